From an optimization exercise on the open Yosys and OpenROAD flow, aimed at a short achievable clock period and few clock cycles; shortcuts taken in it are not production practice. RTL that was checked went through simulation tests only; none was proved equivalent to the original. The runs stand in the order in which they began. Some may have run side by side, so a run need not build on the results above it, and the first need not be the original design. Not every run is shown, and edits may drop behaviour that the tests do not exercise. For run 2, only the layout was checked, not whether the RTL still works. The clock port is modelled as an ideal driver; clocking choices that lean on that would not hold on a real chip.

<file path="design/flow/config.mk">
export PLATFORM = sky130hd
export DESIGN_NAME = cpu
export DESIGN_NICKNAME = cpu
export VERILOG_FILES = /design/flow/design.v
export SDC_FILE = /design/flow/constraint.sdc
export NUM_CORES = 8
export LEC_CHECK = 0
export CAP_MARGIN = 30
export CORE_MARGIN = 2
export CORE_UTILIZATION = 40
export SLEW_MARGIN = 30
</file>
<file path="design/flow/constraint.sdc">
create_clock -name core_clock -period 25.0 [get_ports {clk}]
set_input_delay 5.0000 -clock core_clock [delete_from_list [all_inputs] [get_ports {clk}]]
set_output_delay 5.0000 -clock core_clock [all_outputs]
set_load 0.01 [all_outputs]
</file>
<file path="design/flow/design.v">
    localparam INST_LW     = 6'b00_0001;
    localparam INST_SW     = 6'b00_0000;
    localparam INST_LF     = 6'b10_0001;
    localparam INST_LWR    = 6'b01_0001;
    localparam INST_LFR    = 6'b11_0001;
    localparam INST_SF     = 6'b01_0000;
    localparam INST_ADD    = 6'b00_0010;
    localparam INST_SUB    = 6'b00_0011;
    localparam INST_MUL    = 6'b00_0100;
    localparam INST_XOR    = 6'b00_0101;
    localparam INST_ADDI   = 6'b00_1000;
    localparam INST_SI     = 6'b00_1001;
    localparam INST_ORI    = 6'b00_1010;
    localparam INST_FADD   = 6'b11_0010;
    localparam INST_FSUB   = 6'b11_0011;
    localparam INST_FMUL   = 6'b11_0100;
    localparam INST_FDIV   = 6'b11_0101;
    localparam INST_FNEG   = 6'b11_0110;
    localparam INST_FABS   = 6'b11_0111;
    localparam INST_SQRT   = 6'b11_1000;
    localparam INST_FLOOR  = 6'b11_1001;
    localparam INST_FTOI   = 6'b01_1010;
    localparam INST_ITOF   = 6'b10_1010;
    localparam INST_MOVF   = 6'b11_1010;
    localparam INST_J      = 6'b00_1011;
    localparam INST_JAL    = 6'b00_1100;
    localparam INST_JALR   = 6'b00_1101;
    localparam INST_SLT    = 6'b00_0111;
    localparam INST_SLTF   = 6'b01_0010;
    localparam INST_BNE    = 6'b10_1100;
    localparam INST_BLE    = 6'b10_1110;
    localparam INST_BEQF   = 6'b01_1100;
    localparam INST_BLTF   = 6'b01_1101;
    localparam INST_OUTB   = 6'b00_1110;
    localparam INST_INF    = 6'b11_1111;
    localparam INST_IN     = 6'b00_1111;
    function is_branch_inst(input [5:0] opecode);
        begin
            is_branch_inst = (opecode[5]^opecode[4]) && opecode[3] && opecode[2];
        end
    endfunction
    function is_write_inst(input [5:0] opecode);
        begin
            is_write_inst = opecode[3:0] != 4'b0000 &&
                            opecode != INST_J && opecode != INST_OUTB && ~is_branch_inst(opecode);
        end
    endfunction
    function use_ft_inst(input [5:0] opecode);
        begin
            use_ft_inst = opecode == INST_FADD || opecode == INST_FSUB ||
                          opecode == INST_FMUL || opecode == INST_FDIV;
        end
    endfunction
    function use_fpu_inst(input [5:0] opecode);
        begin
            use_fpu_inst = opecode == INST_FADD || opecode == INST_FSUB ||
                          opecode == INST_FMUL || opecode == INST_FDIV ||
                          opecode == INST_SQRT || opecode == INST_FTOI ||
                          opecode == INST_ITOF || opecode == INST_FLOOR;
        end
    endfunction
module fadd_stage1(
  input wire [31:0] s,
  input wire [31:0] t,
  output wire [26:0] one_mantissa_d_27bit,
  output wire [7:0] relative_scale,
  output wire for_sticky
);
wire [0:0] sign_s, sign_t, sign_d;
wire [7:0] exponent_s, exponent_t, exponent_d;
wire [22:0] mantissa_s, mantissa_t, mantissa_d;
assign sign_s = s[31:31];
assign sign_t = t[31:31];
assign exponent_s = s[30:23];
assign exponent_t = t[30:23];
assign mantissa_s = s[22:0];
assign mantissa_t = t[22:0];
wire s_greater_than_t, s_less_than_t;
assign s_greater_than_t = ({exponent_s, mantissa_s} > {exponent_t, mantissa_t}) ? 1 : 0;
assign s_less_than_t = ({exponent_s, mantissa_s} < {exponent_t, mantissa_t}) ? 1 : 0;
wire is_add, is_sub;
assign is_add = sign_s == sign_t ? 1 : 0;
assign is_sub = sign_s != sign_t ? 1 : 0;
wire [0:0] sign_g, sign_l;
wire [7:0] exponent_g, exponent_l;
wire [22:0] mantissa_g, mantissa_l;
assign sign_g = s_greater_than_t ? sign_s : sign_t;
assign sign_l = s_less_than_t ? sign_s : sign_t;
assign exponent_g = s_greater_than_t ? exponent_s : exponent_t;
assign exponent_l = s_less_than_t ? exponent_s : exponent_t;
assign mantissa_g = s_greater_than_t ? mantissa_s : mantissa_t;
assign mantissa_l = s_less_than_t ? mantissa_s : mantissa_t;
wire [7:0] one_exponent_s, one_exponent_t;
wire [7:0] one_exponent_g, one_exponent_l;
assign one_exponent_g =
    exponent_g;
assign one_exponent_l =
    exponent_l;
wire [24:0] one_mantissa_g, one_mantissa_l;
assign one_mantissa_g = 
    {2'b01, mantissa_g};
assign one_mantissa_l = 
    {2'b01, mantissa_l};
wire [4:0] pre_shift;
wire [55:0] one_mantissa_g_56bit, one_mantissa_l_56bit, one_mantissa_d_56bit;
assign relative_scale = one_exponent_g - one_exponent_l;
assign pre_shift =  (relative_scale > 8'b00011001) ? 5'b11111 : relative_scale[4:0];
assign one_mantissa_g_56bit = {one_mantissa_g, 31'b0};
assign one_mantissa_l_56bit = {one_mantissa_l, 31'b0} >> pre_shift;
wire [26:0] one_mantissa_g_27bit, one_mantissa_l_27bit;
assign one_mantissa_g_27bit = one_mantissa_g_56bit[55:29];
assign one_mantissa_l_27bit = one_mantissa_l_56bit[55:29];
assign one_mantissa_d_27bit =
  is_add ? one_mantissa_g_27bit + one_mantissa_l_27bit : one_mantissa_g_27bit - one_mantissa_l_27bit;
assign for_sticky = |(one_mantissa_l_56bit[28:0]);
endmodule
module fadd_stage2(
  input wire [31:0] s,
  input wire [31:0] t,
  input wire [26:0] one_mantissa_d_27bit,
  input wire [7:0] relative_scale,
  input wire for_sticky,
  output wire [31:0] d
);
wire [0:0] sign_s, sign_t, sign_d;
wire [7:0] exponent_s, exponent_t, exponent_d;
wire [22:0] mantissa_s, mantissa_t, mantissa_d;
assign sign_s = s[31:31];
assign sign_t = t[31:31];
assign exponent_s = s[30:23];
assign exponent_t = t[30:23];
assign mantissa_s = s[22:0];
assign mantissa_t = t[22:0];
wire s_greater_than_t, s_less_than_t;
assign s_greater_than_t = ({exponent_s, mantissa_s} > {exponent_t, mantissa_t}) ? 1 : 0;
assign s_less_than_t = ({exponent_s, mantissa_s} < {exponent_t, mantissa_t}) ? 1 : 0;
wire is_add, is_sub;
assign is_add = sign_s == sign_t ? 1 : 0;
assign is_sub = sign_s != sign_t ? 1 : 0;
wire [0:0] sign_g, sign_l;
wire [7:0] exponent_g, exponent_l;
wire [22:0] mantissa_g, mantissa_l;
assign sign_g = s_greater_than_t ? sign_s : sign_t;
assign sign_l = s_less_than_t ? sign_s : sign_t;
assign exponent_g = s_greater_than_t ? exponent_s : exponent_t;
assign exponent_l = s_less_than_t ? exponent_s : exponent_t;
assign mantissa_g = s_greater_than_t ? mantissa_s : mantissa_t;
assign mantissa_l = s_less_than_t ? mantissa_s : mantissa_t;
wire [7:0] one_exponent_s, one_exponent_t;
wire [7:0] one_exponent_g, one_exponent_l;
assign one_exponent_g =
    exponent_g;
assign one_exponent_l =
    exponent_l;
wire shift_right;
wire [4:0] shift_left, shift;
wire [55:0] one_mantissa_d_scaled;
wire [22:0] mantissa_d_scaled;
wire carry;
wire ulp, guard, round, sticky, flag;
assign carry = one_mantissa_d_27bit[26:26];
assign shift_right = carry;
assign shift = 
    (one_mantissa_d_27bit[25:25] == 1'b1) ? 0 :
    (one_mantissa_d_27bit[24:24] == 1'b1) ? 1 :
    (one_mantissa_d_27bit[23:23] == 1'b1) ? 2 :
    (one_mantissa_d_27bit[22:22] == 1'b1) ? 3 :
    (one_mantissa_d_27bit[21:21] == 1'b1) ? 4 :
    (one_mantissa_d_27bit[20:20] == 1'b1) ? 5 :
    (one_mantissa_d_27bit[19:19] == 1'b1) ? 6 :
    (one_mantissa_d_27bit[18:18] == 1'b1) ? 7 :
    (one_mantissa_d_27bit[17:17] == 1'b1) ? 8 :
    (one_mantissa_d_27bit[16:16] == 1'b1) ? 9 :
    (one_mantissa_d_27bit[15:15] == 1'b1) ? 10 :
    (one_mantissa_d_27bit[14:14] == 1'b1) ? 11 :
    (one_mantissa_d_27bit[13:13] == 1'b1) ? 12 :
    (one_mantissa_d_27bit[12:12] == 1'b1) ? 13 :
    (one_mantissa_d_27bit[11:11] == 1'b1) ? 14 :
    (one_mantissa_d_27bit[10:10] == 1'b1) ? 15 :
    (one_mantissa_d_27bit[9:9] == 1'b1) ? 16 :
    (one_mantissa_d_27bit[8:8] == 1'b1) ? 17 :
    (one_mantissa_d_27bit[7:7] == 1'b1) ? 18 :
    (one_mantissa_d_27bit[6:6] == 1'b1) ? 19 :
    (one_mantissa_d_27bit[5:5] == 1'b1) ? 20 :
    (one_mantissa_d_27bit[4:4] == 1'b1) ? 21 :
    (one_mantissa_d_27bit[3:3] == 1'b1) ? 22 :
    (one_mantissa_d_27bit[2:2] == 1'b1) ? 23 :
    (one_mantissa_d_27bit[1:1] == 1'b1) ? 24 :
    (one_mantissa_d_27bit[0:0] == 1'b1) ? 25 : 26;
assign shift_left =
    shift >= one_exponent_g ? one_exponent_g - 8'd1 : shift;
wire [55:0] d_concat_l;
wire [55:0] d_concat_l_shift;
wire [55:0] one_mantissa_d_56bit;
assign d_concat_l =
  { one_mantissa_d_27bit, 29'd0 };
assign d_concat_l_shift =
  is_add ? d_concat_l >> shift_right : d_concat_l << shift_left;
assign one_mantissa_d_56bit = d_concat_l_shift;
assign one_mantissa_d_scaled =
    one_mantissa_d_56bit[53:31];
wire [23:0] mantissa_d_rounded;  
wire carry_round;
assign ulp = one_mantissa_d_56bit[31:31];
assign guard = one_mantissa_d_56bit[30:30];
assign round = one_mantissa_d_56bit[29:29];
assign sticky = for_sticky || (carry && one_mantissa_d_27bit[0:0]);
assign flag =
    (ulp && guard && (~round) && (~sticky)) ||
    (guard && (~round) && sticky && (sign_s == sign_t)) ||
    (guard && round);
assign mantissa_d_rounded = {1'b0,one_mantissa_d_scaled} + {23'b0, flag};
assign carry_round = mantissa_d_rounded[23:23];
assign sign_d = sign_g;
assign exponent_d =
is_add ? 
    one_exponent_g + {7'b0, shift_right} + {7'b0, carry_round}
:
    one_exponent_g - {3'b0, shift_left} + {7'b0, carry_round};
assign mantissa_d = mantissa_d_rounded[22:0];
wire s_is_nan;
assign s_is_nan =
    exponent_s == 8'd255 && mantissa_s != 8'd0;
wire t_is_nan;
assign t_is_nan =
    exponent_t == 8'd255 && mantissa_t != 8'd0;
wire s_is_inf;
assign s_is_inf =
    exponent_s == 8'd255 && mantissa_s == 8'd0;
wire t_is_inf;
assign t_is_inf =
    exponent_t == 8'd255 && mantissa_t == 8'd0;
wire d_is_inf;
assign d_is_inf =
    exponent_d == 8'd255 && carry == 1'b1;
wire s_is_zero;
assign s_is_zero =
    exponent_s == 8'd0 && mantissa_s == 8'd0;
wire t_is_zero;
assign t_is_zero =
    exponent_t == 8'd0 && mantissa_t == 8'd0;
wire d_is_s, d_is_t, d_is_zero;
assign d_is_s =
    t_is_zero || (s_greater_than_t && relative_scale > 8'b00011000);
assign d_is_t =
    s_is_zero || (s_less_than_t && relative_scale > 8'b00011000);
assign d_is_zero =
    (sign_s != sign_t) && (exponent_s == exponent_t) && (mantissa_s == mantissa_t);
wire d_is_denormalized;
assign d_is_denormalized = 
    ~is_add && (shift_left < shift);
wire [45:0] tmp1, tmp2, tmp3;
wire [22:0] tmp4;
assign tmp1 = {23'b0, mantissa_d} << (exponent_d - 8'b1);
assign tmp2 = is_add ? tmp1 - {23'b1, 23'b0} : tmp1 + {23'b1, 23'b0};
assign tmp3 = tmp2 >> (exponent_d - 8'b1);
assign tmp4 = tmp3[22:0];
assign d = 
    t_is_nan ? {sign_t, 8'd255, mantissa_t} :
    s_is_nan ? {sign_s, 8'd255, mantissa_s} :
    s_is_inf && t_is_inf ? (sign_s == sign_t ? {sign_s, 8'd255, 23'd0} : {1'b0, 8'd255, 1'b1, 22'd0}) :
    s_is_inf ? {sign_s, 8'd255, 23'd0} :
    t_is_inf ? {sign_t, 8'd255, 23'd0} :
    d_is_inf ? {sign_d, 8'd255, 23'b0} :
    d_is_s ? {sign_s, exponent_s, mantissa_s} :
    d_is_t ? {sign_t, exponent_t, mantissa_t} :
    d_is_zero ? {1'b0, 8'b0, 23'b0} :
    d_is_denormalized ? {sign_d, 8'd0, mantissa_d} :
    {sign_d, exponent_d, mantissa_d};
endmodule
module fadd(
  input wire clk,
  input wire [31:0] s,
  input wire [31:0] t,
  output wire [31:0] d
);
reg [31:0] s2_reg, t2_reg;
wire sticky1_reg;
reg sticky2_reg;
wire [26:0] mantissa1_reg;
reg [26:0] mantissa2_reg;
wire [7:0] scale1_reg;
reg [7:0] scale2_reg;
fadd_stage1 u1(s, t, mantissa1_reg, scale1_reg, sticky1_reg);
fadd_stage2 u2(s2_reg,t2_reg,mantissa2_reg,scale2_reg,sticky2_reg,d);
always @(posedge clk) begin
  s2_reg <= s;
  t2_reg <= t;
  mantissa2_reg <= mantissa1_reg;
  scale2_reg <= scale1_reg;
  sticky2_reg <= sticky1_reg;
end
endmodule
module fmul_stage1(
  input wire [31:0] s,
  input wire [31:0] t,
  output wire [47:0] mantissa
);
wire [23:0] one_mantissa_s, one_mantissa_t;
assign one_mantissa_s = {1'b1, s[22:0]};
assign one_mantissa_t = {1'b1, t[22:0]};
assign mantissa = {24'b0, one_mantissa_s} * {24'b0, one_mantissa_t};
endmodule
module fmul_stage2(
  input wire [31:0] s,
  input wire [31:0] t,
  input wire [47:0] one_mantissa_d_48bit,
  output wire [31:0] d
);
wire [0:0] sign_s, sign_t, sign_d;
wire [7:0] exponent_s, exponent_t, exponent_d;
wire [22:0] mantissa_s, mantissa_t, mantissa_d;
wire overflow, underflow;
assign sign_s = s[31:31];
assign sign_t = t[31:31];
assign exponent_s = s[30:23];
assign exponent_t = t[30:23];
assign mantissa_s = s[22:0];
assign mantissa_t = t[22:0];
wire carry;
assign carry = one_mantissa_d_48bit[47:47];
wire [7:0] shift;
wire shift_left;
wire [4:0] shift_right;
assign shift = 
    (one_mantissa_d_48bit[47:47] == 1'b1) ? 0 :
    (one_mantissa_d_48bit[46:46] == 1'b1) ? 0 :
    (one_mantissa_d_48bit[45:45] == 1'b1) ? 1 :
    (one_mantissa_d_48bit[44:44] == 1'b1) ? 2 :
    (one_mantissa_d_48bit[43:43] == 1'b1) ? 3 :
    (one_mantissa_d_48bit[42:42] == 1'b1) ? 4 :
    (one_mantissa_d_48bit[41:41] == 1'b1) ? 5 :
    (one_mantissa_d_48bit[40:40] == 1'b1) ? 6 :
    (one_mantissa_d_48bit[39:39] == 1'b1) ? 7 :
    (one_mantissa_d_48bit[38:38] == 1'b1) ? 8 :
    (one_mantissa_d_48bit[37:37] == 1'b1) ? 9 :
    (one_mantissa_d_48bit[36:36] == 1'b1) ? 10 :
    (one_mantissa_d_48bit[35:35] == 1'b1) ? 11 :
    (one_mantissa_d_48bit[34:34] == 1'b1) ? 12 :
    (one_mantissa_d_48bit[33:33] == 1'b1) ? 13 :
    (one_mantissa_d_48bit[32:32] == 1'b1) ? 14 :
    (one_mantissa_d_48bit[31:31] == 1'b1) ? 15 :
    (one_mantissa_d_48bit[30:30] == 1'b1) ? 16 :
    (one_mantissa_d_48bit[29:29] == 1'b1) ? 17 :
    (one_mantissa_d_48bit[28:28] == 1'b1) ? 18 :
    (one_mantissa_d_48bit[27:27] == 1'b1) ? 19 :
    (one_mantissa_d_48bit[26:26] == 1'b1) ? 20 :
    (one_mantissa_d_48bit[25:25] == 1'b1) ? 21 :
    (one_mantissa_d_48bit[24:24] == 1'b1) ? 22 : 23;
assign shift_right = 5'd0;
assign shift_left =
    {1'b0, exponent_s} + {1'b0, exponent_t} < {1'b0, shift} + 9'd127 ? 8'd0 : shift;
wire [47:0] tmp;
wire [47:0] one_mantissa_d_scaled;
assign tmp = one_mantissa_d_48bit >> shift_right;
assign one_mantissa_d_scaled = tmp << shift_left;
wire [23:0] one_mantissa_d_24bit;
assign one_mantissa_d_24bit =
    carry == 1'b1 ?
    one_mantissa_d_scaled[47:24]:
    one_mantissa_d_scaled[46:23];
wire [23:0] one_mantissa_d;
wire ulp, guard, round, sticky, flag;
assign ulp = (carry == 1'b1) ?
    one_mantissa_d_scaled[24:24] :
    one_mantissa_d_scaled[23:23];
assign guard = (carry == 1'b1) ?
    one_mantissa_d_scaled[23:23] :
    one_mantissa_d_scaled[22:22];
assign round = (carry == 1'b1) ?
    one_mantissa_d_scaled[22:22] :
    one_mantissa_d_scaled[21:21];
assign sticky = (carry == 1'b1) ?
    |(one_mantissa_d_scaled[21:0]) :
    |(one_mantissa_d_scaled[20:0]); 
assign flag = 
    (ulp && guard && (~round) && (~sticky)) ||
    (guard && (~round) && sticky) ||
    (guard && round);
assign one_mantissa_d = one_mantissa_d_24bit + {23'b0, flag};
assign overflow = 
    ({1'b0, exponent_s} + {1'b0, exponent_t} + {8'd0, carry} >= 9'b011111111 + 9'b001111111);
assign underflow = 
    {1'b0, exponent_s} + {1'b0, exponent_t} < 9'b001111111;
assign sign_d = (sign_s == sign_t) ? 0 : 1;
assign exponent_d =
    overflow ?
        8'b11111111
    : underflow ?
        8'b00000000
    : exponent_s + exponent_t + {7'b0, carry} - 8'b01111111 - shift_left;
assign mantissa_d =
    overflow ?
        23'b0
    : underflow ?
        23'b0
    : one_mantissa_d[22:0];
wire s_is_nan;
assign s_is_nan =
    exponent_s == 8'd255 && mantissa_s != 8'd0;
wire t_is_nan;
assign t_is_nan =
    exponent_t == 8'd255 && mantissa_t != 8'd0;
wire s_is_inf;
assign s_is_inf =
    exponent_s == 8'd255 && mantissa_s == 8'd0;
wire t_is_inf;
assign t_is_inf =
    exponent_t == 8'd255 && mantissa_t == 8'd0;
wire s_is_zero;
assign s_is_zero =
    exponent_s == 8'd0 && mantissa_s == 8'd0;
wire t_is_zero;
assign t_is_zero =
    exponent_t == 8'd0 && mantissa_t == 8'd0;
assign d = 
    s_is_nan ?
        {sign_s, exponent_s, 1'b1, mantissa_s[21:0]}
    : t_is_nan ?
        {sign_t, exponent_t, 1'b1, mantissa_t[21:0]}
    : s_is_inf || t_is_inf ?
        {sign_d, 8'd255, 23'b0}
    : s_is_zero ?
        {sign_d, exponent_s, mantissa_s}
    : t_is_zero ?
        {sign_d, exponent_t, mantissa_t}
    : overflow ?
        {sign_d, 8'd255, 23'b0}
    : underflow ?
        {sign_d, 8'd0, 23'b0} 
    : {sign_d, exponent_d, mantissa_d};
endmodule
module fmul(
  input wire clk,
  input wire [31:0] s,
  input wire [31:0] t,
  output wire [31:0] d
);
reg [31:0] s2_reg, t2_reg;
wire [47:0] mantissa1_reg;
reg [47:0] mantissa2_reg;
fmul_stage1 u1(s, t, mantissa1_reg);
fmul_stage2 u2(s2_reg,t2_reg,mantissa2_reg,d);
always @(posedge clk) begin
  s2_reg <= s;
  t2_reg <= t;
  mantissa2_reg <= mantissa1_reg;
end
endmodule
module finv_stage1(
  input wire [31:0] s,
  output wire [63:0] target,
  output wire [63:0] a1,
  output wire [63:0] b1,
  output wire [63:0] x0
);
wire [0:0] sign_s, sign_d;
wire [7:0] exponent_s, exponent_d;
wire [22:0] mantissa_s, mantissa_d;
assign sign_s = s[31:31];
assign exponent_s = s[30:23];
assign mantissa_s = s[22:0];
wire [23:0] one_mantissa_s;
assign one_mantissa_s = {1'b1, mantissa_s};
wire [7:0] upper8;
assign target = {32'b0, one_mantissa_s, 8'b0};
assign upper8 =
mantissa_s[22:15] == 8'b00000000 ? 8'b11111111 :
mantissa_s[22:15] == 8'b00000001 ? 8'b11111110 :
mantissa_s[22:15] == 8'b00000010 ? 8'b11111100 :
mantissa_s[22:15] == 8'b00000011 ? 8'b11111010 :
mantissa_s[22:15] == 8'b00000100 ? 8'b11111000 :
mantissa_s[22:15] == 8'b00000101 ? 8'b11110110 :
mantissa_s[22:15] == 8'b00000110 ? 8'b11110100 :
mantissa_s[22:15] == 8'b00000111 ? 8'b11110010 :
mantissa_s[22:15] == 8'b00001000 ? 8'b11110000 :
mantissa_s[22:15] == 8'b00001001 ? 8'b11101110 :
mantissa_s[22:15] == 8'b00001010 ? 8'b11101100 :
mantissa_s[22:15] == 8'b00001011 ? 8'b11101010 :
mantissa_s[22:15] == 8'b00001100 ? 8'b11101001 :
mantissa_s[22:15] == 8'b00001101 ? 8'b11100111 :
mantissa_s[22:15] == 8'b00001110 ? 8'b11100101 :
mantissa_s[22:15] == 8'b00001111 ? 8'b11100011 :
mantissa_s[22:15] == 8'b00010000 ? 8'b11100001 :
mantissa_s[22:15] == 8'b00010001 ? 8'b11100000 :
mantissa_s[22:15] == 8'b00010010 ? 8'b11011110 :
mantissa_s[22:15] == 8'b00010011 ? 8'b11011100 :
mantissa_s[22:15] == 8'b00010100 ? 8'b11011010 :
mantissa_s[22:15] == 8'b00010101 ? 8'b11011001 :
mantissa_s[22:15] == 8'b00010110 ? 8'b11010111 :
mantissa_s[22:15] == 8'b00010111 ? 8'b11010101 :
mantissa_s[22:15] == 8'b00011000 ? 8'b11010100 :
mantissa_s[22:15] == 8'b00011001 ? 8'b11010010 :
mantissa_s[22:15] == 8'b00011010 ? 8'b11010000 :
mantissa_s[22:15] == 8'b00011011 ? 8'b11001111 :
mantissa_s[22:15] == 8'b00011100 ? 8'b11001101 :
mantissa_s[22:15] == 8'b00011101 ? 8'b11001011 :
mantissa_s[22:15] == 8'b00011110 ? 8'b11001010 :
mantissa_s[22:15] == 8'b00011111 ? 8'b11001000 :
mantissa_s[22:15] == 8'b00100000 ? 8'b11000111 :
mantissa_s[22:15] == 8'b00100001 ? 8'b11000101 :
mantissa_s[22:15] == 8'b00100010 ? 8'b11000011 :
mantissa_s[22:15] == 8'b00100011 ? 8'b11000010 :
mantissa_s[22:15] == 8'b00100100 ? 8'b11000000 :
mantissa_s[22:15] == 8'b00100101 ? 8'b10111111 :
mantissa_s[22:15] == 8'b00100110 ? 8'b10111101 :
mantissa_s[22:15] == 8'b00100111 ? 8'b10111100 :
mantissa_s[22:15] == 8'b00101000 ? 8'b10111010 :
mantissa_s[22:15] == 8'b00101001 ? 8'b10111001 :
mantissa_s[22:15] == 8'b00101010 ? 8'b10110111 :
mantissa_s[22:15] == 8'b00101011 ? 8'b10110110 :
mantissa_s[22:15] == 8'b00101100 ? 8'b10110100 :
mantissa_s[22:15] == 8'b00101101 ? 8'b10110011 :
mantissa_s[22:15] == 8'b00101110 ? 8'b10110010 :
mantissa_s[22:15] == 8'b00101111 ? 8'b10110000 :
mantissa_s[22:15] == 8'b00110000 ? 8'b10101111 :
mantissa_s[22:15] == 8'b00110001 ? 8'b10101101 :
mantissa_s[22:15] == 8'b00110010 ? 8'b10101100 :
mantissa_s[22:15] == 8'b00110011 ? 8'b10101010 :
mantissa_s[22:15] == 8'b00110100 ? 8'b10101001 :
mantissa_s[22:15] == 8'b00110101 ? 8'b10101000 :
mantissa_s[22:15] == 8'b00110110 ? 8'b10100110 :
mantissa_s[22:15] == 8'b00110111 ? 8'b10100101 :
mantissa_s[22:15] == 8'b00111000 ? 8'b10100100 :
mantissa_s[22:15] == 8'b00111001 ? 8'b10100010 :
mantissa_s[22:15] == 8'b00111010 ? 8'b10100001 :
mantissa_s[22:15] == 8'b00111011 ? 8'b10100000 :
mantissa_s[22:15] == 8'b00111100 ? 8'b10011110 :
mantissa_s[22:15] == 8'b00111101 ? 8'b10011101 :
mantissa_s[22:15] == 8'b00111110 ? 8'b10011100 :
mantissa_s[22:15] == 8'b00111111 ? 8'b10011010 :
mantissa_s[22:15] == 8'b01000000 ? 8'b10011001 :
mantissa_s[22:15] == 8'b01000001 ? 8'b10011000 :
mantissa_s[22:15] == 8'b01000010 ? 8'b10010111 :
mantissa_s[22:15] == 8'b01000011 ? 8'b10010101 :
mantissa_s[22:15] == 8'b01000100 ? 8'b10010100 :
mantissa_s[22:15] == 8'b01000101 ? 8'b10010011 :
mantissa_s[22:15] == 8'b01000110 ? 8'b10010010 :
mantissa_s[22:15] == 8'b01000111 ? 8'b10010000 :
mantissa_s[22:15] == 8'b01001000 ? 8'b10001111 :
mantissa_s[22:15] == 8'b01001001 ? 8'b10001110 :
mantissa_s[22:15] == 8'b01001010 ? 8'b10001101 :
mantissa_s[22:15] == 8'b01001011 ? 8'b10001011 :
mantissa_s[22:15] == 8'b01001100 ? 8'b10001010 :
mantissa_s[22:15] == 8'b01001101 ? 8'b10001001 :
mantissa_s[22:15] == 8'b01001110 ? 8'b10001000 :
mantissa_s[22:15] == 8'b01001111 ? 8'b10000111 :
mantissa_s[22:15] == 8'b01010000 ? 8'b10000110 :
mantissa_s[22:15] == 8'b01010001 ? 8'b10000100 :
mantissa_s[22:15] == 8'b01010010 ? 8'b10000011 :
mantissa_s[22:15] == 8'b01010011 ? 8'b10000010 :
mantissa_s[22:15] == 8'b01010100 ? 8'b10000001 :
mantissa_s[22:15] == 8'b01010101 ? 8'b10000000 :
mantissa_s[22:15] == 8'b01010110 ? 8'b01111111 :
mantissa_s[22:15] == 8'b01010111 ? 8'b01111110 :
mantissa_s[22:15] == 8'b01011000 ? 8'b01111101 :
mantissa_s[22:15] == 8'b01011001 ? 8'b01111011 :
mantissa_s[22:15] == 8'b01011010 ? 8'b01111010 :
mantissa_s[22:15] == 8'b01011011 ? 8'b01111001 :
mantissa_s[22:15] == 8'b01011100 ? 8'b01111000 :
mantissa_s[22:15] == 8'b01011101 ? 8'b01110111 :
mantissa_s[22:15] == 8'b01011110 ? 8'b01110110 :
mantissa_s[22:15] == 8'b01011111 ? 8'b01110101 :
mantissa_s[22:15] == 8'b01100000 ? 8'b01110100 :
mantissa_s[22:15] == 8'b01100001 ? 8'b01110011 :
mantissa_s[22:15] == 8'b01100010 ? 8'b01110010 :
mantissa_s[22:15] == 8'b01100011 ? 8'b01110001 :
mantissa_s[22:15] == 8'b01100100 ? 8'b01110000 :
mantissa_s[22:15] == 8'b01100101 ? 8'b01101111 :
mantissa_s[22:15] == 8'b01100110 ? 8'b01101110 :
mantissa_s[22:15] == 8'b01100111 ? 8'b01101101 :
mantissa_s[22:15] == 8'b01101000 ? 8'b01101100 :
mantissa_s[22:15] == 8'b01101001 ? 8'b01101011 :
mantissa_s[22:15] == 8'b01101010 ? 8'b01101010 :
mantissa_s[22:15] == 8'b01101011 ? 8'b01101001 :
mantissa_s[22:15] == 8'b01101100 ? 8'b01101000 :
mantissa_s[22:15] == 8'b01101101 ? 8'b01100111 :
mantissa_s[22:15] == 8'b01101110 ? 8'b01100110 :
mantissa_s[22:15] == 8'b01101111 ? 8'b01100101 :
mantissa_s[22:15] == 8'b01110000 ? 8'b01100100 :
mantissa_s[22:15] == 8'b01110001 ? 8'b01100011 :
mantissa_s[22:15] == 8'b01110010 ? 8'b01100010 :
mantissa_s[22:15] == 8'b01110011 ? 8'b01100001 :
mantissa_s[22:15] == 8'b01110100 ? 8'b01100000 :
mantissa_s[22:15] == 8'b01110101 ? 8'b01011111 :
mantissa_s[22:15] == 8'b01110110 ? 8'b01011110 :
mantissa_s[22:15] == 8'b01110111 ? 8'b01011101 :
mantissa_s[22:15] == 8'b01111000 ? 8'b01011100 :
mantissa_s[22:15] == 8'b01111001 ? 8'b01011011 :
mantissa_s[22:15] == 8'b01111010 ? 8'b01011010 :
mantissa_s[22:15] == 8'b01111011 ? 8'b01011001 :
mantissa_s[22:15] == 8'b01111100 ? 8'b01011000 :
mantissa_s[22:15] == 8'b01111101 ? 8'b01011000 :
mantissa_s[22:15] == 8'b01111110 ? 8'b01010111 :
mantissa_s[22:15] == 8'b01111111 ? 8'b01010110 :
mantissa_s[22:15] == 8'b10000000 ? 8'b01010101 :
mantissa_s[22:15] == 8'b10000001 ? 8'b01010100 :
mantissa_s[22:15] == 8'b10000010 ? 8'b01010011 :
mantissa_s[22:15] == 8'b10000011 ? 8'b01010010 :
mantissa_s[22:15] == 8'b10000100 ? 8'b01010001 :
mantissa_s[22:15] == 8'b10000101 ? 8'b01010000 :
mantissa_s[22:15] == 8'b10000110 ? 8'b01010000 :
mantissa_s[22:15] == 8'b10000111 ? 8'b01001111 :
mantissa_s[22:15] == 8'b10001000 ? 8'b01001110 :
mantissa_s[22:15] == 8'b10001001 ? 8'b01001101 :
mantissa_s[22:15] == 8'b10001010 ? 8'b01001100 :
mantissa_s[22:15] == 8'b10001011 ? 8'b01001011 :
mantissa_s[22:15] == 8'b10001100 ? 8'b01001010 :
mantissa_s[22:15] == 8'b10001101 ? 8'b01001010 :
mantissa_s[22:15] == 8'b10001110 ? 8'b01001001 :
mantissa_s[22:15] == 8'b10001111 ? 8'b01001000 :
mantissa_s[22:15] == 8'b10010000 ? 8'b01000111 :
mantissa_s[22:15] == 8'b10010001 ? 8'b01000110 :
mantissa_s[22:15] == 8'b10010010 ? 8'b01000110 :
mantissa_s[22:15] == 8'b10010011 ? 8'b01000101 :
mantissa_s[22:15] == 8'b10010100 ? 8'b01000100 :
mantissa_s[22:15] == 8'b10010101 ? 8'b01000011 :
mantissa_s[22:15] == 8'b10010110 ? 8'b01000010 :
mantissa_s[22:15] == 8'b10010111 ? 8'b01000010 :
mantissa_s[22:15] == 8'b10011000 ? 8'b01000001 :
mantissa_s[22:15] == 8'b10011001 ? 8'b01000000 :
mantissa_s[22:15] == 8'b10011010 ? 8'b00111111 :
mantissa_s[22:15] == 8'b10011011 ? 8'b00111110 :
mantissa_s[22:15] == 8'b10011100 ? 8'b00111110 :
mantissa_s[22:15] == 8'b10011101 ? 8'b00111101 :
mantissa_s[22:15] == 8'b10011110 ? 8'b00111100 :
mantissa_s[22:15] == 8'b10011111 ? 8'b00111011 :
mantissa_s[22:15] == 8'b10100000 ? 8'b00111011 :
mantissa_s[22:15] == 8'b10100001 ? 8'b00111010 :
mantissa_s[22:15] == 8'b10100010 ? 8'b00111001 :
mantissa_s[22:15] == 8'b10100011 ? 8'b00111000 :
mantissa_s[22:15] == 8'b10100100 ? 8'b00111000 :
mantissa_s[22:15] == 8'b10100101 ? 8'b00110111 :
mantissa_s[22:15] == 8'b10100110 ? 8'b00110110 :
mantissa_s[22:15] == 8'b10100111 ? 8'b00110101 :
mantissa_s[22:15] == 8'b10101000 ? 8'b00110101 :
mantissa_s[22:15] == 8'b10101001 ? 8'b00110100 :
mantissa_s[22:15] == 8'b10101010 ? 8'b00110011 :
mantissa_s[22:15] == 8'b10101011 ? 8'b00110010 :
mantissa_s[22:15] == 8'b10101100 ? 8'b00110010 :
mantissa_s[22:15] == 8'b10101101 ? 8'b00110001 :
mantissa_s[22:15] == 8'b10101110 ? 8'b00110000 :
mantissa_s[22:15] == 8'b10101111 ? 8'b00110000 :
mantissa_s[22:15] == 8'b10110000 ? 8'b00101111 :
mantissa_s[22:15] == 8'b10110001 ? 8'b00101110 :
mantissa_s[22:15] == 8'b10110010 ? 8'b00101110 :
mantissa_s[22:15] == 8'b10110011 ? 8'b00101101 :
mantissa_s[22:15] == 8'b10110100 ? 8'b00101100 :
mantissa_s[22:15] == 8'b10110101 ? 8'b00101011 :
mantissa_s[22:15] == 8'b10110110 ? 8'b00101011 :
mantissa_s[22:15] == 8'b10110111 ? 8'b00101010 :
mantissa_s[22:15] == 8'b10111000 ? 8'b00101001 :
mantissa_s[22:15] == 8'b10111001 ? 8'b00101001 :
mantissa_s[22:15] == 8'b10111010 ? 8'b00101000 :
mantissa_s[22:15] == 8'b10111011 ? 8'b00100111 :
mantissa_s[22:15] == 8'b10111100 ? 8'b00100111 :
mantissa_s[22:15] == 8'b10111101 ? 8'b00100110 :
mantissa_s[22:15] == 8'b10111110 ? 8'b00100101 :
mantissa_s[22:15] == 8'b10111111 ? 8'b00100101 :
mantissa_s[22:15] == 8'b11000000 ? 8'b00100100 :
mantissa_s[22:15] == 8'b11000001 ? 8'b00100011 :
mantissa_s[22:15] == 8'b11000010 ? 8'b00100011 :
mantissa_s[22:15] == 8'b11000011 ? 8'b00100010 :
mantissa_s[22:15] == 8'b11000100 ? 8'b00100001 :
mantissa_s[22:15] == 8'b11000101 ? 8'b00100001 :
mantissa_s[22:15] == 8'b11000110 ? 8'b00100000 :
mantissa_s[22:15] == 8'b11000111 ? 8'b00100000 :
mantissa_s[22:15] == 8'b11001000 ? 8'b00011111 :
mantissa_s[22:15] == 8'b11001001 ? 8'b00011110 :
mantissa_s[22:15] == 8'b11001010 ? 8'b00011110 :
mantissa_s[22:15] == 8'b11001011 ? 8'b00011101 :
mantissa_s[22:15] == 8'b11001100 ? 8'b00011100 :
mantissa_s[22:15] == 8'b11001101 ? 8'b00011100 :
mantissa_s[22:15] == 8'b11001110 ? 8'b00011011 :
mantissa_s[22:15] == 8'b11001111 ? 8'b00011011 :
mantissa_s[22:15] == 8'b11010000 ? 8'b00011010 :
mantissa_s[22:15] == 8'b11010001 ? 8'b00011001 :
mantissa_s[22:15] == 8'b11010010 ? 8'b00011001 :
mantissa_s[22:15] == 8'b11010011 ? 8'b00011000 :
mantissa_s[22:15] == 8'b11010100 ? 8'b00011000 :
mantissa_s[22:15] == 8'b11010101 ? 8'b00010111 :
mantissa_s[22:15] == 8'b11010110 ? 8'b00010110 :
mantissa_s[22:15] == 8'b11010111 ? 8'b00010110 :
mantissa_s[22:15] == 8'b11011000 ? 8'b00010101 :
mantissa_s[22:15] == 8'b11011001 ? 8'b00010101 :
mantissa_s[22:15] == 8'b11011010 ? 8'b00010100 :
mantissa_s[22:15] == 8'b11011011 ? 8'b00010011 :
mantissa_s[22:15] == 8'b11011100 ? 8'b00010011 :
mantissa_s[22:15] == 8'b11011101 ? 8'b00010010 :
mantissa_s[22:15] == 8'b11011110 ? 8'b00010010 :
mantissa_s[22:15] == 8'b11011111 ? 8'b00010001 :
mantissa_s[22:15] == 8'b11100000 ? 8'b00010001 :
mantissa_s[22:15] == 8'b11100001 ? 8'b00010000 :
mantissa_s[22:15] == 8'b11100010 ? 8'b00001111 :
mantissa_s[22:15] == 8'b11100011 ? 8'b00001111 :
mantissa_s[22:15] == 8'b11100100 ? 8'b00001110 :
mantissa_s[22:15] == 8'b11100101 ? 8'b00001110 :
mantissa_s[22:15] == 8'b11100110 ? 8'b00001101 :
mantissa_s[22:15] == 8'b11100111 ? 8'b00001101 :
mantissa_s[22:15] == 8'b11101000 ? 8'b00001100 :
mantissa_s[22:15] == 8'b11101001 ? 8'b00001100 :
mantissa_s[22:15] == 8'b11101010 ? 8'b00001011 :
mantissa_s[22:15] == 8'b11101011 ? 8'b00001010 :
mantissa_s[22:15] == 8'b11101100 ? 8'b00001010 :
mantissa_s[22:15] == 8'b11101101 ? 8'b00001001 :
mantissa_s[22:15] == 8'b11101110 ? 8'b00001001 :
mantissa_s[22:15] == 8'b11101111 ? 8'b00001000 :
mantissa_s[22:15] == 8'b11110000 ? 8'b00001000 :
mantissa_s[22:15] == 8'b11110001 ? 8'b00000111 :
mantissa_s[22:15] == 8'b11110010 ? 8'b00000111 :
mantissa_s[22:15] == 8'b11110011 ? 8'b00000110 :
mantissa_s[22:15] == 8'b11110100 ? 8'b00000110 :
mantissa_s[22:15] == 8'b11110101 ? 8'b00000101 :
mantissa_s[22:15] == 8'b11110110 ? 8'b00000101 :
mantissa_s[22:15] == 8'b11110111 ? 8'b00000100 :
mantissa_s[22:15] == 8'b11111000 ? 8'b00000100 :
mantissa_s[22:15] == 8'b11111001 ? 8'b00000011 :
mantissa_s[22:15] == 8'b11111010 ? 8'b00000011 :
mantissa_s[22:15] == 8'b11111011 ? 8'b00000010 :
mantissa_s[22:15] == 8'b11111100 ? 8'b00000010 :
mantissa_s[22:15] == 8'b11111101 ? 8'b00000001 :
mantissa_s[22:15] == 8'b11111110 ? 8'b00000001 : 00000000;
assign x0 = {33'b1, upper8, 23'b0};
assign a1 = x0 << 8'd1;
assign b1 = (target * x0) >> 8'd31;
endmodule
module finv_stage2(
  input wire [63:0] x0,
  input wire [63:0] a1,
  input wire [63:0] b1,
  output wire [63:0] x1
);
wire [63:0] c1;
assign c1 = (b1 * x0) >> 8'd32;
assign x1 = a1 - c1;
endmodule
module finv_stage3(
  input wire [63:0] x1,
  input wire [63:0] target,
  output wire [63:0] a2,
  output wire [63:0] b2
);
assign a2 = x1 << 8'd1;
assign b2 = (target * x1) >> 8'd31;
endmodule
module finv_stage4(
  input wire [63:0] x1,
  input wire [63:0] a2,
  input wire [63:0] b2,
  output wire [63:0] x2
);
wire [63:0] c2;
assign c2 = (b2 * x1) >> 8'd32;
assign x2 = a2 - c2;
endmodule
module finv_stage5(
  input wire [31:0] s,
  input wire [63:0] x2,
  output wire [31:0] d
);
wire [0:0] sign_s, sign_d;
wire [7:0] exponent_s, exponent_d;
wire [22:0] mantissa_s, mantissa_d;
assign sign_s = s[31:31];
assign exponent_s = s[30:23];
assign mantissa_s = s[22:0];
assign sign_d = sign_s;
assign exponent_d = 
    exponent_s == 8'd254 ? 8'd0 :
    mantissa_s == 23'd0 ? 8'd254 - exponent_s : 8'd253 - exponent_s;
wire ulp, guard, round, sticky, flag;
assign ulp = x2[8:8];
assign guard = x2[7:7];
assign round = x2[6:6];
assign sticky = |(x2[5:0]);
assign flag = 
    (ulp && guard && (~round) && (~sticky)) ||
    (guard && (~round) && sticky) ||
    (guard && round);
assign mantissa_d =
    exponent_s == 8'd253 ? x2[31:9] :
    exponent_s == 8'd254 ? x2[32:10] : 
    mantissa_s == 8'd0 ? mantissa_s : x2[30:8] + {22'b0, flag};
assign d = {sign_d, exponent_d, mantissa_d}; 
endmodule
module finv(
    input wire clk,
    input wire [31:0] s,
    output wire [31:0] d
);
wire [63:0] target1;
wire [63:0] wire_a1, wire_a3;
wire [63:0] wire_b1, wire_b3;
wire [63:0] wire_x1, wire_x22, x5_;
reg [31:0] s2, s3, s4, s5;
reg [63:0] target2, target3;
reg [63:0] a2, a4;
reg [63:0] b2, b4;
reg [63:0] x21, x3, x4, x5;
finv_stage1 u1(s,target1,wire_a1,wire_b1,wire_x1);
finv_stage2 u2(x21,a2,b2,wire_x22);
finv_stage3 u3(x3,target3,wire_a3,wire_b3);
finv_stage4 u4(x4,a4,b4,x5_);
finv_stage5 u5(s5,x5,d);
always @(posedge clk) begin
  s2 <= s;
  s3 <= s2;
  s4 <= s3;
  s5 <= s4;
  a2 <= wire_a1;
  b2 <= wire_b1;
  a4 <= wire_a3;
  b4 <= wire_b3;
  x21 <= wire_x1;
  x3 <= wire_x22;
  x4 <= x3;
  target2 <= target1;
  target3 <= target2;
  x5 <= x5_;
end
endmodule
module fsqrt_stage1(
    input wire [31:0] s,
    output wire [63:0] target,
    output wire [63:0] b1,
    output wire [63:0] c1,
    output wire [63:0] d1
);
wire [0:0] sign_s;
wire [7:0] exponent_s;
wire [22:0] mantissa_s;
assign sign_s = s[31:31];
assign exponent_s = s[30:23];
assign mantissa_s = s[22:0];
wire [23:0] one_mantissa_s;
assign one_mantissa_s = {1'b1, mantissa_s};
assign target = 
  exponent_s[0:0] == 1'b0 ? {31'b0, one_mantissa_s, 9'b0} : {32'b0, one_mantissa_s, 8'b0};
wire [6:0] upper7;
assign upper7 =
exponent_s[0:0] == 1'b1 ? (
mantissa_s[22:16] == 7'b0000000 ? 7'b1111111 :
mantissa_s[22:16] == 7'b0000001 ? 7'b1111111 :
mantissa_s[22:16] == 7'b0000010 ? 7'b1111111 :
mantissa_s[22:16] == 7'b0000011 ? 7'b1111110 :
mantissa_s[22:16] == 7'b0000100 ? 7'b1111110 :
mantissa_s[22:16] == 7'b0000101 ? 7'b1111101 :
mantissa_s[22:16] == 7'b0000110 ? 7'b1111101 :
mantissa_s[22:16] == 7'b0000111 ? 7'b1111100 :
mantissa_s[22:16] == 7'b0001000 ? 7'b1111100 :
mantissa_s[22:16] == 7'b0001001 ? 7'b1111011 :
mantissa_s[22:16] == 7'b0001010 ? 7'b1111011 :
mantissa_s[22:16] == 7'b0001011 ? 7'b1111010 :
mantissa_s[22:16] == 7'b0001100 ? 7'b1111010 :
mantissa_s[22:16] == 7'b0001101 ? 7'b1111001 :
mantissa_s[22:16] == 7'b0001110 ? 7'b1111001 :
mantissa_s[22:16] == 7'b0001111 ? 7'b1111001 :
mantissa_s[22:16] == 7'b0010000 ? 7'b1111000 :
mantissa_s[22:16] == 7'b0010001 ? 7'b1111000 :
mantissa_s[22:16] == 7'b0010010 ? 7'b1110111 :
mantissa_s[22:16] == 7'b0010011 ? 7'b1110111 :
mantissa_s[22:16] == 7'b0010100 ? 7'b1110111 :
mantissa_s[22:16] == 7'b0010101 ? 7'b1110110 :
mantissa_s[22:16] == 7'b0010110 ? 7'b1110110 :
mantissa_s[22:16] == 7'b0010111 ? 7'b1110101 :
mantissa_s[22:16] == 7'b0011000 ? 7'b1110101 :
mantissa_s[22:16] == 7'b0011001 ? 7'b1110101 :
mantissa_s[22:16] == 7'b0011010 ? 7'b1110100 :
mantissa_s[22:16] == 7'b0011011 ? 7'b1110100 :
mantissa_s[22:16] == 7'b0011100 ? 7'b1110011 :
mantissa_s[22:16] == 7'b0011101 ? 7'b1110011 :
mantissa_s[22:16] == 7'b0011110 ? 7'b1110011 :
mantissa_s[22:16] == 7'b0011111 ? 7'b1110010 :
mantissa_s[22:16] == 7'b0100000 ? 7'b1110010 :
mantissa_s[22:16] == 7'b0100001 ? 7'b1110010 :
mantissa_s[22:16] == 7'b0100010 ? 7'b1110001 :
mantissa_s[22:16] == 7'b0100011 ? 7'b1110001 :
mantissa_s[22:16] == 7'b0100100 ? 7'b1110001 :
mantissa_s[22:16] == 7'b0100101 ? 7'b1110000 :
mantissa_s[22:16] == 7'b0100110 ? 7'b1110000 :
mantissa_s[22:16] == 7'b0100111 ? 7'b1110000 :
mantissa_s[22:16] == 7'b0101000 ? 7'b1101111 :
mantissa_s[22:16] == 7'b0101001 ? 7'b1101111 :
mantissa_s[22:16] == 7'b0101010 ? 7'b1101111 :
mantissa_s[22:16] == 7'b0101011 ? 7'b1101110 :
mantissa_s[22:16] == 7'b0101100 ? 7'b1101110 :
mantissa_s[22:16] == 7'b0101101 ? 7'b1101110 :
mantissa_s[22:16] == 7'b0101110 ? 7'b1101101 :
mantissa_s[22:16] == 7'b0101111 ? 7'b1101101 :
mantissa_s[22:16] == 7'b0110000 ? 7'b1101101 :
mantissa_s[22:16] == 7'b0110001 ? 7'b1101100 :
mantissa_s[22:16] == 7'b0110010 ? 7'b1101100 :
mantissa_s[22:16] == 7'b0110011 ? 7'b1101100 :
mantissa_s[22:16] == 7'b0110100 ? 7'b1101011 :
mantissa_s[22:16] == 7'b0110101 ? 7'b1101011 :
mantissa_s[22:16] == 7'b0110110 ? 7'b1101011 :
mantissa_s[22:16] == 7'b0110111 ? 7'b1101011 :
mantissa_s[22:16] == 7'b0111000 ? 7'b1101010 :
mantissa_s[22:16] == 7'b0111001 ? 7'b1101010 :
mantissa_s[22:16] == 7'b0111010 ? 7'b1101010 :
mantissa_s[22:16] == 7'b0111011 ? 7'b1101001 :
mantissa_s[22:16] == 7'b0111100 ? 7'b1101001 :
mantissa_s[22:16] == 7'b0111101 ? 7'b1101001 :
mantissa_s[22:16] == 7'b0111110 ? 7'b1101001 :
mantissa_s[22:16] == 7'b0111111 ? 7'b1101000 :
mantissa_s[22:16] == 7'b1000000 ? 7'b1101000 :
mantissa_s[22:16] == 7'b1000001 ? 7'b1101000 :
mantissa_s[22:16] == 7'b1000010 ? 7'b1100111 :
mantissa_s[22:16] == 7'b1000011 ? 7'b1100111 :
mantissa_s[22:16] == 7'b1000100 ? 7'b1100111 :
mantissa_s[22:16] == 7'b1000101 ? 7'b1100111 :
mantissa_s[22:16] == 7'b1000110 ? 7'b1100110 :
mantissa_s[22:16] == 7'b1000111 ? 7'b1100110 :
mantissa_s[22:16] == 7'b1001000 ? 7'b1100110 :
mantissa_s[22:16] == 7'b1001001 ? 7'b1100110 :
mantissa_s[22:16] == 7'b1001010 ? 7'b1100101 :
mantissa_s[22:16] == 7'b1001011 ? 7'b1100101 :
mantissa_s[22:16] == 7'b1001100 ? 7'b1100101 :
mantissa_s[22:16] == 7'b1001101 ? 7'b1100101 :
mantissa_s[22:16] == 7'b1001110 ? 7'b1100100 :
mantissa_s[22:16] == 7'b1001111 ? 7'b1100100 :
mantissa_s[22:16] == 7'b1010000 ? 7'b1100100 :
mantissa_s[22:16] == 7'b1010001 ? 7'b1100100 :
mantissa_s[22:16] == 7'b1010010 ? 7'b1100011 :
mantissa_s[22:16] == 7'b1010011 ? 7'b1100011 :
mantissa_s[22:16] == 7'b1010100 ? 7'b1100011 :
mantissa_s[22:16] == 7'b1010101 ? 7'b1100011 :
mantissa_s[22:16] == 7'b1010110 ? 7'b1100010 :
mantissa_s[22:16] == 7'b1010111 ? 7'b1100010 :
mantissa_s[22:16] == 7'b1011000 ? 7'b1100010 :
mantissa_s[22:16] == 7'b1011001 ? 7'b1100010 :
mantissa_s[22:16] == 7'b1011010 ? 7'b1100010 :
mantissa_s[22:16] == 7'b1011011 ? 7'b1100001 :
mantissa_s[22:16] == 7'b1011100 ? 7'b1100001 :
mantissa_s[22:16] == 7'b1011101 ? 7'b1100001 :
mantissa_s[22:16] == 7'b1011110 ? 7'b1100001 :
mantissa_s[22:16] == 7'b1011111 ? 7'b1100000 :
mantissa_s[22:16] == 7'b1100000 ? 7'b1100000 :
mantissa_s[22:16] == 7'b1100001 ? 7'b1100000 :
mantissa_s[22:16] == 7'b1100010 ? 7'b1100000 :
mantissa_s[22:16] == 7'b1100011 ? 7'b1100000 :
mantissa_s[22:16] == 7'b1100100 ? 7'b1011111 :
mantissa_s[22:16] == 7'b1100101 ? 7'b1011111 :
mantissa_s[22:16] == 7'b1100110 ? 7'b1011111 :
mantissa_s[22:16] == 7'b1100111 ? 7'b1011111 :
mantissa_s[22:16] == 7'b1101000 ? 7'b1011111 :
mantissa_s[22:16] == 7'b1101001 ? 7'b1011110 :
mantissa_s[22:16] == 7'b1101010 ? 7'b1011110 :
mantissa_s[22:16] == 7'b1101011 ? 7'b1011110 :
mantissa_s[22:16] == 7'b1101100 ? 7'b1011110 :
mantissa_s[22:16] == 7'b1101101 ? 7'b1011110 :
mantissa_s[22:16] == 7'b1101110 ? 7'b1011101 :
mantissa_s[22:16] == 7'b1101111 ? 7'b1011101 :
mantissa_s[22:16] == 7'b1110000 ? 7'b1011101 :
mantissa_s[22:16] == 7'b1110001 ? 7'b1011101 :
mantissa_s[22:16] == 7'b1110010 ? 7'b1011101 :
mantissa_s[22:16] == 7'b1110011 ? 7'b1011100 :
mantissa_s[22:16] == 7'b1110100 ? 7'b1011100 :
mantissa_s[22:16] == 7'b1110101 ? 7'b1011100 :
mantissa_s[22:16] == 7'b1110110 ? 7'b1011100 :
mantissa_s[22:16] == 7'b1110111 ? 7'b1011100 :
mantissa_s[22:16] == 7'b1111000 ? 7'b1011011 :
mantissa_s[22:16] == 7'b1111001 ? 7'b1011011 :
mantissa_s[22:16] == 7'b1111010 ? 7'b1011011 :
mantissa_s[22:16] == 7'b1111011 ? 7'b1011011 :
mantissa_s[22:16] == 7'b1111100 ? 7'b1011011 :
mantissa_s[22:16] == 7'b1111101 ? 7'b1011011 :
mantissa_s[22:16] == 7'b1111110 ? 7'b1011010 : 7'b1011010
) : (
mantissa_s[22:16] == 7'b0000000 ? 7'b1011010 :
mantissa_s[22:16] == 7'b0000001 ? 7'b1011010 :
mantissa_s[22:16] == 7'b0000010 ? 7'b1011001 :
mantissa_s[22:16] == 7'b0000011 ? 7'b1011001 :
mantissa_s[22:16] == 7'b0000100 ? 7'b1011001 :
mantissa_s[22:16] == 7'b0000101 ? 7'b1011000 :
mantissa_s[22:16] == 7'b0000110 ? 7'b1011000 :
mantissa_s[22:16] == 7'b0000111 ? 7'b1011000 :
mantissa_s[22:16] == 7'b0001000 ? 7'b1010111 :
mantissa_s[22:16] == 7'b0001001 ? 7'b1010111 :
mantissa_s[22:16] == 7'b0001010 ? 7'b1010111 :
mantissa_s[22:16] == 7'b0001011 ? 7'b1010110 :
mantissa_s[22:16] == 7'b0001100 ? 7'b1010110 :
mantissa_s[22:16] == 7'b0001101 ? 7'b1010110 :
mantissa_s[22:16] == 7'b0001110 ? 7'b1010101 :
mantissa_s[22:16] == 7'b0001111 ? 7'b1010101 :
mantissa_s[22:16] == 7'b0010000 ? 7'b1010101 :
mantissa_s[22:16] == 7'b0010001 ? 7'b1010101 :
mantissa_s[22:16] == 7'b0010010 ? 7'b1010100 :
mantissa_s[22:16] == 7'b0010011 ? 7'b1010100 :
mantissa_s[22:16] == 7'b0010100 ? 7'b1010100 :
mantissa_s[22:16] == 7'b0010101 ? 7'b1010011 :
mantissa_s[22:16] == 7'b0010110 ? 7'b1010011 :
mantissa_s[22:16] == 7'b0010111 ? 7'b1010011 :
mantissa_s[22:16] == 7'b0011000 ? 7'b1010011 :
mantissa_s[22:16] == 7'b0011001 ? 7'b1010010 :
mantissa_s[22:16] == 7'b0011010 ? 7'b1010010 :
mantissa_s[22:16] == 7'b0011011 ? 7'b1010010 :
mantissa_s[22:16] == 7'b0011100 ? 7'b1010001 :
mantissa_s[22:16] == 7'b0011101 ? 7'b1010001 :
mantissa_s[22:16] == 7'b0011110 ? 7'b1010001 :
mantissa_s[22:16] == 7'b0011111 ? 7'b1010001 :
mantissa_s[22:16] == 7'b0100000 ? 7'b1010000 :
mantissa_s[22:16] == 7'b0100001 ? 7'b1010000 :
mantissa_s[22:16] == 7'b0100010 ? 7'b1010000 :
mantissa_s[22:16] == 7'b0100011 ? 7'b1010000 :
mantissa_s[22:16] == 7'b0100100 ? 7'b1001111 :
mantissa_s[22:16] == 7'b0100101 ? 7'b1001111 :
mantissa_s[22:16] == 7'b0100110 ? 7'b1001111 :
mantissa_s[22:16] == 7'b0100111 ? 7'b1001111 :
mantissa_s[22:16] == 7'b0101000 ? 7'b1001111 :
mantissa_s[22:16] == 7'b0101001 ? 7'b1001110 :
mantissa_s[22:16] == 7'b0101010 ? 7'b1001110 :
mantissa_s[22:16] == 7'b0101011 ? 7'b1001110 :
mantissa_s[22:16] == 7'b0101100 ? 7'b1001110 :
mantissa_s[22:16] == 7'b0101101 ? 7'b1001101 :
mantissa_s[22:16] == 7'b0101110 ? 7'b1001101 :
mantissa_s[22:16] == 7'b0101111 ? 7'b1001101 :
mantissa_s[22:16] == 7'b0110000 ? 7'b1001101 :
mantissa_s[22:16] == 7'b0110001 ? 7'b1001100 :
mantissa_s[22:16] == 7'b0110010 ? 7'b1001100 :
mantissa_s[22:16] == 7'b0110011 ? 7'b1001100 :
mantissa_s[22:16] == 7'b0110100 ? 7'b1001100 :
mantissa_s[22:16] == 7'b0110101 ? 7'b1001100 :
mantissa_s[22:16] == 7'b0110110 ? 7'b1001011 :
mantissa_s[22:16] == 7'b0110111 ? 7'b1001011 :
mantissa_s[22:16] == 7'b0111000 ? 7'b1001011 :
mantissa_s[22:16] == 7'b0111001 ? 7'b1001011 :
mantissa_s[22:16] == 7'b0111010 ? 7'b1001011 :
mantissa_s[22:16] == 7'b0111011 ? 7'b1001010 :
mantissa_s[22:16] == 7'b0111100 ? 7'b1001010 :
mantissa_s[22:16] == 7'b0111101 ? 7'b1001010 :
mantissa_s[22:16] == 7'b0111110 ? 7'b1001010 :
mantissa_s[22:16] == 7'b0111111 ? 7'b1001010 :
mantissa_s[22:16] == 7'b1000000 ? 7'b1001001 :
mantissa_s[22:16] == 7'b1000001 ? 7'b1001001 :
mantissa_s[22:16] == 7'b1000010 ? 7'b1001001 :
mantissa_s[22:16] == 7'b1000011 ? 7'b1001001 :
mantissa_s[22:16] == 7'b1000100 ? 7'b1001001 :
mantissa_s[22:16] == 7'b1000101 ? 7'b1001000 :
mantissa_s[22:16] == 7'b1000110 ? 7'b1001000 :
mantissa_s[22:16] == 7'b1000111 ? 7'b1001000 :
mantissa_s[22:16] == 7'b1001000 ? 7'b1001000 :
mantissa_s[22:16] == 7'b1001001 ? 7'b1001000 :
mantissa_s[22:16] == 7'b1001010 ? 7'b1001000 :
mantissa_s[22:16] == 7'b1001011 ? 7'b1000111 :
mantissa_s[22:16] == 7'b1001100 ? 7'b1000111 :
mantissa_s[22:16] == 7'b1001101 ? 7'b1000111 :
mantissa_s[22:16] == 7'b1001110 ? 7'b1000111 :
mantissa_s[22:16] == 7'b1001111 ? 7'b1000111 :
mantissa_s[22:16] == 7'b1010000 ? 7'b1000111 :
mantissa_s[22:16] == 7'b1010001 ? 7'b1000110 :
mantissa_s[22:16] == 7'b1010010 ? 7'b1000110 :
mantissa_s[22:16] == 7'b1010011 ? 7'b1000110 :
mantissa_s[22:16] == 7'b1010100 ? 7'b1000110 :
mantissa_s[22:16] == 7'b1010101 ? 7'b1000110 :
mantissa_s[22:16] == 7'b1010110 ? 7'b1000101 :
mantissa_s[22:16] == 7'b1010111 ? 7'b1000101 :
mantissa_s[22:16] == 7'b1011000 ? 7'b1000101 :
mantissa_s[22:16] == 7'b1011001 ? 7'b1000101 :
mantissa_s[22:16] == 7'b1011010 ? 7'b1000101 :
mantissa_s[22:16] == 7'b1011011 ? 7'b1000101 :
mantissa_s[22:16] == 7'b1011100 ? 7'b1000101 :
mantissa_s[22:16] == 7'b1011101 ? 7'b1000100 :
mantissa_s[22:16] == 7'b1011110 ? 7'b1000100 :
mantissa_s[22:16] == 7'b1011111 ? 7'b1000100 :
mantissa_s[22:16] == 7'b1100000 ? 7'b1000100 :
mantissa_s[22:16] == 7'b1100001 ? 7'b1000100 :
mantissa_s[22:16] == 7'b1100010 ? 7'b1000100 :
mantissa_s[22:16] == 7'b1100011 ? 7'b1000011 :
mantissa_s[22:16] == 7'b1100100 ? 7'b1000011 :
mantissa_s[22:16] == 7'b1100101 ? 7'b1000011 :
mantissa_s[22:16] == 7'b1100110 ? 7'b1000011 :
mantissa_s[22:16] == 7'b1100111 ? 7'b1000011 :
mantissa_s[22:16] == 7'b1101000 ? 7'b1000011 :
mantissa_s[22:16] == 7'b1101001 ? 7'b1000011 :
mantissa_s[22:16] == 7'b1101010 ? 7'b1000010 :
mantissa_s[22:16] == 7'b1101011 ? 7'b1000010 :
mantissa_s[22:16] == 7'b1101100 ? 7'b1000010 :
mantissa_s[22:16] == 7'b1101101 ? 7'b1000010 :
mantissa_s[22:16] == 7'b1101110 ? 7'b1000010 :
mantissa_s[22:16] == 7'b1101111 ? 7'b1000010 :
mantissa_s[22:16] == 7'b1110000 ? 7'b1000010 :
mantissa_s[22:16] == 7'b1110001 ? 7'b1000001 :
mantissa_s[22:16] == 7'b1110010 ? 7'b1000001 :
mantissa_s[22:16] == 7'b1110011 ? 7'b1000001 :
mantissa_s[22:16] == 7'b1110100 ? 7'b1000001 :
mantissa_s[22:16] == 7'b1110101 ? 7'b1000001 :
mantissa_s[22:16] == 7'b1110110 ? 7'b1000001 :
mantissa_s[22:16] == 7'b1110111 ? 7'b1000001 :
mantissa_s[22:16] == 7'b1111000 ? 7'b1000001 :
mantissa_s[22:16] == 7'b1111001 ? 7'b1000000 :
mantissa_s[22:16] == 7'b1111010 ? 7'b1000000 :
mantissa_s[22:16] == 7'b1111011 ? 7'b1000000 :
mantissa_s[22:16] == 7'b1111100 ? 7'b1000000 :
mantissa_s[22:16] == 7'b1111101 ? 7'b1000000 :
mantissa_s[22:16] == 7'b1111110 ? 7'b1000000 : 7'b1000000
);
wire [63:0] x0, a1;
assign x0 = {33'b0, upper7, 24'b0};
assign a1 = {34'b0, upper7, 23'b0};  
assign b1 = a1 + x0;  
assign c1 = (target * x0) >> 8'd31;  
assign d1 = (x0 * x0) >> 8'd31;  
endmodule
module fsqrt_stage2(
    input wire [63:0] target,
    input wire [63:0] b1,
    input wire [63:0] c1,
    input wire [63:0] d1,
    output wire [63:0] x1
);
wire [63:0] e1;
assign e1 = (c1 * d1) >> 8'd32;  
assign x1 = b1 - e1;    
endmodule
module fsqrt_stage3(
    input wire [63:0] target,
    input wire [63:0] x1,
    output wire [63:0] b2,
    output wire [63:0] c2,
    output wire [63:0] d2
);
wire [63:0] a2;
assign a2 = x1 >> 8'd1;  
assign b2 = a2 + x1;  
assign c2 = (target * x1) >> 8'd31;  
assign d2 = (x1 * x1) >> 8'd31;  
endmodule
module fsqrt_stage4(
    input wire [63:0] b2,
    input wire [63:0] c2,
    input wire [63:0] d2,
    output wire [63:0] x2
);
wire [63:0] e2;
assign e2 = (c2 * d2) >> 8'd32;  
assign x2 = b2 - e2;     
endmodule
module fsqrt_stage5(
    input wire [63:0] target,
    input wire [63:0] x2,
    output wire [63:0] y2
);
assign y2 = (x2 * target) >> 8'd31;
endmodule
module fsqrt_stage6(
    input wire [31:0] s,
    input wire [63:0] y2,
    output wire [31:0] d
);
wire [0:0] sign_s, sign_d;
wire [7:0] exponent_s, exponent_d;
wire [22:0] mantissa_s, mantissa_d;
assign sign_s = s[31:31];
assign exponent_s = s[30:23];
assign mantissa_s = s[22:0];
assign sign_d = 1'b0;
wire [8:0] tmp1, tmp2, tmp3;
assign tmp1 = {1'b0, exponent_s} - 9'd127;
assign tmp2 = tmp1 >> 1'b1;
assign tmp3 = tmp2 + 9'd127;
assign exponent_d = tmp3[7:0];
wire ulp, guard, round, sticky, flag;
assign ulp = y2[8:8];
assign guard = y2[7:7];
assign round = y2[6:6];
assign sticky = |(y2[5:0]);
assign flag = 
    (ulp && guard && (~round) && (~sticky)) ||
    (guard && (~round) && sticky) ||
    (guard && round);
assign mantissa_d = y2[30:8] + {22'b0, flag};
assign d = 
  sign_s == 1'b0 ? {sign_d, exponent_d, mantissa_d}
  : {1'b0, 8'd0, 23'd0};
endmodule
module fsqrt(
  input wire clk,
  input wire [31:0] s,
  output wire [31:0] d
);
wire [63:0] target1;
wire [63:0] wire_b1, wire_b3;
wire [63:0] wire_c1, wire_c3;
wire [63:0] wire_d1, wire_d3;
wire [63:0] wire_x2, x4, y5;
reg [31:0] s2, s3, s4, s5, s6;
reg [63:0] target2, target3, target4, target5;
reg [63:0] b2, b4;
reg [63:0] c2, c4;
reg [63:0] d2, d4;
reg [63:0] x3, x5, y6;
fsqrt_stage1 u1(s,target1,wire_b1,wire_c1,wire_d1);
fsqrt_stage2 u2(target2,b2,c2,d2,wire_x2);
fsqrt_stage3 u3(target3,x3,wire_b3,wire_c3,wire_d3);
fsqrt_stage4 u4(b4,c4,d4,x4);
fsqrt_stage5 u5(target5,x5,y5);
fsqrt_stage6 u6(s6,y6,d);
always @(posedge clk) begin
  s2 <= s;
  s3 <= s2;
  s4 <= s3;
  s5 <= s4;
  s6 <= s5;
  target2 <= target1;
  target3 <= target2;
  target4 <= target3;
  target5 <= target4;
  b2 <= wire_b1;
  c2 <= wire_c1;
  d2 <= wire_d1;
  x3 <= wire_x2;
  b4 <= wire_b3;
  c4 <= wire_c3;
  d4 <= wire_d3;
  x5 <= x4;
  y6 <= y5;
end
endmodule
module ftoi(
  input wire [31:0] s,
  output wire [31:0] d
);
wire sign_s;
wire [7:0] exponent_s, exponent_s_minus127;
wire [22:0] mantissa_s;
wire [23:0] one_mantissa_s;
assign sign_s = s[31:31];
assign exponent_s = s[30:23];
assign exponent_s_minus127 = (exponent_s > 8'd127 ? exponent_s - 8'd127 : 8'd0);
assign mantissa_s = s[22:0];
wire [54:0] mantissa_ex, mantissa_shift;
wire [31:0] mantissa_round, tmp4;
assign mantissa_ex = {32'b1, mantissa_s};
assign mantissa_shift = (mantissa_ex << (exponent_s - 8'd126));
wire ulp, guard, round, sticky, flag, carry;
assign ulp = mantissa_shift[24:24];
assign guard = mantissa_shift[23:23];
assign round = mantissa_shift[22:22];
assign sticky = |(mantissa_shift[21:0]);
assign flag =
    (guard && (~round) && (~sticky)) ||
    (guard && (~round) && sticky) ||
    (guard && round);
assign mantissa_round = {1'b0, mantissa_shift[54:24]} + {31'b0, flag};
wire d_is_inf, d_is_zero;
assign d_is_inf = (exponent_s_minus127 >= 8'd31);
assign d_is_zero = (exponent_s < 8'd126);
assign d =
    d_is_inf ? {1'b1, 31'b0} :
    d_is_zero ? 32'd0 :
    sign_s ? ~mantissa_round + 32'b1 : mantissa_round;
endmodule
module itof(
  input wire clk,
  input wire [31:0] s,
  output wire [31:0] d
);
wire [7:0] exponent_d_minus127, exponent_d, shift;
wire [22:0] mantissa_d;
wire [31:0] abs_s;
assign abs_s = s[31] ? ~s + 32'd1 : s;
assign exponent_d_minus127 =
    abs_s[31] ? 8'd31 :
    abs_s[30] ? 8'd30 :
    abs_s[29] ? 8'd29 :
    abs_s[28] ? 8'd28 :
    abs_s[27] ? 8'd27 :
    abs_s[26] ? 8'd26 :
    abs_s[25] ? 8'd25 :
    abs_s[24] ? 8'd24 :
    abs_s[23] ? 8'd23 :
    abs_s[22] ? 8'd22 :
    abs_s[21] ? 8'd21 :
    abs_s[20] ? 8'd20 :
    abs_s[19] ? 8'd19 :
    abs_s[18] ? 8'd18 :
    abs_s[17] ? 8'd17 :
    abs_s[16] ? 8'd16 :
    abs_s[15] ? 8'd15 :
    abs_s[14] ? 8'd14 :
    abs_s[13] ? 8'd13 :
    abs_s[12] ? 8'd12 :
    abs_s[11] ? 8'd11 :
    abs_s[10] ? 8'd10 :
    abs_s[9] ? 8'd9 :
    abs_s[8] ? 8'd8 :
    abs_s[7] ? 8'd7 :
    abs_s[6] ? 8'd6 :
    abs_s[5] ? 8'd5 :
    abs_s[4] ? 8'd4 :
    abs_s[3] ? 8'd3 :
    abs_s[2] ? 8'd2 :
    abs_s[1] ? 8'd1 : 8'd0;
assign shift = 8'd32 - exponent_d_minus127;
wire [31:0] tmp0;
reg [31:0] tmp, s1, exp1;
assign tmp0 = abs_s << shift;
wire ulp, guard, round, sticky, flag, carry;
assign ulp = tmp[9:9];
assign guard = tmp[8:8];
assign round = tmp[7:7];
assign sticky = |(tmp[6:0]);
assign flag = 
    (ulp && guard && (~round) && (~sticky)) ||
    (guard && (~round) && sticky) ||
    (guard && round);
assign carry = &(tmp[31:9]) && flag;
wire d_is_zero;
assign d_is_zero = (s1 == 32'b0);
assign exponent_d =
    d_is_zero ? 32'b0 : exp1 + 8'd127 + carry;
assign mantissa_d =
    d_is_zero ? 32'b0 : tmp[31:9] + {22'b0, flag};
assign d = {s1[31], exponent_d, mantissa_d};
always @(posedge clk) begin
    tmp <= tmp0;
    s1 <= s;
    exp1 <= exponent_d_minus127;
end
endmodule
module floor(
  input wire [31:0] s,
  output wire [31:0] d
);
wire sign_s, sign_d;
wire [7:0] exponent_s, exponent_s_minus127, exponent_d;
wire [22:0] mantissa_s, mantissa_d;
wire [23:0] one_mantissa_s;
assign sign_s = s[31:31];
assign exponent_s = s[30:23];
assign exponent_s_minus127 = (exponent_s > 8'd127 ? exponent_s - 8'd127 : 8'd0);
assign mantissa_s = s[22:0];
wire [22:0] decimal_part;
wire [22:0] integer_part, integer_part_plusone;
wire flag, carry;
assign decimal_part = mantissa_s << exponent_s_minus127;
assign flag = |(decimal_part) && sign_s;
assign integer_part = mantissa_s >> (8'd23 - exponent_s_minus127);
assign integer_part_plusone = integer_part + {22'd0, flag};
assign carry = sign_s && (mantissa_s != 23'd0) && (mantissa_d == 23'd0); 
assign sign_d = sign_s;
assign exponent_d = exponent_s + {7'd0, carry};
assign mantissa_d = integer_part_plusone << (8'd23 - exponent_s_minus127);
wire d_is_nan, d_is_s, d_is_zero, d_is_minuszero, d_is_minusone;
assign d_is_s = (exponent_s_minus127 >= 8'd24);
assign d_is_zero = (exponent_s <= 8'd126) && ~sign_s;
assign d_is_minuszero = (exponent_s == 8'd0) && sign_s;
assign d_is_minusone = (exponent_s <= 8'd126) && sign_s;
assign d =
    d_is_s ? s :
    d_is_zero ? 32'd0 :
    d_is_minuszero ? {1'b1, 31'b0} :
    d_is_minusone ? {1'b1, 8'd127, 23'b0} :
    {sign_d, exponent_d, mantissa_d};
endmodule
`default_nettype none
module core(
	input wire rfmode1,
	input wire rfmode2,
	input wire[4:0] rreg1,
	input wire[4:0] rreg2,
	output wire[31:0] reg_out1,
	output wire[31:0] reg_out2,
	input wire[4:0] jr_reg,
	output wire[31:0] jr_data,
	input wire wenable,
	input wire wfmode,
	input wire[4:0] wreg,
	input wire[31:0] wdata,
	input wire clk,
	input wire rstn
);
	reg[31:0] greg[31:0], freg[31:0];
	assign reg_out1 = wenable && rfmode1 == wfmode && rreg1 == wreg && (rfmode1 || rreg1 != 5'h0) ? wdata : rfmode1 ? freg[rreg1] : greg[rreg1];
	assign reg_out2 = wenable && rfmode2 == wfmode && rreg2 == wreg && (rfmode2 || rreg2 != 5'h0) ? wdata : rfmode2 ? freg[rreg2] : greg[rreg2];
	assign jr_data = wenable && ~wfmode && jr_reg == wreg && jr_reg != 5'h0 ? wdata : greg[jr_reg];
	always @(posedge clk) begin
		if(~rstn) begin
		end else begin
			if(wenable) begin
				if(wfmode) begin
					freg[wreg] <= wdata;
				end else begin
					greg[wreg] <= wdata;
				end
			end
		end
		greg[0] <= 32'h0;
	end
endmodule  
`default_nettype wire
`default_nettype none
module core_wrapper(
	input wire rfmode1,
	input wire rfmode2,
	input wire[4:0] rreg1,
	input wire[4:0] rreg2,
	output wire[31:0] reg_out1,
	output wire[31:0] reg_out2,
	input wire[4:0] jr_reg,
	output wire[31:0] jr_data,
	input wire wenable,
	input wire wfmode,
	input wire[4:0] wreg,
	input wire[31:0] wdata,
	input wire clk,
	input wire rstn
);
	core u1(
		rfmode1,
		rfmode2,
		rreg1,
		rreg2,
		reg_out1,
		reg_out2,
		jr_reg,
		jr_data,
		wenable,
		wfmode,
		wreg,
		wdata,
		clk,
		rstn
	);
endmodule  
`default_nettype wire
`default_nettype none
module decode_inner(
	input wire enable,
	input wire[31:0] pc,
	input wire[31:0] command,
	output reg[5:0] opecode,
	output reg[15:0] offset,
	output reg[31:0] pc_out,
	output reg[31:0] rs,
	output reg[31:0] rt,
	output reg[4:0] rd_no,
	output reg[4:0] rs_no,
	output reg[4:0] rt_no,
	output reg fmode1_reg,
	output reg fmode2_reg,
	output wire fmode1,
	output wire fmode2,
	output wire[4:0] reg1,
	output wire[4:0] reg2,
	input wire[31:0] reg_out1,
	input wire[31:0] reg_out2,
	input wire clk,
	input wire rstn
);
    localparam INST_LW     = 6'b00_0001;
    localparam INST_SW     = 6'b00_0000;
    localparam INST_LF     = 6'b10_0001;
    localparam INST_LWR    = 6'b01_0001;
    localparam INST_LFR    = 6'b11_0001;
    localparam INST_SF     = 6'b01_0000;
    localparam INST_ADD    = 6'b00_0010;
    localparam INST_SUB    = 6'b00_0011;
    localparam INST_MUL    = 6'b00_0100;
    localparam INST_XOR    = 6'b00_0101;
    localparam INST_ADDI   = 6'b00_1000;
    localparam INST_SI     = 6'b00_1001;
    localparam INST_ORI    = 6'b00_1010;
    localparam INST_FADD   = 6'b11_0010;
    localparam INST_FSUB   = 6'b11_0011;
    localparam INST_FMUL   = 6'b11_0100;
    localparam INST_FDIV   = 6'b11_0101;
    localparam INST_FNEG   = 6'b11_0110;
    localparam INST_FABS   = 6'b11_0111;
    localparam INST_SQRT   = 6'b11_1000;
    localparam INST_FLOOR  = 6'b11_1001;
    localparam INST_FTOI   = 6'b01_1010;
    localparam INST_ITOF   = 6'b10_1010;
    localparam INST_MOVF   = 6'b11_1010;
    localparam INST_J      = 6'b00_1011;
    localparam INST_JAL    = 6'b00_1100;
    localparam INST_JALR   = 6'b00_1101;
    localparam INST_SLT    = 6'b00_0111;
    localparam INST_SLTF   = 6'b01_0010;
    localparam INST_BNE    = 6'b10_1100;
    localparam INST_BLE    = 6'b10_1110;
    localparam INST_BEQF   = 6'b01_1100;
    localparam INST_BLTF   = 6'b01_1101;
    localparam INST_OUTB   = 6'b00_1110;
    localparam INST_INF    = 6'b11_1111;
    localparam INST_IN     = 6'b00_1111;
    function is_branch_inst(input [5:0] opecode);
        begin
            is_branch_inst = (opecode[5]^opecode[4]) && opecode[3] && opecode[2];
        end
    endfunction
    function is_write_inst(input [5:0] opecode);
        begin
            is_write_inst = opecode[3:0] != 4'b0000 &&
                            opecode != INST_J && opecode != INST_OUTB && ~is_branch_inst(opecode);
        end
    endfunction
    function use_ft_inst(input [5:0] opecode);
        begin
            use_ft_inst = opecode == INST_FADD || opecode == INST_FSUB ||
                          opecode == INST_FMUL || opecode == INST_FDIV;
        end
    endfunction
    function use_fpu_inst(input [5:0] opecode);
        begin
            use_fpu_inst = opecode == INST_FADD || opecode == INST_FSUB ||
                          opecode == INST_FMUL || opecode == INST_FDIV ||
                          opecode == INST_SQRT || opecode == INST_FTOI ||
                          opecode == INST_ITOF || opecode == INST_FLOOR;
        end
    endfunction
	assign reg1 = command[20:16];
	assign reg2 = command[29:26] == 4'b0000 || is_branch_inst(command[31:26]) ? command[25:21] : command[15:11];
	assign fmode1 = command[30] && command[29:27] != 3'b000;
	assign fmode2 = command[30] && command[29:26] != 4'b0001;
	always @(posedge clk) begin
		if(~rstn) begin
			opecode <= INST_J;
			offset <= 16'h0;
			pc_out <= 32'h0;
			rs <= 32'h0;
			rt <= 32'h0;
			rd_no <= 5'h0;
			rs_no <= 5'h0;
			rt_no <= 5'h0;
			fmode1_reg <= 1'b0;
			fmode2_reg <= 1'b0;
		end else begin
			if(enable) begin
				opecode <= command[31:26];
				offset <= command[15:0];
				pc_out <= pc;
				rs <= reg_out1;
				rt <= reg_out2;
				rd_no <= command[25:21];
				rs_no <= reg1;
				rt_no <= reg2;
				fmode1_reg <= fmode1;
				fmode2_reg <= fmode2;
			end
		end
	end
endmodule  
`default_nettype wire
`default_nettype none
module decode(
	input wire enable,
	input wire[31:0] pc,
	input wire[31:0] command,
	output wire[5:0] opecode,
	output wire[15:0] offset,
	output wire[31:0] pc_out,
	output wire[31:0] rs,
	output wire[31:0] rt,
	output wire[4:0] rd_no,
	output wire[4:0] rs_no,
	output wire[4:0] rt_no,
	output wire fmode1_reg,
	output wire fmode2_reg,
	output wire fmode1,
	output wire fmode2,
	output wire[4:0] reg1,
	output wire[4:0] reg2,
	input wire[31:0] reg_out1,
	input wire[31:0] reg_out2,
	input wire clk,
	input wire rstn
);
	decode_inner u1(
		enable,
		pc,
		command,
		opecode,
		offset,
		pc_out,
		rs,
		rt,
		rd_no,
		rs_no,
		rt_no,
		fmode1_reg,
		fmode2_reg,
		fmode1,
		fmode2,
		reg1,
		reg2,
		reg_out1,
		reg_out2,
		clk,
		rstn
	);
endmodule  
`default_nettype wire
`default_nettype none
module fetch_inner(
	input wire enable,
	input wire pcenable,
	input wire[31:0] next_pc,
	output reg[31:0] pc,
	output reg[31:0] command,
	output wire[4:0] jr_reg,
	input wire[31:0] jr_data,
	output wire[16:0] inst_addr,
	input wire[31:0] inst_data,
	input wire clk,
	input wire rstn
);
    localparam INST_LW     = 6'b00_0001;
    localparam INST_SW     = 6'b00_0000;
    localparam INST_LF     = 6'b10_0001;
    localparam INST_LWR    = 6'b01_0001;
    localparam INST_LFR    = 6'b11_0001;
    localparam INST_SF     = 6'b01_0000;
    localparam INST_ADD    = 6'b00_0010;
    localparam INST_SUB    = 6'b00_0011;
    localparam INST_MUL    = 6'b00_0100;
    localparam INST_XOR    = 6'b00_0101;
    localparam INST_ADDI   = 6'b00_1000;
    localparam INST_SI     = 6'b00_1001;
    localparam INST_ORI    = 6'b00_1010;
    localparam INST_FADD   = 6'b11_0010;
    localparam INST_FSUB   = 6'b11_0011;
    localparam INST_FMUL   = 6'b11_0100;
    localparam INST_FDIV   = 6'b11_0101;
    localparam INST_FNEG   = 6'b11_0110;
    localparam INST_FABS   = 6'b11_0111;
    localparam INST_SQRT   = 6'b11_1000;
    localparam INST_FLOOR  = 6'b11_1001;
    localparam INST_FTOI   = 6'b01_1010;
    localparam INST_ITOF   = 6'b10_1010;
    localparam INST_MOVF   = 6'b11_1010;
    localparam INST_J      = 6'b00_1011;
    localparam INST_JAL    = 6'b00_1100;
    localparam INST_JALR   = 6'b00_1101;
    localparam INST_SLT    = 6'b00_0111;
    localparam INST_SLTF   = 6'b01_0010;
    localparam INST_BNE    = 6'b10_1100;
    localparam INST_BLE    = 6'b10_1110;
    localparam INST_BEQF   = 6'b01_1100;
    localparam INST_BLTF   = 6'b01_1101;
    localparam INST_OUTB   = 6'b00_1110;
    localparam INST_INF    = 6'b11_1111;
    localparam INST_IN     = 6'b00_1111;
    function is_branch_inst(input [5:0] opecode);
        begin
            is_branch_inst = (opecode[5]^opecode[4]) && opecode[3] && opecode[2];
        end
    endfunction
    function is_write_inst(input [5:0] opecode);
        begin
            is_write_inst = opecode[3:0] != 4'b0000 &&
                            opecode != INST_J && opecode != INST_OUTB && ~is_branch_inst(opecode);
        end
    endfunction
    function use_ft_inst(input [5:0] opecode);
        begin
            use_ft_inst = opecode == INST_FADD || opecode == INST_FSUB ||
                          opecode == INST_FMUL || opecode == INST_FDIV;
        end
    endfunction
    function use_fpu_inst(input [5:0] opecode);
        begin
            use_fpu_inst = opecode == INST_FADD || opecode == INST_FSUB ||
                          opecode == INST_FMUL || opecode == INST_FDIV ||
                          opecode == INST_SQRT || opecode == INST_FTOI ||
                          opecode == INST_ITOF || opecode == INST_FLOOR;
        end
    endfunction
	reg[31:0] pc_history;
	reg[9:0] branch_pc;
	reg is_branch0, is_branch1;
	wire[31:0] pc_;
	wire[5:0] opecode;
	wire[15:0] offset;
	reg set;
	reg[1023:0] branch_prediction;
	reg[1023:0] prediction_miss;
	assign opecode = command[31:26];
	assign offset = command[15:0];
	assign jr_reg = command[20:16];
	assign pc_ = pcenable && pc_history != next_pc ? next_pc :
				 opecode == INST_J || opecode == INST_JAL ? {4'b0000, command[25:0], 2'b00} :									 
				 is_branch_inst(opecode) ? (branch_prediction[pc[11:2]] ? pc + {{14{offset[15]}}, offset, 2'h0} : pc + 32'h4) :	 
				 opecode == INST_JALR ? {jr_data[31:2], 2'b00} : pc + 32'h4;													 
	assign inst_addr = pc_[18:2];
	always @(posedge clk) begin
		if(~rstn) begin
			pc <= 32'hfffffffc;
			pc_history <= 32'hffffffff;
			set <= 1'b0;
			branch_prediction <= {1024{1'b1}};
			prediction_miss <= {1024{1'b1}};
			is_branch0 <= 1'b0;
			is_branch1 <= 1'b0;
			branch_pc <= 10'h0;
		end else begin
			set <= 1'b0;
			if(enable) begin
				pc <= pc_;
				pc_history <= pc;
				set <= 1'b1;
				branch_pc <= pc_history[11:2];
				is_branch0 <= is_branch_inst(opecode);
				is_branch1 <= is_branch0;
				if(is_branch1) begin
					if(pcenable && pc_history != next_pc) begin
						if(prediction_miss[branch_pc]) branch_prediction[branch_pc] <= ~branch_prediction[branch_pc];
						prediction_miss[branch_pc] <= 1'b1;
					end else begin
						prediction_miss[branch_pc] <= 1'b0;
					end
				end
			end
		end
	end
	always @(negedge clk) begin
		if(~rstn) begin
			command <= {INST_J, 26'h0};
		end else begin
			if(set) command <= inst_data;
		end
	end
endmodule  
`default_nettype wire
`default_nettype none
module fetch(
	input wire enable,
	input wire pcenable,
	input wire[31:0] next_pc,
	output wire[31:0] pc,
	output wire[31:0] command,
	output wire[4:0] jr_reg,
	input wire[31:0] jr_data,
	output wire[15:0] inst_addr,
	input wire[31:0] inst_data,
	input wire clk,
	input wire rstn
);
	wire [16:0] inst_addr_;
	assign inst_addr = inst_addr_[15:0];
	fetch_inner u1(
		enable,
		pcenable,
		next_pc,
		pc,
		command,
		jr_reg,
		jr_data,
		inst_addr_,
		inst_data,
		clk,
		rstn
	);
endmodule  
`default_nettype wire
`default_nettype none
module exec_inner(
	input wire enable,
	output reg done,
	output wire stop,
	input wire[5:0] opecode,
	input wire[15:0] offset,
	input wire[31:0] pc,
	input wire[31:0] rs,
	input wire[31:0] rt,
	input wire[4:0] rd_no,
	input wire[4:0] rs_no,
	input wire[4:0] rt_no,
	input wire fmode1,
	input wire fmode2,
	output reg pcenable,
	output reg [31:0] next_pc,
	output reg wenable,
	output reg wfmode,
	output reg [4:0] wreg,
	output reg [31:0] wdata,
	output reg uart_wenable,
	input wire uart_wdone,
	output reg[31:0] uart_wd,
	output reg uart_renable,
	input wire uart_rdone,
	input wire[31:0] uart_rd,
	output wire[18:0] mem_addr,
	output wire[31:0] mem_wdata,
	input wire[31:0] mem_rdata,
	output wire mem_enable,
	output wire[3:0] mem_wea,
	input wire clk,
	input wire rstn
);
    localparam INST_LW     = 6'b00_0001;
    localparam INST_SW     = 6'b00_0000;
    localparam INST_LF     = 6'b10_0001;
    localparam INST_LWR    = 6'b01_0001;
    localparam INST_LFR    = 6'b11_0001;
    localparam INST_SF     = 6'b01_0000;
    localparam INST_ADD    = 6'b00_0010;
    localparam INST_SUB    = 6'b00_0011;
    localparam INST_MUL    = 6'b00_0100;
    localparam INST_XOR    = 6'b00_0101;
    localparam INST_ADDI   = 6'b00_1000;
    localparam INST_SI     = 6'b00_1001;
    localparam INST_ORI    = 6'b00_1010;
    localparam INST_FADD   = 6'b11_0010;
    localparam INST_FSUB   = 6'b11_0011;
    localparam INST_FMUL   = 6'b11_0100;
    localparam INST_FDIV   = 6'b11_0101;
    localparam INST_FNEG   = 6'b11_0110;
    localparam INST_FABS   = 6'b11_0111;
    localparam INST_SQRT   = 6'b11_1000;
    localparam INST_FLOOR  = 6'b11_1001;
    localparam INST_FTOI   = 6'b01_1010;
    localparam INST_ITOF   = 6'b10_1010;
    localparam INST_MOVF   = 6'b11_1010;
    localparam INST_J      = 6'b00_1011;
    localparam INST_JAL    = 6'b00_1100;
    localparam INST_JALR   = 6'b00_1101;
    localparam INST_SLT    = 6'b00_0111;
    localparam INST_SLTF   = 6'b01_0010;
    localparam INST_BNE    = 6'b10_1100;
    localparam INST_BLE    = 6'b10_1110;
    localparam INST_BEQF   = 6'b01_1100;
    localparam INST_BLTF   = 6'b01_1101;
    localparam INST_OUTB   = 6'b00_1110;
    localparam INST_INF    = 6'b11_1111;
    localparam INST_IN     = 6'b00_1111;
    function is_branch_inst(input [5:0] opecode);
        begin
            is_branch_inst = (opecode[5]^opecode[4]) && opecode[3] && opecode[2];
        end
    endfunction
    function is_write_inst(input [5:0] opecode);
        begin
            is_write_inst = opecode[3:0] != 4'b0000 &&
                            opecode != INST_J && opecode != INST_OUTB && ~is_branch_inst(opecode);
        end
    endfunction
    function use_ft_inst(input [5:0] opecode);
        begin
            use_ft_inst = opecode == INST_FADD || opecode == INST_FSUB ||
                          opecode == INST_FMUL || opecode == INST_FDIV;
        end
    endfunction
    function use_fpu_inst(input [5:0] opecode);
        begin
            use_fpu_inst = opecode == INST_FADD || opecode == INST_FSUB ||
                          opecode == INST_FMUL || opecode == INST_FDIV ||
                          opecode == INST_SQRT || opecode == INST_FTOI ||
                          opecode == INST_ITOF || opecode == INST_FLOOR;
        end
    endfunction
function lti(input [31:0] a, input [31:0] b);
	begin
		lti = a[31]^b[31] ? a[31] : a < b;
	end
endfunction
function eqf(input [31:0] a, input [31:0] b);
	begin
		eqf = a[31]^b[31] ? a[30:0] == 31'h0 && b[30:0] == 31'h0 : a == b;
	end
endfunction
function ltf(input [31:0] a, input [31:0] b);
	begin
		ltf = (a[31] == b[31] && ((a[30:0] < b[30:0])^a[31])) || (a[31] != b[31] && a[31] && (b[30:0] != 31'h0 || a[30:0] != 31'h0));
	end
endfunction
function do_forward(input [5:0] opecode, input fmode, input [4:0] rd_no, input [4:0] rs_no);
	begin
		do_forward = is_write_inst(opecode) && opecode[5] == fmode && (fmode || rd_no != 5'h0) && rd_no == rs_no;
	end
endfunction
	reg[31:0] fadd_s, fadd_t, fmul_s, fmul_t, fdiv_s, fdiv_s_2, fdiv_t, sqrt_s, ftoi_s, itof_s, floor_s;
	wire[31:0] fadd_d, fmul_d, finv_d, sqrt_d, ftoi_d, itof_d, floor_d;
	fadd u_fadd(clk, fadd_s, fadd_t, fadd_d);
	fmul u_fmul(clk, fmul_s, fmul_t, fmul_d);
	finv u_finv(clk, fdiv_t, finv_d);
	fsqrt u_fsqrt(clk, sqrt_s, sqrt_d);
	ftoi u_ftoi(ftoi_s, ftoi_d);
	itof u_itof(clk, itof_s, itof_d);
	floor u_floor(floor_s, floor_d);
	reg[5:0] opecode_1, opecode_2, opecode_3;
	reg[31:0] data_1, data_3;
	reg[4:0] rd_no_1, rd_no_2, rd_no_3;
	reg[8:0] wait_1, wait_2;
	wire[31:0] rs_0, rt_0;
	wire[31:0] data_select_1, data_select_2;
	wire[63:0] tmp_srai;
	wire stall;
	reg stalled;
	task nop();
		begin
			opecode_1 <= INST_J;
		end
	endtask
	assign data_select_1 = opecode_1[3:0] == 4'b0001	? mem_rdata :
						   opecode_1 == INST_FADD		? fadd_d :
						   opecode_1 == INST_FSUB		? fadd_d :
						   opecode_1 == INST_FMUL		? fmul_d :
						   opecode_1 == INST_SQRT		? sqrt_d :
						   opecode_1 == INST_FLOOR		? floor_d :
						   opecode_1 == INST_FTOI		? ftoi_d :
						   opecode_1 == INST_ITOF		? itof_d : 32'h0;
	assign data_select_2 = opecode_2[3:0] == 4'b0001	? mem_rdata :
						   opecode_2 == INST_FADD		? fadd_d :
						   opecode_2 == INST_FSUB		? fadd_d :
						   opecode_2 == INST_FMUL		? fmul_d :
						   opecode_2 == INST_SQRT		? sqrt_d :
						   opecode_2 == INST_FLOOR		? floor_d :
						   opecode_2 == INST_FTOI		? ftoi_d :
						   opecode_2 == INST_ITOF		? itof_d : 32'h0;
	assign rs_0 = do_forward(opecode_1, fmode1, rd_no_1, rs_no) ? 
					(wait_1[0] ? data_select_1 : data_1) :
				  do_forward(opecode_2, fmode1, rd_no_2, rs_no) ? wdata :
				  do_forward(opecode_3, fmode1, rd_no_3, rs_no) ? data_3 : rs;
	assign rt_0 = do_forward(opecode_1, fmode2, rd_no_1, rt_no) ?
					(wait_1[0] ? data_select_1 : data_1) :
				  do_forward(opecode_2, fmode2, rd_no_2, rt_no) ? wdata :
				  do_forward(opecode_3, fmode2, rd_no_3, rt_no) ? data_3 : rt;
	assign tmp_srai = {{32{rs_0[31]}}, rs_0} >> offset[4:0];
	assign mem_addr = opecode[4] && opecode[0] ? rs_0 + rt_0 : rs_0 + {{16{offset[15]}}, offset};
	assign mem_wdata = rt_0;
	assign mem_enable = enable && ~stall && ~stalled && ~stop;
	assign mem_wea = opecode[3:0] == 4'h0 ? 4'hf : 4'h0;
	assign stall = (is_branch_inst(opecode_1) || opecode_1 == INST_JALR) && pc != next_pc;
	assign stop = ((do_forward(opecode_1, fmode1, rd_no_1, rs_no) || do_forward(opecode_1, fmode2, rd_no_1, rt_no)) && |wait_1[8:1]) ||
					(opecode_1 == INST_FDIV && opecode == INST_FMUL && wait_1[2]) ||
					((opecode == INST_OUTB || opecode[3:0] == 4'b1111) && (opecode_1 == INST_OUTB || opecode_1[3:0] == 4'b1111) &&
					 wait_1[8] && ~uart_wdone && ~uart_rdone);
	always @(posedge clk) begin
		if(~rstn) begin
			done <= 1'b0;
			pcenable <= 1'b0;
			next_pc <= 32'h0;
			wenable <= 1'b0;
			wfmode <= 1'b0;
			wreg <= 5'h0;
			uart_wenable <= 1'b0;
			uart_wd <= 32'h0;
			uart_renable <= 1'b0;
			opecode_1 <= INST_J;
			data_1 <= 32'h0;
			rd_no_1 <= 5'h0;
			wait_1 <= 9'h0;
			opecode_2 <= INST_J;
			wdata <= 32'h0;
			rd_no_2 <= 5'h0;
			opecode_3 <= INST_J;
			data_3 <= 32'h0;
			rd_no_3 <= 5'h0;
			wait_2 <= 9'h0;
			stalled <= 1'b1;
		end else begin
			uart_renable <= 1'b0;
			uart_wenable <= 1'b0;
			wait_1[7:0] <= {1'b0, wait_1[7:1]};
			wait_2 <= {wait_2[8], 1'b0, wait_2[7:1]};
			done <= 1'b0;
			wenable <= 1'b0;
			if(enable) begin
				pcenable <= 1'b0;
				stalled <= 1'b0;
				opecode_1 <= opecode;
				rd_no_1 <= rd_no;
				wait_1 <= 9'h0;
				opecode_2 <= opecode_1;
				wdata <= data_1;
				rd_no_2 <= rd_no_1;
				opecode_3 <= opecode_2;
				data_3 <= wdata;
				rd_no_3 <= rd_no_2;
				wait_2 <= {wait_1[8], 1'b0, wait_1[7:1]};
				fdiv_s_2 <= fdiv_s;
				if(stalled) begin
					nop();
				end else if(stall) begin
					stalled <= 1'b1;
					nop();
				end else if(stop) begin
					nop();
				end else begin
					next_pc <= pc + 32'h4;
					pcenable <= is_branch_inst(opecode) || opecode == INST_JALR;
					if(opecode[3:0] == 4'b0000) begin
					end else if(opecode[3:0] == 4'b0001) begin
						wait_1 <= 9'h1;
					end else if(opecode == INST_ADD) begin
						data_1 <= rs_0 + rt_0;
					end else if(opecode == INST_SUB) begin
						data_1 <= rs_0 - rt_0;
					end else if(opecode == INST_MUL) begin
						data_1 <= rs_0 * rt_0;
					end else if(opecode == INST_XOR) begin
						data_1 <= rs_0 ^ rt_0;
					end else if(opecode == INST_ADDI) begin
						data_1 <= rs_0 + {{16{offset[15]}}, offset};
					end else if(opecode == INST_SI) begin
						data_1 <= ~offset[5] ? rs_0 << offset[4:0] :
								  ~offset[6] ? rs_0 >> offset[4:0] : tmp_srai[31:0];
					end else if(opecode == INST_ORI) begin
						data_1 <= rs_0 | {16'h0, offset};
					end else if(opecode == INST_FADD) begin
						fadd_s <= rs_0;
						fadd_t <= rt_0;
						wait_1 <= 9'h2;
					end else if(opecode == INST_FSUB) begin
						fadd_s <= rs_0;
						fadd_t <= {~rt_0[31], rt_0[30:0]};
						wait_1 <= 9'h2;
					end else if(opecode == INST_FMUL) begin
						fmul_s <= rs_0;
						fmul_t <= rt_0;
						wait_1 <= 9'h2;
					end else if(opecode == INST_FDIV) begin
						fdiv_s <= rs_0;
						fdiv_t <= rt_0;
						wait_1 <= 9'h40;
					end else if(opecode == INST_FNEG) begin
						data_1 <= {~rs_0[31], rs_0[30:0]};
					end else if(opecode == INST_FABS) begin
						data_1 <= {1'b0, rs_0[30:0]};
					end else if(opecode == INST_SQRT) begin
						sqrt_s <= rs_0;
						wait_1 <= 9'h20;
					end else if(opecode == INST_FLOOR) begin
						floor_s <= rs_0;
						wait_1 <= 9'h1;
					end else if(opecode == INST_FTOI) begin
						ftoi_s <= rs_0;
						wait_1 <= 9'h1;
					end else if(opecode == INST_ITOF) begin
						itof_s <= rs_0;
						wait_1 <= 9'h2;
					end else if(opecode == INST_MOVF) begin
						data_1 <= rs_0;
					end else if(opecode == INST_J) begin
						next_pc <= {4'h0, rd_no, rs_no, offset, 2'h0};
					end else if(opecode == INST_JAL) begin
						next_pc <= {4'h0, rd_no, rs_no, offset, 2'h0};
						data_1 <= pc + 32'h4;
						rd_no_1 <= 5'h1f;
					end else if(opecode == INST_JALR) begin
						next_pc <= {rs_0[31:2], 2'b00};
						data_1 <= pc + 32'h4;
					end else if(opecode == INST_SLT) begin
						data_1 <= {31'h0, lti(rs_0, rt_0)};
					end else if(opecode == INST_SLTF) begin
						data_1 <= {31'h0, ltf(rs_0, rt_0)};
					end else if(opecode == INST_BNE) begin
						next_pc <= rt_0 != rs_0 ? pc + {{14{offset[15]}}, offset, 2'h0} : pc + 32'h4;
					end else if(opecode == INST_BLE) begin
						next_pc <= ~lti(rs_0, rt_0) ? pc + {{14{offset[15]}}, offset, 2'h0} : pc + 32'h4;
					end else if(opecode == INST_BEQF) begin
						next_pc <= eqf(rs_0, rt_0) ? pc + {{14{offset[15]}}, offset, 2'h0} : pc + 32'h4;
					end else if(opecode == INST_BLTF) begin
						next_pc <= ltf(rt_0, rs_0) ? pc + {{14{offset[15]}}, offset, 2'h0} : pc + 32'h4;
					end else if(opecode == INST_OUTB) begin
						uart_wenable <= 1'b1;
						uart_wd <= rs_0;
						wait_1[8] <= 1'b1;
					end else if(opecode[3:0] == 4'b1111) begin
						uart_renable <= 1'b1;
						wait_1[8] <= 1'b1;
					end
				end
			end
			if(enable && (~|wait_1[8:1] || (wait_1[8] && (uart_rdone || uart_wdone)))) begin
				done <= 1'b1;
				wenable <= is_write_inst(opecode_1);
				wfmode <= opecode_1[5];
				wreg <= rd_no_1;
			end 
			if(~enable && (~|wait_2[8:1] || (wait_2[8] && (uart_rdone || uart_wdone)))) begin
				done <= 1'b1;
				wenable <= is_write_inst(opecode_2);
				wfmode <= opecode_2[5];
				wreg <= rd_no_2;
			end
			if(wait_1[0]) begin
				if(enable) begin
					wdata <= data_select_1;
				end else begin
					data_1 <= data_select_1;
				end
			end
			if(wait_2[0]) begin
				wdata <= data_select_2;
			end
			if(opecode_1 == INST_FDIV && wait_1[2]) begin
				fmul_s <= fdiv_s;
				fmul_t <= finv_d;
				if(enable) begin
					opecode_2 <= INST_FMUL;
				end else begin
					opecode_1 <= INST_FMUL;
				end
			end
			if(opecode_2 == INST_FDIV && wait_2[2]) begin
				fmul_s <= fdiv_s_2;
				fmul_t <= finv_d;
				opecode_2 <= INST_FMUL;
			end
			if(uart_rdone) begin
				if(wait_1[8] && !enable) begin
					data_1 <= uart_rd;
					wait_1[8] <= 1'b0;
				end else begin
					wdata <= uart_rd;
					wait_2[8] <= 1'b0;
				end
			end
			if(uart_wdone) begin
				if(wait_1[8] && !enable) begin
					wait_1[8] <= 1'b0;
				end else begin
					wait_2[8] <= 1'b0;
				end
			end
		end
	end
endmodule  
`default_nettype wire
`default_nettype none
module exec(
	output wire done,
	input wire[5:0] opecode,
	input wire[15:0] offset,
	input wire[31:0] pc,
	input wire[31:0] rs,
	input wire[31:0] rt,
	input wire[4:0] rd_no,
	input wire[4:0] rs_no,
	input wire[4:0] rt_no,
	input wire fmode1,
	input wire fmode2,
	output wire pcenable,
	output wire [31:0] next_pc,
	output wire wenable,
	output wire wfmode,
	output wire [4:0] wreg,
	output wire [31:0] wdata,
	output wire uart_wenable,
	input wire uart_wdone,
	output wire[31:0] uart_wd,
	output wire uart_renable,
	input wire uart_rdone,
	input wire[31:0] uart_rd,
	output wire[18:0] mem_addr,
	output wire[31:0] mem_wdata,
	input wire[31:0] mem_rdata,
	output wire mem_enable,
	output wire[3:0] mem_wea,
	input wire clk,
	input wire rstn
);
	wire stop, done_;
	assign done = done_ && ~stop;
	exec_inner u1(
		done_,
		done_,
		stop,
		opecode,
		offset,
		pc,
		rs,
		rt,
		rd_no,
		rs_no,
		rt_no,
		fmode1,
		fmode2,
		pcenable,
		next_pc,
		wenable,
		wfmode,
		wreg,
		wdata,
		uart_wenable,
		uart_wdone,
		uart_wd,
		uart_renable,
		uart_rdone,
		uart_rd,
		mem_addr,
		mem_wdata,
		mem_rdata,
		mem_enable,
		mem_wea,
		clk,
		rstn
	);
endmodule  
`default_nettype wire
`default_nettype none
module cpu(
	input wire clk,
	input wire rstn,
	output wire[15:0] inst_addr,
	input wire[31:0] inst_data,
	output wire[18:0] mem_addr,
	output wire[31:0] mem_wdata,
	input wire[31:0] mem_rdata,
	output wire mem_enable,
	output wire[3:0] mem_wea,
	output wire uart_wenable,
	input wire uart_wdone,
	output wire[31:0] uart_wd,
	output wire uart_renable,
	input wire uart_rdone,
	input wire[31:0] uart_rd
);
	wire done;
	wire[31:0] pc, command;
	wire[4:0] jr_reg;
	wire[31:0] jr_data;
	wire pcenable;
	wire[31:0] next_pc;
	wire[5:0] opecode;
	wire[15:0] offset;
	wire[31:0] pc_out, rs, rt;
	wire[4:0] rd_no, rs_no, rt_no;
	wire fmode1_reg, fmode2_reg;
	wire fmode1, fmode2;
	wire[4:0] reg1, reg2;
	wire[31:0] reg_out1, reg_out2;
	wire wenable, wfmode;
	wire[4:0] wreg;
	wire[31:0] wdata;
	fetch fetch_0(
		done,
		pcenable,
		next_pc,
		pc,
		command,
		jr_reg,
		jr_data,
		inst_addr,
		inst_data,
		clk,
		rstn
	);
	decode decode_0(
		done,
		pc,
		command,
		opecode,
		offset,
		pc_out,
		rs,
		rt,
		rd_no,
		rs_no,
		rt_no,
		fmode1_reg,
		fmode2_reg,
		fmode1,
		fmode2,
		reg1,
		reg2,
		reg_out1,
		reg_out2,
		clk,
		rstn
	);
	exec exec_0(
		done,
		opecode,
		offset,
		pc_out,
		rs,
		rt,
		rd_no,
		rs_no,
		rt_no,
		fmode1_reg,
		fmode2_reg,
		pcenable,
		next_pc,
		wenable,
		wfmode,
		wreg,
		wdata,
		uart_wenable,
		uart_wdone,
		uart_wd,
		uart_renable,
		uart_rdone,
		uart_rd,
		mem_addr,
		mem_wdata,
		mem_rdata,
		mem_enable,
		mem_wea,
		clk,
		rstn
	);
	core_wrapper core_wrapper_0(
		fmode1,
		fmode2,
		reg1,
		reg2,
		reg_out1,
		reg_out2,
		jr_reg,
		jr_data,
		wenable,
		wfmode,
		wreg,
		wdata,
		clk,
		rstn
	);
endmodule
`default_nettype wire
</file>
<file path="design/flow/run.sh">
#!/bin/bash
# synth_recipe.tcl (not shown) runs the flow's synth.tcl, then flattens the netlist and writes it again
# the make line also repeats each setting of config.mk as NAME=value (left out here)
make -C /OpenROAD-flow-scripts/flow DESIGN_CONFIG=/design/flow/config.mk WORK_HOME=/design/flow/orfs CLKGATE_MAP_FILE= SYNTH_SCRIPT=/design/flow/synth_recipe.tcl finish
</file>
==> insert_results.sql, run 1 <==
INSERT INTO impl_metrics (metric_group, metric, value, unit) VALUES
('run_status', 'outcome', 'finished clean', ''),
('timing', 'timing.final.crit_share', '95.89', '%'),
('worst_setup_path', 'worst_path_largest_cell_delay', '620', 'ps'),
('floorplanning', 'design.core.area', '1.407', 'sq mm'),
('layout', 'final_layout_size_suffix_gt1_share', '10.16', '%'),
('global_routing', 'grt_max_degree', '250', ''),
('clock_tree', 'cts_root_buf', 'sky130_fd_sc_hd__clkbuf_16', ''),
('timing', 'timing.setup.tns', '0', 'ps'),
('flow_run', 'drv.max_cap_violation_count', '0', ''),
('placement', 'gp_congestion', '1.079', ''),
('logic_synthesis', 'yosysUniqueCellTypes', '144', ''),
('worst_setup_path', 'required', '20000', 'ps'),
('worst_setup_path', 'type_of_the_setup_path_with_the_least_slack', 'reg2out', ''),
('timing', 'final.setup_skew', '196.4', 'ps'),
('clock_tree', 'cts.path.max_buffers', '5', ''),
('floorplanning', 'die_width', '1191', 'um'),
('worst_setup_path', 'critPathArrivalTime', '18970', 'ps'),
('worst_setup_path', 'cpMaxStageDelayCell', 'sky130_fd_sc_hd__or4_4', ''),
('clock_tree', 'cts_tree', 'built', ''),
('layout', 'num-nets-final', '64769', ''),
('global_routing', 'first_pass_grt_wire_length', '3152000', 'um'),
('logic_synthesis', 'synth_edf_count', '2368', ''),
('clock_tree', 'post_cts.repair.setup_buffers', '0', ''),
('logic_synthesis', 'mappedNetlistArea', '0.5634', 'sq mm'),
('logic_synthesis', 'synth.area.top_cells', 'sky130_fd_sc_hd__fa_1 26%, sky130_fd_sc_hd__edfxtp_1 13%, sky130_fd_sc_hd__dfxtp_1 12%', ''),
('floorplanning', 'die_y', '1191', 'um'),
('timing', 'max_freq', '41.72', 'MHz'),
('global_routing', 'number_of_antenna_violations_at_the_first_check_in_global_routing', '189', ''),
('layout', 'synthToLayoutAreaGrowth', '8.665', '%'),
('clock_tree', 'path_clk_slew', '60', 'ps'),
('worst_hold_path', 'whs_path_depth', '0', ''),
('logic_synthesis', 'netlist_instances', '56109', ''),
('detailed_routing', 'route.vias.total', '441059', ''),
('logic_synthesis', 'dominantRegCellSynth', 'sky130_fd_sc_hd__dfxtp_1', ''),
('worst_setup_path', 'timing.rr.end', 'exec_0.u1.data_1[31]$_SDFF_PN0_', ''),
('floorplanning', 'rows', '436', ''),
('detailed_routing', 'avgRoutedWirePerCell', '29.44', 'um'),
('floorplanning', 'initial_core_util', '40.05', '%'),
('clock_tree', 'cts-htree-levels', '6', ''),
('clock_tree', 'hold_buffers', '0', ''),
('detailed_routing', 'via_per_inst', '5.966', ''),
('worst_setup_path', 'critical-path-top-delay-family', 'compound AO/OA/AOI/OAI gates', ''),
('placement', 'numPortBuffers', '205', ''),
('logic_synthesis', 'synth-async-reset-ratio', '0', '%'),
('floorplanning', 'i_o_pin_count', '206', ''),
('worst_setup_path', 'reg2regPathDepth', '75', ''),
('worst_hold_path', 'hp-start', 'exec_0.u1.u_fsqrt.target2[9]$_DFF_P_', ''),
('logic_synthesis', 'synthesis.yosys.warnings', '9', ''),
('timing', 'report.final.hold_viol_count', '0', ''),
('logic_synthesis', 'synth-seq-cells', '5878', ''),
('worst_setup_path', 'start_of_the_worst_register_to_register_path', 'exec_0.u1.u_fadd.t2_reg[27]$_DFF_P_', ''),
('timing', 'tightestPinTransition', '1314', 'ps'),
('logic_synthesis', 'most_used_standard_cells_in_the_synthesized_netlist', '8367 x sky130_fd_sc_hd__inv_1, 7378 x sky130_fd_sc_hd__fa_1, 7108 x sky130_fd_sc_hd__nand2_1', ''),
('clock_tree', 'cts_num_sinks', '5878', ''),
('clock_tree', 'cts_resized', '0', ''),
('logic_synthesis', 'synthDominantAreaCellType', 'sky130_fd_sc_hd__fa_1', ''),
('placement', 'detailed_placer_s_ending_hpwl', '1543000', 'um'),
('logic_synthesis', 'top_area_cell_type_share_of_the_netlist_area', '26.22', '%'),
('worst_setup_path', 'timing.critical_path.fanout_max', '25', ''),
('timing', 'time_the_final_worst_path_needs_with_i_o_delays_and_setup', '23970', 'ps'),
('global_routing', 'grt_util_all_layers', '30.26', '%'),
('logic_synthesis', 'synthesis.area_per_instance', '10.04', 'sq um'),
('detailed_routing', 'first_iter_violations', '50673', ''),
('worst_setup_path', 'crit_buf_inv', '11', ''),
('worst_setup_path', 'rrSetupSlack', '2310', 'ps'),
('detailed_routing', 'detail-route-antenna-nets', '0', ''),
('worst_hold_path', 'timing.hold.worst_endpoint', 'exec_0.u1.u_fsqrt.target3[9]$_DFF_P_', ''),
('global_routing', 'grt_pass1_vias', '443709', ''),
('clock_tree', 'clock_latency_at_the_later_pin_of_the_worst_skew_pair', '1220', 'ps'),
('detailed_routing', 'drt-pass1-iter-count', '9', ''),
('logic_synthesis', 'synth_sequential_area_ratio', '25.09', '%');
-- cells by family (layout without fill, tap and decap cells) --
logic type               count (synthesis)  in the layout  share of synthesized area (%)
adder cells (fa/ha/maj)              10084          10084                          32.23
buffers and inverters                12300          11345                          8.248
XOR/XNOR                              1186           1186                          1.864
flip-flops                            5878           5878                          25.09
AO/OA/AOI/OAI                         9515           9515                          11.13
other                                    1            162                      0.0006656
AND/OR/NAND/NOR                      14289          14289                          11.55
multiplexers                          2856           2856                          9.886
-- how the worst max path moves through the flow --
stage | start | to | slack, ps | depth (start not counted)
after floorplan | fetch_0.u1.command[16]$_SDFFE_NN0P_ | inst_addr[1] | 3760 | 14
after global placement | fetch_0.u1.command[0]$_SDFFE_NN0P_ | inst_addr[14] | 2330 | 22
after detailed placement | fetch_0.u1.command[0]$_SDFFE_NN0P_ | inst_addr[14] | 2400 | 22
after CTS | fetch_0.u1.command[0]$_SDFFE_NN0P_ | inst_addr[14] | 1180 | 22
after global routing | exec_0.u1.u_fadd.t2_reg[25]$_DFF_P_ | mem_addr[18] | 10 | 69
final | exec_0.u1.u_fadd.t2_reg[27]$_DFF_P_ | mem_addr[15] | 1030 | 66
-- cell usage in the layout, fill, tap and decap left out, types with 128 or more instances in the layout --
| cell type | synthesis | final |
|---|---|---|
| sky130_fd_sc_hd__mux2_2 | 138 | 133 |
| sky130_fd_sc_hd__edfxtp_1 | 2368 | 2368 |
| sky130_fd_sc_hd__nor4_1 | 140 | 131 |
| sky130_fd_sc_hd__clkbuf_16 | 0 | 693 |
| sky130_fd_sc_hd__or3_1 | 155 | 132 |
| sky130_fd_sc_hd__mux2i_1 | 558 | 538 |
| sky130_fd_sc_hd__a21oi_1 | 1422 | 1398 |
| sky130_fd_sc_hd__a211oi_1 | 496 | 472 |
| sky130_fd_sc_hd__o21ai_0 | 3114 | 3075 |
| sky130_fd_sc_hd__nand3_1 | 869 | 861 |
| sky130_fd_sc_hd__inv_1 | 8367 | 8388 |
| sky130_fd_sc_hd__diode_2 | 0 | 161 |
| sky130_fd_sc_hd__dfxtp_1 | 3510 | 3357 |
| sky130_fd_sc_hd__nor3_1 | 510 | 495 |
| sky130_fd_sc_hd__a221oi_1 | 131 | 128 |
| sky130_fd_sc_hd__buf_4 | 37 | 1371 |
| sky130_fd_sc_hd__clkdlybuf4s50_1 | 0 | 204 |
| sky130_fd_sc_hd__nor2_1 | 2110 | 1994 |
| sky130_fd_sc_hd__a311oi_1 | 134 | 130 |
| sky130_fd_sc_hd__mux4_2 | 2151 | 2151 |
| sky130_fd_sc_hd__and2_1 | 2409 | 2408 |
| sky130_fd_sc_hd__xnor2_1 | 812 | 795 |
| sky130_fd_sc_hd__fa_1 | 7378 | 7378 |
| sky130_fd_sc_hd__o311ai_0 | 1082 | 1081 |
| sky130_fd_sc_hd__o211ai_1 | 1137 | 1137 |
| sky130_fd_sc_hd__nor2b_1 | 203 | 198 |
| sky130_fd_sc_hd__nand2_1 | 7108 | 7076 |
| sky130_fd_sc_hd__ha_1 | 2705 | 2703 |
| sky130_fd_sc_hd__xor2_1 | 365 | 360 |
| sky130_fd_sc_hd__o21bai_1 | 155 | 154 |
| sky130_fd_sc_hd__clkbuf_1 | 3259 | 135 |
| sky130_fd_sc_hd__and3_1 | 203 | 202 |
| sky130_fd_sc_hd__dfxtp_2 | 0 | 129 |
| sky130_fd_sc_hd__a21o_1 | 256 | 249 |
| sky130_fd_sc_hd__a31oi_1 | 239 | 235 |
| sky130_fd_sc_hd__o21a_1 | 153 | 153 |
-- worst reg2reg max path, delay by kind of cell, from the launching register on --
family,cells,cell delay (ps)
AND/OR/NAND/NOR,18,4950
flip-flops,1,550
adder cells (fa/ha/maj),13,5240
XOR/XNOR,13,3350
multiplexers,1,390
AO/OA/AOI/OAI,19,5430
buffers and inverters,11,2680
-- stage by stage --
step	hold slack [ps]	instances	util [%]	instance area, sq um	setup slack [ps]
4_1_cts	263.9	73751	43.44	611200	1177
3_5_place_dp	312.0	72474	41.77	587700	2401
6_report	283.3	73930	43.51	612200	1028
5_1_grt	285.5	73835	43.50	612000	12.21
3_3_place_gp	309.9	72463	41.73	587100	2328
2_1_floorplan	309.6	56109	-	563400	3757
-- per-layer routing --
metal | part of all wire [%] | vias up | track usage (%)
met5 | 0.021 | - | 0.01671
met2 | 44 | 24128 | 46.09
met3 | 11 | 5452 | 8.725
li1 | - | 185515 | -
met1 | 38 | 225896 | 38.80
met4 | 6.8 | 68 | 16.79
-- final cells by class --
cell class / instances / area, sq um
Inverter: 8419 / 31630
Clock buffer: 897 / 18790
Multi-Input combinational cell: 37931 / 378000
Antenna cell: 161 / 402.9
Tap cell: 18615 / 23290
Clock inverter: 381 / 4762
Timing Repair Buffer: 1648 / 13760
Sequential cell: 5878 / 141600
Fill cell: 134247 / 794700
Testbench counts, summed over its fixed seeds: cycles 124,756.
Power of run 1 is left out: the tool's default activity adds up to more than one toggle a clock period on the data nets, which glitch-free logic cannot reach.
==> run 2: changes to the inputs <==
--- a/design/flow/design.v
+++ b/design/flow/design.v
@@ -1,64 +1,3 @@
-    localparam INST_LW     = 6'b00_0001;
-    localparam INST_SW     = 6'b00_0000;
-    localparam INST_LF     = 6'b10_0001;
-    localparam INST_LWR    = 6'b01_0001;
-    localparam INST_LFR    = 6'b11_0001;
-    localparam INST_SF     = 6'b01_0000;
-    localparam INST_ADD    = 6'b00_0010;
-    localparam INST_SUB    = 6'b00_0011;
-    localparam INST_MUL    = 6'b00_0100;
-    localparam INST_XOR    = 6'b00_0101;
-    localparam INST_ADDI   = 6'b00_1000;
-    localparam INST_SI     = 6'b00_1001;
-    localparam INST_ORI    = 6'b00_1010;
-    localparam INST_FADD   = 6'b11_0010;
-    localparam INST_FSUB   = 6'b11_0011;
-    localparam INST_FMUL   = 6'b11_0100;
-    localparam INST_FDIV   = 6'b11_0101;
-    localparam INST_FNEG   = 6'b11_0110;
-    localparam INST_FABS   = 6'b11_0111;
-    localparam INST_SQRT   = 6'b11_1000;
-    localparam INST_FLOOR  = 6'b11_1001;
-    localparam INST_FTOI   = 6'b01_1010;
-    localparam INST_ITOF   = 6'b10_1010;
-    localparam INST_MOVF   = 6'b11_1010;
-    localparam INST_J      = 6'b00_1011;
-    localparam INST_JAL    = 6'b00_1100;
-    localparam INST_JALR   = 6'b00_1101;
-    localparam INST_SLT    = 6'b00_0111;
-    localparam INST_SLTF   = 6'b01_0010;
-    localparam INST_BNE    = 6'b10_1100;
-    localparam INST_BLE    = 6'b10_1110;
-    localparam INST_BEQF   = 6'b01_1100;
-    localparam INST_BLTF   = 6'b01_1101;
-    localparam INST_OUTB   = 6'b00_1110;
-    localparam INST_INF    = 6'b11_1111;
-    localparam INST_IN     = 6'b00_1111;
-    function is_branch_inst(input [5:0] opecode);
-        begin
-            is_branch_inst = (opecode[5]^opecode[4]) && opecode[3] && opecode[2];
-        end
-    endfunction
-    function is_write_inst(input [5:0] opecode);
-        begin
-            is_write_inst = opecode[3:0] != 4'b0000 &&
-                            opecode != INST_J && opecode != INST_OUTB && ~is_branch_inst(opecode);
-        end
-    endfunction
-    function use_ft_inst(input [5:0] opecode);
-        begin
-            use_ft_inst = opecode == INST_FADD || opecode == INST_FSUB ||
-                          opecode == INST_FMUL || opecode == INST_FDIV;
-        end
-    endfunction
-    function use_fpu_inst(input [5:0] opecode);
-        begin
-            use_fpu_inst = opecode == INST_FADD || opecode == INST_FSUB ||
-                          opecode == INST_FMUL || opecode == INST_FDIV ||
-                          opecode == INST_SQRT || opecode == INST_FTOI ||
-                          opecode == INST_ITOF || opecode == INST_FLOOR;
-        end
-    endfunction
 module fadd_stage1(
   input wire [31:0] s,
   input wire [31:0] t,
@@ -1355,960 +1294,502 @@
     {sign_d, exponent_d, mantissa_d};
 endmodule
 `default_nettype none
-module core(
-	input wire rfmode1,
-	input wire rfmode2,
-	input wire[4:0] rreg1,
-	input wire[4:0] rreg2,
-	output wire[31:0] reg_out1,
-	output wire[31:0] reg_out2,
-	input wire[4:0] jr_reg,
-	output wire[31:0] jr_data,
-	input wire wenable,
-	input wire wfmode,
-	input wire[4:0] wreg,
-	input wire[31:0] wdata,
-	input wire clk,
-	input wire rstn
-);
-	reg[31:0] greg[31:0], freg[31:0];
-	assign reg_out1 = wenable && rfmode1 == wfmode && rreg1 == wreg && (rfmode1 || rreg1 != 5'h0) ? wdata : rfmode1 ? freg[rreg1] : greg[rreg1];
-	assign reg_out2 = wenable && rfmode2 == wfmode && rreg2 == wreg && (rfmode2 || rreg2 != 5'h0) ? wdata : rfmode2 ? freg[rreg2] : greg[rreg2];
-	assign jr_data = wenable && ~wfmode && jr_reg == wreg && jr_reg != 5'h0 ? wdata : greg[jr_reg];
-	always @(posedge clk) begin
-		if(~rstn) begin
-		end else begin
-			if(wenable) begin
-				if(wfmode) begin
-					freg[wreg] <= wdata;
-				end else begin
-					greg[wreg] <= wdata;
-				end
-			end
-		end
-		greg[0] <= 32'h0;
-	end
-endmodule  
-`default_nettype wire
-`default_nettype none
-module core_wrapper(
-	input wire rfmode1,
-	input wire rfmode2,
-	input wire[4:0] rreg1,
-	input wire[4:0] rreg2,
-	output wire[31:0] reg_out1,
-	output wire[31:0] reg_out2,
-	input wire[4:0] jr_reg,
-	output wire[31:0] jr_data,
-	input wire wenable,
-	input wire wfmode,
-	input wire[4:0] wreg,
-	input wire[31:0] wdata,
-	input wire clk,
-	input wire rstn
-);
-	core u1(
-		rfmode1,
-		rfmode2,
-		rreg1,
-		rreg2,
-		reg_out1,
-		reg_out2,
-		jr_reg,
-		jr_data,
-		wenable,
-		wfmode,
-		wreg,
-		wdata,
-		clk,
-		rstn
-	);
-endmodule  
-`default_nettype wire
-`default_nettype none
-module decode_inner(
-	input wire enable,
-	input wire[31:0] pc,
-	input wire[31:0] command,
-	output reg[5:0] opecode,
-	output reg[15:0] offset,
-	output reg[31:0] pc_out,
-	output reg[31:0] rs,
-	output reg[31:0] rt,
-	output reg[4:0] rd_no,
-	output reg[4:0] rs_no,
-	output reg[4:0] rt_no,
-	output reg fmode1_reg,
-	output reg fmode2_reg,
-	output wire fmode1,
-	output wire fmode2,
-	output wire[4:0] reg1,
-	output wire[4:0] reg2,
-	input wire[31:0] reg_out1,
-	input wire[31:0] reg_out2,
-	input wire clk,
-	input wire rstn
-);
-    localparam INST_LW     = 6'b00_0001;
-    localparam INST_SW     = 6'b00_0000;
-    localparam INST_LF     = 6'b10_0001;
-    localparam INST_LWR    = 6'b01_0001;
-    localparam INST_LFR    = 6'b11_0001;
-    localparam INST_SF     = 6'b01_0000;
-    localparam INST_ADD    = 6'b00_0010;
-    localparam INST_SUB    = 6'b00_0011;
-    localparam INST_MUL    = 6'b00_0100;
-    localparam INST_XOR    = 6'b00_0101;
-    localparam INST_ADDI   = 6'b00_1000;
-    localparam INST_SI     = 6'b00_1001;
-    localparam INST_ORI    = 6'b00_1010;
-    localparam INST_FADD   = 6'b11_0010;
-    localparam INST_FSUB   = 6'b11_0011;
-    localparam INST_FMUL   = 6'b11_0100;
-    localparam INST_FDIV   = 6'b11_0101;
-    localparam INST_FNEG   = 6'b11_0110;
-    localparam INST_FABS   = 6'b11_0111;
-    localparam INST_SQRT   = 6'b11_1000;
-    localparam INST_FLOOR  = 6'b11_1001;
-    localparam INST_FTOI   = 6'b01_1010;
-    localparam INST_ITOF   = 6'b10_1010;
-    localparam INST_MOVF   = 6'b11_1010;
-    localparam INST_J      = 6'b00_1011;
-    localparam INST_JAL    = 6'b00_1100;
-    localparam INST_JALR   = 6'b00_1101;
-    localparam INST_SLT    = 6'b00_0111;
-    localparam INST_SLTF   = 6'b01_0010;
-    localparam INST_BNE    = 6'b10_1100;
-    localparam INST_BLE    = 6'b10_1110;
-    localparam INST_BEQF   = 6'b01_1100;
-    localparam INST_BLTF   = 6'b01_1101;
-    localparam INST_OUTB   = 6'b00_1110;
-    localparam INST_INF    = 6'b11_1111;
-    localparam INST_IN     = 6'b00_1111;
-    function is_branch_inst(input [5:0] opecode);
-        begin
-            is_branch_inst = (opecode[5]^opecode[4]) && opecode[3] && opecode[2];
-        end
-    endfunction
-    function is_write_inst(input [5:0] opecode);
-        begin
-            is_write_inst = opecode[3:0] != 4'b0000 &&
-                            opecode != INST_J && opecode != INST_OUTB && ~is_branch_inst(opecode);
-        end
-    endfunction
-    function use_ft_inst(input [5:0] opecode);
-        begin
-            use_ft_inst = opecode == INST_FADD || opecode == INST_FSUB ||
-                          opecode == INST_FMUL || opecode == INST_FDIV;
-        end
-    endfunction
-    function use_fpu_inst(input [5:0] opecode);
-        begin
-            use_fpu_inst = opecode == INST_FADD || opecode == INST_FSUB ||
-                          opecode == INST_FMUL || opecode == INST_FDIV ||
-                          opecode == INST_SQRT || opecode == INST_FTOI ||
-                          opecode == INST_ITOF || opecode == INST_FLOOR;
-        end
-    endfunction
-	assign reg1 = command[20:16];
-	assign reg2 = command[29:26] == 4'b0000 || is_branch_inst(command[31:26]) ? command[25:21] : command[15:11];
-	assign fmode1 = command[30] && command[29:27] != 3'b000;
-	assign fmode2 = command[30] && command[29:26] != 4'b0001;
-	always @(posedge clk) begin
-		if(~rstn) begin
-			opecode <= INST_J;
-			offset <= 16'h0;
-			pc_out <= 32'h0;
-			rs <= 32'h0;
-			rt <= 32'h0;
-			rd_no <= 5'h0;
-			rs_no <= 5'h0;
-			rt_no <= 5'h0;
-			fmode1_reg <= 1'b0;
-			fmode2_reg <= 1'b0;
-		end else begin
-			if(enable) begin
-				opecode <= command[31:26];
-				offset <= command[15:0];
-				pc_out <= pc;
-				rs <= reg_out1;
-				rt <= reg_out2;
-				rd_no <= command[25:21];
-				rs_no <= reg1;
-				rt_no <= reg2;
-				fmode1_reg <= fmode1;
-				fmode2_reg <= fmode2;
-			end
-		end
-	end
-endmodule  
-`default_nettype wire
-`default_nettype none
-module decode(
-	input wire enable,
-	input wire[31:0] pc,
-	input wire[31:0] command,
-	output wire[5:0] opecode,
-	output wire[15:0] offset,
-	output wire[31:0] pc_out,
-	output wire[31:0] rs,
-	output wire[31:0] rt,
-	output wire[4:0] rd_no,
-	output wire[4:0] rs_no,
-	output wire[4:0] rt_no,
-	output wire fmode1_reg,
-	output wire fmode2_reg,
-	output wire fmode1,
-	output wire fmode2,
-	output wire[4:0] reg1,
-	output wire[4:0] reg2,
-	input wire[31:0] reg_out1,
-	input wire[31:0] reg_out2,
-	input wire clk,
-	input wire rstn
-);
-	decode_inner u1(
-		enable,
-		pc,
-		command,
-		opecode,
-		offset,
-		pc_out,
-		rs,
-		rt,
-		rd_no,
-		rs_no,
-		rt_no,
-		fmode1_reg,
-		fmode2_reg,
-		fmode1,
-		fmode2,
-		reg1,
-		reg2,
-		reg_out1,
-		reg_out2,
-		clk,
-		rstn
-	);
-endmodule  
-`default_nettype wire
-`default_nettype none
-module fetch_inner(
-	input wire enable,
-	input wire pcenable,
-	input wire[31:0] next_pc,
-	output reg[31:0] pc,
-	output reg[31:0] command,
-	output wire[4:0] jr_reg,
-	input wire[31:0] jr_data,
-	output wire[16:0] inst_addr,
-	input wire[31:0] inst_data,
+module cpu(
 	input wire clk,
-	input wire rstn
-);
-    localparam INST_LW     = 6'b00_0001;
-    localparam INST_SW     = 6'b00_0000;
-    localparam INST_LF     = 6'b10_0001;
-    localparam INST_LWR    = 6'b01_0001;
-    localparam INST_LFR    = 6'b11_0001;
-    localparam INST_SF     = 6'b01_0000;
-    localparam INST_ADD    = 6'b00_0010;
-    localparam INST_SUB    = 6'b00_0011;
-    localparam INST_MUL    = 6'b00_0100;
-    localparam INST_XOR    = 6'b00_0101;
-    localparam INST_ADDI   = 6'b00_1000;
-    localparam INST_SI     = 6'b00_1001;
-    localparam INST_ORI    = 6'b00_1010;
-    localparam INST_FADD   = 6'b11_0010;
-    localparam INST_FSUB   = 6'b11_0011;
-    localparam INST_FMUL   = 6'b11_0100;
-    localparam INST_FDIV   = 6'b11_0101;
-    localparam INST_FNEG   = 6'b11_0110;
-    localparam INST_FABS   = 6'b11_0111;
-    localparam INST_SQRT   = 6'b11_1000;
-    localparam INST_FLOOR  = 6'b11_1001;
-    localparam INST_FTOI   = 6'b01_1010;
-    localparam INST_ITOF   = 6'b10_1010;
-    localparam INST_MOVF   = 6'b11_1010;
-    localparam INST_J      = 6'b00_1011;
-    localparam INST_JAL    = 6'b00_1100;
-    localparam INST_JALR   = 6'b00_1101;
-    localparam INST_SLT    = 6'b00_0111;
-    localparam INST_SLTF   = 6'b01_0010;
-    localparam INST_BNE    = 6'b10_1100;
-    localparam INST_BLE    = 6'b10_1110;
-    localparam INST_BEQF   = 6'b01_1100;
-    localparam INST_BLTF   = 6'b01_1101;
-    localparam INST_OUTB   = 6'b00_1110;
-    localparam INST_INF    = 6'b11_1111;
-    localparam INST_IN     = 6'b00_1111;
-    function is_branch_inst(input [5:0] opecode);
-        begin
-            is_branch_inst = (opecode[5]^opecode[4]) && opecode[3] && opecode[2];
-        end
-    endfunction
-    function is_write_inst(input [5:0] opecode);
-        begin
-            is_write_inst = opecode[3:0] != 4'b0000 &&
-                            opecode != INST_J && opecode != INST_OUTB && ~is_branch_inst(opecode);
-        end
-    endfunction
-    function use_ft_inst(input [5:0] opecode);
-        begin
-            use_ft_inst = opecode == INST_FADD || opecode == INST_FSUB ||
-                          opecode == INST_FMUL || opecode == INST_FDIV;
-        end
-    endfunction
-    function use_fpu_inst(input [5:0] opecode);
-        begin
-            use_fpu_inst = opecode == INST_FADD || opecode == INST_FSUB ||
-                          opecode == INST_FMUL || opecode == INST_FDIV ||
-                          opecode == INST_SQRT || opecode == INST_FTOI ||
-                          opecode == INST_ITOF || opecode == INST_FLOOR;
-        end
-    endfunction
-	reg[31:0] pc_history;
-	reg[9:0] branch_pc;
-	reg is_branch0, is_branch1;
-	wire[31:0] pc_;
-	wire[5:0] opecode;
-	wire[15:0] offset;
-	reg set;
-	reg[1023:0] branch_prediction;
-	reg[1023:0] prediction_miss;
-	assign opecode = command[31:26];
-	assign offset = command[15:0];
-	assign jr_reg = command[20:16];
-	assign pc_ = pcenable && pc_history != next_pc ? next_pc :
-				 opecode == INST_J || opecode == INST_JAL ? {4'b0000, command[25:0], 2'b00} :									 
-				 is_branch_inst(opecode) ? (branch_prediction[pc[11:2]] ? pc + {{14{offset[15]}}, offset, 2'h0} : pc + 32'h4) :	 
-				 opecode == INST_JALR ? {jr_data[31:2], 2'b00} : pc + 32'h4;													 
-	assign inst_addr = pc_[18:2];
-	always @(posedge clk) begin
-		if(~rstn) begin
-			pc <= 32'hfffffffc;
-			pc_history <= 32'hffffffff;
-			set <= 1'b0;
-			branch_prediction <= {1024{1'b1}};
-			prediction_miss <= {1024{1'b1}};
-			is_branch0 <= 1'b0;
-			is_branch1 <= 1'b0;
-			branch_pc <= 10'h0;
-		end else begin
-			set <= 1'b0;
-			if(enable) begin
-				pc <= pc_;
-				pc_history <= pc;
-				set <= 1'b1;
-				branch_pc <= pc_history[11:2];
-				is_branch0 <= is_branch_inst(opecode);
-				is_branch1 <= is_branch0;
-				if(is_branch1) begin
-					if(pcenable && pc_history != next_pc) begin
-						if(prediction_miss[branch_pc]) branch_prediction[branch_pc] <= ~branch_prediction[branch_pc];
-						prediction_miss[branch_pc] <= 1'b1;
-					end else begin
-						prediction_miss[branch_pc] <= 1'b0;
-					end
-				end
-			end
-		end
-	end
-	always @(negedge clk) begin
-		if(~rstn) begin
-			command <= {INST_J, 26'h0};
-		end else begin
-			if(set) command <= inst_data;
-		end
-	end
-endmodule  
-`default_nettype wire
-`default_nettype none
-module fetch(
-	input wire enable,
-	input wire pcenable,
-	input wire[31:0] next_pc,
-	output wire[31:0] pc,
-	output wire[31:0] command,
-	output wire[4:0] jr_reg,
-	input wire[31:0] jr_data,
+	input wire rstn,
 	output wire[15:0] inst_addr,
 	input wire[31:0] inst_data,
-	input wire clk,
-	input wire rstn
-);
-	wire [16:0] inst_addr_;
-	assign inst_addr = inst_addr_[15:0];
-	fetch_inner u1(
-		enable,
-		pcenable,
-		next_pc,
-		pc,
-		command,
-		jr_reg,
-		jr_data,
-		inst_addr_,
-		inst_data,
-		clk,
-		rstn
-	);
-endmodule  
-`default_nettype wire
-`default_nettype none
-module exec_inner(
-	input wire enable,
-	output reg done,
-	output wire stop,
-	input wire[5:0] opecode,
-	input wire[15:0] offset,
-	input wire[31:0] pc,
-	input wire[31:0] rs,
-	input wire[31:0] rt,
-	input wire[4:0] rd_no,
-	input wire[4:0] rs_no,
-	input wire[4:0] rt_no,
-	input wire fmode1,
-	input wire fmode2,
-	output reg pcenable,
-	output reg [31:0] next_pc,
-	output reg wenable,
-	output reg wfmode,
-	output reg [4:0] wreg,
-	output reg [31:0] wdata,
-	output reg uart_wenable,
-	input wire uart_wdone,
-	output reg[31:0] uart_wd,
-	output reg uart_renable,
-	input wire uart_rdone,
-	input wire[31:0] uart_rd,
 	output wire[18:0] mem_addr,
 	output wire[31:0] mem_wdata,
 	input wire[31:0] mem_rdata,
 	output wire mem_enable,
 	output wire[3:0] mem_wea,
-	input wire clk,
-	input wire rstn
+	output wire uart_wenable,
+	input wire uart_wdone,
+	output wire[31:0] uart_wd,
+	output wire uart_renable,
+	input wire uart_rdone,
+	input wire[31:0] uart_rd
 );
-    localparam INST_LW     = 6'b00_0001;
-    localparam INST_SW     = 6'b00_0000;
-    localparam INST_LF     = 6'b10_0001;
-    localparam INST_LWR    = 6'b01_0001;
-    localparam INST_LFR    = 6'b11_0001;
-    localparam INST_SF     = 6'b01_0000;
-    localparam INST_ADD    = 6'b00_0010;
-    localparam INST_SUB    = 6'b00_0011;
-    localparam INST_MUL    = 6'b00_0100;
-    localparam INST_XOR    = 6'b00_0101;
-    localparam INST_ADDI   = 6'b00_1000;
-    localparam INST_SI     = 6'b00_1001;
-    localparam INST_ORI    = 6'b00_1010;
-    localparam INST_FADD   = 6'b11_0010;
-    localparam INST_FSUB   = 6'b11_0011;
-    localparam INST_FMUL   = 6'b11_0100;
-    localparam INST_FDIV   = 6'b11_0101;
-    localparam INST_FNEG   = 6'b11_0110;
-    localparam INST_FABS   = 6'b11_0111;
-    localparam INST_SQRT   = 6'b11_1000;
-    localparam INST_FLOOR  = 6'b11_1001;
-    localparam INST_FTOI   = 6'b01_1010;
-    localparam INST_ITOF   = 6'b10_1010;
-    localparam INST_MOVF   = 6'b11_1010;
-    localparam INST_J      = 6'b00_1011;
-    localparam INST_JAL    = 6'b00_1100;
-    localparam INST_JALR   = 6'b00_1101;
-    localparam INST_SLT    = 6'b00_0111;
-    localparam INST_SLTF   = 6'b01_0010;
-    localparam INST_BNE    = 6'b10_1100;
-    localparam INST_BLE    = 6'b10_1110;
-    localparam INST_BEQF   = 6'b01_1100;
-    localparam INST_BLTF   = 6'b01_1101;
-    localparam INST_OUTB   = 6'b00_1110;
-    localparam INST_INF    = 6'b11_1111;
-    localparam INST_IN     = 6'b00_1111;
-    function is_branch_inst(input [5:0] opecode);
-        begin
-            is_branch_inst = (opecode[5]^opecode[4]) && opecode[3] && opecode[2];
-        end
-    endfunction
-    function is_write_inst(input [5:0] opecode);
-        begin
-            is_write_inst = opecode[3:0] != 4'b0000 &&
-                            opecode != INST_J && opecode != INST_OUTB && ~is_branch_inst(opecode);
-        end
-    endfunction
-    function use_ft_inst(input [5:0] opecode);
-        begin
-            use_ft_inst = opecode == INST_FADD || opecode == INST_FSUB ||
-                          opecode == INST_FMUL || opecode == INST_FDIV;
-        end
-    endfunction
-    function use_fpu_inst(input [5:0] opecode);
-        begin
-            use_fpu_inst = opecode == INST_FADD || opecode == INST_FSUB ||
-                          opecode == INST_FMUL || opecode == INST_FDIV ||
-                          opecode == INST_SQRT || opecode == INST_FTOI ||
-                          opecode == INST_ITOF || opecode == INST_FLOOR;
-        end
-    endfunction
-function lti(input [31:0] a, input [31:0] b);
-	begin
-		lti = a[31]^b[31] ? a[31] : a < b;
+	localparam OP_LW    = 6'b00_0001;
+	localparam OP_SW    = 6'b00_0000;
+	localparam OP_LF    = 6'b10_0001;
+	localparam OP_LWR   = 6'b01_0001;
+	localparam OP_LFR   = 6'b11_0001;
+	localparam OP_SF    = 6'b01_0000;
+	localparam OP_ADD   = 6'b00_0010;
+	localparam OP_SUB   = 6'b00_0011;
+	localparam OP_MUL   = 6'b00_0100;
+	localparam OP_XOR   = 6'b00_0101;
+	localparam OP_ADDI  = 6'b00_1000;
+	localparam OP_SI    = 6'b00_1001;
+	localparam OP_ORI   = 6'b00_1010;
+	localparam OP_FADD  = 6'b11_0010;
+	localparam OP_FSUB  = 6'b11_0011;
+	localparam OP_FMUL  = 6'b11_0100;
+	localparam OP_FDIV  = 6'b11_0101;
+	localparam OP_FNEG  = 6'b11_0110;
+	localparam OP_FABS  = 6'b11_0111;
+	localparam OP_SQRT  = 6'b11_1000;
+	localparam OP_FLOOR = 6'b11_1001;
+	localparam OP_FTOI  = 6'b01_1010;
+	localparam OP_ITOF  = 6'b10_1010;
+	localparam OP_MOVF  = 6'b11_1010;
+	localparam OP_J     = 6'b00_1011;
+	localparam OP_JAL   = 6'b00_1100;
+	localparam OP_JALR  = 6'b00_1101;
+	localparam OP_SLT   = 6'b00_0111;
+	localparam OP_SLTF  = 6'b01_0010;
+	localparam OP_BNE   = 6'b10_1100;
+	localparam OP_BLE   = 6'b10_1110;
+	localparam OP_BEQF  = 6'b01_1100;
+	localparam OP_BLTF  = 6'b01_1101;
+	localparam OP_OUTB  = 6'b00_1110;
+	localparam OP_INF   = 6'b11_1111;
+	localparam OP_IN    = 6'b00_1111;
+	localparam N_ITOF  = 2;
+	localparam N_FLOOR = 1;
+	localparam N_FADD  = 2;
+	localparam N_FMUL  = 2;
+	localparam N_FDIV  = 6;
+	localparam N_SQRT  = 6;
+	localparam KM = 15;
+	localparam S_ALU = 4'd0, S_MUL = 4'd1, S_FTOI = 4'd2, S_ITOF = 4'd3, S_MEM = 4'd4,
+	           S_FADD = 4'd5, S_FMUL = 4'd6, S_FDIV = 4'd7, S_SQRT = 4'd8, S_FLOOR = 4'd9;
+	localparam F_ADD = 4'd0, F_SUB = 4'd1, F_XOR = 4'd2, F_OR = 4'd3, F_SLT = 4'd4,
+	           F_SHIFT = 4'd5, F_SLTF = 4'd6, F_PASS = 4'd7, F_NEG = 4'd8, F_ABS = 4'd9;
+	localparam T_COND = 2'd0, T_JUMP = 2'd1, T_CALL = 2'd2, T_RET = 2'd3;
+	function lti(input [31:0] a, input [31:0] b);
+		begin
+			lti = a[31]^b[31] ? a[31] : a < b;
+		end
+	endfunction
+	function eqf(input [31:0] a, input [31:0] b);
+		begin
+			eqf = a[31]^b[31] ? a[30:0] == 31'h0 && b[30:0] == 31'h0 : a == b;
+		end
+	endfunction
+	function ltf(input [31:0] a, input [31:0] b);
+		begin
+			ltf = (a[31] == b[31] && ((a[30:0] < b[30:0])^a[31])) || (a[31] != b[31] && a[31] && (b[30:0] != 31'h0 || a[30:0] != 31'h0));
+		end
+	endfunction
+	integer j;
+	reg [31:0] f1_pc;
+	reg f1_valid;
+	reg [31:0] f2_pc, f2_pred;
+	reg f2_valid;
+	assign inst_addr = f1_pc[17:2];
+	reg        btb_v   [0:63];
+	reg [9:0]  btb_tag [0:63];
+	reg [15:0] btb_tgt [0:63];
+	reg [1:0]  btb_ty  [0:63];
+	reg [1:0]  btb_ctr [0:63];
+	reg [31:0] ras_s [0:7];
+	reg [2:0]  ras_sp;
+	reg [31:0] ras_a [0:7];
+	reg [2:0]  ras_ap;
+	reg [31:0] q_inst [0:3];
+	reg [31:0] q_pc   [0:3];
+	reg [31:0] q_pred [0:3];
+	reg [2:0]  q_cnt;
+	wire [5:0] f1_bi = f1_pc[7:2];
+	wire f1_hit = btb_v[f1_bi] && btb_tag[f1_bi] == f1_pc[17:8];
+	wire [31:0] f1_seq = f1_pc + 32'd4;
+	wire [31:0] f1_btgt = {f1_pc[31:18], btb_tgt[f1_bi], 2'b00};
+	wire [31:0] ras_s_top = ras_s[ras_sp - 3'd1];
+	reg [31:0] f1_next;
+	reg f1_push, f1_pop;
+	always @* begin
+		f1_next = f1_seq;
+		f1_push = 1'b0;
+		f1_pop = 1'b0;
+		if (f1_hit) begin
+			case (btb_ty[f1_bi])
+				T_COND: if (btb_ctr[f1_bi][1]) f1_next = f1_btgt;
+				T_JUMP: f1_next = f1_btgt;
+				T_CALL: begin f1_next = f1_btgt; f1_push = 1'b1; end
+				default: begin f1_next = ras_s_top; f1_pop = 1'b1; end
+			endcase
+		end
 	end
-endfunction
-function eqf(input [31:0] a, input [31:0] b);
-	begin
-		eqf = a[31]^b[31] ? a[30:0] == 31'h0 && b[30:0] == 31'h0 : a == b;
+	wire [2:0] f_occ = q_cnt + {2'b0, f1_valid} + {2'b0, f2_valid};
+	wire f_room = f_occ <= 3'd3;
+	reg [31:0] irf [0:31];
+	reg [31:0] frf [0:31];
+	reg        sb_busy [0:63];
+	reg [3:0]  sb_rem  [0:63];
+	reg        sb_fwd  [0:63];
+	reg        sb_late [0:63];
+	reg        iw_v [0:KM];
+	reg [4:0]  iw_r [0:KM];
+	reg [3:0]  iw_s [0:KM];
+	reg        fw_v [0:KM];
+	reg [4:0]  fw_r [0:KM];
+	reg [3:0]  fw_s [0:KM];
+	reg [3:0]  ex_fn;
+	reg [31:0] ex_a, ex_b;
+	reg [31:0] alu_res, mul_res, ftoi_res;
+	wire [31:0] itof_q, floor_q, fadd_q, fmul_q, fdiv_q, sqrt_q;
+	wire [63:0] ex_sra = {{32{ex_a[31]}}, ex_a} >> ex_b[4:0];
+	reg [31:0] alu_out;
+	always @* begin
+		case (ex_fn)
+			F_ADD:   alu_out = ex_a + ex_b;
+			F_SUB:   alu_out = ex_a - ex_b;
+			F_XOR:   alu_out = ex_a ^ ex_b;
+			F_OR:    alu_out = ex_a | ex_b;
+			F_SLT:   alu_out = {31'h0, lti(ex_a, ex_b)};
+			F_SHIFT: alu_out = ~ex_b[5] ? ex_a << ex_b[4:0] :
+			                   ~ex_b[6] ? ex_a >> ex_b[4:0] : ex_sra[31:0];
+			F_SLTF:  alu_out = {31'h0, ltf(ex_a, ex_b)};
+			F_NEG:   alu_out = {~ex_a[31], ex_a[30:0]};
+			F_ABS:   alu_out = {1'b0, ex_a[30:0]};
+			default: alu_out = ex_a;
+		endcase
 	end
-endfunction
-function ltf(input [31:0] a, input [31:0] b);
-	begin
-		ltf = (a[31] == b[31] && ((a[30:0] < b[30:0])^a[31])) || (a[31] != b[31] && a[31] && (b[30:0] != 31'h0 || a[30:0] != 31'h0));
+	wire [31:0] ftoi_d;
+	ftoi u_ftoi(ex_a, ftoi_d);
+	fpu_itof  #(N_ITOF)  u_itof (clk, ex_a, itof_q);
+	fpu_floor #(N_FLOOR) u_floor(clk, ex_a, floor_q);
+	fpu_fadd  #(N_FADD)  u_fadd (clk, ex_a, ex_b, fadd_q);
+	fpu_fmul  #(N_FMUL)  u_fmul (clk, ex_a, ex_b, fmul_q);
+	fpu_fdiv  #(N_FDIV)  u_fdiv (clk, ex_a, ex_b, fdiv_q);
+	fpu_sqrt  #(N_SQRT)  u_sqrt (clk, ex_a, sqrt_q);
+	reg [31:0] iwb_e, fwb_e;
+	always @* begin
+		case (iw_s[0])
+			S_MUL:   iwb_e = mul_res;
+			S_FTOI:  iwb_e = ftoi_res;
+			default: iwb_e = alu_res;
+		endcase
+		case (fw_s[0])
+			S_ITOF:  fwb_e = itof_q;
+			S_FLOOR: fwb_e = floor_q;
+			S_FADD:  fwb_e = fadd_q;
+			S_FMUL:  fwb_e = fmul_q;
+			S_FDIV:  fwb_e = fdiv_q;
+			S_SQRT:  fwb_e = sqrt_q;
+			default: fwb_e = alu_res;
+		endcase
 	end
-endfunction
-function do_forward(input [5:0] opecode, input fmode, input [4:0] rd_no, input [4:0] rs_no);
-	begin
-		do_forward = is_write_inst(opecode) && opecode[5] == fmode && (fmode || rd_no != 5'h0) && rd_no == rs_no;
+	wire iwb_late = iw_s[0] == S_MEM;
+	wire fwb_late = fw_s[0] == S_MEM;
+	wire [31:0] iwb = iwb_late ? mem_rdata : iwb_e;
+	wire [31:0] fwb = fwb_late ? mem_rdata : fwb_e;
+	wire d_valid = q_cnt != 3'd0;
+	wire [31:0] di = q_inst[0];
+	wire [31:0] d_pc = q_pc[0];
+	wire [31:0] d_pred = q_pred[0];
+	wire [5:0] op = di[31:26];
+	wire [4:0] f_rd = di[25:21];
+	wire [4:0] f_rs = di[20:16];
+	wire [4:0] f_rt = di[15:11];
+	wire [15:0] imm = di[15:0];
+	reg uA, aF, uB, bF, wr, wF;
+	reg [3:0] k;       
+	reg [3:0] src;     
+	reg [3:0] fn;      
+	reg c_load, c_store, c_br, c_j, c_jal, c_jalr, c_out, c_in, c_lwr, c_fsub;
+	reg b_imm;
+	reg [31:0] immv;
+	always @* begin
+		uA = 1'b0; aF = 1'b0; uB = 1'b0; bF = 1'b0; wr = 1'b0; wF = op[5];
+		k = 4'd2; src = S_ALU; fn = F_PASS;
+		c_load = 1'b0; c_store = 1'b0; c_br = 1'b0; c_j = 1'b0; c_jal = 1'b0; c_jalr = 1'b0;
+		c_out = 1'b0; c_in = 1'b0; c_lwr = 1'b0; c_fsub = 1'b0;
+		b_imm = 1'b0; immv = {{16{imm[15]}}, imm};
+		case (op)
+			OP_LW, OP_LF: begin uA = 1'b1; wr = 1'b1; c_load = 1'b1; src = S_MEM; end
+			OP_LWR, OP_LFR: begin uA = 1'b1; uB = 1'b1; wr = 1'b1; c_load = 1'b1; c_lwr = 1'b1; src = S_MEM; end
+			OP_SW: begin uA = 1'b1; uB = 1'b1; c_store = 1'b1; end
+			OP_SF: begin uA = 1'b1; uB = 1'b1; bF = 1'b1; c_store = 1'b1; end
+			OP_ADD: begin uA = 1'b1; uB = 1'b1; wr = 1'b1; fn = F_ADD; end
+			OP_SUB: begin uA = 1'b1; uB = 1'b1; wr = 1'b1; fn = F_SUB; end
+			OP_XOR: begin uA = 1'b1; uB = 1'b1; wr = 1'b1; fn = F_XOR; end
+			OP_SLT: begin uA = 1'b1; uB = 1'b1; wr = 1'b1; fn = F_SLT; end
+			OP_MUL: begin uA = 1'b1; uB = 1'b1; wr = 1'b1; src = S_MUL; end
+			OP_ADDI: begin uA = 1'b1; wr = 1'b1; fn = F_ADD; b_imm = 1'b1; end
+			OP_SI: begin uA = 1'b1; wr = 1'b1; fn = F_SHIFT; b_imm = 1'b1; end
+			OP_ORI: begin uA = 1'b1; wr = 1'b1; fn = F_OR; b_imm = 1'b1; immv = {16'h0, imm}; end
+			OP_FADD: begin uA = 1'b1; aF = 1'b1; uB = 1'b1; bF = 1'b1; wr = 1'b1; src = S_FADD; k = N_FADD + 1; end
+			OP_FSUB: begin uA = 1'b1; aF = 1'b1; uB = 1'b1; bF = 1'b1; wr = 1'b1; src = S_FADD; k = N_FADD + 1; c_fsub = 1'b1; end
+			OP_FMUL: begin uA = 1'b1; aF = 1'b1; uB = 1'b1; bF = 1'b1; wr = 1'b1; src = S_FMUL; k = N_FMUL + 1; end
+			OP_FDIV: begin uA = 1'b1; aF = 1'b1; uB = 1'b1; bF = 1'b1; wr = 1'b1; src = S_FDIV; k = N_FDIV + 1; end
+			OP_FNEG: begin uA = 1'b1; aF = 1'b1; wr = 1'b1; fn = F_NEG; end
+			OP_FABS: begin uA = 1'b1; aF = 1'b1; wr = 1'b1; fn = F_ABS; end
+			OP_MOVF: begin uA = 1'b1; aF = 1'b1; wr = 1'b1; fn = F_PASS; end
+			OP_SQRT: begin uA = 1'b1; aF = 1'b1; wr = 1'b1; src = S_SQRT; k = N_SQRT + 1; end
+			OP_FLOOR: begin uA = 1'b1; aF = 1'b1; wr = 1'b1; src = S_FLOOR; k = N_FLOOR + 1; end
+			OP_FTOI: begin uA = 1'b1; aF = 1'b1; wr = 1'b1; src = S_FTOI; end
+			OP_ITOF: begin uA = 1'b1; wr = 1'b1; src = S_ITOF; k = N_ITOF + 1; end
+			OP_SLTF: begin uA = 1'b1; aF = 1'b1; uB = 1'b1; bF = 1'b1; wr = 1'b1; fn = F_SLTF; end
+			OP_J: begin c_j = 1'b1; end
+			OP_JAL: begin wr = 1'b1; c_j = 1'b1; c_jal = 1'b1; end
+			OP_JALR: begin uA = 1'b1; wr = 1'b1; c_jalr = 1'b1; end
+			OP_BNE, OP_BLE: begin uA = 1'b1; uB = 1'b1; c_br = 1'b1; end
+			OP_BEQF, OP_BLTF: begin uA = 1'b1; aF = 1'b1; uB = 1'b1; bF = 1'b1; c_br = 1'b1; end
+			OP_OUTB: begin uA = 1'b1; c_out = 1'b1; end
+			OP_IN, OP_INF: begin wr = 1'b1; c_in = 1'b1; end
+			default: ;
+		endcase
+	end
+	wire [4:0] aIdx = f_rs;
+	wire [4:0] bIdx = (op[3:0] == 4'b0000 || c_br) ? f_rd : f_rt;
+	wire [4:0] wIdx = c_jal ? 5'd31 : f_rd;
+	wire wr_eff = wr && (wF || wIdx != 5'd0);
+	wire [5:0] a_key = {aF, aIdx};
+	wire [5:0] b_key = {bF, bIdx};
+	wire [5:0] w_key = {wF, wIdx};
+	wire a_busy = sb_busy[a_key];
+	wire [3:0] a_rem = sb_rem[a_key];
+	wire a_late = sb_late[a_key];
+	wire b_busy = sb_busy[b_key];
+	wire [3:0] b_rem = sb_rem[b_key];
+	wire b_late = sb_late[b_key];
+	wire [31:0] a_rf = aF ? frf[aIdx] : (aIdx == 5'd0 ? 32'h0 : irf[aIdx]);
+	wire [31:0] b_rf = bF ? frf[bIdx] : (bIdx == 5'd0 ? 32'h0 : irf[bIdx]);
+	wire [31:0] a_early = !a_busy ? a_rf : (a_rem == 4'd0 ? (aF ? fwb_e : iwb_e) : alu_out);
+	wire [31:0] b_early = !b_busy ? b_rf : (b_rem == 4'd0 ? (bF ? fwb_e : iwb_e) : alu_out);
+	wire [31:0] a_cap = (a_busy && a_rem == 4'd0 && a_late) ? mem_rdata : a_early;
+	wire [31:0] b_cap = (b_busy && b_rem == 4'd0 && b_late) ? mem_rdata : b_early;
+	wire a_rdyE = !a_busy || (a_rem == 4'd0 && !a_late) || (a_rem == 4'd1 && sb_fwd[a_key]);
+	wire a_rdyC = !a_busy || (a_rem == 4'd0) || (a_rem == 4'd1 && sb_fwd[a_key]);
+	wire b_rdyE = !b_busy || (b_rem == 4'd0 && !b_late) || (b_rem == 4'd1 && sb_fwd[b_key]);
+	wire b_rdyC = !b_busy || (b_rem == 4'd0) || (b_rem == 4'd1 && sb_fwd[b_key]);
+	wire needAE = c_load || c_store || c_br || c_jalr;
+	wire needBE = c_lwr || c_br;
+	reg uart_pend;
+	reg [1:0] uin_st;      
+	reg [31:0] uart_data;
+	wire w_slot = wF ? fw_v[k] : iw_v[k];
+	wire stall =
+		(uA && !(needAE ? a_rdyE : a_rdyC)) ||
+		(uB && !(needBE ? b_rdyE : b_rdyC)) ||
+		(wr_eff && sb_busy[w_key] && sb_rem[w_key] >= k) ||
+		(wr_eff && w_slot) ||
+		(c_out && uart_pend) ||
+		(c_in && uin_st != 2'd2);
+	wire issue = d_valid && !stall;
+	wire [31:0] pc4 = d_pc + 32'd4;
+	wire [31:0] btgt = d_pc + {{14{imm[15]}}, imm, 2'b00};
+	wire [31:0] jtgt = {4'b0, di[25:0], 2'b00};
+	wire [31:0] rtgt = {a_early[31:2], 2'b00};
+	reg taken;
+	always @* begin
+		case (op)
+			OP_BNE:  taken = b_early != a_early;
+			OP_BLE:  taken = ~lti(a_early, b_early);
+			OP_BEQF: taken = eqf(a_early, b_early);
+			default: taken = ltf(b_early, a_early);
+		endcase
+	end
+	wire eq_pc4 = d_pred == pc4;
+	wire eq_btgt = d_pred == btgt;
+	wire eq_jtgt = d_pred == jtgt;
+	wire eq_rtgt = d_pred == rtgt;
+	wire mis = c_br ? (taken ? !eq_btgt : !eq_pc4) :
+	           c_j ? !eq_jtgt :
+	           c_jalr ? !eq_rtgt : !eq_pc4;
+	wire [31:0] act_next = c_br ? (taken ? btgt : pc4) : c_j ? jtgt : c_jalr ? rtgt : pc4;
+	wire redirect = issue && mis;
+	wire [5:0] d_bi = d_pc[7:2];
+	wire d_hit_cond = btb_v[d_bi] && btb_tag[d_bi] == d_pc[17:8] && btb_ty[d_bi] == T_COND;
+	wire [1:0] d_ctr = btb_ctr[d_bi];
+	wire [1:0] new_ctr = !d_hit_cond ? (taken ? 2'b10 : 2'b01) :
+	                     taken ? (d_ctr == 2'b11 ? 2'b11 : d_ctr + 2'b01) :
+	                             (d_ctr == 2'b00 ? 2'b00 : d_ctr - 2'b01);
+	wire [31:0] agu = a_early + (c_lwr ? b_early : {{16{imm[15]}}, imm});
+	reg [18:0] mem_addr_r;
+	reg [31:0] mem_wdata_r;
+	reg mem_en_r;
+	reg [3:0] mem_wea_r;
+	reg uart_wen_r, uart_ren_r;
+	reg [31:0] uart_wd_r;
+	assign mem_addr = mem_addr_r;
+	assign mem_wdata = mem_wdata_r;
+	assign mem_enable = mem_en_r;
+	assign mem_wea = mem_wea_r;
+	assign uart_wenable = uart_wen_r;
+	assign uart_renable = uart_ren_r;
+	assign uart_wd = uart_wd_r;
+	reg [2:0] ras_ap_n;
+	always @* begin
+		ras_ap_n = ras_ap;
+		if (issue && c_jal) ras_ap_n = ras_ap + 3'd1;
+		else if (issue && c_jalr) ras_ap_n = ras_ap - 3'd1;
 	end
-endfunction
-	reg[31:0] fadd_s, fadd_t, fmul_s, fmul_t, fdiv_s, fdiv_s_2, fdiv_t, sqrt_s, ftoi_s, itof_s, floor_s;
-	wire[31:0] fadd_d, fmul_d, finv_d, sqrt_d, ftoi_d, itof_d, floor_d;
-	fadd u_fadd(clk, fadd_s, fadd_t, fadd_d);
-	fmul u_fmul(clk, fmul_s, fmul_t, fmul_d);
-	finv u_finv(clk, fdiv_t, finv_d);
-	fsqrt u_fsqrt(clk, sqrt_s, sqrt_d);
-	ftoi u_ftoi(ftoi_s, ftoi_d);
-	itof u_itof(clk, itof_s, itof_d);
-	floor u_floor(floor_s, floor_d);
-	reg[5:0] opecode_1, opecode_2, opecode_3;
-	reg[31:0] data_1, data_3;
-	reg[4:0] rd_no_1, rd_no_2, rd_no_3;
-	reg[8:0] wait_1, wait_2;
-	wire[31:0] rs_0, rt_0;
-	wire[31:0] data_select_1, data_select_2;
-	wire[63:0] tmp_srai;
-	wire stall;
-	reg stalled;
-	task nop();
-		begin
-			opecode_1 <= INST_J;
-		end
-	endtask
-	assign data_select_1 = opecode_1[3:0] == 4'b0001	? mem_rdata :
-						   opecode_1 == INST_FADD		? fadd_d :
-						   opecode_1 == INST_FSUB		? fadd_d :
-						   opecode_1 == INST_FMUL		? fmul_d :
-						   opecode_1 == INST_SQRT		? sqrt_d :
-						   opecode_1 == INST_FLOOR		? floor_d :
-						   opecode_1 == INST_FTOI		? ftoi_d :
-						   opecode_1 == INST_ITOF		? itof_d : 32'h0;
-	assign data_select_2 = opecode_2[3:0] == 4'b0001	? mem_rdata :
-						   opecode_2 == INST_FADD		? fadd_d :
-						   opecode_2 == INST_FSUB		? fadd_d :
-						   opecode_2 == INST_FMUL		? fmul_d :
-						   opecode_2 == INST_SQRT		? sqrt_d :
-						   opecode_2 == INST_FLOOR		? floor_d :
-						   opecode_2 == INST_FTOI		? ftoi_d :
-						   opecode_2 == INST_ITOF		? itof_d : 32'h0;
-	assign rs_0 = do_forward(opecode_1, fmode1, rd_no_1, rs_no) ? 
-					(wait_1[0] ? data_select_1 : data_1) :
-				  do_forward(opecode_2, fmode1, rd_no_2, rs_no) ? wdata :
-				  do_forward(opecode_3, fmode1, rd_no_3, rs_no) ? data_3 : rs;
-	assign rt_0 = do_forward(opecode_1, fmode2, rd_no_1, rt_no) ?
-					(wait_1[0] ? data_select_1 : data_1) :
-				  do_forward(opecode_2, fmode2, rd_no_2, rt_no) ? wdata :
-				  do_forward(opecode_3, fmode2, rd_no_3, rt_no) ? data_3 : rt;
-	assign tmp_srai = {{32{rs_0[31]}}, rs_0} >> offset[4:0];
-	assign mem_addr = opecode[4] && opecode[0] ? rs_0 + rt_0 : rs_0 + {{16{offset[15]}}, offset};
-	assign mem_wdata = rt_0;
-	assign mem_enable = enable && ~stall && ~stalled && ~stop;
-	assign mem_wea = opecode[3:0] == 4'h0 ? 4'hf : 4'h0;
-	assign stall = (is_branch_inst(opecode_1) || opecode_1 == INST_JALR) && pc != next_pc;
-	assign stop = ((do_forward(opecode_1, fmode1, rd_no_1, rs_no) || do_forward(opecode_1, fmode2, rd_no_1, rt_no)) && |wait_1[8:1]) ||
-					(opecode_1 == INST_FDIV && opecode == INST_FMUL && wait_1[2]) ||
-					((opecode == INST_OUTB || opecode[3:0] == 4'b1111) && (opecode_1 == INST_OUTB || opecode_1[3:0] == 4'b1111) &&
-					 wait_1[8] && ~uart_wdone && ~uart_rdone);
 	always @(posedge clk) begin
-		if(~rstn) begin
-			done <= 1'b0;
-			pcenable <= 1'b0;
-			next_pc <= 32'h0;
-			wenable <= 1'b0;
-			wfmode <= 1'b0;
-			wreg <= 5'h0;
-			uart_wenable <= 1'b0;
-			uart_wd <= 32'h0;
-			uart_renable <= 1'b0;
-			opecode_1 <= INST_J;
-			data_1 <= 32'h0;
-			rd_no_1 <= 5'h0;
-			wait_1 <= 9'h0;
-			opecode_2 <= INST_J;
-			wdata <= 32'h0;
-			rd_no_2 <= 5'h0;
-			opecode_3 <= INST_J;
-			data_3 <= 32'h0;
-			rd_no_3 <= 5'h0;
-			wait_2 <= 9'h0;
-			stalled <= 1'b1;
-		end else begin
-			uart_renable <= 1'b0;
-			uart_wenable <= 1'b0;
-			wait_1[7:0] <= {1'b0, wait_1[7:1]};
-			wait_2 <= {wait_2[8], 1'b0, wait_2[7:1]};
-			done <= 1'b0;
-			wenable <= 1'b0;
-			if(enable) begin
-				pcenable <= 1'b0;
-				stalled <= 1'b0;
-				opecode_1 <= opecode;
-				rd_no_1 <= rd_no;
-				wait_1 <= 9'h0;
-				opecode_2 <= opecode_1;
-				wdata <= data_1;
-				rd_no_2 <= rd_no_1;
-				opecode_3 <= opecode_2;
-				data_3 <= wdata;
-				rd_no_3 <= rd_no_2;
-				wait_2 <= {wait_1[8], 1'b0, wait_1[7:1]};
-				fdiv_s_2 <= fdiv_s;
-				if(stalled) begin
-					nop();
-				end else if(stall) begin
-					stalled <= 1'b1;
-					nop();
-				end else if(stop) begin
-					nop();
-				end else begin
-					next_pc <= pc + 32'h4;
-					pcenable <= is_branch_inst(opecode) || opecode == INST_JALR;
-					if(opecode[3:0] == 4'b0000) begin
-					end else if(opecode[3:0] == 4'b0001) begin
-						wait_1 <= 9'h1;
-					end else if(opecode == INST_ADD) begin
-						data_1 <= rs_0 + rt_0;
-					end else if(opecode == INST_SUB) begin
-						data_1 <= rs_0 - rt_0;
-					end else if(opecode == INST_MUL) begin
-						data_1 <= rs_0 * rt_0;
-					end else if(opecode == INST_XOR) begin
-						data_1 <= rs_0 ^ rt_0;
-					end else if(opecode == INST_ADDI) begin
-						data_1 <= rs_0 + {{16{offset[15]}}, offset};
-					end else if(opecode == INST_SI) begin
-						data_1 <= ~offset[5] ? rs_0 << offset[4:0] :
-								  ~offset[6] ? rs_0 >> offset[4:0] : tmp_srai[31:0];
-					end else if(opecode == INST_ORI) begin
-						data_1 <= rs_0 | {16'h0, offset};
-					end else if(opecode == INST_FADD) begin
-						fadd_s <= rs_0;
-						fadd_t <= rt_0;
-						wait_1 <= 9'h2;
-					end else if(opecode == INST_FSUB) begin
-						fadd_s <= rs_0;
-						fadd_t <= {~rt_0[31], rt_0[30:0]};
-						wait_1 <= 9'h2;
-					end else if(opecode == INST_FMUL) begin
-						fmul_s <= rs_0;
-						fmul_t <= rt_0;
-						wait_1 <= 9'h2;
-					end else if(opecode == INST_FDIV) begin
-						fdiv_s <= rs_0;
-						fdiv_t <= rt_0;
-						wait_1 <= 9'h40;
-					end else if(opecode == INST_FNEG) begin
-						data_1 <= {~rs_0[31], rs_0[30:0]};
-					end else if(opecode == INST_FABS) begin
-						data_1 <= {1'b0, rs_0[30:0]};
-					end else if(opecode == INST_SQRT) begin
-						sqrt_s <= rs_0;
-						wait_1 <= 9'h20;
-					end else if(opecode == INST_FLOOR) begin
-						floor_s <= rs_0;
-						wait_1 <= 9'h1;
-					end else if(opecode == INST_FTOI) begin
-						ftoi_s <= rs_0;
-						wait_1 <= 9'h1;
-					end else if(opecode == INST_ITOF) begin
-						itof_s <= rs_0;
-						wait_1 <= 9'h2;
-					end else if(opecode == INST_MOVF) begin
-						data_1 <= rs_0;
-					end else if(opecode == INST_J) begin
-						next_pc <= {4'h0, rd_no, rs_no, offset, 2'h0};
-					end else if(opecode == INST_JAL) begin
-						next_pc <= {4'h0, rd_no, rs_no, offset, 2'h0};
-						data_1 <= pc + 32'h4;
-						rd_no_1 <= 5'h1f;
-					end else if(opecode == INST_JALR) begin
-						next_pc <= {rs_0[31:2], 2'b00};
-						data_1 <= pc + 32'h4;
-					end else if(opecode == INST_SLT) begin
-						data_1 <= {31'h0, lti(rs_0, rt_0)};
-					end else if(opecode == INST_SLTF) begin
-						data_1 <= {31'h0, ltf(rs_0, rt_0)};
-					end else if(opecode == INST_BNE) begin
-						next_pc <= rt_0 != rs_0 ? pc + {{14{offset[15]}}, offset, 2'h0} : pc + 32'h4;
-					end else if(opecode == INST_BLE) begin
-						next_pc <= ~lti(rs_0, rt_0) ? pc + {{14{offset[15]}}, offset, 2'h0} : pc + 32'h4;
-					end else if(opecode == INST_BEQF) begin
-						next_pc <= eqf(rs_0, rt_0) ? pc + {{14{offset[15]}}, offset, 2'h0} : pc + 32'h4;
-					end else if(opecode == INST_BLTF) begin
-						next_pc <= ltf(rt_0, rs_0) ? pc + {{14{offset[15]}}, offset, 2'h0} : pc + 32'h4;
-					end else if(opecode == INST_OUTB) begin
-						uart_wenable <= 1'b1;
-						uart_wd <= rs_0;
-						wait_1[8] <= 1'b1;
-					end else if(opecode[3:0] == 4'b1111) begin
-						uart_renable <= 1'b1;
-						wait_1[8] <= 1'b1;
-					end
-				end
+		alu_res <= alu_out;
+		mul_res <= ex_a * ex_b;
+		ftoi_res <= ftoi_d;
+		if (uart_rdone) uart_data <= uart_rd;
+		if (iw_v[0] && iw_r[0] != 5'd0) irf[iw_r[0]] <= iwb;
+		if (fw_v[0]) frf[fw_r[0]] <= fwb;
+		if (issue) begin
+			ex_fn <= fn;
+			ex_a <= (c_jal || c_jalr) ? pc4 : c_in ? uart_data : a_cap;
+			ex_b <= b_imm ? immv : c_fsub ? {~b_cap[31], b_cap[30:0]} : b_cap;
+		end
+		if (issue && (c_load || c_store)) begin
+			mem_addr_r <= agu[18:0];
+			mem_wdata_r <= b_cap;
+		end
+		if (issue && c_out) uart_wd_r <= a_cap;
+		if (issue && c_jal) ras_a[ras_ap] <= pc4;
+		if (issue && (c_br || c_j || c_jalr)) begin
+			btb_tag[d_bi] <= d_pc[17:8];
+			btb_tgt[d_bi] <= c_br ? btgt[17:2] : jtgt[17:2];
+			btb_ty[d_bi] <= c_br ? T_COND : c_jalr ? T_RET : c_jal ? T_CALL : T_JUMP;
+			btb_ctr[d_bi] <= new_ctr;
+		end
+		for (j = 0; j < 4; j = j + 1) begin
+			if ((issue ? j + 1 : j) < q_cnt) begin
+				q_inst[j] <= q_inst[issue ? j + 1 : j];
+				q_pc[j] <= q_pc[issue ? j + 1 : j];
+				q_pred[j] <= q_pred[issue ? j + 1 : j];
+			end else if ((issue ? j + 1 : j) == q_cnt) begin
+				q_inst[j] <= inst_data;
+				q_pc[j] <= f2_pc;
+				q_pred[j] <= f2_pred;
+			end
+		end
+		if (f1_valid) begin
+			f2_pc <= f1_pc;
+			f2_pred <= f1_next;
+		end
+		if (redirect) begin
+			for (j = 0; j < 8; j = j + 1) ras_s[j] <= ras_a[j];
+			if (c_jal) ras_s[ras_ap] <= pc4;
+		end else if (f1_valid && f1_push) begin
+			ras_s[ras_sp] <= f1_seq;
+		end
+		if (!rstn) begin
+			f1_pc <= 32'h0;
+			f1_valid <= 1'b1;
+			f2_valid <= 1'b0;
+			q_cnt <= 3'd0;
+			ras_sp <= 3'd0;
+			ras_ap <= 3'd0;
+			for (j = 0; j < 64; j = j + 1) begin
+				btb_v[j] <= 1'b0;
+				sb_busy[j] <= 1'b0;
 			end
-			if(enable && (~|wait_1[8:1] || (wait_1[8] && (uart_rdone || uart_wdone)))) begin
-				done <= 1'b1;
-				wenable <= is_write_inst(opecode_1);
-				wfmode <= opecode_1[5];
-				wreg <= rd_no_1;
-			end 
-			if(~enable && (~|wait_2[8:1] || (wait_2[8] && (uart_rdone || uart_wdone)))) begin
-				done <= 1'b1;
-				wenable <= is_write_inst(opecode_2);
-				wfmode <= opecode_2[5];
-				wreg <= rd_no_2;
+			for (j = 0; j <= KM; j = j + 1) begin
+				iw_v[j] <= 1'b0;
+				fw_v[j] <= 1'b0;
 			end
-			if(wait_1[0]) begin
-				if(enable) begin
-					wdata <= data_select_1;
-				end else begin
-					data_1 <= data_select_1;
+			mem_en_r <= 1'b0;
+			mem_wea_r <= 4'h0;
+			uart_wen_r <= 1'b0;
+			uart_ren_r <= 1'b0;
+			uart_pend <= 1'b0;
+			uin_st <= 2'd0;
+		end else begin
+			if (redirect) begin
+				f1_pc <= act_next;
+				f1_valid <= 1'b1;
+				f2_valid <= 1'b0;
+				q_cnt <= 3'd0;
+				ras_sp <= ras_ap_n;
+			end else begin
+				f2_valid <= f1_valid;
+				if (f1_valid) begin
+					f1_pc <= f1_next;
+					if (f1_push) ras_sp <= ras_sp + 3'd1;
+					else if (f1_pop) ras_sp <= ras_sp - 3'd1;
 				end
+				f1_valid <= f_room;
+				q_cnt <= q_cnt - {2'b0, issue} + {2'b0, f2_valid};
 			end
-			if(wait_2[0]) begin
-				wdata <= data_select_2;
-			end
-			if(opecode_1 == INST_FDIV && wait_1[2]) begin
-				fmul_s <= fdiv_s;
-				fmul_t <= finv_d;
-				if(enable) begin
-					opecode_2 <= INST_FMUL;
-				end else begin
-					opecode_1 <= INST_FMUL;
+			ras_ap <= ras_ap_n;
+			if (issue && (c_br || c_j || c_jalr)) btb_v[d_bi] <= 1'b1;
+			for (j = 0; j < 64; j = j + 1) begin
+				if (sb_busy[j]) begin
+					if (sb_rem[j] == 4'd0) sb_busy[j] <= 1'b0;
+					else sb_rem[j] <= sb_rem[j] - 4'd1;
 				end
 			end
-			if(opecode_2 == INST_FDIV && wait_2[2]) begin
-				fmul_s <= fdiv_s_2;
-				fmul_t <= finv_d;
-				opecode_2 <= INST_FMUL;
+			if (issue && wr_eff) begin
+				sb_busy[w_key] <= 1'b1;
+				sb_rem[w_key] <= k - 4'd1;
+				sb_fwd[w_key] <= src == S_ALU;
+				sb_late[w_key] <= src == S_MEM;
 			end
-			if(uart_rdone) begin
-				if(wait_1[8] && !enable) begin
-					data_1 <= uart_rd;
-					wait_1[8] <= 1'b0;
+			for (j = 0; j < KM; j = j + 1) begin
+				iw_v[j] <= iw_v[j + 1];
+				iw_r[j] <= iw_r[j + 1];
+				iw_s[j] <= iw_s[j + 1];
+				fw_v[j] <= fw_v[j + 1];
+				fw_r[j] <= fw_r[j + 1];
+				fw_s[j] <= fw_s[j + 1];
+			end
+			iw_v[KM] <= 1'b0;
+			fw_v[KM] <= 1'b0;
+			if (issue && wr_eff) begin
+				if (wF) begin
+					fw_v[k - 4'd1] <= 1'b1;
+					fw_r[k - 4'd1] <= wIdx;
+					fw_s[k - 4'd1] <= src;
 				end else begin
-					wdata <= uart_rd;
-					wait_2[8] <= 1'b0;
+					iw_v[k - 4'd1] <= 1'b1;
+					iw_r[k - 4'd1] <= wIdx;
+					iw_s[k - 4'd1] <= src;
 				end
 			end
-			if(uart_wdone) begin
-				if(wait_1[8] && !enable) begin
-					wait_1[8] <= 1'b0;
-				end else begin
-					wait_2[8] <= 1'b0;
+			mem_en_r <= issue && (c_load || c_store);
+			mem_wea_r <= (issue && c_store) ? 4'hf : 4'h0;
+			uart_wen_r <= issue && c_out;
+			uart_ren_r <= 1'b0;
+			if (issue && c_out) uart_pend <= 1'b1;
+			else if (uart_wdone || uart_rdone) uart_pend <= 1'b0;
+			if (d_valid && c_in) begin
+				if (uin_st == 2'd0 && !uart_pend) begin
+					uart_ren_r <= 1'b1;
+					uart_pend <= 1'b1;
+					uin_st <= 2'd1;
+				end else if (uin_st == 2'd1 && uart_rdone) begin
+					uin_st <= 2'd2;
+				end else if (uin_st == 2'd2 && issue) begin
+					uin_st <= 2'd0;
 				end
 			end
 		end
 	end
-endmodule  
-`default_nettype wire
-`default_nettype none
-module exec(
-	output wire done,
-	input wire[5:0] opecode,
-	input wire[15:0] offset,
-	input wire[31:0] pc,
-	input wire[31:0] rs,
-	input wire[31:0] rt,
-	input wire[4:0] rd_no,
-	input wire[4:0] rs_no,
-	input wire[4:0] rt_no,
-	input wire fmode1,
-	input wire fmode2,
-	output wire pcenable,
-	output wire [31:0] next_pc,
-	output wire wenable,
-	output wire wfmode,
-	output wire [4:0] wreg,
-	output wire [31:0] wdata,
-	output wire uart_wenable,
-	input wire uart_wdone,
-	output wire[31:0] uart_wd,
-	output wire uart_renable,
-	input wire uart_rdone,
-	input wire[31:0] uart_rd,
-	output wire[18:0] mem_addr,
-	output wire[31:0] mem_wdata,
-	input wire[31:0] mem_rdata,
-	output wire mem_enable,
-	output wire[3:0] mem_wea,
-	input wire clk,
-	input wire rstn
-);
-	wire stop, done_;
-	assign done = done_ && ~stop;
-	exec_inner u1(
-		done_,
-		done_,
-		stop,
-		opecode,
-		offset,
-		pc,
-		rs,
-		rt,
-		rd_no,
-		rs_no,
-		rt_no,
-		fmode1,
-		fmode2,
-		pcenable,
-		next_pc,
-		wenable,
-		wfmode,
-		wreg,
-		wdata,
-		uart_wenable,
-		uart_wdone,
-		uart_wd,
-		uart_renable,
-		uart_rdone,
-		uart_rd,
-		mem_addr,
-		mem_wdata,
-		mem_rdata,
-		mem_enable,
-		mem_wea,
-		clk,
-		rstn
-	);
-endmodule  
-`default_nettype wire
-`default_nettype none
-module cpu(
-	input wire clk,
-	input wire rstn,
-	output wire[15:0] inst_addr,
-	input wire[31:0] inst_data,
-	output wire[18:0] mem_addr,
-	output wire[31:0] mem_wdata,
-	input wire[31:0] mem_rdata,
-	output wire mem_enable,
-	output wire[3:0] mem_wea,
-	output wire uart_wenable,
-	input wire uart_wdone,
-	output wire[31:0] uart_wd,
-	output wire uart_renable,
-	input wire uart_rdone,
-	input wire[31:0] uart_rd
-);
-	wire done;
-	wire[31:0] pc, command;
-	wire[4:0] jr_reg;
-	wire[31:0] jr_data;
-	wire pcenable;
-	wire[31:0] next_pc;
-	wire[5:0] opecode;
-	wire[15:0] offset;
-	wire[31:0] pc_out, rs, rt;
-	wire[4:0] rd_no, rs_no, rt_no;
-	wire fmode1_reg, fmode2_reg;
-	wire fmode1, fmode2;
-	wire[4:0] reg1, reg2;
-	wire[31:0] reg_out1, reg_out2;
-	wire wenable, wfmode;
-	wire[4:0] wreg;
-	wire[31:0] wdata;
-	fetch fetch_0(
-		done,
-		pcenable,
-		next_pc,
-		pc,
-		command,
-		jr_reg,
-		jr_data,
-		inst_addr,
-		inst_data,
-		clk,
-		rstn
-	);
-	decode decode_0(
-		done,
-		pc,
-		command,
-		opecode,
-		offset,
-		pc_out,
-		rs,
-		rt,
-		rd_no,
-		rs_no,
-		rt_no,
-		fmode1_reg,
-		fmode2_reg,
-		fmode1,
-		fmode2,
-		reg1,
-		reg2,
-		reg_out1,
-		reg_out2,
-		clk,
-		rstn
-	);
-	exec exec_0(
-		done,
-		opecode,
-		offset,
-		pc_out,
-		rs,
-		rt,
-		rd_no,
-		rs_no,
-		rt_no,
-		fmode1_reg,
-		fmode2_reg,
-		pcenable,
-		next_pc,
-		wenable,
-		wfmode,
-		wreg,
-		wdata,
-		uart_wenable,
-		uart_wdone,
-		uart_wd,
-		uart_renable,
-		uart_rdone,
-		uart_rd,
-		mem_addr,
-		mem_wdata,
-		mem_rdata,
-		mem_enable,
-		mem_wea,
-		clk,
-		rstn
-	);
-	core_wrapper core_wrapper_0(
-		fmode1,
-		fmode2,
-		reg1,
-		reg2,
-		reg_out1,
-		reg_out2,
-		jr_reg,
-		jr_data,
-		wenable,
-		wfmode,
-		wreg,
-		wdata,
-		clk,
-		rstn
-	);
+endmodule
+module fpu_itof #(parameter N = 2) (input wire clk, input wire [31:0] a, output reg [31:0] q);
+	wire [31:0] d;
+	itof u(clk, a, d);
+	always @(posedge clk) q <= d;
+endmodule
+module fpu_floor #(parameter N = 1) (input wire clk, input wire [31:0] a, output reg [31:0] q);
+	wire [31:0] d;
+	floor u(a, d);
+	always @(posedge clk) q <= d;
+endmodule
+module fpu_fadd #(parameter N = 2) (input wire clk, input wire [31:0] a, input wire [31:0] b, output reg [31:0] q);
+	wire [31:0] d;
+	fadd u(clk, a, b, d);
+	always @(posedge clk) q <= d;
+endmodule
+module fpu_fmul #(parameter N = 2) (input wire clk, input wire [31:0] a, input wire [31:0] b, output reg [31:0] q);
+	wire [31:0] d;
+	fmul u(clk, a, b, d);
+	always @(posedge clk) q <= d;
+endmodule
+module fpu_fdiv #(parameter N = 6) (input wire clk, input wire [31:0] a, input wire [31:0] b, output reg [31:0] q);
+	wire [31:0] inv, d;
+	reg [31:0] a1, a2, a3, a4;
+	finv ui(clk, b, inv);
+	fmul um(clk, a4, inv, d);
+	always @(posedge clk) begin
+		a1 <= a; a2 <= a1; a3 <= a2; a4 <= a3;
+		q <= d;
+	end
+endmodule
+module fpu_sqrt #(parameter N = 6) (input wire clk, input wire [31:0] a, output reg [31:0] q);
+	wire [31:0] d;
+	fsqrt u(clk, a, d);
+	always @(posedge clk) q <= d;
 endmodule
 `default_nettype wire
==> run 2 against run 1 <==
Against the previous run:
- now fails the layout checks on antenna rules
- maximum frequency is 63% higher
- cell count is 7.8% higher
- utilization is 0.21 points higher
- worst hold slack better by 11 ps
- area after synthesis is 15% higher
- register-to-register slack better by 8000 ps
- setup slack better by 9200 ps
- non-clock buffer count is 43 higher
- critical path depth is 10 lower
- sequential share of layout area is 5.4 points higher
- clock-buffer cell count is 55 higher
- largest cell class unchanged
==> insert_results.sql, run 2 <==
INSERT INTO impl_metrics (metric_group, metric, value, unit) VALUES
('run_status', 'check-failures', 'antenna rules', ''),
('logic_synthesis', 'synth.mux.area_fraction', '10.40', '%'),
('timing', 'final.setup_skew', '189.3', 'ps'),
('timing', 'unrepaired_setup_endpoints_after_global_routing', 'no', ''),
('timing', 'max_freq', '67.87', 'MHz'),
('floorplanning', 'rows', '466', ''),
('detailed_routing', 'route.vias.total', '458790', ''),
('worst_setup_path', 'cpMaxStageDelayCell', 'sky130_fd_sc_hd__nor4_1', ''),
('placement', 'gp_congestion', '1.008', ''),
('logic_synthesis', 'yosysUniqueCellTypes', '118', ''),
('placement', 'numPortBuffers', '205', ''),
('detailed_routing', 'avgRoutedWirePerCell', '29.23', 'um'),
('floorplanning', 'i_o_pin_count', '206', ''),
('detailed_routing', 'detail-route-antenna-nets', '1', ''),
('logic_synthesis', 'netlist_instances', '58254', ''),
('logic_synthesis', 'synth-compound-area-share', '5.919', '%'),
('global_routing', 'gr-total-overflow', '0', ''),
('logic_synthesis', 'synthDominantAreaCellType', 'sky130_fd_sc_hd__edfxtp_1', ''),
('floorplanning', 'die_y', '1274', 'um'),
('clock_tree', 'cts_root_buf', 'sky130_fd_sc_hd__clkbuf_16', ''),
('worst_setup_path', 'type_of_the_setup_path_with_the_least_slack', 'reg2reg', ''),
('worst_setup_path', 'required', '26080', 'ps'),
('worst_setup_path', 'worst_path_largest_cell_delay', '770', 'ps'),
('logic_synthesis', 'synth-seq-cells', '7208', ''),
('logic_synthesis', 'combinational_family_with_the_most_area_after_synthesis', 'adder cells', ''),
('detailed_routing', 'drt-pass1-iter-count', '13', ''),
('global_routing', 'grt_pass1_vias', '468415', ''),
('worst_setup_path', 'critPathArrivalTime', '15810', 'ps'),
('timing', 'time_the_final_worst_path_needs_with_i_o_delays_and_setup', '14730', 'ps'),
('flow_run', 'drv.max_cap_violation_count', '0', ''),
('worst_setup_path', 'timing.critical_path.fanout_max', '44', ''),
('logic_synthesis', 'post-synth-top-count-cell', 'sky130_fd_sc_hd__inv_1', ''),
('worst_setup_path', 'startpoint_type_of_the_worst_setup_path', 'flop', ''),
('worst_setup_path', 'end_kind', 'flop', ''),
('logic_synthesis', 'most_used_standard_cells_in_the_synthesized_netlist', '9858 x sky130_fd_sc_hd__inv_1, 8339 x sky130_fd_sc_hd__fa_1, 7644 x sky130_fd_sc_hd__nand2_1', ''),
('clock_tree', 'cts_resized', '0', ''),
('worst_hold_path', 'worst_hold_path_type', 'reg2reg', ''),
('layout', 'register_area', '0.2009', 'sq mm'),
('timing', 'tightestPinTransition', '1222', 'ps'),
('clock_tree', 'cts.path.max_buffers', '5', ''),
('layout', 'synthToLayoutAreaGrowth', '9.017', '%'),
('layout', 'final_layout_size_suffix_gt1_share', '11.21', '%'),
('timing', 'worst_rel_slew_slack', '17.64', '%'),
('detailed_routing', 'via_per_inst', '5.758', ''),
('timing', 'timing.setup.tns', '0', 'ps'),
('layout', 'num-nets-final', '68989', ''),
('logic_synthesis', 'synth_sequential_area_ratio', '31.08', '%'),
('logic_synthesis', 'simple_gate_portion_of_the_synthesized_area', '10.73', '%'),
('clock_tree', 'cts-htree-levels', '6', ''),
('detailed_routing', 'drc_errors', '0', ''),
('layout', 'fillers', '150483', ''),
('global_routing', 'number_of_antenna_violations_at_the_first_check_in_global_routing', '268', ''),
('logic_synthesis', 'synth_edf_count', '5630', ''),
('placement', 'detailed_placer_s_ending_hpwl', '1652000', 'um'),
('logic_synthesis', 'synthesis.area_per_instance', '11.08', 'sq um'),
('logic_synthesis', 'yosys.area_share.xor_xnor', '2.053', '%'),
('logic_synthesis', 'top_area_cell_type_share_of_the_netlist_area', '26.19', '%'),
('global_routing', 'grt_max_degree', '193', ''),
('clock_tree', 'post_cts.repair.setup_buffers', '0', ''),
('worst_setup_path', 'critPathMostFrequentCell', 'sky130_fd_sc_hd__o21ai_0', ''),
('detailed_routing', 'first_iter_violations', '52811', ''),
('layout', 'layout.cell_area.non_filler', '0.7037', 'sq mm'),
('floorplanning', 'die_width', '1274', 'um'),
('logic_synthesis', 'synth-async-reset-ratio', '0', '%'),
('logic_synthesis', 'synthesis.yosys.warnings', '17', ''),
('floorplanning', 'design.core.area', '1.609', 'sq mm'),
('global_routing', 'grt_util_all_layers', '28.38', '%'),
('floorplanning', 'initial_core_util', '40.11', '%'),
('run_status', 'outcome', 'complete, but fails checks', ''),
('logic_synthesis', 'yosys.area_share.adder', '31.97', '%'),
('timing', 'report.final.hold_viol_count', '0', ''),
('clock_tree', 'hold_buffers', '0', ''),
('clock_tree', 'cts_num_sinks', '7208', ''),
('clock_tree', 'path_clk_slew', '70', 'ps'),
('detailed_routing', 'total_routed_length', '2329000', 'um'),
('logic_synthesis', 'synth.area.top_cells', 'sky130_fd_sc_hd__edfxtp_1 26%, sky130_fd_sc_hd__fa_1 26%, sky130_fd_sc_hd__mux4_2 8.0%', ''),
('logic_synthesis', 'dominantRegCellSynth', 'sky130_fd_sc_hd__edfxtp_1', ''),
('clock_tree', 'cts_tree', 'built', ''),
('layout', 'post-route-util', '43.73', '%'),
('timing', 'setup-violations-final', '0', ''),
('floorplanning', 'design.die.area', '1.624', 'sq mm'),
('timing', 'maxSlewViolCount', '0', ''),
('clock_tree', 'clock_latency_at_the_later_pin_of_the_worst_skew_pair', '1290', 'ps'),
('clock_tree', 'cts_made_buffers', '790', ''),
('timing', 'timing.final.crit_share', '58.93', '%'),
('layout', 'most_common_library_cell_in_the_layout_ignoring_fill_and_taps', 'sky130_fd_sc_hd__inv_1', ''),
('layout', 'leading_cell_types_in_the_layout_fill_and_taps_excluded', '9844 x sky130_fd_sc_hd__inv_1, 8339 x sky130_fd_sc_hd__fa_1, 7626 x sky130_fd_sc_hd__nand2_1', ''),
('placement', 'placedInstanceArea', '0.6756', 'sq mm'),
('layout', 'multiInputGateArea', '0.3974', 'sq mm'),
('global_routing', 'first_pass_grt_wire_length', '3349000', 'um'),
('logic_synthesis', 'mappedNetlistArea', '0.6455', 'sq mm');
==> run 2: kinds of logic after synthesis <==
family	Yosys count
xor gates and xnor gates	1513
and+or+nand+nor	15297
AOI/OAI and AO/OA	5795
muxes	3674
buffers and inverters	13276
DFF	7208
other	1
adders and majority gates	11490
==> run 2: final timing paths <==
kind                                                            to  depth (start not counted)                     from  slack [ps]
worst min register to register             u_fdiv.ui.s5[6]$_DFF_P_                          0  u_fdiv.ui.s4[6]$_DFF_P_         290
worst max register to register  u_fadd.u.mantissa2_reg[25]$_DFF_P_                         56       ex_a[27]$_DFFE_PP_       10270
worst min-delay path                       u_fdiv.ui.s5[6]$_DFF_P_                          0  u_fdiv.ui.s4[6]$_DFF_P_         290
worst max-delay path            u_fadd.u.mantissa2_reg[25]$_DFF_P_                         56       ex_a[27]$_DFFE_PP_       10270
==> run 2: metal layers <==
metal  global-route usage, %  part of all wire [%]  up-vias
met5                 0.09011                 0.047        -
met4                   14.92                   6.5      132
met3                   7.553                    11     5731
met2                   43.90                    44    25239
met1                   36.63                    38   237126
li1                        -                     -   190562
==> run 2: final cells by class <==
class / instances / share of cell area (%)
sequential: 7208 / 28.55
multi-input combinational: 37806 / 56.48
clock inverter: 510 / 0.8760
timing repair buffer: 1691 / 1.964
tap: 21294 / 3.786
clock buffer: 952 / 2.950
antenna: 317 / 0.1127
inverter: 9906 / 5.284
==> run 2: metrics by stage <==
step,instances,hold slack (ps),setup WS (ps)
2_1_floorplan,58290,309.6,8637
3_3_place_gp,77870,310.1,10430
3_5_place_dp,77892,311.8,10700
4_1_cts,79354,279.2,10590
5_1_grt,79482,310.6,9303
6_report,79684,294.0,10270
==> run 2: worst max-delay path: cells and delay by family (launching register included) <==
kind / cells / cell delay [ps]
mux: 1 / 410
flops: 1 / 320
fa+ha+maj: 3 / 1030
compound gates: 23 / 4700
buf+inv: 11 / 2980
simple gates: 17 / 4920
xor+xnor: 1 / 140
Power of run 2 is left out for the same reason.
==> run 3: too many edits to list; what changed since run 2 <==
design/flow/design.v: 1795 -> 2353 lines; modules unchanged: 1
  fadd_c1: new, 49 lines
  fadd_c2: new, 21 lines
  fadd_c3: new, 32 lines
  fadd_p: new, 28 lines
  fmul_s1: new, 32 lines
  fmul_s2: new, 24 lines
  fmul_p: new, 26 lines
  csmul: new, 55 lines
  csmula: new, 58 lines
  fdiv_p: new, 99 lines
  fdiv_s7: new, 45 lines
  finv_tab: new, 514 lines, not shown
  fsqrt_p: new, 107 lines
  fsqrt_tab: new, 515 lines, not shown
  itof_p: new, 34 lines
  floor_p: new, 45 lines
  cpu: edited, 463 -> 556 lines, shown in part
  alu: new, 35 lines
  brcmp: new, 34 lines
  add3: new, 8 lines
  removed: fadd_stage1, fadd_stage2, fadd, fmul_stage1, fmul_stage2, fmul, finv_stage1, finv_stage2, finv_stage3, finv_stage4, finv_stage5, finv, fsqrt_stage1, fsqrt_stage2, fsqrt_stage3, fsqrt_stage4, fsqrt_stage5, fsqrt_stage6, fsqrt, itof, floor, fpu_itof, fpu_floor, fpu_fadd, fpu_fmul, fpu_fdiv, fpu_sqrt
==> module fadd_c1 as of run 3 <==
module fadd_c1(
  input wire [31:0] s,
  input wire [31:0] t,
  output wire [26:0] g27,
  output wire [26:0] l27,
  output wire [7:0] exp_g,
  output wire sign_g,
  output wire is_add,
  output wire for_sticky,
  output wire [31:0] spec_d,    
  output wire [1:0] spec        
);
  wire ss = s[31], st = t[31];
  wire [7:0] es = s[30:23], et = t[30:23];
  wire [22:0] ms = s[22:0], mt = t[22:0];
  wire gt = s[30:0] > t[30:0];
  wire lt = s[30:0] < t[30:0];
  assign is_add = ss == st;
  assign sign_g = gt ? ss : st;
  assign exp_g = gt ? es : et;
  wire [22:0] man_g = gt ? ms : mt;
  wire [22:0] man_l = lt ? ms : mt;
  wire [7:0] d_st = es - et;
  wire [7:0] d_ts = et - es;
  wire [7:0] rel = es >= et ? d_st : d_ts;
  wire [4:0] pre_shift = (rel > 8'd25) ? 5'd31 : rel[4:0];
  wire [55:0] l56 = {2'b01, man_l, 31'b0} >> pre_shift;
  assign g27 = {2'b01, man_g, 2'b00};
  assign l27 = l56[55:29];
  assign for_sticky = |l56[28:0];
  wire s_nan = es == 8'd255 && ms != 23'd0;
  wire t_nan = et == 8'd255 && mt != 23'd0;
  wire s_inf = es == 8'd255 && ms == 23'd0;
  wire t_inf = et == 8'd255 && mt == 23'd0;
  wire s_zero = es == 8'd0 && ms == 23'd0;
  wire t_zero = et == 8'd0 && mt == 23'd0;
  wire d_is_s = t_zero || (gt && rel > 8'd24);
  wire d_is_t = s_zero || (lt && rel > 8'd24);
  wire d_is_zero = (ss != st) && (es == et) && (ms == mt);
  assign spec = {t_nan || s_nan || s_inf || t_inf, d_is_s || d_is_t || d_is_zero};
  assign spec_d =
    t_nan ? {st, 8'd255, mt} :
    s_nan ? {ss, 8'd255, ms} :
    s_inf && t_inf ? (ss == st ? {ss, 8'd255, 23'd0} : {1'b0, 8'd255, 1'b1, 22'd0}) :
    s_inf ? {ss, 8'd255, 23'd0} :
    t_inf ? {st, 8'd255, 23'd0} :
    d_is_s ? s :
    d_is_t ? t : 32'd0;
endmodule
==> module fadd_c2 as of run 3 <==
module fadd_c2(
  input wire [26:0] g27,
  input wire [26:0] l27,
  input wire is_add,
  input wire [7:0] exp_g,
  output wire [26:0] d27,
  output wire [4:0] shift,
  output wire [4:0] shift_left
);
  assign d27 = is_add ? g27 + l27 : g27 - l27;
  assign shift =
    d27[25] ? 5'd0 : d27[24] ? 5'd1 : d27[23] ? 5'd2 : d27[22] ? 5'd3 :
    d27[21] ? 5'd4 : d27[20] ? 5'd5 : d27[19] ? 5'd6 : d27[18] ? 5'd7 :
    d27[17] ? 5'd8 : d27[16] ? 5'd9 : d27[15] ? 5'd10 : d27[14] ? 5'd11 :
    d27[13] ? 5'd12 : d27[12] ? 5'd13 : d27[11] ? 5'd14 : d27[10] ? 5'd15 :
    d27[9] ? 5'd16 : d27[8] ? 5'd17 : d27[7] ? 5'd18 : d27[6] ? 5'd19 :
    d27[5] ? 5'd20 : d27[4] ? 5'd21 : d27[3] ? 5'd22 : d27[2] ? 5'd23 :
    d27[1] ? 5'd24 : d27[0] ? 5'd25 : 5'd26;
  wire [7:0] eg_m1 = exp_g - 8'd1;
  assign shift_left = {3'b0, shift} >= exp_g ? eg_m1[4:0] : shift;
endmodule
==> module fadd_c3 as of run 3 <==
module fadd_c3(
  input wire [26:0] d27,
  input wire [7:0] exp_g,
  input wire sign_g,
  input wire is_add,
  input wire for_sticky,
  input wire [4:0] shift,
  input wire [4:0] shift_left,
  input wire [31:0] spec_d,
  input wire [1:0] spec,
  output wire [31:0] d
);
  wire carry = d27[26];
  wire [7:0] exp_b = is_add ? exp_g + {7'b0, carry} : exp_g - {3'b0, shift_left};
  wire [55:0] dc = {d27, 29'd0};
  wire [55:0] d56 = is_add ? dc >> carry : dc << shift_left;
  wire [22:0] scaled = d56[53:31];
  wire ulp = d56[31], guard = d56[30], round = d56[29];
  wire sticky = for_sticky || (carry && d27[0]);
  wire flag = (ulp && guard && !round && !sticky) || (guard && !round && sticky && is_add) || (guard && round);
  wire [23:0] rounded = {1'b0, scaled} + {23'b0, flag};
  wire carry_round = rounded[23];
  wire [7:0] exp_d = exp_b + {7'b0, carry_round};
  wire d_is_inf = exp_d == 8'd255 && carry;
  wire d_is_den = !is_add && (shift_left < shift);
  assign d =
    spec[1] ? spec_d :
    d_is_inf ? {sign_g, 8'd255, 23'b0} :
    spec[0] ? spec_d :
    d_is_den ? {sign_g, 8'd0, rounded[22:0]} :
    {sign_g, exp_d, rounded[22:0]};
endmodule
==> module fadd_p as of run 3 <==
module fadd_p(
  input wire clk,
  input wire [31:0] s,
  input wire [31:0] t,
  output wire [31:0] d,         
  output reg [31:0] q
);
  wire [26:0] g27, l27; wire [7:0] exp_g; wire sign_g, is_add, for_sticky; wire [1:0] spec;
  wire [31:0] spec_d;
  fadd_c1 u1(s, t, g27, l27, exp_g, sign_g, is_add, for_sticky, spec_d, spec);
  reg [26:0] g27_2, l27_2; reg [7:0] exp_g_2; reg sign_g_2, is_add_2, for_sticky_2; reg [1:0] spec_2;
  reg [31:0] spec_d_2;
  always @(posedge clk) begin
    g27_2 <= g27; l27_2 <= l27; exp_g_2 <= exp_g; sign_g_2 <= sign_g; is_add_2 <= is_add;
    for_sticky_2 <= for_sticky; spec_2 <= spec; spec_d_2 <= spec_d;
  end
  wire [26:0] d27; wire [4:0] shift, shift_left;
  fadd_c2 u2(g27_2, l27_2, is_add_2, exp_g_2, d27, shift, shift_left);
  reg [26:0] d27_3; reg [7:0] exp_g_3; reg sign_g_3, is_add_3, for_sticky_3; reg [1:0] spec_3;
  reg [31:0] spec_d_3; reg [4:0] shift_3, shift_left_3;
  always @(posedge clk) begin
    d27_3 <= d27; exp_g_3 <= exp_g_2; sign_g_3 <= sign_g_2; is_add_3 <= is_add_2;
    for_sticky_3 <= for_sticky_2; spec_3 <= spec_2; spec_d_3 <= spec_d_2;
    shift_3 <= shift; shift_left_3 <= shift_left;
  end
  fadd_c3 u3(d27_3, exp_g_3, sign_g_3, is_add_3, for_sticky_3, shift_3, shift_left_3, spec_d_3, spec_3, d);
  always @(posedge clk) q <= d;
endmodule
==> module fmul_s1 as of run 3 <==
module fmul_s1(
  input wire [31:0] s,
  input wire [31:0] t,
  output wire [47:0] ps,
  output wire [47:0] pc,
  output wire [4:0] info,       
  output wire [7:0] exp0,       
  output wire [31:0] spec_d     
);
  wire [7:0] es = s[30:23], et = t[30:23];
  wire [22:0] ms = s[22:0], mt = t[22:0];
  csmul #(24, 24) um({1'b1, ms}, {1'b1, mt}, ps, pc);
  wire [8:0] sum9 = {1'b0, es} + {1'b0, et};
  wire sign_d = s[31] ^ t[31];
  wire underflow = sum9 < 9'd127;
  wire ovf0 = sum9 >= 9'd382;
  wire ovf1 = sum9 >= 9'd381;
  wire s_nan = es == 8'd255 && ms != 23'd0;
  wire t_nan = et == 8'd255 && mt != 23'd0;
  wire s_inf = es == 8'd255 && ms == 23'd0;
  wire t_inf = et == 8'd255 && mt == 23'd0;
  wire s_zero = es == 8'd0 && ms == 23'd0;
  wire t_zero = et == 8'd0 && mt == 23'd0;
  wire spec = s_nan || t_nan || s_inf || t_inf || s_zero || t_zero;
  assign info = {sign_d, underflow, ovf0, ovf1, spec};
  assign exp0 = es + et - 8'd127;
  assign spec_d =
    s_nan ? {s[31], es, 1'b1, ms[21:0]} :
    t_nan ? {t[31], et, 1'b1, mt[21:0]} :
    (s_inf || t_inf) ? {sign_d, 8'd255, 23'b0} :
    {sign_d, 31'b0};
endmodule
==> module fmul_s2 as of run 3 <==
module fmul_s2(
  input wire [47:0] m,          
  input wire [4:0] info,
  input wire [7:0] exp0,
  input wire [31:0] spec_d,
  output wire [31:0] d
);
  wire sign_d = info[4], underflow = info[3], ovf0 = info[2], ovf1 = info[1], spec = info[0];
  wire carry = m[47];
  wire [23:0] m24 = carry ? m[47:24] : m[46:23];
  wire ulp = carry ? m[24] : m[23];
  wire guard = carry ? m[23] : m[22];
  wire round = carry ? m[22] : m[21];
  wire sticky = carry ? |m[21:0] : |m[20:0];
  wire flag = guard && (ulp || round || sticky);
  wire [23:0] one_m = m24 + {23'b0, flag};
  wire overflow = carry ? ovf1 : ovf0;
  wire [7:0] exp_d = exp0 + {7'b0, carry};
  assign d =
    spec ? spec_d :
    overflow ? {sign_d, 8'd255, 23'b0} :
    underflow ? {sign_d, 31'b0} :
    {sign_d, exp_d, one_m[22:0]};
endmodule
==> module fmul_p as of run 3 <==
module fmul_p(
  input wire clk,
  input wire [31:0] s,
  input wire [31:0] t,
  output wire [31:0] d,         
  output reg [31:0] q
);
  wire [47:0] ps, pc;
  wire [4:0] info;
  wire [7:0] exp0;
  wire [31:0] spec_d;
  fmul_s1 u1(s, t, ps, pc, info, exp0, spec_d);
  reg [47:0] ps_r, pc_r;
  reg [4:0] info_r;
  reg [7:0] exp0_r;
  reg [31:0] spec_r;
  fmul_s2 u2(ps_r + pc_r, info_r, exp0_r, spec_r, d);
  always @(posedge clk) begin
    ps_r <= ps;
    pc_r <= pc;
    info_r <= info;
    exp0_r <= exp0;
    spec_r <= spec_d;
    q <= d;
  end
endmodule
==> module csmul as of run 3 <==
module csmul #(parameter NA = 24, parameter NB = 24) (
  input wire [NA-1:0] a,
  input wire [NB-1:0] b,
  output wire [NA+NB-1:0] s,
  output wire [NA+NB-1:0] c
);
  localparam W = NA + NB;
  function integer nrows(input integer lvl);
    integer r, i;
    begin
      r = NB;
      for (i = 0; i < lvl; i = i + 1) r = (r / 3) * 2 + (r % 3);
      nrows = r;
    end
  endfunction
  function integer nlev(input integer dummy);
    integer r, l;
    begin
      r = NB;
      l = 0;
      for (l = 0; r > 2; l = l + 1) r = (r / 3) * 2 + (r % 3);
      nlev = l;
    end
  endfunction
  localparam L = nlev(0);
  wire [W*NB*(L+1)-1:0] R;
  genvar i, l, g;
  generate
    for (i = 0; i < NB; i = i + 1) begin : pp
      assign R[i*W +: W] = b[i] ? ({{NB{1'b0}}, a} << i) : {W{1'b0}};
    end
    for (l = 0; l < L; l = l + 1) begin : lev
      localparam RI = nrows(l);
      for (g = 0; g < RI / 3; g = g + 1) begin : grp
        wire [W-1:0] x = R[(l*NB + 3*g)*W +: W];
        wire [W-1:0] y = R[(l*NB + 3*g + 1)*W +: W];
        wire [W-1:0] z = R[(l*NB + 3*g + 2)*W +: W];
        assign R[((l+1)*NB + 2*g)*W +: W] = x ^ y ^ z;
        assign R[((l+1)*NB + 2*g + 1)*W +: W] = ((x & y) | (x & z) | (y & z)) << 1;
      end
      for (g = 0; g < RI % 3; g = g + 1) begin : pass
        assign R[((l+1)*NB + 2*(RI/3) + g)*W +: W] = R[(l*NB + 3*(RI/3) + g)*W +: W];
      end
      for (g = nrows(l+1); g < NB; g = g + 1) begin : unused
        assign R[((l+1)*NB + g)*W +: W] = {W{1'b0}};
      end
    end
    if (nrows(L) > 1) begin : two
      assign c = R[(L*NB + 1)*W +: W];
    end else begin : one
      assign c = {W{1'b0}};
    end
  endgenerate
  assign s = R[(L*NB)*W +: W];
endmodule
==> module csmula as of run 3 <==
module csmula #(parameter NA = 24, parameter NB = 24) (
  input wire [NA-1:0] a,
  input wire [NB-1:0] b,
  input wire [NA+NB-1:0] e,
  output wire [NA+NB-1:0] s,
  output wire [NA+NB-1:0] c
);
  localparam W = NA + NB;
  localparam N0 = NB + 1;
  function integer nrows(input integer lvl);
    integer r, i;
    begin
      r = N0;
      for (i = 0; i < lvl; i = i + 1) r = (r / 3) * 2 + (r % 3);
      nrows = r;
    end
  endfunction
  function integer nlev(input integer dummy);
    integer r, l;
    begin
      r = N0;
      l = 0;
      for (l = 0; r > 2; l = l + 1) r = (r / 3) * 2 + (r % 3);
      nlev = l;
    end
  endfunction
  localparam L = nlev(0);
  wire [W*N0*(L+1)-1:0] R;
  genvar i, l, g;
  generate
    for (i = 0; i < NB; i = i + 1) begin : pp
      assign R[i*W +: W] = b[i] ? ({{NB{1'b0}}, a} << i) : {W{1'b0}};
    end
    assign R[NB*W +: W] = e;
    for (l = 0; l < L; l = l + 1) begin : lev
      localparam RI = nrows(l);
      for (g = 0; g < RI / 3; g = g + 1) begin : grp
        wire [W-1:0] x = R[(l*N0 + 3*g)*W +: W];
        wire [W-1:0] y = R[(l*N0 + 3*g + 1)*W +: W];
        wire [W-1:0] z = R[(l*N0 + 3*g + 2)*W +: W];
        assign R[((l+1)*N0 + 2*g)*W +: W] = x ^ y ^ z;
        assign R[((l+1)*N0 + 2*g + 1)*W +: W] = ((x & y) | (x & z) | (y & z)) << 1;
      end
      for (g = 0; g < RI % 3; g = g + 1) begin : pass
        assign R[((l+1)*N0 + 2*(RI/3) + g)*W +: W] = R[(l*N0 + 3*(RI/3) + g)*W +: W];
      end
      for (g = nrows(l+1); g < N0; g = g + 1) begin : unused
        assign R[((l+1)*N0 + g)*W +: W] = {W{1'b0}};
      end
    end
    if (nrows(L) > 1) begin : two
      assign c = R[(L*N0 + 1)*W +: W];
    end else begin : one
      assign c = {W{1'b0}};
    end
  endgenerate
  assign s = R[(L*N0)*W +: W];
endmodule
==> module fdiv_p as of run 3 <==
module fdiv_p(
  input wire clk,
  input wire [31:0] a,
  input wire [31:0] b,
  output wire [31:0] d,         
  output reg [31:0] q,
  output wire [31:0] inv7       
);
  wire [8:0] u0;
  wire [17:0] usq0;
  finv_tab ut(b[22:15], u0, usq0);
  reg [8:0] u1;
  reg [17:0] usq1;
  reg [31:0] a1, b1;
  always @(posedge clk) begin
    u1 <= u0; usq1 <= usq0; a1 <= a; b1 <= b;
  end
  wire [23:0] m1 = {1'b1, b1[22:0]};
  wire [41:0] p1s, p1c;
  csmul #(24, 18) um1(m1, usq1, p1s, p1c);
  reg [41:0] p1s_2, p1c_2;
  reg [8:0] u_2;
  reg [23:0] m_2;
  reg [8:0] e_2;    
  reg mz_2;         
  reg [31:0] a_2;
  always @(posedge clk) begin
    p1s_2 <= p1s; p1c_2 <= p1c; u_2 <= u1; m_2 <= m1;
    e_2 <= b1[31:23]; mz_2 <= b1[22:0] == 23'd0; a_2 <= a1;
  end
  wire [41:0] p1 = p1s_2 + p1c_2;
  wire [33:0] x1w = {1'b0, u_2, 24'b0} - {1'b0, p1[41:9]};
  reg [31:0] x1_3;
  reg [23:0] m_3;
  reg [8:0] e_3;
  reg mz_3;
  reg [31:0] a_3;
  always @(posedge clk) begin
    x1_3 <= x1w[31:0]; m_3 <= m_2; e_3 <= e_2; mz_3 <= mz_2; a_3 <= a_2;
  end
  wire [55:0] p2s, p2c;
  csmul #(24, 32) um2(m_3, x1_3, p2s, p2c);
  reg [55:0] p2s_4, p2c_4;
  reg [31:0] x1_4;
  reg [8:0] e_4;
  reg mz_4;
  reg [31:0] a_4;
  always @(posedge clk) begin
    p2s_4 <= p2s; p2c_4 <= p2c; x1_4 <= x1_3; e_4 <= e_3; mz_4 <= mz_3; a_4 <= a_3;
  end
  wire [55:0] p2 = p2s_4 + p2c_4;
  reg [32:0] b2_5;
  reg [31:0] x1_5;
  reg [8:0] e_5;
  reg mz_5;
  reg [31:0] a_5;
  always @(posedge clk) begin
    b2_5 <= p2[55:23]; x1_5 <= x1_4; e_5 <= e_4; mz_5 <= mz_4; a_5 <= a_4;
  end
  wire [64:0] p3s, p3c;
  csmul #(33, 32) um3(b2_5, x1_5, p3s, p3c);
  reg [64:0] p3s_6, p3c_6;
  reg [31:0] x1_6;
  reg [8:0] e_6;
  reg mz_6;
  reg [31:0] a_6;
  always @(posedge clk) begin
    p3s_6 <= p3s; p3c_6 <= p3c; x1_6 <= x1_5; e_6 <= e_5; mz_6 <= mz_5; a_6 <= a_5;
  end
  wire [64:0] p3 = p3s_6 + p3c_6;
  wire [33:0] x2w = {1'b0, x1_6, 1'b0} - {2'b0, p3[63:32]};
  reg [32:0] x2_7;
  reg [8:0] e_7;
  reg mz_7;
  reg [31:0] a_7;
  always @(posedge clk) begin
    x2_7 <= x2w[32:0]; e_7 <= e_6; mz_7 <= mz_6; a_7 <= a_6;
  end
  wire [22:0] tm;
  wire fl;
  wire [4:0] info;
  wire [7:0] exp0;
  wire [31:0] spec_d;
  fdiv_s7 u7(a_7, e_7, mz_7, x2_7, tm, fl, info, exp0, spec_d, inv7);
  wire [47:0] ps, pc;
  csmula #(24, 24) um4({1'b1, a_7[22:0]}, {1'b1, tm}, fl ? {24'b0, 1'b1, a_7[22:0]} : 48'b0, ps, pc);
  reg [47:0] ps_8, pc_8;
  reg [4:0] info_8;
  reg [7:0] exp0_8;
  reg [31:0] spec_8;
  always @(posedge clk) begin
    ps_8 <= ps; pc_8 <= pc;
    info_8 <= info;
    exp0_8 <= exp0;
    spec_8 <= spec_d;
  end
  fmul_s2 u2(ps_8 + pc_8, info_8, exp0_8, spec_8, d);
  always @(posedge clk) q <= d;
endmodule
==> module fdiv_s7 as of run 3 <==
module fdiv_s7(
  input wire [31:0] a,
  input wire [8:0] e_b,         
  input wire mz,                
  input wire [32:0] x2,
  output wire [22:0] tm,
  output wire fl,
  output wire [4:0] info,
  output wire [7:0] exp0,
  output wire [31:0] spec_d,
  output wire [31:0] inv         
);
  wire [7:0] eb = e_b[7:0];
  wire ulp = x2[8], guard = x2[7], round = x2[6];
  wire sticky = |x2[5:0];
  wire e253 = eb == 8'd253, e254 = eb == 8'd254;
  assign fl = !e253 && !e254 && !mz && guard && (ulp || round || sticky);
  assign tm = e253 ? x2[31:9] : e254 ? x2[32:10] : mz ? 23'd0 : x2[30:8];
  wire [22:0] mt = tm + {22'b0, fl};                  
  wire [7:0] et = e254 ? 8'd0 : mz ? 8'd254 - eb : 8'd253 - eb;    
  wire st = e_b[8];
  wire [7:0] es = a[30:23];
  wire [22:0] ms = a[22:0];
  wire [8:0] sum9 = {1'b0, es} + {1'b0, et};
  wire sign_d = a[31] ^ st;
  wire underflow = sum9 < 9'd127;
  wire ovf0 = sum9 >= 9'd382;
  wire ovf1 = sum9 >= 9'd381;
  wire mt_zero = tm == 23'd0 && !fl;
  wire s_nan = es == 8'd255 && ms != 23'd0;
  wire t_nan = et == 8'd255 && !mt_zero;
  wire s_inf = es == 8'd255 && ms == 23'd0;
  wire t_inf = et == 8'd255 && mt_zero;
  wire s_zero = es == 8'd0 && ms == 23'd0;
  wire t_zero = et == 8'd0 && mt_zero;
  wire spec = s_nan || t_nan || s_inf || t_inf || s_zero || t_zero;
  assign info = {sign_d, underflow, ovf0, ovf1, spec};
  assign exp0 = es + et - 8'd127;
  assign inv = {st, et, mt};
  assign spec_d =
    s_nan ? {a[31], es, 1'b1, ms[21:0]} :
    t_nan ? {st, et, 1'b1, mt[21:0]} :
    (s_inf || t_inf) ? {sign_d, 8'd255, 23'b0} :
    {sign_d, 31'b0};
endmodule
==> module fsqrt_p as of run 3 <==
module fsqrt_p(
  input wire clk,
  input wire [31:0] s,
  output wire [31:0] d,         
  output reg [31:0] q
);
  wire [6:0] u0;
  wire [20:0] cube0;
  fsqrt_tab ut(s[23], s[22:16], u0, cube0);
  wire [8:0] tmp1 = {1'b0, s[30:23]} - 9'd127;
  wire [8:0] tmp2 = tmp1 >> 1;
  wire [8:0] tmp3 = tmp2 + 9'd127;
  reg [6:0] u1;
  reg [20:0] cube1;
  reg [31:0] s1;
  reg [7:0] ex_1;
  always @(posedge clk) begin
    u1 <= u0; cube1 <= cube0; s1 <= s; ex_1 <= tmp3[7:0];
  end
  wire [23:0] m1 = {1'b1, s1[22:0]};
  wire [44:0] p1s, p1c;
  csmul #(24, 21) um1(m1, cube1, p1s, p1c);
  reg [44:0] p1s_2, p1c_2;
  reg [6:0] u_2;
  reg [23:0] m_2;
  reg par_2, sgn_2;
  reg [7:0] ex_2;
  always @(posedge clk) begin
    p1s_2 <= p1s; p1c_2 <= p1c; u_2 <= u1; m_2 <= m1;
    par_2 <= s1[23]; sgn_2 <= s1[31]; ex_2 <= ex_1;
  end
  wire [44:0] p1 = p1s_2 + p1c_2;
  wire [29:0] e1 = par_2 ? p1[43:14] : p1[42:13];
  wire [31:0] b1 = {u_2 * 9'd3, 23'b0};
  wire [32:0] x1w = {1'b0, b1} - {3'b0, e1};
  reg [30:0] x1_3;
  reg [23:0] m_3;
  reg par_3, sgn_3;
  reg [7:0] ex_3;
  always @(posedge clk) begin
    x1_3 <= x1w[30:0]; m_3 <= m_2; par_3 <= par_2; sgn_3 <= sgn_2; ex_3 <= ex_2;
  end
  wire [54:0] pas, pac;
  csmul #(24, 31) um2(m_3, x1_3, pas, pac);
  wire [61:0] pbs, pbc;
  csmul #(31, 31) um3(x1_3, x1_3, pbs, pbc);
  reg [54:0] pas_4, pac_4;
  reg [61:0] pbs_4, pbc_4;
  reg [31:0] b2_4;
  reg [23:0] m_4;
  reg par_4, sgn_4;
  reg [7:0] ex_4;
  always @(posedge clk) begin
    pas_4 <= pas; pac_4 <= pac; pbs_4 <= pbs; pbc_4 <= pbc;
    b2_4 <= {1'b0, x1_3} + {2'b0, x1_3[30:1]};
    m_4 <= m_3; par_4 <= par_3; sgn_4 <= sgn_3; ex_4 <= ex_3;
  end
  wire [54:0] mx1 = pas_4 + pac_4;
  wire [61:0] sq = pbs_4 + pbc_4;
  reg [31:0] c2_5;
  reg [30:0] d2_5;
  reg [31:0] b2_5;
  reg [23:0] m_5;
  reg par_5, sgn_5;
  reg [7:0] ex_5;
  always @(posedge clk) begin
    c2_5 <= par_4 ? mx1[54:23] : mx1[53:22];
    d2_5 <= sq[61:31];
    b2_5 <= b2_4; m_5 <= m_4; par_5 <= par_4; sgn_5 <= sgn_4; ex_5 <= ex_4;
  end
  wire [62:0] pcs, pcc;
  csmul #(32, 31) um4(c2_5, d2_5, pcs, pcc);
  reg [62:0] pcs_6, pcc_6;
  reg [31:0] b2_6;
  reg [23:0] m_6;
  reg par_6, sgn_6;
  reg [7:0] ex_6;
  always @(posedge clk) begin
    pcs_6 <= pcs; pcc_6 <= pcc;
    b2_6 <= b2_5; m_6 <= m_5; par_6 <= par_5; sgn_6 <= sgn_5; ex_6 <= ex_5;
  end
  wire [62:0] cd = pcs_6 + pcc_6;
  wire [31:0] x2w = b2_6 - {2'b0, cd[61:32]};
  reg [30:0] x2_7;
  reg [23:0] m_7;
  reg par_7, sgn_7;
  reg [7:0] ex_7;
  always @(posedge clk) begin
    x2_7 <= x2w[30:0]; m_7 <= m_6; par_7 <= par_6; sgn_7 <= sgn_6; ex_7 <= ex_6;
  end
  wire [54:0] pds, pdc;
  csmul #(31, 24) um5(x2_7, m_7, pds, pdc);
  reg [54:0] pds_8, pdc_8;
  reg par_8, sgn_8;
  reg [7:0] ex_8;
  always @(posedge clk) begin
    pds_8 <= pds; pdc_8 <= pdc; par_8 <= par_7; sgn_8 <= sgn_7; ex_8 <= ex_7;
  end
  wire [54:0] xm = pds_8 + pdc_8;
  wire [31:0] y2 = par_8 ? xm[54:23] : xm[53:22];
  wire ulp = y2[8], guard = y2[7], round = y2[6];
  wire sticky = |y2[5:0];
  wire flag = guard && (ulp || round || sticky);
  wire [22:0] mant = y2[30:8] + {22'b0, flag};
  assign d = sgn_8 ? 32'd0 : {1'b0, ex_8, mant};
  always @(posedge clk) q <= d;
endmodule
==> module itof_p as of run 3 <==
module itof_p(
  input wire clk,
  input wire [31:0] s,
  output wire [31:0] d,
  output reg [31:0] q
);
  wire [31:0] abs_s = s[31] ? ~s + 32'd1 : s;
  wire [7:0] e =
    abs_s[31] ? 8'd31 : abs_s[30] ? 8'd30 : abs_s[29] ? 8'd29 : abs_s[28] ? 8'd28 :
    abs_s[27] ? 8'd27 : abs_s[26] ? 8'd26 : abs_s[25] ? 8'd25 : abs_s[24] ? 8'd24 :
    abs_s[23] ? 8'd23 : abs_s[22] ? 8'd22 : abs_s[21] ? 8'd21 : abs_s[20] ? 8'd20 :
    abs_s[19] ? 8'd19 : abs_s[18] ? 8'd18 : abs_s[17] ? 8'd17 : abs_s[16] ? 8'd16 :
    abs_s[15] ? 8'd15 : abs_s[14] ? 8'd14 : abs_s[13] ? 8'd13 : abs_s[12] ? 8'd12 :
    abs_s[11] ? 8'd11 : abs_s[10] ? 8'd10 : abs_s[9] ? 8'd9 : abs_s[8] ? 8'd8 :
    abs_s[7] ? 8'd7 : abs_s[6] ? 8'd6 : abs_s[5] ? 8'd5 : abs_s[4] ? 8'd4 :
    abs_s[3] ? 8'd3 : abs_s[2] ? 8'd2 : abs_s[1] ? 8'd1 : 8'd0;
  wire [7:0] shift = 8'd32 - e;
  reg [31:0] tmp, s1;
  reg [7:0] exp1;
  always @(posedge clk) begin
    tmp <= abs_s << shift;
    s1 <= s;
    exp1 <= e;
  end
  wire ulp = tmp[9], guard = tmp[8], round = tmp[7];
  wire sticky = |tmp[6:0];
  wire flag = (ulp && guard && (~round) && (~sticky)) || (guard && (~round) && sticky) || (guard && round);
  wire carry = &(tmp[31:9]) && flag;
  wire d_is_zero = s1 == 32'b0;
  wire [7:0] exponent_d = d_is_zero ? 8'd0 : exp1 + 8'd127 + {7'd0, carry};
  wire [22:0] mantissa_d = d_is_zero ? 23'd0 : tmp[31:9] + {22'b0, flag};
  assign d = {s1[31], exponent_d, mantissa_d};
  always @(posedge clk) q <= d;
endmodule
==> module floor_p as of run 3 <==
module floor_p(
  input wire clk,
  input wire [31:0] s,
  output wire [31:0] d,
  output reg [31:0] q
);
  wire sign_s = s[31];
  wire [7:0] exponent_s = s[30:23];
  wire [22:0] mantissa_s = s[22:0];
  wire [7:0] e127 = exponent_s > 8'd127 ? exponent_s - 8'd127 : 8'd0;
  wire [7:0] k = 8'd23 - e127;
  wire [22:0] low = ~(23'h7fffff << k[4:0]);           
  wire flag = |(mantissa_s & low) && sign_s;
  wire [23:0] inc = {23'b0, flag} << k[4:0];
  wire d_is_s = e127 >= 8'd24;
  wire d_is_zero = (exponent_s <= 8'd126) && ~sign_s;
  wire d_is_minuszero = (exponent_s == 8'd0) && sign_s;
  wire d_is_minusone = (exponent_s <= 8'd126) && sign_s;
  wire [1:0] sel =
    d_is_s ? 2'd0 :
    d_is_zero ? 2'd1 :
    (d_is_minuszero || d_is_minusone) ? 2'd2 : 2'd3;
  wire [31:0] spec_d =
    d_is_s ? s :
    d_is_zero ? 32'd0 :
    d_is_minuszero ? {1'b1, 31'b0} : {1'b1, 8'd127, 23'b0};
  reg [22:0] hi_2, inc_2;
  reg [31:0] spec_2;
  reg norm_2, sign_2, mnz_2;
  reg [7:0] exp_2;
  always @(posedge clk) begin
    hi_2 <= mantissa_s & ~low;
    inc_2 <= inc[22:0];
    spec_2 <= spec_d;
    norm_2 <= sel == 2'd3;
    sign_2 <= sign_s;
    mnz_2 <= mantissa_s != 23'd0;
    exp_2 <= exponent_s;
  end
  wire [22:0] mantissa_d = hi_2 + inc_2;
  wire carry = sign_2 && mnz_2 && (mantissa_d == 23'd0);
  wire [7:0] exponent_d = exp_2 + {7'd0, carry};
  assign d = norm_2 ? {sign_2, exponent_d, mantissa_d} : spec_2;
  always @(posedge clk) q <= d;
endmodule
==> module cpu, changes in run 3, first 52 of 605 lines <==
@@ -52,30 +52,27 @@
 	localparam OP_INF   = 6'b11_1111;
 	localparam OP_IN    = 6'b00_1111;
 	localparam N_ITOF  = 2;
-	localparam N_FLOOR = 1;
-	localparam N_FADD  = 2;
+	localparam N_FLOOR = 2;
+	localparam N_MUL   = 2;
+	localparam N_FADD  = 3;
 	localparam N_FMUL  = 2;
-	localparam N_FDIV  = 6;
-	localparam N_SQRT  = 6;
-	localparam KM = 15;
+	localparam N_FDIV  = 9;
+	localparam N_SQRT  = 9;
+	localparam KM = 10;       
 	localparam S_ALU = 4'd0, S_MUL = 4'd1, S_FTOI = 4'd2, S_ITOF = 4'd3, S_MEM = 4'd4,
 	           S_FADD = 4'd5, S_FMUL = 4'd6, S_FDIV = 4'd7, S_SQRT = 4'd8, S_FLOOR = 4'd9;
 	localparam F_ADD = 4'd0, F_SUB = 4'd1, F_XOR = 4'd2, F_OR = 4'd3, F_SLT = 4'd4,
 	           F_SHIFT = 4'd5, F_SLTF = 4'd6, F_PASS = 4'd7, F_NEG = 4'd8, F_ABS = 4'd9;
 	localparam T_COND = 2'd0, T_JUMP = 2'd1, T_CALL = 2'd2, T_RET = 2'd3;
-	function lti(input [31:0] a, input [31:0] b);
+	function [11:0] opkeys(input [31:0] w);
+		reg [5:0] o;
+		reg br, af, bf;
 		begin
-			lti = a[31]^b[31] ? a[31] : a < b;
-		end
-	endfunction
-	function eqf(input [31:0] a, input [31:0] b);
-		begin
-			eqf = a[31]^b[31] ? a[30:0] == 31'h0 && b[30:0] == 31'h0 : a == b;
-		end
-	endfunction
-	function ltf(input [31:0] a, input [31:0] b);
-		begin
-			ltf = (a[31] == b[31] && ((a[30:0] < b[30:0])^a[31])) || (a[31] != b[31] && a[31] && (b[30:0] != 31'h0 || a[30:0] != 31'h0));
+			o = w[31:26];
+			br = (o[5] ^ o[4]) && o[3] && o[2];
+			af = o[4] && o[3:1] != 3'b000;
+			bf = o[4] && o[3:0] != 4'b0001;
+			opkeys = {af, w[20:16], bf, (o[3:0] == 4'b0000 || br) ? w[25:21] : w[15:11]};
 		end
 	endfunction
 	integer j;
@@ -96,6 +93,8 @@
 	reg [31:0] q_inst [0:3];
 	reg [31:0] q_pc   [0:3];
 	reg [31:0] q_pred [0:3];
+	reg [11:0] q_keys [0:3];
+	reg [1:0]  q_head;
 	reg [2:0]  q_cnt;
==> module alu as of run 3 <==
module alu(
	input wire [3:0] fn,
	input wire [31:0] a,
	input wire [31:0] b,
	output reg [31:0] y
);
	localparam F_ADD = 4'd0, F_SUB = 4'd1, F_XOR = 4'd2, F_OR = 4'd3, F_SLT = 4'd4,
	           F_SHIFT = 4'd5, F_SLTF = 4'd6, F_PASS = 4'd7, F_NEG = 4'd8, F_ABS = 4'd9;
	function lti(input [31:0] a, input [31:0] b);
		begin
			lti = a[31]^b[31] ? a[31] : a < b;
		end
	endfunction
	function ltf(input [31:0] a, input [31:0] b);
		begin
			ltf = (a[31] == b[31] && ((a[30:0] < b[30:0])^a[31])) || (a[31] != b[31] && a[31] && (b[30:0] != 31'h0 || a[30:0] != 31'h0));
		end
	endfunction
	wire [63:0] sra = {{32{a[31]}}, a} >> b[4:0];
	always @* begin
		case (fn)
			F_ADD:   y = a + b;
			F_SUB:   y = a - b;
			F_XOR:   y = a ^ b;
			F_OR:    y = a | b;
			F_SLT:   y = {31'h0, lti(a, b)};
			F_SHIFT: y = ~b[5] ? a << b[4:0] :
			             ~b[6] ? a >> b[4:0] : sra[31:0];
			F_SLTF:  y = {31'h0, ltf(a, b)};
			F_NEG:   y = {~a[31], a[30:0]};
			F_ABS:   y = {1'b0, a[30:0]};
			default: y = a;
		endcase
	end
endmodule
==> module brcmp as of run 3 <==
module brcmp(
	input wire [5:0] op,
	input wire [31:0] a,
	input wire [31:0] b,
	input wire [31:0] pred,
	output reg taken,
	output wire eq_rtgt
);
	localparam OP_BNE = 6'b10_1100, OP_BLE = 6'b10_1110, OP_BEQF = 6'b01_1100;
	function lti(input [31:0] a, input [31:0] b);
		begin
			lti = a[31]^b[31] ? a[31] : a < b;
		end
	endfunction
	function eqf(input [31:0] a, input [31:0] b);
		begin
			eqf = a[31]^b[31] ? a[30:0] == 31'h0 && b[30:0] == 31'h0 : a == b;
		end
	endfunction
	function ltf(input [31:0] a, input [31:0] b);
		begin
			ltf = (a[31] == b[31] && ((a[30:0] < b[30:0])^a[31])) || (a[31] != b[31] && a[31] && (b[30:0] != 31'h0 || a[30:0] != 31'h0));
		end
	endfunction
	always @* begin
		case (op)
			OP_BNE:  taken = b != a;
			OP_BLE:  taken = ~lti(a, b);
			OP_BEQF: taken = eqf(a, b);
			default: taken = ltf(b, a);
		endcase
	end
	assign eq_rtgt = pred == {a[31:2], 2'b00};
endmodule
==> module add3 as of run 3 <==
module add3 #(parameter W = 19) (
	input wire [W-1:0] x,
	input wire [W-1:0] y,
	input wire [W-1:0] z,
	output wire [W-1:0] s
);
	assign s = x + y + z;
endmodule
removed: design/flow/run.sh
==> design/flow/flow/run.sh (new file) <==
#!/bin/bash
# Layout flow: the standard synthesis, then the standard ORFS steps with
# their timing repair asked to reach below the clock period (a setup margin;
# the SDC, clock and I/O constraints are the standard flow's, unchanged), without gate
# cloning (its clones can leave small slew/capacitance violations after
# routing), and with more antenna-repair passes after detailed routing.
# Each step's output goes to a log of its own in the work folder.
set -euo pipefail
KNOBS=(SETUP_SLACK_MARGIN=${MARGIN:-18} TNS_END_PERCENT=${TNS:-30} SKIP_GATE_CLONING=1 MAX_REPAIR_ANTENNAS_ITER_DRT=12)
bash standard.sh synth > flow_1_synth.log 2>&1
bash standard.sh "${KNOBS[@]}" floorplan > flow_2_floorplan.log 2>&1
bash standard.sh "${KNOBS[@]}" place > flow_3_place.log 2>&1
bash standard.sh "${KNOBS[@]}" cts > flow_4_cts.log 2>&1
bash standard.sh "${KNOBS[@]}" grt > flow_5_grt.log 2>&1
bash standard.sh "${KNOBS[@]}" finish > flow_6_route_finish.log 2>&1
==> design/flow/standard.sh (new file) <==
#!/bin/bash
# synth_recipe.tcl (not shown) runs the flow's synth.tcl, then flattens the netlist and writes it again
# the make line also repeats each setting of config.mk as NAME=value (left out here)
make -C /OpenROAD-flow-scripts/flow DESIGN_CONFIG=/design/flow/config.mk WORK_HOME=/design/flow/orfs CLKGATE_MAP_FILE= SYNTH_SCRIPT=/design/flow/synth_recipe.tcl "${@:-finish}"
==> design/flow/config.mk (replaced) <==
export PLATFORM = sky130hd
export DESIGN_NAME = cpu
export DESIGN_NICKNAME = cpu
export VERILOG_FILES = /design/flow/design.v
export SDC_FILE = /design/flow/constraint.sdc
export NUM_CORES = 8
export LEC_CHECK = 0
export CAP_MARGIN = 35
export CORE_MARGIN = 2
export CORE_UTILIZATION = 40
export SLEW_MARGIN = 35
export SYNTH_HIERARCHICAL = 1
==> run 3 against run 2 <==
Against the previous run:
- now clean on timing, DRC and antenna
- via count is 4.7% lower
- clock-buffer cell count grew 310
- first-iteration DRC count is 10% lower
- setup slack improved by 7100 ps
- flip-flop and latch count rose by 1849
- clock skew down 18 ps
- sequential share of layout area increased by 5.3 points
==> insert_results.sql, run 3 <==
INSERT INTO impl_metrics (metric_group, metric, value, unit) VALUES
('run_status', 'outcome', 'finished clean', ''),
('global_routing', 'grt_max_degree', '120', ''),
('detailed_routing', 'drc_errors', '0', ''),
('timing', 'worst_rel_slew_slack', '21.09', '%'),
('worst_setup_path', 'start_of_the_worst_register_to_register_path', 'd_keys[4]$_DFFE_PN_', ''),
('worst_setup_path', 'cpMaxStageDelayCell', 'sky130_fd_sc_hd__edfxtp_1', ''),
('timing', 'maxSlewViolCount', '0', ''),
('clock_tree', 'cts_root_buf', 'sky130_fd_sc_hd__clkbuf_16', ''),
('timing', 'final.setup_skew', '171.5', 'ps'),
('clock_tree', 'cts-htree-levels', '6', ''),
('placement', 'placement.setup.worst_slack', '15890', 'ps'),
('layout', 'largest_register_ff_count', '2016', ''),
('detailed_routing', 'detail-route-antenna-nets', '0', ''),
('layout', 'fillers', '148576', ''),
('logic_synthesis', 'netlist_instances', '54915', ''),
('logic_synthesis', 'synthesis.yosys.warnings', '19', ''),
('floorplanning', 'i_o_pin_count', '206', ''),
('placement', 'numPortBuffers', '205', ''),
('layout', 'num-nets-final', '63448', ''),
('layout', 'most_common_library_cell_in_the_layout_ignoring_fill_and_taps', 'sky130_fd_sc_hd__fa_1', ''),
('clock_tree', 'clock_latency_at_the_later_pin_of_the_worst_skew_pair', '1320', 'ps'),
('worst_setup_path', 'critical-path-top-delay-family', 'flip-flops', ''),
('detailed_routing', 'drt-pass1-iter-count', '8', ''),
('global_routing', 'grt_util_all_layers', '25.94', '%'),
('clock_tree', 'path_clk_slew', '60', 'ps'),
('detailed_routing', 'route.vias.total', '437350', ''),
('timing', 'report.final.hold_viol_count', '0', ''),
('worst_hold_path', 'worst_hold_path_type', 'reg2reg', ''),
('worst_setup_path', 'crit_path_cell_trace', 'buf_2', ''),
('detailed_routing', 'first_iter_violations', '47347', ''),
('worst_hold_path', 'hp-start', 'u_sqrt.b2_5[20]$_DFF_P_', ''),
('detailed_routing', 'avgRoutedWirePerCell', '27.81', 'um'),
('timing', 'time_the_final_worst_path_needs_with_i_o_delays_and_setup', '7614', 'ps'),
('clock_tree', 'cts_made_buffers', '965', ''),
('worst_setup_path', 'critPathArrivalTime', '2610', 'ps'),
('worst_setup_path', 'end_kind', 'output port', ''),
('worst_setup_path', 'reg2regPathDepth', '18', ''),
('worst_setup_path', 'type_of_the_setup_path_with_the_least_slack', 'reg2out', ''),
('global_routing', 'gr-total-overflow', '0', ''),
('worst_setup_path', 'required', '20000', 'ps'),
('worst_setup_path', 'timing.critical_path.fanout_max', '17', ''),
('detailed_routing', 'via_per_inst', '5.685', ''),
('layout', 'synthToLayoutAreaGrowth', '9.801', '%'),
('floorplanning', 'die_width', '1276', 'um'),
('timing', 'max_freq', '131.3', 'MHz'),
('worst_setup_path', 'crit_buf_inv', '1', ''),
('timing', 'timing.final.crit_share', '30.46', '%'),
('timing', 'timing.setup.tns', '0', 'ps'),
('floorplanning', 'design.die.area', '1.627', 'sq mm'),
('floorplanning', 'rows', '467', ''),
('worst_setup_path', 'rrSetupSlack', '17770', 'ps'),
('timing', 'setup-violations-final', '0', ''),
('layout', 'final_layout_size_suffix_gt1_share', '13.14', '%'),
('clock_tree', 'cts.path.max_buffers', '5', ''),
('layout', 'leading_cell_types_in_the_layout_fill_and_taps_excluded', '6900 x sky130_fd_sc_hd__fa_1, 6564 x sky130_fd_sc_hd__inv_1, 5814 x sky130_fd_sc_hd__edfxtp_1', ''),
('placement', 'detailed_placer_s_ending_hpwl', '1490000', 'um'),
('global_routing', 'first_pass_grt_wire_length', '3112000', 'um'),
('detailed_routing', 'total_routed_length', '2139000', 'um'),
('worst_setup_path', 'startpoint_type_of_the_worst_setup_path', 'flop', ''),
('worst_setup_path', 'worst_path_largest_cell_delay', '1120', 'ps'),
('floorplanning', 'design.core.area', '1.614', 'sq mm'),
('worst_setup_path', 'cp_num_cells', '1', ''),
('floorplanning', 'die_y', '1276', 'um'),
('floorplanning', 'initial_core_util', '40.06', '%'),
('clock_tree', 'cts_num_sinks', '9057', ''),
('placement', 'gp_congestion', '1.009', ''),
('global_routing', 'number_of_antenna_violations_at_the_first_check_in_global_routing', '240', ''),
('timing', 'layout_setup_ws', '17390', 'ps'),
('layout', 'register_area', '0.2401', 'sq mm'),
('layout', 'multiInputGateArea', '0.3700', 'sq mm'),
('logic_synthesis', 'mappedNetlistArea', '0.6468', 'sq mm'),
('worst_setup_path', 'timing.rr.end', 'fa_a[30]$_DFFE_PP_', ''),
('logic_synthesis', 'synthesis.area_per_instance', '11.78', 'sq um'),
('worst_setup_path', 'worst_setup_path_startpoint', 'uart_wd_r[14]$_DFFE_PP_', ''),
('global_routing', 'grt_pass1_vias', '444349', ''),
('timing', 'unrepaired_setup_endpoints_after_global_routing', 'yes', ''),
('clock_tree', 'cts_tree', 'built', ''),
('timing', 'tightestPinTransition', '1180', 'ps'),
('flow_run', 'drv.max_cap_violation_count', '0', ''),
('worst_setup_path', 'worstSetupEndpoint', 'uart_wd[14]', '');
==> run 3: worst min-delay path by stage <==
stage                                  endpoint  slack (ps)  cells after the start
CTS                       u_sqrt.m_5[2]$_DFF_P_         260                      0
detailed placement        u_fdiv.a_7[6]$_DFF_P_         310                      0
finish                  u_sqrt.b2_6[20]$_DFF_P_         270                      0
global route              u_sqrt.m_5[2]$_DFF_P_         280                      0
global placement        u_fdiv.x1_5[16]$_DFF_P_         310                      0
floorplan           u_fadd.for_sticky_3$_DFF_P_         310                      0
==> run 3: final cells by class <==
cell class                 instances  share of cell area, %
antenna                          473                 0.1667
clock buffer                    1262                  3.722
clock inverter                   553                 0.9033
inverter                        6596                  3.490
multi-input combinational      35782                  52.10
sequential                      9057                  33.80
tap                            21574                  3.801
timing repair buffer            1639                  2.012
==> run 3: per-layer routing <==
layer | track usage, % | vias to the layer above | share of wire (%)
met5 | 0.3226 | - | 0.054
met4 | 12.55 | 70 | 5.7
met3 | 5.826 | 4280 | 9.6
met2 | 39.75 | 20724 | 44
met1 | 34.94 | 227615 | 40
li1 | - | 184661 | -
==> run 3: stage by stage <==
stage          instances  hold WS [ps]  utilization (%)  instance area [sq um]
2_1_floorplan      55086         309.6                -                 647400
3_3_place_gp       74414         309.8            41.53                 670500
3_5_place_dp       74466         312.0            41.61                 671800
4_1_cts            76344         263.9            43.75                 706300
5_1_grt            76813         281.1            43.97                 709800
6_report           76936         269.9            43.99                 710100
==> run 3: what timing repair did <==
action | in CTS | in global routing
resized for setup | 459 | 362
setup buffers | 63 | 103
pin swaps | 34 | 95
hold endpoints to repair | 0 | 0
hold buffers | 0 | 0
endpoints found under the setup margin | 1269 | 925
Testbench counts for the RTL of run 3, summed over its fixed seeds: cycles 127,137.
Power of run 3 is left out for the same reason.
==> run 4: changes to the inputs <==
--- a/design/flow/design.v
+++ b/design/flow/design.v
@@ -1804,7 +1804,10 @@
 	reg [9:0]  btb_tag [0:63];
 	reg [15:0] btb_tgt [0:63];
 	reg [1:0]  btb_ty  [0:63];
-	reg [1:0]  btb_ctr [0:63];
+	reg [1:0]  btb_ctr [0:63];    
+	reg [5:0]  btb_lh  [0:63];    
+	reg [1:0]  btb_ch  [0:63];    
+	reg [1:0]  pht     [0:63];    
 	reg [31:0] ras_s [0:7];
 	reg [2:0]  ras_sp;
 	reg [31:0] ras_a [0:7];
@@ -1828,7 +1831,7 @@
 		f1_pop = 1'b0;
 		if (f1_hit) begin
 			case (btb_ty[f1_bi])
-				T_COND: if (btb_ctr[f1_bi][1]) f1_next = f1_btgt;
+				T_COND: if (btb_ch[f1_bi][1] ? pht[btb_lh[f1_bi] ^ f1_bi][1] : btb_ctr[f1_bi][1]) f1_next = f1_btgt;
 				T_JUMP: f1_next = f1_btgt;
 				T_CALL: begin f1_next = f1_btgt; f1_push = 1'b1; end
 				default: begin f1_next = ras_s_top; f1_pop = 1'b1; end
@@ -2044,22 +2047,32 @@
 	wire [31:0] fast_next = c_j ? jtgt : pc4;
 	wire redirect = mis_r || redirect_fast;
 	wire [5:0] d_bi = d_pc[7:2];
-	wire d_hit_cond = btb_v[d_bi] && btb_tag[d_bi] == d_pc[17:8] && btb_ty[d_bi] == T_COND;
-	wire [1:0] d_ctr = btb_ctr[d_bi];
 	wire [18:0] off = c_lwr ? b_rw[18:0] : imm[15] ? {3'b111, imm} : {3'b000, imm};
 	wire [18:0] ag_x = (a_n || (c_lwr && b_n)) ? ex_a[18:0] : a_rw[18:0];
 	wire [18:0] ag_y = (a_n || (c_lwr && b_n)) ? ex_b[18:0] : off;
 	wire [18:0] ag_z = a_n ? off : (c_lwr && b_n) ? a_rw[18:0] : 19'd0;
 	wire [18:0] agu;
 	add3 #(19) u_agu(ag_x, ag_y, ag_z, agu);
-	reg bu_v, bu_taken, bu_hit;
+	reg bu_v, bu_taken;
 	reg [5:0] bu_idx;
 	reg [9:0] bu_tag;
 	reg [15:0] bu_tgt;
-	reg [1:0] bu_ty, bu_ctr;
-	wire [1:0] bu_new_ctr = !bu_hit ? (bu_taken ? 2'b10 : 2'b01) :
-	                        bu_taken ? (bu_ctr == 2'b11 ? 2'b11 : bu_ctr + 2'b01) :
-	                                   (bu_ctr == 2'b00 ? 2'b00 : bu_ctr - 2'b01);
+	reg [1:0] bu_ty;
+	wire bu_hit = btb_v[bu_idx] && btb_tag[bu_idx] == bu_tag && btb_ty[bu_idx] == T_COND;
+	wire [1:0] bu_ctr = btb_ctr[bu_idx];
+	wire [5:0] bu_lh = btb_lh[bu_idx];
+	wire [1:0] bu_ch = btb_ch[bu_idx];
+	wire [5:0] bu_pi = bu_lh ^ bu_idx;
+	wire [1:0] bu_pht = pht[bu_pi];
+	function [1:0] cnt(input [1:0] c, input up);
+		begin
+			cnt = up ? (c == 2'b11 ? 2'b11 : c + 2'b01) : (c == 2'b00 ? 2'b00 : c - 2'b01);
+		end
+	endfunction
+	wire [1:0] bu_new_ctr = !bu_hit ? (bu_taken ? 2'b10 : 2'b01) : cnt(bu_ctr, bu_taken);
+	wire [5:0] bu_new_lh = !bu_hit ? {5'b0, bu_taken} : {bu_lh[4:0], bu_taken};
+	wire [1:0] bu_new_ch = !bu_hit ? 2'b01 :
+	                       bu_ctr[1] == bu_pht[1] ? bu_ch : cnt(bu_ch, bu_pht[1] == bu_taken);
 	reg [18:0] mem_addr_r;
 	reg [31:0] mem_wdata_r;
 	reg mem_en_r;
@@ -2127,13 +2140,13 @@
 		bu_tgt <= c_br ? btgt[17:2] : jtgt[17:2];
 		bu_ty <= c_br ? T_COND : c_jalr ? T_RET : c_jal ? T_CALL : T_JUMP;
 		bu_taken <= taken;
-		bu_hit <= d_hit_cond;
-		bu_ctr <= d_ctr;
 		if (bu_v) begin
 			btb_tag[bu_idx] <= bu_tag;
 			btb_tgt[bu_idx] <= bu_tgt;
 			btb_ty[bu_idx] <= bu_ty;
 			btb_ctr[bu_idx] <= bu_new_ctr;
+			btb_lh[bu_idx] <= bu_new_lh;
+			btb_ch[bu_idx] <= bu_new_ch;
 		end
 		if (f2_valid) begin
 			q_inst[q_tail] <= inst_data;
@@ -2177,7 +2190,10 @@
 			rc_v <= 1'b0;
 			for (j = 1; j <= 8; j = j + 1) fl_v[j] <= 1'b0;
 			bu_v <= 1'b0;
-			for (j = 0; j < 64; j = j + 1) btb_v[j] <= 1'b0;
+			for (j = 0; j < 64; j = j + 1) begin
+				btb_v[j] <= 1'b0;
+				pht[j] <= 2'b01;
+			end
 			for (j = 0; j <= KM; j = j + 1) begin
 				iw_v[j] <= 1'b0;
 				fw_v[j] <= 1'b0;
@@ -2220,6 +2236,7 @@
 			else if (issue && c_jalr) ras_ap <= ras_ap - 3'd1;
 			bu_v <= issue && (c_br || c_j || c_jalr);
 			if (bu_v) btb_v[bu_idx] <= 1'b1;
+			if (bu_v && bu_hit) pht[bu_pi] <= cnt(bu_pht, bu_taken);
 			for (j = 1; j < 8; j = j + 1) begin
 				fl_v[j + 1] <= fl_v[j] && !(issue && wr_eff && w_key == fl_k[j]);
 				fl_k[j + 1] <= fl_k[j];
==> run 4 against run 3 <==
Against the previous run:
- wire length rose by 11%
- critical path depth is the same
- flip-flop and latch count rose by 631
- first-iteration DRC count up 18%
- clock skew increased by 37 ps
- global-route usage is 1.7 points higher
- sequential share of layout area up 0.95 points
- die area rose by 4.3%
- register-to-register slack got worse by 50 ps
==> insert_results.sql, run 4 <==
INSERT INTO impl_metrics (metric_group, metric, value, unit) VALUES
('run_status', 'outcome', 'finished clean', ''),
('worst_setup_path', 'end_kind', 'output port', ''),
('worst_setup_path', 'type_of_the_setup_path_with_the_least_slack', 'reg2out', ''),
('clock_tree', 'clock_latency_at_the_later_pin_of_the_worst_skew_pair', '1390', 'ps'),
('layout', 'fillers', '154536', ''),
('floorplanning', 'rows', '477', ''),
('detailed_routing', 'drt-pass1-iter-count', '7', ''),
('clock_tree', 'path_clk_slew', '60', 'ps'),
('global_routing', 'grt_max_degree', '150', ''),
('layout', 'most_common_library_cell_in_the_layout_ignoring_fill_and_taps', 'sky130_fd_sc_hd__fa_1', ''),
('logic_synthesis', 'synthesis.area_per_instance', '11.76', 'sq um'),
('logic_synthesis', 'mappedNetlistArea', '0.6749', 'sq mm'),
('detailed_routing', 'detail-route-antenna-nets', '0', ''),
('floorplanning', 'die_y', '1303', 'um'),
('worst_setup_path', 'cpMaxStageDelayCell', 'sky130_fd_sc_hd__edfxtp_1', ''),
('worst_setup_path', 'required', '20000', 'ps'),
('floorplanning', 'design.die.area', '1.698', 'sq mm'),
('detailed_routing', 'avgRoutedWirePerCell', '29.70', 'um'),
('floorplanning', 'i_o_pin_count', '206', ''),
('global_routing', 'first_pass_grt_wire_length', '3428000', 'um'),
('layout', 'leading_cell_types_in_the_layout_fill_and_taps_excluded', '6900 x sky130_fd_sc_hd__fa_1, 6592 x sky130_fd_sc_hd__inv_1, 6454 x sky130_fd_sc_hd__edfxtp_1', ''),
('timing', 'timing.setup.tns', '0', 'ps'),
('global_routing', 'gr-total-overflow', '0', ''),
('detailed_routing', 'route.vias.total', '467866', ''),
('worst_setup_path', 'worst_path_largest_cell_delay', '970', 'ps'),
('clock_tree', 'cts-htree-levels', '7', ''),
('worst_setup_path', 'startpoint_type_of_the_worst_setup_path', 'flop', ''),
('worst_hold_path', 'worst_hold_path_type', 'reg2reg', ''),
('global_routing', 'number_of_antenna_violations_at_the_first_check_in_global_routing', '313', ''),
('timing', 'timing.final.crit_share', '30.66', '%'),
('layout', 'num-nets-final', '66091', ''),
('clock_tree', 'cts_tree', 'built', ''),
('placement', 'numPortBuffers', '205', ''),
('timing', 'hold-worst-slack', '207.0', 'ps'),
('detailed_routing', 'total_routed_length', '2384000', 'um'),
('clock_tree', 'cts_root_buf', 'sky130_fd_sc_hd__clkbuf_16', ''),
('detailed_routing', 'via_per_inst', '5.828', ''),
('clock_tree', 'hold_buffers', '0', ''),
('worst_setup_path', 'crit_path_cell_trace', 'buf_2', ''),
('timing', 'max_freq', '130.5', 'MHz'),
('worst_setup_path', 'rrSetupSlack', '17720', 'ps'),
('flow_run', 'drv.max_cap_violation_count', '0', ''),
('timing', 'maxSlewViolCount', '0', ''),
('timing', 'unrepaired_setup_endpoints_after_global_routing', 'yes', ''),
('floorplanning', 'design.core.area', '1.685', 'sq mm'),
('timing', 'final.setup_skew', '208.4', 'ps'),
('logic_synthesis', 'synthesis.yosys.warnings', '19', ''),
('placement', 'gp_congestion', '0.9875', ''),
('clock_tree', 'cts_num_sinks', '9688', ''),
('layout', 'synthToLayoutAreaGrowth', '10.48', '%'),
('timing', 'tightestPinTransition', '1090', 'ps'),
('timing', 'time_the_final_worst_path_needs_with_i_o_delays_and_setup', '7664', 'ps'),
('worst_setup_path', 'critical-path-top-delay-family', 'flip-flops', ''),
('layout', 'largest_register_ff_count', '2016', ''),
('layout', 'final_layout_size_suffix_gt1_share', '13.13', '%'),
('worst_setup_path', 'critPathArrivalTime', '2660', 'ps'),
('clock_tree', 'cts_made_buffers', '1150', ''),
('layout', 'post-route-util', '44.25', '%'),
('timing', 'worst_rel_slew_slack', '26.54', '%'),
('global_routing', 'grt_util_all_layers', '27.68', '%'),
('floorplanning', 'initial_core_util', '40.06', '%'),
('logic_synthesis', 'netlist_instances', '57372', ''),
('timing', 'report.final.hold_viol_count', '0', ''),
('clock_tree', 'cts.path.max_buffers', '6', ''),
('worst_setup_path', 'crit_buf_inv', '1', ''),
('detailed_routing', 'first_iter_violations', '56068', ''),
('global_routing', 'grt_pass1_vias', '472481', ''),
('floorplanning', 'die_width', '1303', 'um'),
('placement', 'detailed_placer_s_ending_hpwl', '1647000', 'um'),
('timing', 'setup-violations-final', '0', ''),
('worst_setup_path', 'timing.critical_path.fanout_max', '2', ''),
('detailed_routing', 'drc_errors', '0', '');
run 4: layout make-up:
class / count / area (sq um) / area share [%]
multi-input combinational: 37356 / 378800 / 50.80
inverter: 6633 / 24940 / 3.344
antenna: 267 / 668.1 / 0.08961
clock inverter: 502 / 5383 / 0.7219
timing repair buffer: 1855 / 17350 / 2.326
clock buffer: 1463 / 31240 / 4.189
sequential: 9688 / 259100 / 34.75
tap: 22513 / 28170 / 3.778
run 4: worst paths after layout:
check / start / endpoint / depth (start not counted)
hold reg to reg: u_sqrt.u1[3]$_DFF_P_ / u_sqrt.u_2[3]$_DFF_P_ / 0
setup / recovery: mem_addr_r[14]$_DFFE_PP_ / mem_addr[14] / 1
setup reg to reg: flop / ras_s[4][12]$_DFFE_PP_ / 16
hold / removal: u_sqrt.u1[3]$_DFF_P_ / u_sqrt.u_2[3]$_DFF_P_ / 0
run 4: routing by layer:
| layer | global-route usage (%) | vias up | wire length [um] |
|---|---|---|---|
| li1 | - | 194420 | - |
| met5 | 0 | - | 921 |
| met4 | 14.46 | 140 | 151200 |
| met3 | 7.177 | 5714 | 262300 |
| met1 | 36.32 | 241939 | 917500 |
| met2 | 42.33 | 25653 | 1052000 |
run 4: repair_timing:
item,4_1_cts,5_1_grt
pin swaps,27,80
cloned,0,0
endpoints found under the hold margin,0,0
gates resized for setup,348,644
setup endpoints to repair,1476,1579
buffers inserted,60,142
run 4: per-stage QoR:
stage,setup WS [ps],instance area (sq um),std cells
after detailed placement,15830,702900,77817
after floorplan,16870,675500,57543
after global placement,15370,700600,77742
after global routing,17330,745300,80150
final,17340,745600,80277
after CTS,17350,741500,79842
Testbench counts for the RTL of run 4, summed over its fixed seeds: cycles 125,790.
Power of run 4 is left out for the same reason.
==> run 5: changes to the inputs <==
--- a/design/flow/design.v
+++ b/design/flow/design.v
@@ -27,7 +27,11 @@
   wire [55:0] l56 = {2'b01, man_l, 31'b0} >> pre_shift;
   assign g27 = {2'b01, man_g, 2'b00};
   assign l27 = l56[55:29];
-  assign for_sticky = |l56[28:0];
+  wire [4:0] tz_s, tz_t;
+  tzc23 uzs(ms, tz_s);
+  tzc23 uzt(mt, tz_t);
+  wire [4:0] tz_l = lt ? tz_s : tz_t;
+  assign for_sticky = pre_shift > 5'd2 && tz_l < pre_shift - 5'd2;
   wire s_nan = es == 8'd255 && ms != 23'd0;
   wire t_nan = et == 8'd255 && mt != 23'd0;
   wire s_inf = es == 8'd255 && ms == 23'd0;
@@ -47,6 +51,14 @@
     d_is_s ? s :
     d_is_t ? t : 32'd0;
 endmodule
+module tzc23(input wire [22:0] x, output reg [4:0] n);
+  integer i;
+  always @* begin
+    n = 5'd23;
+    for (i = 22; i >= 0; i = i - 1)
+      if (x[i]) n = i;
+  end
+endmodule
 module fadd_c2(
   input wire [26:0] g27,
   input wire [26:0] l27,
@@ -1607,35 +1619,18 @@
   input wire [31:0] s,
   output wire [31:0] d
 );
-wire sign_s;
-wire [7:0] exponent_s, exponent_s_minus127;
-wire [22:0] mantissa_s;
-wire [23:0] one_mantissa_s;
-assign sign_s = s[31:31];
-assign exponent_s = s[30:23];
-assign exponent_s_minus127 = (exponent_s > 8'd127 ? exponent_s - 8'd127 : 8'd0);
-assign mantissa_s = s[22:0];
-wire [54:0] mantissa_ex, mantissa_shift;
-wire [31:0] mantissa_round, tmp4;
-assign mantissa_ex = {32'b1, mantissa_s};
-assign mantissa_shift = (mantissa_ex << (exponent_s - 8'd126));
-wire ulp, guard, round, sticky, flag, carry;
-assign ulp = mantissa_shift[24:24];
-assign guard = mantissa_shift[23:23];
-assign round = mantissa_shift[22:22];
-assign sticky = |(mantissa_shift[21:0]);
-assign flag =
-    (guard && (~round) && (~sticky)) ||
-    (guard && (~round) && sticky) ||
-    (guard && round);
-assign mantissa_round = {1'b0, mantissa_shift[54:24]} + {31'b0, flag};
-wire d_is_inf, d_is_zero;
-assign d_is_inf = (exponent_s_minus127 >= 8'd31);
-assign d_is_zero = (exponent_s < 8'd126);
-assign d =
+  wire sign_s = s[31];
+  wire [7:0] exponent_s = s[30:23];
+  wire [54:0] mantissa_shift = {32'b1, s[22:0]} << (exponent_s - 8'd126);
+  wire [31:0] m = {1'b0, mantissa_shift[54:24]};
+  wire guard = mantissa_shift[23];
+  wire [31:0] x = sign_s ? ~m : m;
+  wire [31:0] r = x + {31'b0, sign_s ^ guard};
+  wire d_is_inf = exponent_s >= 8'd158;
+  wire d_is_zero = exponent_s < 8'd126;
+  assign d =
     d_is_inf ? {1'b1, 31'b0} :
-    d_is_zero ? 32'd0 :
-    sign_s ? ~mantissa_round + 32'b1 : mantissa_round;
+    d_is_zero ? 32'd0 : r;
 endmodule
 module itof_p(
   input wire clk,
@@ -1799,7 +1794,8 @@
 	reg f1_valid;
 	reg [31:0] f2_pc, f2_pred;
 	reg f2_valid;
-	assign inst_addr = f1_pc[17:2];
+	reg [15:0] ia_n;
+	assign inst_addr = ~ia_n;
 	reg        btb_v   [0:63];
 	reg [9:0]  btb_tag [0:63];
 	reg [15:0] btb_tgt [0:63];
@@ -1822,7 +1818,11 @@
 	wire f1_hit = btb_v[f1_bi] && btb_tag[f1_bi] == f1_pc[17:8];
 	wire [31:0] f1_seq = f1_pc + 32'd4;
 	wire [31:0] f1_btgt = {f1_pc[31:18], btb_tgt[f1_bi], 2'b00};
-	wire [31:0] ras_s_top = ras_s[ras_sp - 3'd1];
+	reg push_r;
+	reg [2:0] push_idx;
+	reg [31:0] push_val;
+	wire [2:0] ras_top_i = ras_sp - 3'd1;
+	wire [31:0] ras_s_top = (push_r && push_idx == ras_top_i) ? push_val : ras_s[ras_top_i];
 	reg [31:0] f1_next;
 	reg f1_push, f1_pop;
 	always @* begin
@@ -1921,9 +1921,16 @@
 	reg rc_v;
 	reg [5:0] rc_key;
 	reg [31:0] rc_val;
+	reg pc_v;
+	reg [5:0] pc_key;
+	reg [31:0] pc_val;
 	reg fl_v [1:8];           
 	reg [5:0] fl_k [1:8];
-	wire fdiv_hit = op == OP_FDIV && rc_v && b_key == rc_key;
+	reg fl_p [1:8];           
+	wire hit_r = rc_v && b_key == rc_key;
+	wire hit_p = pc_v && b_key == pc_key;
+	wire fdiv_hit = op == OP_FDIV && (hit_r || hit_p);
+	wire [31:0] rc_hit_val = hit_r ? rc_val : pc_val;
 	reg uA, uB, wr, wF;
 	reg [3:0] k;       
 	reg [3:0] src;     
@@ -1978,11 +1985,12 @@
 	wire wr_eff = wr && (wF || wIdx != 5'd0);
 	wire [5:0] w_key = {wF, wIdx};
 	reg [KM:0] a_m, b_m, w_m;
+	integer jm;
 	always @* begin
-		for (j = 0; j <= KM; j = j + 1) begin
-			a_m[j] = aF ? (fw_v[j] && fw_r[j] == a_key[4:0]) : (iw_v[j] && iw_r[j] == a_key[4:0]);
-			b_m[j] = bF ? (fw_v[j] && fw_r[j] == b_key[4:0]) : (iw_v[j] && iw_r[j] == b_key[4:0]);
-			w_m[j] = wF ? (fw_v[j] && fw_r[j] == wIdx) : (iw_v[j] && iw_r[j] == wIdx);
+		for (jm = 0; jm <= KM; jm = jm + 1) begin
+			a_m[jm] = aF ? (fw_v[jm] && fw_r[jm] == a_key[4:0]) : (iw_v[jm] && iw_r[jm] == a_key[4:0]);
+			b_m[jm] = bF ? (fw_v[jm] && fw_r[jm] == b_key[4:0]) : (iw_v[jm] && iw_r[jm] == b_key[4:0]);
+			w_m[jm] = wF ? (fw_v[jm] && fw_r[jm] == wIdx) : (iw_v[jm] && iw_r[jm] == wIdx);
 		end
 	end
 	wire a_far = |a_m[KM:2];                  
@@ -2003,6 +2011,10 @@
 	wire [31:0] b_rw = b_w ? (bF ? fwb_e : iwb_e) : b_rf;
 	wire [31:0] a_cap = a_n ? (aF ? fwb_n : iwb_n) : (a_w && a_late) ? mem_rdata : a_rw;
 	wire [31:0] b_cap = b_n ? (bF ? fwb_n : iwb_n) : (b_w && b_late) ? mem_rdata : b_rw;
+	wire [31:0] a_capf = a_n ? fwb_n : (a_w && a_late) ? mem_rdata : a_rw;
+	wire [31:0] b_capf = b_n ? fwb_n : (b_w && b_late) ? mem_rdata : b_rw;
+	wire [31:0] a_capi = a_n ? iwb_n : (a_w && a_late) ? mem_rdata : a_rw;
+	wire [31:0] b_capi = b_n ? iwb_n : (b_w && b_late) ? mem_rdata : b_rw;
 	wire [31:0] a_br = a_n ? alu_out : (a_w && a_late) ? mem_rdata : a_rw;
 	wire [31:0] b_br = b_n ? alu_out : (b_w && b_late) ? mem_rdata : b_rw;
 	wire a_rdyB = !a_far && (!a_n || a_s1 == S_ALU);
@@ -2031,9 +2043,20 @@
 	reg [31:0] sl_btgt, sl_pc4, sl_rtgt;
 	wire mis_r = sl_v && (sl_br ? (sl_tk ? sl_nb : sl_n4) : sl_nr);
 	wire [31:0] tgt_r = sl_br ? (sl_tk ? sl_btgt : sl_pc4) : sl_rtgt;
-	reg fast_r;        
-	wire d_ok = d_valid && !mis_r;
+	reg fast_r;
+	reg [31:0] fast_tgt;
+	wire d_ok = d_valid && !mis_r && !fast_r;
 	wire issue = d_ok && !stall;
+	reg [KM:1] pf_younger;
+	integer jp;
+	always @* begin
+		for (jp = 1; jp <= KM; jp = jp + 1) pf_younger[jp] = fw_v[jp] && fw_r[jp] == fw_r[0];
+	end
+	wire [5:0] pf_key = {1'b1, fw_r[0]};
+	wire pf_busy = fl_v[1] && fl_p[1] || fl_v[2] && fl_p[2] || fl_v[3] && fl_p[3] || fl_v[4] && fl_p[4] ||
+	               fl_v[5] && fl_p[5] || fl_v[6] && fl_p[6] || fl_v[7] && fl_p[7] || fl_v[8] && fl_p[8];
+	wire pf_go = fw_v[0] && fw_s[0] == S_MEM && !(|pf_younger) && !pf_busy &&
+	             !(d_ok && op == OP_FDIV) && !(d_ok && wr_eff && w_key == pf_key);
 	wire [31:0] pc4 = d_pc + 32'd4;
 	wire [31:0] btgt = d_pc + {{14{imm[15]}}, imm, 2'b00};
 	wire [31:0] jtgt = {4'b0, di[25:0], 2'b00};
@@ -2043,9 +2066,9 @@
 	wire eq_pc4 = d_pred == pc4;
 	wire eq_btgt = d_pred == btgt;
 	wire eq_jtgt = d_pred == jtgt;
-	wire redirect_fast = issue && !c_br && !c_jalr && (c_j ? !eq_jtgt : !eq_pc4);
+	wire mis_fast = !c_br && !c_jalr && (c_j ? !eq_jtgt : !eq_pc4);
 	wire [31:0] fast_next = c_j ? jtgt : pc4;
-	wire redirect = mis_r || redirect_fast;
+	wire redirect = mis_r || fast_r;
 	wire [5:0] d_bi = d_pc[7:2];
 	wire [18:0] off = c_lwr ? b_rw[18:0] : imm[15] ? {3'b111, imm} : {3'b000, imm};
 	wire [18:0] ag_x = (a_n || (c_lwr && b_n)) ? ex_a[18:0] : a_rw[18:0];
@@ -2062,7 +2085,8 @@
 	wire [1:0] bu_ctr = btb_ctr[bu_idx];
 	wire [5:0] bu_lh = btb_lh[bu_idx];
 	wire [1:0] bu_ch = btb_ch[bu_idx];
-	wire [5:0] bu_pi = bu_lh ^ bu_idx;
+	reg [5:0] bu_lhd;    
+	wire [5:0] bu_pi = bu_lhd ^ bu_idx;
 	wire [1:0] bu_pht = pht[bu_pi];
 	function [1:0] cnt(input [1:0] c, input up);
 		begin
@@ -2086,6 +2110,9 @@
 	assign uart_wenable = uart_wen_r;
 	assign uart_renable = uart_ren_r;
 	assign uart_wd = uart_wd_r;
+	wire [31:0] f1_pc_n = !rstn ? 32'h0 :
+	                      redirect ? (mis_r ? tgt_r : fast_tgt) :
+	                      f1_valid ? f1_next : f1_pc;
 	wire d_take = !d_valid || issue;
 	wire q_nonempty = q_cnt != 3'd0;
 	wire [1:0] q_tail = q_head + q_cnt[1:0];
@@ -2106,36 +2133,40 @@
 		if (uart_rdone) uart_data <= uart_rd;
 		if (iw_v[0] && iw_r[0] != 5'd0) rf[{1'b0, iw_r[0]}] <= iwb;
 		if (fw_v[0]) rf[{1'b1, fw_r[0]}] <= fwb;
-		if (issue && (src == S_ALU || src == S_MEM)) begin
+		if (d_ok && src == S_ALU) begin
 			ex_fn <= fn;
 			ex_a <= (c_jal || c_jalr) ? pc4 : c_in ? uart_data : a_cap;
 			ex_b <= b_imm ? immv : b_cap;
 		end
-		if (issue && src == S_MUL) begin
-			mu_a <= a_cap;
-			mu_b <= b_cap;
+		if (d_ok && src == S_MUL) begin
+			mu_a <= a_capi;
+			mu_b <= b_capi;
 		end
-		if (issue && (src == S_FTOI || src == S_ITOF || src == S_FLOOR)) cv_a <= a_cap;
-		if (issue && src == S_FADD) begin
-			fa_a <= a_cap;
-			fa_b <= c_fsub ? {~b_cap[31], b_cap[30:0]} : b_cap;
+		if (d_ok && (src == S_FTOI || src == S_ITOF || src == S_FLOOR)) cv_a <= a_cap;
+		if (d_ok && src == S_FADD) begin
+			fa_a <= a_capf;
+			fa_b <= c_fsub ? {~b_capf[31], b_capf[30:0]} : b_capf;
 		end
-		if (issue && src == S_FMUL) begin
-			fm_a <= a_cap;
-			fm_b <= fdiv_hit ? rc_val : b_cap;
+		if (d_ok && src == S_FMUL) begin
+			fm_a <= a_capf;
+			fm_b <= fdiv_hit ? rc_hit_val : b_capf;
 		end
-		if (issue && src == S_FDIV) begin
-			fd_a <= a_cap;
-			fd_b <= b_cap;
+		if (pf_go) fd_b <= mem_rdata;
+		else if (d_ok && src == S_FDIV) begin
+			fd_a <= a_capf;
+			fd_b <= b_capf;
 		end
-		if (issue && src == S_SQRT) sq_a <= a_cap;
-		if (issue && (c_load || c_store)) begin
-			mem_addr_r <= agu;
-			mem_wdata_r <= b_cap;
-		end
-		if (issue && c_out) uart_wd_r <= a_cap;
+		if (d_ok && src == S_SQRT) sq_a <= a_capf;
+		fast_tgt <= fast_next;
+		push_idx <= ras_sp;
+		push_val <= f1_seq;
+		mem_addr_r <= agu;
+		mem_wdata_r <= b_cap;
+		uart_wd_r <= a_capi;
+		ia_n <= ~f1_pc_n[17:2];
 		if (issue && c_jal) ras_a[ras_ap] <= pc4;
 		bu_idx <= d_bi;
+		bu_lhd <= btb_lh[d_bi];
 		bu_tag <= d_pc[17:8];
 		bu_tgt <= c_br ? btgt[17:2] : jtgt[17:2];
 		bu_ty <= c_br ? T_COND : c_jalr ? T_RET : c_jal ? T_CALL : T_JUMP;
@@ -2173,8 +2204,8 @@
 		end
 		if (mis_r || fast_r) begin
 			for (j = 0; j < 8; j = j + 1) ras_s[j] <= ras_a[j];
-		end else if (f1_valid && f1_push) begin
-			ras_s[ras_sp] <= f1_seq;
+		end else if (push_r) begin
+			ras_s[push_idx] <= push_val;
 		end
 		if (!rstn) begin
 			f1_pc <= 32'h0;
@@ -2187,7 +2218,9 @@
 			ras_ap <= 3'd0;
 			sl_v <= 1'b0;
 			fast_r <= 1'b0;
+			push_r <= 1'b0;
 			rc_v <= 1'b0;
+			pc_v <= 1'b0;
 			for (j = 1; j <= 8; j = j + 1) fl_v[j] <= 1'b0;
 			bu_v <= 1'b0;
 			for (j = 0; j < 64; j = j + 1) begin
@@ -2206,16 +2239,16 @@
 			uin_st <= 2'd0;
 		end else begin
 			sl_v <= issue && (c_br || c_jalr);
-			fast_r <= redirect_fast;
+			fast_r <= issue && mis_fast;
 			if (redirect) begin
-				f1_pc <= mis_r ? tgt_r : fast_next;
+				f1_pc <= f1_pc_n;
 				f1_valid <= 1'b1;
 				f2_valid <= 1'b0;
 				q_cnt <= 3'd0;
 				d_valid <= 1'b0;
 			end else begin
 				f2_valid <= f1_valid;
-				if (f1_valid) f1_pc <= f1_next;
+				f1_pc <= f1_pc_n;
 				f1_valid <= f_room;
 				if (d_take) begin
 					d_valid <= q_nonempty || f2_valid;
@@ -2232,6 +2265,7 @@
 			if (mis_r || fast_r) ras_sp <= ras_ap;
 			else if (!redirect && f1_valid && f1_push) ras_sp <= ras_sp + 3'd1;
 			else if (!redirect && f1_valid && f1_pop) ras_sp <= ras_sp - 3'd1;
+			push_r <= !redirect && f1_valid && f1_push;
 			if (issue && c_jal) ras_ap <= ras_ap + 3'd1;
 			else if (issue && c_jalr) ras_ap <= ras_ap - 3'd1;
 			bu_v <= issue && (c_br || c_j || c_jalr);
@@ -2240,15 +2274,23 @@
 			for (j = 1; j < 8; j = j + 1) begin
 				fl_v[j + 1] <= fl_v[j] && !(issue && wr_eff && w_key == fl_k[j]);
 				fl_k[j + 1] <= fl_k[j];
+				fl_p[j + 1] <= fl_p[j];
 			end
-			fl_v[1] <= issue && op == OP_FDIV && !fdiv_hit && !(wr_eff && w_key == b_key);
-			fl_k[1] <= b_key;
-			if (fl_v[8]) begin
+			fl_v[1] <= pf_go || (issue && op == OP_FDIV && !fdiv_hit && !(wr_eff && w_key == b_key));
+			fl_k[1] <= pf_go ? pf_key : b_key;
+			fl_p[1] <= pf_go;
+			if (fl_v[8] && !fl_p[8]) begin
 				rc_v <= 1'b1;
 				rc_key <= fl_k[8];
 				rc_val <= inv7;
 			end
-			if (issue && wr_eff && w_key == (fl_v[8] ? fl_k[8] : rc_key)) rc_v <= 1'b0;
+			if (issue && wr_eff && w_key == ((fl_v[8] && !fl_p[8]) ? fl_k[8] : rc_key)) rc_v <= 1'b0;
+			if (fl_v[8] && fl_p[8]) begin
+				pc_v <= 1'b1;
+				pc_key <= fl_k[8];
+				pc_val <= inv7;
+			end
+			if (issue && wr_eff && w_key == ((fl_v[8] && fl_p[8]) ? fl_k[8] : pc_key)) pc_v <= 1'b0;
 			for (j = 0; j < KM; j = j + 1) begin
 				iw_v[j] <= iw_v[j + 1];
 				iw_r[j] <= iw_r[j + 1];
==> design/flow/flow/run.sh (replaced) <==
#!/bin/bash
# Layout flow: the standard synthesis, then the standard ORFS steps with
# their timing repair asked to reach below the clock period (a setup margin;
# the SDC, clock and I/O constraints are the standard flow's, unchanged), without gate
# cloning (its clones can leave small slew/capacitance violations after
# routing), with the port buffers made of ordinary buffers (sizable by the
# repair) rather than delay cells, and with more antenna-repair passes after
# detailed routing.
# Each step's output goes to a log of its own in the work folder.
set -euo pipefail
KNOBS=(SETUP_SLACK_MARGIN=${MARGIN:-18.3} TNS_END_PERCENT=${TNS:-30} SKIP_GATE_CLONING=1
       MAX_REPAIR_ANTENNAS_ITER_DRT=12 "BUFFER_PORTS_ARGS=-buffer_cell sky130_fd_sc_hd__buf_4")
bash standard.sh synth > flow_1_synth.log 2>&1
bash standard.sh "${KNOBS[@]}" floorplan > flow_2_floorplan.log 2>&1
bash standard.sh "${KNOBS[@]}" place > flow_3_place.log 2>&1
bash standard.sh "${KNOBS[@]}" cts > flow_4_cts.log 2>&1
bash standard.sh "${KNOBS[@]}" grt > flow_5_grt.log 2>&1
bash standard.sh "${KNOBS[@]}" finish > flow_6_route_finish.log 2>&1
==> run 5 against run 4 <==
Against the previous run:
- worst hold slack improved by 5.0 ps
- critical path depth increased by 20
- cell area increased by 0.26%
- via count is 0.53% lower
- wire length shrank 0.55%
- first-iteration DRC count down 3.2%
- setup slack improved by 610 ps
- die area is 0.47% higher
- register-to-register slack gained 220 ps
- utilization fell by 0.072 points
- cell count fell by 0.33%
- clock-buffer cell count is 24 higher
- highest routed layer unchanged
==> insert_results.sql, run 5 <==
INSERT INTO impl_metrics (metric_group, metric, value, unit) VALUES
('run_status', 'outcome', 'finished clean', ''),
('timing', 'max_freq', '141.7', 'MHz'),
('worst_setup_path', 'critical-path-top-delay-family', 'compound AO/OA/AOI/OAI gates', ''),
('global_routing', 'gr-total-overflow', '0', ''),
('floorplanning', 'die_width', '1306', 'um'),
('global_routing', 'first_pass_grt_wire_length', '3409000', 'um'),
('detailed_routing', 'drc_errors', '0', ''),
('detailed_routing', 'first_iter_violations', '54286', ''),
('floorplanning', 'die_y', '1306', 'um'),
('placement', 'detailed_placer_s_ending_hpwl', '1637000', 'um'),
('clock_tree', 'path_clk_slew', '70', 'ps'),
('detailed_routing', 'total_routed_length', '2371000', 'um'),
('global_routing', 'grtUsageMet2', '41.93', '%'),
('layout', 'largest_register_ff_count', '2016', ''),
('global_routing', 'fraction_of_met1_tracks_used_by_global_routing', '36.20', '%'),
('worst_setup_path', 'cpMaxStageDelayCell', 'sky130_fd_sc_hd__o32a_1', ''),
('worst_setup_path', 'cp_num_cells', '21', ''),
('timing', 'unrepaired_setup_endpoints_after_global_routing', 'yes', ''),
('layout', 'leading_cell_types_in_the_layout_fill_and_taps_excluded', '6899 x sky130_fd_sc_hd__fa_1, 6575 x sky130_fd_sc_hd__inv_1, 6417 x sky130_fd_sc_hd__edfxtp_1', ''),
('clock_tree', 'cts_tree', 'built', ''),
('worst_setup_path', 'type_of_the_setup_path_with_the_least_slack', 'reg2reg', ''),
('placement', 'gp_congestion', '0.9909', ''),
('logic_synthesis', 'mappedNetlistArea', '0.6780', 'sq mm'),
('worst_setup_path', 'end_kind', 'flop', ''),
('worst_setup_path', 'timing.critical_path.fanout_max', '17', ''),
('floorplanning', 'design.die.area', '1.706', 'sq mm'),
('floorplanning', 'design.core.area', '1.692', 'sq mm'),
('worst_setup_path', 'worst_path_largest_cell_delay', '690', 'ps'),
('worst_setup_path', 'reg2regPathDepth', '21', ''),
('floorplanning', 'i_o_pin_count', '206', ''),
('worst_setup_path', 'crit_buf_inv', '2', ''),
('clock_tree', 'cts-htree-levels', '7', ''),
('timing', 'worst_rel_slew_slack', '24.85', '%'),
('timing', 'final.setup_skew', '194.8', 'ps'),
('clock_tree', 'cts_made_buffers', '1167', ''),
('placement', 'numPortBuffers', '205', ''),
('timing', 'timing.setup.tns', '0', 'ps'),
('worst_hold_path', 'worst_hold_path_type', 'reg2reg', ''),
('timing', 'timing.final.crit_share', '28.24', '%'),
('timing', 'tightestPinTransition', '1127', 'ps'),
('worst_setup_path', 'startpoint_type_of_the_worst_setup_path', 'flop', ''),
('logic_synthesis', 'netlist_instances', '57141', ''),
('flow_run', 'drv.max_cap_violation_count', '0', ''),
('global_routing', 'grt_pass1_vias', '472033', ''),
('worst_setup_path', 'worstSetupEndpoint', 'bu_taken$_DFF_P_', ''),
('clock_tree', 'cts.path.max_buffers', '6', ''),
('worst_setup_path', 'worst_setup_path_startpoint', 'ex_b[5]$_DFFE_PP_', ''),
('global_routing', 'top_usage_layer_grt', 'met2', ''),
('worst_setup_path', 'start_of_the_worst_register_to_register_path', 'ex_b[5]$_DFFE_PP_', ''),
('layout', 'most_common_library_cell_in_the_layout_ignoring_fill_and_taps', 'sky130_fd_sc_hd__fa_1', ''),
('timing', 'time_the_final_worst_path_needs_with_i_o_delays_and_setup', '7059', 'ps'),
('placement', 'placed_cells', '77670', ''),
('layout', 'layout.cell_area.non_filler', '0.7476', 'sq mm'),
('clock_tree', 'cts_root_buf', 'sky130_fd_sc_hd__clkbuf_16', ''),
('detailed_routing', 'drt-pass1-iter-count', '10', ''),
('global_routing', 'grt_util_all_layers', '27.34', '%'),
('clock_tree', 'clock_latency_at_the_later_pin_of_the_worst_skew_pair', '1390', 'ps'),
('timing', 'report.final.hold_viol_count', '0', ''),
('placement', 'placedInstanceArea', '0.7056', 'sq mm'),
('detailed_routing', 'route.vias.total', '465368', ''),
('detailed_routing', 'detail-route-antenna-nets', '0', ''),
('timing', 'maxSlewViolCount', '0', ''),
('layout', 'post-route-util', '44.18', '%'),
('global_routing', 'grt_max_degree', '149', ''),
('layout', 'final_layout_size_suffix_gt1_share', '13.63', '%'),
('layout', 'num-nets-final', '65790', ''),
('timing', 'setup-violations-final', '0', ''),
('logic_synthesis', 'synthesis.yosys.warnings', '21', ''),
('worst_setup_path', 'required', '26230', 'ps'),
('worst_setup_path', 'critPathArrivalTime', '8290', 'ps'),
('worst_hold_path', 'whs_path_depth', '0', ''),
('floorplanning', 'initial_core_util', '40.07', '%'),
('global_routing', 'use_met3', '6.682', '%'),
('worst_setup_path', 'crit_path_cell_trace', 'inv_1 > ha_1 > or3b_1 > and3b_1 > o221ai_1 > nand3b_1 > a31o_1 > a21oi_2 > mux2i_1 > a41o_1 > o32a_1 > a21o_1 > inv_1 > ha_4 > nand3_4 > nor3_4 > nand3_2 > o311ai_1 > nor2_1 > a31o_1 > a22oi_2', ''),
('layout', 'non_filler_instances', '80015', ''),
('worst_setup_path', 'timing.rr.end', 'bu_taken$_DFF_P_', ''),
('global_routing', 'number_of_antenna_violations_at_the_first_check_in_global_routing', '279', ''),
('floorplanning', 'rows', '478', ''),
('detailed_routing', 'avgRoutedWirePerCell', '29.64', 'um'),
('worst_setup_path', 'rrSetupSlack', '17940', 'ps'),
('detailed_routing', 'via_per_inst', '5.816', ''),
('layout', 'synthToLayoutAreaGrowth', '10.25', '%'),
('clock_tree', 'cts_num_sinks', '9831', ''),
('logic_synthesis', 'synthesis.area_per_instance', '11.87', 'sq um');
run 5: cell count changes in the layout (fill, tap and decap cells not counted), moves of 110 or more:
cell	previous run	this run
sky130_fd_sc_hd__a22oi_1	461	601
sky130_fd_sc_hd__a21o_1	406	516
sky130_fd_sc_hd__dfxtp_1	2968	3083
sky130_fd_sc_hd__xor2_1	563	681
sky130_fd_sc_hd__mux2_2	262	491
sky130_fd_sc_hd__o21ai_0	1338	1190
sky130_fd_sc_hd__nor2_1	2043	1866
sky130_fd_sc_hd__nand2_1	5253	5133
run 5: through the flow:
stage                     hold slack [ps]  setup WS (ps)
final                               211.9          17940
after global routing                241.0          17920
after CTS                           233.8          17900
after detailed placement            311.8          15900
after global placement              309.5          15940
after floorplan                     309.6          17960
run 5: metal layers:
layer / wire length, um / share of wire, % / vias up
met5: 620 / 0.026 / -
met4: 142900 / 6.0 / 94
met3: 245300 / 10 / 5300
met2: 1053000 / 44 / 24319
met1: 929300 / 39 / 242155
li1: - / - / 193500
run 5: worst min-delay path by stage:
stage	from	endpoint	slack (ps)
2_1_floorplan	u_fadd.for_sticky_2$_DFF_P_	u_fadd.for_sticky_3$_DFF_P_	310
3_3_place_gp	u_fdiv.e_4[8]$_DFF_P_	u_fdiv.e_5[8]$_DFF_P_	310
3_5_place_dp	u_fdiv.m_2[15]$_DFF_P_	u_fdiv.m_3[15]$_DFF_P_	310
4_1_cts	u_fdiv.a_6[25]$_DFF_P_	u_fdiv.a_7[25]$_DFF_P_	230
5_1_grt	u_fdiv.a_6[25]$_DFF_P_	u_fdiv.a_7[25]$_DFF_P_	240
6_report	u_sqrt.ex_3[0]$_DFF_P_	u_sqrt.ex_4[0]$_DFF_P_	210
run 5: cell type report:
cell class                 instances  area (sq um)
multi-input combinational      37055        379300
inverter                        6639         24940
sequential                      9831        261900
fill                          155180        944400
clock buffer                    1487         31940
timing repair buffer            1687         15260
antenna                          232         580.6
clock inverter                   524          5370
tap                            22560         28230
run 5: worst reg2reg max path, stage by stage, from the launching register on:
cell and delay (ps):
sky130_fd_sc_hd__edfxtp_1 650, sky130_fd_sc_hd__inv_1 480, sky130_fd_sc_hd__ha_1 580, sky130_fd_sc_hd__or3b_1 400, sky130_fd_sc_hd__and3b_1 200, sky130_fd_sc_hd__o221ai_1 310
sky130_fd_sc_hd__nand3b_1 330, sky130_fd_sc_hd__a31o_1 410, sky130_fd_sc_hd__a21oi_2 230, sky130_fd_sc_hd__mux2i_1 230, sky130_fd_sc_hd__a41o_1 120, sky130_fd_sc_hd__o32a_1 690
sky130_fd_sc_hd__a21o_1 530, sky130_fd_sc_hd__inv_1 160, sky130_fd_sc_hd__ha_4 310, sky130_fd_sc_hd__nand3_4 70, sky130_fd_sc_hd__nor3_4 290, sky130_fd_sc_hd__nand3_2 170
sky130_fd_sc_hd__o311ai_1 360, sky130_fd_sc_hd__nor2_1 100, sky130_fd_sc_hd__a31o_1 200, sky130_fd_sc_hd__a22oi_2 170
run 5: repair_timing:
action / in CTS / in global routing
resized for setup: 335 / 294
buffers inserted: 33 / 40
endpoints found under the setup margin: 1579 / 1025
cloned: 0 / 0
hold buffers: 0 / 0
pin swaps: 20 / 69
Testbench counts for the RTL of run 5, summed over its fixed seeds: cycles 122,120.
Power of run 5 is left out for the same reason.
==> run 6: changes to the inputs <==
--- a/design/flow/design.v
+++ b/design/flow/design.v
@@ -1796,13 +1796,13 @@
 	reg f2_valid;
 	reg [15:0] ia_n;
 	assign inst_addr = ~ia_n;
-	reg        btb_v   [0:63];
-	reg [9:0]  btb_tag [0:63];
-	reg [15:0] btb_tgt [0:63];
-	reg [1:0]  btb_ty  [0:63];
-	reg [1:0]  btb_ctr [0:63];    
-	reg [5:0]  btb_lh  [0:63];    
-	reg [1:0]  btb_ch  [0:63];    
+	reg        btb_v   [0:31];
+	reg [10:0] btb_tag [0:31];
+	reg [15:0] btb_tgt [0:31];
+	reg [1:0]  btb_ty  [0:31];
+	reg [1:0]  btb_ctr [0:31];    
+	reg [5:0]  btb_lh  [0:31];    
+	reg [1:0]  btb_ch  [0:31];    
 	reg [1:0]  pht     [0:63];    
 	reg [31:0] ras_s [0:7];
 	reg [2:0]  ras_sp;
@@ -1814,8 +1814,8 @@
 	reg [11:0] q_keys [0:3];
 	reg [1:0]  q_head;
 	reg [2:0]  q_cnt;
-	wire [5:0] f1_bi = f1_pc[7:2];
-	wire f1_hit = btb_v[f1_bi] && btb_tag[f1_bi] == f1_pc[17:8];
+	wire [4:0] f1_bi = f1_pc[6:2];
+	wire f1_hit = btb_v[f1_bi] && btb_tag[f1_bi] == f1_pc[17:7];
 	wire [31:0] f1_seq = f1_pc + 32'd4;
 	wire [31:0] f1_btgt = {f1_pc[31:18], btb_tgt[f1_bi], 2'b00};
 	reg push_r;
@@ -1831,7 +1831,7 @@
 		f1_pop = 1'b0;
 		if (f1_hit) begin
 			case (btb_ty[f1_bi])
-				T_COND: if (btb_ch[f1_bi][1] ? pht[btb_lh[f1_bi] ^ f1_bi][1] : btb_ctr[f1_bi][1]) f1_next = f1_btgt;
+				T_COND: if (btb_ch[f1_bi][1] ? pht[btb_lh[f1_bi] ^ {1'b0, f1_bi}][1] : btb_ctr[f1_bi][1]) f1_next = f1_btgt;
 				T_JUMP: f1_next = f1_btgt;
 				T_CALL: begin f1_next = f1_btgt; f1_push = 1'b1; end
 				default: begin f1_next = ras_s_top; f1_pop = 1'b1; end
@@ -1842,6 +1842,7 @@
 	wire f_room = f_occ <= 3'd3;
 	wire [11:0] f2_keys = opkeys(inst_data);
 	reg d_valid;
+	reg d_el;           
 	reg [31:0] d_inst, d_pc, d_pred;
 	reg [11:0] d_keys;
 	reg [31:0] rf [1:63];
@@ -1851,6 +1852,8 @@
 	reg        fw_v [0:KM];
 	reg [4:0]  fw_r [0:KM];
 	reg [3:0]  fw_s [0:KM];
+	reg        iw_e [0:KM];    
+	reg        fw_e [0:KM];
 	reg [3:0]  ex_fn;
 	reg [31:0] ex_a, ex_b;            
 	reg [31:0] mu_a, mu_b;            
@@ -1860,6 +1863,7 @@
 	reg [31:0] fd_a, fd_b;            
 	reg [31:0] sq_a;                  
 	reg [31:0] alu_res, mul_res, ftoi_res;
+	reg [31:0] ld_hold;       
 	wire [31:0] itof_d, floor_d, fadd_d, fmul_d, fdiv_d, sqrt_d;
 	wire [31:0] itof_q, floor_q, fadd_q, fmul_q, fdiv_q, sqrt_q;
 	wire [31:0] alu_out;
@@ -1880,11 +1884,13 @@
 	reg [31:0] iwb_e, fwb_e, iwb_n, fwb_n;
 	always @* begin
 		case (iw_s[0])
+			S_MEM:   iwb_e = ld_hold;
 			S_MUL:   iwb_e = mul_res;
 			S_FTOI:  iwb_e = ftoi_res;
 			default: iwb_e = alu_res;
 		endcase
 		case (fw_s[0])
+			S_MEM:   fwb_e = ld_hold;
 			S_ITOF:  fwb_e = itof_q;
 			S_FLOOR: fwb_e = floor_q;
 			S_FADD:  fwb_e = fadd_q;
@@ -1908,8 +1914,8 @@
 			default: fwb_n = alu_out;
 		endcase
 	end
-	wire [31:0] iwb = iw_s[0] == S_MEM ? mem_rdata : iwb_e;
-	wire [31:0] fwb = fw_s[0] == S_MEM ? mem_rdata : fwb_e;
+	wire [31:0] iwb = (iw_s[0] == S_MEM && !iw_e[0]) ? mem_rdata : iwb_e;
+	wire [31:0] fwb = (fw_s[0] == S_MEM && !fw_e[0]) ? mem_rdata : fwb_e;
 	wire [31:0] di = d_inst;
 	wire [5:0] op = di[31:26];
 	wire [4:0] f_rd = di[25:21];
@@ -1945,7 +1951,7 @@
 		c_out = 1'b0; c_in = 1'b0; c_lwr = 1'b0; c_fsub = 1'b0;
 		b_imm = 1'b0; immv = {{16{imm[15]}}, imm};
 		case (op)
-			OP_LW, OP_LF: begin uA = 1'b1; wr = 1'b1; c_load = 1'b1; src = S_MEM; end
+			OP_LW, OP_LF: begin uA = !d_el; wr = 1'b1; c_load = 1'b1; src = S_MEM; end
 			OP_LWR, OP_LFR: begin uA = 1'b1; uB = 1'b1; wr = 1'b1; c_load = 1'b1; c_lwr = 1'b1; src = S_MEM; end
 			OP_SW, OP_SF: begin uA = 1'b1; uB = 1'b1; c_store = 1'b1; end
 			OP_ADD: begin uA = 1'b1; uB = 1'b1; wr = 1'b1; fn = F_ADD; end
@@ -2003,27 +2009,35 @@
 	wire a_w = a_m[0] && !a_m[1];              
 	wire b_n = b_m[1];
 	wire b_w = b_m[0] && !b_m[1];
-	wire a_late = a_s0 == S_MEM;               
-	wire b_late = b_s0 == S_MEM;
+	wire a_e1 = aF ? fw_e[1] : iw_e[1];         
+	wire b_e1 = bF ? fw_e[1] : iw_e[1];
+	wire a_e0 = aF ? fw_e[0] : iw_e[0];
+	wire b_e0 = bF ? fw_e[0] : iw_e[0];
+	wire a_late = a_s0 == S_MEM && !a_e0;      
+	wire b_late = b_s0 == S_MEM && !b_e0;
+	wire a_ld1 = a_s1 == S_MEM && a_e1;        
+	wire b_ld1 = b_s1 == S_MEM && b_e1;
 	wire [31:0] a_rf = a_key == 6'd0 ? 32'h0 : rf[a_key];
 	wire [31:0] b_rf = b_key == 6'd0 ? 32'h0 : rf[b_key];
 	wire [31:0] a_rw = a_w ? (aF ? fwb_e : iwb_e) : a_rf;
 	wire [31:0] b_rw = b_w ? (bF ? fwb_e : iwb_e) : b_rf;
-	wire [31:0] a_cap = a_n ? (aF ? fwb_n : iwb_n) : (a_w && a_late) ? mem_rdata : a_rw;
-	wire [31:0] b_cap = b_n ? (bF ? fwb_n : iwb_n) : (b_w && b_late) ? mem_rdata : b_rw;
-	wire [31:0] a_capf = a_n ? fwb_n : (a_w && a_late) ? mem_rdata : a_rw;
-	wire [31:0] b_capf = b_n ? fwb_n : (b_w && b_late) ? mem_rdata : b_rw;
-	wire [31:0] a_capi = a_n ? iwb_n : (a_w && a_late) ? mem_rdata : a_rw;
-	wire [31:0] b_capi = b_n ? iwb_n : (b_w && b_late) ? mem_rdata : b_rw;
-	wire [31:0] a_br = a_n ? alu_out : (a_w && a_late) ? mem_rdata : a_rw;
-	wire [31:0] b_br = b_n ? alu_out : (b_w && b_late) ? mem_rdata : b_rw;
-	wire a_rdyB = !a_far && (!a_n || a_s1 == S_ALU);
-	wire b_rdyB = !b_far && (!b_n || b_s1 == S_ALU);
+	wire a_mem = (a_n && a_ld1) || (a_w && a_late);    
+	wire b_mem = (b_n && b_ld1) || (b_w && b_late);
+	wire [31:0] a_cap = a_mem ? mem_rdata : a_n ? (aF ? fwb_n : iwb_n) : a_rw;
+	wire [31:0] b_cap = b_mem ? mem_rdata : b_n ? (bF ? fwb_n : iwb_n) : b_rw;
+	wire [31:0] a_capf = a_mem ? mem_rdata : a_n ? fwb_n : a_rw;
+	wire [31:0] b_capf = b_mem ? mem_rdata : b_n ? fwb_n : b_rw;
+	wire [31:0] a_capi = a_mem ? mem_rdata : a_n ? iwb_n : a_rw;
+	wire [31:0] b_capi = b_mem ? mem_rdata : b_n ? iwb_n : b_rw;
+	wire [31:0] a_br = a_mem ? mem_rdata : a_n ? alu_out : a_rw;
+	wire [31:0] b_br = b_mem ? mem_rdata : b_n ? alu_out : b_rw;
+	wire a_rdyB = !a_far && (!a_n || a_s1 == S_ALU || a_ld1);
+	wire b_rdyB = !b_far && (!b_n || b_s1 == S_ALU || b_ld1);
 	wire ex_sum = ex_fn == F_ADD;
 	wire a_rdyE = !a_far && (a_n ? (a_s1 == S_ALU && ex_sum) : !(a_w && a_late));
 	wire b_rdyE = !b_far && (b_n ? (b_s1 == S_ALU && ex_sum && !a_n) : !(b_w && b_late));
-	wire a_rdyC = !a_far && (!a_n || a_s1 != S_MEM);
-	wire b_rdyC = !b_far && (!b_n || b_s1 != S_MEM);
+	wire a_rdyC = !a_far && (!a_n || a_s1 != S_MEM || a_e1);
+	wire b_rdyC = !b_far && (!b_n || b_s1 != S_MEM || b_e1);
 	wire needAE = c_load || c_store;
 	wire needBE = c_lwr;
 	wire needAB = c_br || c_jalr;
@@ -2069,7 +2083,7 @@
 	wire mis_fast = !c_br && !c_jalr && (c_j ? !eq_jtgt : !eq_pc4);
 	wire [31:0] fast_next = c_j ? jtgt : pc4;
 	wire redirect = mis_r || fast_r;
-	wire [5:0] d_bi = d_pc[7:2];
+	wire [4:0] d_bi = d_pc[6:2];
 	wire [18:0] off = c_lwr ? b_rw[18:0] : imm[15] ? {3'b111, imm} : {3'b000, imm};
 	wire [18:0] ag_x = (a_n || (c_lwr && b_n)) ? ex_a[18:0] : a_rw[18:0];
 	wire [18:0] ag_y = (a_n || (c_lwr && b_n)) ? ex_b[18:0] : off;
@@ -2077,8 +2091,8 @@
 	wire [18:0] agu;
 	add3 #(19) u_agu(ag_x, ag_y, ag_z, agu);
 	reg bu_v, bu_taken;
-	reg [5:0] bu_idx;
-	reg [9:0] bu_tag;
+	reg [4:0] bu_idx;
+	reg [10:0] bu_tag;
 	reg [15:0] bu_tgt;
 	reg [1:0] bu_ty;
 	wire bu_hit = btb_v[bu_idx] && btb_tag[bu_idx] == bu_tag && btb_ty[bu_idx] == T_COND;
@@ -2086,8 +2100,10 @@
 	wire [5:0] bu_lh = btb_lh[bu_idx];
 	wire [1:0] bu_ch = btb_ch[bu_idx];
 	reg [5:0] bu_lhd;    
-	wire [5:0] bu_pi = bu_lhd ^ bu_idx;
+	wire [5:0] bu_pi = bu_lhd ^ {1'b0, bu_idx};
 	wire [1:0] bu_pht = pht[bu_pi];
+	reg pu_v, pu_taken;
+	reg [5:0] pu_pi;
 	function [1:0] cnt(input [1:0] c, input up);
 		begin
 			cnt = up ? (c == 2'b11 ? 2'b11 : c + 2'b01) : (c == 2'b00 ? 2'b00 : c - 2'b01);
@@ -2116,8 +2132,25 @@
 	wire d_take = !d_valid || issue;
 	wire q_nonempty = q_cnt != 3'd0;
 	wire [1:0] q_tail = q_head + q_cnt[1:0];
+	wire [31:0] qh_inst = q_inst[q_head];
+	wire [4:0] qh_base = qh_inst[20:16];
+	wire qh_ld = qh_inst[31:26] == OP_LW || qh_inst[31:26] == OP_LF;
+	reg qh_pend;
+	integer je;
+	always @* begin
+		qh_pend = iw_v[0] && iw_r[0] == qh_base && iw_s[0] == S_MEM && !iw_e[0];
+		for (je = 1; je <= KM; je = je + 1)
+			if (iw_v[je] && iw_r[je] == qh_base) qh_pend = 1'b1;
+	end
+	wire qh_w = iw_v[0] && iw_r[0] == qh_base;
+	wire [31:0] qh_rb = qh_base == 5'd0 ? 32'h0 : qh_w ? iwb_e : rf[{1'b0, qh_base}];
+	wire [18:0] el_addr = qh_rb[18:0] + {{3{qh_inst[15]}}, qh_inst[15:0]};
+	wire el_go = q_nonempty && qh_ld && !qh_pend && !mis_r && !fast_r &&
+	             !(d_ok && (c_load || c_store)) &&
+	             !(d_ok && wr_eff && !wF && wIdx == qh_base);
 	always @(posedge clk) begin
 		alu_res <= alu_out;
+		ld_hold <= mem_rdata;
 		mu_s_r <= mu_s[31:0];
 		mu_c_r <= mu_c[31:0];
 		mul_res <= mul_d;
@@ -2151,7 +2184,7 @@
 			fm_a <= a_capf;
 			fm_b <= fdiv_hit ? rc_hit_val : b_capf;
 		end
-		if (pf_go) fd_b <= mem_rdata;
+		if (pf_go) fd_b <= fw_e[0] ? ld_hold : mem_rdata;
 		else if (d_ok && src == S_FDIV) begin
 			fd_a <= a_capf;
 			fd_b <= b_capf;
@@ -2160,14 +2193,16 @@
 		fast_tgt <= fast_next;
 		push_idx <= ras_sp;
 		push_val <= f1_seq;
-		mem_addr_r <= agu;
+		mem_addr_r <= el_go ? el_addr : agu;
 		mem_wdata_r <= b_cap;
 		uart_wd_r <= a_capi;
 		ia_n <= ~f1_pc_n[17:2];
 		if (issue && c_jal) ras_a[ras_ap] <= pc4;
+		pu_pi <= bu_pi;
+		pu_taken <= bu_taken;
 		bu_idx <= d_bi;
 		bu_lhd <= btb_lh[d_bi];
-		bu_tag <= d_pc[17:8];
+		bu_tag <= d_pc[17:7];
 		bu_tgt <= c_br ? btgt[17:2] : jtgt[17:2];
 		bu_ty <= c_br ? T_COND : c_jalr ? T_RET : c_jal ? T_CALL : T_JUMP;
 		bu_taken <= taken;
@@ -2185,6 +2220,7 @@
 			q_pred[q_tail] <= f2_pred;
 			q_keys[q_tail] <= f2_keys;
 		end
+		d_el <= d_take && q_nonempty && el_go;
 		if (d_take) begin
 			if (q_nonempty) begin
 				d_inst <= q_inst[q_head];
@@ -2223,10 +2259,9 @@
 			pc_v <= 1'b0;
 			for (j = 1; j <= 8; j = j + 1) fl_v[j] <= 1'b0;
 			bu_v <= 1'b0;
-			for (j = 0; j < 64; j = j + 1) begin
-				btb_v[j] <= 1'b0;
-				pht[j] <= 2'b01;
-			end
+			pu_v <= 1'b0;
+			for (j = 0; j < 32; j = j + 1) btb_v[j] <= 1'b0;
+			for (j = 0; j < 64; j = j + 1) pht[j] <= 2'b01;
 			for (j = 0; j <= KM; j = j + 1) begin
 				iw_v[j] <= 1'b0;
 				fw_v[j] <= 1'b0;
@@ -2270,7 +2305,8 @@
 			else if (issue && c_jalr) ras_ap <= ras_ap - 3'd1;
 			bu_v <= issue && (c_br || c_j || c_jalr);
 			if (bu_v) btb_v[bu_idx] <= 1'b1;
-			if (bu_v && bu_hit) pht[bu_pi] <= cnt(bu_pht, bu_taken);
+			pu_v <= bu_v && bu_hit;
+			if (pu_v) pht[pu_pi] <= cnt(pht[pu_pi], pu_taken);
 			for (j = 1; j < 8; j = j + 1) begin
 				fl_v[j + 1] <= fl_v[j] && !(issue && wr_eff && w_key == fl_k[j]);
 				fl_k[j + 1] <= fl_k[j];
@@ -2295,9 +2331,11 @@
 				iw_v[j] <= iw_v[j + 1];
 				iw_r[j] <= iw_r[j + 1];
 				iw_s[j] <= iw_s[j + 1];
+				iw_e[j] <= iw_e[j + 1];
 				fw_v[j] <= fw_v[j + 1];
 				fw_r[j] <= fw_r[j + 1];
 				fw_s[j] <= fw_s[j + 1];
+				fw_e[j] <= fw_e[j + 1];
 			end
 			iw_v[KM] <= 1'b0;
 			fw_v[KM] <= 1'b0;
@@ -2306,13 +2344,15 @@
 					fw_v[k - 4'd1] <= 1'b1;
 					fw_r[k - 4'd1] <= wIdx;
 					fw_s[k - 4'd1] <= src;
+					fw_e[k - 4'd1] <= c_load && d_el;
 				end else begin
 					iw_v[k - 4'd1] <= 1'b1;
 					iw_r[k - 4'd1] <= wIdx;
 					iw_s[k - 4'd1] <= src;
+					iw_e[k - 4'd1] <= c_load && d_el;
 				end
 			end
-			mem_en_r <= issue && (c_load || c_store);
+			mem_en_r <= el_go || (issue && (c_store || (c_load && !d_el)));
 			mem_wea_r <= (issue && c_store) ? 4'hf : 4'h0;
 			uart_wen_r <= issue && c_out;
 			uart_ren_r <= 1'b0;
==> run 6 against run 5 <==
Against the previous run:
- synthesized cell count shrank 0.77%
- sequential share of layout area shrank 2.8 points
- largest cell class unchanged
- register-to-register slack gained 40 ps
- clock skew grew 1.7 ps
- worst hold slack gained 36 ps
- cell area shrank 5.9%
- wire length shrank 3.4%
- area after synthesis shrank 5.4%
- global-route usage grew 0.62 points
- critical path depth shrank 20
- maximum frequency shrank 0.86%
- critical endpoint is now mem_addr[4]
==> insert_results.sql, run 6 <==
INSERT INTO impl_metrics (metric_group, metric, value, unit) VALUES
('worst_setup_path', 'crit_buf_inv', '1', ''),
('global_routing', 'grt_util_all_layers', '27.96', '%'),
('timing', 'unrepaired_setup_endpoints_after_global_routing', 'yes', ''),
('clock_tree', 'cts_num_sinks', '8673', ''),
('placement', 'gp_congestion', '1.037', ''),
('layout', 'synthToLayoutAreaGrowth', '9.659', '%'),
('timing', 'final.setup_skew', '196.5', 'ps'),
('detailed_routing', 'drc_errors', '0', ''),
('clock_tree', 'cts_root_buf', 'sky130_fd_sc_hd__clkbuf_16', ''),
('detailed_routing', 'total_routed_length', '2291000', 'um'),
('timing', 'setup-violations-final', '0', ''),
('layout', 'largest_register_ff_count', '2016', ''),
('layout', 'layout.cell_area.non_filler', '0.7033', 'sq mm'),
('placement', 'numPortBuffers', '205', ''),
('worst_setup_path', 'required', '20000', 'ps'),
('worst_setup_path', 'reg2regPathDepth', '24', ''),
('worst_setup_path', 'cp_num_cells', '1', ''),
('clock_tree', 'cts.path.max_buffers', '5', ''),
('floorplanning', 'design.core.area', '1.601', 'sq mm'),
('floorplanning', 'rows', '465', ''),
('timing', 'timing.final.crit_share', '28.48', '%'),
('worst_setup_path', 'crit_path_cell_trace', 'buf_4', ''),
('worst_setup_path', 'critical-path-top-delay-family', 'flip-flops', ''),
('flow_run', 'drv.max_cap_violation_count', '0', ''),
('timing', 'timing.setup.tns', '0', 'ps'),
('timing', 'time_the_final_worst_path_needs_with_i_o_delays_and_setup', '7120', 'ps'),
('worst_setup_path', 'rrSetupSlack', '17980', 'ps'),
('detailed_routing', 'via_per_inst', '5.759', ''),
('floorplanning', 'die_y', '1270', 'um'),
('global_routing', 'gr-total-overflow', '0', ''),
('detailed_routing', 'first_iter_violations', '50153', ''),
('worst_hold_path', 'timing.hold.worst_endpoint', 'u_fdiv.e_7[0]$_DFF_P_', ''),
('timing', 'worst_rel_slew_slack', '11.43', '%'),
('detailed_routing', 'detail-route-antenna-nets', '0', ''),
('clock_tree', 'path_clk_slew', '60', 'ps'),
('detailed_routing', 'drt-pass1-iter-count', '7', ''),
('placement', 'placedInstanceArea', '0.6659', 'sq mm'),
('worst_setup_path', 'worst_path_largest_cell_delay', '570', 'ps'),
('clock_tree', 'clock_latency_at_the_later_pin_of_the_worst_skew_pair', '1350', 'ps'),
('worst_setup_path', 'timing.rr.end', 'bu_taken$_DFF_P_', ''),
('timing', 'report.final.hold_viol_count', '0', ''),
('worst_setup_path', 'startpoint_type_of_the_worst_setup_path', 'flop', ''),
('global_routing', 'grt_pass1_vias', '457080', ''),
('worst_setup_path', 'critPathArrivalTime', '2120', 'ps'),
('logic_synthesis', 'synthesis.area_per_instance', '11.31', 'sq um'),
('worst_setup_path', 'start_of_the_worst_register_to_register_path', 'ex_b[1]$_DFFE_PP_', ''),
('layout', 'leading_cell_types_in_the_layout_fill_and_taps_excluded', '6901 x sky130_fd_sc_hd__fa_1, 6616 x sky130_fd_sc_hd__inv_1, 5612 x sky130_fd_sc_hd__nand2_1', ''),
('logic_synthesis', 'synthesis.yosys.warnings', '21', ''),
('layout', 'final_layout_size_suffix_gt1_share', '12.66', '%'),
('global_routing', 'number_of_antenna_violations_at_the_first_check_in_global_routing', '261', ''),
('layout', 'most_common_library_cell_in_the_layout_ignoring_fill_and_taps', 'sky130_fd_sc_hd__fa_1', ''),
('worst_setup_path', 'worst_setup_path_startpoint', 'mem_addr_r[4]$_DFF_P_', ''),
('global_routing', 'grt_max_degree', '135', ''),
('worst_hold_path', 'hp-start', 'u_fdiv.e_6[0]$_DFF_P_', ''),
('worst_hold_path', 'whs_path_depth', '0', ''),
('timing', 'maxSlewViolCount', '0', ''),
('timing', 'max_freq', '140.4', 'MHz'),
('logic_synthesis', 'netlist_instances', '56703', ''),
('floorplanning', 'initial_core_util', '40.06', '%'),
('placement', 'detailed_placer_s_ending_hpwl', '1636000', 'um'),
('detailed_routing', 'avgRoutedWirePerCell', '29.32', 'um'),
('detailed_routing', 'route.vias.total', '450093', ''),
('timing', 'tightestPinTransition', '1329', 'ps'),
('floorplanning', 'i_o_pin_count', '206', ''),
('logic_synthesis', 'mappedNetlistArea', '0.6414', 'sq mm'),
('run_status', 'outcome', 'finished clean', ''),
('clock_tree', 'cts_made_buffers', '933', ''),
('layout', 'num-nets-final', '65034', ''),
('floorplanning', 'die_width', '1270', 'um'),
('clock_tree', 'cts_tree', 'built', ''),
('worst_hold_path', 'worst_hold_path_type', 'reg2reg', ''),
('worst_setup_path', 'type_of_the_setup_path_with_the_least_slack', 'reg2out', ''),
('global_routing', 'first_pass_grt_wire_length', '3304000', 'um'),
('floorplanning', 'design.die.area', '1.614', 'sq mm'),
('worst_setup_path', 'cpMaxStageDelayCell', 'sky130_fd_sc_hd__dfxtp_2', ''),
('worst_setup_path', 'end_kind', 'output port', ''),
('clock_tree', 'cts-htree-levels', '6', ''),
('worst_setup_path', 'timing.critical_path.fanout_max', '1', '');
run 6: changes by cell type in the layout (fill, tap and decap cells not counted), sizes merged, moves of 69 or more:
| cell | before | now |
|---|---|---|
| mux4 | 2341 | 2009 |
| o21ai | 1409 | 1534 |
| nand2 | 5158 | 5648 |
| mux2 | 504 | 573 |
| nand3 | 608 | 732 |
| edfxtp | 6417 | 5255 |
| a22oi | 612 | 421 |
| clkbuf | 1491 | 1255 |
| diode | 232 | 473 |
| a21o | 523 | 452 |
| o22ai | 283 | 197 |
| mux2i | 630 | 754 |
run 6: routing by layer:
layer	GRT usage [%]	wire, um	vias to the layer above
met5	0	979	-
met4	15.89	156700	82
met3	5.482	211000	4752
met2	43.70	1031000	22220
met1	36.51	891200	233311
li1	-	-	189728
run 6: repair_timing:
action                      CTS  global route
gates resized for setup     383            82
buffers inserted             74            10
gates cloned                  0             0
hold buffers                  0             0
setup endpoints to repair  1002          1115
pin swaps                    37             4
run 6: worst max path at each step:
stage / slack (ps) / end
2_1_floorplan: 17240 / pc_val[0]$_DFFE_PP_
3_5_place_dp: 15990 / bu_taken$_DFF_P_
3_3_place_gp: 15960 / bu_taken$_DFF_P_
4_1_cts: 17890 / mem_wdata[15]
5_1_grt: 17910 / mem_addr_r[17]$_DFF_P_
6_report: 17880 / mem_addr[4]
run 6: stage by stage:
step	worst slack (ps)	hold slack, ps	util, %	instances
3_5_place_dp	15990	311.8	41.59	75812
4_1_cts	17890	260.7	43.79	77644
5_1_grt	17910	260.8	43.90	77987
3_3_place_gp	15960	309.5	41.49	75770
2_1_floorplan	17240	309.6	-	56876
6_report	17880	247.9	43.93	78150
run 6: layout make-up:
type / instances / area, sq um
Sequential cell: 8673 / 226800
Timing Repair Buffer: 1648 / 14620
Antenna cell: 473 / 1184
Inverter: 6663 / 25040
Multi-Input combinational cell: 37687 / 376400
Fill cell: 148871 / 897800
Tap cell: 21248 / 26590
Clock buffer: 1253 / 26310
Clock inverter: 505 / 6317
Testbench counts for the RTL of run 6, summed over its fixed seeds: cycles 118,261.
Power of run 6 is left out for the same reason.
==> run 7: changes to the inputs <==
--- a/design/flow/design.v
+++ b/design/flow/design.v
@@ -2166,30 +2166,19 @@
 		if (uart_rdone) uart_data <= uart_rd;
 		if (iw_v[0] && iw_r[0] != 5'd0) rf[{1'b0, iw_r[0]}] <= iwb;
 		if (fw_v[0]) rf[{1'b1, fw_r[0]}] <= fwb;
-		if (d_ok && src == S_ALU) begin
-			ex_fn <= fn;
-			ex_a <= (c_jal || c_jalr) ? pc4 : c_in ? uart_data : a_cap;
-			ex_b <= b_imm ? immv : b_cap;
-		end
-		if (d_ok && src == S_MUL) begin
-			mu_a <= a_capi;
-			mu_b <= b_capi;
-		end
-		if (d_ok && (src == S_FTOI || src == S_ITOF || src == S_FLOOR)) cv_a <= a_cap;
-		if (d_ok && src == S_FADD) begin
-			fa_a <= a_capf;
-			fa_b <= c_fsub ? {~b_capf[31], b_capf[30:0]} : b_capf;
-		end
-		if (d_ok && src == S_FMUL) begin
-			fm_a <= a_capf;
-			fm_b <= fdiv_hit ? rc_hit_val : b_capf;
-		end
-		if (pf_go) fd_b <= fw_e[0] ? ld_hold : mem_rdata;
-		else if (d_ok && src == S_FDIV) begin
-			fd_a <= a_capf;
-			fd_b <= b_capf;
-		end
-		if (d_ok && src == S_SQRT) sq_a <= a_capf;
+		ex_fn <= fn;
+		ex_a <= (c_jal || c_jalr) ? pc4 : c_in ? uart_data : a_cap;
+		ex_b <= b_imm ? immv : b_cap;
+		mu_a <= src == S_MUL ? a_capi : 32'h0;
+		mu_b <= src == S_MUL ? b_capi : 32'h0;
+		cv_a <= (src == S_FTOI || src == S_ITOF || src == S_FLOOR) ? a_cap : 32'h0;
+		fa_a <= src == S_FADD ? a_capf : 32'h0;
+		fa_b <= src != S_FADD ? 32'h0 : c_fsub ? {~b_capf[31], b_capf[30:0]} : b_capf;
+		fm_a <= src == S_FMUL ? a_capf : 32'h0;
+		fm_b <= src != S_FMUL ? 32'h0 : fdiv_hit ? rc_hit_val : b_capf;
+		fd_a <= src == S_FDIV ? a_capf : 32'h0;
+		fd_b <= pf_go ? (fw_e[0] ? ld_hold : mem_rdata) : src == S_FDIV ? b_capf : 32'h0;
+		sq_a <= src == S_SQRT ? a_capf : 32'h0;
 		fast_tgt <= fast_next;
 		push_idx <= ras_sp;
 		push_val <= f1_seq;
==> run 7 against run 6 <==
Against the previous run:
- clock skew up 32 ps
- critical endpoint is now mem_wdata[13]
- register-to-register slack better by 270 ps
- die area down 0.70%
- clock-buffer cell count down 94
- flip-flop and latch count up 1
- sequential share of layout area down 0.36 points
- cell area down 0.50%
- first-iteration DRC count up 2.2%
- via count about the same
- utilization up 0.13 points
- area after synthesis down 0.70%
==> insert_results.sql, run 7 <==
INSERT INTO impl_metrics (metric_group, metric, value, unit) VALUES
('run_status', 'outcome', 'finished clean', ''),
('clock_tree', 'path_clk_slew', '70', 'ps'),
('clock_tree', 'cts_num_sinks', '8674', ''),
('timing', 'worst_rel_slew_slack', '19.70', '%'),
('global_routing', 'grt_util_all_layers', '27.94', '%'),
('worst_setup_path', 'end_kind', 'output port', ''),
('floorplanning', 'design.die.area', '1.602', 'sq mm'),
('clock_tree', 'clock_latency_at_the_later_pin_of_the_worst_skew_pair', '1380', 'ps'),
('floorplanning', 'rows', '463', ''),
('global_routing', 'grt_max_degree', '128', ''),
('clock_tree', 'cts_tree', 'built', ''),
('timing', 'setup-violations-final', '0', ''),
('layout', 'num-nets-final', '64689', ''),
('flow_run', 'drv.max_cap_violation_count', '0', ''),
('logic_synthesis', 'synthesis.yosys.warnings', '21', ''),
('global_routing', 'grt_pass1_vias', '451350', ''),
('placement', 'detailed_placer_s_ending_hpwl', '1626000', 'um'),
('worst_setup_path', 'critPathArrivalTime', '2080', 'ps'),
('floorplanning', 'i_o_pin_count', '206', ''),
('timing', 'maxSlewViolCount', '0', ''),
('layout', 'leading_cell_types_in_the_layout_fill_and_taps_excluded', '6901 x sky130_fd_sc_hd__fa_1, 6586 x sky130_fd_sc_hd__inv_1, 5222 x sky130_fd_sc_hd__nand2_1', ''),
('placement', 'gp_congestion', '1.025', ''),
('worst_setup_path', 'timing.critical_path.fanout_max', '1', ''),
('detailed_routing', 'total_routed_length', '2281000', 'um'),
('floorplanning', 'initial_core_util', '40.09', '%'),
('global_routing', 'number_of_antenna_violations_at_the_first_check_in_global_routing', '301', ''),
('floorplanning', 'die_y', '1266', 'um'),
('worst_setup_path', 'crit_buf_inv', '1', ''),
('layout', 'fillers', '147299', ''),
('timing', 'timing.final.crit_share', '28.30', '%'),
('worst_setup_path', 'crit_path_cell_trace', 'buf_4', ''),
('worst_setup_path', 'cpMaxStageDelayCell', 'sky130_fd_sc_hd__dfxtp_2', ''),
('detailed_routing', 'drt-pass1-iter-count', '7', ''),
('clock_tree', 'cts.path.max_buffers', '5', ''),
('layout', 'largest_register_ff_count', '2016', ''),
('layout', 'most_common_library_cell_in_the_layout_ignoring_fill_and_taps', 'sky130_fd_sc_hd__fa_1', ''),
('timing', 'final.setup_skew', '228.9', 'ps'),
('floorplanning', 'design.core.area', '1.588', 'sq mm'),
('worst_setup_path', 'startpoint_type_of_the_worst_setup_path', 'flop', ''),
('floorplanning', 'die_width', '1266', 'um'),
('worst_hold_path', 'worst_hold_path_type', 'reg2reg', ''),
('layout', 'final_layout_size_suffix_gt1_share', '13.24', '%'),
('worst_setup_path', 'critical-path-top-delay-family', 'flip-flops', ''),
('clock_tree', 'cts_made_buffers', '939', ''),
('timing', 'tightestPinTransition', '1204', 'ps'),
('timing', 'report.final.hold_viol_count', '0', ''),
('timing', 'max_freq', '141.3', 'MHz'),
('detailed_routing', 'route.vias.total', '450523', ''),
('global_routing', 'gr-total-overflow', '0', ''),
('timing', 'hold-worst-slack', '204.7', 'ps'),
('worst_setup_path', 'required', '20000', 'ps'),
('detailed_routing', 'avgRoutedWirePerCell', '29.39', 'um'),
('detailed_routing', 'detail-route-antenna-nets', '0', ''),
('worst_setup_path', 'worst_path_largest_cell_delay', '590', 'ps'),
('clock_tree', 'cts_root_buf', 'sky130_fd_sc_hd__clkbuf_16', ''),
('detailed_routing', 'first_iter_violations', '51276', ''),
('logic_synthesis', 'netlist_instances', '56310', ''),
('timing', 'timing.setup.tns', '0', 'ps'),
('layout', 'synthToLayoutAreaGrowth', '9.880', '%'),
('detailed_routing', 'via_per_inst', '5.805', ''),
('detailed_routing', 'drc_errors', '0', ''),
('worst_setup_path', 'type_of_the_setup_path_with_the_least_slack', 'reg2out', ''),
('clock_tree', 'hold_buffers', '0', ''),
('logic_synthesis', 'mappedNetlistArea', '0.6369', 'sq mm'),
('timing', 'unrepaired_setup_endpoints_after_global_routing', 'yes', ''),
('global_routing', 'first_pass_grt_wire_length', '3270000', 'um'),
('logic_synthesis', 'synthesis.area_per_instance', '11.31', 'sq um'),
('placement', 'numPortBuffers', '205', ''),
('timing', 'time_the_final_worst_path_needs_with_i_o_delays_and_setup', '7076', 'ps'),
('clock_tree', 'cts-htree-levels', '6', '');
-- run 7: metal layers --
layer / routed length, um / vias up / share of wire, % / track usage, %
li1: - / 188048 / - / -
met1: 889000 / 232530 / 39 / 36.55
met2: 989200 / 24104 / 43 / 41.77
met3: 247900 / 5649 / 11 / 7.965
met4: 152900 / 192 / 6.7 / 15.66
met5: 2034 / - / 0.089 / 0.04701
-- run 7: final timing paths --
| path | slack [ps] | to | from | cells past startpoint |
|---|---|---|---|---|
| max reg2reg | 18250 | cv_a[25]$_SDFF_PN0_ | cv_a[25]$_SDFF_PN0_ | 18 |
| max | 17920 | mem_wdata[13] | mem_wdata_r[13]$_DFF_P_ | 1 |
| min | 200 | u_fadd.spec_d_3[11]$_DFF_P_ | u_fadd.spec_d_2[11]$_DFF_P_ | 0 |
| min reg2reg | 200 | u_fadd.spec_d_3[11]$_DFF_P_ | u_fadd.spec_d_2[11]$_DFF_P_ | 0 |
-- run 7: what timing repair did --
action                                 in CTS  in global routing
endpoints found under the hold margin       0                  0
resized for setup                         367                283
buffers inserted                           60                 74
pin swaps                                  22                 54
setup endpoints to repair                 878                737
gates cloned                                0                  0
-- run 7: cell type report --
| class | count | area, sq um | area share, % |
|---|---|---|---|
| clock inverter | 609 | 7627 | 1.090 |
| sequential | 8674 | 223200 | 31.89 |
| antenna | 369 | 923.4 | 0.1320 |
| inverter | 6632 | 24920 | 3.561 |
| timing repair buffer | 1692 | 15380 | 2.198 |
| clock buffer | 1159 | 25220 | 3.604 |
| tap | 21157 | 26470 | 3.783 |
| multi-input combinational | 37322 | 376100 | 53.74 |
-- run 7: through the flow --
stage,utilization (%),instance area [sq um],setup WS [ps],instances
global placement,41.49,659100,16160,75250
CTS,43.85,696500,17930,77158
floorplan,-,637600,18040,56483
finish,44.05,699800,17920,77614
global route,44.03,699400,17990,77449
detailed placement,41.64,661400,16600,75330
Testbench counts for the RTL of run 7, summed over its fixed seeds: cycles 118,261.
Power of run 7 is left out for the same reason.
==> run 8: changes to the inputs <==
--- a/design/flow/flow/run.sh
+++ b/design/flow/flow/run.sh
@@ -4,12 +4,13 @@
 # the SDC, clock and I/O constraints are the standard flow's, unchanged), without gate
 # cloning (its clones can leave small slew/capacitance violations after
 # routing), with the port buffers made of ordinary buffers (sizable by the
-# repair) rather than delay cells, and with more antenna-repair passes after
-# detailed routing.
+# repair) rather than delay cells, with the clock pin at the middle of an edge
+# (flow/clkpin.tcl), and with more antenna-repair passes after detailed routing.
 # Each step's output goes to a log of its own in the work folder.
 set -euo pipefail
 KNOBS=(SETUP_SLACK_MARGIN=${MARGIN:-18.3} TNS_END_PERCENT=${TNS:-30} SKIP_GATE_CLONING=1
-       MAX_REPAIR_ANTENNAS_ITER_DRT=12 "BUFFER_PORTS_ARGS=-buffer_cell sky130_fd_sc_hd__buf_4")
+       MAX_REPAIR_ANTENNAS_ITER_DRT=12 "BUFFER_PORTS_ARGS=-buffer_cell sky130_fd_sc_hd__buf_4"
+       "PRE_IO_PLACEMENT_TCL=$PWD/flow/clkpin.tcl")
 bash standard.sh synth > flow_1_synth.log 2>&1
 bash standard.sh "${KNOBS[@]}" floorplan > flow_2_floorplan.log 2>&1
 bash standard.sh "${KNOBS[@]}" place > flow_3_place.log 2>&1
==> design/flow/flow/clkpin.tcl (new file) <==
# The clock pin goes at the middle of the top edge, the nearest edge point to
# the clock tree's root at the middle of the core, instead of wherever the pin
# placer would put it (a corner, in earlier layouts).
set die [ord::get_die_area]
set xl [lindex $die 0]
set xh [lindex $die 2]
set w [expr {$xh - $xl}]
set_io_pin_constraint -pin_names {clk} \
  -region [format "top:%.2f-%.2f" [expr {$xl + 0.49 * $w}] [expr {$xl + 0.51 * $w}]]
--- a/design/flow/config.mk
+++ b/design/flow/config.mk
@@ -7,6 +7,6 @@
 export LEC_CHECK = 0
 export CAP_MARGIN = 35
 export CORE_MARGIN = 2
-export CORE_UTILIZATION = 40
+export CORE_UTILIZATION = 50
 export SLEW_MARGIN = 35
 export SYNTH_HIERARCHICAL = 1
==> run 8 against run 7 <==
Against the previous run:
- still clean
- register-to-register slack worse by 240 ps
- critical path depth is 1 higher
- flip-flop and latch count stayed put
- utilization is 11 points higher
- global-route usage is 10 points higher
- critical endpoint is now inst_addr[0]
- highest routed layer unchanged
==> insert_results.sql, run 8 <==
INSERT INTO impl_metrics (metric_group, metric, value, unit) VALUES
('layout', 'multiInputGateArea', '0.3771', 'sq mm'),
('placement', 'gp_congestion', '1.054', ''),
('placement', 'numPortBuffers', '205', ''),
('worst_setup_path', 'startpoint_type_of_the_worst_setup_path', 'flop', ''),
('logic_synthesis', 'synthesis.area_per_instance', '11.31', 'sq um'),
('layout', 'num-nets-final', '64874', ''),
('placement', 'detailed_placer_s_ending_hpwl', '1762000', 'um'),
('timing', 'maxSlewViolCount', '0', ''),
('layout', 'fillers', '107777', ''),
('worst_setup_path', 'end_kind', 'output port', ''),
('layout', 'final_layout_size_suffix_gt1_share', '13.58', '%'),
('worst_setup_path', 'required', '20000', 'ps'),
('timing', 'timing.setup.tns', '0', 'ps'),
('detailed_routing', 'via_per_inst', '6.236', ''),
('worst_setup_path', 'timing.critical_path.fanout_max', '5', ''),
('run_status', 'outcome', 'finished clean', ''),
('detailed_routing', 'avgRoutedWirePerCell', '33.42', 'um'),
('timing', 'timing.final.crit_share', '28.96', '%'),
('floorplanning', 'die_y', '1133', 'um'),
('detailed_routing', 'route.vias.total', '459595', ''),
('detailed_routing', 'first_iter_violations', '53207', ''),
('layout', 'leading_cell_types_in_the_layout_fill_and_taps_excluded', '6900 x sky130_fd_sc_hd__fa_1, 6584 x sky130_fd_sc_hd__inv_1, 5199 x sky130_fd_sc_hd__nand2_1', ''),
('timing', 'time_the_final_worst_path_needs_with_i_o_delays_and_setup', '7241', 'ps'),
('global_routing', 'gr-total-overflow', '0', ''),
('timing', 'report.final.hold_viol_count', '0', ''),
('clock_tree', 'cts_made_buffers', '949', ''),
('floorplanning', 'rows', '414', ''),
('timing', 'tightestPinTransition', '1266', 'ps'),
('timing', 'max_freq', '138.1', 'MHz'),
('worst_setup_path', 'type_of_the_setup_path_with_the_least_slack', 'reg2out', ''),
('floorplanning', 'initial_core_util', '50.14', '%'),
('global_routing', 'number_of_antenna_violations_at_the_first_check_in_global_routing', '340', ''),
('floorplanning', 'i_o_pin_count', '206', ''),
('worst_setup_path', 'rrSetupSlack', '18010', 'ps'),
('timing', 'unrepaired_setup_endpoints_after_global_routing', 'yes', ''),
('logic_synthesis', 'mappedNetlistArea', '0.6369', 'sq mm'),
('clock_tree', 'path_clk_slew', '60', 'ps'),
('logic_synthesis', 'synthesis.yosys.warnings', '21', ''),
('flow_run', 'drv.max_cap_violation_count', '0', ''),
('layout', 'register_area', '0.2229', 'sq mm'),
('clock_tree', 'cts_root_buf', 'sky130_fd_sc_hd__clkbuf_16', ''),
('timing', 'setup-violations-final', '0', ''),
('clock_tree', 'cts-htree-levels', '6', ''),
('detailed_routing', 'drt-pass1-iter-count', '12', ''),
('layout', 'most_common_library_cell_in_the_layout_ignoring_fill_and_taps', 'sky130_fd_sc_hd__fa_1', ''),
('floorplanning', 'die_width', '1133', 'um'),
('global_routing', 'grt_pass1_vias', '473458', ''),
('detailed_routing', 'total_routed_length', '2463000', 'um'),
('clock_tree', 'cts.path.max_buffers', '5', ''),
('timing', 'worst_rel_slew_slack', '15.52', '%'),
('clock_tree', 'cts_tree', 'built', ''),
('floorplanning', 'design.core.area', '1.270', 'sq mm'),
('global_routing', 'grt_util_all_layers', '37.99', '%'),
('floorplanning', 'design.die.area', '1.283', 'sq mm'),
('clock_tree', 'hold_buffers', '0', ''),
('layout', 'synthToLayoutAreaGrowth', '9.487', '%'),
('detailed_routing', 'drc_errors', '0', ''),
('worst_hold_path', 'worst_hold_path_type', 'reg2reg', ''),
('detailed_routing', 'detail-route-antenna-nets', '0', ''),
('global_routing', 'grt_max_degree', '109', ''),
('worst_setup_path', 'critPathArrivalTime', '2240', 'ps'),
('global_routing', 'first_pass_grt_wire_length', '3500000', 'um'),
('layout', 'largest_register_ff_count', '2016', ''),
('clock_tree', 'clock_latency_at_the_later_pin_of_the_worst_skew_pair', '1270', 'ps'),
('logic_synthesis', 'netlist_instances', '56310', ''),
('clock_tree', 'cts_num_sinks', '8674', ''),
('timing', 'final.setup_skew', '162.0', 'ps');
-- run 8: metal layers --
metal	track usage, %	vias to the layer above	part of all wire [%]	wire, um
li1	-	188647	-	-
met5	0.4335	-	0.081	1995
met2	57.58	26016	44	1086000
met3	10.41	5928	11	260500
met1	49.20	238850	38	940700
met4	22.17	154	7.1	173800
-- run 8: final timing paths --
check	startpoint	endpoint	cells past startpoint
setup / recovery	ia_n[0]$_DFF_P_	inst_addr[0]	2
hold / removal	u_fdiv.a1[7]$_DFF_P_	u_fdiv.a_2[7]$_DFF_P_	0
setup reg to reg	fw_s[0][3]$_DFFE_PP_	mem_addr_r[16]$_DFF_P_	20
hold reg to reg	u_fdiv.a1[7]$_DFF_P_	u_fdiv.a_2[7]$_DFF_P_	0
-- run 8: through the flow --
| step | cells | hold WS, ps | cell area [sq um] | utilization (%) | worst slack, ps |
|---|---|---|---|---|---|
| final | 73704 | 254.0 | 697300 | 54.90 | 17760 |
| after CTS | 73015 | 273.5 | 693200 | 54.58 | 17690 |
| after floorplan | 56483 | 309.6 | 637600 | - | 18040 |
| after global placement | 71102 | 310.2 | 655300 | 51.59 | 15840 |
| after detailed placement | 71167 | 312.0 | 657400 | 51.76 | 16360 |
| after global routing | 73496 | 297.6 | 696700 | 54.86 | 17650 |
-- run 8: what timing repair did --
action	in CTS	in global routing
resized for setup	332	345
pin swaps	41	72
setup buffers	82	73
endpoints found under the setup margin	927	985
-- run 8: worst max-delay path: stages, from the launching register on --
cell and delay, ps:
sky130_fd_sc_hd__dfxtp_4 530, sky130_fd_sc_hd__inv_1 220, sky130_fd_sc_hd__buf_4 190
-- run 8: area by class of cell --
class / instances / share of cell area, %
Antenna cell: 595 / 0.2135
Multi-Input combinational cell: 37322 / 54.08
Inverter: 6632 / 3.575
Clock buffer: 1228 / 3.753
Timing Repair Buffer: 1867 / 2.378
Sequential cell: 8674 / 31.97
Tap cell: 16848 / 3.023
Clock inverter: 538 / 1.005
Power of run 8 is left out for the same reason.
==> run 9: changes to the inputs <==
--- a/design/flow/design.v
+++ b/design/flow/design.v
@@ -1803,6 +1803,7 @@
 	reg [1:0]  btb_ctr [0:31];    
 	reg [5:0]  btb_lh  [0:31];    
 	reg [1:0]  btb_ch  [0:31];    
+	reg        btb_pl  [0:31];    
 	reg [1:0]  pht     [0:63];    
 	reg [31:0] ras_s [0:7];
 	reg [2:0]  ras_sp;
@@ -1831,7 +1832,7 @@
 		f1_pop = 1'b0;
 		if (f1_hit) begin
 			case (btb_ty[f1_bi])
-				T_COND: if (btb_ch[f1_bi][1] ? pht[btb_lh[f1_bi] ^ {1'b0, f1_bi}][1] : btb_ctr[f1_bi][1]) f1_next = f1_btgt;
+				T_COND: if (btb_ch[f1_bi][1] ? btb_pl[f1_bi] : btb_ctr[f1_bi][1]) f1_next = f1_btgt;
 				T_JUMP: f1_next = f1_btgt;
 				T_CALL: begin f1_next = f1_btgt; f1_push = 1'b1; end
 				default: begin f1_next = ras_s_top; f1_pop = 1'b1; end
@@ -2102,8 +2103,11 @@
 	reg [5:0] bu_lhd;    
 	wire [5:0] bu_pi = bu_lhd ^ {1'b0, bu_idx};
 	wire [1:0] bu_pht = pht[bu_pi];
-	reg pu_v, pu_taken;
-	reg [5:0] pu_pi;
+	reg pu_v, pu_taken, pu_b;
+	reg [5:0] pu_pi, pu_npi;
+	reg [4:0] pu_idx;
+	wire [1:0] pu_pht = pht[pu_pi];
+	wire [1:0] pu_npht = pu_npi == pu_pi ? cnt(pu_pht, pu_taken) : pht[pu_npi];
 	function [1:0] cnt(input [1:0] c, input up);
 		begin
 			cnt = up ? (c == 2'b11 ? 2'b11 : c + 2'b01) : (c == 2'b00 ? 2'b00 : c - 2'b01);
@@ -2189,6 +2193,9 @@
 		if (issue && c_jal) ras_a[ras_ap] <= pc4;
 		pu_pi <= bu_pi;
 		pu_taken <= bu_taken;
+		pu_npi <= bu_new_lh ^ {1'b0, bu_idx};
+		pu_idx <= bu_idx;
+		if (pu_b) btb_pl[pu_idx] <= pu_npht[1];
 		bu_idx <= d_bi;
 		bu_lhd <= btb_lh[d_bi];
 		bu_tag <= d_pc[17:7];
@@ -2249,6 +2256,7 @@
 			for (j = 1; j <= 8; j = j + 1) fl_v[j] <= 1'b0;
 			bu_v <= 1'b0;
 			pu_v <= 1'b0;
+			pu_b <= 1'b0;
 			for (j = 0; j < 32; j = j + 1) btb_v[j] <= 1'b0;
 			for (j = 0; j < 64; j = j + 1) pht[j] <= 2'b01;
 			for (j = 0; j <= KM; j = j + 1) begin
@@ -2295,7 +2303,8 @@
 			bu_v <= issue && (c_br || c_j || c_jalr);
 			if (bu_v) btb_v[bu_idx] <= 1'b1;
 			pu_v <= bu_v && bu_hit;
-			if (pu_v) pht[pu_pi] <= cnt(pht[pu_pi], pu_taken);
+			pu_b <= bu_v;
+			if (pu_v) pht[pu_pi] <= cnt(pu_pht, pu_taken);
 			for (j = 1; j < 8; j = j + 1) begin
 				fl_v[j + 1] <= fl_v[j] && !(issue && wr_eff && w_key == fl_k[j]);
 				fl_k[j + 1] <= fl_k[j];
--- a/design/flow/flow/run.sh
+++ b/design/flow/flow/run.sh
@@ -8,7 +8,7 @@
 # (flow/clkpin.tcl), and with more antenna-repair passes after detailed routing.
 # Each step's output goes to a log of its own in the work folder.
 set -euo pipefail
-KNOBS=(SETUP_SLACK_MARGIN=${MARGIN:-18.3} TNS_END_PERCENT=${TNS:-30} SKIP_GATE_CLONING=1
+KNOBS=(SETUP_SLACK_MARGIN=${MARGIN:-18.3} TNS_END_PERCENT=${TNS:-100} SKIP_GATE_CLONING=1
        MAX_REPAIR_ANTENNAS_ITER_DRT=12 "BUFFER_PORTS_ARGS=-buffer_cell sky130_fd_sc_hd__buf_4"
        "PRE_IO_PLACEMENT_TCL=$PWD/flow/clkpin.tcl")
 bash standard.sh synth > flow_1_synth.log 2>&1
==> run 9 against run 8 <==
Against the previous run:
- still clean
- via count fell by 0.78%
- cell area barely moved
- cell count is 0.22% lower
- flip-flop and latch count is 41 higher
- critical path depth is 19 higher
- worst hold slack improved by 15 ps
- clock skew rose by 9.6 ps
- synthesized cell count rose by 0.15%
- register-to-register slack lost 130 ps
- global-route usage fell by 0.79 points
- wire length shrank 1.7%
- critical endpoint is now bu_taken$_DFF_P_
==> insert_results.sql, run 9 <==
INSERT INTO impl_metrics (metric_group, metric, value, unit) VALUES
('detailed_routing', 'avgRoutedWirePerCell', '32.91', 'um'),
('clock_tree', 'cts_made_buffers', '947', ''),
('layout', 'leading_cell_types_in_the_layout_fill_and_taps_excluded', '6901 x sky130_fd_sc_hd__fa_1, 6553 x sky130_fd_sc_hd__inv_1, 5259 x sky130_fd_sc_hd__nand2_1', ''),
('detailed_routing', 'drt-pass1-iter-count', '10', ''),
('worst_hold_path', 'worst_hold_path_type', 'reg2reg', ''),
('clock_tree', 'clock_latency_at_the_later_pin_of_the_worst_skew_pair', '1360', 'ps'),
('layout', 'final_layout_size_suffix_gt1_share', '13.53', '%'),
('worst_setup_path', 'startpoint_type_of_the_worst_setup_path', 'flop', ''),
('detailed_routing', 'drc_errors', '0', ''),
('detailed_routing', 'via_per_inst', '6.201', ''),
('detailed_routing', 'detail-route-antenna-nets', '0', ''),
('timing', 'maxSlewViolCount', '0', ''),
('timing', 'setup-violations-final', '0', ''),
('clock_tree', 'cts_num_sinks', '8715', ''),
('detailed_routing', 'first_iter_violations', '52988', ''),
('layout', 'layout.cell_area.non_filler', '0.6972', 'sq mm'),
('clock_tree', 'cts_root_buf', 'sky130_fd_sc_hd__clkbuf_16', ''),
('floorplanning', 'rows', '414', ''),
('clock_tree', 'cts.path.max_buffers', '5', ''),
('timing', 'timing.setup.tns', '0', 'ps'),
('timing', 'worst_rel_slew_slack', '21.52', '%'),
('flow_run', 'drv.max_cap_violation_count', '0', ''),
('logic_synthesis', 'synthesis.area_per_instance', '11.31', 'sq um'),
('floorplanning', 'design.core.area', '1.271', 'sq mm'),
('floorplanning', 'initial_core_util', '50.17', '%'),
('timing', 'time_the_final_worst_path_needs_with_i_o_delays_and_setup', '7118', 'ps'),
('detailed_routing', 'route.vias.total', '456024', ''),
('placement', 'numPortBuffers', '205', ''),
('placement', 'detailed_placer_s_ending_hpwl', '1729000', 'um'),
('layout', 'largest_register_ff_count', '2016', ''),
('global_routing', 'number_of_antenna_violations_at_the_first_check_in_global_routing', '271', ''),
('worst_setup_path', 'required', '26180', 'ps'),
('worst_setup_path', 'critPathArrivalTime', '8300', 'ps'),
('clock_tree', 'cts_tree', 'built', ''),
('timing', 'final.setup_skew', '171.6', 'ps'),
('detailed_routing', 'total_routed_length', '2420000', 'um'),
('timing', 'report.final.hold_viol_count', '0', ''),
('worst_setup_path', 'type_of_the_setup_path_with_the_least_slack', 'reg2reg', ''),
('run_status', 'outcome', 'finished clean', ''),
('timing', 'unrepaired_setup_endpoints_after_global_routing', 'yes', ''),
('floorplanning', 'die_y', '1133', 'um'),
('worst_setup_path', 'end_kind', 'flop', ''),
('global_routing', 'grt_max_degree', '112', ''),
('layout', 'fillers', '108384', ''),
('layout', 'synthToLayoutAreaGrowth', '9.320', '%'),
('timing', 'timing.final.crit_share', '28.47', '%'),
('placement', 'placedInstanceArea', '0.6573', 'sq mm'),
('layout', 'num-nets-final', '64876', ''),
('global_routing', 'gr-total-overflow', '0', ''),
('timing', 'tightestPinTransition', '1173', 'ps'),
('logic_synthesis', 'mappedNetlistArea', '0.6377', 'sq mm'),
('floorplanning', 'die_width', '1133', 'um'),
('worst_setup_path', 'timing.critical_path.fanout_max', '31', ''),
('floorplanning', 'design.die.area', '1.285', 'sq mm'),
('floorplanning', 'i_o_pin_count', '206', ''),
('logic_synthesis', 'synthesis.yosys.warnings', '21', ''),
('timing', 'max_freq', '140.5', 'MHz'),
('global_routing', 'grt_pass1_vias', '470089', ''),
('placement', 'gp_congestion', '1.044', ''),
('clock_tree', 'cts-htree-levels', '6', ''),
('global_routing', 'first_pass_grt_wire_length', '3449000', 'um'),
('clock_tree', 'path_clk_slew', '70', 'ps'),
('global_routing', 'grt_util_all_layers', '37.20', '%'),
('logic_synthesis', 'netlist_instances', '56394', ''),
('layout', 'most_common_library_cell_in_the_layout_ignoring_fill_and_taps', 'sky130_fd_sc_hd__fa_1', '');
run 9: area by class of cell:
| type | instances | area (sq um) | share of cell area, % |
|---|---|---|---|
| Inverter | 6615 | 24860 | 3.566 |
| Clock inverter | 585 | 7458 | 1.070 |
| Clock buffer | 1202 | 25760 | 3.695 |
| Sequential cell | 8715 | 224400 | 32.18 |
| Tap cell | 16848 | 21080 | 3.024 |
| Timing Repair Buffer | 1788 | 16460 | 2.361 |
| Multi-Input combinational cell | 37381 | 376200 | 53.96 |
| Antenna cell | 408 | 1021 | 0.1464 |
run 9: layer usage:
layer | global-route usage, % | part of all wire, % | wire length (um) | vias to the layer above
li1 | - | - | - | 188505
met1 | 49.29 | 39 | 940600 | 237111
met2 | 56.65 | 44 | 1073000 | 24945
met3 | 8.341 | 9.8 | 237500 | 5375
met4 | 21.56 | 7.0 | 168800 | 88
met5 | 0.02204 | 0.026 | 631 | -
run 9: critical path, cell delays in order, from the launching register on:
cell	delay (ps)
sky130_fd_sc_hd__edfxtp_1	320
sky130_fd_sc_hd__buf_4	510
sky130_fd_sc_hd__xnor2_1	190
sky130_fd_sc_hd__nand4_1	210
sky130_fd_sc_hd__o22ai_4	200
sky130_fd_sc_hd__buf_4	550
sky130_fd_sc_hd__nand2_1	440
sky130_fd_sc_hd__and2_4	410
sky130_fd_sc_hd__buf_4	280
sky130_fd_sc_hd__buf_6	270
sky130_fd_sc_hd__a21oi_1	890
sky130_fd_sc_hd__o21ai_0	210
sky130_fd_sc_hd__nand2_1	480
sky130_fd_sc_hd__inv_1	90
sky130_fd_sc_hd__ha_1	350
sky130_fd_sc_hd__nand2_1	110
sky130_fd_sc_hd__a21oi_1	60
sky130_fd_sc_hd__a211oi_1	240
sky130_fd_sc_hd__o21ai_0	220
sky130_fd_sc_hd__a31oi_1	250
sky130_fd_sc_hd__mux2_2	370
sky130_fd_sc_hd__a22oi_2	130
run 9: final timing paths:
path	slack (ps)	end	depth (start not counted)	start
setup / recovery	17880	bu_taken$_DFF_P_	21	d_inst[19]$_DFFE_PN_
hold / removal	270	u_fdiv.a_6[29]$_DFF_P_	0	u_fdiv.a_5[29]$_DFF_P_
setup reg to reg	17880	bu_taken$_DFF_P_	21	d_inst[19]$_DFFE_PN_
hold reg to reg	270	u_fdiv.a_6[29]$_DFF_P_	0	u_fdiv.a_5[29]$_DFF_P_
run 9: metrics by stage:
step           worst slack [ps]  hold slack, ps  util, %  instances
2_1_floorplan             17950           309.6        -      56567
3_3_place_gp              16070           310.0    51.51      71082
3_5_place_dp              16220           312.0    51.71      71150
4_1_cts                   17920           270.0    54.54      73013
5_1_grt                   17990           271.6    54.82      73435
6_report                  17880           269.2    54.85      73542
run 9: repair_timing:
| action | in CTS | in global routing |
|---|---|---|
| setup endpoints to repair | 760 | 481 |
| gates resized for setup | 585 | 293 |
| setup buffers | 76 | 96 |
| hold buffers | 0 | 0 |
| pin swaps | 41 | 81 |
Testbench counts for the RTL of run 9, summed over its fixed seeds: cycles 118,261.
Power of run 9 is left out for the same reason.
==> run 10: changes to the inputs <==
--- a/design/flow/design.v
+++ b/design/flow/design.v
@@ -1794,8 +1794,8 @@
 	reg f1_valid;
 	reg [31:0] f2_pc, f2_pred;
 	reg f2_valid;
-	reg [15:0] ia_n;
-	assign inst_addr = ~ia_n;
+	reg [15:0] ia_r;
+	assign inst_addr = ia_r;
 	reg        btb_v   [0:31];
 	reg [10:0] btb_tag [0:31];
 	reg [15:0] btb_tgt [0:31];
@@ -2189,7 +2189,7 @@
 		mem_addr_r <= el_go ? el_addr : agu;
 		mem_wdata_r <= b_cap;
 		uart_wd_r <= a_capi;
-		ia_n <= ~f1_pc_n[17:2];
+		ia_r <= !rstn ? 16'hffff : f1_pc_n[17:2];
 		if (issue && c_jal) ras_a[ras_ap] <= pc4;
 		pu_pi <= bu_pi;
 		pu_taken <= bu_taken;
@@ -2241,7 +2241,7 @@
 		end
 		if (!rstn) begin
 			f1_pc <= 32'h0;
-			f1_valid <= 1'b1;
+			f1_valid <= 1'b0;
 			f2_valid <= 1'b0;
 			q_cnt <= 3'd0;
 			q_head <= 2'd0;
==> design/flow/flow/run.sh (replaced) <==
#!/bin/bash
# Layout flow: the standard synthesis, then the standard ORFS steps with
# their timing repair asked to reach below the clock period (a setup margin;
# the SDC, clock and I/O constraints are the standard flow's, unchanged), without gate
# cloning (its clones can leave small slew/capacitance violations after
# routing), with the port buffers made of ordinary buffers (sizable by the
# repair) rather than delay cells, and with more antenna-repair passes after
# detailed routing.
# Each step's output goes to a log of its own in the work folder.
set -euo pipefail
KNOBS=(SETUP_SLACK_MARGIN=${MARGIN:-18.3} TNS_END_PERCENT=${TNS:-100} SKIP_GATE_CLONING=1
       MAX_REPAIR_ANTENNAS_ITER_DRT=12 "BUFFER_PORTS_ARGS=-buffer_cell sky130_fd_sc_hd__buf_4")
bash standard.sh synth > flow_1_synth.log 2>&1
bash standard.sh "${KNOBS[@]}" floorplan > flow_2_floorplan.log 2>&1
bash standard.sh "${KNOBS[@]}" place > flow_3_place.log 2>&1
bash standard.sh "${KNOBS[@]}" cts > flow_4_cts.log 2>&1
bash standard.sh "${KNOBS[@]}" grt > flow_5_grt.log 2>&1
bash standard.sh "${KNOBS[@]}" finish > flow_6_route_finish.log 2>&1
--- a/design/flow/config.mk
+++ b/design/flow/config.mk
@@ -7,6 +7,6 @@
 export LEC_CHECK = 0
 export CAP_MARGIN = 35
 export CORE_MARGIN = 2
-export CORE_UTILIZATION = 50
+export CORE_UTILIZATION = 40
 export SLEW_MARGIN = 35
 export SYNTH_HIERARCHICAL = 1
removed: design/flow/flow/clkpin.tcl
==> run 10 against run 9 <==
Against the previous run:
- clock-buffer cell count down 4
- maximum frequency rose by 1.0%
- clock skew up 61 ps
- register-to-register slack better by 380 ps
- flip-flop and latch count up 1
- worst hold slack better by 25 ps
- critical path type is now reg2out
- cell area increased by 0.40%
- synthesized cell count decreased by 0.57%
- critical path depth down 20
- die area up 25%
==> insert_results.sql, run 10 <==
INSERT INTO impl_metrics (metric_group, metric, value, unit) VALUES
('run_status', 'outcome', 'finished clean', ''),
('global_routing', 'gr-total-overflow', '0', ''),
('worst_setup_path', 'startpoint_type_of_the_worst_setup_path', 'flop', ''),
('detailed_routing', 'drt-pass1-iter-count', '9', ''),
('worst_setup_path', 'worst_path_largest_cell_delay', '530', 'ps'),
('detailed_routing', 'route.vias.total', '446686', ''),
('timing', 'timing.final.crit_share', '28.19', '%'),
('floorplanning', 'die_y', '1265', 'um'),
('detailed_routing', 'first_iter_violations', '49478', ''),
('worst_setup_path', 'critical-path-top-delay-family', 'flip-flops', ''),
('clock_tree', 'cts_tree', 'built', ''),
('layout', 'largest_register_ff_count', '2016', ''),
('floorplanning', 'initial_core_util', '40.08', '%'),
('detailed_routing', 'avgRoutedWirePerCell', '30.01', 'um'),
('clock_tree', 'cts-htree-levels', '6', ''),
('placement', 'detailed_placer_s_ending_hpwl', '1650000', 'um'),
('placement', 'numPortBuffers', '205', ''),
('timing', 'tightestPinTransition', '1113', 'ps'),
('worst_setup_path', 'type_of_the_setup_path_with_the_least_slack', 'reg2out', ''),
('clock_tree', 'clock_latency_at_the_later_pin_of_the_worst_skew_pair', '1360', 'ps'),
('clock_tree', 'cts_made_buffers', '947', ''),
('worst_setup_path', 'timing.critical_path.fanout_max', '1', ''),
('flow_run', 'drv.max_cap_violation_count', '0', ''),
('timing', 'maxSlewViolCount', '0', ''),
('placement', 'gp_congestion', '1.019', ''),
('worst_hold_path', 'hp-start', 'u_fdiv.x1_4[10]$_DFF_P_', ''),
('worst_setup_path', 'crit_path_cell_trace', 'buf_6', ''),
('layout', 'synthToLayoutAreaGrowth', '9.968', '%'),
('logic_synthesis', 'netlist_instances', '56074', ''),
('worst_setup_path', 'worst_setup_path_startpoint', 'mem_wdata_r[21]$_DFF_P_', ''),
('detailed_routing', 'detail-route-antenna-nets', '0', ''),
('layout', 'fillers', '147112', ''),
('worst_setup_path', 'cp_num_cells', '1', ''),
('logic_synthesis', 'synthesis.yosys.warnings', '21', ''),
('clock_tree', 'cts_num_sinks', '8716', ''),
('global_routing', 'number_of_antenna_violations_at_the_first_check_in_global_routing', '278', ''),
('worst_setup_path', 'required', '20000', 'ps'),
('layout', 'num-nets-final', '64494', ''),
('worst_setup_path', 'crit_buf_inv', '1', ''),
('global_routing', 'first_pass_grt_wire_length', '3313000', 'um'),
('timing', 'max_freq', '141.9', 'MHz'),
('floorplanning', 'design.core.area', '1.588', 'sq mm'),
('timing', 'time_the_final_worst_path_needs_with_i_o_delays_and_setup', '7048', 'ps'),
('timing', 'unrepaired_setup_endpoints_after_global_routing', 'yes', ''),
('worst_hold_path', 'worst_hold_path_type', 'reg2reg', ''),
('global_routing', 'grt_util_all_layers', '28.47', '%'),
('worst_setup_path', 'timing.rr.end', 'mem_addr_r[14]$_DFF_P_', ''),
('layout', 'final_layout_size_suffix_gt1_share', '13.45', '%'),
('timing', 'setup-violations-final', '0', ''),
('detailed_routing', 'drc_errors', '0', ''),
('layout', 'leading_cell_types_in_the_layout_fill_and_taps_excluded', '6901 x sky130_fd_sc_hd__fa_1, 6562 x sky130_fd_sc_hd__inv_1, 5225 x sky130_fd_sc_hd__nand2_1', ''),
('timing', 'worst_rel_slew_slack', '25.37', '%'),
('timing', 'final.setup_skew', '232.9', 'ps'),
('worst_setup_path', 'end_kind', 'output port', ''),
('layout', 'multiInputGateArea', '0.3752', 'sq mm'),
('clock_tree', 'path_clk_slew', '70', 'ps'),
('layout', 'register_area', '0.2244', 'sq mm'),
('clock_tree', 'cts.path.max_buffers', '5', ''),
('global_routing', 'grt_pass1_vias', '451934', ''),
('floorplanning', 'rows', '463', ''),
('timing', 'timing.setup.tns', '0', 'ps'),
('worst_setup_path', 'critPathArrivalTime', '2050', 'ps'),
('detailed_routing', 'via_per_inst', '5.775', ''),
('worst_setup_path', 'cpMaxStageDelayCell', 'sky130_fd_sc_hd__dfxtp_4', ''),
('clock_tree', 'cts_root_buf', 'sky130_fd_sc_hd__clkbuf_16', ''),
('timing', 'report.final.hold_viol_count', '0', ''),
('floorplanning', 'die_width', '1265', 'um'),
('logic_synthesis', 'mappedNetlistArea', '0.6365', 'sq mm'),
('layout', 'most_common_library_cell_in_the_layout_ignoring_fill_and_taps', 'sky130_fd_sc_hd__fa_1', ''),
('worst_setup_path', 'reg2regPathDepth', '18', ''),
('floorplanning', 'design.die.area', '1.601', 'sq mm'),
('worst_setup_path', 'worstSetupEndpoint', 'mem_wdata[21]', ''),
('worst_setup_path', 'rrSetupSlack', '18260', 'ps'),
('detailed_routing', 'total_routed_length', '2321000', 'um'),
('clock_tree', 'hold_buffers', '0', ''),
('floorplanning', 'i_o_pin_count', '206', ''),
('logic_synthesis', 'synthesis.area_per_instance', '11.35', 'sq um'),
('global_routing', 'grt_max_degree', '142', '');
-- run 10: worst min path at each step --
| stage | end | depth (start not counted) |
|---|---|---|
| 2_1_floorplan | u_fadd.for_sticky_3$_DFF_P_ | 0 |
| 3_3_place_gp | u_sqrt.sgn_2$_DFF_P_ | 0 |
| 3_5_place_dp | u_fdiv.m_3[15]$_DFF_P_ | 0 |
| 4_1_cts | u_fdiv.x1_5[10]$_DFF_P_ | 0 |
| 5_1_grt | u_sqrt.m_7[12]$_DFF_P_ | 0 |
| 6_report | u_fdiv.x1_5[10]$_DFF_P_ | 0 |
-- run 10: cell type report --
type	count	area share [%]
Timing Repair Buffer	1702	2.222
Antenna cell	292	0.1044
Sequential cell	8716	32.06
Tap cell	21157	3.782
Inverter	6600	3.543
Clock inverter	585	0.9728
Multi-Input combinational cell	37099	53.60
Clock buffer	1198	3.713
-- run 10: per-stage QoR --
step	setup WS (ps)	utilization (%)	hold WS, ps	area [sq um]	std cells
final	17950	44.08	294.2	699900	77349
after global routing	17940	44.06	308.3	699600	77211
after CTS	17950	43.88	298.1	696800	76969
after detailed placement	15170	41.64	312.0	661200	75127
after global placement	15220	41.54	309.8	659700	75093
after floorplan	18140	-	309.6	637400	56247
-- run 10: per-layer routing --
| layer | part of all wire, % | global-route usage (%) | vias up | wire (um) |
|---|---|---|---|---|
| li1 | - | - | 187284 | - |
| met1 | 39 | 37.56 | 231821 | 914000 |
| met2 | 44 | 43.61 | 22724 | 1026000 |
| met3 | 10 | 6.761 | 4737 | 232100 |
| met4 | 6.4 | 15.19 | 120 | 147900 |
| met5 | 0.036 | 0 | - | 828 |
-- run 10: repair_timing --
action                     CTS  global route
setup buffers               59            76
gates resized for setup    579           305
setup endpoints to repair  697           511
pin swaps                   26            57
gates cloned                 0             0
Testbench counts for the RTL of run 10, summed over its fixed seeds: cycles 118,301.
Power of run 10 is left out for the same reason.
==> run 11: changes to the inputs <==
--- a/design/flow/design.v
+++ b/design/flow/design.v
@@ -1789,6 +1789,11 @@
 			opkeys = {af, w[20:16], bf, (o[3:0] == 4'b0000 || br) ? w[25:21] : w[15:11]};
 		end
 	endfunction
+	function [5:0] wkey(input [31:0] w);
+		begin
+			wkey = {w[31], w[31:26] == OP_JAL ? 5'd31 : w[25:21]};
+		end
+	endfunction
 	integer j;
 	reg [31:0] f1_pc;
 	reg f1_valid;
@@ -1813,6 +1818,7 @@
 	reg [31:0] q_pc   [0:3];
 	reg [31:0] q_pred [0:3];
 	reg [11:0] q_keys [0:3];
+	reg [5:0]  q_wk   [0:3];
 	reg [1:0]  q_head;
 	reg [2:0]  q_cnt;
 	wire [4:0] f1_bi = f1_pc[6:2];
@@ -1842,10 +1848,12 @@
 	wire [2:0] f_occ = q_cnt + {2'b0, f1_valid} + {2'b0, f2_valid};
 	wire f_room = f_occ <= 3'd3;
 	wire [11:0] f2_keys = opkeys(inst_data);
+	wire [5:0] f2_wk = wkey(inst_data);
 	reg d_valid;
 	reg d_el;           
 	reg [31:0] d_inst, d_pc, d_pred;
 	reg [11:0] d_keys;
+	reg [5:0] d_wk;
 	reg [31:0] rf [1:63];
 	reg        iw_v [0:KM];
 	reg [4:0]  iw_r [0:KM];
@@ -1992,12 +2000,23 @@
 	wire wr_eff = wr && (wF || wIdx != 5'd0);
 	wire [5:0] w_key = {wF, wIdx};
 	reg [KM:0] a_m, b_m, w_m;
+	wire [11:0] nk_ab = !d_take ? d_keys : q_nonempty ? q_keys[q_head] : f2_keys;
+	wire [5:0] nk_w = !d_take ? d_wk : q_nonempty ? q_wk[q_head] : f2_wk;
+	reg [KM:0] a_mn, b_mn, w_mn;
 	integer jm;
 	always @* begin
-		for (jm = 0; jm <= KM; jm = jm + 1) begin
-			a_m[jm] = aF ? (fw_v[jm] && fw_r[jm] == a_key[4:0]) : (iw_v[jm] && iw_r[jm] == a_key[4:0]);
-			b_m[jm] = bF ? (fw_v[jm] && fw_r[jm] == b_key[4:0]) : (iw_v[jm] && iw_r[jm] == b_key[4:0]);
-			w_m[jm] = wF ? (fw_v[jm] && fw_r[jm] == wIdx) : (iw_v[jm] && iw_r[jm] == wIdx);
+		for (jm = 0; jm < KM; jm = jm + 1) begin
+			a_mn[jm] = nk_ab[11] ? (fw_v[jm + 1] && fw_r[jm + 1] == nk_ab[10:6]) : (iw_v[jm + 1] && iw_r[jm + 1] == nk_ab[10:6]);
+			b_mn[jm] = nk_ab[5] ? (fw_v[jm + 1] && fw_r[jm + 1] == nk_ab[4:0]) : (iw_v[jm + 1] && iw_r[jm + 1] == nk_ab[4:0]);
+			w_mn[jm] = nk_w[5] ? (fw_v[jm + 1] && fw_r[jm + 1] == nk_w[4:0]) : (iw_v[jm + 1] && iw_r[jm + 1] == nk_w[4:0]);
+		end
+		a_mn[KM] = 1'b0;
+		b_mn[KM] = 1'b0;
+		w_mn[KM] = 1'b0;
+		if (issue && wr_eff) begin
+			if (nk_ab[11:6] == w_key) a_mn[k - 4'd1] = 1'b1;
+			if (nk_ab[5:0] == w_key) b_mn[k - 4'd1] = 1'b1;
+			if (nk_w == w_key) w_mn[k - 4'd1] = 1'b1;
 		end
 	end
 	wire a_far = |a_m[KM:2];                  
@@ -2215,6 +2234,7 @@
 			q_pc[q_tail] <= f2_pc;
 			q_pred[q_tail] <= f2_pred;
 			q_keys[q_tail] <= f2_keys;
+			q_wk[q_tail] <= f2_wk;
 		end
 		d_el <= d_take && q_nonempty && el_go;
 		if (d_take) begin
@@ -2223,11 +2243,13 @@
 				d_pc <= q_pc[q_head];
 				d_pred <= q_pred[q_head];
 				d_keys <= q_keys[q_head];
+				d_wk <= q_wk[q_head];
 			end else begin
 				d_inst <= inst_data;
 				d_pc <= f2_pc;
 				d_pred <= f2_pred;
 				d_keys <= f2_keys;
+				d_wk <= f2_wk;
 			end
 		end
 		if (f1_valid) begin
@@ -2250,6 +2272,9 @@
 			ras_ap <= 3'd0;
 			sl_v <= 1'b0;
 			fast_r <= 1'b0;
+			a_m <= {(KM+1){1'b0}};
+			b_m <= {(KM+1){1'b0}};
+			w_m <= {(KM+1){1'b0}};
 			push_r <= 1'b0;
 			rc_v <= 1'b0;
 			pc_v <= 1'b0;
@@ -2305,6 +2330,9 @@
 			pu_v <= bu_v && bu_hit;
 			pu_b <= bu_v;
 			if (pu_v) pht[pu_pi] <= cnt(pu_pht, pu_taken);
+			a_m <= a_mn;
+			b_m <= b_mn;
+			w_m <= w_mn;
 			for (j = 1; j < 8; j = j + 1) begin
 				fl_v[j + 1] <= fl_v[j] && !(issue && wr_eff && w_key == fl_k[j]);
 				fl_k[j + 1] <= fl_k[j];
==> run 11 against run 10 <==
Against the previous run:
- highest routed layer unchanged
- sequential share of layout area barely moved
- synthesized cell count grew 1.8%
- clock-buffer cell count up 24
- clock skew fell by 82 ps
- still clean on timing, DRC and antenna
==> insert_results.sql, run 11 <==
INSERT INTO impl_metrics (metric_group, metric, value, unit) VALUES
('run_status', 'outcome', 'finished clean', ''),
('clock_tree', 'cts-htree-levels', '6', ''),
('clock_tree', 'cts.path.max_buffers', '5', ''),
('worst_setup_path', 'end_kind', 'output port', ''),
('floorplanning', 'design.die.area', '1.607', 'sq mm'),
('worst_setup_path', 'worstSetupEndpoint', 'mem_wdata[22]', ''),
('floorplanning', 'die_y', '1268', 'um'),
('detailed_routing', 'detail-route-antenna-nets', '0', ''),
('flow_run', 'drv.max_cap_violation_count', '0', ''),
('placement', 'detailed_placer_s_ending_hpwl', '1622000', 'um'),
('floorplanning', 'design.core.area', '1.594', 'sq mm'),
('global_routing', 'number_of_antenna_violations_at_the_first_check_in_global_routing', '293', ''),
('timing', 'maxSlewViolCount', '0', ''),
('layout', 'leading_cell_types_in_the_layout_fill_and_taps_excluded', '6900 x sky130_fd_sc_hd__fa_1, 6573 x sky130_fd_sc_hd__inv_1, 5509 x sky130_fd_sc_hd__nand2_1', ''),
('layout', 'final_layout_size_suffix_gt1_share', '12.91', '%'),
('layout', 'fillers', '148758', ''),
('worst_setup_path', 'critical-path-top-delay-family', 'flip-flops', ''),
('worst_setup_path', 'timing.critical_path.fanout_max', '1', ''),
('timing', 'report.final.hold_viol_count', '0', ''),
('clock_tree', 'cts_made_buffers', '940', ''),
('global_routing', 'grt_util_all_layers', '28.06', '%'),
('clock_tree', 'path_clk_slew', '70', 'ps'),
('logic_synthesis', 'mappedNetlistArea', '0.6387', 'sq mm'),
('logic_synthesis', 'synthesis.yosys.warnings', '21', ''),
('placement', 'placedInstanceArea', '0.6636', 'sq mm'),
('detailed_routing', 'drt-pass1-iter-count', '10', ''),
('worst_setup_path', 'timing.rr.end', 'mem_addr_r[17]$_DFF_P_', ''),
('timing', 'max_freq', '141.4', 'MHz'),
('clock_tree', 'cts_tree', 'built', ''),
('layout', 'num-nets-final', '65429', ''),
('global_routing', 'gr-total-overflow', '0', ''),
('timing', 'hold-worst-slack', '268.7', 'ps'),
('timing', 'time_the_final_worst_path_needs_with_i_o_delays_and_setup', '7070', 'ps'),
('placement', 'gp_congestion', '1.006', ''),
('timing', 'timing.setup.tns', '0', 'ps'),
('detailed_routing', 'via_per_inst', '5.778', ''),
('worst_hold_path', 'worst_hold_path_type', 'reg2reg', ''),
('logic_synthesis', 'synthesis.area_per_instance', '11.19', 'sq um'),
('timing', 'unrepaired_setup_endpoints_after_global_routing', 'yes', ''),
('placement', 'placed_cells', '76084', ''),
('detailed_routing', 'route.vias.total', '454088', ''),
('timing', 'worst_rel_slew_slack', '23.02', '%'),
('global_routing', 'grt_pass1_vias', '458421', ''),
('global_routing', 'first_pass_grt_wire_length', '3299000', 'um'),
('layout', 'synthToLayoutAreaGrowth', '10.14', '%'),
('placement', 'numPortBuffers', '205', ''),
('detailed_routing', 'total_routed_length', '2297000', 'um'),
('timing', 'final.setup_skew', '150.8', 'ps'),
('floorplanning', 'die_width', '1268', 'um'),
('clock_tree', 'hold_buffers', '0', ''),
('layout', 'layout.cell_area.non_filler', '0.7034', 'sq mm'),
('worst_setup_path', 'cp_num_cells', '1', ''),
('worst_setup_path', 'type_of_the_setup_path_with_the_least_slack', 'reg2out', ''),
('worst_setup_path', 'cpMaxStageDelayCell', 'sky130_fd_sc_hd__dfxtp_4', ''),
('worst_setup_path', 'worst_setup_path_startpoint', 'mem_wdata_r[22]$_DFF_P_', ''),
('worst_setup_path', 'crit_buf_inv', '1', ''),
('floorplanning', 'initial_core_util', '40.06', '%'),
('timing', 'timing.final.crit_share', '28.28', '%'),
('worst_setup_path', 'worst_path_largest_cell_delay', '590', 'ps'),
('layout', 'largest_register_ff_count', '2016', ''),
('floorplanning', 'rows', '464', ''),
('clock_tree', 'cts_root_buf', 'sky130_fd_sc_hd__clkbuf_16', ''),
('layout', 'most_common_library_cell_in_the_layout_ignoring_fill_and_taps', 'sky130_fd_sc_hd__fa_1', ''),
('worst_setup_path', 'critPathArrivalTime', '2070', 'ps'),
('detailed_routing', 'drc_errors', '0', ''),
('worst_setup_path', 'rrSetupSlack', '18230', 'ps'),
('timing', 'setup-violations-final', '0', ''),
('clock_tree', 'cts_num_sinks', '8765', ''),
('worst_setup_path', 'start_of_the_worst_register_to_register_path', 'd_keys[9]$_DFF_P_', ''),
('worst_setup_path', 'required', '20000', 'ps'),
('worst_setup_path', 'reg2regPathDepth', '16', ''),
('layout', 'non_filler_instances', '78584', ''),
('clock_tree', 'clock_latency_at_the_later_pin_of_the_worst_skew_pair', '1350', 'ps'),
('detailed_routing', 'avgRoutedWirePerCell', '29.23', 'um'),
('logic_synthesis', 'netlist_instances', '57075', ''),
('global_routing', 'grt_max_degree', '142', ''),
('floorplanning', 'i_o_pin_count', '206', ''),
('detailed_routing', 'first_iter_violations', '51872', ''),
('timing', 'tightestPinTransition', '1123', 'ps'),
('worst_setup_path', 'startpoint_type_of_the_worst_setup_path', 'flop', ''),
('worst_setup_path', 'crit_path_cell_trace', 'buf_6', '');
[run 11: cell types whose count changed in the layout (fill, tap and decap cells not counted), sizes merged, moves of 51 or more]
cell    delta
a21oi    +105
diode    +266
mux2i    +316
mux4     -346
nand2    +275
nor2      +61
o221ai    +51
xnor2    +109
[run 11: timing repair]
action                                  CTS  global route
endpoints found under the hold margin     0             0
gates resized for setup                 545           335
buffers inserted                         44           119
pin swaps                                28           103
endpoints found under the setup margin  630           547
[run 11: layer usage]
metal	vias to the layer above	part of all wire [%]	GRT usage (%)
met2	23595	44	42.63
met4	76	6.2	14.64
met1	234838	39	37.24
met3	5020	10	6.946
li1	190559	-	-
met5	-	0.024	0.07014
[run 11: stage by stage]
stage	worst slack (ps)	util, %
2_1_floorplan	17530	-
3_3_place_gp	16170	41.50
3_5_place_dp	16210	41.63
4_1_cts	17940	43.84
5_1_grt	17940	44.10
6_report	17930	44.13
[run 11: area by class of cell]
cell class	count	area (sq um)	area share, %
Timing Repair Buffer	1711	15900	2.260
Sequential cell	8765	225500	32.06
Inverter	6625	24910	3.541
Tap cell	21203	26530	3.771
Antenna cell	558	1396	0.1985
Clock buffer	1222	25970	3.692
Multi-Input combinational cell	37957	376500	53.53
Clock inverter	543	6704	0.9530
[run 11: how the worst min path moves through the flow]
stage	startpoint	endpoint	slack (ps)	cells past startpoint
final	u_sqrt.ex_3[1]$_DFF_P_	u_sqrt.ex_4[1]$_DFF_P_	270	0
after global routing	u_sqrt.ex_3[1]$_DFF_P_	u_sqrt.ex_4[1]$_DFF_P_	270	0
after CTS	u_sqrt.ex_3[1]$_DFF_P_	u_sqrt.ex_4[1]$_DFF_P_	270	0
after detailed placement	u_fdiv.m_2[15]$_DFF_P_	u_fdiv.m_3[15]$_DFF_P_	310	0
after global placement	u_fdiv.m_2[16]$_DFF_P_	u_fdiv.m_3[16]$_DFF_P_	310	0
after floorplan	u_fadd.for_sticky_2$_DFF_P_	u_fadd.for_sticky_3$_DFF_P_	310	0
Testbench counts for the RTL of run 11, summed over its fixed seeds: cycles 118,301.
Power of run 11 is left out for the same reason.
==> run 12: changes to the inputs <==
--- a/design/flow/design.v
+++ b/design/flow/design.v
@@ -1789,11 +1789,6 @@
 			opkeys = {af, w[20:16], bf, (o[3:0] == 4'b0000 || br) ? w[25:21] : w[15:11]};
 		end
 	endfunction
-	function [5:0] wkey(input [31:0] w);
-		begin
-			wkey = {w[31], w[31:26] == OP_JAL ? 5'd31 : w[25:21]};
-		end
-	endfunction
 	integer j;
 	reg [31:0] f1_pc;
 	reg f1_valid;
@@ -1818,7 +1813,6 @@
 	reg [31:0] q_pc   [0:3];
 	reg [31:0] q_pred [0:3];
 	reg [11:0] q_keys [0:3];
-	reg [5:0]  q_wk   [0:3];
 	reg [1:0]  q_head;
 	reg [2:0]  q_cnt;
 	wire [4:0] f1_bi = f1_pc[6:2];
@@ -1848,12 +1842,10 @@
 	wire [2:0] f_occ = q_cnt + {2'b0, f1_valid} + {2'b0, f2_valid};
 	wire f_room = f_occ <= 3'd3;
 	wire [11:0] f2_keys = opkeys(inst_data);
-	wire [5:0] f2_wk = wkey(inst_data);
 	reg d_valid;
 	reg d_el;           
 	reg [31:0] d_inst, d_pc, d_pred;
 	reg [11:0] d_keys;
-	reg [5:0] d_wk;
 	reg [31:0] rf [1:63];
 	reg        iw_v [0:KM];
 	reg [4:0]  iw_r [0:KM];
@@ -2000,23 +1992,12 @@
 	wire wr_eff = wr && (wF || wIdx != 5'd0);
 	wire [5:0] w_key = {wF, wIdx};
 	reg [KM:0] a_m, b_m, w_m;
-	wire [11:0] nk_ab = !d_take ? d_keys : q_nonempty ? q_keys[q_head] : f2_keys;
-	wire [5:0] nk_w = !d_take ? d_wk : q_nonempty ? q_wk[q_head] : f2_wk;
-	reg [KM:0] a_mn, b_mn, w_mn;
 	integer jm;
 	always @* begin
-		for (jm = 0; jm < KM; jm = jm + 1) begin
-			a_mn[jm] = nk_ab[11] ? (fw_v[jm + 1] && fw_r[jm + 1] == nk_ab[10:6]) : (iw_v[jm + 1] && iw_r[jm + 1] == nk_ab[10:6]);
-			b_mn[jm] = nk_ab[5] ? (fw_v[jm + 1] && fw_r[jm + 1] == nk_ab[4:0]) : (iw_v[jm + 1] && iw_r[jm + 1] == nk_ab[4:0]);
-			w_mn[jm] = nk_w[5] ? (fw_v[jm + 1] && fw_r[jm + 1] == nk_w[4:0]) : (iw_v[jm + 1] && iw_r[jm + 1] == nk_w[4:0]);
-		end
-		a_mn[KM] = 1'b0;
-		b_mn[KM] = 1'b0;
-		w_mn[KM] = 1'b0;
-		if (issue && wr_eff) begin
-			if (nk_ab[11:6] == w_key) a_mn[k - 4'd1] = 1'b1;
-			if (nk_ab[5:0] == w_key) b_mn[k - 4'd1] = 1'b1;
-			if (nk_w == w_key) w_mn[k - 4'd1] = 1'b1;
+		for (jm = 0; jm <= KM; jm = jm + 1) begin
+			a_m[jm] = aF ? (fw_v[jm] && fw_r[jm] == a_key[4:0]) : (iw_v[jm] && iw_r[jm] == a_key[4:0]);
+			b_m[jm] = bF ? (fw_v[jm] && fw_r[jm] == b_key[4:0]) : (iw_v[jm] && iw_r[jm] == b_key[4:0]);
+			w_m[jm] = wF ? (fw_v[jm] && fw_r[jm] == wIdx) : (iw_v[jm] && iw_r[jm] == wIdx);
 		end
 	end
 	wire a_far = |a_m[KM:2];                  
@@ -2049,8 +2030,9 @@
 	wire [31:0] b_capf = b_mem ? mem_rdata : b_n ? fwb_n : b_rw;
 	wire [31:0] a_capi = a_mem ? mem_rdata : a_n ? iwb_n : a_rw;
 	wire [31:0] b_capi = b_mem ? mem_rdata : b_n ? iwb_n : b_rw;
-	wire [31:0] a_br = a_mem ? mem_rdata : a_n ? alu_out : a_rw;
-	wire [31:0] b_br = b_mem ? mem_rdata : b_n ? alu_out : b_rw;
+	wire [31:0] a_bn = a_n ? alu_out : a_rw;
+	wire [31:0] b_bn = b_n ? alu_out : b_rw;
+	wire [31:0] a_br = a_mem ? mem_rdata : a_bn;
 	wire a_rdyB = !a_far && (!a_n || a_s1 == S_ALU || a_ld1);
 	wire b_rdyB = !b_far && (!b_n || b_s1 == S_ALU || b_ld1);
 	wire ex_sum = ex_fn == F_ADD;
@@ -2095,8 +2077,13 @@
 	wire [31:0] btgt = d_pc + {{14{imm[15]}}, imm, 2'b00};
 	wire [31:0] jtgt = {4'b0, di[25:0], 2'b00};
 	wire [31:0] rtgt = {a_br[31:2], 2'b00};
-	wire taken, eq_rtgt;
-	brcmp u_brcmp(op, a_br, b_br, d_pred, taken, eq_rtgt);
+	wire t00, t10, t01, t11, e00, e10, e01, e11;
+	brcmp u_brcmp00(op, a_bn, b_bn, d_pred, t00, e00);
+	brcmp u_brcmp10(op, mem_rdata, b_bn, d_pred, t10, e10);
+	brcmp u_brcmp01(op, a_bn, mem_rdata, d_pred, t01, e01);
+	brcmp u_brcmp11(op, mem_rdata, mem_rdata, d_pred, t11, e11);
+	wire taken = a_mem ? (b_mem ? t11 : t10) : (b_mem ? t01 : t00);
+	wire eq_rtgt = a_mem ? e10 : e00;
 	wire eq_pc4 = d_pred == pc4;
 	wire eq_btgt = d_pred == btgt;
 	wire eq_jtgt = d_pred == jtgt;
@@ -2234,7 +2221,6 @@
 			q_pc[q_tail] <= f2_pc;
 			q_pred[q_tail] <= f2_pred;
 			q_keys[q_tail] <= f2_keys;
-			q_wk[q_tail] <= f2_wk;
 		end
 		d_el <= d_take && q_nonempty && el_go;
 		if (d_take) begin
@@ -2243,13 +2229,11 @@
 				d_pc <= q_pc[q_head];
 				d_pred <= q_pred[q_head];
 				d_keys <= q_keys[q_head];
-				d_wk <= q_wk[q_head];
 			end else begin
 				d_inst <= inst_data;
 				d_pc <= f2_pc;
 				d_pred <= f2_pred;
 				d_keys <= f2_keys;
-				d_wk <= f2_wk;
 			end
 		end
 		if (f1_valid) begin
@@ -2272,9 +2256,6 @@
 			ras_ap <= 3'd0;
 			sl_v <= 1'b0;
 			fast_r <= 1'b0;
-			a_m <= {(KM+1){1'b0}};
-			b_m <= {(KM+1){1'b0}};
-			w_m <= {(KM+1){1'b0}};
 			push_r <= 1'b0;
 			rc_v <= 1'b0;
 			pc_v <= 1'b0;
@@ -2330,9 +2311,6 @@
 			pu_v <= bu_v && bu_hit;
 			pu_b <= bu_v;
 			if (pu_v) pht[pu_pi] <= cnt(pu_pht, pu_taken);
-			a_m <= a_mn;
-			b_m <= b_mn;
-			w_m <= w_mn;
 			for (j = 1; j < 8; j = j + 1) begin
 				fl_v[j + 1] <= fl_v[j] && !(issue && wr_eff && w_key == fl_k[j]);
 				fl_k[j + 1] <= fl_k[j];
--- a/design/flow/flow/run.sh
+++ b/design/flow/flow/run.sh
@@ -4,12 +4,14 @@
 # the SDC, clock and I/O constraints are the standard flow's, unchanged), without gate
 # cloning (its clones can leave small slew/capacitance violations after
 # routing), with the port buffers made of ordinary buffers (sizable by the
-# repair) rather than delay cells, and with more antenna-repair passes after
-# detailed routing.
+# repair) rather than delay cells, with each output port's buffer moved next
+# to the cell driving it before detailed placement (flow/move_out_bufs.tcl),
+# and with more antenna-repair passes after detailed routing.
 # Each step's output goes to a log of its own in the work folder.
 set -euo pipefail
 KNOBS=(SETUP_SLACK_MARGIN=${MARGIN:-18.3} TNS_END_PERCENT=${TNS:-100} SKIP_GATE_CLONING=1
-       MAX_REPAIR_ANTENNAS_ITER_DRT=12 "BUFFER_PORTS_ARGS=-buffer_cell sky130_fd_sc_hd__buf_4")
+       MAX_REPAIR_ANTENNAS_ITER_DRT=12 "BUFFER_PORTS_ARGS=-buffer_cell sky130_fd_sc_hd__buf_4"
+       "PRE_DETAIL_PLACE_TCL=$PWD/flow/move_out_bufs.tcl")
 bash standard.sh synth > flow_1_synth.log 2>&1
 bash standard.sh "${KNOBS[@]}" floorplan > flow_2_floorplan.log 2>&1
 bash standard.sh "${KNOBS[@]}" place > flow_3_place.log 2>&1
==> design/flow/flow/move_out_bufs.tcl (new file) <==
# Run before detailed placement (PRE_DETAIL_PLACE_TCL): move each output
# port's buffer next to the cell that drives it, so that the buffer, not the
# driving flip-flop, drives the long wire to the pin.  Detailed placement then
# legalizes the moved buffers.
set block [ord::get_db_block]
set n 0
foreach bt [$block getBTerms] {
  if {[$bt getIoType] != "OUTPUT"} continue
  set net [$bt getNet]
  if {$net == "NULL"} continue
  set bufi ""
  foreach it [$net getITerms] { if {[$it isOutputSignal]} { set bufi [$it getInst] } }
  if {$bufi == ""} continue
  set srci ""
  foreach it [$bufi getITerms] {
    if {[$it isInputSignal]} {
      set in [$it getNet]
      if {$in == "NULL"} continue
      foreach it2 [$in getITerms] { if {[$it2 isOutputSignal]} { set srci [$it2 getInst] } }
    }
  }
  if {$srci == ""} continue
  set loc [$srci getLocation]
  $bufi setLocation [lindex $loc 0] [lindex $loc 1]
  incr n
}
puts "move_out_bufs: moved $n output buffers"
==> run 12 against run 11 <==
Against the previous run:
- still clean
- cell area is 0.70% higher
- register-to-register slack got worse by 130 ps
- cell count shrank 0.14%
- via count down 0.45%
- maximum frequency grew 1.4%
- wire length up 0.23%
- critical path type unchanged
- critical endpoint is now uart_wd[30]
- highest routed layer unchanged
==> insert_results.sql, run 12 <==
INSERT INTO impl_metrics (metric_group, metric, value, unit) VALUES
('run_status', 'outcome', 'finished clean', ''),
('layout', 'largest_register_ff_count', '2016', ''),
('worst_setup_path', 'required', '20000', 'ps'),
('clock_tree', 'clock_latency_at_the_later_pin_of_the_worst_skew_pair', '1370', 'ps'),
('layout', 'num-nets-final', '65650', ''),
('layout', 'most_common_library_cell_in_the_layout_ignoring_fill_and_taps', 'sky130_fd_sc_hd__fa_1', ''),
('global_routing', 'grt_max_degree', '185', ''),
('clock_tree', 'path_clk_slew', '60', 'ps'),
('global_routing', 'grt_pass1_vias', '456027', ''),
('worst_setup_path', 'worst_setup_path_startpoint', 'uart_wd_r[30]$_DFF_P_', ''),
('timing', 'max_freq', '143.5', 'MHz'),
('floorplanning', 'die_y', '1272', 'um'),
('worst_setup_path', 'timing.critical_path.fanout_max', '1', ''),
('global_routing', 'grt_util_all_layers', '27.99', '%'),
('global_routing', 'number_of_antenna_violations_at_the_first_check_in_global_routing', '259', ''),
('global_routing', 'gr-total-overflow', '0', ''),
('floorplanning', 'design.die.area', '1.618', 'sq mm'),
('timing', 'final.setup_skew', '280.7', 'ps'),
('timing', 'tightestPinTransition', '1260', 'ps'),
('placement', 'numPortBuffers', '205', ''),
('detailed_routing', 'detail-route-antenna-nets', '0', ''),
('worst_setup_path', 'critPathArrivalTime', '1970', 'ps'),
('timing', 'setup-violations-final', '0', ''),
('timing', 'timing.final.crit_share', '27.88', '%'),
('clock_tree', 'cts_root_buf', 'sky130_fd_sc_hd__clkbuf_16', ''),
('layout', 'final_layout_size_suffix_gt1_share', '13.60', '%'),
('clock_tree', 'cts_made_buffers', '949', ''),
('placement', 'gp_congestion', '1.024', ''),
('global_routing', 'first_pass_grt_wire_length', '3313000', 'um'),
('floorplanning', 'design.core.area', '1.603', 'sq mm'),
('logic_synthesis', 'synthesis.area_per_instance', '11.29', 'sq um'),
('floorplanning', 'initial_core_util', '40.13', '%'),
('flow_run', 'drv.max_cap_violation_count', '0', ''),
('worst_setup_path', 'start_of_the_worst_register_to_register_path', 'fw_s[0][0]$_DFFE_PP_', ''),
('timing', 'maxSlewViolCount', '0', ''),
('layout', 'leading_cell_types_in_the_layout_fill_and_taps_excluded', '6901 x sky130_fd_sc_hd__fa_1, 6765 x sky130_fd_sc_hd__inv_1, 5217 x sky130_fd_sc_hd__nand2_1', ''),
('floorplanning', 'i_o_pin_count', '206', ''),
('placement', 'detailed_placer_s_ending_hpwl', '1643000', 'um'),
('floorplanning', 'die_width', '1272', 'um'),
('timing', 'worst_rel_slew_slack', '15.78', '%'),
('logic_synthesis', 'netlist_instances', '56942', ''),
('worst_hold_path', 'hp-start', 'u_fdiv.a_6[24]$_DFF_P_', ''),
('detailed_routing', 'via_per_inst', '5.760', ''),
('logic_synthesis', 'mappedNetlistArea', '0.6432', 'sq mm'),
('clock_tree', 'cts_tree', 'built', ''),
('layout', 'post-route-util', '44.19', '%'),
('detailed_routing', 'avgRoutedWirePerCell', '29.34', 'um'),
('timing', 'unrepaired_setup_endpoints_after_global_routing', 'yes', ''),
('timing', 'report.final.hold_viol_count', '0', ''),
('detailed_routing', 'drc_errors', '0', ''),
('detailed_routing', 'total_routed_length', '2302000', 'um'),
('worst_setup_path', 'startpoint_type_of_the_worst_setup_path', 'flop', ''),
('detailed_routing', 'drt-pass1-iter-count', '10', ''),
('worst_setup_path', 'type_of_the_setup_path_with_the_least_slack', 'reg2out', ''),
('worst_hold_path', 'worst_hold_path_type', 'reg2reg', ''),
('layout', 'synthToLayoutAreaGrowth', '10.14', '%'),
('worst_setup_path', 'end_kind', 'output port', ''),
('timing', 'timing.setup.tns', '0', 'ps'),
('clock_tree', 'cts_num_sinks', '8716', ''),
('floorplanning', 'rows', '465', ''),
('clock_tree', 'cts.path.max_buffers', '5', ''),
('timing', 'time_the_final_worst_path_needs_with_i_o_delays_and_setup', '6970', 'ps'),
('detailed_routing', 'route.vias.total', '452043', ''),
('logic_synthesis', 'synthesis.yosys.warnings', '21', ''),
('detailed_routing', 'first_iter_violations', '50207', ''),
('clock_tree', 'cts-htree-levels', '6', '');
## run 12: timing repair
action                                  CTS  global route
resized for setup                       681           294
endpoints found under the setup margin  636           511
pin swaps                                36            89
hold buffers                              0             0
setup buffers                            73           115
## run 12: final timing paths
| check | end | slack [ps] | depth (start not counted) |
|---|---|---|---|
| min reg2reg | u_fdiv.a_7[24]$_DFF_P_ | 230 | 0 |
| max | uart_wd[30] | 18030 | 2 |
| max reg2reg | mu_b[23]$_SDFF_PP0_ | 18100 | 15 |
| min | u_fdiv.a_7[24]$_DFF_P_ | 230 | 0 |
## run 12: worst max-delay path, stage by stage, from the launching register on
cell and delay [ps]:
sky130_fd_sc_hd__dfxtp_2 320, sky130_fd_sc_hd__buf_6 90, sky130_fd_sc_hd__buf_12 180
## run 12: cell type report
| type | instances | area (sq um) |
|---|---|---|
| Tap cell | 21248 | 26590 |
| Sequential cell | 8716 | 224200 |
| Multi-Input combinational cell | 37778 | 381100 |
| Clock buffer | 1219 | 26120 |
| Clock inverter | 560 | 6783 |
| Antenna cell | 370 | 925.9 |
| Timing Repair Buffer | 1776 | 17030 |
| Inverter | 6809 | 25590 |
| Fill cell | 148757 | 894500 |
## run 12: metrics by stage
step	std cells	hold WS, ps	area (sq um)	worst slack, ps
6_report	78476	226.3	708400	18030
4_1_cts	77974	214.3	704500	17960
3_5_place_dp	76122	312.0	668000	15770
2_1_floorplan	57115	309.6	643900	18120
3_3_place_gp	76068	309.6	666000	15350
5_1_grt	78396	230.7	708200	18030
## run 12: per-layer routing
metal / wire length, um / vias to the layer above / global-route usage [%]
met5: 442 / - / 0.02338
met4: 136800 / 64 / 13.62
met3: 227600 / 4486 / 6.567
met2: 1012000 / 22327 / 42.78
met1: 925100 / 234620 / 37.56
li1: - / 190546 / -
Testbench counts for the RTL of run 12, summed over its fixed seeds: cycles 118,301.
Power of run 12 is left out for the same reason.
==> run 13: changes to the inputs <==
--- a/design/flow/config.mk
+++ b/design/flow/config.mk
@@ -7,6 +7,6 @@
 export LEC_CHECK = 0
 export CAP_MARGIN = 35
 export CORE_MARGIN = 2
-export CORE_UTILIZATION = 40
+export CORE_UTILIZATION = 55
 export SLEW_MARGIN = 35
 export SYNTH_HIERARCHICAL = 1
==> run 13 against run 12 <==
Against the previous run:
- area after synthesis did not move
- register-to-register slack got worse by 70 ps
- via count rose by 5.5%
- cell area fell by 0.48%
- setup slack improved by 1.3 ps
- still clean
- clock skew fell by 110 ps
- flip-flop and latch count did not move
- die area fell by 27%
- worst hold slack improved by 58 ps
- cell count fell by 6.5%
- non-clock buffer count rose by 200
==> insert_results.sql, run 13 <==
INSERT INTO impl_metrics (metric_group, metric, value, unit) VALUES
('run_status', 'outcome', 'finished clean', ''),
('global_routing', 'first_pass_grt_wire_length', '3604000', 'um'),
('layout', 'largest_register_ff_count', '2016', ''),
('placement', 'gp_congestion', '1.092', ''),
('floorplanning', 'design.core.area', '1.167', 'sq mm'),
('timing', 'report.final.hold_viol_count', '0', ''),
('floorplanning', 'die_width', '1085', 'um'),
('placement', 'detailed_placer_s_ending_hpwl', '1820000', 'um'),
('worst_hold_path', 'worst_hold_path_type', 'reg2reg', ''),
('logic_synthesis', 'synthesis.yosys.warnings', '21', ''),
('flow_run', 'drv.max_cap_violation_count', '0', ''),
('timing', 'maxSlewViolCount', '0', ''),
('global_routing', 'gr-total-overflow', '0', ''),
('clock_tree', 'path_clk_slew', '70', 'ps'),
('worst_setup_path', 'type_of_the_setup_path_with_the_least_slack', 'reg2reg', ''),
('global_routing', 'number_of_antenna_violations_at_the_first_check_in_global_routing', '390', ''),
('floorplanning', 'initial_core_util', '55.10', '%'),
('floorplanning', 'design.die.area', '1.178', 'sq mm'),
('worst_setup_path', 'required', '26180', 'ps'),
('floorplanning', 'rows', '397', ''),
('clock_tree', 'cts_root_buf', 'sky130_fd_sc_hd__clkbuf_16', ''),
('detailed_routing', 'drt-pass1-iter-count', '11', ''),
('detailed_routing', 'first_iter_violations', '64454', ''),
('worst_setup_path', 'end_kind', 'flop', ''),
('timing', 'tightestPinTransition', '1224', 'ps'),
('layout', 'leading_cell_types_in_the_layout_fill_and_taps_excluded', '6899 x sky130_fd_sc_hd__fa_1, 6761 x sky130_fd_sc_hd__inv_1, 5207 x sky130_fd_sc_hd__nand2_1', ''),
('placement', 'numPortBuffers', '205', ''),
('timing', 'timing.final.crit_share', '27.87', '%'),
('clock_tree', 'hold_buffers', '0', ''),
('worst_setup_path', 'timing.critical_path.fanout_max', '25', ''),
('floorplanning', 'i_o_pin_count', '206', ''),
('global_routing', 'grt_pass1_vias', '486347', ''),
('clock_tree', 'cts_num_sinks', '8716', ''),
('clock_tree', 'cts_tree', 'built', ''),
('logic_synthesis', 'mappedNetlistArea', '0.6432', 'sq mm'),
('timing', 'unrepaired_setup_endpoints_after_global_routing', 'yes', ''),
('detailed_routing', 'total_routed_length', '2565000', 'um'),
('logic_synthesis', 'synthesis.area_per_instance', '11.29', 'sq um'),
('detailed_routing', 'avgRoutedWirePerCell', '34.96', 'um'),
('global_routing', 'grt_util_all_layers', '42.92', '%'),
('timing', 'max_freq', '143.5', 'MHz'),
('floorplanning', 'die_y', '1085', 'um'),
('timing', 'timing.setup.tns', '0', 'ps'),
('clock_tree', 'cts-htree-levels', '6', ''),
('layout', 'synthToLayoutAreaGrowth', '9.615', '%'),
('timing', 'worst_rel_slew_slack', '18.39', '%'),
('timing', 'setup-violations-final', '0', ''),
('layout', 'num-nets-final', '65834', ''),
('detailed_routing', 'via_per_inst', '6.497', ''),
('clock_tree', 'cts_made_buffers', '933', ''),
('worst_setup_path', 'rrSetupSlack', '18030', 'ps'),
('worst_setup_path', 'startpoint_type_of_the_worst_setup_path', 'flop', ''),
('timing', 'time_the_final_worst_path_needs_with_i_o_delays_and_setup', '6968', 'ps'),
('logic_synthesis', 'netlist_instances', '56942', ''),
('clock_tree', 'clock_latency_at_the_later_pin_of_the_worst_skew_pair', '1320', 'ps'),
('detailed_routing', 'drc_errors', '0', ''),
('timing', 'final.setup_skew', '167.1', 'ps'),
('clock_tree', 'cts.path.max_buffers', '5', ''),
('worst_setup_path', 'critPathArrivalTime', '8140', 'ps'),
('detailed_routing', 'detail-route-antenna-nets', '0', ''),
('layout', 'most_common_library_cell_in_the_layout_ignoring_fill_and_taps', 'sky130_fd_sc_hd__fa_1', ''),
('detailed_routing', 'route.vias.total', '476762', ''),
('layout', 'final_layout_size_suffix_gt1_share', '14.17', '%'),
('global_routing', 'grt_max_degree', '122', '');
==> run 13: final cells by class <==
class,instances,area (sq um)
fillers,93097,462300
multi-input cells,37778,382300
inverters,6809,25600
flip-flops and latches,8716,224300
diodes,772,1932
clock buffers,1192,25690
well taps,15561,19470
repair buffers,1976,18730
clock inverters,575,6968
==> run 13: final timing paths <==
check                         startpoint                      to  cells after the start
setup / recovery     ex_fn[3]$_SDFF_PN0_        bu_taken$_DFF_P_                     24
hold / removal    u_sqrt.ex_4[7]$_DFF_P_  u_sqrt.ex_5[7]$_DFF_P_                      0
setup reg to reg     ex_fn[3]$_SDFF_PN0_        bu_taken$_DFF_P_                     24
hold reg to reg   u_sqrt.ex_4[7]$_DFF_P_  u_sqrt.ex_5[7]$_DFF_P_                      0
==> run 13: through the flow <==
stage	worst slack (ps)	util [%]	area, sq um	hold slack, ps	instances
floorplan	18120	-	643900	309.6	57115
global placement	15040	56.59	660600	309.6	70550
detailed placement	15080	56.81	663100	312.0	70623
CTS	18050	59.91	699400	271.7	72475
global route	18040	60.34	704300	285.8	73101
finish	18030	60.40	705000	283.9	73379
==> run 13: routing by layer <==
layer	global-route usage, %	share of wire [%]
met1	54.79	36
met2	61.87	42
met3	15.80	14
met4	27.54	7.8
met5	0.7131	0.076
==> run 13: worst max-delay path, stage by stage, from the launching register on <==
cell                        delay (ps)
sky130_fd_sc_hd__dfxtp_1           310
sky130_fd_sc_hd__buf_4             220
sky130_fd_sc_hd__or2_2             460
sky130_fd_sc_hd__nor2_1            750
sky130_fd_sc_hd__nand2_1           700
sky130_fd_sc_hd__o221ai_1          450
sky130_fd_sc_hd__a21oi_1           150
sky130_fd_sc_hd__o2111ai_1         160
sky130_fd_sc_hd__nand4_1           180
sky130_fd_sc_hd__o22ai_4           570
sky130_fd_sc_hd__a21o_1            210
sky130_fd_sc_hd__buf_6             230
sky130_fd_sc_hd__inv_1              70
sky130_fd_sc_hd__ha_1              360
sky130_fd_sc_hd__nand4_2           230
sky130_fd_sc_hd__nor3_4            250
sky130_fd_sc_hd__buf_12            140
sky130_fd_sc_hd__nand3_2            80
sky130_fd_sc_hd__o311ai_1          290
sky130_fd_sc_hd__nor2_1            140
sky130_fd_sc_hd__a31o_1            230
sky130_fd_sc_hd__a22oi_2           210
sky130_fd_sc_hd__nand2_1            70
sky130_fd_sc_hd__and3_1            200
sky130_fd_sc_hd__a31oi_1           130
==> run 13: timing repair <==
| item | 4_1_cts | 5_1_grt |
|---|---|---|
| setup buffers | 85 | 110 |
| pin swaps | 35 | 114 |
| setup endpoints to repair | 732 | 540 |
| gates resized for setup | 650 | 460 |
Power of run 13 is left out for the same reason.
==> run 14: changes to the inputs <==
--- a/design/flow/design.v
+++ b/design/flow/design.v
@@ -1882,24 +1882,8 @@
 	wire [31:0] inv7;
 	fdiv_p u_fdiv(clk, fd_a, fd_b, fdiv_d, fdiv_q, inv7);
 	fsqrt_p u_sqrt(clk, sq_a, sqrt_d, sqrt_q);
-	reg [31:0] iwb_e, fwb_e, iwb_n, fwb_n;
+	reg [31:0] iwb_n, fwb_n;
 	always @* begin
-		case (iw_s[0])
-			S_MEM:   iwb_e = ld_hold;
-			S_MUL:   iwb_e = mul_res;
-			S_FTOI:  iwb_e = ftoi_res;
-			default: iwb_e = alu_res;
-		endcase
-		case (fw_s[0])
-			S_MEM:   fwb_e = ld_hold;
-			S_ITOF:  fwb_e = itof_q;
-			S_FLOOR: fwb_e = floor_q;
-			S_FADD:  fwb_e = fadd_q;
-			S_FMUL:  fwb_e = fmul_q;
-			S_FDIV:  fwb_e = fdiv_q;
-			S_SQRT:  fwb_e = sqrt_q;
-			default: fwb_e = alu_res;
-		endcase
 		case (iw_s[1])
 			S_MUL:   iwb_n = mul_d;
 			S_FTOI:  iwb_n = ftoi_d;
@@ -1915,8 +1899,17 @@
 			default: fwb_n = alu_out;
 		endcase
 	end
-	wire [31:0] iwb = (iw_s[0] == S_MEM && !iw_e[0]) ? mem_rdata : iwb_e;
-	wire [31:0] fwb = (fw_s[0] == S_MEM && !fw_e[0]) ? mem_rdata : fwb_e;
+	reg [31:0] iwb_e, fwb_e;
+	reg il0, fl0, fm0;
+	always @(posedge clk) begin
+		iwb_e <= iw_s[1] == S_MEM ? mem_rdata : iwb_n;
+		fwb_e <= fw_s[1] == S_MEM ? mem_rdata : fwb_n;
+		il0 <= iw_s[1] == S_MEM && !iw_e[1];
+		fl0 <= fw_s[1] == S_MEM && !fw_e[1];
+		fm0 <= fw_s[1] == S_MEM;
+	end
+	wire [31:0] iwb = il0 ? mem_rdata : iwb_e;
+	wire [31:0] fwb = fl0 ? mem_rdata : fwb_e;
 	wire [31:0] di = d_inst;
 	wire [5:0] op = di[31:26];
 	wire [4:0] f_rd = di[25:21];
@@ -2003,19 +1996,15 @@
 	wire a_far = |a_m[KM:2];                  
 	wire b_far = |b_m[KM:2];
 	wire [3:0] a_s1 = aF ? fw_s[1] : iw_s[1];    
-	wire [3:0] a_s0 = aF ? fw_s[0] : iw_s[0];    
 	wire [3:0] b_s1 = bF ? fw_s[1] : iw_s[1];
-	wire [3:0] b_s0 = bF ? fw_s[0] : iw_s[0];
 	wire a_n = a_m[1];                         
 	wire a_w = a_m[0] && !a_m[1];              
 	wire b_n = b_m[1];
 	wire b_w = b_m[0] && !b_m[1];
 	wire a_e1 = aF ? fw_e[1] : iw_e[1];         
 	wire b_e1 = bF ? fw_e[1] : iw_e[1];
-	wire a_e0 = aF ? fw_e[0] : iw_e[0];
-	wire b_e0 = bF ? fw_e[0] : iw_e[0];
-	wire a_late = a_s0 == S_MEM && !a_e0;      
-	wire b_late = b_s0 == S_MEM && !b_e0;
+	wire a_late = aF ? fl0 : il0;              
+	wire b_late = bF ? fl0 : il0;
 	wire a_ld1 = a_s1 == S_MEM && a_e1;        
 	wire b_ld1 = b_s1 == S_MEM && b_e1;
 	wire [31:0] a_rf = a_key == 6'd0 ? 32'h0 : rf[a_key];
@@ -2071,7 +2060,7 @@
 	wire [5:0] pf_key = {1'b1, fw_r[0]};
 	wire pf_busy = fl_v[1] && fl_p[1] || fl_v[2] && fl_p[2] || fl_v[3] && fl_p[3] || fl_v[4] && fl_p[4] ||
 	               fl_v[5] && fl_p[5] || fl_v[6] && fl_p[6] || fl_v[7] && fl_p[7] || fl_v[8] && fl_p[8];
-	wire pf_go = fw_v[0] && fw_s[0] == S_MEM && !(|pf_younger) && !pf_busy &&
+	wire pf_go = fw_v[0] && fm0 && !(|pf_younger) && !pf_busy &&
 	             !(d_ok && op == OP_FDIV) && !(d_ok && wr_eff && w_key == pf_key);
 	wire [31:0] pc4 = d_pc + 32'd4;
 	wire [31:0] btgt = d_pc + {{14{imm[15]}}, imm, 2'b00};
@@ -2148,7 +2137,7 @@
 	reg qh_pend;
 	integer je;
 	always @* begin
-		qh_pend = iw_v[0] && iw_r[0] == qh_base && iw_s[0] == S_MEM && !iw_e[0];
+		qh_pend = iw_v[0] && iw_r[0] == qh_base && il0;
 		for (je = 1; je <= KM; je = je + 1)
 			if (iw_v[je] && iw_r[je] == qh_base) qh_pend = 1'b1;
 	end
@@ -2187,7 +2176,7 @@
 		fm_a <= src == S_FMUL ? a_capf : 32'h0;
 		fm_b <= src != S_FMUL ? 32'h0 : fdiv_hit ? rc_hit_val : b_capf;
 		fd_a <= src == S_FDIV ? a_capf : 32'h0;
-		fd_b <= pf_go ? (fw_e[0] ? ld_hold : mem_rdata) : src == S_FDIV ? b_capf : 32'h0;
+		fd_b <= pf_go ? (fl0 ? mem_rdata : ld_hold) : src == S_FDIV ? b_capf : 32'h0;
 		sq_a <= src == S_SQRT ? a_capf : 32'h0;
 		fast_tgt <= fast_next;
 		push_idx <= ras_sp;
--- a/design/flow/config.mk
+++ b/design/flow/config.mk
@@ -7,6 +7,6 @@
 export LEC_CHECK = 0
 export CAP_MARGIN = 35
 export CORE_MARGIN = 2
-export CORE_UTILIZATION = 55
+export CORE_UTILIZATION = 40
 export SLEW_MARGIN = 35
 export SYNTH_HIERARCHICAL = 1
==> run 14 against run 13 <==
Against the previous run:
- worst hold slack got worse by 47 ps
- utilization shrank 16 points
- non-clock buffer count shrank 294
- clock skew up 75 ps
- maximum frequency grew 0.78%
- clock-buffer cell count is 22 higher
- critical path depth down 23
- critical endpoint is now mem_wdata[31]
==> insert_results.sql, run 14 <==
INSERT INTO impl_metrics (metric_group, metric, value, unit) VALUES
('run_status', 'outcome', 'finished clean', ''),
('detailed_routing', 'route.vias.total', '448451', ''),
('timing', 'tightestPinTransition', '1093', 'ps'),
('logic_synthesis', 'mappedNetlistArea', '0.6355', 'sq mm'),
('layout', 'leading_cell_types_in_the_layout_fill_and_taps_excluded', '6900 x sky130_fd_sc_hd__fa_1, 6754 x sky130_fd_sc_hd__inv_1, 5380 x sky130_fd_sc_hd__nand2_1', ''),
('placement', 'placedInstanceArea', '0.6597', 'sq mm'),
('worst_setup_path', 'crit_buf_inv', '1', ''),
('layout', 'most_common_library_cell_in_the_layout_ignoring_fill_and_taps', 'sky130_fd_sc_hd__fa_1', ''),
('clock_tree', 'cts_num_sinks', '8487', ''),
('worst_hold_path', 'worst_hold_path_type', 'reg2reg', ''),
('clock_tree', 'clock_latency_at_the_later_pin_of_the_worst_skew_pair', '1360', 'ps'),
('global_routing', 'grt_util_all_layers', '27.78', '%'),
('worst_setup_path', 'startpoint_type_of_the_worst_setup_path', 'flop', ''),
('timing', 'worst_rel_slew_slack', '26.60', '%'),
('worst_setup_path', 'reg2regPathDepth', '17', ''),
('detailed_routing', 'avgRoutedWirePerCell', '29.12', 'um'),
('layout', 'post-route-util', '44.01', '%'),
('timing', 'timing.setup.tns', '0', 'ps'),
('layout', 'largest_register_ff_count', '2016', ''),
('worst_setup_path', 'cpMaxStageDelayCell', 'sky130_fd_sc_hd__dfxtp_2', ''),
('floorplanning', 'i_o_pin_count', '206', ''),
('timing', 'timing.final.crit_share', '27.66', '%'),
('timing', 'report.final.hold_viol_count', '0', ''),
('logic_synthesis', 'netlist_instances', '56309', ''),
('placement', 'gp_congestion', '1.033', ''),
('placement', 'numPortBuffers', '205', ''),
('worst_setup_path', 'timing.rr.end', 'mem_addr_r[12]$_DFF_P_', ''),
('placement', 'detailed_placer_s_ending_hpwl', '1590000', 'um'),
('layout', 'final_layout_size_suffix_gt1_share', '13.39', '%'),
('global_routing', 'grt_pass1_vias', '454707', ''),
('layout', 'layout.cell_area.non_filler', '0.6983', 'sq mm'),
('flow_run', 'drv.max_cap_violation_count', '0', ''),
('global_routing', 'grt_max_degree', '142', ''),
('detailed_routing', 'detail-route-antenna-nets', '0', ''),
('clock_tree', 'cts-htree-levels', '6', ''),
('timing', 'final.setup_skew', '241.9', 'ps'),
('timing', 'unrepaired_setup_endpoints_after_global_routing', 'yes', ''),
('worst_setup_path', 'critPathArrivalTime', '1910', 'ps'),
('layout', 'fillers', '147171', ''),
('layout', 'non_filler_instances', '77638', ''),
('worst_setup_path', 'type_of_the_setup_path_with_the_least_slack', 'reg2out', ''),
('logic_synthesis', 'synthesis.area_per_instance', '11.29', 'sq um'),
('floorplanning', 'die_y', '1264', 'um'),
('floorplanning', 'rows', '463', ''),
('layout', 'synthToLayoutAreaGrowth', '9.888', '%'),
('worst_setup_path', 'end_kind', 'output port', ''),
('worst_setup_path', 'worst_setup_path_startpoint', 'mem_wdata_r[31]$_DFF_P_', ''),
('floorplanning', 'design.die.area', '1.599', 'sq mm'),
('clock_tree', 'cts.path.max_buffers', '5', ''),
('global_routing', 'number_of_antenna_violations_at_the_first_check_in_global_routing', '253', ''),
('worst_setup_path', 'cp_num_cells', '1', ''),
('detailed_routing', 'via_per_inst', '5.776', ''),
('floorplanning', 'initial_core_util', '40.05', '%'),
('detailed_routing', 'drc_errors', '0', ''),
('worst_setup_path', 'rrSetupSlack', '18240', 'ps'),
('worst_setup_path', 'worst_path_largest_cell_delay', '360', 'ps'),
('timing', 'maxSlewViolCount', '0', ''),
('clock_tree', 'cts_tree', 'built', ''),
('detailed_routing', 'drt-pass1-iter-count', '6', ''),
('layout', 'register_area', '0.2196', 'sq mm'),
('clock_tree', 'cts_made_buffers', '925', ''),
('logic_synthesis', 'synthesis.yosys.warnings', '21', ''),
('worst_setup_path', 'required', '20000', 'ps'),
('worst_setup_path', 'timing.critical_path.fanout_max', '1', ''),
('placement', 'placed_cells', '75410', ''),
('floorplanning', 'design.core.area', '1.587', 'sq mm'),
('worst_setup_path', 'critical-path-top-delay-family', 'flip-flops', ''),
('floorplanning', 'die_width', '1264', 'um'),
('timing', 'time_the_final_worst_path_needs_with_i_o_delays_and_setup', '6915', 'ps'),
('global_routing', 'first_pass_grt_wire_length', '3259000', 'um'),
('detailed_routing', 'total_routed_length', '2261000', 'um'),
('clock_tree', 'cts_root_buf', 'sky130_fd_sc_hd__clkbuf_16', ''),
('detailed_routing', 'first_iter_violations', '49491', ''),
('timing', 'max_freq', '144.6', 'MHz'),
('global_routing', 'gr-total-overflow', '0', ''),
('clock_tree', 'path_clk_slew', '60', 'ps'),
('worst_setup_path', 'crit_path_cell_trace', 'buf_12', ''),
('layout', 'multiInputGateArea', '0.3779', 'sq mm'),
('timing', 'setup-violations-final', '0', ''),
('layout', 'num-nets-final', '64959', ''),
('worst_setup_path', 'worstSetupEndpoint', 'mem_wdata[31]', '');
[run 14: metal layers]
metal,vias to the layer above,routed length (um),global-route usage [%]
met2,23282,998800,42.65
met1,232139,888600,36.61
met5,-,1648,0.1998
met3,5176,241700,7.613
met4,99,130000,12.97
li1,187755,-,-
[run 14: worst min path at each step]
stage,end,startpoint,depth (start not counted)
6_report,u_sqrt.ex_6[5]$_DFF_P_,u_sqrt.ex_5[5]$_DFF_P_,0
4_1_cts,u_sqrt.ex_6[5]$_DFF_P_,u_sqrt.ex_5[5]$_DFF_P_,0
3_5_place_dp,u_fdiv.m_3[15]$_DFF_P_,u_fdiv.m_2[15]$_DFF_P_,0
5_1_grt,u_sqrt.ex_6[5]$_DFF_P_,u_sqrt.ex_5[5]$_DFF_P_,0
2_1_floorplan,u_fadd.for_sticky_3$_DFF_P_,u_fadd.for_sticky_2$_DFF_P_,0
3_3_place_gp,u_sqrt.m_3[4]$_DFF_P_,u_sqrt.m_2[4]$_DFF_P_,0
[run 14: layout make-up]
| cell class | instances | share of cell area [%] |
|---|---|---|
| clock buffer | 1214 | 3.672 |
| antenna | 337 | 0.1208 |
| tap | 21157 | 3.791 |
| sequential | 8487 | 31.45 |
| inverter | 6805 | 3.667 |
| multi-input combinational | 37438 | 54.12 |
| timing repair buffer | 1682 | 2.303 |
| clock inverter | 518 | 0.8828 |
[run 14: repair_timing]
action / in CTS / in global routing
hold buffers: 0 / 0
setup endpoints to repair: 916 / 633
buffers inserted: 74 / 73
resized for setup: 653 / 346
pin swaps: 24 / 56
[run 14: through the flow]
stage | hold slack [ps] | setup WS, ps
finish | 236.8 | 18090
global placement | 309.5 | 15020
global route | 252.5 | 18100
CTS | 237.8 | 18070
floorplan | 309.6 | 18130
detailed placement | 312.0 | 14930
Testbench counts for the RTL of run 14, summed over its fixed seeds: cycles 118,301.
Power of run 14 is left out for the same reason.
==> run 15: changes to the inputs <==
--- a/design/flow/design.v
+++ b/design/flow/design.v
@@ -1678,37 +1678,33 @@
   wire [7:0] e127 = exponent_s > 8'd127 ? exponent_s - 8'd127 : 8'd0;
   wire [7:0] k = 8'd23 - e127;
   wire [22:0] low = ~(23'h7fffff << k[4:0]);           
-  wire flag = |(mantissa_s & low) && sign_s;
-  wire [23:0] inc = {23'b0, flag} << k[4:0];
+  wire [22:0] por;
+  wire [23:0] sand;
+  assign sand[23] = 1'b1;
+  genvar j;
+  generate
+    for (j = 0; j < 23; j = j + 1) begin : ps
+      assign por[j] = |mantissa_s[j:0];
+      assign sand[j] = &mantissa_s[22:j];
+    end
+  endgenerate
+  wire frac = k[4:0] == 5'd0 ? 1'b0 : por[k[4:0] - 5'd1];
+  wire flag = frac && sign_s;
+  wire [22:0] up = mantissa_s | low;
+  wire [22:0] up1 = up + 23'd1;
+  wire [22:0] mantissa_d = flag ? up1 : mantissa_s & ~low;
+  wire carry = flag && sand[k[4:0]];
+  wire [7:0] exponent_d = carry ? exponent_s + 8'd1 : exponent_s;
   wire d_is_s = e127 >= 8'd24;
   wire d_is_zero = (exponent_s <= 8'd126) && ~sign_s;
   wire d_is_minuszero = (exponent_s == 8'd0) && sign_s;
   wire d_is_minusone = (exponent_s <= 8'd126) && sign_s;
-  wire [1:0] sel =
-    d_is_s ? 2'd0 :
-    d_is_zero ? 2'd1 :
-    (d_is_minuszero || d_is_minusone) ? 2'd2 : 2'd3;
-  wire [31:0] spec_d =
+  assign d =
     d_is_s ? s :
     d_is_zero ? 32'd0 :
-    d_is_minuszero ? {1'b1, 31'b0} : {1'b1, 8'd127, 23'b0};
-  reg [22:0] hi_2, inc_2;
-  reg [31:0] spec_2;
-  reg norm_2, sign_2, mnz_2;
-  reg [7:0] exp_2;
-  always @(posedge clk) begin
-    hi_2 <= mantissa_s & ~low;
-    inc_2 <= inc[22:0];
-    spec_2 <= spec_d;
-    norm_2 <= sel == 2'd3;
-    sign_2 <= sign_s;
-    mnz_2 <= mantissa_s != 23'd0;
-    exp_2 <= exponent_s;
-  end
-  wire [22:0] mantissa_d = hi_2 + inc_2;
-  wire carry = sign_2 && mnz_2 && (mantissa_d == 23'd0);
-  wire [7:0] exponent_d = exp_2 + {7'd0, carry};
-  assign d = norm_2 ? {sign_2, exponent_d, mantissa_d} : spec_2;
+    d_is_minuszero ? {1'b1, 31'b0} :
+    d_is_minusone ? {1'b1, 8'd127, 23'b0} :
+    {sign_s, exponent_d, mantissa_d};
   always @(posedge clk) q <= d;
 endmodule
 `default_nettype none
@@ -1766,7 +1762,7 @@
 	localparam OP_INF   = 6'b11_1111;
 	localparam OP_IN    = 6'b00_1111;
 	localparam N_ITOF  = 2;
-	localparam N_FLOOR = 2;
+	localparam N_FLOOR = 1;
 	localparam N_MUL   = 2;
 	localparam N_FADD  = 3;
 	localparam N_FMUL  = 2;
==> run 15 against run 14 <==
Against the previous run:
- still clean
- worst hold slack better by 45 ps
- flip-flop and latch count down 89
- global-route usage up 0.69 points
- setup slack better by 61 ps
- cell area about the same
- critical path depth unchanged
- area after synthesis down 0.15%
- wire length up 2.6%
- die area down 0.15%
- critical endpoint is now mem_wdata[17]
- sequential share of layout area down 0.22 points
- register-to-register slack worse by 30 ps
- clock skew down 73 ps
==> insert_results.sql, run 15 <==
INSERT INTO impl_metrics (metric_group, metric, value, unit) VALUES
('global_routing', 'gr-total-overflow', '0', ''),
('placement', 'detailed_placer_s_ending_hpwl', '1622000', 'um'),
('floorplanning', 'initial_core_util', '40.11', '%'),
('detailed_routing', 'drc_errors', '0', ''),
('detailed_routing', 'total_routed_length', '2319000', 'um'),
('worst_setup_path', 'startpoint_type_of_the_worst_setup_path', 'flop', ''),
('layout', 'num-nets-final', '64907', ''),
('global_routing', 'first_pass_grt_wire_length', '3320000', 'um'),
('global_routing', 'grt_pass1_vias', '455366', ''),
('worst_setup_path', 'timing.critical_path.fanout_max', '1', ''),
('detailed_routing', 'route.vias.total', '449891', ''),
('detailed_routing', 'drt-pass1-iter-count', '9', ''),
('clock_tree', 'path_clk_slew', '60', 'ps'),
('timing', 'maxSlewViolCount', '0', ''),
('layout', 'synthToLayoutAreaGrowth', '9.956', '%'),
('timing', 'tightestPinTransition', '1194', 'ps'),
('worst_setup_path', 'crit_path_cell_trace', 'buf_12', ''),
('global_routing', 'grt_max_degree', '128', ''),
('clock_tree', 'cts_num_sinks', '8398', ''),
('global_routing', 'number_of_antenna_violations_at_the_first_check_in_global_routing', '262', ''),
('timing', 'final.setup_skew', '168.9', 'ps'),
('global_routing', 'grt_util_all_layers', '28.48', '%'),
('timing', 'timing.final.crit_share', '27.42', '%'),
('worst_setup_path', 'crit_buf_inv', '1', ''),
('worst_setup_path', 'required', '20000', 'ps'),
('timing', 'setup-violations-final', '0', ''),
('logic_synthesis', 'mappedNetlistArea', '0.6345', 'sq mm'),
('clock_tree', 'cts_tree', 'built', ''),
('layout', 'most_common_library_cell_in_the_layout_ignoring_fill_and_taps', 'sky130_fd_sc_hd__fa_1', ''),
('worst_setup_path', 'critPathArrivalTime', '1850', 'ps'),
('detailed_routing', 'first_iter_violations', '49646', ''),
('clock_tree', 'cts.path.max_buffers', '5', ''),
('placement', 'gp_congestion', '1.034', ''),
('timing', 'report.final.hold_viol_count', '0', ''),
('floorplanning', 'rows', '462', ''),
('placement', 'numPortBuffers', '205', ''),
('logic_synthesis', 'synthesis.yosys.warnings', '21', ''),
('clock_tree', 'cts-htree-levels', '6', ''),
('flow_run', 'drv.max_cap_violation_count', '0', ''),
('layout', 'final_layout_size_suffix_gt1_share', '13.57', '%'),
('layout', 'largest_register_ff_count', '2016', ''),
('floorplanning', 'i_o_pin_count', '206', ''),
('detailed_routing', 'avgRoutedWirePerCell', '29.86', 'um'),
('timing', 'time_the_final_worst_path_needs_with_i_o_delays_and_setup', '6854', 'ps'),
('logic_synthesis', 'synthesis.area_per_instance', '11.27', 'sq um'),
('run_status', 'outcome', 'finished clean', ''),
('worst_setup_path', 'type_of_the_setup_path_with_the_least_slack', 'reg2out', ''),
('worst_setup_path', 'end_kind', 'output port', ''),
('timing', 'timing.setup.tns', '0', 'ps'),
('floorplanning', 'die_width', '1264', 'um'),
('detailed_routing', 'detail-route-antenna-nets', '0', ''),
('worst_setup_path', 'worst_path_largest_cell_delay', '350', 'ps'),
('detailed_routing', 'via_per_inst', '5.794', ''),
('layout', 'leading_cell_types_in_the_layout_fill_and_taps_excluded', '6900 x sky130_fd_sc_hd__fa_1, 6747 x sky130_fd_sc_hd__inv_1, 5340 x sky130_fd_sc_hd__nand2_1', ''),
('logic_synthesis', 'netlist_instances', '56294', ''),
('timing', 'max_freq', '145.9', 'MHz'),
('clock_tree', 'clock_latency_at_the_later_pin_of_the_worst_skew_pair', '1300', 'ps'),
('worst_setup_path', 'cpMaxStageDelayCell', 'sky130_fd_sc_hd__dfxtp_2', ''),
('placement', 'placedInstanceArea', '0.6586', 'sq mm'),
('floorplanning', 'design.core.area', '1.582', 'sq mm'),
('floorplanning', 'design.die.area', '1.596', 'sq mm'),
('floorplanning', 'die_y', '1264', 'um'),
('clock_tree', 'cts_made_buffers', '917', ''),
('clock_tree', 'hold_buffers', '0', ''),
('timing', 'worst_rel_slew_slack', '20.40', '%'),
('worst_setup_path', 'critical-path-top-delay-family', 'flip-flops', ''),
('layout', 'layout.cell_area.non_filler', '0.6977', 'sq mm'),
('timing', 'unrepaired_setup_endpoints_after_global_routing', 'yes', ''),
('clock_tree', 'cts_root_buf', 'sky130_fd_sc_hd__clkbuf_16', ''),
('worst_hold_path', 'worst_hold_path_type', 'reg2reg', '');
run 15: layer usage:
layer,vias to the layer above,GRT usage (%),wire length (um)
met2,23266,43.50,1020000
met1,233134,37.18,910300
met3,5360,7.130,233000
met5,-,0,639
li1,188035,-,-
met4,96,15.75,154600
run 15: path summary, 6_finish.rpt:
check | slack (ps) | endpoint | depth (start not counted) | start
worst max-delay path | 18150 | mem_wdata[17] | 1 | mem_wdata_r[17]$_DFF_P_
worst min-delay path | 280 | u_sqrt.b2_6[26]$_DFF_P_ | 0 | u_sqrt.b2_5[26]$_DFF_P_
worst max register to register | 18210 | bu_taken$_DFF_P_ | 25 | ex_b[0]$_DFF_P_
worst min register to register | 280 | u_sqrt.b2_6[26]$_DFF_P_ | 0 | u_sqrt.b2_5[26]$_DFF_P_
run 15: stage by stage:
step	setup slack, ps	cells	utilization [%]	hold WS (ps)
after floorplan	18130	56466	-	309.6
after global placement	16210	75257	41.52	309.6
after detailed placement	16440	75305	41.63	311.8
after CTS	18100	77108	43.82	289.6
after global routing	18150	77505	44.08	296.1
final	18150	77642	44.10	281.6
run 15: cell type report:
cell class	instances	area, sq um
Antenna cell	410	1026
Inverter	6797	25560
Fill cell	146821	884400
Tap cell	21112	26420
Clock buffer	1192	25160
Timing Repair Buffer	1713	16610
Sequential cell	8398	217900
Clock inverter	536	5939
Multi-Input combinational cell	37484	379100
run 15: what timing repair did:
| item | in CTS | in global routing |
|---|---|---|
| pin swaps | 30 | 68 |
| setup endpoints to repair | 980 | 629 |
| resized for setup | 651 | 400 |
| buffers inserted | 75 | 111 |
Testbench counts for the RTL of run 15, summed over its fixed seeds: cycles 117,533.
Power of run 15 is left out for the same reason.
==> run 16: changes to the inputs <==
--- a/design/flow/design.v
+++ b/design/flow/design.v
@@ -1852,6 +1852,9 @@
 	reg        iw_e [0:KM];    
 	reg        fw_e [0:KM];
 	reg [3:0]  ex_fn;
+	reg [8:0]  ex_oh;                 
+	reg        ex_sub;
+	reg [6:0]  ex_sh;                 
 	reg [31:0] ex_a, ex_b;            
 	reg [31:0] mu_a, mu_b;            
 	reg [31:0] cv_a;                  
@@ -1864,7 +1867,7 @@
 	wire [31:0] itof_d, floor_d, fadd_d, fmul_d, fdiv_d, sqrt_d;
 	wire [31:0] itof_q, floor_q, fadd_q, fmul_q, fdiv_q, sqrt_q;
 	wire [31:0] alu_out;
-	alu u_alu(ex_fn, ex_a, ex_b, alu_out);
+	alu u_alu(ex_oh, ex_sub, ex_sh, ex_a, ex_b, alu_out);
 	wire [63:0] mu_s, mu_c;
 	csmul #(32, 32) u_mul(mu_a, mu_b, mu_s, mu_c);
 	reg [31:0] mu_s_r, mu_c_r;
@@ -2162,6 +2165,11 @@
 		if (iw_v[0] && iw_r[0] != 5'd0) rf[{1'b0, iw_r[0]}] <= iwb;
 		if (fw_v[0]) rf[{1'b1, fw_r[0]}] <= fwb;
 		ex_fn <= fn;
+		ex_oh <= {fn == F_ABS, fn == F_NEG, fn == F_SLTF, fn == F_SHIFT, fn == F_SLT,
+		          fn == F_OR, fn == F_XOR, fn == F_ADD || fn == F_SUB,
+		          !(fn <= F_SLTF || fn == F_NEG || fn == F_ABS)};
+		ex_sub <= fn == F_SUB;
+		ex_sh <= fn == F_SHIFT ? immv[6:0] : 7'd0;
 		ex_a <= (c_jal || c_jalr) ? pc4 : c_in ? uart_data : a_cap;
 		ex_b <= b_imm ? immv : b_cap;
 		mu_a <= src == S_MUL ? a_capi : 32'h0;
@@ -2362,13 +2370,13 @@
 	end
 endmodule
 module alu(
-	input wire [3:0] fn,
+	input wire [8:0] oh,      
+	input wire sub,
+	input wire [6:0] sh,      
 	input wire [31:0] a,
 	input wire [31:0] b,
-	output reg [31:0] y
+	output wire [31:0] y
 );
-	localparam F_ADD = 4'd0, F_SUB = 4'd1, F_XOR = 4'd2, F_OR = 4'd3, F_SLT = 4'd4,
-	           F_SHIFT = 4'd5, F_SLTF = 4'd6, F_PASS = 4'd7, F_NEG = 4'd8, F_ABS = 4'd9;
 	function lti(input [31:0] a, input [31:0] b);
 		begin
 			lti = a[31]^b[31] ? a[31] : a < b;
@@ -2379,22 +2387,19 @@
 			ltf = (a[31] == b[31] && ((a[30:0] < b[30:0])^a[31])) || (a[31] != b[31] && a[31] && (b[30:0] != 31'h0 || a[30:0] != 31'h0));
 		end
 	endfunction
-	wire [63:0] sra = {{32{a[31]}}, a} >> b[4:0];
-	always @* begin
-		case (fn)
-			F_ADD:   y = a + b;
-			F_SUB:   y = a - b;
-			F_XOR:   y = a ^ b;
-			F_OR:    y = a | b;
-			F_SLT:   y = {31'h0, lti(a, b)};
-			F_SHIFT: y = ~b[5] ? a << b[4:0] :
-			             ~b[6] ? a >> b[4:0] : sra[31:0];
-			F_SLTF:  y = {31'h0, ltf(a, b)};
-			F_NEG:   y = {~a[31], a[30:0]};
-			F_ABS:   y = {1'b0, a[30:0]};
-			default: y = a;
-		endcase
-	end
+	wire [31:0] as = a + (b ^ {32{sub}}) + {31'h0, sub};
+	wire [63:0] sra = {{32{a[31]}}, a} >> sh[4:0];
+	wire [31:0] shv = ~sh[5] ? a << sh[4:0] : ~sh[6] ? a >> sh[4:0] : sra[31:0];
+	assign y =
+		({32{oh[1]}} & as) |
+		({32{oh[2]}} & (a ^ b)) |
+		({32{oh[3]}} & (a | b)) |
+		({32{oh[4]}} & {31'h0, lti(a, b)}) |
+		({32{oh[5]}} & shv) |
+		({32{oh[6]}} & {31'h0, ltf(a, b)}) |
+		({32{oh[7]}} & {~a[31], a[30:0]}) |
+		({32{oh[8]}} & {1'b0, a[30:0]}) |
+		({32{oh[0]}} & a);
 endmodule
 module brcmp(
 	input wire [5:0] op,
==> run 16 against run 15 <==
Against the previous run:
- maximum frequency shrank 1.2%
- clock-buffer cell count increased by 10
- largest cell class unchanged
- highest routed layer unchanged
- wire length is 3.0% lower
- die area about the same
- first-iteration DRC count rose by 1.2%
- critical path type is now reg2reg
- flip-flop and latch count rose by 16
- via count is 1.0% lower
==> insert_results.sql, run 16 <==
INSERT INTO impl_metrics (metric_group, metric, value, unit) VALUES
('run_status', 'outcome', 'finished clean', ''),
('global_routing', 'grt_util_all_layers', '27.69', '%'),
('timing', 'max_freq', '144.1', 'MHz'),
('worst_setup_path', 'timing.rr.end', 'bu_taken$_DFF_P_', ''),
('layout', 'num-nets-final', '64488', ''),
('layout', 'most_common_library_cell_in_the_layout_ignoring_fill_and_taps', 'sky130_fd_sc_hd__fa_1', ''),
('timing', 'report.final.hold_viol_count', '0', ''),
('worst_setup_path', 'critPathArrivalTime', '8040', 'ps'),
('floorplanning', 'initial_core_util', '40.08', '%'),
('detailed_routing', 'drt-pass1-iter-count', '8', ''),
('clock_tree', 'clock_latency_at_the_later_pin_of_the_worst_skew_pair', '1380', 'ps'),
('worst_setup_path', 'type_of_the_setup_path_with_the_least_slack', 'reg2reg', ''),
('worst_hold_path', 'timing.hold.worst_endpoint', 'u_sqrt.sgn_8$_DFF_P_', ''),
('global_routing', 'first_pass_grt_wire_length', '3240000', 'um'),
('floorplanning', 'design.die.area', '1.595', 'sq mm'),
('clock_tree', 'path_clk_slew', '60', 'ps'),
('clock_tree', 'hold_buffers', '0', ''),
('detailed_routing', 'first_iter_violations', '50222', ''),
('clock_tree', 'cts_root_buf', 'sky130_fd_sc_hd__clkbuf_16', ''),
('floorplanning', 'i_o_pin_count', '206', ''),
('timing', 'maxSlewViolCount', '0', ''),
('clock_tree', 'cts_made_buffers', '926', ''),
('timing', 'worst_rel_slew_slack', '22.06', '%'),
('layout', 'post-route-util', '44.00', '%'),
('worst_setup_path', 'worst_path_largest_cell_delay', '670', 'ps'),
('detailed_routing', 'total_routed_length', '2250000', 'um'),
('floorplanning', 'rows', '462', ''),
('worst_setup_path', 'critPathMostFrequentCell', 'sky130_fd_sc_hd__buf_16', ''),
('global_routing', 'grt_pass1_vias', '451933', ''),
('timing', 'tightestPinTransition', '1169', 'ps'),
('global_routing', 'use_met3', '7.338', '%'),
('global_routing', 'top_usage_layer_grt', 'met2', ''),
('timing', 'unrepaired_setup_endpoints_after_global_routing', 'yes', ''),
('global_routing', 'fraction_of_met1_tracks_used_by_global_routing', '36.11', '%'),
('worst_hold_path', 'whs_path_depth', '0', ''),
('worst_setup_path', 'timing.critical_path.fanout_max', '52', ''),
('placement', 'numPortBuffers', '205', ''),
('detailed_routing', 'drc_errors', '0', ''),
('worst_hold_path', 'worst_hold_path_type', 'reg2reg', ''),
('global_routing', 'number_of_antenna_violations_at_the_first_check_in_global_routing', '222', ''),
('clock_tree', 'cts_tree', 'built', ''),
('detailed_routing', 'avgRoutedWirePerCell', '29.16', 'um'),
('layout', 'final_layout_size_suffix_gt1_share', '13.49', '%'),
('global_routing', 'grtUsageMet2', '41.97', '%'),
('floorplanning', 'die_y', '1263', 'um'),
('worst_hold_path', 'hp-start', 'u_sqrt.sgn_7$_DFF_P_', ''),
('worst_setup_path', 'rrSetupSlack', '18060', 'ps'),
('timing', 'setup-violations-final', '0', ''),
('layout', 'synthToLayoutAreaGrowth', '9.784', '%'),
('worst_setup_path', 'crit_path_cell_trace', 'buf_16 > buf_16 > buf_16 > buf_16 > buf_12 > mux4_2 > mux4_2 > mux4_2 > a21oi_1 > nor2_2 > buf_4 > inv_1 > ha_1 > nand3_1 > a21oi_1 > a211oi_1 > mux2_2 > a221oi_1 > a22oi_2 > nand2_1 > and3_1 > a31oi_1', ''),
('global_routing', 'grt_max_degree', '114', ''),
('worst_setup_path', 'cpMaxStageDelayCell', 'sky130_fd_sc_hd__mux4_2', ''),
('timing', 'final.setup_skew', '226.7', 'ps'),
('timing', 'timing.final.crit_share', '27.76', '%'),
('logic_synthesis', 'netlist_instances', '55998', ''),
('floorplanning', 'design.core.area', '1.582', 'sq mm'),
('clock_tree', 'cts_num_sinks', '8414', ''),
('floorplanning', 'die_width', '1263', 'um'),
('detailed_routing', 'detail-route-antenna-nets', '0', ''),
('worst_setup_path', 'end_kind', 'flop', ''),
('worst_setup_path', 'reg2regPathDepth', '22', ''),
('logic_synthesis', 'mappedNetlistArea', '0.6339', 'sq mm'),
('placement', 'detailed_placer_s_ending_hpwl', '1558000', 'um'),
('flow_run', 'drv.max_cap_violation_count', '0', ''),
('timing', 'timing.setup.tns', '0', 'ps'),
('layout', 'leading_cell_types_in_the_layout_fill_and_taps_excluded', '6899 x sky130_fd_sc_hd__fa_1, 6749 x sky130_fd_sc_hd__inv_1, 5377 x sky130_fd_sc_hd__nand2_1', ''),
('worst_setup_path', 'startpoint_type_of_the_worst_setup_path', 'flop', ''),
('detailed_routing', 'via_per_inst', '5.770', ''),
('global_routing', 'gr-total-overflow', '0', ''),
('layout', 'largest_register_ff_count', '2016', ''),
('logic_synthesis', 'synthesis.area_per_instance', '11.32', 'sq um'),
('worst_setup_path', 'required', '26100', 'ps'),
('placement', 'gp_congestion', '1.017', ''),
('timing', 'time_the_final_worst_path_needs_with_i_o_delays_and_setup', '6940', 'ps'),
('logic_synthesis', 'synthesis.yosys.warnings', '21', ''),
('detailed_routing', 'route.vias.total', '445252', ''),
('clock_tree', 'cts-htree-levels', '6', ''),
('clock_tree', 'cts.path.max_buffers', '5', '');
[run 16: critical path, delay by kind of cell, from the launching register on]
kind	cells	cell delay (ps)
AO/OA/AOI/OAI	6	1400
adder cells (fa/ha/maj)	1	290
buffers and inverters	7	1840
flip-flops	1	540
multiplexers	4	1880
AND/OR/NAND/NOR	4	650
[run 16: metal layers]
layer / up-vias / share of wire [%]
li1: 186604 / -
met1: 229786 / 39
met2: 23377 / 44
met3: 5379 / 10
met4: 106 / 6.8
met5: - / 0.048
[run 16: worst max-delay path by stage]
stage,to,cells after the start,startpoint
floorplan,bu_taken$_DFF_P_,12,mem_rdata[6]
global route,bu_taken$_DFF_P_,23,flop
global placement,bu_taken$_DFF_P_,22,flop
CTS,bu_taken$_DFF_P_,20,flop
finish,bu_taken$_DFF_P_,22,flop
detailed placement,bu_taken$_DFF_P_,22,flop
[run 16: final cells by class]
type | instances | area (sq um)
inverter | 6790 | 25520
timing repair buffer | 1588 | 15250
clock buffer | 1202 | 25400
fill | 146992 | 885600
antenna | 363 | 908.4
multi-input combinational | 37168 | 377400
tap | 21112 | 26420
clock inverter | 530 | 6878
sequential | 8414 | 218200
[run 16: stage by stage]
stage | instance area, sq um | setup WS (ps) | hold slack [ps] | instances
after floorplan | 634700 | 18140 | 309.6 | 56170
after global placement | 655600 | 15180 | 309.5 | 74866
after detailed placement | 657100 | 15440 | 312.0 | 74903
after CTS | 692400 | 17880 | 271.6 | 76697
after global routing | 695700 | 18130 | 263.0 | 77071
final | 696000 | 18060 | 224.7 | 77167
[run 16: timing repair]
item | 4_1_cts | 5_1_grt
gates resized for setup | 578 | 281
endpoints found under the hold margin | 0 | 0
pin swaps | 22 | 57
setup endpoints to repair | 680 | 474
setup buffers | 62 | 91
Testbench counts for the RTL of run 16, summed over its fixed seeds: cycles 117,533.
Power of run 16 is left out for the same reason.
==> run 17: changes to the inputs <==
--- a/design/flow/design.v
+++ b/design/flow/design.v
@@ -1842,7 +1842,9 @@
 	reg d_el;           
 	reg [31:0] d_inst, d_pc, d_pred;
 	reg [11:0] d_keys;
-	reg [31:0] rf [1:63];
+	reg [11:0] d_keys_h;
+	reg [15:0] rf_l [1:63];
+	reg [15:0] rf_h [1:63];
 	reg        iw_v [0:KM];
 	reg [4:0]  iw_r [0:KM];
 	reg [3:0]  iw_s [0:KM];
@@ -1915,6 +1917,8 @@
 	wire [15:0] imm = di[15:0];
 	wire [5:0] a_key = d_keys[11:6];
 	wire [5:0] b_key = d_keys[5:0];
+	wire [5:0] a_kh = d_keys_h[11:6];
+	wire [5:0] b_kh = d_keys_h[5:0];
 	wire aF = a_key[5];
 	wire bF = b_key[5];
 	reg rc_v;
@@ -2006,8 +2010,8 @@
 	wire b_late = bF ? fl0 : il0;
 	wire a_ld1 = a_s1 == S_MEM && a_e1;        
 	wire b_ld1 = b_s1 == S_MEM && b_e1;
-	wire [31:0] a_rf = a_key == 6'd0 ? 32'h0 : rf[a_key];
-	wire [31:0] b_rf = b_key == 6'd0 ? 32'h0 : rf[b_key];
+	wire [31:0] a_rf = a_key == 6'd0 ? 32'h0 : {rf_h[a_kh], rf_l[a_key]};
+	wire [31:0] b_rf = b_key == 6'd0 ? 32'h0 : {rf_h[b_kh], rf_l[b_key]};
 	wire [31:0] a_rw = a_w ? (aF ? fwb_e : iwb_e) : a_rf;
 	wire [31:0] b_rw = b_w ? (bF ? fwb_e : iwb_e) : b_rf;
 	wire a_mem = (a_n && a_ld1) || (a_w && a_late);    
@@ -2141,7 +2145,7 @@
 			if (iw_v[je] && iw_r[je] == qh_base) qh_pend = 1'b1;
 	end
 	wire qh_w = iw_v[0] && iw_r[0] == qh_base;
-	wire [31:0] qh_rb = qh_base == 5'd0 ? 32'h0 : qh_w ? iwb_e : rf[{1'b0, qh_base}];
+	wire [31:0] qh_rb = qh_base == 5'd0 ? 32'h0 : qh_w ? iwb_e : {rf_h[{1'b0, qh_base}], rf_l[{1'b0, qh_base}]};
 	wire [18:0] el_addr = qh_rb[18:0] + {{3{qh_inst[15]}}, qh_inst[15:0]};
 	wire el_go = q_nonempty && qh_ld && !qh_pend && !mis_r && !fast_r &&
 	             !(d_ok && (c_load || c_store)) &&
@@ -2162,8 +2166,14 @@
 		sl_pc4 <= pc4;
 		sl_rtgt <= rtgt;
 		if (uart_rdone) uart_data <= uart_rd;
-		if (iw_v[0] && iw_r[0] != 5'd0) rf[{1'b0, iw_r[0]}] <= iwb;
-		if (fw_v[0]) rf[{1'b1, fw_r[0]}] <= fwb;
+		if (iw_v[0] && iw_r[0] != 5'd0) begin
+			rf_l[{1'b0, iw_r[0]}] <= iwb[15:0];
+			rf_h[{1'b0, iw_r[0]}] <= iwb[31:16];
+		end
+		if (fw_v[0]) begin
+			rf_l[{1'b1, fw_r[0]}] <= fwb[15:0];
+			rf_h[{1'b1, fw_r[0]}] <= fwb[31:16];
+		end
 		ex_fn <= fn;
 		ex_oh <= {fn == F_ABS, fn == F_NEG, fn == F_SLTF, fn == F_SHIFT, fn == F_SLT,
 		          fn == F_OR, fn == F_XOR, fn == F_ADD || fn == F_SUB,
@@ -2222,11 +2232,13 @@
 				d_pc <= q_pc[q_head];
 				d_pred <= q_pred[q_head];
 				d_keys <= q_keys[q_head];
+				d_keys_h <= q_keys[q_head];
 			end else begin
 				d_inst <= inst_data;
 				d_pc <= f2_pc;
 				d_pred <= f2_pred;
 				d_keys <= f2_keys;
+				d_keys_h <= f2_keys;
 			end
 		end
 		if (f1_valid) begin
@@ -2245,6 +2257,7 @@
 			q_cnt <= 3'd0;
 			q_head <= 2'd0;
 			d_valid <= 1'b0;
+			d_keys_h <= 12'd0;
 			ras_sp <= 3'd0;
 			ras_ap <= 3'd0;
 			sl_v <= 1'b0;
==> run 17 against run 16 <==
Against the previous run:
- worst hold slack better by 48 ps
- non-clock buffer count is 149 higher
- flip-flop and latch count rose by 25
- critical endpoint is now uart_renable
- critical path type is now reg2out
- still clean
==> insert_results.sql, run 17 <==
INSERT INTO impl_metrics (metric_group, metric, value, unit) VALUES
('clock_tree', 'cts-htree-levels', '6', ''),
('timing', 'setup-violations-final', '0', ''),
('floorplanning', 'i_o_pin_count', '206', ''),
('floorplanning', 'design.core.area', '1.583', 'sq mm'),
('detailed_routing', 'drt-pass1-iter-count', '9', ''),
('placement', 'detailed_placer_s_ending_hpwl', '1623000', 'um'),
('floorplanning', 'rows', '462', ''),
('logic_synthesis', 'synthesis.area_per_instance', '11.33', 'sq um'),
('timing', 'max_freq', '144.9', 'MHz'),
('worst_hold_path', 'worst_hold_path_type', 'reg2reg', ''),
('worst_setup_path', 'worst_setup_path_startpoint', 'uart_ren_r$_SDFF_PN0_', ''),
('clock_tree', 'cts.path.max_buffers', '5', ''),
('layout', 'fillers', '147475', ''),
('placement', 'gp_congestion', '1.013', ''),
('logic_synthesis', 'synthesis.yosys.warnings', '21', ''),
('timing', 'maxSlewViolCount', '0', ''),
('timing', 'time_the_final_worst_path_needs_with_i_o_delays_and_setup', '6900', 'ps'),
('worst_setup_path', 'end_kind', 'output port', ''),
('detailed_routing', 'via_per_inst', '5.738', ''),
('global_routing', 'number_of_antenna_violations_at_the_first_check_in_global_routing', '259', ''),
('layout', 'multiInputGateArea', '0.3780', 'sq mm'),
('detailed_routing', 'detail-route-antenna-nets', '0', ''),
('worst_setup_path', 'required', '20000', 'ps'),
('clock_tree', 'cts_num_sinks', '8439', ''),
('worst_setup_path', 'reg2regPathDepth', '17', ''),
('flow_run', 'drv.max_cap_violation_count', '0', ''),
('global_routing', 'gr-total-overflow', '0', ''),
('global_routing', 'grt_max_degree', '127', ''),
('worst_setup_path', 'worstSetupEndpoint', 'uart_renable', ''),
('floorplanning', 'die_width', '1264', 'um'),
('layout', 'most_common_library_cell_in_the_layout_ignoring_fill_and_taps', 'sky130_fd_sc_hd__fa_1', ''),
('detailed_routing', 'drc_errors', '0', ''),
('clock_tree', 'path_clk_slew', '70', 'ps'),
('worst_setup_path', 'worst_path_largest_cell_delay', '350', 'ps'),
('floorplanning', 'initial_core_util', '40.12', '%'),
('timing', 'unrepaired_setup_endpoints_after_global_routing', 'yes', ''),
('placement', 'numPortBuffers', '205', ''),
('worst_setup_path', 'crit_path_cell_trace', 'buf_8', ''),
('worst_setup_path', 'start_of_the_worst_register_to_register_path', 'cv_a[24]$_SDFF_PN0_', ''),
('clock_tree', 'cts_made_buffers', '921', ''),
('layout', 'leading_cell_types_in_the_layout_fill_and_taps_excluded', '6898 x sky130_fd_sc_hd__fa_1, 6755 x sky130_fd_sc_hd__inv_1, 5153 x sky130_fd_sc_hd__nand2_1', ''),
('layout', 'num-nets-final', '64693', ''),
('detailed_routing', 'total_routed_length', '2306000', 'um'),
('worst_setup_path', 'type_of_the_setup_path_with_the_least_slack', 'reg2out', ''),
('worst_setup_path', 'rrSetupSlack', '18260', 'ps'),
('floorplanning', 'design.die.area', '1.597', 'sq mm'),
('timing', 'final.setup_skew', '200.0', 'ps'),
('worst_setup_path', 'cpMaxStageDelayCell', 'sky130_fd_sc_hd__dfxtp_2', ''),
('timing', 'report.final.hold_viol_count', '0', ''),
('layout', 'final_layout_size_suffix_gt1_share', '13.64', '%'),
('timing', 'timing.setup.tns', '0', 'ps'),
('worst_setup_path', 'timing.rr.end', 'mu_a[28]$_SDFF_PP0_', ''),
('logic_synthesis', 'mappedNetlistArea', '0.6349', 'sq mm'),
('layout', 'register_area', '0.2187', 'sq mm'),
('global_routing', 'grt_util_all_layers', '28.40', '%'),
('worst_setup_path', 'critPathArrivalTime', '1900', 'ps'),
('timing', 'tightestPinTransition', '1169', 'ps'),
('global_routing', 'first_pass_grt_wire_length', '3306000', 'um'),
('timing', 'timing.final.crit_share', '27.60', '%'),
('clock_tree', 'hold_buffers', '0', ''),
('worst_setup_path', 'startpoint_type_of_the_worst_setup_path', 'flop', ''),
('global_routing', 'grt_pass1_vias', '453921', ''),
('worst_setup_path', 'cp_num_cells', '1', ''),
('worst_setup_path', 'timing.critical_path.fanout_max', '1', ''),
('clock_tree', 'cts_root_buf', 'sky130_fd_sc_hd__clkbuf_16', ''),
('detailed_routing', 'avgRoutedWirePerCell', '29.69', 'um'),
('clock_tree', 'cts_tree', 'built', ''),
('floorplanning', 'die_y', '1264', 'um'),
('worst_setup_path', 'crit_buf_inv', '1', ''),
('detailed_routing', 'first_iter_violations', '47735', ''),
('layout', 'synthToLayoutAreaGrowth', '9.963', '%'),
('logic_synthesis', 'netlist_instances', '56053', ''),
('run_status', 'outcome', 'finished clean', ''),
('timing', 'worst_rel_slew_slack', '21.85', '%'),
('clock_tree', 'clock_latency_at_the_later_pin_of_the_worst_skew_pair', '1380', 'ps'),
('detailed_routing', 'route.vias.total', '445640', ''),
('worst_setup_path', 'critical-path-top-delay-family', 'flip-flops', '');
## run 17: what timing repair did
action | in CTS | in global routing
setup endpoints to repair | 1048 | 715
pin swaps | 53 | 76
setup buffers | 105 | 92
resized for setup | 603 | 301
## run 17: worst min path at each step
stage,start,endpoint,slack (ps),cells past startpoint
6_report,u_sqrt.m_4[11]$_DFF_P_,u_sqrt.m_5[11]$_DFF_P_,270,0
3_5_place_dp,u_sqrt.m_6[10]$_DFF_P_,u_sqrt.m_7[10]$_DFF_P_,310,0
5_1_grt,u_sqrt.m_5[9]$_DFF_P_,u_sqrt.m_6[9]$_DFF_P_,270,0
4_1_cts,u_sqrt.m_5[9]$_DFF_P_,u_sqrt.m_6[9]$_DFF_P_,260,0
2_1_floorplan,u_fadd.for_sticky_2$_DFF_P_,u_fadd.for_sticky_3$_DFF_P_,310,0
3_3_place_gp,u_fdiv.a1[27]$_DFF_P_,u_fdiv.a_2[27]$_DFF_P_,310,0
## run 17: through the flow
stage	std cells	hold WS [ps]	utilization, %	instance area (sq um)	setup slack, ps
final	77662	273.0	44.11	698200	18100
after global routing	77567	270.1	44.10	697900	18090
after CTS	76910	255.5	43.85	694000	18040
after detailed placement	75073	312.0	41.63	658800	14480
after global placement	75029	309.6	41.54	657500	14470
after floorplan	56225	309.6	-	635700	18140
## run 17: cell type report
type / instances / area share, %
sequential: 8439 / 31.32
antenna: 648 / 0.2323
clock buffer: 1183 / 3.637
timing repair buffer: 1737 / 2.316
inverter: 6810 / 3.669
clock inverter: 549 / 0.9016
multi-input combinational: 37184 / 54.14
tap: 21112 / 3.783
## run 17: per-layer routing
layer	global-route usage (%)	wire length [um]	vias to the layer above
li1	-	-	187233
met1	36.47	889100	231239
met2	43.66	1026000	21978
met3	6.297	214500	5102
met4	18.01	175600	88
met5	0	586	-
Testbench counts for the RTL of run 17, summed over its fixed seeds: cycles 117,533.
Power of run 17 is left out for the same reason.
==> run 18: changes to the inputs <==
--- a/design/flow/design.v
+++ b/design/flow/design.v
@@ -2055,6 +2055,7 @@
 	reg [31:0] fast_tgt;
 	wire d_ok = d_valid && !mis_r && !fast_r;
 	wire issue = d_ok && !stall;
+	wire [2:0] ras_ap_n = c_jal ? ras_ap + 3'd1 : ras_ap - 3'd1;    
 	reg [KM:1] pf_younger;
 	integer jp;
 	always @* begin
@@ -2199,7 +2200,7 @@
 		mem_wdata_r <= b_cap;
 		uart_wd_r <= a_capi;
 		ia_r <= !rstn ? 16'hffff : f1_pc_n[17:2];
-		if (issue && c_jal) ras_a[ras_ap] <= pc4;
+		if (d_ok && c_jal) ras_a[ras_ap] <= pc4;
 		pu_pi <= bu_pi;
 		pu_taken <= bu_taken;
 		pu_npi <= bu_new_lh ^ {1'b0, bu_idx};
@@ -2310,8 +2311,7 @@
 			else if (!redirect && f1_valid && f1_push) ras_sp <= ras_sp + 3'd1;
 			else if (!redirect && f1_valid && f1_pop) ras_sp <= ras_sp - 3'd1;
 			push_r <= !redirect && f1_valid && f1_push;
-			if (issue && c_jal) ras_ap <= ras_ap + 3'd1;
-			else if (issue && c_jalr) ras_ap <= ras_ap - 3'd1;
+			if (issue && (c_jal || c_jalr)) ras_ap <= ras_ap_n;
 			bu_v <= issue && (c_br || c_j || c_jalr);
 			if (bu_v) btb_v[bu_idx] <= 1'b1;
 			pu_v <= bu_v && bu_hit;
==> run 18 against run 17 <==
Against the previous run:
- cell area about the same
- utilization about the same
- maximum frequency decreased by 0.42%
- largest cell class unchanged
- first-iteration DRC count increased by 0.76%
- critical path type unchanged
==> insert_results.sql, run 18 <==
INSERT INTO impl_metrics (metric_group, metric, value, unit) VALUES
('detailed_routing', 'drt-pass1-iter-count', '9', ''),
('global_routing', 'number_of_antenna_violations_at_the_first_check_in_global_routing', '255', ''),
('timing', 'final.setup_skew', '178.0', 'ps'),
('layout', 'most_common_library_cell_in_the_layout_ignoring_fill_and_taps', 'sky130_fd_sc_hd__fa_1', ''),
('layout', 'fillers', '146804', ''),
('worst_setup_path', 'crit_buf_inv', '1', ''),
('global_routing', 'first_pass_grt_wire_length', '3253000', 'um'),
('detailed_routing', 'avgRoutedWirePerCell', '29.17', 'um'),
('timing', 'tightestPinTransition', '1107', 'ps'),
('global_routing', 'grt_max_degree', '123', ''),
('clock_tree', 'hold_buffers', '0', ''),
('logic_synthesis', 'mappedNetlistArea', '0.6346', 'sq mm'),
('logic_synthesis', 'synthesis.yosys.warnings', '21', ''),
('worst_hold_path', 'worst_hold_path_type', 'reg2reg', ''),
('worst_setup_path', 'timing.critical_path.fanout_max', '4', ''),
('layout', 'synthToLayoutAreaGrowth', '9.933', '%'),
('run_status', 'outcome', 'finished clean', ''),
('floorplanning', 'i_o_pin_count', '206', ''),
('global_routing', 'grtUsageMet2', '42.60', '%'),
('clock_tree', 'clock_latency_at_the_later_pin_of_the_worst_skew_pair', '1330', 'ps'),
('logic_synthesis', 'synthesis.area_per_instance', '11.33', 'sq um'),
('global_routing', 'grt_pass1_vias', '453637', ''),
('timing', 'report.final.hold_viol_count', '0', ''),
('global_routing', 'use_met3', '6.998', '%'),
('worst_setup_path', 'critical-path-top-delay-family', 'flip-flops', ''),
('detailed_routing', 'drc_errors', '0', ''),
('detailed_routing', 'via_per_inst', '5.752', ''),
('clock_tree', 'cts_tree', 'built', ''),
('global_routing', 'top_usage_layer_grt', 'met2', ''),
('timing', 'setup-violations-final', '0', ''),
('layout', 'num-nets-final', '64580', ''),
('floorplanning', 'die_y', '1264', 'um'),
('flow_run', 'drv.max_cap_violation_count', '0', ''),
('timing', 'maxSlewViolCount', '0', ''),
('placement', 'gp_congestion', '1.037', ''),
('timing', 'max_freq', '144.3', 'MHz'),
('logic_synthesis', 'netlist_instances', '55994', ''),
('placement', 'numPortBuffers', '205', ''),
('worst_setup_path', 'crit_path_cell_trace', 'buf_8', ''),
('timing', 'time_the_final_worst_path_needs_with_i_o_delays_and_setup', '6929', 'ps'),
('worst_setup_path', 'end_kind', 'output port', ''),
('detailed_routing', 'total_routed_length', '2256000', 'um'),
('timing', 'timing.final.crit_share', '27.72', '%'),
('timing', 'timing.setup.tns', '0', 'ps'),
('worst_setup_path', 'type_of_the_setup_path_with_the_least_slack', 'reg2out', ''),
('clock_tree', 'cts_root_buf', 'sky130_fd_sc_hd__clkbuf_16', ''),
('global_routing', 'gr-total-overflow', '0', ''),
('floorplanning', 'die_width', '1264', 'um'),
('placement', 'detailed_placer_s_ending_hpwl', '1588000', 'um'),
('clock_tree', 'cts_num_sinks', '8438', ''),
('layout', 'final_layout_size_suffix_gt1_share', '13.68', '%'),
('clock_tree', 'cts.path.max_buffers', '5', ''),
('detailed_routing', 'detail-route-antenna-nets', '0', ''),
('worst_setup_path', 'cpMaxStageDelayCell', 'sky130_fd_sc_hd__dfxtp_4', ''),
('global_routing', 'fraction_of_met1_tracks_used_by_global_routing', '36.05', '%'),
('worst_setup_path', 'required', '20000', 'ps'),
('detailed_routing', 'first_iter_violations', '48099', ''),
('floorplanning', 'design.die.area', '1.597', 'sq mm'),
('timing', 'worst_rel_slew_slack', '25.06', '%'),
('clock_tree', 'cts_made_buffers', '925', ''),
('worst_setup_path', 'worst_path_largest_cell_delay', '400', 'ps'),
('layout', 'leading_cell_types_in_the_layout_fill_and_taps_excluded', '6897 x sky130_fd_sc_hd__fa_1, 6722 x sky130_fd_sc_hd__inv_1, 5208 x sky130_fd_sc_hd__nand2_1', ''),
('floorplanning', 'initial_core_util', '40.11', '%'),
('global_routing', 'grt_util_all_layers', '27.78', '%'),
('floorplanning', 'design.core.area', '1.582', 'sq mm'),
('worst_setup_path', 'startpoint_type_of_the_worst_setup_path', 'flop', ''),
('timing', 'unrepaired_setup_endpoints_after_global_routing', 'yes', ''),
('detailed_routing', 'route.vias.total', '444814', ''),
('floorplanning', 'rows', '462', ''),
('worst_setup_path', 'critPathArrivalTime', '1930', 'ps'),
('clock_tree', 'path_clk_slew', '60', 'ps'),
('clock_tree', 'cts-htree-levels', '6', '');
==> run 18: path summary, 6_finish.rpt <==
path / startpoint / endpoint / slack (ps) / cells past startpoint
min: u_fdiv.a_4[24]$_DFF_P_ / u_fdiv.a_5[24]$_DFF_P_ / 270 / 0
max: mem_wea_r[2]$_SDFF_PN0_ / mem_wea[2] / 18070 / 1
min reg2reg: u_fdiv.a_4[24]$_DFF_P_ / u_fdiv.a_5[24]$_DFF_P_ / 270 / 0
max reg2reg: ex_b[6]$_DFF_P_ / bu_taken$_DFF_P_ / 18240 / 20
==> run 18: cell type report <==
| type | instances | area, sq um | share of cell area (%) |
|---|---|---|---|
| Clock buffer | 1191 | 25430 | 3.645 |
| Timing Repair Buffer | 1665 | 15600 | 2.237 |
| Clock inverter | 550 | 7032 | 1.008 |
| Antenna cell | 425 | 1064 | 0.1525 |
| Sequential cell | 8438 | 218700 | 31.35 |
| Inverter | 6782 | 25490 | 3.654 |
| Multi-Input combinational cell | 37168 | 377900 | 54.17 |
| Tap cell | 21112 | 26420 | 3.787 |
==> run 18: layer usage <==
| layer | vias to the layer above | share of wire [%] |
|---|---|---|
| met4 | 86 | 6.8 |
| met5 | - | 0.045 |
| li1 | 186834 | - |
| met3 | 5250 | 10 |
| met2 | 22436 | 44 |
| met1 | 230208 | 39 |
==> run 18: repair_timing <==
action | CTS | global route
endpoints found under the setup margin | 730 | 563
buffers inserted | 65 | 85
pin swaps | 47 | 102
endpoints found under the hold margin | 0 | 0
cloned | 0 | 0
gates resized for setup | 556 | 311
==> run 18: per-stage QoR <==
| step | hold WS, ps | util [%] | setup slack, ps | std cells | area, sq um |
|---|---|---|---|---|---|
| floorplan | 309.6 | - | 18070 | 56166 | 635400 |
| global placement | 309.9 | 41.54 | 16400 | 74960 | 657200 |
| detailed placement | 312.0 | 41.64 | 16480 | 74997 | 658700 |
| CTS | 269.0 | 43.86 | 18020 | 76803 | 694000 |
| global route | 284.6 | 44.07 | 18040 | 77210 | 697300 |
| finish | 270.2 | 44.09 | 18070 | 77331 | 697600 |
Testbench counts for the RTL of run 18, summed over its fixed seeds: cycles 117,533.
Power of run 18 is left out for the same reason.

-- what the ideal ports hide --
How much do the figures lean on ideal ports? The routed layouts below were timed once more, with nothing changed but the port constraints. Step 1 assumes that a clkbuf_16 drives the clock port and a buf_2 every other input. Step 2 times the ports against the registers' clock, not the clock port: input delays grow and output delays shrink by t, the midpoint of the rising clock arrivals with the driver on. a / b / c = ideal / step 1 / step 2; a / b = the first two.
| run | t, ns | setup WS [ns] | worst register clock-pin slew, ns | worst data-port slew with drivers (ns) |
|---|---|---|---|---|
| run 2 | 1.377 | 10.266 / 10.266 / 10.266 | 0.08 / 0.08 | 0.50 |
| run 3 | 1.401 | 17.386 / 17.201 / 16.390 | 0.08 / 0.08 | 0.37 |
| run 4 | 1.497 | 17.336 / 17.142 / 16.176 | 0.08 / 0.08 | 0.77 |
| run 5 | 1.477 | 17.941 / 17.764 / 16.407 | 0.08 / 0.08 | 0.46 |
| run 6 | 1.454 | 17.880 / 17.672 / 16.540 | 0.08 / 0.08 | 0.71 |
| run 7 | 1.445 | 17.924 / 17.738 / 16.772 | 0.09 / 0.09 | 0.60 |
| run 8 | 1.337 | 17.759 / 17.627 / 16.704 | 0.08 / 0.08 | 0.59 |
| run 9 | 1.376 | 17.882 / 17.834 / 16.736 | 0.08 / 0.08 | 0.58 |
| run 10 | 1.438 | 17.952 / 17.762 / 16.622 | 0.08 / 0.08 | 0.60 |
| run 11 | 1.433 | 17.930 / 17.741 / 17.005 | 0.08 / 0.08 | 0.31 |
| run 12 | 1.421 | 18.030 / 17.857 / 16.939 | 0.08 / 0.08 | 0.21 |
| run 13 | 1.437 | 18.032 / 17.921 / 16.752 | 0.09 / 0.09 | 0.27 |
| run 14 | 1.440 | 18.085 / 17.889 / 17.050 | 0.08 / 0.08 | 0.15 |
| run 15 | 1.423 | 18.146 / 17.949 / 17.079 | 0.08 / 0.08 | 0.37 |
| run 16 | 1.458 | 18.060 / 17.938 / 16.887 | 0.07 / 0.07 | 0.17 |
| run 17 | 1.444 | 18.100 / 17.908 / 16.964 | 0.08 / 0.08 | 0.21 |
| run 18 | 1.439 | 18.071 / 17.877 / 16.737 | 0.08 / 0.08 | 0.50 |
For run 5, which loses most, drivers alone change the setup slack by -0.177 ns; drivers and shift together by -1.534 ns.
